What follows belongs to an exercise in optimizing a design on an open flow for small area, a short achievable clock period and few clock cycles per item; a production flow would make more cautious choices.
At most, simulation tests tie the RTL to the original design; equivalence was not proved.
Runs are listed by start time; runs that overlapped did not see each other's results, and the first one shown may already differ from the original design.
Some runs may be left out. An edit can pass the tests and still lose a function that they never use.
No functional check of the RTL was part of runs 3 to 10, 13 to 16, 20 to 22, 26 and 31.

==> design.v <==
module skid_buffer#(parameter DATA_WIDTH=110,OPT_LOWPOWER=1,OPT_OUTREG=1)(
    input clk,
    input reset,
    input s_axis_valid,
    input [DATA_WIDTH-1:0] s_axis_data,
    output reg s_axis_ready,
    output reg [DATA_WIDTH-1:0] m_axis_data,
    output  reg m_axis_valid,
    input m_axis_ready
);
    reg r_valid;
    reg [DATA_WIDTH-1:0] r_data;
    always@(posedge clk)
        begin
            if(reset)
                begin
                    r_valid<=0;
                end
          else if((((s_axis_valid && s_axis_ready) && (  m_axis_valid && !m_axis_ready))) || ((s_axis_valid && s_axis_ready)  && (!m_axis_ready)))
                begin
                    r_valid<=1;
                end
            else if(m_axis_ready)
                begin
                    r_valid<=0;
                end
        end
  always@(posedge clk)
    begin
      if(OPT_LOWPOWER && reset)
        begin
          r_data<=0;
        end
      else if(OPT_LOWPOWER && ( m_axis_ready))
        begin
          r_data<=0;
        end
      else if((!OPT_LOWPOWER || s_axis_valid ) && (s_axis_ready))
        begin
          r_data<=s_axis_data;
        end
      else if((!OPT_LOWPOWER || !OPT_OUTREG || s_axis_valid) && s_axis_ready)
        begin
          r_data<=s_axis_data;
        end
      else
        begin
        end
    end
  always@(*)
    begin
      s_axis_ready=!r_valid;
    end
  generate if(!OPT_OUTREG)
    begin
      always@(*)
        begin
          m_axis_valid=s_axis_valid || r_valid;
        end
      always@(*)
        begin
          if(r_valid)
            m_axis_data=r_data;
          else if(!OPT_LOWPOWER || s_axis_valid)
            m_axis_data=s_axis_data;
          else
            m_axis_data=0;
        end
    end
    else
      begin
        always@(posedge clk)
          begin
            if(reset)
              begin
                m_axis_valid<=0;
              end
            else if( m_axis_ready)
              begin
                m_axis_valid<=r_valid || s_axis_valid;
              end
            else
              begin
              end
          end
        always@(posedge clk)
          begin
            if(OPT_LOWPOWER && reset)
              m_axis_data<=0;
            else if( m_axis_ready)
              begin
                if(r_valid)
                  m_axis_data<=r_data;
                else if(!OPT_LOWPOWER || s_axis_valid)
                  m_axis_data<=s_axis_data;
                else
                  m_axis_data<=0;
              end
            else
              begin
              end
          end
      end
  endgenerate
endmodule
module pdcch_controller#(
  parameter CONT_OP_CONFIG_BIT_WIDTH=105,
  CONT_IP_CONFIG_BIT_WIDTH=110)(
  input clk,
  input reset,
  input [CONT_IP_CONFIG_BIT_WIDTH-1:0] s_axis_cont_config_data,
  input s_axis_cont_config_valid,
  output reg s_axis_cont_config_ready,
  output reg [CONT_OP_CONFIG_BIT_WIDTH-1:0] m_axis_cont_config_data,
  output reg m_axis_cont_config_valid,
  input m_axis_cont_config_ready
);
  reg [CONT_IP_CONFIG_BIT_WIDTH-1:0] top_configs_1;
  wire [8:0]  Bwpsize            = top_configs_1[109:101];
  wire [11:0] Bwpstart           = top_configs_1[100:89];
  wire [1:0]  coreset_type0      = top_configs_1[88:87];
  wire [6:0]  slotnumber         = top_configs_1[86:80];
  wire [15:0] N_id               = top_configs_1[79:64];
  wire [3:0]  start_symbol       = top_configs_1[63:60];
  wire [12:0] dmrs_offset        = top_configs_1[57:45];
  wire [44:0] freq_bitmap        = top_configs_1[44:0];
  localparam [1:0] IDLE=2'd0, CONT_CONFIG_READ=2'd1, CONT_DATA_CALC=2'd2, CONT_DATA_OUT=2'd3;
  reg [1:0] cont_present_state,cont_next_state;
  reg [63:0] c_init_full;
  reg [15:0] pn_len;
  always@(posedge clk)
    begin
      if(reset)
        begin
          cont_present_state<=IDLE;
        end
      else
        cont_present_state<=cont_next_state;
    end
  always@(*)
    begin
      case(cont_present_state)
        IDLE:begin
          cont_next_state=CONT_CONFIG_READ;
        end
        CONT_CONFIG_READ:begin
          if(s_axis_cont_config_valid && s_axis_cont_config_ready)
            cont_next_state=CONT_DATA_CALC;
          else
            cont_next_state=CONT_CONFIG_READ;
        end
        CONT_DATA_CALC:begin
          cont_next_state=CONT_DATA_OUT;
        end
        CONT_DATA_OUT:begin
          if(m_axis_cont_config_ready)
            cont_next_state=IDLE;
          else
            cont_next_state=CONT_DATA_OUT;
        end
        default:cont_next_state=IDLE;
      endcase
    end
  always@(*)
    begin
      c_init_full=((64'd1<<17)*(((64'd14*slotnumber)+start_symbol+64'd1)*(64'd2*N_id+64'd1))+64'd2*N_id)%(64'd1<<31);
      if(coreset_type0==1)
        pn_len=(Bwpsize*Bwpstart)*6;
      else
        pn_len=Bwpsize*6;
    end
  always@(posedge clk)
    begin
      if(reset)begin
        top_configs_1<=0;
        m_axis_cont_config_data<=0;
      end
      else
        begin
          case(cont_present_state)
            CONT_CONFIG_READ:begin
              if(s_axis_cont_config_valid && s_axis_cont_config_ready)
                top_configs_1<=s_axis_cont_config_data;
            end
            CONT_DATA_CALC:begin
              m_axis_cont_config_data<={c_init_full[30:0],pn_len,dmrs_offset,freq_bitmap};
            end
            default:begin
            end
          endcase
        end
    end
  always@(*)
    begin
      s_axis_cont_config_ready=(cont_present_state==CONT_CONFIG_READ);
      m_axis_cont_config_valid=(cont_present_state==CONT_DATA_OUT);
    end
endmodule
module pdcch_main_module#(
  parameter MAIN_MOD_CONFIG_BIT_WIDTH=105,
  			MAIN_MOD_OP_DATA_WIDTH=8)(
  input clk,
  input reset,
  input [MAIN_MOD_CONFIG_BIT_WIDTH-1:0] s_axis_main_config_data,
  input s_axis_main_config_valid,
  output reg s_axis_main_config_ready,
  output reg [MAIN_MOD_OP_DATA_WIDTH-1:0] m_axis_main_data,
  output reg m_axis_main_valid,
  input m_axis_main_ready
);
  reg [MAIN_MOD_CONFIG_BIT_WIDTH-1:0] cont_configs_2;
  wire [30:0] c_init      = cont_configs_2[104:74];
  wire [15:0] pn_len      = cont_configs_2[73:58];
  wire [12:0] dmrs_offset = cont_configs_2[57:45];
  reg [30:0] x1,x2;
  reg [30:0] lfsr_x1,lfsr_x2;
  reg [15:0] count;
  localparam [2:0] IDLE=3'd0, CONT_CONFIG_READ=3'd1, DATA_CALC=3'd2, LFSR_READ=3'd3, DATA_OUT=3'd4;
  reg [2:0] present_state,next_state;
  wire emit = (count >= {3'b000,dmrs_offset});
  wire step = (present_state==DATA_OUT) && (!emit || m_axis_main_ready);
  always@(posedge clk)
    begin
      if(reset)
        present_state<=IDLE;
      else
        present_state<=next_state;
    end
  always@(*)
    begin
      case(present_state)
        IDLE:next_state=CONT_CONFIG_READ;
        CONT_CONFIG_READ:begin
          if(s_axis_main_config_valid&&s_axis_main_config_ready)
            next_state=DATA_CALC;
          else
            next_state=CONT_CONFIG_READ;
        end
        DATA_CALC:next_state=LFSR_READ;
        LFSR_READ:next_state=DATA_OUT;
        DATA_OUT:begin
          if(step && count==pn_len)
            next_state=IDLE;
          else
            next_state=DATA_OUT;
        end
        default:next_state=IDLE;
      endcase
    end
  always@(posedge clk)
    begin
      if(reset)
        begin
          count<=0;
          cont_configs_2<=0;
          x1<=0;
          x2<=0;
          lfsr_x1<=0;
          lfsr_x2<=0;
        end
      else
        begin
          case(present_state)
            CONT_CONFIG_READ:begin
              if(s_axis_main_config_valid&&s_axis_main_config_ready)
                cont_configs_2<=s_axis_main_config_data;
            end
            DATA_CALC:begin
              x1<=31'h5e485840;
              x2[0] <= ^(c_init & 31'h0099110e);
              x2[1] <= ^(c_init & 31'h0132221c);
              x2[2] <= ^(c_init & 31'h02644438);
              x2[3] <= ^(c_init & 31'h04c88870);
              x2[4] <= ^(c_init & 31'h099110e0);
              x2[5] <= ^(c_init & 31'h132221c0);
              x2[6] <= ^(c_init & 31'h26444380);
              x2[7] <= ^(c_init & 31'h4c888700);
              x2[8] <= ^(c_init & 31'h19110e0f);
              x2[9] <= ^(c_init & 31'h32221c1e);
              x2[10] <= ^(c_init & 31'h6444383c);
              x2[11] <= ^(c_init & 31'h48887077);
              x2[12] <= ^(c_init & 31'h1110e0e1);
              x2[13] <= ^(c_init & 31'h2221c1c2);
              x2[14] <= ^(c_init & 31'h44438384);
              x2[15] <= ^(c_init & 31'h08870707);
              x2[16] <= ^(c_init & 31'h110e0e0e);
              x2[17] <= ^(c_init & 31'h221c1c1c);
              x2[18] <= ^(c_init & 31'h44383838);
              x2[19] <= ^(c_init & 31'h0870707f);
              x2[20] <= ^(c_init & 31'h10e0e0fe);
              x2[21] <= ^(c_init & 31'h21c1c1fc);
              x2[22] <= ^(c_init & 31'h438383f8);
              x2[23] <= ^(c_init & 31'h070707ff);
              x2[24] <= ^(c_init & 31'h0e0e0ffe);
              x2[25] <= ^(c_init & 31'h1c1c1ffc);
              x2[26] <= ^(c_init & 31'h38383ff8);
              x2[27] <= ^(c_init & 31'h70707ff0);
              x2[28] <= ^(c_init & 31'h60e0ffef);
              x2[29] <= ^(c_init & 31'h41c1ffd1);
              x2[30] <= ^(c_init & 31'h0383ffad);
            end
            LFSR_READ:begin
              lfsr_x1<=x1;
              lfsr_x2<=x2;
              count<=0;
            end
            DATA_OUT:begin
              if(step)
                begin
                  lfsr_x1<={lfsr_x1[4]^lfsr_x1[1],lfsr_x1[3]^lfsr_x1[0],lfsr_x1[30:2]};
                  lfsr_x2<={lfsr_x2[4]^lfsr_x2[3]^lfsr_x2[2]^lfsr_x2[1],
                            lfsr_x2[3]^lfsr_x2[2]^lfsr_x2[1]^lfsr_x2[0],lfsr_x2[30:2]};
                  count<=count+1'b1;
                end
            end
            default:begin
            end
          endcase
        end
    end
  always@(*)
    begin
      s_axis_main_config_ready=(present_state==CONT_CONFIG_READ);
      m_axis_main_valid=(present_state==DATA_OUT) && emit;
      m_axis_main_data={6'b000000,lfsr_x1[1]^lfsr_x2[1],lfsr_x1[0]^lfsr_x2[0]};
    end
endmodule
module sync_fifo #(parameter DATA_WIDTH=8,DEPTH=16,PTR_SIZE=$clog2(DEPTH))(
  input aclk,
  input reset,
  input [DATA_WIDTH-1:0] s_axis_data,
  input s_axis_valid,
  output s_axis_ready,
  output [DATA_WIDTH-1:0] m_axis_data,
  output m_axis_valid,
  input m_axis_ready,
  output full,
  output empty
);
  reg [DATA_WIDTH-1:0] fifo[0:DEPTH-1];
  reg [PTR_SIZE:0] wr_ptr,rd_ptr;
  always@(posedge aclk)
    begin
      if(reset)
        wr_ptr<=0;
      else if(s_axis_valid && s_axis_ready)
        begin
          fifo[wr_ptr[PTR_SIZE-1:0]]<=s_axis_data;
          wr_ptr<=wr_ptr+1'b1;
        end
    end
  always@(posedge aclk)
    begin
      if(reset)
        rd_ptr<=0;
      else if(m_axis_valid && m_axis_ready)
        rd_ptr<=rd_ptr+1'b1;
    end
  assign s_axis_ready=!full;
  assign m_axis_data=fifo[rd_ptr[PTR_SIZE-1:0]];
  assign m_axis_valid=!empty;
  assign full=(wr_ptr[PTR_SIZE]!=rd_ptr[PTR_SIZE]) && (wr_ptr[PTR_SIZE-1:0]==rd_ptr[PTR_SIZE-1:0]);
  assign empty=(wr_ptr==rd_ptr);
endmodule
module pdcch_top#(parameter
  TOP_CONFIG_BIT_WIDTH=110,
  CONT_CONFIG_BIT_WIDTH=105,
  OP_DATA_WIDTH=8,
  FIFO_DEPTH=16,
  PTR_SIZE=$clog2(FIFO_DEPTH)
)
  (
    input 								clk,
  	input 								reset,
  	input [TOP_CONFIG_BIT_WIDTH-1:0]  	s_axis_top_config_data,
  	input 								s_axis_top_config_valid,
  	output 								s_axis_top_config_ready,
  	output [OP_DATA_WIDTH-1:0] 	m_axis_top_data,
  	output 						m_axis_top_valid,
  	input 								m_axis_top_ready
);
  wire [TOP_CONFIG_BIT_WIDTH-1:0] 		skid_data;
  wire 									skid_valid;
  wire 									skid_ready;
  skid_buffer#(
    TOP_CONFIG_BIT_WIDTH) 
  s1(
    clk,
    reset,
    s_axis_top_config_valid,
    s_axis_top_config_data,
    s_axis_top_config_ready,
    skid_data,
    skid_valid,
    skid_ready
  );
  wire [CONT_CONFIG_BIT_WIDTH-1:0] 		cont_data;
  wire 									cont_valid;
  wire 									cont_ready;
  pdcch_controller#(
    CONT_CONFIG_BIT_WIDTH,
    TOP_CONFIG_BIT_WIDTH)
  p1(
    clk,
    reset,
    skid_data,
    skid_valid,
    skid_ready,
    cont_data,
    cont_valid,
    cont_ready
  );
  wire [CONT_CONFIG_BIT_WIDTH-1:0] 		skid_2_main_data;
  wire 									skid_2_main_valid;
  wire 									skid_2_main_ready;
  skid_buffer#(
    CONT_CONFIG_BIT_WIDTH)
  s2(
    clk,
    reset,
    cont_valid,
    cont_data,
    cont_ready,
    skid_2_main_data,
    skid_2_main_valid,
    skid_2_main_ready
  );
  wire [OP_DATA_WIDTH-1:0] 				main_2_fifo_data;
  wire 									main_2_fifo_valid;
  wire 									main_2_fifo_ready;
  pdcch_main_module#(
    CONT_CONFIG_BIT_WIDTH,
    OP_DATA_WIDTH)
  m1(
    clk,
    reset,
    skid_2_main_data,
    skid_2_main_valid,
    skid_2_main_ready,
    main_2_fifo_data,
    main_2_fifo_valid,
    main_2_fifo_ready
  );
  wire full,empty;
  sync_fifo#(
    OP_DATA_WIDTH,
    FIFO_DEPTH,
    PTR_SIZE) 
  sf_1(
    clk,
    reset,
    main_2_fifo_data,
    main_2_fifo_valid,
    main_2_fifo_ready,
    m_axis_top_data,
    m_axis_top_valid,
    m_axis_top_ready,
    full,
    empty
  );
endmodule
==> config.mk <==
export PLATFORM = sky130hd
export DESIGN_NAME = pdcch_top
export DESIGN_NICKNAME = pdcch_top
export VERILOG_FILES = /design/flow/design.v
export SDC_FILE = /design/flow/constraint.sdc
export NUM_CORES = 4
export LEC_CHECK = 0
export CAP_MARGIN = 20
export CORE_MARGIN = 2
export CORE_UTILIZATION = 40
export SLEW_MARGIN = 20
==> constraint.sdc <==
create_clock -name core_clock -period 8.5 [get_ports {clk}]
set_input_delay 1.7000 -clock core_clock [delete_from_list [all_inputs] [get_ports {clk}]]
set_output_delay 1.7000 -clock core_clock [all_outputs]
set_load 0.01 [all_outputs]
==> run.sh <==
#!/bin/bash
# synth_recipe.tcl (not shown) runs the flow's synth.tcl, then flattens the netlist and writes it again
# the make line also repeats each setting of config.mk as NAME=value (left out here)
make -C /OpenROAD-flow-scripts/flow DESIGN_CONFIG=/design/flow/config.mk WORK_HOME=/design/flow/orfs CLKGATE_MAP_FILE= SYNTH_SCRIPT=/design/flow/synth_recipe.tcl finish
==> impl_metrics.py, run 1 <==
metrics = {
    "job": {
        "drv_cap": 0,
    },
    "synth": {
        "synth-edff-count": 32,
        "yosys_warnings": 5,
        "synth_top_area_share": 0.362,
        "yosysSeqAreaShare": 0.393,
        "dominantRegCellSynth": "dfxtp_1",
        "synth_commonest_cells": "nand2_1, dfxtp_1, a21oi_1",
        "synthArstFlopShare": 0,
        "netlist-cell-type-count": 61,
        "avgSynthCellArea_um2": 8.43,
        "postSynthCellCount": 3638,
        "netlist_area_mm2": 0.0307,
        "synth_area_leaders": "dfxtp_1, nand2_1, fa_1",
        "yosys.area.top_type": "dfxtp_1",
        "yosys.cell_count.top_type": "nand2_1",
        "synth_seq_cells": 586,
    },
    "routing": {
        "antenna_left": 0,
        "wl_per_cell_um": 14.2,
        "wirelength_um": 65800,
        "drc": 0,
        "vias": 22900,
        "drt_iter0_markers": 1431,
        "first_pass_iters": 5,
        "via_per_inst": 4.94,
    },
    "global_route": {
        "grt_first_pass_wirelength_um": 112000,
        "grt_overflow": 0,
        "globalRouteTotalUtil": 0.169,
        "grt_max_degree": 122,
        "grt_pass1_vias": 22000,
        "antenna_found_initial": 1,
    },
    "clocking": {
        "cts_tree": "yes",
        "postCtsSetupRepairBufs": 0,
        "cts_hold_buf": 0,
        "htree_levels": 2,
        "cts_sinks": 586,
        "clk_latency_ns": 0.63,
        "cts_max_path_buffers": 3,
        "cts_buffers": 61,
        "clk_pin_slew_ns": 0.07,
        "root_buffer": "clkbuf_16",
        "ctsResizeCount": 0,
    },
    "layout": {
        "multi_input_area_mm2": 0.0170,
        "nets": 3903,
        "diodes": 0,
        "synthToLayoutAreaGrowth_pct": 11.7,
        "drive_gt1_frac": 0.0531,
        "ff_latch_area_mm2": 0.0121,
        "num-fill-cells": 7634,
        "final_core_util": 0.451,
    },
    "placement": {
        "place_ws_ns": 0.126,
        "place_hpwl_um": 43900,
        "io_buffers": 70,
        "gp_congestion": 0.859,
    },
    "timing": {
        "slew_viol_final": 0,
        "hold_violations": 0,
        "fin_ws_ns": 0.436,
        "post-route-period-util": 0.949,
        "maxSlewHeadroom": 0.319,
        "worst_pin_slew_ns": 1.02,
        "finClkSkew_ns": 0.0286,
        "period_minus_slack_ns": 8.06,
        "setup_tns_ns": 0,
        "rsz0062_at_grt": "false",
        "whs_ns": 0.434,
        "setup_viol": 0,
        "fmax_mhz": 124,
    },
    "setup_path": {
        "critPathRequiredTime_ns": 8.98,
        "critPathMostFrequentCell": "fa_1",
        "reg2reg_slack_ns": 0.44,
        "path_class": "register to register",
        "critical_path_depth": 30,
        "crit_path_start_kind": "register",
        "critPathArrivalTime_ns": 8.54,
        "cp_max_fo": 4,
        "ff2ff_path_depth": 30,
        "critPathSlowestCell": "fa_1",
        "cp_num_buf_inv": 4,
        "crit_family": "adder cells",
        "critPathCaptureType": "register",
        "cpPeakStageDelay_ns": 0.57,
    },
    "floorplan": {
        "row_count": 101,
        "initial_utilization": 0.404,
        "dieArea_mm2": 0.0789,
        "coreArea_mm2": 0.0759,
        "pin_count": 124,
        "die_w_um": 281,
        "die_h_um": 281,
    },
    "hold_path": {
        "hp-class": "register to register",
        "whs_path_depth": 2,
    },
    "outcome": {
        "status": "no timing/DRC/antenna violations",
    },
}
-- metal layers --
metal,track usage,share of wire
met1,0.241,0.50
met2,0.270,0.45
met5,0,0.00020
met3,0.0213,0.030
met4,0.0394,0.018
-- final timing paths --
path	start	to
worst max-delay path	p1.top_configs_1[81]$_SDFFE_PP0P_	p1.m_axis_cont_config_data[104]$_SDFFE_PP0N_
worst min-delay path	s2.m_axis_data[61]$_SDFFE_PP0P_	m1.cont_configs_2[61]$_SDFFE_PP0P_
worst max register to register	p1.top_configs_1[81]$_SDFFE_PP0P_	p1.m_axis_cont_config_data[104]$_SDFFE_PP0N_
worst min register to register	s2.m_axis_data[61]$_SDFFE_PP0P_	m1.cont_configs_2[61]$_SDFFE_PP0P_
-- layout make-up --
type,count,share of cell area
clock buffer,81,0.0524
clock inverter,32,0.0122
inverter,196,0.0215
multi-input combinational,2596,0.496
sequential,586,0.352
tap,1030,0.0376
timing repair buffer,105,0.0284
-- flip-flops by register name, summed over array words and instances, names as in the netlist, 2 cells and up, named ones only --
signal                      flops
s2.m_axis_data                 58
m1.lfsr_x1                     31
m1.cont_configs_2              58
s1.m_axis_data                 63
p1.top_configs_1               63
sf_1.wr_ptr                     5
m1.present_state                3
s2.r_data                      58
sf_1.rd_ptr                     5
sf_1.fifo                      32
m1.x2                          31
m1.count                       16
p1.cont_present_state           2
s1.r_data                      63
p1.m_axis_cont_config_data     58
m1.lfsr_x2                     31
-- cells in the final DEF (no fill, tap or decap), types with 7 or more instances in the layout --
cell type / synthesis / routed
clkdlybuf4s50_1: 0 / 69
ha_1: 120 / 120
xnor2_1: 194 / 192
clkbuf_8: 0 / 11
nand2b_1: 10 / 10
inv_1: 196 / 195
mux4_2: 10 / 10
o21ai_0: 84 / 84
nand2_1: 891 / 888
nand4_1: 7 / 7
dfxtp_1: 554 / 551
o21a_1: 7 / 7
o31ai_1: 11 / 11
a31oi_1: 59 / 59
or4_1: 12 / 12
nor2_1: 163 / 160
o21bai_1: 8 / 8
nor3_1: 23 / 23
fa_1: 123 / 123
xor2_1: 70 / 68
nand3_1: 39 / 37
nor2b_1: 22 / 20
clkbuf_16: 0 / 65
o211ai_1: 8 / 8
buf_4: 7 / 34
nor4_1: 17 / 16
clkinv_2: 0 / 14
a311oi_1: 66 / 66
a21oi_1: 395 / 394
a211oi_1: 64 / 62
bufinv_16: 0 / 9
edfxtp_1: 32 / 32
a21o_1: 20 / 20
and2_1: 74 / 72
mux2i_1: 33 / 33
-- through the flow --
step / area (um2) / cells
2_1_floorplan: 30700 / 3643
3_3_place_gp: 32000 / 4513
3_5_place_dp: 32000 / 4513
4_1_cts: 34200 / 4626
5_1_grt: 34300 / 4626
6_report: 34300 / 4626
-- cells by family after synthesis --
kind of cell / Yosys count / share of synthesized area
DFF: 586 / 0.393
and+or+nand+nor: 1285 / 0.175
AOI/OAI and AO/OA: 746 / 0.145
muxes: 43 / 0.0181
adders and majority gates: 243 / 0.129
buffers and inverters: 461 / 0.0578
xor gates and xnor gates: 273 / 0.0817
other: 1 / 0.000122
-- tightest hold or removal path, delay by kind of cell (launching register included) --
kind | cells | cell delay (ns)
AO/OA/AOI/OAI | 1 | 0.05
flip-flops | 1 | 0.31
AND/OR/NAND/NOR | 1 | 0.05
Testbench counts, summed over its fixed seeds: cycles 18,818, items 13,663.
Power of run 1 is not shown: the default activity estimate is doubtful for this run.
==> run 2: changes to the inputs <==
==> design.v (replaced) <==
module pdcch_top #(parameter
  TOP_CONFIG_BIT_WIDTH=110,
  CONT_CONFIG_BIT_WIDTH=105,
  OP_DATA_WIDTH=8,
  FIFO_DEPTH=16,
  PTR_SIZE=$clog2(FIFO_DEPTH)
)(
  input                             clk,
  input                             reset,
  input  [TOP_CONFIG_BIT_WIDTH-1:0] s_axis_top_config_data,
  input                             s_axis_top_config_valid,
  output                            s_axis_top_config_ready,
  output [OP_DATA_WIDTH-1:0]        m_axis_top_data,
  output                            m_axis_top_valid,
  input                             m_axis_top_ready
);
  localparam [30:0] X1C = 31'h5e485840;   
  localparam [30:0] R0  = 31'h0099110e;   
  localparam [30:0] R1  = 31'h0132221c;   
  wire [109:0] din  = s_axis_top_config_data;
  wire         vin  = s_axis_top_config_valid;
  wire         mrdy = m_axis_top_ready;
  wire [8:0]  bwpsize  = din[109:101];
  wire [11:0] bwpstart = din[100:89];
  wire        c1       = (din[88:87] == 2'd1);
  wire [6:0]  slot     = din[86:80];
  wire [15:0] nid      = din[79:64];
  wire [3:0]  sym      = din[63:60];
  wire [12:0] doff     = din[57:45];
  wire [11:0] six_b    = {bwpsize, 2'b00} + {1'b0, bwpsize, 1'b0};
  function automatic [30:0] a1_2(input [30:0] s);
    a1_2 = {s[4]^s[1], s[3]^s[0], s[30:2]};
  endfunction
  function automatic [30:0] a2_2(input [30:0] s);
    a2_2 = {s[4]^s[3]^s[2]^s[1], s[3]^s[2]^s[1]^s[0], s[30:2]};
  endfunction
  function automatic [30:0] a1_16(input [30:0] s);
    integer m;
    reg [15:0] e;
    begin
      for (m = 0; m < 16; m = m + 1) e[m] = s[m] ^ s[m+3];
      a1_16 = {e, s[30:16]};
    end
  endfunction
  function automatic [30:0] a2_16(input [30:0] s);
    integer m;
    reg [15:0] e;
    begin
      for (m = 0; m < 16; m = m + 1) e[m] = s[m] ^ s[m+1] ^ s[m+2] ^ s[m+3];
      a2_16 = {e, s[30:16]};
    end
  endfunction
  localparam [2:0] WAIT=3'd0, MUL=3'd1, SKIP=3'd2, ACC=3'd3, EMIT=3'd4;
  reg [2:0]  ph;
  reg [30:0] x1, u;
  reg [13:0] acc;
  reg [12:0] sk;
  reg [16:0] cnt;
  reg [3:0]  j;
  reg [1:0]  pst;
  reg        pcur;
  reg [1:0]  od;
  reg        ov, rdy;
  wire ofree    = !ov || mrdy;
  wire p_ok     = (pst == 2'd3);
  wire last     = (cnt == 17'd0);
  wire emit_now = ((ph == EMIT) || (ph == ACC && !cnt[16])) && ofree;
  wire load     = p_ok && ((ph == WAIT) || (ph == EMIT && emit_now && last));
  wire fast     = |sk[12:3];
  wire skz      = (sk == 13'd0);
  wire [12:0] sk_dec = fast ? sk - 13'd8 : sk - 13'd1;
  wire [16:0] cnt_dec = (ph == SKIP && fast) ? cnt - 17'd8 : cnt - 17'd1;
  wire [1:0] item = {x1[1] ^ (^(u & R1)), x1[0] ^ (^(u & R0))};
  wire [10:0] a_val = {sk[10:4], 4'b0} - {3'b0, sk[10:4], 1'b0} + {7'b0, sk[3:0]} + 11'd1;
  wire [13:0] b_vec = {nid[12:0], 1'b1};    
  wire        bj    = b_vec[j];
  always @(posedge clk) begin
    if (reset) begin
      ph   <= WAIT;
      pst  <= 2'd0;
      pcur <= 1'b0;
      ov   <= 1'b0;
      rdy  <= 1'b0;
    end else begin
      rdy <= 1'b0;
      if (emit_now) begin
        od <= item;
        ov <= 1'b1;
      end else if (mrdy)
        ov <= 1'b0;
      if (!pcur) begin
        if (vin) begin
          sk   <= {2'b00, slot, sym};
          acc  <= 14'd0;
          pst  <= 2'd1;
          pcur <= 1'b1;
        end
      end else if (pst == 2'd1) begin
        sk  <= {2'b00, a_val};
        j   <= 4'd13;
        pst <= 2'd2;
      end else if (pst == 2'd2) begin
        acc <= {acc[12:0], 1'b0} + (bj ? {1'b0, sk} : 14'd0);
        j   <= j - 4'd1;
        if (j == 4'd0) pst <= 2'd3;
      end
      if (load) begin
        u  <= {acc, nid, 1'b0};
        x1 <= c1 ? {X1C[30:12], six_b} : X1C;
        if (c1) begin
          cnt <= 17'd0;
          sk  <= {1'b0, bwpstart};
          ph  <= MUL;
        end else begin
          cnt <= {5'd0, six_b};
          sk  <= doff;
          if (doff == 13'd0) begin
            ph  <= ACC;
            rdy <= 1'b1;
          end else
            ph <= SKIP;
        end
      end else begin
        case (ph)
          MUL: begin
            if (!skz) begin
              cnt[15:0] <= cnt[15:0] + {4'd0, x1[11:0]};
              sk <= sk - 13'd1;
            end else begin
              x1 <= X1C;
              sk <= doff;
              ph <= SKIP;
            end
          end
          SKIP: begin
            if (skz) begin
              ph  <= ACC;
              rdy <= 1'b1;
            end else begin
              if (fast) begin
                x1 <= a1_16(x1);
                u  <= a2_16(u);
              end else begin
                x1 <= a1_2(x1);
                u  <= a2_2(u);
              end
              sk  <= sk_dec;
              cnt <= cnt_dec;
              if (sk_dec == 13'd0) begin
                ph  <= ACC;
                rdy <= 1'b1;
              end
            end
          end
          ACC, EMIT: begin
            if (ph == ACC) begin
              pcur <= 1'b0;
              pst  <= 2'd0;
            end
            if (ph == ACC && cnt[16])
              ph <= WAIT;
            else if (emit_now) begin
              x1  <= a1_2(x1);
              u   <= a2_2(u);
              cnt <= cnt_dec;
              if (last) ph <= WAIT;
              else      ph <= EMIT;
            end else
              ph <= EMIT;
          end
          default: ;
        endcase
      end
    end
  end
  assign s_axis_top_config_ready = rdy;
  assign m_axis_top_valid = ov;
  assign m_axis_top_data  = {6'b000000, od};
endmodule
==> run 2 against run 1 <==
Net effect:
- core utilization up 2.1 points
- clock skew is 0.015 ns lower
- critical path depth decreased by 15
- non-clock buffer count shrank 24
- design area is 66% lower
- worst hold slack gained 0.11 ns
- via count down 62%
- routed wire length fell by 56%
- worst setup slack better by 2.7 ns
- fmax rose by 50%
- synthesized area fell by 67%
- first-iteration DRC count fell by 50%
- critical path type is now primary input to register
==> impl_metrics.py, run 2 <==
metrics = {
    "placement": {
        "io_buffers": 70,
        "gp_congestion": 0.933,
        "place_hpwl_um": 21200,
    },
    "clocking": {
        "cts_buffers": 17,
        "cts_hold_buf": 0,
        "postCtsSetupRepairBufs": 0,
        "root_buffer": "clkbuf_16",
        "cts_tree": "yes",
        "ctsResizeCount": 0,
        "cts_max_path_buffers": 2,
        "cts_sinks": 120,
        "clk_latency_ns": 0.42,
        "clk_pin_slew_ns": 0.07,
        "htree_levels": 4,
    },
    "layout": {
        "layout_common_cells": "nand2_1, edfxtp_1, nor2_1, o21ai_0, xnor2_1",
        "reg_top3": "u: 31 flops, x1: 31 flops, cnt: 17 flops",
        "diodes": 0,
        "synthToLayoutAreaGrowth_pct": 15.6,
        "layout_commonest_cell": "nand2_1",
        "nets": 1356,
        "drive_gt1_frac": 0.0589,
        "num-fill-cells": 2406,
    },
    "timing": {
        "maxSlewHeadroom": 0.258,
        "hold_violations": 0,
        "setup_viol": 0,
        "finClkSkew_ns": 0.0139,
        "post-route-period-util": 0.633,
        "worst_pin_slew_ns": 1.11,
        "slew_viol_final": 0,
        "fmax_mhz": 186,
        "rsz0062_at_grt": "false",
        "setup_tns_ns": 0,
        "period_minus_slack_ns": 5.38,
    },
    "floorplan": {
        "row_count": 57,
        "coreArea_mm2": 0.0245,
        "dieArea_mm2": 0.0263,
        "pin_count": 124,
        "die_h_um": 162,
        "initial_utilization": 0.409,
        "die_w_um": 162,
    },
    "global_route": {
        "antenna_found_initial": 0,
        "grt_overflow": 0,
        "grt_pass1_vias": 8314,
        "globalRouteTotalUtil": 0.220,
        "grt_max_degree": 50,
        "grt_first_pass_wirelength_um": 45500,
    },
    "setup_path": {
        "path_class": "primary input to register",
        "cp_num_buf_inv": 2,
        "cpPeakStageDelay_ns": 0.49,
        "critPathCaptureType": "register",
        "cp_max_fo": 13,
        "crit_family": "compound AO/OA/AOI/OAI gates",
        "critPathRequiredTime_ns": 8.68,
        "path_cells": "clkdlybuf4s50_1 > mux4_2 > a211oi_1 > a21oi_1 > buf_4 > and2_1 > ha_1 > fa_1 > a211oi_1 > nor2_1 > o41ai_1 > o21ai_0 > o41ai_1 > xnor2_1 > and2_1",
        "critPathSlowestCell": "mux4_2",
        "critPathArrivalTime_ns": 5.56,
        "crit_path_start_kind": "primary input",
    },
    "job": {
        "drv_cap": 0,
    },
    "routing": {
        "wirelength_um": 28800,
        "via_per_inst": 5.75,
        "vias": 8689,
        "wl_per_cell_um": 19.0,
        "drt_iter0_markers": 720,
        "first_pass_iters": 5,
        "antenna_left": 0,
        "drc": 0,
    },
    "synth": {
        "dominantRegCellSynth": "edfxtp_1",
        "netlist_area_mm2": 0.0100,
        "yosys_warnings": 1,
        "synthArstFlopShare": 0,
        "postSynthCellCount": 1131,
        "yosys.area.top_type": "edfxtp_1",
        "yosys.cell_count.top_type": "nand2_1",
        "avgSynthCellArea_um2": 8.84,
        "netlist-cell-type-count": 81,
        "synth_seq_cells": 120,
        "synth_commonest_cells": "nand2_1, edfxtp_1, nor2_1",
        "synth_top_area_share": 0.336,
        "synth_area_leaders": "edfxtp_1, ha_1, xnor2_1",
        "synth-edff-count": 112,
        "yosysSeqAreaShare": 0.352,
    },
    "outcome": {
        "status": "no timing/DRC/antenna violations",
    },
    "hold_path": {
        "hp-class": "register to register",
    },
}
[run 2: cell types whose count changed after synthesis, sizes merged, moves of 47 or more]
cell and change:
a21oi -323, a311oi -61, and2 -47, clkbuf -193
dfxtp -546, edfxtp +80, fa -119, ha -57
inv -161, nand2 -766, nor2 -50, xnor2 -119
[run 2: per-layer routing]
layer  routed length [um]  vias to the layer above  part of all wire  track usage
met5                    0                        -                 0            0
met4                  638                        0             0.022       0.0744
met3                 1360                       38             0.047       0.0281
met2                13500                      268              0.47        0.367
met1                13300                     4115              0.46        0.296
li1                     -                     4268                 -            -
[run 2: kinds of logic (layout without fill, tap and decap cells)]
kind of cell,after synthesis,count (layout),synth area share
compound gates,327,327,0.214
xor+xnor,108,108,0.0946
fa+ha+maj,67,67,0.0869
buf+inv,96,148,0.0432
flops,120,120,0.352
mux,8,8,0.0105
other cells,1,6,0.000375
simple gates,404,404,0.198
[run 2: area by class of cell]
cell class	instances	area [um2]	area share
Clock buffer	17	425	0.0368
Clock inverter	15	224	0.0194
Inverter	35	131	0.0114
Multi-Input combinational cell	920	6070	0.525
Sequential cell	120	3520	0.305
Tap cell	324	405	0.0351
Timing Repair Buffer	81	783	0.0678
[run 2: worst paths after layout]
path,from,endpoint,slack (ns),cells past startpoint
worst min-delay path,x1[21]$_SDFFCE_PP0P_,x1[5]$_DFFE_PP_,0.55,2
worst min register to register,x1[21]$_SDFFCE_PP0P_,x1[5]$_DFFE_PP_,0.55,2
worst max register to register,j[0]$_SDFFCE_PP1P_,acc[13]$_SDFFCE_PN0P_,4.14,14
worst max-delay path,s_axis_top_config_data[70],acc[13]$_SDFFCE_PN0P_,3.12,15
[run 2: per-stage QoR]
stage	cells	util	hold WS [ns]	setup slack, ns	area (um2)
CTS	1512	0.473	0.546	3.14	11600
floorplan	1136	-	0.510	3.72	10000
global placement	1480	0.446	0.534	2.73	10900
global route	1512	0.473	0.561	2.85	11600
detailed placement	1480	0.446	0.531	2.71	10900
finish	1512	0.473	0.547	3.12	11600
[run 2: worst min-delay path, delay by kind of cell (launching register included)]
kind / cells / cell delay [ns]
DFF: 1 / 0.35
and+or+nand+nor: 2 / 0.10
Testbench counts for the RTL of run 2, summed over its fixed seeds: cycles 14,881, items 13,663.
Power of run 2 is not shown: the default activity estimate is doubtful for this run.
==> run 3: changes to the inputs <==
--- a/design.v
+++ b/design.v
@@ -27,7 +27,6 @@
   wire [15:0] nid      = din[79:64];
   wire [3:0]  sym      = din[63:60];
   wire [12:0] doff     = din[57:45];
-  wire [11:0] six_b    = {bwpsize, 2'b00} + {1'b0, bwpsize, 1'b0};
   function automatic [30:0] a1_2(input [30:0] s);
     a1_2 = {s[4]^s[1], s[3]^s[0], s[30:2]};
   endfunction
@@ -63,7 +62,10 @@
   reg        ov, rdy;
   wire ofree    = !ov || mrdy;
   wire p_ok     = (pst == 2'd3);
-  wire last     = (cnt == 17'd0);
+  reg  last;                        
+  wire cnt_hi0  = (cnt[16:4] == 13'd0);
+  wire cnt_is1  = cnt_hi0 && (cnt[3:0] == 4'd1);
+  wire cnt_is8  = cnt_hi0 && (cnt[3:0] == 4'd8);
   wire emit_now = ((ph == EMIT) || (ph == ACC && !cnt[16])) && ofree;
   wire load     = p_ok && ((ph == WAIT) || (ph == EMIT && emit_now && last));
   wire fast     = |sk[12:3];
@@ -74,6 +76,8 @@
   wire [10:0] a_val = {sk[10:4], 4'b0} - {3'b0, sk[10:4], 1'b0} + {7'b0, sk[3:0]} + 11'd1;
   wire [13:0] b_vec = {nid[12:0], 1'b1};    
   wire        bj    = b_vec[j];
+  wire [13:0] acc_add = {acc[12:0], 1'b0} + {1'b0, sk};
+  wire [11:0] six_b = {sk[8:0], 2'b00} + {1'b0, sk[8:0], 1'b0};   
   always @(posedge clk) begin
     if (reset) begin
       ph   <= WAIT;
@@ -100,19 +104,24 @@
         j   <= 4'd13;
         pst <= 2'd2;
       end else if (pst == 2'd2) begin
-        acc <= {acc[12:0], 1'b0} + (bj ? {1'b0, sk} : 14'd0);
+        acc <= bj ? acc_add : {acc[12:0], 1'b0};
         j   <= j - 4'd1;
-        if (j == 4'd0) pst <= 2'd3;
+        if (j == 4'd0) begin
+          pst <= 2'd3;
+          sk  <= {4'd0, bwpsize};
+        end
       end
       if (load) begin
         u  <= {acc, nid, 1'b0};
         x1 <= c1 ? {X1C[30:12], six_b} : X1C;
         if (c1) begin
           cnt <= 17'd0;
+          last <= 1'b1;
           sk  <= {1'b0, bwpstart};
           ph  <= MUL;
         end else begin
           cnt <= {5'd0, six_b};
+          last <= (sk[8:0] == 9'd0);
           sk  <= doff;
           if (doff == 13'd0) begin
             ph  <= ACC;
@@ -128,6 +137,7 @@
               sk <= sk - 13'd1;
             end else begin
               x1 <= X1C;
+              last <= (cnt == 17'd0);
               sk <= doff;
               ph <= SKIP;
             end
@@ -146,6 +156,7 @@
               end
               sk  <= sk_dec;
               cnt <= cnt_dec;
+              last <= fast ? cnt_is8 : cnt_is1;
               if (sk_dec == 13'd0) begin
                 ph  <= ACC;
                 rdy <= 1'b1;
@@ -163,6 +174,7 @@
               x1  <= a1_2(x1);
               u   <= a2_2(u);
               cnt <= cnt_dec;
+              last <= cnt_is1;
               if (last) ph <= WAIT;
               else      ph <= EMIT;
             end else
--- a/config.mk
+++ b/config.mk
@@ -5,7 +5,9 @@
 export SDC_FILE = /design/flow/constraint.sdc
 export NUM_CORES = 4
 export LEC_CHECK = 0
+export ABC_CLOCK_PERIOD_IN_PS = 2500
 export CAP_MARGIN = 20
 export CORE_MARGIN = 2
 export CORE_UTILIZATION = 40
+export SETUP_SLACK_MARGIN = 5
 export SLEW_MARGIN = 20
==> run 3 against run 2 <==
Net effect:
- design area grew 4.6%
- count of clock-buffer cells in the layout rose by 3
- worst hold slack better by 0.0068 ns
- still clean on timing, DRC and antenna
- final cell count is 2.7% higher
- die area rose by 1.4%
- synthesized cell count up 1.7%
- global-route usage grew 2.2 points
- flip-flop and latch count grew 1
- sequential share of layout area down 1.1 points
- non-clock buffer count is 18 higher
- routed wire length up 11%
- via count up 4.5%
==> impl_metrics.py, run 3 <==
metrics = {
    "outcome": {
        "status": "no timing/DRC/antenna violations",
    },
    "setup_path": {
        "cp_max_fo": 9,
        "critPathRequiredTime_ns": 8.65,
        "critPathCaptureType": "register",
        "critPathArrivalTime_ns": 3.69,
        "path_class": "primary input to register",
        "crit_path_start_kind": "primary input",
    },
    "clocking": {
        "root_buffer": "clkbuf_16",
        "clk_latency_ns": 0.43,
        "cts_max_path_buffers": 2,
        "cts_sinks": 121,
        "clk_pin_slew_ns": 0.07,
        "cts_tree": "yes",
        "cts_buffers": 17,
        "cts_hold_buf": 0,
        "htree_levels": 4,
    },
    "timing": {
        "finClkSkew_ns": 0.0183,
        "fmax_mhz": 282,
        "worst_pin_slew_ns": 1.05,
        "hold_violations": 0,
        "maxSlewHeadroom": 0.295,
        "slew_viol_final": 0,
        "post-route-period-util": 0.417,
        "setup_tns_ns": 0,
        "period_minus_slack_ns": 3.54,
        "setup_viol": 0,
        "rsz0062_at_grt": "true",
    },
    "routing": {
        "drc": 0,
        "drt_iter0_markers": 911,
        "antenna_left": 0,
        "vias": 9082,
        "via_per_inst": 5.85,
        "wl_per_cell_um": 20.5,
        "wirelength_um": 31900,
        "first_pass_iters": 8,
    },
    "layout": {
        "layout_common_cells": "nand2_1, edfxtp_1, nor2_1, xnor2_1, a21oi_1",
        "reg_top3": "u: 31 flops, x1: 31 flops, cnt: 17 flops",
        "layout_commonest_cell": "nand2_1",
        "diodes": 0,
        "nets": 1401,
        "synthToLayoutAreaGrowth_pct": 19.3,
        "drive_gt1_frac": 0.0883,
        "final_core_util": 0.483,
    },
    "placement": {
        "gp_congestion": 0.978,
        "place_hpwl_um": 22400,
        "io_buffers": 70,
    },
    "synth": {
        "dominantRegCellSynth": "edfxtp_1",
        "synth-edff-count": 113,
        "yosys_warnings": 1,
        "netlist_area_mm2": 0.0101,
        "yosys.cell_count.top_type": "nand2_1",
        "avgSynthCellArea_um2": 8.82,
        "synth_top_area_share": 0.335,
        "yosysSeqAreaShare": 0.350,
        "synth_area_leaders": "edfxtp_1, ha_1, xnor2_1",
        "synthArstFlopShare": 0,
        "synth_commonest_cells": "nand2_1, nor2_1, edfxtp_1",
        "postSynthCellCount": 1150,
        "yosys.area.top_type": "edfxtp_1",
        "synth_seq_cells": 121,
        "netlist-cell-type-count": 76,
    },
    "global_route": {
        "grt_overflow": 0,
        "grt_max_degree": 58,
        "antenna_found_initial": 0,
        "globalRouteTotalUtil": 0.242,
        "grt_pass1_vias": 8663,
        "grt_first_pass_wirelength_um": 49400,
    },
    "floorplan": {
        "dieArea_mm2": 0.0266,
        "row_count": 58,
        "coreArea_mm2": 0.0250,
        "initial_utilization": 0.405,
        "pin_count": 124,
        "die_w_um": 163,
        "die_h_um": 163,
    },
    "hold_path": {
        "hp-class": "register to register",
    },
    "job": {
        "drv_cap": 0,
    },
}
-- run 3: worst max-delay path, stage by stage --
cell and delay [ns]:
clkdlybuf4s50_1 0.46, nand2b_4 0.17, nand2_1 0.12, nand2_2 0.09, and3_4 0.22, buf_12 0.15, nand2_8 0.09, o21ai_4 0.10
a221oi_2 0.39, o21ai_0 0.19
-- run 3: worst paths after layout --
check                        start               to  cells after the start  slack [ns]
hold / removal     ov$_SDFFE_PP0P_  ov$_SDFFE_PP0P_                      2        0.55
setup / recovery  m_axis_top_ready  sk[3]$_DFFE_PN_                     10        4.96
hold reg to reg    ov$_SDFFE_PP0P_  ov$_SDFFE_PP0P_                      2        0.55
setup reg to reg   sk[7]$_DFFE_PN_  sk[3]$_DFFE_PN_                      8        5.09
-- run 3: final cells by class --
type,instances,area (um2)
tap,330,413
clock inverter,12,141
clock buffer,20,457
fill,2407,12900
inverter,47,181
sequential,121,3550
multi-input combinational,924,6330
timing repair buffer,99,1020
-- run 3: through the flow --
stage          std cells  area, um2  worst slack [ns]  hold slack (ns)
2_1_floorplan       1155      10200              5.01            0.527
3_3_place_gp        1501      11100              3.98            0.536
3_5_place_dp        1501      11100              3.93            0.552
4_1_cts             1541      11900              4.91            0.570
5_1_grt             1553      12100              4.92            0.602
6_report            1553      12100              4.96            0.553
-- run 3: per-layer routing --
layer  global-route usage  up-vias  routed length, um
met5                    0        -                  0
met4                0.102        0               1250
met3               0.0396       77               2110
met2                0.371      387              14000
met1                0.337     4293              14600
li1                     -     4325                  -
-- run 3: cell families after synthesis --
group / count (synthesis) / synth area share
adders and majority gates: 77 / 0.0980
AOI/OAI and AO/OA: 325 / 0.206
buffers and inverters: 112 / 0.0455
xor gates and xnor gates: 123 / 0.106
other: 1 / 0.000370
muxes: 24 / 0.0274
DFF: 121 / 0.350
and+or+nand+nor: 367 / 0.166
-- run 3: what timing repair did --
action                                  in CTS  in global routing
pin swaps                                    4                  3
setup buffers                                6                 10
endpoints found under the setup margin     136                 80
gates cloned                                 2                  2
gates resized for setup                     32                 17
Power of run 3 is not shown: the default activity estimate is doubtful for this run.
==> run 4: changes to the inputs <==
--- a/config.mk
+++ b/config.mk
@@ -5,9 +5,7 @@
 export SDC_FILE = /design/flow/constraint.sdc
 export NUM_CORES = 4
 export LEC_CHECK = 0
-export ABC_CLOCK_PERIOD_IN_PS = 2500
 export CAP_MARGIN = 20
 export CORE_MARGIN = 2
 export CORE_UTILIZATION = 40
-export SETUP_SLACK_MARGIN = 5
 export SLEW_MARGIN = 20
==> run 4 against run 3 <==
Net effect:
- synthesized cell count did not move
- flip-flop and latch count did not move
- count of clock-buffer cells in the layout fell by 2
- via count down 3.1%
- worst setup slack got worse by 0.54 ns
- highest routed layer unchanged
- core utilization decreased by 1.6 points
- still clean
- largest cell class unchanged
- routed wire length shrank 5.3%
- clock skew down 0.0038 ns
- critical path type unchanged
==> impl_metrics.py, run 4 <==
metrics = {
    "synth": {
        "synthArstFlopShare": 0,
        "synth_area_leaders": "edfxtp_1, ha_1, xnor2_1",
        "avgSynthCellArea_um2": 8.82,
        "yosys_warnings": 1,
        "netlist-cell-type-count": 76,
        "yosys.area.top_type": "edfxtp_1",
        "synth_commonest_cells": "nand2_1, nor2_1, edfxtp_1",
        "synth_top_area_share": 0.335,
        "yosysSeqAreaShare": 0.350,
        "synth-edff-count": 113,
        "yosys.cell_count.top_type": "nand2_1",
        "dominantRegCellSynth": "edfxtp_1",
        "synth_seq_cells": 121,
        "postSynthCellCount": 1150,
        "netlist_area_mm2": 0.0101,
    },
    "placement": {
        "place_ws_ns": 3.99,
        "io_buffers": 70,
        "gp_congestion": 0.944,
        "place_hpwl_um": 22600,
        "place_inst": 1504,
    },
    "timing": {
        "fin_ws_ns": 4.41,
        "post-route-period-util": 0.481,
        "period_minus_slack_ns": 4.09,
        "setup_viol": 0,
        "finClkSkew_ns": 0.0144,
        "whs_ns": 0.569,
        "worst_pin_slew_ns": 1.10,
        "setup_tns_ns": 0,
        "maxSlewHeadroom": 0.263,
        "rsz0062_at_grt": "false",
        "hold_violations": 0,
        "fmax_mhz": 245,
        "slew_viol_final": 0,
    },
    "setup_path": {
        "r2r_end": "sk[10]$_DFFE_PN_",
        "cp_max_fo": 15,
        "path_class": "primary input to register",
        "reg2reg_slack_ns": 4.61,
        "ff2ff_path_depth": 10,
        "critPathArrivalTime_ns": 4.36,
        "critPathCaptureType": "register",
        "timing.rr.start": "sk[8]$_DFFE_PN_",
        "crit_path_start_kind": "primary input",
        "crit_path_end": "sk[3]$_DFFE_PN_",
        "critPathRequiredTime_ns": 8.78,
        "timing.critical_path.from": "m_axis_top_ready",
    },
    "layout": {
        "layout_common_cells": "nand2_1, edfxtp_1, nor2_1, xnor2_1, a21oi_1",
        "diodes": 0,
        "reg_top3": "u: 31 flops, x1: 31 flops, cnt: 17 flops",
        "num-fill-cells": 2424,
        "multi_input_area_mm2": 0.00616,
        "layout_commonest_cell": "nand2_1",
        "nets": 1384,
        "stdcell_count": 1535,
        "synthToLayoutAreaGrowth_pct": 15.4,
        "ff_latch_area_mm2": 0.00355,
        "drive_gt1_frac": 0.0523,
    },
    "hold_path": {
        "hp-class": "register to register",
        "min-delay-start": "x1[26]$_SDFFCE_PP1P_",
    },
    "routing": {
        "wl_per_cell_um": 19.7,
        "drc": 0,
        "via_per_inst": 5.73,
        "wirelength_um": 30200,
        "antenna_left": 0,
        "vias": 8803,
        "drt_iter0_markers": 843,
        "first_pass_iters": 6,
    },
    "job": {
        "drv_cap": 0,
    },
    "floorplan": {
        "die_h_um": 163,
        "row_count": 58,
        "coreArea_mm2": 0.0250,
        "initial_utilization": 0.405,
        "die_w_um": 163,
        "dieArea_mm2": 0.0266,
        "pin_count": 124,
    },
    "clocking": {
        "cts_sinks": 121,
        "ctsResizeCount": 0,
        "postCtsSetupRepairBufs": 0,
        "htree_levels": 4,
        "clk_latency_ns": 0.43,
        "root_buffer": "clkbuf_16",
        "cts_tree": "yes",
        "cts_max_path_buffers": 2,
        "clk_pin_slew_ns": 0.06,
        "cts_buffers": 17,
        "cts_hold_buf": 0,
    },
    "outcome": {
        "status": "no timing/DRC/antenna violations",
    },
    "global_route": {
        "grt_max_degree": 47,
        "globalRouteTotalUtil": 0.232,
        "grt_overflow": 0,
        "grt_pass1_vias": 8405,
        "antenna_found_initial": 0,
        "grt_first_pass_wirelength_um": 47100,
    },
}
run 4: cell counts after synthesis:
No cell type changed its count.
run 4: cell type report:
| type | count | share of cell area |
|---|---|---|
| clock buffers | 18 | 0.0367 |
| clock inverters | 13 | 0.0144 |
| inverters | 47 | 0.0151 |
| multi-input cells | 922 | 0.526 |
| flip-flops and latches | 121 | 0.304 |
| well taps | 330 | 0.0353 |
| repair buffers | 84 | 0.0689 |
run 4: routing by layer:
| metal | vias to the layer above | wire length [um] | GRT usage |
|---|---|---|---|
| li1 | 4274 | - | - |
| met1 | 4144 | 13800 | 0.321 |
| met2 | 333 | 13400 | 0.356 |
| met3 | 52 | 2080 | 0.0488 |
| met4 | 0 | 857 | 0.0869 |
| met5 | - | 0 | 0 |
run 4: stage by stage:
| step | instance area (um2) | util |
|---|---|---|
| global placement | 11100 | 0.444 |
| finish | 11700 | 0.467 |
| global route | 11700 | 0.467 |
| floorplan | 10200 | - |
| CTS | 11700 | 0.467 |
| detailed placement | 11100 | 0.444 |
run 4: cell families after synthesis:
| group | synth area share |
|---|---|
| XOR/XNOR | 0.106 |
| AO/OA/AOI/OAI | 0.206 |
| buffers and inverters | 0.0455 |
| adder cells (fa/ha/maj) | 0.0980 |
| AND/OR/NAND/NOR | 0.166 |
| flip-flops | 0.350 |
| other | 0.000370 |
| multiplexers | 0.0274 |
run 4: critical path: stages:
cell	delay [ns]
clkdlybuf4s50_1	0.51
nand2b_1	0.17
nand2_1	0.11
nand2_1	0.10
nand3_2	0.35
nor2_1	0.98
a221oi_1	0.29
o21ai_0	0.14
run 4: how the worst min path moves through the flow:
stage | endpoint | slack (ns) | depth (start not counted)
after floorplan | x1[18]$_SDFFCE_PP0P_ | 0.53 | 2
after global placement | x1[18]$_SDFFCE_PP0P_ | 0.54 | 2
after detailed placement | x1[18]$_SDFFCE_PP0P_ | 0.55 | 2
after CTS | x1[24]$_SDFFCE_PP0P_ | 0.56 | 2
after global routing | x1[24]$_SDFFCE_PP0P_ | 0.58 | 2
final | x1[24]$_SDFFCE_PP0P_ | 0.57 | 2
Power of run 4 is not shown: the default activity estimate is doubtful for this run.
==> run 5: changes to the inputs <==
--- a/design.v
+++ b/design.v
@@ -54,75 +54,107 @@
   reg [30:0] x1, u;
   reg [13:0] acc;
   reg [12:0] sk;
+  reg        fast, skz;             
   reg [16:0] cnt;
+  reg        last;                  
   reg [3:0]  j;
   reg [1:0]  pst;
   reg        pcur;
-  reg [1:0]  od;
-  reg        ov, rdy;
-  wire ofree    = !ov || mrdy;
+  reg [1:0]  od, td;                
+  reg        ov, tv;
+  reg        rdy;
   wire p_ok     = (pst == 2'd3);
-  reg  last;                        
+  wire gen      = ((ph == EMIT) || (ph == ACC && !cnt[16])) && !tv;
+  wire load     = p_ok && ((ph == WAIT) || (ph == EMIT && !tv && last));
+  wire [1:0] item = {x1[1] ^ (^(u & R1)), x1[0] ^ (^(u & R0))};
   wire cnt_hi0  = (cnt[16:4] == 13'd0);
   wire cnt_is1  = cnt_hi0 && (cnt[3:0] == 4'd1);
   wire cnt_is8  = cnt_hi0 && (cnt[3:0] == 4'd8);
-  wire emit_now = ((ph == EMIT) || (ph == ACC && !cnt[16])) && ofree;
-  wire load     = p_ok && ((ph == WAIT) || (ph == EMIT && emit_now && last));
-  wire fast     = |sk[12:3];
-  wire skz      = (sk == 13'd0);
+  wire [16:0] cnt_dec = cnt - ((ph == SKIP && fast) ? 17'd8 : 17'd1);
+  wire sk_is1   = (sk == 13'd1);
+  wire sk_is8   = (sk == 13'd8);
   wire [12:0] sk_dec = fast ? sk - 13'd8 : sk - 13'd1;
-  wire [16:0] cnt_dec = (ph == SKIP && fast) ? cnt - 17'd8 : cnt - 17'd1;
-  wire [1:0] item = {x1[1] ^ (^(u & R1)), x1[0] ^ (^(u & R0))};
   wire [10:0] a_val = {sk[10:4], 4'b0} - {3'b0, sk[10:4], 1'b0} + {7'b0, sk[3:0]} + 11'd1;
   wire [13:0] b_vec = {nid[12:0], 1'b1};    
   wire        bj    = b_vec[j];
   wire [13:0] acc_add = {acc[12:0], 1'b0} + {1'b0, sk};
   wire [11:0] six_b = {sk[8:0], 2'b00} + {1'b0, sk[8:0], 1'b0};   
+  reg [12:0] sk_n;
+  reg        sk_w;
+  always @(*) begin
+    sk_w = 1'b0;
+    sk_n = sk;
+    if (!pcur) begin
+      if (vin) begin sk_w = 1'b1; sk_n = {2'b00, slot, sym}; end
+    end else if (pst == 2'd1) begin
+      sk_w = 1'b1; sk_n = {2'b00, a_val};
+    end else if (pst == 2'd2 && j == 4'd0) begin
+      sk_w = 1'b1; sk_n = {4'd0, bwpsize};
+    end
+    if (load) begin
+      sk_w = 1'b1; sk_n = c1 ? {1'b0, bwpstart} : doff;
+    end else if (ph == MUL) begin
+      sk_w = 1'b1; sk_n = skz ? doff : sk - 13'd1;
+    end else if (ph == SKIP && !skz) begin
+      sk_w = 1'b1; sk_n = sk_dec;
+    end
+  end
+  always @(posedge clk) begin
+    if (sk_w) begin
+      sk   <= sk_n;
+      fast <= |sk_n[12:3];
+      skz  <= (sk_n == 13'd0);
+    end
+  end
   always @(posedge clk) begin
     if (reset) begin
       ph   <= WAIT;
       pst  <= 2'd0;
       pcur <= 1'b0;
       ov   <= 1'b0;
+      tv   <= 1'b0;
       rdy  <= 1'b0;
     end else begin
       rdy <= 1'b0;
-      if (emit_now) begin
-        od <= item;
-        ov <= 1'b1;
+      if (tv) begin
+        if (mrdy) begin
+          od <= td;
+          tv <= 1'b0;
+        end
+      end else if (gen) begin
+        if (!ov || mrdy) begin
+          od <= item;
+          ov <= 1'b1;
+        end else begin
+          td <= item;
+          tv <= 1'b1;
+        end
       end else if (mrdy)
         ov <= 1'b0;
       if (!pcur) begin
         if (vin) begin
-          sk   <= {2'b00, slot, sym};
           acc  <= 14'd0;
           pst  <= 2'd1;
           pcur <= 1'b1;
         end
       end else if (pst == 2'd1) begin
-        sk  <= {2'b00, a_val};
         j   <= 4'd13;
         pst <= 2'd2;
       end else if (pst == 2'd2) begin
         acc <= bj ? acc_add : {acc[12:0], 1'b0};
         j   <= j - 4'd1;
-        if (j == 4'd0) begin
-          pst <= 2'd3;
-          sk  <= {4'd0, bwpsize};
-        end
+        if (j == 4'd0) pst <= 2'd3;
       end
       if (load) begin
         u  <= {acc, nid, 1'b0};
         x1 <= c1 ? {X1C[30:12], six_b} : X1C;
         if (c1) begin
-          cnt <= 17'd0;
+          cnt  <= 17'd0;
           last <= 1'b1;
-          sk  <= {1'b0, bwpstart};
-          ph  <= MUL;
+          ph   <= MUL;
         end else begin
-          cnt <= {5'd0, six_b};
+          cnt  <= {5'd0, six_b};
           last <= (sk[8:0] == 9'd0);
-          sk  <= doff;
           if (doff == 13'd0) begin
             ph  <= ACC;
             rdy <= 1'b1;
@@ -132,14 +164,12 @@
       end else begin
         case (ph)
           MUL: begin
-            if (!skz) begin
+            if (!skz)
               cnt[15:0] <= cnt[15:0] + {4'd0, x1[11:0]};
-              sk <= sk - 13'd1;
-            end else begin
-              x1 <= X1C;
+            else begin
+              x1   <= X1C;
               last <= (cnt == 17'd0);
-              sk <= doff;
-              ph <= SKIP;
+              ph   <= SKIP;
             end
           end
           SKIP: begin
@@ -154,10 +184,9 @@
                 x1 <= a1_2(x1);
                 u  <= a2_2(u);
               end
-              sk  <= sk_dec;
-              cnt <= cnt_dec;
+              cnt  <= cnt_dec;
               last <= fast ? cnt_is8 : cnt_is1;
-              if (sk_dec == 13'd0) begin
+              if (fast ? sk_is8 : sk_is1) begin
                 ph  <= ACC;
                 rdy <= 1'b1;
               end
@@ -170,13 +199,12 @@
             end
             if (ph == ACC && cnt[16])
               ph <= WAIT;
-            else if (emit_now) begin
-              x1  <= a1_2(x1);
-              u   <= a2_2(u);
-              cnt <= cnt_dec;
+            else if (gen) begin
+              x1   <= a1_2(x1);
+              u    <= a2_2(u);
+              cnt  <= cnt_dec;
               last <= cnt_is1;
-              if (last) ph <= WAIT;
-              else      ph <= EMIT;
+              ph   <= last ? WAIT : EMIT;
             end else
               ph <= EMIT;
           end
--- a/config.mk
+++ b/config.mk
@@ -5,7 +5,9 @@
 export SDC_FILE = /design/flow/constraint.sdc
 export NUM_CORES = 4
 export LEC_CHECK = 0
+export ABC_CLOCK_PERIOD_IN_PS = 2500
 export CAP_MARGIN = 20
 export CORE_MARGIN = 2
 export CORE_UTILIZATION = 40
+export SETUP_SLACK_MARGIN = 5
 export SLEW_MARGIN = 20
==> run 5 against run 4 <==
Net effect:
- still clean on timing, DRC and antenna
- global-route usage increased by 0.92 points
- synthesized area up 1.5%
- routed wire length up 5.5%
- clock skew down 0.0034 ns
- critical path depth rose by 2
- first-iteration DRC count is 2.0% lower
- worst hold slack got worse by 0.015 ns
- design area up 7.7%
- largest cell class unchanged
- register-to-register slack better by 0.18 ns
- count of clock-buffer cells in the layout down 1
- fmax up 10%
- sequential share of layout area decreased by 1.0 points
==> impl_metrics.py, run 5 <==
metrics = {
    "placement": {
        "io_buffers": 70,
        "gp_congestion": 0.919,
        "place_hpwl_um": 22000,
    },
    "timing": {
        "worst_pin_slew_ns": 0.971,
        "hold_violations": 0,
        "slew_viol_final": 0,
        "setup_viol": 0,
        "setup_tns_ns": 0,
        "period_minus_slack_ns": 3.71,
        "rsz0062_at_grt": "true",
        "fmax_mhz": 269,
        "post-route-period-util": 0.437,
        "maxSlewHeadroom": 0.353,
        "finClkSkew_ns": 0.0110,
    },
    "routing": {
        "via_per_inst": 5.87,
        "drc": 0,
        "first_pass_iters": 9,
        "drt_iter0_markers": 826,
        "wl_per_cell_um": 20.7,
        "wirelength_um": 31800,
        "vias": 9026,
        "antenna_left": 0,
    },
    "floorplan": {
        "die_w_um": 164,
        "coreArea_mm2": 0.0253,
        "row_count": 58,
        "dieArea_mm2": 0.0270,
        "die_h_um": 164,
        "pin_count": 124,
        "initial_utilization": 0.408,
    },
    "synth": {
        "yosys.area.top_type": "edfxtp_1",
        "yosys.cell_count.top_type": "edfxtp_1",
        "yosys_warnings": 1,
        "synth_seq_cells": 126,
        "yosysSeqAreaShare": 0.359,
        "netlist_area_mm2": 0.0103,
        "synth_area_leaders": "edfxtp_1, ha_1, xnor2_1",
        "netlist-cell-type-count": 74,
        "synth_top_area_share": 0.341,
        "synth-edff-count": 117,
        "synth_commonest_cells": "edfxtp_1, nor2_1, nand2_1",
        "postSynthCellCount": 1103,
        "avgSynthCellArea_um2": 9.33,
        "synthArstFlopShare": 0,
        "dominantRegCellSynth": "edfxtp_1",
    },
    "layout": {
        "diodes": 0,
        "drive_gt1_frac": 0.131,
        "layout_common_cells": "edfxtp_1, nor2_1, nand2_1, xnor2_1, ha_1",
        "nets": 1385,
        "synthToLayoutAreaGrowth_pct": 22.5,
        "layout_commonest_cell": "edfxtp_1",
        "reg_top3": "u: 31 flops, x1: 31 flops, cnt: 17 flops",
        "num-fill-cells": 2358,
    },
    "job": {
        "drv_cap": 0,
    },
    "clocking": {
        "htree_levels": 4,
        "cts_buffers": 17,
        "cts_sinks": 126,
        "root_buffer": "clkbuf_16",
        "cts_max_path_buffers": 2,
        "clk_latency_ns": 0.43,
        "cts_tree": "yes",
        "clk_pin_slew_ns": 0.06,
    },
    "setup_path": {
        "critPathCaptureType": "register",
        "crit_path_start_kind": "register",
        "critPathRequiredTime_ns": 8.76,
        "path_class": "register to register",
        "cp_max_fo": 6,
        "critPathArrivalTime_ns": 3.97,
    },
    "hold_path": {
        "hp-class": "register to register",
    },
    "global_route": {
        "grt_pass1_vias": 8676,
        "grt_first_pass_wirelength_um": 49400,
        "globalRouteTotalUtil": 0.241,
        "antenna_found_initial": 0,
        "grt_max_degree": 91,
        "grt_overflow": 0,
    },
    "outcome": {
        "status": "no timing/DRC/antenna violations",
    },
}
run 5: changes by cell type after synthesis, sizes merged, moves of 10 or more:
cell	change
a31oi	-18
a21oi	-20
o21ai	-12
mux2i	+29
nand2	-41
clkbuf	-10
run 5: stage by stage:
stage               instances   util  worst slack [ns]  hold WS [ns]  instance area, um2
floorplan                1108      -              4.55         0.523               10400
global placement         1461  0.448              3.52         0.538               11300
detailed placement       1461  0.448              3.48         0.544               11300
CTS                      1530  0.493              4.80         0.557               12500
global route             1538  0.499              4.70         0.573               12600
finish                   1538  0.499              4.79         0.554               12600
run 5: final timing paths:
kind | slack [ns] | cells past startpoint | start | to
max | 4.79 | 10 | sk[9]$_DFFE_PP_ | skz$_DFFE_PP_
min | 0.55 | 2 | ov$_SDFFE_PP0P_ | ov$_SDFFE_PP0P_
min reg2reg | 0.55 | 2 | ov$_SDFFE_PP0P_ | ov$_SDFFE_PP0P_
max reg2reg | 4.79 | 10 | sk[9]$_DFFE_PP_ | skz$_DFFE_PP_
run 5: layout make-up:
type,instances,area [um2],area share
sequential,126,3700,0.293
tap,330,413,0.0328
clock buffer,17,425,0.0337
timing repair buffer,127,1170,0.0928
clock inverter,15,219,0.0174
multi-input combinational,884,6520,0.517
inverter,39,164,0.0130
run 5: cells by family (layout without fill, tap and decap cells):
family | after synthesis | in the layout | share of synthesized area
simple gates | 341 | 342 | 0.160
other cells | 1 | 6 | 0.000364
mux | 55 | 55 | 0.0574
buf+inv | 100 | 198 | 0.0407
compound gates | 281 | 282 | 0.183
fa+ha+maj | 76 | 76 | 0.0953
flops | 126 | 126 | 0.359
xor+xnor | 123 | 123 | 0.105
run 5: timing repair:
| item | CTS | global route |
|---|---|---|
| cloned | 1 | 1 |
| setup buffers | 36 | 7 |
| resized for setup | 74 | 25 |
| hold buffers | 0 | 0 |
| endpoints found under the setup margin | 56 | 35 |
| pin swaps | 28 | 12 |
run 5: worst max-delay path: stages (launching register included):
cell,delay (ns)
edfxtp_1,0.53
inv_1,0.27
ha_1,0.29
ha_1,0.39
o21ai_0,0.14
a31oi_1,0.22
nand3_2,0.16
a221o_1,0.36
or4_4,0.53
or4_4,0.53
nor4_4,0.14
run 5: metal layers:
| layer | wire length [um] | vias up | GRT usage | part of all wire |
|---|---|---|---|---|
| li1 | - | 4266 | - | - |
| met1 | 14100 | 4304 | 0.324 | 0.44 |
| met2 | 14300 | 379 | 0.380 | 0.45 |
| met3 | 1900 | 77 | 0.0397 | 0.060 |
| met4 | 1490 | 0 | 0.114 | 0.047 |
| met5 | 0 | - | 0 | 0 |
Power of run 5 is not shown: the default activity estimate is doubtful for this run.
==> run 6: changes to the inputs <==
==> flow/run.sh (new file) <==
#!/bin/bash
# Standard layout, with the port buffers made of buf_4 cells instead of the
# default choice (a slow delay buffer).
set -euo pipefail
export BUFFER_PORTS_ARGS="-buffer_cell sky130_fd_sc_hd__buf_4"
bash standard.sh > standard_flow.log 2>&1
==> standard.sh (new file) <==
#!/bin/bash
# synth_recipe.tcl (not shown) runs the flow's synth.tcl, then flattens the netlist and writes it again
# the make line also repeats each setting of config.mk as NAME=value (left out here)
make -C /OpenROAD-flow-scripts/flow DESIGN_CONFIG=/design/flow/config.mk WORK_HOME=/design/flow/orfs CLKGATE_MAP_FILE= SYNTH_SCRIPT=/design/flow/synth_recipe.tcl "${@:-finish}"
removed: run.sh
==> run 6 against run 5 <==
Net effect:
- still clean
- via count shrank 1.3%
- synthesized cell count is the same
- synthesized area unchanged
- routed wire length is 2.0% lower
- sequential share of layout area rose by 0.76 points
- clock skew is 0.0065 ns higher
- register-to-register slack improved by 0.06 ns
- critical path type is now primary input to register
==> impl_metrics.py, run 6 <==
metrics = {
    "global_route": {
        "grt_overflow": 0,
        "antenna_found_initial": 0,
        "grt_pass1_vias": 8445,
        "globalRouteTotalUtil": 0.233,
        "grt_first_pass_wirelength_um": 47700,
        "grt_max_degree": 91,
        "met1_usage": 0.309,
        "grt-busiest-layer": "met2",
        "grtUsageMet2": 0.363,
        "gr-usage-met3": 0.0389,
    },
    "synth": {
        "synth_commonest_cells": "edfxtp_1, nor2_1, nand2_1",
        "synth_area_leaders": "edfxtp_1, ha_1, xnor2_1",
        "postSynthCellCount": 1103,
        "synth_top_area_share": 0.341,
        "netlist-cell-type-count": 74,
        "synth_seq_cells": 126,
        "synthMuxAreaShare": 0.0574,
        "synthSimpleGateAreaFrac": 0.160,
        "dominantRegCellSynth": "edfxtp_1",
        "synth_xor_xnor_area_share": 0.105,
        "avgSynthCellArea_um2": 9.33,
        "yosys.cell_count.top_type": "edfxtp_1",
        "synth_top_family_by_area": "compound AO/OA/AOI/OAI gates",
        "netlist_area_mm2": 0.0103,
        "synthArstFlopShare": 0,
        "synth_compound_area_frac": 0.183,
        "yosysSeqAreaShare": 0.359,
        "synth_fa_ha_area_frac": 0.0953,
        "synth-edff-count": 117,
        "yosys.area.top_type": "edfxtp_1",
        "yosys_warnings": 1,
    },
    "floorplan": {
        "initial_utilization": 0.408,
        "pin_count": 124,
        "die_w_um": 164,
        "row_count": 58,
        "coreArea_mm2": 0.0253,
        "die_h_um": 164,
        "dieArea_mm2": 0.0270,
    },
    "clocking": {
        "cts_buffers": 17,
        "clk_pin_slew_ns": 0.06,
        "cts_tree": "yes",
        "cts_sinks": 126,
        "clk_latency_ns": 0.43,
        "root_buffer": "clkbuf_16",
        "htree_levels": 4,
        "cts_max_path_buffers": 2,
    },
    "timing": {
        "worst_pin_slew_ns": 1.00,
        "rsz0062_at_grt": "true",
        "hold_violations": 0,
        "post-route-period-util": 0.432,
        "maxSlewHeadroom": 0.332,
        "period_minus_slack_ns": 3.68,
        "setup_tns_ns": 0,
        "fmax_mhz": 272,
        "slew_viol_final": 0,
        "whs_ns": 0.554,
        "setup_viol": 0,
        "finClkSkew_ns": 0.0175,
    },
    "placement": {
        "gp_congestion": 0.921,
        "place_inst": 1462,
        "place_hpwl_um": 21700,
        "io_buffers": 70,
        "place_area_mm2": 0.0111,
    },
    "setup_path": {
        "critPathArrivalTime_ns": 3.93,
        "critical_path_depth": 11,
        "cpPeakStageDelay_ns": 0.55,
        "critPathSlowestCell": "or4_1",
        "critPathMostFrequentCell": "buf_4",
        "critPathRequiredTime_ns": 8.76,
        "path_class": "primary input to register",
        "critPathCaptureType": "register",
        "crit_family": "simple AND/OR/NAND/NOR gates",
        "path_cells": "buf_6 > nand2b_4 > buf_4 > buf_4 > nand2_2 > a21oi_2 > a31oi_1 > o211ai_1 > or4_1 > or4_4 > nor4_4",
        "cp_num_buf_inv": 3,
        "ff2ff_path_depth": 12,
        "cp_max_fo": 4,
        "crit_path_start_kind": "primary input",
    },
    "routing": {
        "drc": 0,
        "vias": 8910,
        "first_pass_iters": 7,
        "drt_iter0_markers": 694,
        "wirelength_um": 31200,
        "via_per_inst": 5.79,
        "wl_per_cell_um": 20.3,
        "antenna_left": 0,
    },
    "layout": {
        "num-fill-cells": 2421,
        "final_area_mm2": 0.0123,
        "synthToLayoutAreaGrowth_pct": 19.3,
        "layout_commonest_cell": "buf_4",
        "layout_common_cells": "buf_4, edfxtp_1, nor2_1, nand2_1, xnor2_1",
        "multi_input_area_mm2": 0.00645,
        "ff_latch_area_mm2": 0.00369,
        "nets": 1385,
        "reg_top3": "u: 31 flops, x1: 31 flops, cnt: 17 flops",
        "stdcell_count": 1538,
        "diodes": 0,
        "drive_gt1_frac": 0.180,
    },
    "hold_path": {
        "whs_path_depth": 1,
        "hp-class": "register to register",
    },
    "outcome": {
        "status": "no timing/DRC/antenna violations",
    },
    "job": {
        "drv_cap": 0,
    },
}
## run 6: cell counts after synthesis
Identical to the previous run, type by type.
## run 6: metrics by stage
| stage | worst slack [ns] | utilization |
|---|---|---|
| after CTS | 4.87 | 0.478 |
| after global placement | 4.06 | 0.441 |
| after global routing | 4.75 | 0.486 |
| final | 4.82 | 0.486 |
| after floorplan | 4.55 | - |
| after detailed placement | 4.02 | 0.441 |
## run 6: cells by family after synthesis
| kind of cell | count (synthesis) |
|---|---|
| flops | 126 |
| fa+ha+maj | 76 |
| other cells | 1 |
| xor+xnor | 123 |
| compound gates | 281 |
| simple gates | 341 |
| buf+inv | 100 |
| mux | 55 |
## run 6: area by class of cell
type | count | area share
timing repair buffer | 129 | 0.0811
clock buffer | 18 | 0.0349
multi-input combinational | 882 | 0.525
clock inverter | 14 | 0.0117
tap | 330 | 0.0336
sequential | 126 | 0.301
inverter | 39 | 0.0125
## run 6: worst paths after layout
| kind | start | slack, ns | to |
|---|---|---|---|
| max | s_axis_top_config_data[88] | 4.82 | skz$_DFFE_PP_ |
| min | td[1]$_DFFE_PP_ | 0.55 | od[1]$_DFFE_PP_ |
| max reg2reg | sk[4]$_DFFE_PP_ | 4.85 | skz$_DFFE_PP_ |
| min reg2reg | td[1]$_DFFE_PP_ | 0.55 | od[1]$_DFFE_PP_ |
## run 6: layer usage
metal / up-vias / wire (um)
met5: - / 0
met4: 0 / 1590
met3: 87 / 1950
met2: 387 / 13900
met1: 4175 / 13700
li1: 4261 / -
## run 6: timing repair
action	CTS	global route
gates resized for setup	34	22
hold buffers	0	0
buffers inserted	30	14
pin swaps	17	8
endpoints found under the hold margin	0	0
setup endpoints to repair	4	12
Power of run 6 is not shown: the default activity estimate is doubtful for this run.
==> run 7: changes to the inputs <==
--- a/design.v
+++ b/design.v
@@ -99,11 +99,24 @@
       sk_w = 1'b1; sk_n = sk_dec;
     end
   end
+  reg fast_n, skz_n;
+  always @(*) begin
+    if (load) begin
+      fast_n = |doff[12:3];
+      skz_n  = c1 ? (bwpstart == 12'd0) : (doff == 13'd0);
+    end else if (ph == MUL) begin
+      fast_n = |doff[12:3];
+      skz_n  = skz ? (doff == 13'd0) : sk_is1;
+    end else begin
+      fast_n = fast && (sk[12:3] != 10'd1);
+      skz_n  = fast ? sk_is8 : sk_is1;
+    end
+  end
   always @(posedge clk) begin
     if (sk_w) begin
       sk   <= sk_n;
-      fast <= |sk_n[12:3];
-      skz  <= (sk_n == 13'd0);
+      fast <= fast_n;
+      skz  <= skz_n;
     end
   end
   always @(posedge clk) begin
==> flow/run.sh (replaced) <==
#!/bin/bash
# Standard layout, with the port buffers made of buf_4 cells instead of the
# default choice (a slow delay buffer), and repair_timing aiming at a larger
# setup margin.
set -euo pipefail
export BUFFER_PORTS_ARGS="-buffer_cell sky130_fd_sc_hd__buf_4"
export SETUP_SLACK_MARGIN=6
bash standard.sh > standard_flow.log 2>&1
--- a/config.mk
+++ b/config.mk
@@ -9,5 +9,4 @@
 export CAP_MARGIN = 20
 export CORE_MARGIN = 2
 export CORE_UTILIZATION = 40
-export SETUP_SLACK_MARGIN = 5
 export SLEW_MARGIN = 20
==> run 7 against run 6 <==
Net effect:
- die area shrank 1.3%
- critical path type unchanged
- fmax rose by 28%
- largest cell class unchanged
- still clean
- synthesized area is 1.3% lower
- highest routed layer unchanged
- global-route usage rose by 1.5 points
==> impl_metrics.py, run 7 <==
metrics = {
    "outcome": {
        "status": "no timing/DRC/antenna violations",
    },
    "timing": {
        "post-route-period-util": 0.338,
        "hold_violations": 0,
        "finClkSkew_ns": 0.0120,
        "maxSlewHeadroom": 0.466,
        "setup_tns_ns": 0,
        "slew_viol_final": 0,
        "rsz0062_at_grt": "true",
        "setup_viol": 0,
        "worst_pin_slew_ns": 0.801,
        "fmax_mhz": 348,
        "fin_ws_ns": 5.63,
        "whs_ns": 0.558,
        "period_minus_slack_ns": 2.87,
    },
    "clocking": {
        "root_buffer": "clkbuf_16",
        "cts_max_path_buffers": 2,
        "cts_sinks": 126,
        "cts_hold_buf": 0,
        "clk_latency_ns": 0.43,
        "htree_levels": 4,
        "cts_tree": "yes",
        "cts_buffers": 17,
        "clk_pin_slew_ns": 0.06,
    },
    "setup_path": {
        "path_class": "primary input to register",
        "cp_max_fo": 8,
        "critPathCaptureType": "register",
        "ff2ff_path_depth": 12,
        "crit_path_start_kind": "primary input",
        "critPathArrivalTime_ns": 3.05,
        "critPathRequiredTime_ns": 8.67,
    },
    "synth": {
        "synth_commonest_cells": "edfxtp_1, nor2_1, nand2_1",
        "synthArstFlopShare": 0,
        "netlist_area_mm2": 0.0102,
        "yosys.cell_count.top_type": "edfxtp_1",
        "synth_area_leaders": "edfxtp_1, ha_1, xnor2_1",
        "netlist-cell-type-count": 77,
        "yosys_warnings": 1,
        "dominantRegCellSynth": "edfxtp_1",
        "synthMuxAreaShare": 0.0452,
        "yosys.area.top_type": "edfxtp_1",
        "synth_compound_area_frac": 0.200,
        "synthSimpleGateAreaFrac": 0.159,
        "synth_top_family_by_area": "compound AO/OA/AOI/OAI gates",
        "avgSynthCellArea_um2": 9.23,
        "yosysSeqAreaShare": 0.364,
        "synth_seq_cells": 126,
        "synth_xor_xnor_area_share": 0.0966,
        "synth_top_area_share": 0.346,
        "synth_fa_ha_area_frac": 0.0978,
        "postSynthCellCount": 1100,
        "synth-edff-count": 117,
    },
    "layout": {
        "num-fill-cells": 2220,
        "drive_gt1_frac": 0.281,
        "nets": 1457,
        "layout_common_cells": "buf_4, edfxtp_1, nand2_1, nor2_1, xnor2_1",
        "ff_latch_area_mm2": 0.00371,
        "layout_commonest_cell": "buf_4",
        "synthToLayoutAreaGrowth_pct": 33.8,
        "reg_top3": "u: 31 flops, x1: 31 flops, cnt: 17 flops",
        "multi_input_area_mm2": 0.00696,
        "final_core_util": 0.543,
        "diodes": 0,
    },
    "floorplan": {
        "pin_count": 124,
        "initial_utilization": 0.406,
        "row_count": 58,
        "die_w_um": 163,
        "die_h_um": 163,
        "dieArea_mm2": 0.0267,
        "coreArea_mm2": 0.0250,
    },
    "global_route": {
        "grt_pass1_vias": 9003,
        "grt_max_degree": 58,
        "globalRouteTotalUtil": 0.248,
        "grt_first_pass_wirelength_um": 50300,
        "grt_overflow": 0,
        "antenna_found_initial": 0,
    },
    "routing": {
        "via_per_inst": 5.90,
        "vias": 9493,
        "drc": 0,
        "first_pass_iters": 6,
        "wirelength_um": 34200,
        "antenna_left": 0,
        "wl_per_cell_um": 21.2,
        "drt_iter0_markers": 871,
    },
    "hold_path": {
        "hp-class": "register to register",
        "whs_path_depth": 1,
    },
    "job": {
        "drv_cap": 0,
    },
    "placement": {
        "io_buffers": 70,
        "place_hpwl_um": 21800,
        "place_ws_ns": 4.78,
        "gp_congestion": 0.907,
    },
}
-- run 7: worst max-delay path, stage by stage --
cell and delay (ns):
buf_8 0.07, mux2i_1 0.07, a211oi_2 0.32, a211oi_4 0.07, buf_6 0.15, a21oi_4 0.31, o211ai_1 0.19, mux2i_1 0.15
-- run 7: final cells by class --
| class | count | area share |
|---|---|---|
| flip-flops and latches | 126 | 0.273 |
| repair buffers | 189 | 0.130 |
| inverters | 44 | 0.0133 |
| well taps | 330 | 0.0304 |
| clock inverters | 14 | 0.0104 |
| multi-input cells | 888 | 0.512 |
| clock buffers | 18 | 0.0316 |
-- run 7: final timing paths --
kind	startpoint	to	slack, ns
setup / recovery	s_axis_top_config_data[68]	acc[13]$_SDFFCE_PN0P_	5.63
hold / removal	td[1]$_DFFE_PP_	od[1]$_DFFE_PP_	0.56
setup reg to reg	ph[1]$_SDFFE_PP0P_	cnt[8]$_DFFE_PP_	5.79
hold reg to reg	td[1]$_DFFE_PP_	od[1]$_DFFE_PP_	0.56
-- run 7: through the flow --
stage | cells | cell area [um2]
3_3_place_gp | 1464 | 11200
5_1_grt | 1609 | 13600
4_1_cts | 1576 | 12900
3_5_place_dp | 1465 | 11200
2_1_floorplan | 1105 | 10400
6_report | 1609 | 13600
-- run 7: logic make-up (layout without fill, tap and decap cells) --
logic type / Yosys count / after routing
other cells: 1 / 6
fa+ha+maj: 77 / 77
simple gates: 338 / 340
mux: 43 / 43
flops: 126 / 126
buf+inv: 94 / 265
xor+xnor: 112 / 112
compound gates: 309 / 310
-- run 7: layer usage --
| layer | GRT usage | up-vias | wire, um |
|---|---|---|---|
| li1 | - | 4404 | - |
| met1 | 0.338 | 4570 | 14700 |
| met2 | 0.395 | 445 | 15900 |
| met3 | 0.0437 | 74 | 2540 |
| met4 | 0.0913 | 0 | 1060 |
| met5 | 0 | - | 0 |
-- run 7: repair_timing --
item,in CTS,in global routing
pin swaps,41,54
setup endpoints to repair,162,123
setup buffers,74,33
cloned,5,0
gates resized for setup,114,80
Power of run 7 is not shown: the default activity estimate is doubtful for this run.
==> run 8: changes to the inputs <==
==> flow/run.sh (replaced) <==
#!/bin/bash
# Standard layout, with the port buffers made of buf_4 cells instead of the
# default choice (a slow delay buffer).
set -euo pipefail
export BUFFER_PORTS_ARGS="-buffer_cell sky130_fd_sc_hd__buf_4"
bash standard.sh > standard_flow.log 2>&1
--- a/config.mk
+++ b/config.mk
@@ -9,4 +9,5 @@
 export CAP_MARGIN = 20
 export CORE_MARGIN = 2
 export CORE_UTILIZATION = 40
+export SETUP_SLACK_MARGIN = 5
 export SLEW_MARGIN = 20
==> run 8 against run 7 <==
Net effect:
- still clean
- fmax decreased by 13%
- global-route usage fell by 2.8 points
- sequential share of layout area increased by 4.5 points
- core utilization shrank 7.8 points
- final cell count shrank 6.4%
- die area is the same
- via count decreased by 8.5%
- worst setup slack got worse by 0.44 ns
- highest routed layer unchanged
==> impl_metrics.py, run 8 <==
metrics = {
    "job": {
        "drv_cap": 0,
    },
    "setup_path": {
        "critPathArrivalTime_ns": 3.47,
        "r2r_end": "cnt[8]$_DFFE_PP_",
        "ff2ff_path_depth": 10,
        "path_class": "primary input to register",
        "crit_path_start_kind": "primary input",
        "reg2reg_slack_ns": 5.24,
        "cp_max_fo": 11,
        "timing.rr.start": "ph[1]$_SDFFE_PP0P_",
        "critPathCaptureType": "register",
        "critPathRequiredTime_ns": 8.66,
    },
    "clocking": {
        "root_buffer": "clkbuf_16",
        "cts_buffers": 17,
        "clk_latency_ns": 0.43,
        "cts_sinks": 126,
        "cts_hold_buf": 0,
        "cts_tree": "yes",
        "clk_pin_slew_ns": 0.06,
        "cts_max_path_buffers": 2,
        "htree_levels": 4,
    },
    "synth": {
        "yosys.area.top_type": "edfxtp_1",
        "postSynthCellCount": 1100,
        "synthArstFlopShare": 0,
        "synth-edff-count": 117,
        "netlist_area_mm2": 0.0102,
        "synth_top_area_share": 0.346,
        "synth_area_leaders": "edfxtp_1, ha_1, xnor2_1",
        "yosysSeqAreaShare": 0.364,
        "synth_seq_cells": 126,
        "yosys.cell_count.top_type": "edfxtp_1",
        "netlist-cell-type-count": 77,
        "avgSynthCellArea_um2": 9.23,
        "synth_commonest_cells": "edfxtp_1, nor2_1, nand2_1",
        "dominantRegCellSynth": "edfxtp_1",
        "yosys_warnings": 1,
    },
    "layout": {
        "ff_latch_area_mm2": 0.00370,
        "diodes": 0,
        "num-fill-cells": 2430,
        "multi_input_area_mm2": 0.00614,
        "drive_gt1_frac": 0.126,
        "reg_top3": "u: 31 flops, x1: 31 flops, cnt: 17 flops",
        "nets": 1354,
        "layout_common_cells": "edfxtp_1, nor2_1, nand2_1, o21ai_0, buf_4",
        "layout_commonest_cell": "edfxtp_1",
        "synthToLayoutAreaGrowth_pct": 14.7,
    },
    "timing": {
        "rsz0062_at_grt": "false",
        "fmax_mhz": 302,
        "slew_viol_final": 0,
        "finClkSkew_ns": 0.0129,
        "setup_tns_ns": 0,
        "worst_pin_slew_ns": 1.13,
        "post-route-period-util": 0.390,
        "maxSlewHeadroom": 0.244,
        "setup_viol": 0,
        "period_minus_slack_ns": 3.31,
        "hold_violations": 0,
    },
    "placement": {
        "gp_congestion": 0.955,
        "place_hpwl_um": 21500,
        "io_buffers": 70,
    },
    "global_route": {
        "grt_first_pass_wirelength_um": 45500,
        "grt_overflow": 0,
        "globalRouteTotalUtil": 0.221,
        "grt_pass1_vias": 8291,
        "antenna_found_initial": 0,
        "grt_max_degree": 58,
    },
    "floorplan": {
        "coreArea_mm2": 0.0250,
        "die_w_um": 163,
        "dieArea_mm2": 0.0267,
        "initial_utilization": 0.406,
        "die_h_um": 163,
        "row_count": 58,
        "pin_count": 124,
    },
    "hold_path": {
        "min-delay-start": "td[0]$_DFFE_PP_",
        "worstHoldEndpoint": "od[0]$_DFFE_PP_",
        "hp-class": "register to register",
        "whs_path_depth": 1,
    },
    "routing": {
        "via_per_inst": 5.77,
        "wirelength_um": 29300,
        "antenna_left": 0,
        "first_pass_iters": 8,
        "drt_iter0_markers": 799,
        "drc": 0,
        "wl_per_cell_um": 19.4,
        "vias": 8684,
    },
    "outcome": {
        "status": "no timing/DRC/antenna violations",
    },
}
==> run 8: changes by cell type in the layout (fill, tap and decap cells not counted), sizes merged, moves of 2 or more <==
cell      previous run  this run
clkinvlp             4         2
nor2               107       105
inv                 46        49
buf                188        88
==> run 8: per-layer routing <==
layer	wire (um)	GRT usage
met2	12900	0.340
met3	1690	0.0272
met5	0	0
met1	13900	0.319
met4	838	0.0756
==> run 8: repair_timing <==
item	4_1_cts	5_1_grt
endpoints found under the hold margin	0	0
resized for setup	3	4
gates cloned	0	1
setup endpoints to repair	12	8
setup buffers	0	3
==> run 8: cell type report <==
class,instances,share of cell area
clock inverter,15,0.0128
clock buffer,17,0.0365
inverter,44,0.0145
sequential,126,0.317
timing repair buffer,88,0.0567
tap,330,0.0354
multi-input combinational,886,0.527
==> run 8: worst max-delay path by stage <==
stage,from,to,slack (ns),depth (start not counted)
final,s_axis_top_config_data[88],sk[7]$_DFFE_PP_,5.19,6
after CTS,ph[0]$_SDFFE_PP0P_,cnt[13]$_SDFFCE_PP0P_,5.03,11
after global placement,ph[1]$_SDFFE_PP0P_,cnt[8]$_DFFE_PP_,4.40,10
after detailed placement,ph[1]$_SDFFE_PP0P_,cnt[8]$_DFFE_PP_,4.43,10
after floorplan,reset,last$_DFFE_PP_,4.94,5
after global routing,ph[1]$_SDFFE_PP0P_,cnt[13]$_SDFFCE_PP0P_,5.03,11
==> run 8: metrics by stage <==
step	setup slack [ns]	hold WS (ns)	std cells	instance area, um2	util
after floorplan	4.94	0.510	1105	10200	-
after global placement	4.40	0.532	1470	11000	0.441
after detailed placement	4.43	0.532	1470	11000	0.441
after CTS	5.03	0.554	1502	11600	0.464
after global routing	5.03	0.590	1506	11600	0.465
final	5.19	0.554	1506	11600	0.465
==> run 8: worst max-delay path: stages <==
cell and delay, ns:
buf_4 0.11, nand2b_1 0.33, a22o_1 0.51, a22o_1 0.30
a221oi_1 0.36, o21ai_0 0.16
==> run 8: cells by family after synthesis <==
| logic type | Yosys count | share of synthesized area |
|---|---|---|
| adders and majority gates | 77 | 0.0978 |
| muxes | 43 | 0.0452 |
| buffers and inverters | 94 | 0.0381 |
| xor gates and xnor gates | 112 | 0.0966 |
| DFF | 126 | 0.364 |
| other | 1 | 0.000369 |
| AOI/OAI and AO/OA | 309 | 0.200 |
| and+or+nand+nor | 338 | 0.159 |
Power of run 8 is not shown: the default activity estimate is doubtful for this run.
==> run 9: changes to the inputs <==
==> design.v (replaced) <==
module pdcch_top #(parameter
  TOP_CONFIG_BIT_WIDTH=110,
  CONT_CONFIG_BIT_WIDTH=105,
  OP_DATA_WIDTH=8,
  FIFO_DEPTH=16,
  PTR_SIZE=$clog2(FIFO_DEPTH)
)(
  input                             clk,
  input                             reset,
  input  [TOP_CONFIG_BIT_WIDTH-1:0] s_axis_top_config_data,
  input                             s_axis_top_config_valid,
  output                            s_axis_top_config_ready,
  output [OP_DATA_WIDTH-1:0]        m_axis_top_data,
  output                            m_axis_top_valid,
  input                             m_axis_top_ready
);
  localparam [30:0] X1C = 31'h5e485840;   
  localparam [30:0] R0  = 31'h0099110e;   
  localparam [30:0] R1  = 31'h0132221c;   
  wire [109:0] din  = s_axis_top_config_data;
  wire         vin  = s_axis_top_config_valid;
  wire         mrdy = m_axis_top_ready;
  wire [8:0]  bwpsize  = din[109:101];
  wire [11:0] bwpstart = din[100:89];
  wire        c1       = (din[88:87] == 2'd1);
  wire [6:0]  slot     = din[86:80];
  wire [15:0] nid      = din[79:64];
  wire [3:0]  sym      = din[63:60];
  wire [12:0] doff     = din[57:45];
  function automatic [30:0] a1_2(input [30:0] s);
    a1_2 = {s[4]^s[1], s[3]^s[0], s[30:2]};
  endfunction
  function automatic [30:0] a2_2(input [30:0] s);
    a2_2 = {s[4]^s[3]^s[2]^s[1], s[3]^s[2]^s[1]^s[0], s[30:2]};
  endfunction
  function automatic [30:0] a1_16(input [30:0] s);
    integer m;
    reg [15:0] e;
    begin
      for (m = 0; m < 16; m = m + 1) e[m] = s[m] ^ s[m+3];
      a1_16 = {e, s[30:16]};
    end
  endfunction
  function automatic [30:0] a2_16(input [30:0] s);
    integer m;
    reg [15:0] e;
    begin
      for (m = 0; m < 16; m = m + 1) e[m] = s[m] ^ s[m+1] ^ s[m+2] ^ s[m+3];
      a2_16 = {e, s[30:16]};
    end
  endfunction
  reg        s_wait, s_mul, s_skip, s_acc, s_emit;
  reg [30:0] x1, u;
  reg [13:0] acc;
  reg [12:0] sk;
  reg        fast, skz;             
  reg [16:0] cnt;
  reg        last;                  
  reg [3:0]  j;
  reg        bjr;                   
  reg [1:0]  pst;
  reg        pcur;
  reg [1:0]  od, td;                
  reg        ov, tv;
  wire p_ok   = (pst == 2'd3);
  wire gen    = (s_emit || (s_acc && !cnt[16])) && !tv;
  wire load   = p_ok && (s_wait || (s_emit && !tv && last));
  wire sk_run = s_skip && !skz;
  wire [1:0] item = {x1[1] ^ (^(u & R1)), x1[0] ^ (^(u & R0))};
  wire cnt_hi0  = (cnt[16:4] == 13'd0);
  wire cnt_is1  = cnt_hi0 && (cnt[3:0] == 4'd1);
  wire cnt_is8  = cnt_hi0 && (cnt[3:0] == 4'd8);
  wire [16:0] cnt_op  = s_mul ? {5'd0, x1[11:0]} :
                        (s_skip && fast) ? 17'h1fff8 : 17'h1ffff;
  wire [16:0] cnt_sum = cnt + cnt_op;
  wire sk_is1   = (sk == 13'd1);
  wire sk_is8   = (sk == 13'd8);
  wire [12:0] sk_dec = sk - ((s_skip && fast) ? 13'd8 : 13'd1);
  wire skip_end = fast ? sk_is8 : sk_is1;
  wire [10:0] a_val = {sk[10:4], 4'b0} - {3'b0, sk[10:4], 1'b0} + {7'b0, sk[3:0]} + 11'd1;
  wire [13:0] bsh   = {nid[11:0], 1'b1, 1'b0};    
  wire [13:0] acc_add = {acc[12:0], 1'b0} + {1'b0, sk};
  wire [11:0] six_b = {sk[8:0], 2'b00} + {1'b0, sk[8:0], 1'b0};   
  reg [12:0] sk_n;
  reg        sk_w, fast_n, skz_n;
  always @(*) begin
    sk_w   = 1'b0;
    sk_n   = sk;
    fast_n = fast && (sk[12:3] != 10'd1);
    skz_n  = skip_end;
    if (!pcur) begin
      if (vin) begin sk_w = 1'b1; sk_n = {2'b00, slot, sym}; end
    end else if (pst == 2'd1) begin
      sk_w = 1'b1; sk_n = {2'b00, a_val};
    end else if (pst == 2'd2 && j == 4'd0) begin
      sk_w = 1'b1; sk_n = {4'd0, bwpsize};
    end
    if (load) begin
      sk_w   = 1'b1;
      sk_n   = c1 ? {1'b0, bwpstart} : doff;
      fast_n = |doff[12:3];
      skz_n  = c1 ? (bwpstart == 12'd0) : (doff == 13'd0);
    end else if (s_mul) begin
      sk_w   = 1'b1;
      sk_n   = skz ? doff : sk_dec;
      fast_n = |doff[12:3];
      skz_n  = skz ? (doff == 13'd0) : sk_is1;
    end else if (sk_run) begin
      sk_w   = 1'b1;
      sk_n   = sk_dec;
    end
  end
  always @(posedge clk) begin
    if (sk_w) begin
      sk   <= sk_n;
      fast <= fast_n;
      skz  <= skz_n;
    end
  end
  wire lfsr_en = load || sk_run || gen || (s_mul && skz);
  always @(posedge clk) begin
    if (lfsr_en) begin
      if (load) begin
        u  <= {acc, nid, 1'b0};
        x1 <= c1 ? {X1C[30:12], six_b} : X1C;
      end else if (s_mul) begin
        x1 <= X1C;
      end else if (s_skip && fast) begin
        x1 <= a1_16(x1);
        u  <= a2_16(u);
      end else begin
        x1 <= a1_2(x1);
        u  <= a2_2(u);
      end
    end
  end
  always @(posedge clk) begin
    if (load) begin
      cnt  <= c1 ? 17'd0 : {5'd0, six_b};
      last <= c1 || (sk[8:0] == 9'd0);
    end else if (s_mul) begin
      if (!skz) cnt <= {1'b0, cnt_sum[15:0]};
      else      last <= (cnt == 17'd0);
    end else if (sk_run || gen) begin
      cnt  <= cnt_sum;
      last <= (s_skip && fast) ? cnt_is8 : cnt_is1;
    end
  end
  always @(posedge clk) begin
    if (!pcur) begin
      acc <= 14'd0;
    end else if (pst == 2'd1) begin
      j   <= 4'd13;
      bjr <= nid[12];
    end else if (pst == 2'd2) begin
      acc <= bjr ? acc_add : {acc[12:0], 1'b0};
      j   <= j - 4'd1;
      bjr <= bsh[j];
    end
  end
  always @(posedge clk) begin
    if (reset) begin
      s_wait <= 1'b1;
      s_mul  <= 1'b0;
      s_skip <= 1'b0;
      s_acc  <= 1'b0;
      s_emit <= 1'b0;
      pst    <= 2'd0;
      pcur   <= 1'b0;
      ov     <= 1'b0;
      tv     <= 1'b0;
    end else begin
      if (tv) begin
        if (mrdy) begin
          od <= td;
          tv <= 1'b0;
        end
      end else if (gen) begin
        if (!ov || mrdy) begin
          od <= item;
          ov <= 1'b1;
        end else begin
          td <= item;
          tv <= 1'b1;
        end
      end else if (mrdy)
        ov <= 1'b0;
      if (!pcur) begin
        if (vin) begin
          pst  <= 2'd1;
          pcur <= 1'b1;
        end
      end else if (pst == 2'd1)
        pst <= 2'd2;
      else if (pst == 2'd2 && j == 4'd0)
        pst <= 2'd3;
      if (s_acc) begin
        pcur <= 1'b0;
        pst  <= 2'd0;
      end
      if (load) begin
        s_wait <= 1'b0;
        s_emit <= 1'b0;
        s_mul  <= c1;
        s_acc  <= !c1 && (doff == 13'd0);
        s_skip <= !c1 && (doff != 13'd0);
      end else if (s_mul) begin
        if (skz) begin
          s_mul  <= 1'b0;
          s_skip <= 1'b1;
        end
      end else if (s_skip) begin
        if (skz || skip_end) begin
          s_skip <= 1'b0;
          s_acc  <= 1'b1;
        end
      end else if (s_acc) begin
        s_acc <= 1'b0;
        if (cnt[16] || (gen && last)) s_wait <= 1'b1;
        else                          s_emit <= 1'b1;
      end else if (s_emit) begin
        if (gen && last) begin
          s_emit <= 1'b0;
          s_wait <= 1'b1;
        end
      end
    end
  end
  assign s_axis_top_config_ready = s_acc;
  assign m_axis_top_valid = ov;
  assign m_axis_top_data  = {6'b000000, od};
endmodule
==> run 9 against run 8 <==
Net effect:
- first-iteration DRC count is 21% lower
- die area is 5.0% lower
- synthesized cell count down 3.7%
- still clean on timing, DRC and antenna
- design area shrank 4.6%
- critical path depth shrank 1
- count of clock-buffer cells in the layout grew 8
- via count fell by 7.2%
- critical path type unchanged
- worst setup slack got worse by 0.080 ns
- final cell count shrank 3.9%
- clock skew down 0.0039 ns
- non-clock buffer count up 1
- fmax fell by 2.4%
==> impl_metrics.py, run 9 <==
metrics = {
    "clocking": {
        "cts_max_path_buffers": 2,
        "cts_hold_buf": 0,
        "root_buffer": "clkbuf_16",
        "clk_pin_slew_ns": 0.06,
        "clk_latency_ns": 0.43,
        "cts_tree": "yes",
        "cts_sinks": 128,
        "htree_levels": 4,
        "cts_buffers": 17,
    },
    "floorplan": {
        "dieArea_mm2": 0.0254,
        "die_h_um": 159,
        "pin_count": 124,
        "initial_utilization": 0.409,
        "coreArea_mm2": 0.0235,
        "die_w_um": 159,
        "row_count": 56,
    },
    "global_route": {
        "grt_overflow": 0,
        "grt_max_degree": 61,
        "antenna_found_initial": 0,
        "globalRouteTotalUtil": 0.212,
        "grt_first_pass_wirelength_um": 42600,
        "grt_pass1_vias": 7818,
    },
    "outcome": {
        "status": "no timing/DRC/antenna violations",
    },
    "setup_path": {
        "critPathCaptureType": "register",
        "reg2reg_slack_ns": 5.13,
        "critPathArrivalTime_ns": 3.66,
        "timing.critical_path.from": "s_axis_top_config_data[88]",
        "r2r_end": "cnt[16]$_SDFFCE_PP0P_",
        "timing.rr.start": "fast$_DFFE_PP_",
        "critPathSlowestCell": "nor2_1",
        "critPathRequiredTime_ns": 8.77,
        "path_class": "primary input to register",
        "cp_max_fo": 11,
        "path_cells": "buf_4 > nand2b_1 > nor2_1 > a222oi_1 > o21ai_0",
        "cpPeakStageDelay_ns": 0.95,
        "crit_path_start_kind": "primary input",
        "ff2ff_path_depth": 13,
    },
    "synth": {
        "synth_top_area_share": 0.324,
        "yosysSeqAreaShare": 0.374,
        "synth_area_leaders": "edfxtp_1, ha_1, xnor2_1",
        "yosys_warnings": 1,
        "netlist_area_mm2": 0.00964,
        "yosys.area.top_type": "edfxtp_1",
        "avgSynthCellArea_um2": 9.10,
        "postSynthCellCount": 1059,
        "dominantRegCellSynth": "edfxtp_1",
        "synth_seq_cells": 128,
        "synth-edff-count": 104,
        "synthArstFlopShare": 0,
        "synth_commonest_cells": "nand2_1, edfxtp_1, nor2_1",
        "yosys.cell_count.top_type": "nand2_1",
        "netlist-cell-type-count": 75,
    },
    "layout": {
        "diodes": 0,
        "reg_top3": "u: 31 flops, x1: 31 flops, cnt: 17 flops",
        "nets": 1309,
        "synthToLayoutAreaGrowth_pct": 15.4,
        "final_area_mm2": 0.0111,
        "drive_gt1_frac": 0.130,
        "layout_common_cells": "nand2_1, edfxtp_1, nor2_1, buf_4, xnor2_1",
        "layout_commonest_cell": "nand2_1",
    },
    "placement": {
        "place_hpwl_um": 19500,
        "io_buffers": 70,
        "place_area_mm2": 0.0104,
        "gp_congestion": 0.908,
        "place_ws_ns": 3.95,
    },
    "routing": {
        "drt_iter0_markers": 635,
        "drc": 0,
        "wl_per_cell_um": 18.8,
        "via_per_inst": 5.56,
        "wirelength_um": 27200,
        "first_pass_iters": 7,
        "vias": 8057,
        "antenna_left": 0,
    },
    "timing": {
        "hold_violations": 0,
        "fin_ws_ns": 5.10,
        "worst_pin_slew_ns": 1.18,
        "post-route-period-util": 0.399,
        "setup_viol": 0,
        "rsz0062_at_grt": "false",
        "fmax_mhz": 295,
        "setup_tns_ns": 0,
        "maxSlewHeadroom": 0.214,
        "period_minus_slack_ns": 3.40,
        "slew_viol_final": 0,
        "finClkSkew_ns": 0.00905,
    },
    "hold_path": {
        "whs_path_depth": 2,
        "hp-class": "register to register",
        "worstHoldEndpoint": "acc[13]$_SDFFE_PN0P_",
        "min-delay-start": "acc[13]$_SDFFE_PN0P_",
    },
    "job": {
        "drv_cap": 0,
    },
}
-- run 9: cell count changes after synthesis, sizes merged, moves of 13 or more --
cell | previous run | this run
edfxtp | 117 | 104
mux2i | 38 | 25
dfxtp | 9 | 24
a21oi | 62 | 78
o21ai | 95 | 74
nand2 | 100 | 117
a31oi | 4 | 22
-- run 9: critical path, delay by kind of cell --
family	cells	cell delay (ns)
AOI/OAI and AO/OA	2	0.44
and+or+nand+nor	2	1.41
buffers and inverters	1	0.11
-- run 9: how the worst max path moves through the flow --
stage                       endpoint  slack [ns]  cells past startpoint
2_1_floorplan  cnt[14]$_SDFFCE_PP0P_        5.38                     17
5_1_grt        cnt[16]$_SDFFCE_PP0P_        5.00                     13
4_1_cts        cnt[16]$_SDFFCE_PP0P_        5.02                     13
3_3_place_gp   cnt[16]$_SDFFCE_PP0P_        4.01                     15
6_report             sk[6]$_DFFE_PP_        5.10                      5
3_5_place_dp   cnt[16]$_SDFFCE_PP0P_        3.95                     15
-- run 9: layout make-up --
class	instances	area, um2
well taps	319	399
clock buffers	25	517
fillers	2252	12400
multi-input cells	833	5630
inverters	47	189
flip-flops and latches	128	3610
repair buffers	89	723
clock inverters	7	48.8
-- run 9: metrics by stage --
step           cells  utilization  hold slack [ns]
6_report        1448        0.472            0.488
5_1_grt         1448        0.472            0.521
3_5_place_dp    1406        0.442            0.482
4_1_cts         1439        0.468            0.489
3_3_place_gp    1406        0.442            0.479
2_1_floorplan   1064            -            0.463
-- run 9: routing by layer --
layer	vias up	GRT usage	share of wire
met4	0	0.0694	0.016
met5	-	0	0
li1	3930	-	-
met2	265	0.333	0.46
met1	3831	0.299	0.47
met3	31	0.0339	0.055
-- run 9: cells by family after synthesis --
group / share of synthesized area
and+or+nand+nor: 0.156
adders and majority gates: 0.106
other: 0.000389
xor gates and xnor gates: 0.0963
muxes: 0.0330
AOI/OAI and AO/OA: 0.189
buffers and inverters: 0.0456
DFF: 0.374
-- run 9: timing repair --
item	4_1_cts	5_1_grt
resized for setup	9	3
cloned	1	1
buffers inserted	0	8
pin swaps	0	3
endpoints found under the setup margin	24	6
Power of run 9 is not shown: the default activity estimate is doubtful for this run.
==> run 10: changes to the inputs <==
==> flow/run.sh (replaced) <==
#!/bin/bash
# Standard layout, with the port buffers made of buf_4 cells instead of the
# default choice (a slow delay buffer), and repair_timing aiming at a larger
# setup margin.
set -euo pipefail
export BUFFER_PORTS_ARGS="-buffer_cell sky130_fd_sc_hd__buf_4"
export SETUP_SLACK_MARGIN=5.8
bash standard.sh > standard_flow.log 2>&1
--- a/config.mk
+++ b/config.mk
@@ -9,5 +9,4 @@
 export CAP_MARGIN = 20
 export CORE_MARGIN = 2
 export CORE_UTILIZATION = 40
-export SETUP_SLACK_MARGIN = 5
 export SLEW_MARGIN = 20
==> run 10 against run 9 <==
Net effect:
- flip-flop and latch count stayed put
- clock skew is 0.0015 ns lower
- via count is 4.5% higher
- fmax is 17% higher
- critical endpoint is now cnt[16]$_SDFFCE_PP0P_
==> impl_metrics.py, run 10 <==
metrics = {
    "outcome": {
        "status": "no timing/DRC/antenna violations",
    },
    "timing": {
        "period_minus_slack_ns": 2.90,
        "setup_viol": 0,
        "rsz0062_at_grt": "true",
        "post-route-period-util": 0.341,
        "whs_ns": 0.491,
        "fmax_mhz": 345,
        "hold_violations": 0,
        "finClkSkew_ns": 0.00754,
        "setup_tns_ns": 0,
        "fin_ws_ns": 5.60,
        "slew_viol_final": 0,
        "maxSlewHeadroom": 0.493,
        "worst_pin_slew_ns": 0.758,
    },
    "global_route": {
        "grt_pass1_vias": 8068,
        "grt_overflow": 0,
        "met1_usage": 0.304,
        "grtUsageMet2": 0.360,
        "grt-busiest-layer": "met2",
        "grt_max_degree": 33,
        "globalRouteTotalUtil": 0.220,
        "antenna_found_initial": 0,
        "grt_first_pass_wirelength_um": 44300,
        "gr-usage-met3": 0.0339,
    },
    "synth": {
        "yosys.cell_count.top_type": "nand2_1",
        "synth_commonest_cells": "nand2_1, edfxtp_1, nor2_1",
        "yosysSeqAreaShare": 0.374,
        "synth_top_area_share": 0.324,
        "postSynthCellCount": 1059,
        "yosys.area.top_type": "edfxtp_1",
        "yosys_warnings": 1,
        "netlist-cell-type-count": 75,
        "synth_area_leaders": "edfxtp_1, ha_1, xnor2_1",
        "netlist_area_mm2": 0.00964,
        "synth-edff-count": 104,
        "dominantRegCellSynth": "edfxtp_1",
        "synthArstFlopShare": 0,
        "avgSynthCellArea_um2": 9.10,
        "synth_seq_cells": 128,
    },
    "placement": {
        "place_inst": 1407,
        "io_buffers": 70,
        "place_ws_ns": 4.30,
        "gp_congestion": 0.905,
        "place_hpwl_um": 19400,
    },
    "setup_path": {
        "critPathRequiredTime_ns": 8.64,
        "timing.rr.start": "fast$_DFFE_PP_",
        "r2r_end": "cnt[16]$_SDFFCE_PP0P_",
        "crit_path_end": "cnt[16]$_SDFFCE_PP0P_",
        "critPathCaptureType": "register",
        "cp_max_fo": 3,
        "reg2reg_slack_ns": 5.60,
        "timing.critical_path.from": "fast$_DFFE_PP_",
        "crit_path_start_kind": "register",
        "ff2ff_path_depth": 15,
        "path_class": "register to register",
        "critPathArrivalTime_ns": 3.04,
    },
    "clocking": {
        "htree_levels": 4,
        "cts_hold_buf": 0,
        "cts_max_path_buffers": 2,
        "clk_latency_ns": 0.42,
        "cts_tree": "yes",
        "cts_sinks": 128,
        "root_buffer": "clkbuf_16",
        "clk_pin_slew_ns": 0.06,
        "cts_buffers": 17,
    },
    "layout": {
        "nets": 1352,
        "synthToLayoutAreaGrowth_pct": 24.8,
        "reg_top3": "u: 31 flops, x1: 31 flops, cnt: 17 flops",
        "stdcell_count": 1491,
        "drive_gt1_frac": 0.224,
        "layout_common_cells": "buf_4, nand2_1, edfxtp_1, nor2_1, xnor2_1",
        "num-fill-cells": 2219,
        "diodes": 0,
        "layout_commonest_cell": "buf_4",
    },
    "routing": {
        "drt_iter0_markers": 750,
        "via_per_inst": 5.65,
        "vias": 8421,
        "wl_per_cell_um": 19.1,
        "antenna_left": 0,
        "wirelength_um": 28400,
        "drc": 0,
        "first_pass_iters": 5,
    },
    "floorplan": {
        "row_count": 56,
        "coreArea_mm2": 0.0235,
        "die_w_um": 159,
        "die_h_um": 159,
        "initial_utilization": 0.409,
        "pin_count": 124,
        "dieArea_mm2": 0.0254,
    },
    "hold_path": {
        "min-delay-start": "acc[13]$_SDFFE_PN0P_",
        "hp-class": "register to register",
    },
    "job": {
        "drv_cap": 0,
    },
}
-- run 10: cell types whose count changed in the layout (fill, tap and decap cells not counted), moves of 7 or more --
cell,before,now
inv_1,46,39
ha_1,75,64
a21oi_1,78,65
buf_4,86,118
o21ai_0,66,58
a21oi_2,0,9
ha_4,0,8
-- run 10: worst min path at each step --
| stage | endpoint | slack, ns | depth (start not counted) |
|---|---|---|---|
| floorplan | acc[13]$_SDFFE_PN0P_ | 0.46 | 2 |
| global placement | acc[13]$_SDFFE_PN0P_ | 0.48 | 2 |
| detailed placement | acc[13]$_SDFFE_PN0P_ | 0.48 | 2 |
| CTS | acc[13]$_SDFFE_PN0P_ | 0.50 | 2 |
| global route | acc[13]$_SDFFE_PN0P_ | 0.51 | 2 |
| finish | acc[13]$_SDFFE_PN0P_ | 0.49 | 2 |
-- run 10: routing by layer --
metal  routed length [um]  vias to the layer above
li1                     -                     4027
met3                 1670                       53
met2                13200                      326
met1                12900                     4015
met4                  572                        0
met5                    0                        -
-- run 10: per-stage QoR --
stage | instance area, um2 | utilization
floorplan | 9740 | -
global placement | 10500 | 0.444
detailed placement | 10500 | 0.444
CTS | 11600 | 0.493
global route | 12000 | 0.511
finish | 12000 | 0.511
-- run 10: final cells by class --
class | count | area [um2] | share of cell area
Clock buffer | 18 | 429 | 0.0357
Clock inverter | 14 | 213 | 0.0177
Inverter | 47 | 196 | 0.0163
Sequential cell | 128 | 3610 | 0.300
Timing Repair Buffer | 129 | 1070 | 0.0892
Multi-Input combinational cell | 834 | 6090 | 0.506
Tap cell | 319 | 399 | 0.0332
Timing Repair inverter | 2 | 17.5 | 0.00146
-- run 10: kinds of logic (layout without fill, tap and decap cells) --
kind of cell | count (synthesis) | after routing | share of synthesized area
compound gates | 284 | 285 | 0.189
xor+xnor | 106 | 106 | 0.0963
fa+ha+maj | 79 | 79 | 0.106
buf+inv | 103 | 210 | 0.0456
flops | 128 | 128 | 0.374
mux | 30 | 30 | 0.0330
other cells | 1 | 6 | 0.000389
simple gates | 328 | 328 | 0.156
-- run 10: what timing repair did --
item                                    4_1_cts  5_1_grt
endpoints found under the setup margin       70       43
pin swaps                                    23       39
buffers inserted                             26       21
hold endpoints to repair                      0        0
gates resized for setup                      49       57
gates cloned                                  5        0
-- run 10: worst max-delay path, cell delays in order, from the launching register on --
cell and delay, ns:
edfxtp_1 0.37, and2_4 0.17, buf_12 0.12, inv_16 0.03, nor2_4 0.12, a21oi_2 0.05, ha_2 0.20, inv_2 0.05
fa_2 0.22, nor2b_4 0.05, o31a_1 0.26, o311a_4 0.33, o41ai_4 0.31, o21ai_2 0.14, xnor2_1 0.15, nor2_1 0.05
Power of run 10 is not shown: the default activity estimate is doubtful for this run.
==> run 11: changes to the inputs <==
--- a/design.v
+++ b/design.v
@@ -22,7 +22,6 @@
   wire         mrdy = m_axis_top_ready;
   wire [8:0]  bwpsize  = din[109:101];
   wire [11:0] bwpstart = din[100:89];
-  wire        c1       = (din[88:87] == 2'd1);
   wire [6:0]  slot     = din[86:80];
   wire [15:0] nid      = din[79:64];
   wire [3:0]  sym      = din[63:60];
@@ -51,7 +50,8 @@
   endfunction
   reg        s_wait, s_mul, s_skip, s_acc, s_emit;
   reg [30:0] x1, u;
-  reg [13:0] acc;
+  reg [15:0] acc;
+  reg        c1, dz, df;            
   reg [12:0] sk;
   reg        fast, skz;             
   reg [16:0] cnt;
@@ -70,16 +70,15 @@
   wire cnt_hi0  = (cnt[16:4] == 13'd0);
   wire cnt_is1  = cnt_hi0 && (cnt[3:0] == 4'd1);
   wire cnt_is8  = cnt_hi0 && (cnt[3:0] == 4'd8);
-  wire [16:0] cnt_op  = s_mul ? {5'd0, x1[11:0]} :
-                        (s_skip && fast) ? 17'h1fff8 : 17'h1ffff;
-  wire [16:0] cnt_sum = cnt + cnt_op;
+  wire [16:0] cnt_dec = (s_skip && fast) ? {cnt[16:3] - 14'd1, cnt[2:0]} : cnt - 17'd1;
   wire sk_is1   = (sk == 13'd1);
   wire sk_is8   = (sk == 13'd8);
   wire [12:0] sk_dec = sk - ((s_skip && fast) ? 13'd8 : 13'd1);
   wire skip_end = fast ? sk_is8 : sk_is1;
   wire [10:0] a_val = {sk[10:4], 4'b0} - {3'b0, sk[10:4], 1'b0} + {7'b0, sk[3:0]} + 11'd1;
-  wire [13:0] bsh   = {nid[11:0], 1'b1, 1'b0};    
-  wire [13:0] acc_add = {acc[12:0], 1'b0} + {1'b0, sk};
+  wire [15:0] bsh   = {2'b00, nid[11:0], 1'b1, 1'b0};   
+  wire [15:0] bsh2  = {4'd0, bwpstart[10:0], 1'b0};    
+  wire [15:0] acc_add = {acc[14:0], 1'b0} + {3'b0, sk};
   wire [11:0] six_b = {sk[8:0], 2'b00} + {1'b0, sk[8:0], 1'b0};   
   reg [12:0] sk_n;
   reg        sk_w, fast_n, skz_n;
@@ -92,19 +91,19 @@
       if (vin) begin sk_w = 1'b1; sk_n = {2'b00, slot, sym}; end
     end else if (pst == 2'd1) begin
       sk_w = 1'b1; sk_n = {2'b00, a_val};
-    end else if (pst == 2'd2 && j == 4'd0) begin
+    end else if (pst == 2'd2 && j == 4'd0 && !s_mul) begin
       sk_w = 1'b1; sk_n = {4'd0, bwpsize};
     end
     if (load) begin
       sk_w   = 1'b1;
-      sk_n   = c1 ? {1'b0, bwpstart} : doff;
-      fast_n = |doff[12:3];
-      skz_n  = c1 ? (bwpstart == 12'd0) : (doff == 13'd0);
+      sk_n   = c1 ? {1'b0, six_b} : doff;
+      fast_n = df;
+      skz_n  = dz;
     end else if (s_mul) begin
-      sk_w   = 1'b1;
-      sk_n   = skz ? doff : sk_dec;
-      fast_n = |doff[12:3];
-      skz_n  = skz ? (doff == 13'd0) : sk_is1;
+      sk_w   = (pst == 2'd3);
+      sk_n   = doff;
+      fast_n = df;
+      skz_n  = dz;
     end else if (sk_run) begin
       sk_w   = 1'b1;
       sk_n   = sk_dec;
@@ -117,13 +116,11 @@
       skz  <= skz_n;
     end
   end
-  wire lfsr_en = load || sk_run || gen || (s_mul && skz);
+  wire lfsr_en = load || sk_run || gen;
   always @(posedge clk) begin
     if (lfsr_en) begin
       if (load) begin
-        u  <= {acc, nid, 1'b0};
-        x1 <= c1 ? {X1C[30:12], six_b} : X1C;
-      end else if (s_mul) begin
+        u  <= {acc[13:0], nid, 1'b0};
         x1 <= X1C;
       end else if (s_skip && fast) begin
         x1 <= a1_16(x1);
@@ -136,26 +133,33 @@
   end
   always @(posedge clk) begin
     if (load) begin
-      cnt  <= c1 ? 17'd0 : {5'd0, six_b};
-      last <= c1 || (sk[8:0] == 9'd0);
+      cnt  <= {5'd0, six_b};
+      last <= (sk[8:0] == 9'd0);
     end else if (s_mul) begin
-      if (!skz) cnt <= {1'b0, cnt_sum[15:0]};
-      else      last <= (cnt == 17'd0);
+      cnt  <= {1'b0, acc};
+      last <= (acc == 16'd0);
     end else if (sk_run || gen) begin
-      cnt  <= cnt_sum;
+      cnt  <= cnt_dec;
       last <= (s_skip && fast) ? cnt_is8 : cnt_is1;
     end
   end
   always @(posedge clk) begin
-    if (!pcur) begin
-      acc <= 14'd0;
+    c1 <= (din[88:87] == 2'd1);
+    dz <= (doff == 13'd0);
+    df <= |doff[12:3];
+    if (load) begin
+      acc <= 16'd0;
+      j   <= 4'd11;
+      bjr <= bwpstart[11];
+    end else if (!pcur) begin
+      acc <= 16'd0;
     end else if (pst == 2'd1) begin
       j   <= 4'd13;
       bjr <= nid[12];
     end else if (pst == 2'd2) begin
-      acc <= bjr ? acc_add : {acc[12:0], 1'b0};
+      acc <= bjr ? acc_add : {acc[14:0], 1'b0};
       j   <= j - 4'd1;
-      bjr <= bsh[j];
+      bjr <= s_mul ? bsh2[j] : bsh[j];
     end
   end
   always @(posedge clk) begin
@@ -194,6 +198,8 @@
         pst <= 2'd2;
       else if (pst == 2'd2 && j == 4'd0)
         pst <= 2'd3;
+      if (load && c1)
+        pst <= 2'd2;
       if (s_acc) begin
         pcur <= 1'b0;
         pst  <= 2'd0;
@@ -202,10 +208,10 @@
         s_wait <= 1'b0;
         s_emit <= 1'b0;
         s_mul  <= c1;
-        s_acc  <= !c1 && (doff == 13'd0);
-        s_skip <= !c1 && (doff != 13'd0);
+        s_acc  <= !c1 && dz;
+        s_skip <= !c1 && !dz;
       end else if (s_mul) begin
-        if (skz) begin
+        if (pst == 2'd3) begin
           s_mul  <= 1'b0;
           s_skip <= 1'b1;
         end
--- a/flow/run.sh
+++ b/flow/run.sh
@@ -4,5 +4,5 @@
 # setup margin.
 set -euo pipefail
 export BUFFER_PORTS_ARGS="-buffer_cell sky130_fd_sc_hd__buf_4"
-export SETUP_SLACK_MARGIN=5.8
+export SETUP_SLACK_MARGIN=5.5
 bash standard.sh > standard_flow.log 2>&1
==> run 11 against run 10 <==
Net effect:
- clock skew increased by 0.0066 ns
- still clean
- sequential share of layout area increased by 2.8 points
- worst setup slack got worse by 0.043 ns
- via count decreased by 3.8%
- core utilization decreased by 4.0 points
- register-to-register slack improved by 0.07 ns
- non-clock buffer count decreased by 41
- largest cell class unchanged
- die area decreased by 1.2%
- critical endpoint is now s_axis_top_config_ready
- design area decreased by 8.5%
==> impl_metrics.py, run 11 <==
metrics = {
    "outcome": {
        "status": "no timing/DRC/antenna violations",
    },
    "synth": {
        "synthMuxAreaShare": 0.0328,
        "synth_xor_xnor_area_share": 0.0984,
        "synthArstFlopShare": 0,
        "avgSynthCellArea_um2": 8.82,
        "synth_fa_ha_area_frac": 0.0864,
        "yosys.area.top_type": "edfxtp_1",
        "dominantRegCellSynth": "edfxtp_1",
        "postSynthCellCount": 1080,
        "yosysSeqAreaShare": 0.379,
        "synth-edff-count": 95,
        "yosys.cell_count.top_type": "nand2_1",
        "synth_top_family_by_area": "compound AO/OA/AOI/OAI gates",
        "synth_commonest_cells": "nand2_1, nor2_1, edfxtp_1",
        "netlist-cell-type-count": 67,
        "synth_top_area_share": 0.300,
        "netlist_area_mm2": 0.00952,
        "synth_compound_area_frac": 0.192,
        "synthSimpleGateAreaFrac": 0.167,
        "synth_area_leaders": "edfxtp_1, ha_1, dfxtp_1",
        "yosys_warnings": 1,
        "synth_seq_cells": 133,
    },
    "timing": {
        "worst_pin_slew_ns": 0.899,
        "period_minus_slack_ns": 2.94,
        "rsz0062_at_grt": "false",
        "slew_viol_final": 0,
        "setup_tns_ns": 0,
        "post-route-period-util": 0.346,
        "fin_ws_ns": 5.56,
        "setup_viol": 0,
        "fmax_mhz": 340,
        "finClkSkew_ns": 0.0141,
        "hold_violations": 0,
        "maxSlewHeadroom": 0.399,
    },
    "setup_path": {
        "reg2reg_slack_ns": 5.67,
        "cp_max_fo": 8,
        "crit_path_start_kind": "register",
        "path_cells": "buf_4",
        "crit_family": "flip-flops",
        "critPathCaptureType": "output port",
        "critPathSlowestCell": "dfxtp_1",
        "cp_num_buf_inv": 1,
        "path_class": "register to output port",
        "cpPeakStageDelay_ns": 0.60,
        "critPathRequiredTime_ns": 6.80,
        "critPathArrivalTime_ns": 1.24,
    },
    "routing": {
        "drc": 0,
        "met3WireLength_um": 1140,
        "wl_per_cell_um": 18.1,
        "vias": 8104,
        "wl_met1_um": 12400,
        "first_pass_iters": 5,
        "via_per_inst": 5.54,
        "topRoutingLayerUsed": "met4",
        "drt_iter0_markers": 661,
        "wl_met2_um": 12400,
        "wirelength_um": 26500,
        "antenna_left": 0,
    },
    "clocking": {
        "clk_latency_ns": 0.44,
        "cts_hold_buf": 0,
        "clk_pin_slew_ns": 0.06,
        "cts_max_path_buffers": 2,
        "cts_buffers": 17,
        "cts_tree": "yes",
        "root_buffer": "clkbuf_16",
        "cts_sinks": 133,
        "htree_levels": 4,
    },
    "global_route": {
        "antenna_found_initial": 0,
        "grt_overflow": 0,
        "grt_pass1_vias": 7639,
        "globalRouteTotalUtil": 0.218,
        "grt_first_pass_wirelength_um": 41800,
        "grt_max_degree": 75,
    },
    "layout": {
        "nets": 1308,
        "synthToLayoutAreaGrowth_pct": 15.6,
        "num-fill-cells": 2273,
        "diodes": 0,
        "layout_commonest_cell": "nand2_1",
        "drive_gt1_frac": 0.127,
        "multi_input_area_mm2": 0.00556,
        "final_area_mm2": 0.0110,
        "stdcell_count": 1462,
        "layout_common_cells": "nand2_1, nor2_1, edfxtp_1, buf_4, o21ai_0",
        "reg_top3": "u: 31 flops, x1: 31 flops, cnt: 17 flops",
        "ff_latch_area_mm2": 0.00361,
    },
    "placement": {
        "place_area_mm2": 0.0103,
        "place_inst": 1419,
        "place_ws_ns": 5.23,
        "place_hpwl_um": 19200,
        "gp_congestion": 0.937,
        "io_buffers": 70,
    },
    "job": {
        "drv_cap": 0,
    },
    "floorplan": {
        "initial_utilization": 0.407,
        "die_w_um": 158,
        "pin_count": 124,
        "dieArea_mm2": 0.0251,
        "row_count": 56,
        "die_h_um": 158,
        "coreArea_mm2": 0.0234,
    },
    "hold_path": {
        "hp-class": "register to register",
    },
}
run 11: changes by cell type after synthesis, sizes merged, moves of 7 or more:
cell / change
edfxtp: -9
clkbuf: +16
buf: -10
nor3: +8
dfxtp: +14
nand2b: -10
nand2: +9
o22ai: -11
ha: -14
inv: -8
a211oi: +7
o21ai: +13
run 11: path summary, 6_finish.rpt:
| path | startpoint | endpoint | depth (start not counted) |
|---|---|---|---|
| worst max-delay path | s_acc$_SDFFE_PP0P_ | s_axis_top_config_ready | 1 |
| worst min register to register | acc[14]$_SDFFE_PP0P_ | cnt[14]$_SDFFE_PP0P_ | 2 |
| worst min-delay path | acc[14]$_SDFFE_PP0P_ | cnt[14]$_SDFFE_PP0P_ | 2 |
| worst max register to register | sk[1]$_DFFE_PP_ | sk[9]$_DFFE_PP_ | 12 |
run 11: logic make-up (layout without fill, tap and decap cells):
group,count (synthesis),count (layout)
AOI/OAI and AO/OA,296,296
xor gates and xnor gates,107,107
adders and majority gates,64,64
buffers and inverters,104,162
DFF,133,133
muxes,26,26
other,1,6
and+or+nand+nor,349,349
run 11: repair_timing:
item | in CTS | in global routing
resized for setup | 2 | 10
endpoints found under the setup margin | 3 | 9
gates cloned | 0 | 0
buffers inserted | 2 | 9
run 11: per-layer routing:
| metal | up-vias | track usage |
|---|---|---|
| li1 | 4011 | - |
| met4 | 0 | 0.0644 |
| met1 | 3851 | 0.306 |
| met2 | 207 | 0.349 |
| met3 | 35 | 0.0313 |
| met5 | - | 0 |
run 11: layout make-up:
cell class,instances,share of cell area
Timing Repair Buffer,88,0.0615
Clock inverter,11,0.0136
Multi-Input combinational cell,848,0.505
Clock buffer,21,0.0409
Tap cell,319,0.0362
Inverter,42,0.0143
Sequential cell,133,0.328
run 11: per-stage QoR:
stage / utilization / hold WS, ns
floorplan: - / 0.456
global placement: 0.440 / 0.495
detailed placement: 0.440 / 0.491
CTS: 0.466 / 0.495
global route: 0.470 / 0.513
finish: 0.470 / 0.497
Testbench counts for the RTL of run 11, summed over its fixed seeds: cycles 14,881, items 13,663.
Power of run 11 is not shown: the default activity estimate is doubtful for this run.
==> run 12: changes to the inputs <==
--- a/flow/run.sh
+++ b/flow/run.sh
@@ -4,5 +4,5 @@
 # setup margin.
 set -euo pipefail
 export BUFFER_PORTS_ARGS="-buffer_cell sky130_fd_sc_hd__buf_4"
-export SETUP_SLACK_MARGIN=5.5
+export SETUP_SLACK_MARGIN=5.8
 bash standard.sh > standard_flow.log 2>&1
==> run 12 against run 11 <==
Net effect:
- still clean
- design area up 1.6%
- via count shrank 0.53%
- non-clock buffer count up 6
- worst setup slack better by 0.24 ns
- fmax is 8.8% higher
- synthesized cell count unchanged
- synthesized area unchanged
- global-route usage down 0.71 points
- critical path depth up 11
- worst hold slack worse by 0.0027 ns
- first-iteration DRC count decreased by 13%
- sequential share of layout area is 0.46 points lower
==> impl_metrics.py, run 12 <==
metrics = {
    "outcome": {
        "status": "no timing/DRC/antenna violations",
    },
    "floorplan": {
        "die_w_um": 158,
        "initial_utilization": 0.407,
        "pin_count": 124,
        "row_count": 56,
        "die_h_um": 158,
        "coreArea_mm2": 0.0234,
        "dieArea_mm2": 0.0251,
    },
    "timing": {
        "period_minus_slack_ns": 2.71,
        "slew_viol_final": 0,
        "maxSlewHeadroom": 0.429,
        "fmax_mhz": 370,
        "finClkSkew_ns": 0.0183,
        "rsz0062_at_grt": "true",
        "worst_pin_slew_ns": 0.856,
        "post-route-period-util": 0.318,
        "hold_violations": 0,
        "whs_ns": 0.494,
        "setup_tns_ns": 0,
        "setup_viol": 0,
    },
    "synth": {
        "netlist_area_mm2": 0.00952,
        "synth_commonest_cells": "nand2_1, nor2_1, edfxtp_1",
        "netlist-cell-type-count": 67,
        "dominantRegCellSynth": "edfxtp_1",
        "synthArstFlopShare": 0,
        "avgSynthCellArea_um2": 8.82,
        "synth_seq_cells": 133,
        "yosys.cell_count.top_type": "nand2_1",
        "yosys.area.top_type": "edfxtp_1",
        "synth_area_leaders": "edfxtp_1, ha_1, dfxtp_1",
        "yosys_warnings": 1,
        "synth_top_area_share": 0.300,
        "yosysSeqAreaShare": 0.379,
        "synth-edff-count": 95,
        "postSynthCellCount": 1080,
    },
    "clocking": {
        "root_buffer": "clkbuf_16",
        "htree_levels": 4,
        "cts_sinks": 133,
        "cts_hold_buf": 0,
        "cts_tree": "yes",
        "clk_latency_ns": 0.43,
        "cts_buffers": 17,
        "cts_max_path_buffers": 2,
        "clk_pin_slew_ns": 0.07,
    },
    "placement": {
        "gp_congestion": 0.899,
        "io_buffers": 70,
        "place_hpwl_um": 18800,
    },
    "layout": {
        "reg_top3": "u: 31 flops, x1: 31 flops, cnt: 17 flops",
        "layout_commonest_cell": "nand2_1",
        "layout_common_cells": "nand2_1, nor2_1, edfxtp_1, buf_4, xnor2_1",
        "nets": 1314,
        "synthToLayoutAreaGrowth_pct": 17.4,
        "final_core_util": 0.478,
        "diodes": 0,
        "ff_latch_area_mm2": 0.00362,
        "multi_input_area_mm2": 0.00569,
        "num-fill-cells": 2242,
        "drive_gt1_frac": 0.156,
    },
    "global_route": {
        "grt_overflow": 0,
        "antenna_found_initial": 0,
        "grt_pass1_vias": 7689,
        "grt_max_degree": 76,
        "grt_first_pass_wirelength_um": 40800,
        "globalRouteTotalUtil": 0.211,
    },
    "routing": {
        "antenna_left": 0,
        "vias": 8061,
        "drc": 0,
        "first_pass_iters": 5,
        "wirelength_um": 26000,
        "via_per_inst": 5.49,
        "drt_iter0_markers": 578,
        "wl_per_cell_um": 17.7,
    },
    "setup_path": {
        "cp_max_fo": 3,
        "crit_path_start_kind": "register",
        "critPathArrivalTime_ns": 2.88,
        "critPathCaptureType": "register",
        "critPathRequiredTime_ns": 8.68,
        "ff2ff_path_depth": 12,
        "crit_path_end": "sk[9]$_DFFE_PP_",
        "r2r_end": "sk[9]$_DFFE_PP_",
        "timing.rr.start": "sk[1]$_DFFE_PP_",
        "timing.critical_path.from": "sk[1]$_DFFE_PP_",
        "path_class": "register to register",
        "reg2reg_slack_ns": 5.79,
    },
    "hold_path": {
        "hp-class": "register to register",
    },
    "job": {
        "drv_cap": 0,
    },
}
run 12: cell counts after synthesis:
No cell type changed its count.
run 12: how the worst min path moves through the flow:
stage,startpoint,endpoint,slack [ns],depth (start not counted)
finish,s_acc$_SDFFE_PP0P_,pst[1]$_SDFFE_PP0P_,0.49,1
global route,s_acc$_SDFFE_PP0P_,pst[0]$_SDFFE_PP0P_,0.51,1
CTS,acc[14]$_SDFFE_PP0P_,cnt[14]$_SDFFE_PP0P_,0.50,2
detailed placement,acc[14]$_SDFFE_PP0P_,cnt[14]$_SDFFE_PP0P_,0.49,2
global placement,acc[14]$_SDFFE_PP0P_,cnt[14]$_SDFFE_PP0P_,0.49,2
floorplan,acc[14]$_SDFFE_PP0P_,cnt[14]$_SDFFE_PP0P_,0.46,2
run 12: cells by family (layout without fill, tap and decap cells):
logic type | after synthesis | after routing | synth area share
DFF | 133 | 133 | 0.379
adders and majority gates | 64 | 64 | 0.0864
buffers and inverters | 104 | 168 | 0.0434
and+or+nand+nor | 349 | 349 | 0.167
muxes | 26 | 26 | 0.0328
xor gates and xnor gates | 107 | 107 | 0.0984
other | 1 | 6 | 0.000394
AOI/OAI and AO/OA | 296 | 296 | 0.192
run 12: per-layer routing:
layer	vias up	part of all wire	track usage
met5	-	0	0
met4	0	0.015	0.0553
met3	28	0.043	0.0324
met2	215	0.47	0.345
met1	3814	0.47	0.291
li1	4004	-	-
run 12: metrics by stage:
stage,std cells,instance area [um2],setup slack [ns]
after detailed placement,1420,10300,5.33
after CTS,1463,11000,5.75
after floorplan,1085,9580,5.63
final,1468,11200,5.79
after global routing,1468,11200,5.71
after global placement,1420,10300,5.32
run 12: critical path: stages, from the launching register on:
cell	delay, ns
edfxtp_1	0.41
inv_2	0.10
ha_4	0.20
inv_2	0.06
ha_4	0.13
inv_2	0.04
fa_2	0.38
nand2b_4	0.17
a21o_1	0.17
o31ai_2	0.22
xnor2_1	0.09
a221o_1	0.32
a21o_1	0.17
run 12: layout make-up:
| class | instances | share of cell area |
|---|---|---|
| Clock inverter | 15 | 0.0142 |
| Tap cell | 319 | 0.0357 |
| Multi-Input combinational cell | 848 | 0.509 |
| Sequential cell | 133 | 0.324 |
| Clock buffer | 17 | 0.0380 |
| Inverter | 42 | 0.0141 |
| Timing Repair Buffer | 94 | 0.0658 |
run 12: repair_timing:
action                                  4_1_cts  5_1_grt
endpoints found under the setup margin       74       28
pin swaps                                     2        6
resized for setup                            18       27
buffers inserted                             11        5
Power of run 12 is not shown: the default activity estimate is doubtful for this run.
==> run 13: changes to the inputs <==
--- a/design.v
+++ b/design.v
@@ -73,7 +73,7 @@
   wire [16:0] cnt_dec = (s_skip && fast) ? {cnt[16:3] - 14'd1, cnt[2:0]} : cnt - 17'd1;
   wire sk_is1   = (sk == 13'd1);
   wire sk_is8   = (sk == 13'd8);
-  wire [12:0] sk_dec = sk - ((s_skip && fast) ? 13'd8 : 13'd1);
+  wire [12:0] sk_dec = (s_skip && fast) ? {sk[12:3] - 10'd1, sk[2:0]} : {sk[12:3], sk[2:0] - 3'd1};
   wire skip_end = fast ? sk_is8 : sk_is1;
   wire [10:0] a_val = {sk[10:4], 4'b0} - {3'b0, sk[10:4], 1'b0} + {7'b0, sk[3:0]} + 11'd1;
   wire [15:0] bsh   = {2'b00, nid[11:0], 1'b1, 1'b0};   
==> flow/run.sh (replaced) <==
#!/bin/bash
# Standard layout with two changes: the port buffers are buf_1 (inputs) and
# buf_4 (outputs) instead of the default choice (a slow delay buffer), and
# repair_timing aims at a larger setup margin.
set -euo pipefail
here=$(cd "$(dirname "$0")" && pwd)
export BUFFER_PORTS_ARGS="-inputs -buffer_cell sky130_fd_sc_hd__buf_1"
export PRE_GLOBAL_PLACE_TCL="$here/ports.tcl"
export SETUP_SLACK_MARGIN=5.8
bash standard.sh > standard_flow.log 2>&1
==> flow/ports.tcl (new file) <==
# Output ports get buf_4 buffers (they drive the 10 fF port load); the input
# ports are buffered with buf_1 through BUFFER_PORTS_ARGS.
buffer_ports -outputs -buffer_cell sky130_fd_sc_hd__buf_4
==> run 13 against run 12 <==
Net effect:
- sequential share of layout area up 1.2 points
- core utilization down 1.8 points
- die area down 0.36%
==> impl_metrics.py, run 13 <==
metrics = {
    "routing": {
        "wl_per_cell_um": 17.8,
        "via_per_inst": 5.58,
        "first_pass_iters": 5,
        "drc": 0,
        "antenna_left": 0,
        "wl_met2_um": 11800,
        "met3WireLength_um": 1440,
        "wirelength_um": 25700,
        "wl_met1_um": 12000,
        "vias": 8028,
        "topRoutingLayerUsed": "met4",
        "drt_iter0_markers": 826,
    },
    "global_route": {
        "grt_max_degree": 72,
        "grt_pass1_vias": 7395,
        "antenna_found_initial": 0,
        "grt_first_pass_wirelength_um": 40100,
        "grt_overflow": 0,
        "globalRouteTotalUtil": 0.207,
    },
    "setup_path": {
        "reg2reg_slack_ns": 5.90,
        "crit_path_end": "bjr$_DFFE_PP_",
        "critPathCaptureType": "register",
        "timing.rr.start": "sk[2]$_DFFE_PP_",
        "critPathRequiredTime_ns": 8.64,
        "r2r_end": "sk[9]$_DFFE_PP_",
        "timing.critical_path.from": "s_axis_top_config_data[71]",
        "ff2ff_path_depth": 10,
        "cp_max_fo": 2,
        "critPathArrivalTime_ns": 2.75,
        "crit_path_start_kind": "primary input",
        "path_class": "primary input to register",
    },
    "layout": {
        "drive_gt1_frac": 0.0813,
        "stdcell_count": 1438,
        "layout_common_cells": "nand2_1, edfxtp_1, nor2_1, xnor2_1, buf_1",
        "layout_commonest_cell": "nand2_1",
        "num-fill-cells": 2248,
        "nets": 1281,
        "synthToLayoutAreaGrowth_pct": 13.4,
        "reg_top3": "u: 31 flops, x1: 31 flops, cnt: 17 flops",
        "diodes": 0,
    },
    "synth": {
        "synth_xor_xnor_area_share": 0.0951,
        "synth_compound_area_frac": 0.198,
        "netlist-cell-type-count": 74,
        "synth_top_area_share": 0.301,
        "synth-edff-count": 95,
        "synth_fa_ha_area_frac": 0.0828,
        "synth_top_family_by_area": "compound AO/OA/AOI/OAI gates",
        "yosysSeqAreaShare": 0.381,
        "dominantRegCellSynth": "edfxtp_1",
        "yosys_warnings": 1,
        "synth_area_leaders": "edfxtp_1, dfxtp_1, xnor2_1",
        "yosys.area.top_type": "edfxtp_1",
        "postSynthCellCount": 1052,
        "synth_seq_cells": 133,
        "synth_commonest_cells": "nand2_1, edfxtp_1, nor2_1",
        "yosys.cell_count.top_type": "nand2_1",
        "synthArstFlopShare": 0,
        "netlist_area_mm2": 0.00949,
        "synthMuxAreaShare": 0.0352,
        "synthSimpleGateAreaFrac": 0.159,
        "avgSynthCellArea_um2": 9.02,
    },
    "floorplan": {
        "die_w_um": 158,
        "initial_utilization": 0.405,
        "row_count": 56,
        "dieArea_mm2": 0.0250,
        "coreArea_mm2": 0.0234,
        "die_h_um": 158,
        "pin_count": 124,
    },
    "hold_path": {
        "hp-class": "register to register",
    },
    "clocking": {
        "root_buffer": "clkbuf_16",
        "cts_tree": "yes",
        "clk_latency_ns": 0.42,
        "cts_hold_buf": 0,
        "htree_levels": 4,
        "clk_pin_slew_ns": 0.06,
        "cts_sinks": 133,
        "cts_buffers": 17,
        "cts_max_path_buffers": 2,
    },
    "timing": {
        "finClkSkew_ns": 0.0122,
        "hold_violations": 0,
        "period_minus_slack_ns": 2.60,
        "post-route-period-util": 0.306,
        "fmax_mhz": 384,
        "maxSlewHeadroom": 0.349,
        "slew_viol_final": 0,
        "rsz0062_at_grt": "true",
        "whs_ns": 0.520,
        "setup_viol": 0,
        "setup_tns_ns": 0,
        "worst_pin_slew_ns": 0.975,
    },
    "job": {
        "drv_cap": 0,
    },
    "placement": {
        "place_hpwl_um": 18300,
        "gp_congestion": 0.901,
        "place_inst": 1388,
        "io_buffers": 70,
    },
    "outcome": {
        "status": "no timing/DRC/antenna violations",
    },
}
==> run 13: cell types whose count changed in the layout (fill, tap and decap cells not counted), sizes merged, moves of 4 or more <==
| cell | delta |
|---|---|
| a211oi | +5 |
| a21oi | -11 |
| a31oi | +5 |
| clkbuf | +8 |
| nor2 | -12 |
| nor4 | -4 |
| o2111ai | +4 |
| o211ai | +9 |
| o21a | +5 |
| o21ai | -23 |
==> run 13: critical path, cell delays in order <==
cell and delay (ns):
buf_1 0.10, mux2i_1 0.24, a211oi_2 0.11, a311oi_1 0.26, a311oi_1 0.07, a21oi_1 0.16
o31ai_1 0.11
==> run 13: worst min path at each step <==
| stage | cells past startpoint | slack, ns | from | endpoint |
|---|---|---|---|---|
| 4_1_cts | 2 | 0.52 | df$_DFF_P_ | fast$_DFFE_PP_ |
| 6_report | 2 | 0.52 | acc[15]$_SDFFE_PP0P_ | cnt[15]$_SDFFE_PP0P_ |
| 5_1_grt | 2 | 0.57 | df$_DFF_P_ | fast$_DFFE_PP_ |
| 3_3_place_gp | 2 | 0.50 | acc[15]$_SDFFE_PP0P_ | cnt[15]$_SDFFE_PP0P_ |
| 3_5_place_dp | 2 | 0.51 | df$_DFF_P_ | fast$_DFFE_PP_ |
| 2_1_floorplan | 2 | 0.48 | df$_DFF_P_ | fast$_DFFE_PP_ |
==> run 13: stage by stage <==
step	worst slack (ns)	area, um2	utilization
final	5.90	10800	0.460
after global routing	5.78	10800	0.460
after CTS	5.80	10600	0.453
after detailed placement	5.41	9960	0.425
after global placement	5.43	9960	0.425
after floorplan	5.74	9530	-
==> run 13: cells by family (layout without fill, tap and decap cells) <==
group,count (synthesis),after routing
AOI/OAI and AO/OA,287,287
xor gates and xnor gates,103,103
adders and majority gates,61,61
buffers and inverters,107,169
DFF,133,133
muxes,28,28
other,1,6
and+or+nand+nor,332,332
==> run 13: area by class of cell <==
class / count / area (um2) / area share
Inverter: 45 / 176 / 0.0164
Tap cell: 319 / 399 / 0.0371
Multi-Input combinational cell: 817 / 5510 / 0.512
Timing Repair Buffer: 92 / 479 / 0.0445
Sequential cell: 133 / 3620 / 0.336
Clock buffer: 26 / 551 / 0.0511
Clock inverter: 6 / 35.0 / 0.00325
==> run 13: repair_timing <==
| action | in CTS | in global routing |
|---|---|---|
| endpoints found under the setup margin | 33 | 88 |
| pin swaps | 0 | 5 |
| setup buffers | 3 | 15 |
| gates resized for setup | 10 | 17 |
==> run 13: metal layers <==
metal | up-vias | GRT usage
li1 | 3922 | -
met1 | 3826 | 0.290
met2 | 247 | 0.326
met3 | 33 | 0.0381
met4 | 0 | 0.0618
met5 | - | 0
Power of run 13 is not shown: the default activity estimate is doubtful for this run.
==> run 14: changes to the inputs <==
--- a/design.v
+++ b/design.v
@@ -70,10 +70,13 @@
   wire cnt_hi0  = (cnt[16:4] == 13'd0);
   wire cnt_is1  = cnt_hi0 && (cnt[3:0] == 4'd1);
   wire cnt_is8  = cnt_hi0 && (cnt[3:0] == 4'd8);
-  wire [16:0] cnt_dec = (s_skip && fast) ? {cnt[16:3] - 14'd1, cnt[2:0]} : cnt - 17'd1;
+  wire        dec8    = s_skip && fast;
+  wire [13:0] cnt_hid = cnt[16:3] - 14'd1;
+  wire [16:0] cnt_dec = {(dec8 || cnt[2:0] == 3'd0) ? cnt_hid : cnt[16:3],
+                         dec8 ? cnt[2:0] : cnt[2:0] - 3'd1};
   wire sk_is1   = (sk == 13'd1);
   wire sk_is8   = (sk == 13'd8);
-  wire [12:0] sk_dec = (s_skip && fast) ? {sk[12:3] - 10'd1, sk[2:0]} : {sk[12:3], sk[2:0] - 3'd1};
+  wire [12:0] sk_dec = dec8 ? {sk[12:3] - 10'd1, sk[2:0]} : {sk[12:3], sk[2:0] - 3'd1};
   wire skip_end = fast ? sk_is8 : sk_is1;
   wire [10:0] a_val = {sk[10:4], 4'b0} - {3'b0, sk[10:4], 1'b0} + {7'b0, sk[3:0]} + 11'd1;
   wire [15:0] bsh   = {2'b00, nid[11:0], 1'b1, 1'b0};   
==> run 14 against run 13 <==
Net effect:
- still clean on timing, DRC and antenna
- core utilization down 0.19 points
- first-iteration DRC count shrank 16%
- clock skew rose by 0.0044 ns
- critical path type unchanged
==> impl_metrics.py, run 14 <==
metrics = {
    "outcome": {
        "status": "no timing/DRC/antenna violations",
    },
    "timing": {
        "setup_tns_ns": 0,
        "setup_viol": 0,
        "whs_ns": 0.497,
        "fmax_mhz": 371,
        "finClkSkew_ns": 0.0166,
        "worst_pin_slew_ns": 0.937,
        "hold_violations": 0,
        "slew_viol_final": 0,
        "maxSlewHeadroom": 0.376,
        "period_minus_slack_ns": 2.69,
        "rsz0062_at_grt": "true",
        "post-route-period-util": 0.317,
    },
    "floorplan": {
        "die_w_um": 158,
        "initial_utilization": 0.406,
        "dieArea_mm2": 0.0249,
        "die_h_um": 158,
        "row_count": 56,
        "pin_count": 124,
        "coreArea_mm2": 0.0233,
    },
    "setup_path": {
        "path_class": "primary input to register",
        "path_cells": "buf_6 > mux4_2 > mux2i_2 > nand3_1 > a221oi_2 > nor2_1",
        "cpPeakStageDelay_ns": 0.46,
        "cp_max_fo": 2,
        "critPathArrivalTime_ns": 2.87,
        "critPathCaptureType": "register",
        "critPathSlowestCell": "mux4_2",
        "critPathRequiredTime_ns": 8.68,
        "crit_path_start_kind": "primary input",
    },
    "routing": {
        "antenna_left": 0,
        "drc": 0,
        "first_pass_iters": 5,
        "wirelength_um": 25300,
        "via_per_inst": 5.50,
        "drt_iter0_markers": 693,
        "wl_per_cell_um": 17.5,
        "vias": 7988,
    },
    "global_route": {
        "grt_overflow": 0,
        "grt_max_degree": 77,
        "antenna_found_initial": 0,
        "grt_first_pass_wirelength_um": 40100,
        "grt_pass1_vias": 7325,
        "globalRouteTotalUtil": 0.207,
    },
    "layout": {
        "synthToLayoutAreaGrowth_pct": 12.8,
        "diodes": 0,
        "drive_gt1_frac": 0.0891,
        "layout_commonest_cell": "nand2_1",
        "layout_common_cells": "nand2_1, nor2_1, edfxtp_1, xnor2_1, a21oi_1",
        "num-fill-cells": 2289,
        "stdcell_count": 1452,
        "reg_top3": "u: 31 flops, x1: 31 flops, cnt: 17 flops",
        "final_core_util": 0.458,
        "nets": 1295,
    },
    "clocking": {
        "clk_pin_slew_ns": 0.06,
        "clk_latency_ns": 0.43,
        "cts_tree": "yes",
        "root_buffer": "clkbuf_16",
        "htree_levels": 4,
        "cts_buffers": 17,
        "cts_max_path_buffers": 2,
        "cts_hold_buf": 0,
        "cts_sinks": 133,
    },
    "synth": {
        "avgSynthCellArea_um2": 8.87,
        "yosys.cell_count.top_type": "nand2_1",
        "synth_seq_cells": 133,
        "synth_top_area_share": 0.301,
        "synthArstFlopShare": 0,
        "yosysSeqAreaShare": 0.381,
        "yosys.area.top_type": "edfxtp_1",
        "dominantRegCellSynth": "edfxtp_1",
        "yosys_warnings": 1,
        "netlist-cell-type-count": 77,
        "synth-edff-count": 95,
        "postSynthCellCount": 1068,
        "netlist_area_mm2": 0.00947,
        "synth_area_leaders": "edfxtp_1, dfxtp_1, ha_1",
        "synth_commonest_cells": "nand2_1, edfxtp_1, nor2_1",
    },
    "placement": {
        "place_inst": 1404,
        "gp_congestion": 0.897,
        "io_buffers": 70,
        "place_hpwl_um": 18100,
    },
    "job": {
        "drv_cap": 0,
    },
    "hold_path": {
        "hp-class": "register to register",
    },
}
run 14: cell types whose count changed in the layout (fill, tap and decap cells not counted), sizes merged, moves of 7 or more:
cell,previous run,this run
a21oi,68,83
a21o,13,6
clkbuf,26,17
a211oi,29,17
o21ai,64,78
o211ai,22,15
nand2,128,150
run 14: final timing paths:
kind | cells after the start | from | slack, ns | endpoint
worst min register to register | 2 | dz$_DFF_P_ | 0.50 | s_acc$_SDFFE_PP0P_
worst max-delay path | 6 | s_axis_top_config_data[67] | 5.81 | bjr$_DFFE_PP_
worst min-delay path | 2 | dz$_DFF_P_ | 0.50 | s_acc$_SDFFE_PP0P_
worst max register to register | 7 | pst[1]$_SDFFE_PP0P_ | 5.90 | sk[4]$_DFFE_PP_
run 14: area by class of cell:
| class | instances | area [um2] | area share |
|---|---|---|---|
| clock buffers | 17 | 425 | 0.0398 |
| clock inverters | 15 | 119 | 0.0111 |
| inverters | 42 | 158 | 0.0148 |
| multi-input cells | 836 | 5500 | 0.515 |
| flip-flops and latches | 133 | 3620 | 0.338 |
| well taps | 319 | 399 | 0.0373 |
| repair buffers | 90 | 467 | 0.0437 |
run 14: timing repair:
item                       4_1_cts  5_1_grt
setup buffers                    2       14
pin swaps                        0        5
resized for setup                3       17
setup endpoints to repair       17       26
hold endpoints to repair         0        0
run 14: kinds of logic (layout without fill, tap and decap cells):
logic type      count (synthesis)  count (layout)  synth area share
xor+xnor                      103             103            0.0952
other cells                     1               6          0.000396
fa+ha+maj                      61              61            0.0829
flops                         133             133             0.381
compound gates                282             282             0.185
mux                            25              25            0.0325
buf+inv                       104             164            0.0490
simple gates                  359             359             0.173
run 14: critical path: cells and delay by family:
family	cells	cell delay, ns
muxes	2	0.65
AOI/OAI and AO/OA	1	0.23
and+or+nand+nor	2	0.20
buffers and inverters	1	0.09
run 14: per-layer routing:
| layer | vias to the layer above | GRT usage | part of all wire |
|---|---|---|---|
| met5 | - | 0 | 0 |
| met4 | 0 | 0.0597 | 0.014 |
| met3 | 29 | 0.0276 | 0.051 |
| met2 | 218 | 0.320 | 0.46 |
| met1 | 3796 | 0.300 | 0.48 |
| li1 | 3945 | - | - |
run 14: stage by stage:
step	instance area, um2	setup slack, ns
after global routing	10700	5.71
final	10700	5.81
after floorplan	9530	5.60
after CTS	10500	5.72
after global placement	9950	5.32
after detailed placement	9950	5.32
Power of run 14 is not shown: the default activity estimate is doubtful for this run.
==> run 15: changes to the inputs <==
--- a/config.mk
+++ b/config.mk
@@ -9,4 +9,7 @@
 export CAP_MARGIN = 20
 export CORE_MARGIN = 2
 export CORE_UTILIZATION = 40
+export CTS_BUF_LIST = sky130_fd_sc_hd__clkbuf_8
+export CTS_CLUSTER_DIAMETER = 80
+export CTS_CLUSTER_SIZE = 30
 export SLEW_MARGIN = 20
==> run 15 against run 14 <==
Net effect:
- first-iteration DRC count increased by 5.5%
- critical path type unchanged
- flip-flop and latch count unchanged
- sequential share of layout area grew 0.60 points
- fmax is 0.98% higher
- still clean
- highest routed layer unchanged
==> impl_metrics.py, run 15 <==
metrics = {
    "synth": {
        "synthMuxAreaShare": 0.0325,
        "synth_top_family_by_area": "compound AO/OA/AOI/OAI gates",
        "postSynthCellCount": 1068,
        "yosys.cell_count.top_type": "nand2_1",
        "synth_seq_cells": 133,
        "synth_compound_area_frac": 0.185,
        "synth-edff-count": 95,
        "synthArstFlopShare": 0,
        "netlist-cell-type-count": 77,
        "synth_area_leaders": "edfxtp_1, dfxtp_1, ha_1",
        "synthSimpleGateAreaFrac": 0.173,
        "synth_top_area_share": 0.301,
        "dominantRegCellSynth": "edfxtp_1",
        "netlist_area_mm2": 0.00947,
        "synth_xor_xnor_area_share": 0.0952,
        "avgSynthCellArea_um2": 8.87,
        "yosys.area.top_type": "edfxtp_1",
        "synth_commonest_cells": "nand2_1, edfxtp_1, nor2_1",
        "yosysSeqAreaShare": 0.381,
        "yosys_warnings": 1,
        "synth_fa_ha_area_frac": 0.0829,
    },
    "hold_path": {
        "min-delay-start": "dz$_DFF_P_",
        "hp-class": "register to register",
        "worstHoldEndpoint": "s_acc$_SDFFE_PP0P_",
        "whs_path_depth": 2,
    },
    "clocking": {
        "clk_pin_slew_ns": 0.08,
        "cts_tree": "yes",
        "clk_latency_ns": 0.45,
        "cts_sinks": 133,
        "cts_max_path_buffers": 2,
        "root_buffer": "clkbuf_8",
        "cts_hold_buf": 0,
        "htree_levels": 4,
        "cts_buffers": 17,
    },
    "timing": {
        "period_minus_slack_ns": 2.67,
        "worst_pin_slew_ns": 0.941,
        "fmax_mhz": 375,
        "hold_violations": 0,
        "setup_viol": 0,
        "setup_tns_ns": 0,
        "post-route-period-util": 0.314,
        "finClkSkew_ns": 0.0205,
        "slew_viol_final": 0,
        "rsz0062_at_grt": "true",
        "maxSlewHeadroom": 0.373,
    },
    "job": {
        "drv_cap": 0,
    },
    "placement": {
        "place_area_mm2": 0.00995,
        "place_inst": 1404,
        "io_buffers": 70,
        "place_hpwl_um": 18100,
        "gp_congestion": 0.897,
    },
    "layout": {
        "num-fill-cells": 2306,
        "stdcell_count": 1451,
        "layout_commonest_cell": "nand2_1",
        "reg_top3": "u: 31 flops, x1: 31 flops, cnt: 17 flops",
        "final_core_util": 0.450,
        "layout_common_cells": "nand2_1, nor2_1, edfxtp_1, xnor2_1, a21oi_1",
        "final_area_mm2": 0.0105,
        "nets": 1294,
        "synthToLayoutAreaGrowth_pct": 10.8,
        "drive_gt1_frac": 0.0901,
        "diodes": 0,
    },
    "setup_path": {
        "crit_path_start_kind": "primary input",
        "path_class": "primary input to register",
        "ff2ff_path_depth": 7,
        "critPathCaptureType": "register",
        "critPathArrivalTime_ns": 2.87,
        "r2r_end": "sk[9]$_DFFE_PP_",
        "timing.rr.start": "sk[2]$_DFFE_PP_",
        "critPathSlowestCell": "mux4_2",
        "reg2reg_slack_ns": 5.85,
        "cp_max_fo": 2,
        "critPathRequiredTime_ns": 8.70,
        "path_cells": "buf_6 > mux4_2 > mux2i_2 > nand3_1 > a221oi_2 > nor2_1",
        "cpPeakStageDelay_ns": 0.46,
    },
    "routing": {
        "first_pass_iters": 5,
        "drt_iter0_markers": 731,
        "wl_per_cell_um": 17.5,
        "vias": 7981,
        "via_per_inst": 5.50,
        "antenna_left": 0,
        "wirelength_um": 25300,
        "drc": 0,
    },
    "global_route": {
        "grt_max_degree": 77,
        "globalRouteTotalUtil": 0.206,
        "antenna_found_initial": 0,
        "grt_first_pass_wirelength_um": 40000,
        "grt_overflow": 0,
        "grt_pass1_vias": 7334,
    },
    "floorplan": {
        "dieArea_mm2": 0.0249,
        "initial_utilization": 0.406,
        "pin_count": 124,
        "die_w_um": 158,
        "coreArea_mm2": 0.0233,
        "row_count": 56,
        "die_h_um": 158,
    },
    "outcome": {
        "status": "no timing/DRC/antenna violations",
    },
}
run 15: changes by cell type in the layout (fill, tap and decap cells not counted), sizes merged:
cell,before,now
buf,90,89
run 15: layout make-up:
type                    instances  area [um2]  area share
multi-input cells             836        5520       0.525
inverters                      42         158      0.0150
well taps                     319         399      0.0380
clock buffers                  17         234      0.0223
clock inverters                15         119      0.0113
flip-flops and latches        133        3620       0.344
repair buffers                 89         459      0.0437
run 15: cells by family after synthesis:
family	count (synthesis)
AO/OA/AOI/OAI	282
multiplexers	25
XOR/XNOR	103
buffers and inverters	104
adder cells (fa/ha/maj)	61
flip-flops	133
AND/OR/NAND/NOR	359
other	1
run 15: timing repair:
| action | in CTS | in global routing |
|---|---|---|
| pin swaps | 0 | 6 |
| gates resized for setup | 4 | 18 |
| setup endpoints to repair | 18 | 25 |
| setup buffers | 4 | 11 |
run 15: critical path, delay by kind of cell:
family	cells	cell delay, ns
multiplexers	2	0.65
AO/OA/AOI/OAI	1	0.23
buffers and inverters	1	0.09
AND/OR/NAND/NOR	2	0.20
run 15: worst max path at each step:
| stage | startpoint | endpoint |
|---|---|---|
| floorplan | s_axis_top_config_data[96] | bjr$_DFFE_PP_ |
| global placement | s_axis_top_config_data[67] | bjr$_DFFE_PP_ |
| detailed placement | s_axis_top_config_data[66] | bjr$_DFFE_PP_ |
| CTS | acc[0]$_SDFFE_PP0P_ | acc[15]$_SDFFE_PP0P_ |
| global route | sk[7]$_DFFE_PP_ | acc[12]$_SDFFE_PP0P_ |
| finish | s_axis_top_config_data[67] | bjr$_DFFE_PP_ |
run 15: metal layers:
layer,vias up,GRT usage,wire length (um)
li1,3935,-,-
met5,-,0,0
met2,216,0.320,11600
met1,3806,0.300,12200
met4,0,0.0468,288
met3,24,0.0326,1270
run 15: per-stage QoR:
step / setup WS [ns] / hold slack (ns)
after floorplan: 5.60 / 0.473
after global placement: 5.32 / 0.494
after detailed placement: 5.32 / 0.498
after CTS: 5.81 / 0.509
after global routing: 5.74 / 0.539
final: 5.83 / 0.505
Power of run 15 is not shown: the default activity estimate is doubtful for this run.
==> run 16: changes to the inputs <==
==> config.mk (replaced) <==
export PLATFORM = sky130hd
export DESIGN_NAME = pdcch_top
export DESIGN_NICKNAME = pdcch_top
export VERILOG_FILES = /design/flow/design.v
export SDC_FILE = /design/flow/constraint.sdc
export NUM_CORES = 4
export LEC_CHECK = 0
export ABC_AREA = 1
export ABC_CLOCK_PERIOD_IN_PS = 2500
export CAP_MARGIN = 20
export CORE_MARGIN = 2
export CORE_UTILIZATION = 40
export SLEW_MARGIN = 20
==> run 16 against run 15 <==
Net effect:
- worst hold slack gained 0.013 ns
- core utilization grew 0.20 points
- final cell count grew 21%
- highest routed layer unchanged
==> impl_metrics.py, run 16 <==
metrics = {
    "synth": {
        "dominantRegCellSynth": "edfxtp_1",
        "yosys_warnings": 1,
        "yosys.area.top_type": "edfxtp_1",
        "netlist-cell-type-count": 54,
        "synth-edff-count": 95,
        "synth_seq_cells": 133,
        "synth_area_leaders": "edfxtp_1, nand2_1, dfxtp_1",
        "postSynthCellCount": 1361,
        "synth_top_area_share": 0.283,
        "avgSynthCellArea_um2": 7.41,
        "netlist_area_mm2": 0.0101,
        "synthArstFlopShare": 0,
        "synth_commonest_cells": "nand2_1, inv_1, nor2_1",
        "yosysSeqAreaShare": 0.358,
        "yosys.cell_count.top_type": "nand2_1",
    },
    "clocking": {
        "root_buffer": "clkbuf_16",
        "htree_levels": 4,
        "cts_buffers": 17,
        "cts_tree": "yes",
        "cts_max_path_buffers": 2,
        "clk_latency_ns": 0.43,
        "clk_pin_slew_ns": 0.06,
        "cts_sinks": 133,
    },
    "timing": {
        "period_minus_slack_ns": 2.62,
        "post-route-period-util": 0.308,
        "setup_viol": 0,
        "rsz0062_at_grt": "true",
        "maxSlewHeadroom": 0.435,
        "hold_violations": 0,
        "fmax_mhz": 382,
        "slew_viol_final": 0,
        "worst_pin_slew_ns": 0.847,
        "setup_tns_ns": 0,
        "whs_ns": 0.518,
        "finClkSkew_ns": 0.0107,
    },
    "setup_path": {
        "r2r_end": "sk[6]$_DFFE_PP_",
        "ff2ff_path_depth": 8,
        "crit_path_end": "sk[6]$_DFFE_PP_",
        "critPathRequiredTime_ns": 8.65,
        "reg2reg_slack_ns": 5.88,
        "critPathCaptureType": "register",
        "timing.rr.start": "sk[3]$_DFFE_PP_",
        "timing.critical_path.from": "sk[3]$_DFFE_PP_",
        "path_class": "register to register",
        "cp_max_fo": 9,
        "critPathArrivalTime_ns": 2.77,
        "crit_path_start_kind": "register",
    },
    "routing": {
        "via_per_inst": 5.28,
        "wl_per_cell_um": 16.0,
        "drt_iter0_markers": 756,
        "antenna_left": 0,
        "first_pass_iters": 6,
        "wirelength_um": 28200,
        "vias": 9275,
        "drc": 0,
    },
    "placement": {
        "io_buffers": 70,
        "gp_congestion": 0.858,
        "place_inst": 1714,
        "place_hpwl_um": 20600,
        "place_area_mm2": 0.0105,
    },
    "layout": {
        "synthToLayoutAreaGrowth_pct": 11.9,
        "diodes": 0,
        "layout_common_cells": "nand2_1, inv_1, nor2_1, a21oi_1, edfxtp_1",
        "final_area_mm2": 0.0113,
        "stdcell_count": 1757,
        "nets": 1589,
        "reg_top3": "u: 31 flops, x1: 31 flops, cnt: 17 flops",
        "drive_gt1_frac": 0.0694,
        "num-fill-cells": 2549,
        "layout_commonest_cell": "nand2_1",
    },
    "global_route": {
        "grt_first_pass_wirelength_um": 44300,
        "globalRouteTotalUtil": 0.212,
        "grt_pass1_vias": 8461,
        "grt_overflow": 0,
        "antenna_found_initial": 0,
        "grt_max_degree": 82,
    },
    "floorplan": {
        "die_h_um": 163,
        "coreArea_mm2": 0.0250,
        "pin_count": 124,
        "dieArea_mm2": 0.0265,
        "row_count": 58,
        "initial_utilization": 0.404,
        "die_w_um": 163,
    },
    "outcome": {
        "status": "no timing/DRC/antenna violations",
    },
    "job": {
        "drv_cap": 0,
    },
    "hold_path": {
        "hp-class": "register to register",
    },
}
run 16: changes by cell type after synthesis, sizes merged, moves of 15 or more:
cell    before  now
xnor2       82   35
a21oi       83  110
nand2b      16    0
inv         41  171
nand3       21   89
a211oi      17    2
mux2i       18    0
nand2      150  371
run 16: how the worst min path moves through the flow:
stage | from | end | slack (ns) | depth (start not counted)
after floorplan | cnt[16]$_SDFFE_PN0P_ | cnt[16]$_SDFFE_PN0P_ | 0.47 | 2
after global placement | acc[15]$_SDFFE_PP0P_ | acc[15]$_SDFFE_PP0P_ | 0.50 | 2
after detailed placement | td[1]$_DFFE_PP_ | od[1]$_DFFE_PP_ | 0.50 | 2
after CTS | td[1]$_DFFE_PP_ | od[1]$_DFFE_PP_ | 0.52 | 2
after global routing | acc[6]$_SDFFE_PP0P_ | acc[6]$_SDFFE_PP0P_ | 0.53 | 2
final | td[1]$_DFFE_PP_ | od[1]$_DFFE_PP_ | 0.52 | 2
run 16: cell type report:
type,count,area (um2),area share
clock buffers,24,567,0.0502
clock inverters,8,77.6,0.00688
inverters,173,649,0.0576
multi-input cells,1010,5600,0.496
flip-flops and latches,133,3610,0.320
well taps,330,413,0.0366
repair buffers,79,365,0.0324
run 16: kinds of logic (layout without fill, tap and decap cells):
group | after synthesis | count (layout) | synth area share
AO/OA/AOI/OAI | 263 | 263 | 0.156
XOR/XNOR | 64 | 64 | 0.0571
adder cells (fa/ha/maj) | 61 | 61 | 0.0779
buffers and inverters | 225 | 284 | 0.0935
flip-flops | 133 | 133 | 0.358
other | 1 | 6 | 0.000372
AND/OR/NAND/NOR | 614 | 616 | 0.257
run 16: worst max-delay path, cell delays in order, from the launching register on:
cell and delay, ns:
edfxtp_1 0.59, inv_1 0.18, ha_1 0.41, a21oi_1 0.17
nand2_1 0.13, o21ai_0 0.42, nand3_1 0.14, o21ai_0 0.15
nand3_1 0.14
run 16: timing repair:
action / in CTS / in global routing
setup endpoints to repair: 36 / 27
gates resized for setup: 2 / 9
hold buffers: 0 / 0
pin swaps: 1 / 3
gates cloned: 1 / 1
setup buffers: 1 / 8
endpoints found under the hold margin: 0 / 0
run 16: stage by stage:
stage	utilization	worst slack, ns
2_1_floorplan	-	5.80
3_5_place_dp	0.421	5.38
5_1_grt	0.452	5.71
6_report	0.452	5.88
4_1_cts	0.448	5.82
3_3_place_gp	0.421	5.43
run 16: metal layers:
metal / track usage / part of all wire
met4: 0.0567 / 0.015
met1: 0.302 / 0.47
met5: 0 / 0
met3: 0.0326 / 0.057
met2: 0.335 / 0.46
Power of run 16 is not shown: the default activity estimate is doubtful for this run.
==> run 17: changes to the inputs <==
--- a/design.v
+++ b/design.v
@@ -50,7 +50,7 @@
   endfunction
   reg        s_wait, s_mul, s_skip, s_acc, s_emit;
   reg [30:0] x1, u;
-  reg [15:0] acc;
+  reg [14:0] acc;
   reg        c1, dz, df;            
   reg [12:0] sk;
   reg        fast, skz;             
@@ -79,10 +79,28 @@
   wire [12:0] sk_dec = dec8 ? {sk[12:3] - 10'd1, sk[2:0]} : {sk[12:3], sk[2:0] - 3'd1};
   wire skip_end = fast ? sk_is8 : sk_is1;
   wire [10:0] a_val = {sk[10:4], 4'b0} - {3'b0, sk[10:4], 1'b0} + {7'b0, sk[3:0]} + 11'd1;
-  wire [15:0] bsh   = {2'b00, nid[11:0], 1'b1, 1'b0};   
-  wire [15:0] bsh2  = {4'd0, bwpstart[10:0], 1'b0};    
-  wire [15:0] acc_add = {acc[14:0], 1'b0} + {3'b0, sk};
-  wire [11:0] six_b = {sk[8:0], 2'b00} + {1'b0, sk[8:0], 1'b0};   
+  wire [24:0] bin = {bwpstart, nid[12:0]};
+  reg  [24:0] bsel;
+  reg         bone;
+  integer k;
+  always @(*) begin
+    bsel = 25'd0;
+    bone = 1'b0;
+    if (load)
+      bsel[24] = 1'b1;                        
+    else if (pst == 2'd1)
+      bsel[12] = 1'b1;                        
+    else if (s_mul) begin
+      for (k = 1; k < 13; k = k + 1)
+        if (j == k) bsel[12 + k] = 1'b1;      
+    end else begin
+      for (k = 2; k < 14; k = k + 1)
+        if (j == k) bsel[k - 2] = 1'b1;       
+      if (j == 4'd1) bone = 1'b1;             
+    end
+  end
+  wire [14:0] acc_add = {acc[13:0], 1'b0} + {2'b0, sk};
+  wire [10:0] three_b = {1'b0, sk[8:0], 1'b0} + {2'b0, sk[8:0]};   
   reg [12:0] sk_n;
   reg        sk_w, fast_n, skz_n;
   always @(*) begin
@@ -99,7 +117,7 @@
     end
     if (load) begin
       sk_w   = 1'b1;
-      sk_n   = c1 ? {1'b0, six_b} : doff;
+      sk_n   = c1 ? {2'b0, three_b} : doff;
       fast_n = df;
       skz_n  = dz;
     end else if (s_mul) begin
@@ -136,11 +154,11 @@
   end
   always @(posedge clk) begin
     if (load) begin
-      cnt  <= {5'd0, six_b};
+      cnt  <= {5'd0, three_b, 1'b0};
       last <= (sk[8:0] == 9'd0);
     end else if (s_mul) begin
-      cnt  <= {1'b0, acc};
-      last <= (acc == 16'd0);
+      cnt  <= {1'b0, acc, 1'b0};         
+      last <= (acc == 15'd0);
     end else if (sk_run || gen) begin
       cnt  <= cnt_dec;
       last <= (s_skip && fast) ? cnt_is8 : cnt_is1;
@@ -150,19 +168,17 @@
     c1 <= (din[88:87] == 2'd1);
     dz <= (doff == 13'd0);
     df <= |doff[12:3];
+    bjr <= bone | (|(bin & bsel));
     if (load) begin
-      acc <= 16'd0;
+      acc <= 15'd0;
       j   <= 4'd11;
-      bjr <= bwpstart[11];
     end else if (!pcur) begin
-      acc <= 16'd0;
+      acc <= 15'd0;
     end else if (pst == 2'd1) begin
       j   <= 4'd13;
-      bjr <= nid[12];
     end else if (pst == 2'd2) begin
-      acc <= bjr ? acc_add : {acc[14:0], 1'b0};
+      acc <= bjr ? acc_add : {acc[13:0], 1'b0};
       j   <= j - 4'd1;
-      bjr <= s_mul ? bsh2[j] : bsh[j];
     end
   end
   always @(posedge clk) begin
--- a/flow/run.sh
+++ b/flow/run.sh
@@ -6,5 +6,5 @@
 here=$(cd "$(dirname "$0")" && pwd)
 export BUFFER_PORTS_ARGS="-inputs -buffer_cell sky130_fd_sc_hd__buf_1"
 export PRE_GLOBAL_PLACE_TCL="$here/ports.tcl"
-export SETUP_SLACK_MARGIN=5.8
+export SETUP_SLACK_MARGIN=5.9
 bash standard.sh > standard_flow.log 2>&1
--- a/config.mk
+++ b/config.mk
@@ -5,9 +5,11 @@
 export SDC_FILE = /design/flow/constraint.sdc
 export NUM_CORES = 4
 export LEC_CHECK = 0
-export ABC_AREA = 1
 export ABC_CLOCK_PERIOD_IN_PS = 2500
 export CAP_MARGIN = 20
 export CORE_MARGIN = 2
 export CORE_UTILIZATION = 40
+export CTS_BUF_LIST = sky130_fd_sc_hd__clkbuf_8
+export CTS_CLUSTER_DIAMETER = 80
+export CTS_CLUSTER_SIZE = 30
 export SLEW_MARGIN = 20
==> run 17 against run 16 <==
Net effect:
- still clean on timing, DRC and antenna
- fmax fell by 0.95%
- non-clock buffer count rose by 29
- via count fell by 11%
- synthesized cell count fell by 22%
- core utilization rose by 0.84 points
- critical path type unchanged
- critical endpoint is now cnt[10]$_DFFE_PP_
- highest routed layer unchanged
==> impl_metrics.py, run 17 <==
metrics = {
    "layout": {
        "diodes": 0,
        "layout_common_cells": "nand2_1, nor2_1, edfxtp_1, xnor2_1, a21oi_1",
        "layout_commonest_cell": "nand2_1",
        "drive_gt1_frac": 0.110,
        "nets": 1308,
        "final_area_mm2": 0.0107,
        "reg_top3": "u: 31 flops, x1: 31 flops, cnt: 17 flops",
        "synthToLayoutAreaGrowth_pct": 14.1,
        "num-fill-cells": 2287,
    },
    "floorplan": {
        "pin_count": 124,
        "die_w_um": 157,
        "coreArea_mm2": 0.0233,
        "row_count": 56,
        "initial_utilization": 0.403,
        "die_h_um": 157,
        "dieArea_mm2": 0.0247,
    },
    "synth": {
        "dominantRegCellSynth": "edfxtp_1",
        "avgSynthCellArea_um2": 8.89,
        "netlist_area_mm2": 0.00938,
        "synth_area_leaders": "edfxtp_1, dfxtp_1, ha_1",
        "synth-edff-count": 93,
        "synth_seq_cells": 132,
        "postSynthCellCount": 1055,
        "yosys.cell_count.top_type": "nand2_1",
        "yosys_warnings": 1,
        "synth_top_area_share": 0.298,
        "yosys.area.top_type": "edfxtp_1",
        "synthArstFlopShare": 0,
        "netlist-cell-type-count": 79,
        "synth_commonest_cells": "nand2_1, nor2_1, edfxtp_1",
        "yosysSeqAreaShare": 0.381,
    },
    "global_route": {
        "globalRouteTotalUtil": 0.228,
        "antenna_found_initial": 0,
        "grt_pass1_vias": 7766,
        "grt_first_pass_wirelength_um": 43200,
        "grt_max_degree": 74,
        "grt_overflow": 0,
    },
    "placement": {
        "io_buffers": 70,
        "gp_congestion": 0.915,
        "place_area_mm2": 0.00990,
        "place_hpwl_um": 18800,
    },
    "timing": {
        "setup_tns_ns": 0,
        "worst_pin_slew_ns": 0.831,
        "whs_ns": 0.519,
        "period_minus_slack_ns": 2.64,
        "rsz0062_at_grt": "true",
        "maxSlewHeadroom": 0.446,
        "setup_viol": 0,
        "post-route-period-util": 0.311,
        "slew_viol_final": 0,
        "hold_violations": 0,
        "finClkSkew_ns": 0.00996,
        "fmax_mhz": 379,
    },
    "setup_path": {
        "critPathArrivalTime_ns": 2.86,
        "reg2reg_slack_ns": 5.86,
        "timing.rr.start": "sk[1]$_DFFE_PP_",
        "r2r_end": "cnt[10]$_DFFE_PP_",
        "crit_family": "compound AO/OA/AOI/OAI gates",
        "critPathMostFrequentCell": "o31a_1",
        "cpPeakStageDelay_ns": 0.45,
        "path_class": "register to register",
        "ff2ff_path_depth": 11,
        "critPathCaptureType": "register",
        "critPathSlowestCell": "edfxtp_1",
        "path_cells": "buf_6 > ha_1 > inv_1 > fa_2 > nor2b_2 > o31a_1 > o31a_1 > o22ai_2 > xnor2_2 > buf_4 > o21a_1",
        "crit_path_start_kind": "register",
        "critPathRequiredTime_ns": 8.72,
        "cp_num_buf_inv": 3,
        "cp_max_fo": 4,
    },
    "routing": {
        "wirelength_um": 27600,
        "wl_per_cell_um": 18.9,
        "drt_iter0_markers": 768,
        "via_per_inst": 5.64,
        "antenna_left": 0,
        "first_pass_iters": 5,
        "vias": 8252,
        "drc": 0,
    },
    "clocking": {
        "root_buffer": "clkbuf_8",
        "cts_hold_buf": 0,
        "cts_tree": "yes",
        "cts_sinks": 132,
        "clk_pin_slew_ns": 0.08,
        "cts_buffers": 17,
        "clk_latency_ns": 0.46,
        "htree_levels": 4,
        "cts_max_path_buffers": 2,
    },
    "hold_path": {
        "min-delay-start": "ov$_SDFFE_PP0P_",
        "hp-class": "register to register",
        "worstHoldEndpoint": "ov$_SDFFE_PP0P_",
        "whs_path_depth": 2,
    },
    "job": {
        "drv_cap": 0,
    },
    "outcome": {
        "status": "no timing/DRC/antenna violations",
    },
}
run 17: cell types whose count changed in the layout (fill, tap and decap cells not counted), sizes merged, moves of 29 or more:
cell | previous run | this run
a21oi | 110 | 72
buf | 79 | 108
nand2 | 372 | 134
xnor2 | 35 | 73
nand3 | 89 | 23
inv | 173 | 41
run 17: worst max path at each step:
stage	start	endpoint	depth (start not counted)
5_1_grt	sk[1]$_DFFE_PP_	sk[8]$_DFFE_PP_	10
3_3_place_gp	tv$_SDFF_PP0_	sk[10]$_DFFE_PP_	6
2_1_floorplan	s_axis_top_config_data[84]	sk[8]$_DFFE_PP_	5
4_1_cts	od[0]$_DFFE_PP_	m_axis_top_data[0]	0
6_report	sk[1]$_DFFE_PP_	cnt[10]$_DFFE_PP_	11
3_5_place_dp	tv$_SDFF_PP0_	sk[10]$_DFFE_PP_	6
run 17: kinds of logic after synthesis:
group                      count (synthesis)  synth area share
buffers and inverters                     98            0.0441
and+or+nand+nor                          351             0.171
DFF                                      132             0.381
AOI/OAI and AO/OA                        290             0.202
xor gates and xnor gates                  99            0.0924
other                                      1          0.000400
adders and majority gates                 64            0.0877
muxes                                     20            0.0219
run 17: metrics by stage:
| step | setup slack, ns | cells | utilization |
|---|---|---|---|
| final | 5.86 | 1462 | 0.460 |
| after floorplan | 5.85 | 1060 | - |
| after CTS | 5.88 | 1454 | 0.454 |
| after detailed placement | 5.37 | 1397 | 0.425 |
| after global routing | 5.79 | 1462 | 0.460 |
| after global placement | 5.40 | 1397 | 0.425 |
run 17: tightest hold or removal path: cells and delay by family (launching register included):
family	cells	cell delay, ns
AO/OA/AOI/OAI	2	0.13
flip-flops	1	0.35
run 17: area by class of cell:
type,count,area (um2),area share
Multi-Input combinational cell,832,5630,0.526
Clock buffer,17,234,0.0218
Sequential cell,132,3580,0.334
Clock inverter,15,126,0.0118
Inverter,39,150,0.0140
Tap cell,319,399,0.0373
Timing Repair Buffer,108,592,0.0553
run 17: routing by layer:
metal  up-vias  part of all wire  routed length (um)  global-route usage
met5         -                 0                   0                   0
met3        40             0.072                1980              0.0374
met1      3907              0.46               12700               0.324
met4         0             0.027                 741              0.0788
li1       3982                 -                   -                   -
met2       323              0.44               12200               0.350
run 17: timing repair:
action	4_1_cts	5_1_grt
setup buffers	23	8
setup endpoints to repair	20	24
pin swaps	8	9
resized for setup	25	21
hold endpoints to repair	0	0
gates cloned	2	0
Testbench counts for the RTL of run 17, summed over its fixed seeds: cycles 14,881, items 13,663.
Power of run 17 is not shown: the default activity estimate is doubtful for this run.
==> run 18: changes to the inputs <==
--- a/flow/run.sh
+++ b/flow/run.sh
@@ -6,5 +6,5 @@
 here=$(cd "$(dirname "$0")" && pwd)
 export BUFFER_PORTS_ARGS="-inputs -buffer_cell sky130_fd_sc_hd__buf_1"
 export PRE_GLOBAL_PLACE_TCL="$here/ports.tcl"
-export SETUP_SLACK_MARGIN=5.9
+export SETUP_SLACK_MARGIN=5.8
 bash standard.sh > standard_flow.log 2>&1
==> run 18 against run 17 <==
Net effect:
- final cell count down 0.96%
- design area fell by 2.3%
- die area did not move
- critical path type unchanged
- non-clock buffer count decreased by 14
- count of clock-buffer cells in the layout unchanged
- routed wire length is 1.1% lower
- largest cell class unchanged
==> impl_metrics.py, run 18 <==
metrics = {
    "outcome": {
        "status": "no timing/DRC/antenna violations",
    },
    "clocking": {
        "cts_hold_buf": 0,
        "htree_levels": 4,
        "clk_latency_ns": 0.46,
        "cts_max_path_buffers": 2,
        "clk_pin_slew_ns": 0.08,
        "cts_sinks": 132,
        "root_buffer": "clkbuf_8",
        "cts_tree": "yes",
        "cts_buffers": 17,
    },
    "global_route": {
        "globalRouteTotalUtil": 0.222,
        "grt_overflow": 0,
        "gr-usage-met3": 0.0328,
        "grt-busiest-layer": "met2",
        "antenna_found_initial": 0,
        "grt_max_degree": 74,
        "grtUsageMet2": 0.354,
        "grt_first_pass_wirelength_um": 41900,
        "grt_pass1_vias": 7584,
        "met1_usage": 0.311,
    },
    "synth": {
        "synth-edff-count": 93,
        "dominantRegCellSynth": "edfxtp_1",
        "netlist_area_mm2": 0.00938,
        "synth_seq_cells": 132,
        "yosys_warnings": 1,
        "postSynthCellCount": 1055,
        "synthArstFlopShare": 0,
        "avgSynthCellArea_um2": 8.89,
        "yosys.area.top_type": "edfxtp_1",
        "yosysSeqAreaShare": 0.381,
        "yosys.cell_count.top_type": "nand2_1",
        "synth_area_leaders": "edfxtp_1, dfxtp_1, ha_1",
        "synth_top_area_share": 0.298,
        "netlist-cell-type-count": 79,
        "synth_commonest_cells": "nand2_1, nor2_1, edfxtp_1",
    },
    "timing": {
        "rsz0062_at_grt": "true",
        "hold_violations": 0,
        "slew_viol_final": 0,
        "post-route-period-util": 0.312,
        "setup_tns_ns": 0,
        "finClkSkew_ns": 0.0146,
        "setup_viol": 0,
        "worst_pin_slew_ns": 1.04,
        "whs_ns": 0.517,
        "period_minus_slack_ns": 2.65,
        "fmax_mhz": 377,
        "maxSlewHeadroom": 0.301,
    },
    "setup_path": {
        "ff2ff_path_depth": 12,
        "timing.rr.start": "sk[1]$_DFFE_PP_",
        "crit_family": "adder cells",
        "crit_path_start_kind": "register",
        "critPathSlowestCell": "fa_2",
        "cp_max_fo": 3,
        "cp_num_buf_inv": 3,
        "r2r_end": "sk[7]$_DFFE_PP_",
        "cpPeakStageDelay_ns": 0.41,
        "path_cells": "inv_2 > ha_1 > inv_1 > ha_4 > inv_1 > fa_2 > nor2b_2 > o31a_1 > o21ai_0 > mux2i_1 > o2111ai_1 > nand3_1",
        "critPathRequiredTime_ns": 8.68,
        "reg2reg_slack_ns": 5.85,
        "critPathArrivalTime_ns": 2.84,
        "critPathMostFrequentCell": "inv_1",
        "path_class": "register to register",
        "critPathCaptureType": "register",
    },
    "floorplan": {
        "row_count": 56,
        "pin_count": 124,
        "die_h_um": 157,
        "dieArea_mm2": 0.0247,
        "die_w_um": 157,
        "initial_utilization": 0.403,
        "coreArea_mm2": 0.0233,
    },
    "layout": {
        "num-fill-cells": 2331,
        "drive_gt1_frac": 0.0850,
        "nets": 1294,
        "layout_commonest_cell": "nand2_1",
        "layout_common_cells": "nand2_1, nor2_1, edfxtp_1, xnor2_1, a21oi_1",
        "reg_top3": "u: 31 flops, x1: 31 flops, cnt: 17 flops",
        "synthToLayoutAreaGrowth_pct": 11.5,
        "final_core_util": 0.450,
        "diodes": 0,
    },
    "routing": {
        "antenna_left": 0,
        "vias": 8167,
        "wirelength_um": 27300,
        "drc": 0,
        "drt_iter0_markers": 660,
        "wl_per_cell_um": 18.8,
        "first_pass_iters": 7,
        "via_per_inst": 5.64,
    },
    "hold_path": {
        "whs_path_depth": 2,
        "worstHoldEndpoint": "s_acc$_SDFFE_PP0P_",
        "min-delay-start": "dz$_DFF_P_",
        "hp-class": "register to register",
    },
    "placement": {
        "io_buffers": 70,
        "gp_congestion": 0.899,
        "place_hpwl_um": 18800,
    },
    "job": {
        "drv_cap": 0,
    },
}
## run 18: worst max-delay path by stage
stage               cells after the start                to  slack, ns                  startpoint
floorplan                               5   sk[8]$_DFFE_PP_       5.84  s_axis_top_config_data[84]
global placement                        6  sk[10]$_DFFE_PP_       5.33         pst[0]$_SDFFE_PP0P_
detailed placement                      6  sk[10]$_DFFE_PP_       5.32         pst[0]$_SDFFE_PP0P_
CTS                                     9   sk[8]$_DFFE_PP_       5.83             sk[6]$_DFFE_PP_
global route                           12   sk[7]$_DFFE_PP_       5.72             sk[1]$_DFFE_PP_
finish                                 12   sk[7]$_DFFE_PP_       5.85             sk[1]$_DFFE_PP_
## run 18: worst reg2reg max path: stages, from the launching register on
cell       delay [ns]
edfxtp_1         0.40
inv_2            0.09
ha_1             0.23
inv_1            0.09
ha_4             0.14
inv_1            0.06
fa_2             0.41
nor2b_2          0.16
o31a_1           0.21
o21ai_0          0.12
mux2i_1          0.15
o2111ai_1        0.19
nand3_1          0.13
## run 18: metrics by stage
stage / std cells / setup WS (ns) / instance area, um2
after CTS: 1446 / 5.83 / 10400
after global routing: 1448 / 5.72 / 10500
after detailed placement: 1396 / 5.32 / 9880
final: 1448 / 5.85 / 10500
after floorplan: 1060 / 5.84 / 9420
after global placement: 1396 / 5.33 / 9880
## run 18: final cells by class
cell class              instances  area (um2)  share of cell area
multi-input cells             832        5520               0.527
flip-flops and latches        132        3570               0.342
repair buffers                 94         458              0.0438
well taps                     319         399              0.0382
clock buffers                  17         234              0.0224
inverters                      39         150              0.0144
clock inverters                15         128              0.0122
## run 18: cell families after synthesis
| kind of cell | count (synthesis) | share of synthesized area |
|---|---|---|
| AND/OR/NAND/NOR | 351 | 0.171 |
| AO/OA/AOI/OAI | 290 | 0.202 |
| flip-flops | 132 | 0.381 |
| XOR/XNOR | 99 | 0.0924 |
| buffers and inverters | 98 | 0.0441 |
| adder cells (fa/ha/maj) | 64 | 0.0877 |
| multiplexers | 20 | 0.0219 |
| other | 1 | 0.000400 |
## run 18: metal layers
layer / wire length (um) / part of all wire
met5: 0 / 0
met4: 487 / 0.018
met3: 1480 / 0.054
met2: 12400 / 0.45
met1: 12900 / 0.47
## run 18: what timing repair did
action,in CTS,in global routing
resized for setup,8,16
endpoints found under the hold margin,0,0
buffers inserted,16,2
endpoints found under the setup margin,21,17
gates cloned,2,0
pin swaps,1,2
Power of run 18 is not shown: the default activity estimate is doubtful for this run.
==> run 19: changes to the inputs <==
--- a/config.mk
+++ b/config.mk
@@ -8,7 +8,7 @@
 export ABC_CLOCK_PERIOD_IN_PS = 2500
 export CAP_MARGIN = 20
 export CORE_MARGIN = 2
-export CORE_UTILIZATION = 40
+export CORE_UTILIZATION = 65
 export CTS_BUF_LIST = sky130_fd_sc_hd__clkbuf_8
 export CTS_CLUSTER_DIAMETER = 80
 export CTS_CLUSTER_SIZE = 30
==> run 19 against run 18 <==
Net effect:
- non-clock buffer count shrank 3
- via count grew 2.6%
- still clean on timing, DRC and antenna
- global-route usage grew 12 points
- synthesized area is the same
- first-iteration DRC count grew 66%
- sequential share of layout area grew 0.29 points
- worst hold slack lost 0.015 ns
- synthesized cell count is the same
==> impl_metrics.py, run 19 <==
metrics = {
    "clocking": {
        "cts_sinks": 132,
        "htree_levels": 4,
        "clk_pin_slew_ns": 0.08,
        "root_buffer": "clkbuf_8",
        "cts_tree": "yes",
        "cts_hold_buf": 0,
        "clk_latency_ns": 0.47,
        "cts_buffers": 17,
        "cts_max_path_buffers": 2,
    },
    "setup_path": {
        "cpPeakStageDelay_ns": 0.54,
        "critical_path_depth": 8,
        "path_cells": "buf_4 > ha_1 > a21oi_1 > o2111ai_1 > a31oi_1 > o31ai_1 > mux2i_1 > nor2_1",
        "reg2reg_slack_ns": 5.81,
        "timing.critical_path.from": "sk[2]$_DFFE_PP_",
        "critPathCaptureType": "register",
        "r2r_end": "acc[14]$_SDFFE_PN0P_",
        "timing.rr.start": "sk[2]$_DFFE_PP_",
        "cp_num_buf_inv": 1,
        "critPathSlowestCell": "o31ai_1",
        "crit_path_end": "acc[14]$_SDFFE_PN0P_",
        "crit_family": "compound AO/OA/AOI/OAI gates",
        "path_class": "register to register",
        "crit_path_start_kind": "register",
        "ff2ff_path_depth": 8,
        "critPathRequiredTime_ns": 8.85,
        "cp_max_fo": 4,
        "critPathArrivalTime_ns": 3.05,
    },
    "synth": {
        "synth_area_leaders": "edfxtp_1, dfxtp_1, ha_1",
        "netlist-cell-type-count": 79,
        "avgSynthCellArea_um2": 8.89,
        "synth_seq_cells": 132,
        "synth_commonest_cells": "nand2_1, nor2_1, edfxtp_1",
        "yosys_warnings": 1,
        "postSynthCellCount": 1055,
        "synthArstFlopShare": 0,
        "yosysSeqAreaShare": 0.381,
        "yosys.area.top_type": "edfxtp_1",
        "netlist_area_mm2": 0.00938,
        "dominantRegCellSynth": "edfxtp_1",
        "yosys.cell_count.top_type": "nand2_1",
        "synth-edff-count": 93,
        "synth_top_area_share": 0.298,
    },
    "timing": {
        "fmax_mhz": 371,
        "setup_tns_ns": 0,
        "period_minus_slack_ns": 2.69,
        "slew_viol_final": 0,
        "setup_viol": 0,
        "post-route-period-util": 0.317,
        "rsz0062_at_grt": "true",
        "finClkSkew_ns": 0.0127,
        "hold_violations": 0,
        "maxSlewHeadroom": 0.457,
        "worst_pin_slew_ns": 0.815,
    },
    "routing": {
        "drc": 0,
        "drt_iter0_markers": 1096,
        "first_pass_iters": 5,
        "antenna_left": 0,
        "wirelength_um": 26200,
        "vias": 8380,
        "wl_per_cell_um": 20.1,
        "via_per_inst": 6.42,
    },
    "floorplan": {
        "die_w_um": 124,
        "die_h_um": 124,
        "row_count": 43,
        "dieArea_mm2": 0.0154,
        "initial_utilization": 0.671,
        "pin_count": 124,
        "coreArea_mm2": 0.0140,
    },
    "layout": {
        "layout_commonest_cell": "nand2_1",
        "synthToLayoutAreaGrowth_pct": 10.5,
        "final_core_util": 0.741,
        "reg_top3": "u: 31 flops, x1: 31 flops, cnt: 17 flops",
        "layout_common_cells": "nand2_1, nor2_1, edfxtp_1, xnor2_1, a21oi_1",
        "nets": 1291,
        "diodes": 0,
        "drive_gt1_frac": 0.0915,
    },
    "placement": {
        "gp_congestion": 0.956,
        "place_hpwl_um": 18000,
        "io_buffers": 70,
    },
    "global_route": {
        "grt_pass1_vias": 7550,
        "grt_first_pass_wirelength_um": 40000,
        "globalRouteTotalUtil": 0.345,
        "antenna_found_initial": 0,
        "grt_overflow": 0,
        "grt_max_degree": 74,
    },
    "hold_path": {
        "hp-class": "register to register",
    },
    "job": {
        "drv_cap": 0,
    },
    "outcome": {
        "status": "no timing/DRC/antenna violations",
    },
}
run 19: cell count changes in the layout (fill, tap and decap cells not counted), sizes merged:
cell	previous run	this run
clkinv	9	3
bufinv	2	3
inv	42	40
buf	94	91
clkbuf	17	23
clkinvlp	1	2
run 19: through the flow:
step	setup WS (ns)	instance area [um2]	hold WS [ns]	cells
global placement	5.47	9690	0.484	1255
finish	5.81	10400	0.503	1306
CTS	5.78	10300	0.500	1300
global route	5.69	10400	0.519	1306
floorplan	5.84	9420	0.469	1060
detailed placement	5.46	9690	0.497	1255
run 19: worst reg2reg max path: cells and delay by family, from the launching register on:
family                     cells  cell delay [ns]
AOI/OAI and AO/OA              4             1.20
muxes                          1             0.30
and+or+nand+nor                1             0.06
buffers and inverters          1             0.22
DFF                            1             0.52
adders and majority gates      1             0.26
run 19: timing repair:
| item | CTS | global route |
|---|---|---|
| gates cloned | 2 | 0 |
| pin swaps | 2 | 6 |
| buffers inserted | 11 | 6 |
| hold endpoints to repair | 0 | 0 |
| setup endpoints to repair | 6 | 83 |
| resized for setup | 8 | 17 |
run 19: logic make-up (layout without fill, tap and decap cells):
logic type / Yosys count / after routing / share of synthesized area
AND/OR/NAND/NOR: 351 / 351 / 0.171
AO/OA/AOI/OAI: 290 / 292 / 0.202
flip-flops: 132 / 132 / 0.381
XOR/XNOR: 99 / 99 / 0.0924
buffers and inverters: 98 / 162 / 0.0441
adder cells (fa/ha/maj): 64 / 64 / 0.0877
multiplexers: 20 / 20 / 0.0219
other: 1 / 6 / 0.000400
run 19: layout make-up:
type	instances	area, um2
clock buffer	23	317
clock inverter	9	139
fill	1096	3620
inverter	39	150
multi-input combinational	832	5530
sequential	132	3570
tap	180	225
timing repair buffer	91	435
run 19: per-layer routing:
layer	track usage	part of all wire
met5	0	0
met4	0.125	0.026
met3	0.0623	0.080
met2	0.528	0.45
met1	0.490	0.44
run 19: how the worst min path moves through the flow:
stage | start | to | slack (ns) | cells after the start
after CTS | dz$_DFF_P_ | s_acc$_SDFFE_PP0P_ | 0.50 | 2
final | dz$_DFF_P_ | s_acc$_SDFFE_PP0P_ | 0.50 | 2
after global routing | dz$_DFF_P_ | s_acc$_SDFFE_PP0P_ | 0.52 | 2
after detailed placement | dz$_DFF_P_ | s_acc$_SDFFE_PP0P_ | 0.50 | 2
after global placement | dz$_DFF_P_ | s_acc$_SDFFE_PP0P_ | 0.48 | 2
after floorplan | dz$_DFF_P_ | s_acc$_SDFFE_PP0P_ | 0.47 | 2
Power of run 19 is not shown: the default activity estimate is doubtful for this run.
==> run 20: changes to the inputs <==
--- a/design.v
+++ b/design.v
@@ -26,6 +26,9 @@
   wire [15:0] nid      = din[79:64];
   wire [3:0]  sym      = din[63:60];
   wire [12:0] doff     = din[57:45];
+  wire        c1       = (din[88:87] == 2'd1);
+  wire        dz       = (doff == 13'd0);
+  wire        df       = |doff[12:3];
   function automatic [30:0] a1_2(input [30:0] s);
     a1_2 = {s[4]^s[1], s[3]^s[0], s[30:2]};
   endfunction
@@ -51,7 +54,6 @@
   reg        s_wait, s_mul, s_skip, s_acc, s_emit;
   reg [30:0] x1, u;
   reg [14:0] acc;
-  reg        c1, dz, df;            
   reg [12:0] sk;
   reg        fast, skz;             
   reg [16:0] cnt;
@@ -60,11 +62,12 @@
   reg        bjr;                   
   reg [1:0]  pst;
   reg        pcur;
-  reg [1:0]  od, td;                
-  reg        ov, tv;
+  reg [1:0]  od;                    
+  reg        ov;
   wire p_ok   = (pst == 2'd3);
-  wire gen    = (s_emit || (s_acc && !cnt[16])) && !tv;
-  wire load   = p_ok && (s_wait || (s_emit && !tv && last));
+  wire ofree  = !ov || mrdy;
+  wire gen    = (s_emit || (s_acc && !cnt[16])) && ofree;
+  wire load   = p_ok && (s_wait || (s_emit && ofree && last));
   wire sk_run = s_skip && !skz;
   wire [1:0] item = {x1[1] ^ (^(u & R1)), x1[0] ^ (^(u & R0))};
   wire cnt_hi0  = (cnt[16:4] == 13'd0);
@@ -165,9 +168,6 @@
     end
   end
   always @(posedge clk) begin
-    c1 <= (din[88:87] == 2'd1);
-    dz <= (doff == 13'd0);
-    df <= |doff[12:3];
     bjr <= bone | (|(bin & bsel));
     if (load) begin
       acc <= 15'd0;
@@ -191,21 +191,10 @@
       pst    <= 2'd0;
       pcur   <= 1'b0;
       ov     <= 1'b0;
-      tv     <= 1'b0;
     end else begin
-      if (tv) begin
-        if (mrdy) begin
-          od <= td;
-          tv <= 1'b0;
-        end
-      end else if (gen) begin
-        if (!ov || mrdy) begin
-          od <= item;
-          ov <= 1'b1;
-        end else begin
-          td <= item;
-          tv <= 1'b1;
-        end
+      if (gen) begin
+        od <= item;
+        ov <= 1'b1;
       end else if (mrdy)
         ov <= 1'b0;
       if (!pcur) begin
--- a/flow/run.sh
+++ b/flow/run.sh
@@ -6,5 +6,5 @@
 here=$(cd "$(dirname "$0")" && pwd)
 export BUFFER_PORTS_ARGS="-inputs -buffer_cell sky130_fd_sc_hd__buf_1"
 export PRE_GLOBAL_PLACE_TCL="$here/ports.tcl"
-export SETUP_SLACK_MARGIN=5.8
+export SETUP_SLACK_MARGIN=5.9
 bash standard.sh > standard_flow.log 2>&1
--- a/config.mk
+++ b/config.mk
@@ -8,7 +8,7 @@
 export ABC_CLOCK_PERIOD_IN_PS = 2500
 export CAP_MARGIN = 20
 export CORE_MARGIN = 2
-export CORE_UTILIZATION = 65
+export CORE_UTILIZATION = 40
 export CTS_BUF_LIST = sky130_fd_sc_hd__clkbuf_8
 export CTS_CLUSTER_DIAMETER = 80
 export CTS_CLUSTER_SIZE = 30
==> run 20 against run 19 <==
Net effect:
- synthesized cell count fell by 4.0%
- final cell count rose by 10%
- non-clock buffer count grew 60
- global-route usage fell by 13 points
- design area grew 11%
- worst setup slack got worse by 0.14 ns
- first-iteration DRC count down 48%
- flip-flop and latch count shrank 6
- clock skew up 0.0036 ns
- count of clock-buffer cells in the layout down 6
- critical path depth increased by 1
- largest cell class unchanged
==> impl_metrics.py, run 20 <==
metrics = {
    "routing": {
        "via_per_inst": 5.68,
        "wl_per_cell_um": 19.4,
        "antenna_left": 0,
        "drc": 0,
        "wirelength_um": 28000,
        "first_pass_iters": 7,
        "drt_iter0_markers": 573,
        "vias": 8174,
    },
    "synth": {
        "synth_fa_ha_area_frac": 0.0902,
        "synth_xor_xnor_area_share": 0.101,
        "netlist_area_mm2": 0.00912,
        "synth_top_area_share": 0.300,
        "synth_commonest_cells": "nand2_1, nor2_1, edfxtp_1",
        "dominantRegCellSynth": "edfxtp_1",
        "postSynthCellCount": 1013,
        "yosys.area.top_type": "edfxtp_1",
        "synthSimpleGateAreaFrac": 0.169,
        "synth_area_leaders": "edfxtp_1, ha_1, xnor2_1",
        "synth_top_family_by_area": "compound AO/OA/AOI/OAI gates",
        "synthMuxAreaShare": 0.0255,
        "synth_seq_cells": 126,
        "yosysSeqAreaShare": 0.376,
        "synth-edff-count": 91,
        "netlist-cell-type-count": 77,
        "yosys_warnings": 1,
        "yosys.cell_count.top_type": "nand2_1",
        "synth_compound_area_frac": 0.193,
        "avgSynthCellArea_um2": 9.01,
        "synthArstFlopShare": 0,
    },
    "clocking": {
        "clk_latency_ns": 0.46,
        "cts_tree": "yes",
        "root_buffer": "clkbuf_8",
        "htree_levels": 4,
        "cts_sinks": 126,
        "cts_hold_buf": 0,
        "cts_max_path_buffers": 2,
        "clk_pin_slew_ns": 0.09,
        "cts_buffers": 17,
    },
    "floorplan": {
        "die_w_um": 155,
        "die_h_um": 155,
        "initial_utilization": 0.405,
        "row_count": 55,
        "dieArea_mm2": 0.0240,
        "pin_count": 124,
        "coreArea_mm2": 0.0225,
    },
    "global_route": {
        "globalRouteTotalUtil": 0.215,
        "antenna_found_initial": 0,
        "grt_pass1_vias": 7531,
        "grt_overflow": 0,
        "grt_max_degree": 70,
        "grt_first_pass_wirelength_um": 40400,
    },
    "hold_path": {
        "hp-class": "register to register",
        "whs_path_depth": 1,
        "min-delay-start": "s_acc$_SDFFE_PP0P_",
        "worstHoldEndpoint": "pst[0]$_SDFFE_PP0P_",
    },
    "layout": {
        "layout_commonest_cell": "nand2_1",
        "synthToLayoutAreaGrowth_pct": 26.3,
        "num-fill-cells": 2071,
        "layout_common_cells": "nand2_1, nor2_1, edfxtp_1, xnor2_1",
        "diodes": 0,
        "ff_latch_area_mm2": 0.00344,
        "reg_top3": "u: 31 flops, x1: 31 flops, cnt: 17 flops",
        "drive_gt1_frac": 0.211,
        "nets": 1319,
        "multi_input_area_mm2": 0.00606,
    },
    "timing": {
        "slew_viol_final": 0,
        "setup_tns_ns": 0,
        "fmax_mhz": 353,
        "post-route-period-util": 0.334,
        "setup_viol": 0,
        "maxSlewHeadroom": 0.358,
        "finClkSkew_ns": 0.0163,
        "worst_pin_slew_ns": 0.962,
        "hold_violations": 0,
        "period_minus_slack_ns": 2.84,
        "rsz0062_at_grt": "true",
    },
    "placement": {
        "io_buffers": 70,
        "place_hpwl_um": 17200,
        "gp_congestion": 0.864,
    },
    "setup_path": {
        "timing.rr.start": "sk[0]$_DFFE_PP_",
        "cp_max_fo": 6,
        "critPathArrivalTime_ns": 3.03,
        "crit_path_start_kind": "primary input",
        "reg2reg_slack_ns": 5.79,
        "critPathRequiredTime_ns": 8.70,
        "path_class": "primary input to register",
        "critPathCaptureType": "register",
        "r2r_end": "sk[7]$_DFFE_PP_",
        "ff2ff_path_depth": 10,
    },
    "outcome": {
        "status": "no timing/DRC/antenna violations",
    },
    "job": {
        "drv_cap": 0,
    },
}
-- run 20: cell types whose count changed in the layout (fill, tap and decap cells not counted), moves of 9 or more --
cell / delta
buf_12: +9
o21ai_1: +13
nand3_1: -11
buf_6: +22
a211oi_2: +11
xnor2_1: +12
buf_4: +26
nand2_8: +11
o21ai_0: -25
nand2_1: -12
-- run 20: layout make-up --
| class | instances | area share |
|---|---|---|
| Clock buffer | 17 | 0.0203 |
| Multi-Input combinational cell | 810 | 0.525 |
| Clock inverter | 15 | 0.0118 |
| Timing Repair Buffer | 151 | 0.101 |
| Inverter | 35 | 0.0117 |
| Tap cell | 285 | 0.0309 |
| Sequential cell | 126 | 0.298 |
-- run 20: per-stage QoR --
| step | worst slack (ns) | cells | hold slack [ns] | utilization | cell area, um2 |
|---|---|---|---|---|---|
| 2_1_floorplan | 5.48 | 1018 | 0.473 | - | 9490 |
| 3_3_place_gp | 4.47 | 1316 | 0.510 | 0.432 | 9730 |
| 3_5_place_dp | 4.45 | 1316 | 0.513 | 0.432 | 9730 |
| 4_1_cts | 5.66 | 1394 | 0.533 | 0.476 | 10700 |
| 5_1_grt | 5.61 | 1439 | 0.550 | 0.512 | 11500 |
| 6_report | 5.66 | 1439 | 0.540 | 0.512 | 11500 |
-- run 20: how the worst max path moves through the flow --
stage | slack (ns) | startpoint | end | cells past startpoint
3_3_place_gp | 4.47 | m_axis_top_ready | sk[10]$_DFFE_PP_ | 8
2_1_floorplan | 5.48 | m_axis_top_ready | sk[8]$_DFFE_PP_ | 8
4_1_cts | 5.66 | sk[5]$_DFFE_PP_ | sk[10]$_DFFE_PP_ | 10
5_1_grt | 5.61 | sk[5]$_DFFE_PP_ | sk[10]$_DFFE_PP_ | 10
3_5_place_dp | 4.45 | m_axis_top_ready | sk[10]$_DFFE_PP_ | 8
6_report | 5.66 | m_axis_top_ready | sk[7]$_DFFE_PP_ | 9
-- run 20: critical path, cell delays in order --
cell and delay [ns]:
buf_1 0.06, nand2b_4 0.12, a31o_4 0.19, buf_12 0.12, nand2_8 0.08, nor2_8 0.16, nor2_4 0.09, a222oi_1 0.36
o31ai_1 0.13
-- run 20: routing by layer --
metal,vias to the layer above,track usage,share of wire
met5,-,0,0
met4,0,0.0710,0.026
met3,43,0.0440,0.068
met2,311,0.354,0.48
met1,3891,0.283,0.43
li1,3929,-,-
-- run 20: logic make-up after synthesis --
group | count (synthesis)
xor gates and xnor gates | 105
and+or+nand+nor | 336
DFF | 126
adders and majority gates | 64
muxes | 23
AOI/OAI and AO/OA | 264
buffers and inverters | 94
other | 1
-- run 20: repair_timing --
item,4_1_cts,5_1_grt
cloned,8,8
pin swaps,20,42
setup endpoints to repair,212,164
resized for setup,45,91
setup buffers,38,37
Power of run 20 is not shown: the default activity estimate is doubtful for this run.
==> run 21: changes to the inputs <==
--- a/flow/run.sh
+++ b/flow/run.sh
@@ -6,5 +6,5 @@
 here=$(cd "$(dirname "$0")" && pwd)
 export BUFFER_PORTS_ARGS="-inputs -buffer_cell sky130_fd_sc_hd__buf_1"
 export PRE_GLOBAL_PLACE_TCL="$here/ports.tcl"
-export SETUP_SLACK_MARGIN=5.9
+export SETUP_SLACK_MARGIN=5.8
 bash standard.sh > standard_flow.log 2>&1
==> run 21 against run 20 <==
Net effect:
- still clean
- flip-flop and latch count is the same
- clock skew fell by 0.0022 ns
- via count decreased by 5.9%
- critical path depth up 1
- synthesized cell count is the same
- core utilization is 4.2 points lower
- final cell count down 3.6%
- routed wire length fell by 12%
- synthesized area unchanged
- global-route usage down 1.2 points
- die area did not move
- worst hold slack got worse by 0.016 ns
==> impl_metrics.py, run 21 <==
metrics = {
    "hold_path": {
        "hp-class": "register to register",
        "whs_path_depth": 2,
    },
    "floorplan": {
        "row_count": 55,
        "initial_utilization": 0.405,
        "die_w_um": 155,
        "die_h_um": 155,
        "coreArea_mm2": 0.0225,
        "pin_count": 124,
        "dieArea_mm2": 0.0240,
    },
    "synth": {
        "postSynthCellCount": 1013,
        "synthArstFlopShare": 0,
        "yosys_warnings": 1,
        "dominantRegCellSynth": "edfxtp_1",
        "yosys.area.top_type": "edfxtp_1",
        "yosysSeqAreaShare": 0.376,
        "synth_commonest_cells": "nand2_1, nor2_1, edfxtp_1",
        "synth_area_leaders": "edfxtp_1, ha_1, xnor2_1",
        "synth_seq_cells": 126,
        "avgSynthCellArea_um2": 9.01,
        "synth_top_area_share": 0.300,
        "yosys.cell_count.top_type": "nand2_1",
        "synth-edff-count": 91,
        "netlist-cell-type-count": 77,
        "netlist_area_mm2": 0.00912,
    },
    "global_route": {
        "globalRouteTotalUtil": 0.203,
        "antenna_found_initial": 0,
        "grt_first_pass_wirelength_um": 38600,
        "grt_overflow": 0,
        "grt_max_degree": 70,
        "grt_pass1_vias": 7291,
    },
    "timing": {
        "rsz0062_at_grt": "true",
        "post-route-period-util": 0.332,
        "worst_pin_slew_ns": 1.01,
        "setup_viol": 0,
        "hold_violations": 0,
        "period_minus_slack_ns": 2.82,
        "fmax_mhz": 355,
        "setup_tns_ns": 0,
        "slew_viol_final": 0,
        "maxSlewHeadroom": 0.327,
        "finClkSkew_ns": 0.0141,
    },
    "layout": {
        "drive_gt1_frac": 0.141,
        "diodes": 0,
        "layout_common_cells": "nand2_1, nor2_1, edfxtp_1, xnor2_1, a21oi_1",
        "layout_commonest_cell": "nand2_1",
        "reg_top3": "u: 31 flops, x1: 31 flops, cnt: 17 flops",
        "synthToLayoutAreaGrowth_pct": 16.1,
        "nets": 1267,
    },
    "setup_path": {
        "critPathRequiredTime_ns": 8.71,
        "critPathCaptureType": "register",
        "crit_path_start_kind": "primary input",
        "path_class": "primary input to register",
        "ff2ff_path_depth": 12,
        "cp_max_fo": 7,
        "critPathArrivalTime_ns": 3.03,
    },
    "outcome": {
        "status": "no timing/DRC/antenna violations",
    },
    "clocking": {
        "clk_latency_ns": 0.47,
        "clk_pin_slew_ns": 0.09,
        "root_buffer": "clkbuf_8",
        "cts_tree": "yes",
        "cts_max_path_buffers": 2,
        "htree_levels": 4,
        "cts_sinks": 126,
        "cts_buffers": 17,
    },
    "placement": {
        "place_hpwl_um": 16600,
        "gp_congestion": 0.885,
        "io_buffers": 70,
    },
    "routing": {
        "wirelength_um": 24500,
        "first_pass_iters": 5,
        "drt_iter0_markers": 416,
        "drc": 0,
        "vias": 7690,
        "antenna_left": 0,
        "via_per_inst": 5.54,
        "wl_per_cell_um": 17.7,
    },
    "job": {
        "drv_cap": 0,
    },
}
run 21: cell type report:
| cell class | count | area, um2 |
|---|---|---|
| Multi-Input combinational cell | 802 | 5700 |
| Fill cell | 2137 | 11900 |
| Tap cell | 285 | 357 |
| Sequential cell | 126 | 3430 |
| Clock inverter | 15 | 115 |
| Timing Repair Buffer | 107 | 618 |
| Clock buffer | 17 | 234 |
| Inverter | 35 | 131 |
run 21: worst paths after layout:
kind | start | endpoint | slack (ns)
worst max-delay path | m_axis_top_ready | sk[9]$_DFFE_PP_ | 5.68
worst min-delay path | acc[14]$_SDFFE_PN0P_ | acc[14]$_SDFFE_PN0P_ | 0.52
worst max register to register | sk[1]$_DFFE_PP_ | acc[11]$_SDFFE_PN0P_ | 5.75
worst min register to register | acc[14]$_SDFFE_PN0P_ | acc[14]$_SDFFE_PN0P_ | 0.52
run 21: stage by stage:
step	area, um2	utilization	worst slack (ns)	instances	hold WS, ns
2_1_floorplan	9480	-	5.48	1018	0.470
3_3_place_gp	9720	0.432	4.48	1315	0.511
3_5_place_dp	9720	0.432	4.47	1315	0.511
4_1_cts	10500	0.465	5.69	1378	0.531
5_1_grt	10600	0.471	5.64	1387	0.548
6_report	10600	0.471	5.68	1387	0.524
run 21: what timing repair did:
action | CTS | global route
gates resized for setup | 25 | 15
setup buffers | 28 | 8
setup endpoints to repair | 206 | 100
hold buffers | 0 | 0
gates cloned | 3 | 1
pin swaps | 16 | 14
hold endpoints to repair | 0 | 0
run 21: per-layer routing:
| metal | track usage | wire, um |
|---|---|---|
| met1 | 0.276 | 11400 |
| met2 | 0.334 | 11800 |
| met3 | 0.0323 | 1020 |
| met4 | 0.0582 | 287 |
| met5 | 0 | 0 |
run 21: cells by family after synthesis:
family                     count (synthesis)  share of synthesized area
xor gates and xnor gates                 105                      0.101
DFF                                      126                      0.376
adders and majority gates                 64                     0.0902
other                                      1                   0.000411
muxes                                     23                     0.0255
and+or+nand+nor                          336                      0.169
AOI/OAI and AO/OA                        264                      0.193
buffers and inverters                     94                     0.0446
run 21: critical path, cell delays in order:
cell and delay (ns):
buf_1 0.07, nand2b_4 0.13, a31o_4 0.21, a21oi_4 0.08, buf_12 0.17, buf_6 0.13
nand2_8 0.07, nor2_1 0.08, a221oi_2 0.25, o211ai_1 0.13
Power of run 21 is not shown: the default activity estimate is doubtful for this run.
==> run 22: changes to the inputs <==
--- a/design.v
+++ b/design.v
@@ -26,9 +26,6 @@
   wire [15:0] nid      = din[79:64];
   wire [3:0]  sym      = din[63:60];
   wire [12:0] doff     = din[57:45];
-  wire        c1       = (din[88:87] == 2'd1);
-  wire        dz       = (doff == 13'd0);
-  wire        df       = |doff[12:3];
   function automatic [30:0] a1_2(input [30:0] s);
     a1_2 = {s[4]^s[1], s[3]^s[0], s[30:2]};
   endfunction
@@ -54,6 +51,7 @@
   reg        s_wait, s_mul, s_skip, s_acc, s_emit;
   reg [30:0] x1, u;
   reg [14:0] acc;
+  reg        c1, dz, df;            
   reg [12:0] sk;
   reg        fast, skz;             
   reg [16:0] cnt;
@@ -168,6 +166,9 @@
     end
   end
   always @(posedge clk) begin
+    c1 <= (din[88:87] == 2'd1);
+    dz <= (doff == 13'd0);
+    df <= |doff[12:3];
     bjr <= bone | (|(bin & bsel));
     if (load) begin
       acc <= 15'd0;
==> run 22 against run 21 <==
Net effect:
- sequential share of layout area down 2.5 points
- die area increased by 1.1%
- register-to-register slack hardly changed
- synthesized area is 1.1% higher
- via count grew 13%
- still clean on timing, DRC and antenna
- final cell count increased by 4.2%
- highest routed layer unchanged
- largest cell class unchanged
- critical path type unchanged
- fmax decreased by 2.3%
- critical endpoint unchanged
- critical path depth down 3
- global-route usage grew 3.1 points
- flip-flop and latch count increased by 3
- synthesized cell count is 1.3% higher
==> impl_metrics.py, run 22 <==
metrics = {
    "synth": {
        "yosys_warnings": 1,
        "synth-edff-count": 91,
        "postSynthCellCount": 1026,
        "netlist-cell-type-count": 79,
        "synth_seq_cells": 129,
        "yosys.area.top_type": "edfxtp_1",
        "dominantRegCellSynth": "edfxtp_1",
        "yosysSeqAreaShare": 0.379,
        "synthArstFlopShare": 0,
        "netlist_area_mm2": 0.00922,
        "synth_commonest_cells": "nand2_1, edfxtp_1, nor2_1",
        "synth_top_area_share": 0.296,
        "yosys.cell_count.top_type": "nand2_1",
        "avgSynthCellArea_um2": 8.99,
        "synth_area_leaders": "edfxtp_1, ha_1, dfxtp_1",
    },
    "layout": {
        "diodes": 0,
        "nets": 1325,
        "layout_commonest_cell": "nand2_1",
        "drive_gt1_frac": 0.178,
        "reg_top3": "u: 31 flops, x1: 31 flops, cnt: 17 flops",
        "synthToLayoutAreaGrowth_pct": 26.7,
        "layout_common_cells": "nand2_1, edfxtp_1, xnor2_1, nor2_1, buf_1",
    },
    "outcome": {
        "status": "no timing/DRC/antenna violations",
    },
    "floorplan": {
        "die_w_um": 156,
        "initial_utilization": 0.407,
        "row_count": 55,
        "die_h_um": 156,
        "dieArea_mm2": 0.0243,
        "coreArea_mm2": 0.0226,
        "pin_count": 124,
    },
    "setup_path": {
        "cp_max_fo": 5,
        "critPathSlowestCell": "nand3b_1",
        "critPathArrivalTime_ns": 3.10,
        "timing.rr.start": "sk[1]$_DFFE_PP_",
        "crit_path_start_kind": "primary input",
        "cp_num_buf_inv": 1,
        "critPathCaptureType": "register",
        "timing.critical_path.from": "m_axis_top_ready",
        "path_class": "primary input to register",
        "cpPeakStageDelay_ns": 0.36,
        "path_cells": "buf_1 > nand2b_4 > a31oi_4 > nand3b_1 > mux2i_1 > a221o_1 > a211o_1",
        "crit_family": "compound AO/OA/AOI/OAI gates",
        "critPathRequiredTime_ns": 8.71,
    },
    "clocking": {
        "htree_levels": 4,
        "clk_pin_slew_ns": 0.09,
        "cts_sinks": 129,
        "root_buffer": "clkbuf_8",
        "cts_max_path_buffers": 2,
        "cts_hold_buf": 0,
        "cts_tree": "yes",
        "clk_latency_ns": 0.46,
        "cts_buffers": 17,
    },
    "placement": {
        "io_buffers": 70,
        "gp_congestion": 0.865,
        "place_hpwl_um": 18600,
    },
    "routing": {
        "wirelength_um": 30700,
        "via_per_inst": 5.99,
        "antenna_left": 0,
        "first_pass_iters": 5,
        "drc": 0,
        "wl_per_cell_um": 21.2,
        "drt_iter0_markers": 933,
        "vias": 8652,
    },
    "job": {
        "drv_cap": 0,
    },
    "timing": {
        "rsz0062_at_grt": "true",
        "worst_pin_slew_ns": 1.12,
        "post-route-period-util": 0.340,
        "fmax_mhz": 346,
        "slew_viol_final": 0,
        "period_minus_slack_ns": 2.89,
        "setup_viol": 0,
        "setup_tns_ns": 0,
        "maxSlewHeadroom": 0.255,
        "hold_violations": 0,
        "finClkSkew_ns": 0.0174,
    },
    "global_route": {
        "globalRouteTotalUtil": 0.234,
        "grt_overflow": 0,
        "grt_max_degree": 68,
        "grt_first_pass_wirelength_um": 43800,
        "grt_pass1_vias": 7862,
        "antenna_found_initial": 0,
    },
    "hold_path": {
        "min-delay-start": "dz$_DFF_P_",
        "hp-class": "register to register",
    },
}
[run 22: changes by cell type after synthesis, sizes merged, moves of 6 or more]
cell / change
mux2i: -7
clkbuf: +12
nor2: -19
a21oi: -13
o21ai: +7
buf: -13
o21bai: +6
nand3: +14
[run 22: logic make-up after synthesis]
family          Yosys count  share of synthesized area
other cells               1                   0.000407
fa+ha+maj                64                     0.0893
buf+inv                  95                     0.0434
simple gates            341                      0.172
compound gates          281                      0.203
xor+xnor                 97                     0.0921
mux                      18                     0.0213
flops                   129                      0.379
[run 22: final timing paths]
kind / cells after the start / slack, ns / to
max: 7 / 5.61 / sk[9]$_DFFE_PP_
min: 2 / 0.52 / s_acc$_SDFFE_PP0P_
max reg2reg: 12 / 5.74 / sk[9]$_DFFE_PP_
min reg2reg: 2 / 0.52 / s_acc$_SDFFE_PP0P_
[run 22: area by class of cell]
class | count | area (um2)
tap | 285 | 357
timing repair buffer | 147 | 1340
clock buffer | 17 | 234
multi-input combinational | 815 | 5980
fill | 2027 | 11000
clock inverter | 15 | 135
inverter | 37 | 141
sequential | 129 | 3490
[run 22: worst reg2reg max path, cell delays in order, from the launching register on]
cell	delay, ns
edfxtp_1	0.41
inv_2	0.12
ha_1	0.23
inv_1	0.06
ha_2	0.19
inv_1	0.07
fa_1	0.46
nor2b_1	0.16
o31a_1	0.18
or2_1	0.12
a31oi_1	0.09
xnor2_1	0.15
a211o_1	0.30
[run 22: routing by layer]
| layer | vias to the layer above | GRT usage | share of wire |
|---|---|---|---|
| met5 | - | 0 | 0 |
| met4 | 0 | 0.0974 | 0.027 |
| met3 | 49 | 0.0422 | 0.085 |
| met2 | 436 | 0.381 | 0.47 |
| met1 | 4150 | 0.307 | 0.42 |
| li1 | 4017 | - | - |
[run 22: stage by stage]
| stage | cells | worst slack, ns | instance area (um2) | util | hold WS, ns |
|---|---|---|---|---|---|
| 5_1_grt | 1445 | 5.55 | 11700 | 0.516 | 0.538 |
| 2_1_floorplan | 1031 | 5.38 | 9520 | - | 0.474 |
| 3_3_place_gp | 1332 | 4.43 | 9840 | 0.435 | 0.510 |
| 6_report | 1445 | 5.61 | 11700 | 0.516 | 0.523 |
| 4_1_cts | 1401 | 5.65 | 10800 | 0.477 | 0.513 |
| 3_5_place_dp | 1332 | 4.42 | 9840 | 0.435 | 0.506 |
[run 22: repair_timing]
action	in CTS	in global routing
setup endpoints to repair	185	121
cloned	6	18
pin swaps	11	31
gates resized for setup	35	72
setup buffers	31	26
Power of run 22 is not shown: the default activity estimate is doubtful for this run.
==> run 23: changes to the inputs <==
--- a/design.v
+++ b/design.v
@@ -60,12 +60,11 @@
   reg        bjr;                   
   reg [1:0]  pst;
   reg        pcur;
-  reg [1:0]  od;                    
-  reg        ov;
+  reg [1:0]  od, td;                
+  reg        ov, tv;
   wire p_ok   = (pst == 2'd3);
-  wire ofree  = !ov || mrdy;
-  wire gen    = (s_emit || (s_acc && !cnt[16])) && ofree;
-  wire load   = p_ok && (s_wait || (s_emit && ofree && last));
+  wire gen    = (s_emit || (s_acc && !cnt[16])) && !tv;
+  wire load   = p_ok && (s_wait || (s_emit && !tv && last));
   wire sk_run = s_skip && !skz;
   wire [1:0] item = {x1[1] ^ (^(u & R1)), x1[0] ^ (^(u & R0))};
   wire cnt_hi0  = (cnt[16:4] == 13'd0);
@@ -192,10 +191,21 @@
       pst    <= 2'd0;
       pcur   <= 1'b0;
       ov     <= 1'b0;
+      tv     <= 1'b0;
     end else begin
-      if (gen) begin
-        od <= item;
-        ov <= 1'b1;
+      if (tv) begin
+        if (mrdy) begin
+          od <= td;
+          tv <= 1'b0;
+        end
+      end else if (gen) begin
+        if (!ov || mrdy) begin
+          od <= item;
+          ov <= 1'b1;
+        end else begin
+          td <= item;
+          tv <= 1'b1;
+        end
       end else if (mrdy)
         ov <= 1'b0;
       if (!pcur) begin
--- a/flow/run.sh
+++ b/flow/run.sh
@@ -6,5 +6,5 @@
 here=$(cd "$(dirname "$0")" && pwd)
 export BUFFER_PORTS_ARGS="-inputs -buffer_cell sky130_fd_sc_hd__buf_1"
 export PRE_GLOBAL_PLACE_TCL="$here/ports.tcl"
-export SETUP_SLACK_MARGIN=5.8
+export SETUP_SLACK_MARGIN=5.7
 bash standard.sh > standard_flow.log 2>&1
==> run 23 against run 22 <==
Net effect:
- still clean
- first-iteration DRC count fell by 28%
- non-clock buffer count shrank 54
- synthesized cell count rose by 2.8%
- fmax up 4.8%
- register-to-register slack about the same
- clock skew decreased by 0.0012 ns
- global-route usage is 0.82 points lower
- count of clock-buffer cells in the layout unchanged
- final cell count rose by 0.14%
- critical path type is now register to register
- largest cell class unchanged
==> impl_metrics.py, run 23 <==
metrics = {
    "clocking": {
        "cts_sinks": 132,
        "cts_buffers": 17,
        "root_buffer": "clkbuf_8",
        "cts_tree": "yes",
        "htree_levels": 4,
        "clk_latency_ns": 0.46,
        "cts_max_path_buffers": 2,
        "cts_hold_buf": 0,
        "clk_pin_slew_ns": 0.09,
    },
    "routing": {
        "drc": 0,
        "drt_iter0_markers": 672,
        "antenna_left": 0,
        "first_pass_iters": 8,
        "wirelength_um": 27500,
        "via_per_inst": 5.62,
        "vias": 8138,
        "wl_per_cell_um": 19.0,
    },
    "placement": {
        "gp_congestion": 0.921,
        "io_buffers": 70,
        "place_hpwl_um": 18900,
    },
    "timing": {
        "setup_viol": 0,
        "worst_pin_slew_ns": 0.883,
        "post-route-period-util": 0.324,
        "fmax_mhz": 363,
        "rsz0062_at_grt": "true",
        "hold_violations": 0,
        "setup_tns_ns": 0,
        "period_minus_slack_ns": 2.75,
        "maxSlewHeadroom": 0.407,
        "finClkSkew_ns": 0.0162,
        "slew_viol_final": 0,
    },
    "synth": {
        "synth_area_leaders": "edfxtp_1, dfxtp_1, ha_1",
        "synth_seq_cells": 132,
        "synth-edff-count": 93,
        "avgSynthCellArea_um2": 8.89,
        "synth_commonest_cells": "nand2_1, nor2_1, edfxtp_1",
        "synthArstFlopShare": 0,
        "postSynthCellCount": 1055,
        "yosys.area.top_type": "edfxtp_1",
        "netlist_area_mm2": 0.00938,
        "synth_top_area_share": 0.298,
        "yosys.cell_count.top_type": "nand2_1",
        "netlist-cell-type-count": 79,
        "yosysSeqAreaShare": 0.381,
        "dominantRegCellSynth": "edfxtp_1",
        "yosys_warnings": 1,
    },
    "floorplan": {
        "row_count": 56,
        "die_w_um": 157,
        "coreArea_mm2": 0.0233,
        "initial_utilization": 0.403,
        "dieArea_mm2": 0.0247,
        "pin_count": 124,
        "die_h_um": 157,
    },
    "setup_path": {
        "crit_path_start_kind": "register",
        "critPathSlowestCell": "dfxtp_1",
        "cp_num_buf_inv": 1,
        "path_cells": "inv_1 > a22oi_1 > nor2_1 > a31o_2 > a222oi_1 > o21ai_0",
        "path_class": "register to register",
        "critPathRequiredTime_ns": 8.70,
        "cp_max_fo": 15,
        "crit_family": "compound AO/OA/AOI/OAI gates",
        "critPathCaptureType": "register",
        "cpPeakStageDelay_ns": 0.80,
        "critPathArrivalTime_ns": 2.95,
    },
    "layout": {
        "diodes": 0,
        "layout_common_cells": "nand2_1, nor2_1, edfxtp_1, xnor2_1, a21oi_1",
        "synthToLayoutAreaGrowth_pct": 12.1,
        "reg_top3": "u: 31 flops, x1: 31 flops, cnt: 17 flops",
        "layout_commonest_cell": "nand2_1",
        "nets": 1293,
        "drive_gt1_frac": 0.0851,
    },
    "hold_path": {
        "hp-class": "register to register",
    },
    "global_route": {
        "grt_first_pass_wirelength_um": 42800,
        "grt_max_degree": 74,
        "grt_overflow": 0,
        "globalRouteTotalUtil": 0.226,
        "antenna_found_initial": 0,
        "grt_pass1_vias": 7584,
    },
    "outcome": {
        "status": "no timing/DRC/antenna violations",
    },
    "job": {
        "drv_cap": 0,
    },
}
[run 23: worst paths after layout]
path                             end  cells after the start  slack [ns]             from
hold reg to reg   s_acc$_SDFFE_PP0P_                      2        0.52       dz$_DFF_P_
setup / recovery     sk[8]$_DFFE_PP_                      6        5.75  pcur$_SDFF_PP0_
setup reg to reg     sk[8]$_DFFE_PP_                      6        5.75  pcur$_SDFF_PP0_
hold / removal    s_acc$_SDFFE_PP0P_                      2        0.52       dz$_DFF_P_
[run 23: cells by family (layout without fill, tap and decap cells)]
group / Yosys count / count (layout) / synth area share
and+or+nand+nor: 351 / 351 / 0.171
xor gates and xnor gates: 99 / 99 / 0.0924
DFF: 132 / 132 / 0.381
AOI/OAI and AO/OA: 290 / 292 / 0.202
muxes: 20 / 20 / 0.0219
buffers and inverters: 98 / 164 / 0.0441
adders and majority gates: 64 / 64 / 0.0877
other: 1 / 6 / 0.000400
[run 23: cell type report]
class                           count  area, um2
Fill cell                        2299      12700
Multi-Input combinational cell    832       5500
Sequential cell                   132       3570
Timing Repair Buffer               93        463
Tap cell                          319        399
Clock buffer                       17        234
Clock inverter                     15        203
Inverter                           39        146
[run 23: what timing repair did]
| item | CTS | global route |
|---|---|---|
| buffers inserted | 8 | 10 |
| endpoints found under the hold margin | 0 | 0 |
| gates cloned | 2 | 0 |
| endpoints found under the setup margin | 17 | 65 |
| gates resized for setup | 5 | 11 |
| pin swaps | 0 | 2 |
[run 23: per-stage QoR]
stage                     hold WS [ns]  cells  setup slack [ns]  cell area [um2]   util
after detailed placement         0.505   1395              5.15             9870  0.424
final                            0.519   1447              5.75            10500  0.452
after global routing             0.564   1447              5.61            10500  0.452
after global placement           0.501   1395              5.16             9870  0.424
after floorplan                  0.469   1060              5.71             9410      -
after CTS                        0.528   1437              5.71            10400  0.447
[run 23: metal layers]
metal  GRT usage  share of wire
met1       0.323           0.47
met2       0.357           0.45
met3      0.0352          0.060
met5           0              0
met4      0.0589          0.014
[run 23: worst reg2reg max path, stage by stage (launching register included)]
cell	delay [ns]
dfxtp_1	0.80
inv_1	0.57
a22oi_1	0.38
nor2_1	0.07
a31o_2	0.22
a222oi_1	0.29
o21ai_0	0.17
Testbench counts for the RTL of run 23, summed over its fixed seeds: cycles 14,881, items 13,663.
Power of run 23 is not shown: the default activity estimate is doubtful for this run.
==> run 24: changes to the inputs <==
--- a/flow/run.sh
+++ b/flow/run.sh
@@ -6,5 +6,5 @@
 here=$(cd "$(dirname "$0")" && pwd)
 export BUFFER_PORTS_ARGS="-inputs -buffer_cell sky130_fd_sc_hd__buf_1"
 export PRE_GLOBAL_PLACE_TCL="$here/ports.tcl"
-export SETUP_SLACK_MARGIN=5.7
+export SETUP_SLACK_MARGIN=5.8
 bash standard.sh > standard_flow.log 2>&1
--- a/config.mk
+++ b/config.mk
@@ -5,7 +5,7 @@
 export SDC_FILE = /design/flow/constraint.sdc
 export NUM_CORES = 4
 export LEC_CHECK = 0
-export ABC_CLOCK_PERIOD_IN_PS = 2500
+export ABC_CLOCK_PERIOD_IN_PS = 2000
 export CAP_MARGIN = 20
 export CORE_MARGIN = 2
 export CORE_UTILIZATION = 40
==> run 24 against run 23 <==
Net effect:
- die area stayed put
- worst hold slack lost 0.0010 ns
- via count up 0.36%
- global-route usage is 0.43 points lower
- register-to-register slack improved by 0.10 ns
- highest routed layer unchanged
- final cell count is essentially flat
==> impl_metrics.py, run 24 <==
metrics = {
    "floorplan": {
        "dieArea_mm2": 0.0247,
        "row_count": 56,
        "coreArea_mm2": 0.0233,
        "die_h_um": 157,
        "initial_utilization": 0.403,
        "pin_count": 124,
        "die_w_um": 157,
    },
    "hold_path": {
        "whs_path_depth": 2,
        "worstHoldEndpoint": "s_acc$_SDFFE_PP0P_",
        "min-delay-start": "dz$_DFF_P_",
        "hp-class": "register to register",
    },
    "timing": {
        "fmax_mhz": 377,
        "finClkSkew_ns": 0.0146,
        "setup_viol": 0,
        "maxSlewHeadroom": 0.301,
        "slew_viol_final": 0,
        "period_minus_slack_ns": 2.65,
        "hold_violations": 0,
        "post-route-period-util": 0.312,
        "worst_pin_slew_ns": 1.04,
        "rsz0062_at_grt": "true",
        "setup_tns_ns": 0,
    },
    "routing": {
        "via_per_inst": 5.64,
        "wirelength_um": 27300,
        "drc": 0,
        "first_pass_iters": 7,
        "wl_per_cell_um": 18.8,
        "antenna_left": 0,
        "drt_iter0_markers": 660,
        "vias": 8167,
    },
    "clocking": {
        "cts_max_path_buffers": 2,
        "cts_buffers": 17,
        "cts_tree": "yes",
        "clk_latency_ns": 0.46,
        "cts_sinks": 132,
        "root_buffer": "clkbuf_8",
        "htree_levels": 4,
        "clk_pin_slew_ns": 0.08,
    },
    "outcome": {
        "status": "no timing/DRC/antenna violations",
    },
    "setup_path": {
        "critPathRequiredTime_ns": 8.68,
        "path_class": "register to register",
        "critPathArrivalTime_ns": 2.84,
        "timing.rr.start": "sk[1]$_DFFE_PP_",
        "ff2ff_path_depth": 12,
        "crit_path_start_kind": "register",
        "cp_max_fo": 3,
        "reg2reg_slack_ns": 5.85,
        "critPathCaptureType": "register",
        "r2r_end": "sk[7]$_DFFE_PP_",
    },
    "synth": {
        "postSynthCellCount": 1055,
        "synth_area_leaders": "edfxtp_1, dfxtp_1, ha_1",
        "netlist_area_mm2": 0.00938,
        "synth_seq_cells": 132,
        "synth_commonest_cells": "nand2_1, nor2_1, edfxtp_1",
        "dominantRegCellSynth": "edfxtp_1",
        "yosys_warnings": 1,
        "synth-edff-count": 93,
        "yosys.cell_count.top_type": "nand2_1",
        "synth_top_area_share": 0.298,
        "avgSynthCellArea_um2": 8.89,
        "yosysSeqAreaShare": 0.381,
        "synthArstFlopShare": 0,
        "netlist-cell-type-count": 79,
        "yosys.area.top_type": "edfxtp_1",
    },
    "layout": {
        "drive_gt1_frac": 0.0850,
        "layout_common_cells": "nand2_1, nor2_1, edfxtp_1, xnor2_1, a21oi_1",
        "ff_latch_area_mm2": 0.00357,
        "multi_input_area_mm2": 0.00552,
        "num-fill-cells": 2331,
        "diodes": 0,
        "final_area_mm2": 0.0105,
        "final_core_util": 0.450,
        "reg_top3": "u: 31 flops, x1: 31 flops, cnt: 17 flops",
        "nets": 1294,
        "layout_commonest_cell": "nand2_1",
        "synthToLayoutAreaGrowth_pct": 11.5,
    },
    "global_route": {
        "grt_overflow": 0,
        "grt_max_degree": 74,
        "antenna_found_initial": 0,
        "grtUsageMet2": 0.354,
        "gr-usage-met3": 0.0328,
        "globalRouteTotalUtil": 0.222,
        "grt-busiest-layer": "met2",
        "met1_usage": 0.311,
        "grt_first_pass_wirelength_um": 41900,
        "grt_pass1_vias": 7584,
    },
    "job": {
        "drv_cap": 0,
    },
    "placement": {
        "place_hpwl_um": 18800,
        "place_area_mm2": 0.00988,
        "io_buffers": 70,
        "gp_congestion": 0.899,
    },
}
==> run 24: cells by family after synthesis <==
| group | synth area share |
|---|---|
| compound gates | 0.202 |
| xor+xnor | 0.0924 |
| fa+ha+maj | 0.0877 |
| buf+inv | 0.0441 |
| flops | 0.381 |
| mux | 0.0219 |
| other cells | 0.000400 |
| simple gates | 0.171 |
==> run 24: metal layers <==
layer | vias to the layer above | wire length [um]
li1 | 3961 | -
met1 | 3903 | 12900
met2 | 275 | 12400
met3 | 28 | 1480
met4 | 0 | 487
met5 | - | 0
==> run 24: through the flow <==
step | std cells | hold slack, ns | setup WS [ns]
2_1_floorplan | 1060 | 0.469 | 5.84
3_3_place_gp | 1396 | 0.501 | 5.33
3_5_place_dp | 1396 | 0.509 | 5.32
4_1_cts | 1446 | 0.519 | 5.83
5_1_grt | 1448 | 0.558 | 5.72
6_report | 1448 | 0.517 | 5.85
==> run 24: area by class of cell <==
type                    instances  share of cell area
clock inverters                15              0.0122
well taps                     319              0.0382
flip-flops and latches        132               0.342
multi-input cells             832               0.527
clock buffers                  17              0.0224
inverters                      39              0.0144
repair buffers                 94              0.0438
==> run 24: worst max-delay path by stage <==
stage	end	slack, ns	start	depth (start not counted)
final	sk[7]$_DFFE_PP_	5.85	sk[1]$_DFFE_PP_	12
after global routing	sk[7]$_DFFE_PP_	5.72	sk[1]$_DFFE_PP_	12
after detailed placement	sk[10]$_DFFE_PP_	5.32	pst[0]$_SDFFE_PP0P_	6
after CTS	sk[8]$_DFFE_PP_	5.83	sk[6]$_DFFE_PP_	9
after global placement	sk[10]$_DFFE_PP_	5.33	pst[0]$_SDFFE_PP0P_	6
after floorplan	sk[8]$_DFFE_PP_	5.84	s_axis_top_config_data[84]	5
==> run 24: what timing repair did <==
action                                  4_1_cts  5_1_grt
hold buffers                                  0        0
hold endpoints to repair                      0        0
pin swaps                                     1        2
cloned                                        2        0
resized for setup                             8       16
endpoints found under the setup margin       21       17
buffers inserted                             16        2
==> run 24: critical path, cell delays in order, from the launching register on <==
cell and delay (ns):
edfxtp_1 0.40, inv_2 0.09, ha_1 0.23, inv_1 0.09
ha_4 0.14, inv_1 0.06, fa_2 0.41, nor2b_2 0.16
o31a_1 0.20, o21ai_0 0.12, mux2i_1 0.15, o2111ai_1 0.19
nand3_1 0.13
Power of run 24 is not shown: the default activity estimate is doubtful for this run.
==> run 25: changes to the inputs <==
--- a/design.v
+++ b/design.v
@@ -109,7 +109,7 @@
     fast_n = fast && (sk[12:3] != 10'd1);
     skz_n  = skip_end;
     if (!pcur) begin
-      if (vin) begin sk_w = 1'b1; sk_n = {2'b00, slot, sym}; end
+      sk_w = 1'b1; sk_n = {2'b00, slot, sym};
     end else if (pst == 2'd1) begin
       sk_w = 1'b1; sk_n = {2'b00, a_val};
     end else if (pst == 2'd2 && j == 4'd0 && !s_mul) begin
--- a/config.mk
+++ b/config.mk
@@ -5,7 +5,7 @@
 export SDC_FILE = /design/flow/constraint.sdc
 export NUM_CORES = 4
 export LEC_CHECK = 0
-export ABC_CLOCK_PERIOD_IN_PS = 2000
+export ABC_CLOCK_PERIOD_IN_PS = 2500
 export CAP_MARGIN = 20
 export CORE_MARGIN = 2
 export CORE_UTILIZATION = 40
==> run 25 against run 24 <==
Net effect:
- final cell count fell by 2.7%
- die area fell by 1.4%
- worst setup slack improved by 0.059 ns
- design area fell by 0.61%
- synthesized cell count fell by 1.1%
- register-to-register slack improved by 0.07 ns
- critical endpoint is now s_axis_top_config_ready
==> impl_metrics.py, run 25 <==
metrics = {
    "outcome": {
        "status": "no timing/DRC/antenna violations",
    },
    "routing": {
        "antenna_left": 0,
        "via_per_inst": 5.66,
        "drc": 0,
        "wirelength_um": 26000,
        "vias": 7980,
        "wl_per_cell_um": 18.5,
        "drt_iter0_markers": 708,
        "first_pass_iters": 6,
    },
    "layout": {
        "drive_gt1_frac": 0.0881,
        "diodes": 0,
        "nets": 1289,
        "synthToLayoutAreaGrowth_pct": 12.4,
        "layout_common_cells": "nand2_1, edfxtp_1, nor2_1, xnor2_1, a21oi_1",
        "reg_top3": "u: 31 flops, x1: 31 flops, cnt: 17 flops",
        "layout_commonest_cell": "nand2_1",
    },
    "floorplan": {
        "die_h_um": 156,
        "initial_utilization": 0.408,
        "row_count": 55,
        "die_w_um": 156,
        "coreArea_mm2": 0.0226,
        "dieArea_mm2": 0.0244,
        "pin_count": 124,
    },
    "timing": {
        "fmax_mhz": 385,
        "slew_viol_final": 0,
        "worst_pin_slew_ns": 0.947,
        "finClkSkew_ns": 0.0149,
        "setup_tns_ns": 0,
        "hold_violations": 0,
        "rsz0062_at_grt": "false",
        "setup_viol": 0,
        "post-route-period-util": 0.305,
        "maxSlewHeadroom": 0.368,
        "period_minus_slack_ns": 2.60,
    },
    "synth": {
        "yosys_warnings": 1,
        "synth_seq_cells": 132,
        "synth-edff-count": 93,
        "dominantRegCellSynth": "edfxtp_1",
        "netlist-cell-type-count": 69,
        "synth_commonest_cells": "nand2_1, edfxtp_1, nor2_1",
        "yosys.cell_count.top_type": "nand2_1",
        "synthArstFlopShare": 0,
        "synth_top_area_share": 0.302,
        "postSynthCellCount": 1043,
        "netlist_area_mm2": 0.00925,
        "yosys.area.top_type": "edfxtp_1",
        "synth_area_leaders": "edfxtp_1, dfxtp_1, xnor2_1",
        "avgSynthCellArea_um2": 8.87,
        "yosysSeqAreaShare": 0.386,
    },
    "hold_path": {
        "hp-class": "register to register",
    },
    "job": {
        "drv_cap": 0,
    },
    "placement": {
        "place_hpwl_um": 18400,
        "gp_congestion": 0.896,
        "io_buffers": 70,
    },
    "clocking": {
        "cts_sinks": 132,
        "clk_pin_slew_ns": 0.07,
        "cts_buffers": 17,
        "cts_tree": "yes",
        "htree_levels": 4,
        "root_buffer": "clkbuf_8",
        "cts_max_path_buffers": 2,
        "cts_hold_buf": 0,
        "clk_latency_ns": 0.46,
    },
    "setup_path": {
        "critPathArrivalTime_ns": 0.90,
        "cp_max_fo": 9,
        "crit_path_start_kind": "register",
        "critPathCaptureType": "output port",
        "critPathRequiredTime_ns": 6.80,
        "path_class": "register to output port",
    },
    "global_route": {
        "grt_pass1_vias": 7476,
        "globalRouteTotalUtil": 0.215,
        "grt_first_pass_wirelength_um": 40700,
        "grt_max_degree": 78,
        "grt_overflow": 0,
        "antenna_found_initial": 0,
    },
}
## run 25: cell families (layout without fill, tap and decap cells)
group / count (synthesis) / after routing / share of synthesized area
other cells: 1 / 6 / 0.000406
buf+inv: 97 / 173 / 0.0436
fa+ha+maj: 64 / 64 / 0.0890
mux: 17 / 17 / 0.0187
xor+xnor: 107 / 107 / 0.101
simple gates: 339 / 339 / 0.165
compound gates: 286 / 286 / 0.195
flops: 132 / 132 / 0.386
## run 25: final timing paths
kind	depth (start not counted)	start	endpoint	slack [ns]
max	0	s_acc$_SDFFE_PP0P_	s_axis_top_config_ready	5.90
min reg2reg	2	dz$_DFF_P_	s_acc$_SDFFE_PP0P_	0.50
min	2	dz$_DFF_P_	s_acc$_SDFFE_PP0P_	0.50
max reg2reg	13	sk[1]$_DFFE_PP_	sk[5]$_DFFE_PP_	5.92
## run 25: layout make-up
type / instances / area, um2
flip-flops and latches: 132 / 3580
clock buffers: 18 / 248
fillers: 2202 / 12200
multi-input cells: 819 / 5410
well taps: 285 / 357
inverters: 41 / 154
clock inverters: 14 / 98.8
repair buffers: 100 / 551
## run 25: repair_timing
action	in CTS	in global routing
pin swaps	0	8
setup endpoints to repair	33	61
gates resized for setup	16	22
buffers inserted	7	18
## run 25: per-layer routing
layer / global-route usage / up-vias / share of wire
met5: 0 / - / 0
met4: 0.0747 / 0 / 0.023
met2: 0.337 / 253 / 0.46
met1: 0.306 / 3817 / 0.46
li1: - / 3873 / -
met3: 0.0289 / 37 / 0.051
## run 25: stage by stage
stage / setup slack, ns / area [um2] / std cells / hold WS, ns / utilization
finish: 5.90 / 10400 / 1409 / 0.500 / 0.459
global placement: 4.61 / 9710 / 1352 / 0.478 / 0.429
global route: 5.76 / 10400 / 1409 / 0.514 / 0.459
detailed placement: 4.55 / 9710 / 1352 / 0.483 / 0.429
CTS: 5.81 / 10200 / 1391 / 0.493 / 0.450
floorplan: 5.81 / 9280 / 1048 / 0.441 / -
## run 25: tightest hold or removal path, cell delays in order, from the launching register on
cell and delay [ns]:
dfxtp_1 0.33, nand3b_1 0.08, a21oi_1 0.06
Testbench counts for the RTL of run 25, summed over its fixed seeds: cycles 14,881, items 13,663.
Power of run 25 is not shown: the default activity estimate is doubtful for this run.
==> run 26: changes to the inputs <==
--- a/design.v
+++ b/design.v
@@ -58,11 +58,12 @@
   reg        last;                  
   reg [3:0]  j;
   reg        bjr;                   
-  reg [1:0]  pst;
+  reg        p_a, p_h, p_d;         
+  reg        jz;                    
   reg        pcur;
   reg [1:0]  od, td;                
   reg        ov, tv;
-  wire p_ok   = (pst == 2'd3);
+  wire p_ok   = p_d;
   wire gen    = (s_emit || (s_acc && !cnt[16])) && !tv;
   wire load   = p_ok && (s_wait || (s_emit && !tv && last));
   wire sk_run = s_skip && !skz;
@@ -88,7 +89,7 @@
     bone = 1'b0;
     if (load)
       bsel[24] = 1'b1;                        
-    else if (pst == 2'd1)
+    else if (p_a)
       bsel[12] = 1'b1;                        
     else if (s_mul) begin
       for (k = 1; k < 13; k = k + 1)
@@ -110,9 +111,9 @@
     skz_n  = skip_end;
     if (!pcur) begin
       sk_w = 1'b1; sk_n = {2'b00, slot, sym};
-    end else if (pst == 2'd1) begin
+    end else if (p_a) begin
       sk_w = 1'b1; sk_n = {2'b00, a_val};
-    end else if (pst == 2'd2 && j == 4'd0 && !s_mul) begin
+    end else if (p_h && jz && !s_mul) begin
       sk_w = 1'b1; sk_n = {4'd0, bwpsize};
     end
     if (load) begin
@@ -121,7 +122,7 @@
       fast_n = df;
       skz_n  = dz;
     end else if (s_mul) begin
-      sk_w   = (pst == 2'd3);
+      sk_w   = p_d;
       sk_n   = doff;
       fast_n = df;
       skz_n  = dz;
@@ -172,13 +173,16 @@
     if (load) begin
       acc <= 15'd0;
       j   <= 4'd11;
+      jz  <= 1'b0;
     end else if (!pcur) begin
       acc <= 15'd0;
-    end else if (pst == 2'd1) begin
+    end else if (p_a) begin
       j   <= 4'd13;
-    end else if (pst == 2'd2) begin
+      jz  <= 1'b0;
+    end else if (p_h) begin
       acc <= bjr ? acc_add : {acc[13:0], 1'b0};
       j   <= j - 4'd1;
+      jz  <= (j == 4'd1);
     end
   end
   always @(posedge clk) begin
@@ -188,7 +192,9 @@
       s_skip <= 1'b0;
       s_acc  <= 1'b0;
       s_emit <= 1'b0;
-      pst    <= 2'd0;
+      p_a    <= 1'b0;
+      p_h    <= 1'b0;
+      p_d    <= 1'b0;
       pcur   <= 1'b0;
       ov     <= 1'b0;
       tv     <= 1'b0;
@@ -210,18 +216,25 @@
         ov <= 1'b0;
       if (!pcur) begin
         if (vin) begin
-          pst  <= 2'd1;
+          p_a  <= 1'b1;
           pcur <= 1'b1;
         end
-      end else if (pst == 2'd1)
-        pst <= 2'd2;
-      else if (pst == 2'd2 && j == 4'd0)
-        pst <= 2'd3;
-      if (load && c1)
-        pst <= 2'd2;
+      end else if (p_a) begin
+        p_a <= 1'b0;
+        p_h <= 1'b1;
+      end else if (p_h && jz) begin
+        p_h <= 1'b0;
+        p_d <= 1'b1;
+      end
+      if (load && c1) begin
+        p_d <= 1'b0;
+        p_h <= 1'b1;
+      end
       if (s_acc) begin
         pcur <= 1'b0;
-        pst  <= 2'd0;
+        p_a  <= 1'b0;
+        p_h  <= 1'b0;
+        p_d  <= 1'b0;
       end
       if (load) begin
         s_wait <= 1'b0;
@@ -230,7 +243,7 @@
         s_acc  <= !c1 && dz;
         s_skip <= !c1 && !dz;
       end else if (s_mul) begin
-        if (pst == 2'd3) begin
+        if (p_d) begin
           s_mul  <= 1'b0;
           s_skip <= 1'b1;
         end
==> run 26 against run 25 <==
Net effect:
- still clean
- synthesized area grew 1.7%
- routed wire length grew 3.5%
- critical path depth grew 11
- final cell count grew 3.7%
- worst setup slack lost 0.075 ns
- sequential share of layout area shrank 0.26 points
- via count grew 4.5%
- critical path type is now register to register
- critical endpoint is now sk[9]$_DFFE_PP_
==> impl_metrics.py, run 26 <==
metrics = {
    "outcome": {
        "status": "no timing/DRC/antenna violations",
    },
    "global_route": {
        "grt_pass1_vias": 7503,
        "grt_overflow": 0,
        "grt_max_degree": 81,
        "antenna_found_initial": 0,
        "grt_first_pass_wirelength_um": 41900,
        "globalRouteTotalUtil": 0.218,
    },
    "routing": {
        "drt_iter0_markers": 798,
        "vias": 8338,
        "topRoutingLayerUsed": "met4",
        "wl_met2_um": 11800,
        "drc": 0,
        "wirelength_um": 27000,
        "antenna_left": 0,
        "via_per_inst": 5.71,
        "met3WireLength_um": 1580,
        "wl_met1_um": 12800,
        "wl_per_cell_um": 18.4,
        "first_pass_iters": 5,
    },
    "synth": {
        "yosys_warnings": 1,
        "synth_top_family_by_area": "compound AO/OA/AOI/OAI gates",
        "synthMuxAreaShare": 0.0122,
        "postSynthCellCount": 1066,
        "netlist-cell-type-count": 77,
        "synthSimpleGateAreaFrac": 0.178,
        "yosysSeqAreaShare": 0.384,
        "avgSynthCellArea_um2": 8.82,
        "yosys.cell_count.top_type": "nand2_1",
        "synth_compound_area_frac": 0.212,
        "synth_top_area_share": 0.297,
        "dominantRegCellSynth": "edfxtp_1",
        "synth_xor_xnor_area_share": 0.0866,
        "netlist_area_mm2": 0.00940,
        "yosys.area.top_type": "edfxtp_1",
        "synth_seq_cells": 134,
        "synthArstFlopShare": 0,
        "synth-edff-count": 93,
        "synth_fa_ha_area_frac": 0.0822,
        "synth_area_leaders": "edfxtp_1, dfxtp_1, ha_1",
        "synth_commonest_cells": "nand2_1, nor2_1, edfxtp_1",
    },
    "timing": {
        "finClkSkew_ns": 0.0162,
        "rsz0062_at_grt": "true",
        "setup_viol": 0,
        "setup_tns_ns": 0,
        "fmax_mhz": 374,
        "slew_viol_final": 0,
        "worst_pin_slew_ns": 0.915,
        "period_minus_slack_ns": 2.67,
        "hold_violations": 0,
        "maxSlewHeadroom": 0.389,
        "post-route-period-util": 0.314,
    },
    "layout": {
        "layout_common_cells": "nand2_1, nor2_1, edfxtp_1, o21ai_0, xnor2_1",
        "reg_top3": "u: 31 flops, x1: 31 flops, cnt: 17 flops",
        "nets": 1304,
        "drive_gt1_frac": 0.0989,
        "layout_commonest_cell": "nand2_1",
        "synthToLayoutAreaGrowth_pct": 12.7,
        "diodes": 0,
    },
    "floorplan": {
        "row_count": 56,
        "coreArea_mm2": 0.0233,
        "pin_count": 124,
        "dieArea_mm2": 0.0247,
        "die_w_um": 157,
        "die_h_um": 157,
        "initial_utilization": 0.404,
    },
    "setup_path": {
        "critPathArrivalTime_ns": 2.92,
        "cp_max_fo": 3,
        "path_class": "register to register",
        "critPathRequiredTime_ns": 8.75,
        "crit_path_start_kind": "register",
        "reg2reg_slack_ns": 5.83,
        "critPathCaptureType": "register",
    },
    "hold_path": {
        "hp-class": "register to register",
    },
    "clocking": {
        "root_buffer": "clkbuf_8",
        "cts_tree": "yes",
        "clk_latency_ns": 0.45,
        "cts_sinks": 134,
        "htree_levels": 4,
        "clk_pin_slew_ns": 0.08,
        "cts_max_path_buffers": 2,
        "cts_buffers": 17,
    },
    "placement": {
        "gp_congestion": 0.921,
        "place_hpwl_um": 19000,
        "io_buffers": 70,
    },
    "job": {
        "drv_cap": 0,
    },
}
[run 26: kinds of logic after synthesis]
kind of cell             count (synthesis)
multiplexers                            11
flip-flops                             134
XOR/XNOR                                93
buffers and inverters                   96
other                                    1
AND/OR/NAND/NOR                        368
adder cells (fa/ha/maj)                 60
AO/OA/AOI/OAI                          303
[run 26: per-layer routing]
metal	vias to the layer above	track usage
li1	4026	-
met1	3946	0.314
met2	324	0.330
met3	42	0.0303
met4	0	0.0848
met5	-	0
[run 26: path summary, 6_finish.rpt]
kind	startpoint	cells past startpoint	endpoint
worst max-delay path	sk[4]$_DFFE_PP_	11	sk[9]$_DFFE_PP_
worst min-delay path	jz$_SDFFE_PP0P_	2	jz$_SDFFE_PP0P_
worst max register to register	sk[4]$_DFFE_PP_	11	sk[9]$_DFFE_PP_
worst min register to register	jz$_SDFFE_PP0P_	2	jz$_SDFFE_PP0P_
[run 26: metrics by stage]
step,hold WS [ns],util,cells,setup WS (ns),cell area (um2)
floorplan,0.472,-,1071,5.58,9430
global route,0.599,0.455,1461,5.70,10600
detailed placement,0.536,0.425,1406,5.37,9880
finish,0.560,0.455,1461,5.83,10600
global placement,0.538,0.425,1406,5.39,9880
CTS,0.562,0.446,1453,5.78,10400
[run 26: layout make-up]
type | count | area (um2)
Fill cell | 2310 | 12700
Multi-Input combinational cell | 841 | 5590
Sequential cell | 134 | 3620
Timing Repair Buffer | 99 | 503
Tap cell | 319 | 399
Clock buffer | 17 | 234
Inverter | 37 | 141
Clock inverter | 14 | 113
[run 26: worst max-delay path: stages (launching register included)]
cell and delay [ns]:
edfxtp_1 0.47, ha_4 0.30, inv_2 0.03, ha_4 0.16, inv_2 0.06, fa_2 0.20, nor2b_2 0.05, o31a_1 0.31
o21a_1 0.21, o41ai_2 0.26, xnor2_1 0.12, o311ai_1 0.27
[run 26: timing repair]
action                                  CTS  global route
pin swaps                                 3             7
resized for setup                        12            28
setup buffers                            16             8
endpoints found under the setup margin   20            41
hold buffers                              0             0
endpoints found under the hold margin     0             0
Power of run 26 is not shown: the default activity estimate is doubtful for this run.
==> run 27: changes to the inputs <==
==> design.v: back to that of run 25 <==
--- a/flow/run.sh
+++ b/flow/run.sh
@@ -6,5 +6,5 @@
 here=$(cd "$(dirname "$0")" && pwd)
 export BUFFER_PORTS_ARGS="-inputs -buffer_cell sky130_fd_sc_hd__buf_1"
 export PRE_GLOBAL_PLACE_TCL="$here/ports.tcl"
-export SETUP_SLACK_MARGIN=5.8
+export SETUP_SLACK_MARGIN=5.9
 bash standard.sh > standard_flow.log 2>&1
==> run 27 against run 26 <==
Net effect:
- highest routed layer unchanged
- via count fell by 4.9%
- routed wire length decreased by 2.4%
- register-to-register slack better by 0.12 ns
- count of clock-buffer cells in the layout did not move
- still clean
- worst setup slack improved by 0.078 ns
- critical endpoint is now m_axis_top_data[0]
- flip-flop and latch count decreased by 2
- clock skew shrank 0.0050 ns
- first-iteration DRC count shrank 5.9%
- global-route usage decreased by 0.53 points
- synthesized area down 1.7%
==> impl_metrics.py, run 27 <==
metrics = {
    "timing": {
        "worst_pin_slew_ns": 0.967,
        "hold_violations": 0,
        "post-route-period-util": 0.305,
        "rsz0062_at_grt": "true",
        "finClkSkew_ns": 0.0112,
        "setup_tns_ns": 0,
        "slew_viol_final": 0,
        "setup_viol": 0,
        "maxSlewHeadroom": 0.355,
        "period_minus_slack_ns": 2.59,
        "fmax_mhz": 386,
    },
    "clocking": {
        "cts_buffers": 17,
        "clk_latency_ns": 0.46,
        "cts_tree": "yes",
        "root_buffer": "clkbuf_8",
        "clk_pin_slew_ns": 0.08,
        "htree_levels": 4,
        "cts_sinks": 132,
        "cts_max_path_buffers": 2,
    },
    "layout": {
        "ff_latch_area_mm2": 0.00358,
        "diodes": 0,
        "layout_commonest_cell": "nand2_1",
        "reg_top3": "u: 31 flops, x1: 31 flops, cnt: 17 flops",
        "nets": 1290,
        "num-fill-cells": 2166,
        "layout_common_cells": "nand2_1, edfxtp_1, nor2_1, xnor2_1, a21oi_1",
        "multi_input_area_mm2": 0.00546,
        "drive_gt1_frac": 0.100,
        "synthToLayoutAreaGrowth_pct": 14.5,
    },
    "global_route": {
        "globalRouteTotalUtil": 0.213,
        "antenna_found_initial": 2,
        "grt_overflow": 0,
        "grt_pass1_vias": 7454,
        "grt_first_pass_wirelength_um": 40400,
        "grt_max_degree": 78,
    },
    "synth": {
        "dominantRegCellSynth": "edfxtp_1",
        "yosys_warnings": 1,
        "yosys.cell_count.top_type": "nand2_1",
        "synthMuxAreaShare": 0.0187,
        "postSynthCellCount": 1043,
        "netlist-cell-type-count": 69,
        "synth_compound_area_frac": 0.195,
        "yosysSeqAreaShare": 0.386,
        "synth_commonest_cells": "nand2_1, edfxtp_1, nor2_1",
        "synth_seq_cells": 132,
        "synth_fa_ha_area_frac": 0.0890,
        "synth_area_leaders": "edfxtp_1, dfxtp_1, xnor2_1",
        "synth_top_family_by_area": "compound AO/OA/AOI/OAI gates",
        "avgSynthCellArea_um2": 8.87,
        "synthSimpleGateAreaFrac": 0.165,
        "synth_top_area_share": 0.302,
        "synth_xor_xnor_area_share": 0.101,
        "netlist_area_mm2": 0.00925,
        "synthArstFlopShare": 0,
        "synth-edff-count": 93,
        "yosys.area.top_type": "edfxtp_1",
    },
    "setup_path": {
        "critPathRequiredTime_ns": 6.80,
        "cp_max_fo": 1,
        "critPathArrivalTime_ns": 0.89,
        "crit_path_start_kind": "register",
        "path_class": "register to output port",
        "critPathCaptureType": "output port",
    },
    "floorplan": {
        "die_h_um": 156,
        "coreArea_mm2": 0.0226,
        "pin_count": 124,
        "initial_utilization": 0.408,
        "die_w_um": 156,
        "row_count": 55,
        "dieArea_mm2": 0.0244,
    },
    "placement": {
        "gp_congestion": 0.886,
        "io_buffers": 70,
        "place_hpwl_um": 18100,
    },
    "routing": {
        "antenna_left": 0,
        "drc": 0,
        "via_per_inst": 5.62,
        "vias": 7931,
        "first_pass_iters": 6,
        "wirelength_um": 26300,
        "drt_iter0_markers": 751,
        "wl_per_cell_um": 18.6,
    },
    "outcome": {
        "status": "no timing/DRC/antenna violations",
    },
    "job": {
        "drv_cap": 0,
    },
    "hold_path": {
        "hp-class": "register to register",
    },
}
## run 27: worst reg2reg max path: stages, from the launching register on
cell and delay, ns:
edfxtp_1 0.38, buf_4 0.15, ha_1 0.21, inv_1 0.07, fa_1 0.40, nor2b_1 0.13, o21a_1 0.13, o21ai_1 0.13
a2111oi_2 0.41, o21ai_1 0.14, xor2_1 0.20, a21oi_1 0.14
## run 27: what timing repair did
| item | 4_1_cts | 5_1_grt |
|---|---|---|
| cloned | 0 | 1 |
| setup endpoints to repair | 38 | 89 |
| endpoints found under the hold margin | 0 | 0 |
| pin swaps | 8 | 12 |
| hold buffers | 0 | 0 |
| buffers inserted | 15 | 11 |
| resized for setup | 24 | 24 |
## run 27: final cells by class
type	count	area share
flip-flops and latches	132	0.338
inverters	41	0.0149
well taps	285	0.0337
multi-input cells	819	0.516
repair buffers	101	0.0547
clock inverters	15	0.0202
clock buffers	17	0.0221
## run 27: path summary, 6_finish.rpt
| check | start | end | slack (ns) | cells after the start |
|---|---|---|---|---|
| setup / recovery | od[0]$_DFFE_PP_ | m_axis_top_data[0] | 5.91 | 0 |
| hold / removal | cnt[12]$_SDFFE_PP0P_ | cnt[12]$_SDFFE_PP0P_ | 0.49 | 2 |
| setup reg to reg | sk[1]$_DFFE_PP_ | acc[13]$_SDFFE_PN0P_ | 5.95 | 11 |
| hold reg to reg | cnt[12]$_SDFFE_PP0P_ | cnt[12]$_SDFFE_PP0P_ | 0.49 | 2 |
## run 27: kinds of logic after synthesis
| logic type | count (synthesis) |
|---|---|
| AND/OR/NAND/NOR | 339 |
| AO/OA/AOI/OAI | 286 |
| flip-flops | 132 |
| XOR/XNOR | 107 |
| buffers and inverters | 97 |
| adder cells (fa/ha/maj) | 64 |
| multiplexers | 17 |
| other | 1 |
## run 27: routing by layer
metal,track usage,routed length (um)
met5,0,0
met4,0.0690,549
met3,0.0303,1390
met2,0.335,12100
met1,0.301,12300
## run 27: metrics by stage
stage	util	hold slack (ns)	area (um2)	setup slack, ns	instances
floorplan	-	0.441	9280	5.81	1048
global placement	0.429	0.477	9710	4.59	1351
detailed placement	0.429	0.481	9710	4.53	1351
CTS	0.458	0.490	10400	5.88	1398
global route	0.467	0.519	10600	5.78	1410
finish	0.467	0.487	10600	5.91	1410
Testbench counts for the RTL of run 27, summed over its fixed seeds: cycles 14,881, items 13,663.
Power of run 27 is not shown: the default activity estimate is doubtful for this run.
==> run 28: changes to the inputs <==
--- a/flow/run.sh
+++ b/flow/run.sh
@@ -6,5 +6,5 @@
 here=$(cd "$(dirname "$0")" && pwd)
 export BUFFER_PORTS_ARGS="-inputs -buffer_cell sky130_fd_sc_hd__buf_1"
 export PRE_GLOBAL_PLACE_TCL="$here/ports.tcl"
-export SETUP_SLACK_MARGIN=5.9
+export SETUP_SLACK_MARGIN=5.85
 bash standard.sh > standard_flow.log 2>&1
==> run 28 against run 27 <==
Net effect:
- non-clock buffer count fell by 7
- worst setup slack got worse by 0.025 ns
- core utilization shrank 0.36 points
==> impl_metrics.py, run 28 <==
metrics = {
    "hold_path": {
        "hp-class": "register to register",
    },
    "timing": {
        "period_minus_slack_ns": 2.62,
        "worst_pin_slew_ns": 0.958,
        "setup_viol": 0,
        "finClkSkew_ns": 0.0135,
        "rsz0062_at_grt": "true",
        "hold_violations": 0,
        "post-route-period-util": 0.308,
        "fmax_mhz": 382,
        "slew_viol_final": 0,
        "maxSlewHeadroom": 0.360,
        "setup_tns_ns": 0,
        "fin_ws_ns": 5.88,
    },
    "global_route": {
        "antenna_found_initial": 0,
        "grt_pass1_vias": 7222,
        "grt_overflow": 0,
        "grt_max_degree": 78,
        "globalRouteTotalUtil": 0.213,
        "grt_first_pass_wirelength_um": 40400,
    },
    "setup_path": {
        "ff2ff_path_depth": 9,
        "cp_num_buf_inv": 0,
        "path_cells": "ha_1 > ha_1 > a211o_1 > nor2_1 > o21ai_0 > o211a_1 > a31o_2 > xor2_1 > o211ai_1",
        "r2r_end": "sk[10]$_DFFE_PP_",
        "critical_path_depth": 9,
        "critPathCaptureType": "register",
        "critPathMostFrequentCell": "ha_1",
        "critPathSlowestCell": "edfxtp_1",
        "critPathRequiredTime_ns": 8.71,
        "timing.rr.start": "sk[7]$_DFFE_PP_",
        "path_class": "register to register",
        "crit_path_start_kind": "register",
        "crit_path_end": "sk[10]$_DFFE_PP_",
        "timing.critical_path.from": "sk[7]$_DFFE_PP_",
        "crit_family": "compound AO/OA/AOI/OAI gates",
        "cp_max_fo": 7,
        "cpPeakStageDelay_ns": 0.54,
        "reg2reg_slack_ns": 5.88,
        "critPathArrivalTime_ns": 2.82,
    },
    "clocking": {
        "cts_tree": "yes",
        "clk_latency_ns": 0.46,
        "cts_buffers": 17,
        "root_buffer": "clkbuf_8",
        "clk_pin_slew_ns": 0.08,
        "cts_hold_buf": 0,
        "cts_sinks": 132,
        "cts_max_path_buffers": 2,
        "htree_levels": 4,
    },
    "job": {
        "drv_cap": 0,
    },
    "synth": {
        "netlist-cell-type-count": 69,
        "synth_xor_xnor_area_share": 0.101,
        "synth-edff-count": 93,
        "synth_compound_area_frac": 0.195,
        "synth_top_family_by_area": "compound AO/OA/AOI/OAI gates",
        "synth_area_leaders": "edfxtp_1, dfxtp_1, xnor2_1",
        "synthMuxAreaShare": 0.0187,
        "synth_fa_ha_area_frac": 0.0890,
        "yosys.cell_count.top_type": "nand2_1",
        "postSynthCellCount": 1043,
        "synth_top_area_share": 0.302,
        "synthSimpleGateAreaFrac": 0.165,
        "dominantRegCellSynth": "edfxtp_1",
        "synth_seq_cells": 132,
        "synthArstFlopShare": 0,
        "synth_commonest_cells": "nand2_1, edfxtp_1, nor2_1",
        "netlist_area_mm2": 0.00925,
        "yosysSeqAreaShare": 0.386,
        "yosys.area.top_type": "edfxtp_1",
        "yosys_warnings": 1,
        "avgSynthCellArea_um2": 8.87,
    },
    "floorplan": {
        "initial_utilization": 0.408,
        "die_w_um": 156,
        "die_h_um": 156,
        "dieArea_mm2": 0.0244,
        "row_count": 55,
        "pin_count": 124,
        "coreArea_mm2": 0.0226,
    },
    "layout": {
        "diodes": 0,
        "layout_commonest_cell": "nand2_1",
        "layout_common_cells": "nand2_1, edfxtp_1, nor2_1, xnor2_1, a21oi_1",
        "drive_gt1_frac": 0.0930,
        "num-fill-cells": 2182,
        "synthToLayoutAreaGrowth_pct": 13.6,
        "reg_top3": "u: 31 flops, x1: 31 flops, cnt: 17 flops",
        "nets": 1283,
    },
    "routing": {
        "met3WireLength_um": 1430,
        "wl_met1_um": 12100,
        "first_pass_iters": 5,
        "antenna_left": 0,
        "topRoutingLayerUsed": "met4",
        "wirelength_um": 25900,
        "via_per_inst": 5.68,
        "wl_per_cell_um": 18.4,
        "drc": 0,
        "wl_met2_um": 11900,
        "drt_iter0_markers": 710,
        "vias": 7976,
    },
    "placement": {
        "io_buffers": 70,
        "place_hpwl_um": 18300,
        "place_ws_ns": 5.15,
        "gp_congestion": 0.886,
    },
    "outcome": {
        "status": "no timing/DRC/antenna violations",
    },
}
==> run 28: cell counts after synthesis <==
No cell type changed its count.
==> run 28: worst min-delay path by stage <==
stage	start	endpoint	slack (ns)	depth (start not counted)
after floorplan	acc[14]$_SDFFE_PN0P_	cnt[15]$_SDFFE_PP0P_	0.44	2
after global placement	cnt[12]$_SDFFE_PP0P_	cnt[12]$_SDFFE_PP0P_	0.48	2
after detailed placement	cnt[12]$_SDFFE_PP0P_	cnt[12]$_SDFFE_PP0P_	0.48	2
after CTS	cnt[12]$_SDFFE_PP0P_	cnt[12]$_SDFFE_PP0P_	0.49	2
after global routing	cnt[12]$_SDFFE_PP0P_	cnt[12]$_SDFFE_PP0P_	0.52	2
final	cnt[12]$_SDFFE_PP0P_	cnt[12]$_SDFFE_PP0P_	0.50	2
==> run 28: tightest hold or removal path: stages, from the launching register on <==
cell     delay, ns
dfxtp_1       0.31
o31ai_1       0.06
a31oi_1       0.08
==> run 28: logic make-up (layout without fill, tap and decap cells) <==
kind of cell	Yosys count	after routing
AND/OR/NAND/NOR	339	339
AO/OA/AOI/OAI	286	286
flip-flops	132	132
XOR/XNOR	107	107
buffers and inverters	97	167
adder cells (fa/ha/maj)	64	64
multiplexers	17	17
other	1	6
==> run 28: layer usage <==
metal  global-route usage  up-vias
met2                0.330      253
met3               0.0378       22
met1                0.302     3823
li1                     -     3878
met4               0.0673        0
met5                    0        -
==> run 28: what timing repair did <==
action / CTS / global route
endpoints found under the hold margin: 0 / 0
setup endpoints to repair: 31 / 86
pin swaps: 3 / 15
resized for setup: 18 / 31
buffers inserted: 13 / 7
==> run 28: per-stage QoR <==
stage / std cells / hold WS [ns] / area (um2) / utilization
after detailed placement: 1351 / 0.480 / 9700 / 0.429
after floorplan: 1048 / 0.441 / 9280 / -
after CTS: 1396 / 0.494 / 10300 / 0.456
after global routing: 1403 / 0.520 / 10500 / 0.464
after global placement: 1351 / 0.478 / 9700 / 0.429
final: 1403 / 0.495 / 10500 / 0.464
==> run 28: final cells by class <==
type,count,area (um2),share of cell area
Multi-Input combinational cell,819,5460,0.520
Sequential cell,132,3580,0.341
Timing Repair Buffer,94,520,0.0496
Tap cell,285,357,0.0340
Clock buffer,17,234,0.0223
Clock inverter,15,189,0.0180
Inverter,41,163,0.0155
Power of run 28 is not shown: the default activity estimate is doubtful for this run.
==> run 29: changes to the inputs <==
--- a/flow/run.sh
+++ b/flow/run.sh
@@ -6,5 +6,5 @@
 here=$(cd "$(dirname "$0")" && pwd)
 export BUFFER_PORTS_ARGS="-inputs -buffer_cell sky130_fd_sc_hd__buf_1"
 export PRE_GLOBAL_PLACE_TCL="$here/ports.tcl"
-export SETUP_SLACK_MARGIN=5.85
+export SETUP_SLACK_MARGIN=5.8
 bash standard.sh > standard_flow.log 2>&1
--- a/config.mk
+++ b/config.mk
@@ -10,6 +10,5 @@
 export CORE_MARGIN = 2
 export CORE_UTILIZATION = 40
 export CTS_BUF_LIST = sky130_fd_sc_hd__clkbuf_8
-export CTS_CLUSTER_DIAMETER = 80
-export CTS_CLUSTER_SIZE = 30
+export PLACE_DENSITY = 0.5
 export SLEW_MARGIN = 20
==> run 29 against run 28 <==
Net effect:
- routed wire length grew 4.2%
- design area fell by 0.89%
- first-iteration DRC count shrank 4.2%
- sequential share of layout area increased by 0.31 points
- worst hold slack worse by 0.0016 ns
- final cell count grew 0.21%
- synthesized area stayed put
- flip-flop and latch count unchanged
- largest cell class unchanged
==> impl_metrics.py, run 29 <==
metrics = {
    "outcome": {
        "status": "no timing/DRC/antenna violations",
    },
    "floorplan": {
        "row_count": 55,
        "die_h_um": 156,
        "pin_count": 124,
        "initial_utilization": 0.408,
        "die_w_um": 156,
        "coreArea_mm2": 0.0226,
        "dieArea_mm2": 0.0244,
    },
    "synth": {
        "yosys.cell_count.top_type": "nand2_1",
        "yosys_warnings": 1,
        "synthArstFlopShare": 0,
        "yosysSeqAreaShare": 0.386,
        "synth_top_area_share": 0.302,
        "postSynthCellCount": 1043,
        "netlist_area_mm2": 0.00925,
        "synth_commonest_cells": "nand2_1, edfxtp_1, nor2_1",
        "synth-edff-count": 93,
        "netlist-cell-type-count": 69,
        "synth_seq_cells": 132,
        "avgSynthCellArea_um2": 8.87,
        "dominantRegCellSynth": "edfxtp_1",
        "yosys.area.top_type": "edfxtp_1",
        "synth_area_leaders": "edfxtp_1, dfxtp_1, xnor2_1",
    },
    "layout": {
        "reg_top3": "u: 31 flops, x1: 31 flops, cnt: 17 flops",
        "layout_commonest_cell": "nand2_1",
        "diodes": 0,
        "nets": 1286,
        "drive_gt1_frac": 0.0856,
        "synthToLayoutAreaGrowth_pct": 12.5,
        "layout_common_cells": "nand2_1, edfxtp_1, nor2_1, xnor2_1, a21oi_1",
    },
    "setup_path": {
        "ff2ff_path_depth": 9,
        "reg2reg_slack_ns": 5.88,
        "crit_path_start_kind": "register",
        "path_class": "register to register",
        "critPathCaptureType": "register",
        "cp_max_fo": 4,
        "critPathArrivalTime_ns": 2.83,
        "r2r_end": "sk[5]$_DFFE_PP_",
        "critPathRequiredTime_ns": 8.71,
        "timing.rr.start": "sk[2]$_DFFE_PP_",
    },
    "routing": {
        "wirelength_um": 26900,
        "wl_per_cell_um": 19.2,
        "drt_iter0_markers": 680,
        "antenna_left": 0,
        "first_pass_iters": 5,
        "via_per_inst": 5.58,
        "vias": 7848,
        "drc": 0,
    },
    "timing": {
        "setup_viol": 0,
        "fmax_mhz": 382,
        "post-route-period-util": 0.308,
        "maxSlewHeadroom": 0.353,
        "finClkSkew_ns": 0.0151,
        "worst_pin_slew_ns": 0.969,
        "rsz0062_at_grt": "true",
        "slew_viol_final": 0,
        "hold_violations": 0,
        "period_minus_slack_ns": 2.62,
        "setup_tns_ns": 0,
    },
    "hold_path": {
        "hp-class": "register to register",
        "whs_path_depth": 2,
        "worstHoldEndpoint": "cnt[12]$_SDFFE_PP0P_",
        "min-delay-start": "cnt[12]$_SDFFE_PP0P_",
    },
    "clocking": {
        "clk_pin_slew_ns": 0.09,
        "root_buffer": "clkbuf_8",
        "clk_latency_ns": 0.46,
        "cts_buffers": 17,
        "cts_hold_buf": 0,
        "cts_max_path_buffers": 2,
        "htree_levels": 4,
        "cts_sinks": 132,
        "cts_tree": "yes",
    },
    "global_route": {
        "grt_first_pass_wirelength_um": 42000,
        "antenna_found_initial": 0,
        "globalRouteTotalUtil": 0.224,
        "grt_overflow": 0,
        "grt_max_degree": 78,
        "grt_pass1_vias": 7505,
    },
    "placement": {
        "io_buffers": 70,
        "gp_congestion": 0.893,
        "place_hpwl_um": 19200,
    },
    "job": {
        "drv_cap": 0,
    },
}
run 29: cell families (layout without fill, tap and decap cells):
family / after synthesis / after routing / share of synthesized area
buf+inv: 97 / 170 / 0.0436
xor+xnor: 107 / 107 / 0.101
simple gates: 339 / 339 / 0.165
compound gates: 286 / 286 / 0.195
flops: 132 / 132 / 0.386
mux: 17 / 17 / 0.0187
other cells: 1 / 6 / 0.000406
fa+ha+maj: 64 / 64 / 0.0890
run 29: worst max path at each step:
stage	from	to	cells past startpoint
after floorplan	s_axis_top_config_data[72]	bjr$_DFF_P_	6
after global placement	pst[1]$_SDFFE_PP0P_	sk[11]$_DFFE_PP_	7
after detailed placement	pst[1]$_SDFFE_PP0P_	sk[12]$_DFFE_PP_	7
after CTS	sk[1]$_DFFE_PP_	sk[5]$_DFFE_PP_	13
after global routing	sk[1]$_DFFE_PP_	sk[5]$_DFFE_PP_	13
final	sk[2]$_DFFE_PP_	sk[5]$_DFFE_PP_	9
run 29: timing repair:
item | 4_1_cts | 5_1_grt
gates resized for setup | 17 | 16
endpoints found under the setup margin | 30 | 85
pin swaps | 1 | 8
buffers inserted | 9 | 13
run 29: per-stage QoR:
step / hold WS (ns) / std cells / util / cell area [um2] / setup slack (ns)
final: 0.493 / 1406 / 0.460 / 10400 / 5.88
after global routing: 0.524 / 1406 / 0.460 / 10400 / 5.74
after CTS: 0.497 / 1393 / 0.452 / 10200 / 5.81
after detailed placement: 0.487 / 1352 / 0.429 / 9710 / 5.10
after global placement: 0.479 / 1352 / 0.429 / 9710 / 5.11
after floorplan: 0.441 / 1048 / - / 9280 / 5.81
run 29: per-layer routing:
metal  GRT usage  wire (um)  part of all wire  vias up
met5           0          0                 0        -
met4      0.0559        369             0.014        0
met3      0.0314       1190             0.044       32
met2       0.346      11900              0.44      203
met1       0.331      13400              0.50     3721
li1            -          -                 -     3892
run 29: worst max-delay path, cell delays in order (launching register included):
cell and delay (ns):
edfxtp_1 0.46, buf_4 0.17, inv_1 0.14, ha_1 0.29, nor2b_1 0.15, o21ai_1 0.21, nand2_1 0.11, xnor2_1 0.40
o22ai_1 0.16, a221o_1 0.28
run 29: layout make-up:
class / instances / area (um2)
well taps: 285 / 357
fillers: 2292 / 12200
inverters: 41 / 158
multi-input cells: 819 / 5390
clock buffers: 17 / 234
flip-flops and latches: 132 / 3580
clock inverters: 15 / 156
repair buffers: 97 / 537
Power of run 29 is not shown: the default activity estimate is doubtful for this run.
==> run 30: changes to the inputs <==
--- a/config.mk
+++ b/config.mk
@@ -10,5 +10,5 @@
 export CORE_MARGIN = 2
 export CORE_UTILIZATION = 40
 export CTS_BUF_LIST = sky130_fd_sc_hd__clkbuf_8
-export PLACE_DENSITY = 0.5
+export PLACE_DENSITY = 0.7
 export SLEW_MARGIN = 20
==> run 30 against run 29 <==
Net effect:
- worst setup slack got worse by 0.021 ns
- flip-flop and latch count stayed put
- synthesized area unchanged
- sequential share of layout area decreased by 0.25 points
- design area grew 0.71%
- critical path type unchanged
- critical endpoint is now cnt[9]$_DFFE_PP_
==> impl_metrics.py, run 30 <==
metrics = {
    "clocking": {
        "clk_pin_slew_ns": 0.08,
        "clk_latency_ns": 0.47,
        "cts_hold_buf": 0,
        "htree_levels": 4,
        "cts_buffers": 17,
        "cts_tree": "yes",
        "root_buffer": "clkbuf_8",
        "cts_sinks": 132,
        "cts_max_path_buffers": 2,
    },
    "global_route": {
        "antenna_found_initial": 0,
        "grt_pass1_vias": 7459,
        "grt_first_pass_wirelength_um": 39500,
        "grt_max_degree": 77,
        "grt_overflow": 0,
        "globalRouteTotalUtil": 0.204,
    },
    "synth": {
        "avgSynthCellArea_um2": 8.87,
        "synth_commonest_cells": "nand2_1, edfxtp_1, nor2_1",
        "yosys.cell_count.top_type": "nand2_1",
        "synth_seq_cells": 132,
        "netlist-cell-type-count": 69,
        "synth-edff-count": 93,
        "yosys.area.top_type": "edfxtp_1",
        "postSynthCellCount": 1043,
        "synth_area_leaders": "edfxtp_1, dfxtp_1, xnor2_1",
        "yosys_warnings": 1,
        "netlist_area_mm2": 0.00925,
        "synthArstFlopShare": 0,
        "synth_top_area_share": 0.302,
        "yosysSeqAreaShare": 0.386,
        "dominantRegCellSynth": "edfxtp_1",
    },
    "setup_path": {
        "path_class": "register to register",
        "critPathCaptureType": "register",
        "critPathArrivalTime_ns": 2.84,
        "cp_max_fo": 6,
        "crit_path_start_kind": "register",
        "reg2reg_slack_ns": 5.86,
        "critPathRequiredTime_ns": 8.70,
    },
    "layout": {
        "diodes": 0,
        "num-fill-cells": 2138,
        "synthToLayoutAreaGrowth_pct": 13.3,
        "reg_top3": "u: 31 flops, x1: 31 flops, cnt: 17 flops",
        "layout_common_cells": "nand2_1, edfxtp_1, nor2_1, xnor2_1, a21oi_1",
        "layout_commonest_cell": "nand2_1",
        "drive_gt1_frac": 0.0899,
        "nets": 1289,
    },
    "timing": {
        "period_minus_slack_ns": 2.64,
        "setup_tns_ns": 0,
        "fmax_mhz": 379,
        "rsz0062_at_grt": "false",
        "maxSlewHeadroom": 0.387,
        "worst_pin_slew_ns": 0.918,
        "setup_viol": 0,
        "hold_violations": 0,
        "post-route-period-util": 0.310,
        "finClkSkew_ns": 0.0174,
        "slew_viol_final": 0,
    },
    "routing": {
        "first_pass_iters": 7,
        "via_per_inst": 5.73,
        "antenna_left": 0,
        "drt_iter0_markers": 762,
        "topRoutingLayerUsed": "met4",
        "met3WireLength_um": 1820,
        "drc": 0,
        "wl_met1_um": 11400,
        "vias": 8069,
        "wl_per_cell_um": 17.8,
        "wl_met2_um": 11600,
        "wirelength_um": 25100,
    },
    "placement": {
        "gp_congestion": 0.914,
        "place_hpwl_um": 17500,
        "io_buffers": 70,
    },
    "hold_path": {
        "hp-class": "register to register",
    },
    "outcome": {
        "status": "no timing/DRC/antenna violations",
    },
    "floorplan": {
        "initial_utilization": 0.408,
        "pin_count": 124,
        "dieArea_mm2": 0.0244,
        "row_count": 55,
        "die_w_um": 156,
        "die_h_um": 156,
        "coreArea_mm2": 0.0226,
    },
    "job": {
        "drv_cap": 0,
    },
}
run 30: cell counts after synthesis:
Identical to the previous run, type by type.
run 30: final timing paths:
path | start | end | cells after the start
hold reg to reg | cnt[12]$_SDFFE_PP0P_ | cnt[12]$_SDFFE_PP0P_ | 2
hold / removal | cnt[12]$_SDFFE_PP0P_ | cnt[12]$_SDFFE_PP0P_ | 2
setup reg to reg | sk[2]$_DFFE_PP_ | cnt[9]$_DFFE_PP_ | 9
setup / recovery | sk[2]$_DFFE_PP_ | cnt[9]$_DFFE_PP_ | 9
run 30: final cells by class:
| type | count | area [um2] | area share |
|---|---|---|---|
| multi-input cells | 819 | 5420 | 0.517 |
| flip-flops and latches | 132 | 3580 | 0.341 |
| repair buffers | 100 | 559 | 0.0534 |
| well taps | 285 | 357 | 0.0340 |
| clock buffers | 17 | 234 | 0.0223 |
| clock inverters | 15 | 183 | 0.0174 |
| inverters | 41 | 158 | 0.0150 |
run 30: logic make-up (layout without fill, tap and decap cells):
family / count (synthesis) / after routing / synth area share
AO/OA/AOI/OAI: 286 / 286 / 0.195
XOR/XNOR: 107 / 107 / 0.101
adder cells (fa/ha/maj): 64 / 64 / 0.0890
buffers and inverters: 97 / 173 / 0.0436
flip-flops: 132 / 132 / 0.386
multiplexers: 17 / 17 / 0.0187
other: 1 / 6 / 0.000406
AND/OR/NAND/NOR: 339 / 339 / 0.165
run 30: repair_timing:
item | 4_1_cts | 5_1_grt
gates cloned | 0 | 1
setup endpoints to repair | 28 | 81
buffers inserted | 7 | 20
pin swaps | 1 | 9
resized for setup | 13 | 23
run 30: routing by layer:
metal,global-route usage,vias to the layer above
met3,0.0381,26
met4,0.0472,0
li1,-,3894
met1,0.289,3833
met2,0.323,316
met5,0,-
run 30: worst max-delay path, cell delays in order (launching register included):
cell	delay, ns
edfxtp_1	0.52
buf_4	0.19
ha_1	0.26
a21o_1	0.18
a21o_1	0.22
a21o_1	0.21
nand2_1	0.07
a21oi_1	0.10
xnor2_1	0.47
a21oi_1	0.15
run 30: through the flow:
stage	instance area (um2)	util	worst slack, ns	hold WS (ns)	cells
floorplan	9280	-	5.81	0.441	1048
global placement	9690	0.428	5.22	0.475	1349
detailed placement	9690	0.428	5.18	0.489	1349
CTS	10200	0.451	5.81	0.500	1388
global route	10500	0.463	5.76	0.544	1409
finish	10500	0.463	5.86	0.501	1409
Power of run 30 is not shown: the default activity estimate is doubtful for this run.
==> run 31: changes to the inputs <==
--- a/design.v
+++ b/design.v
@@ -78,7 +78,7 @@
   wire sk_is8   = (sk == 13'd8);
   wire [12:0] sk_dec = dec8 ? {sk[12:3] - 10'd1, sk[2:0]} : {sk[12:3], sk[2:0] - 3'd1};
   wire skip_end = fast ? sk_is8 : sk_is1;
-  wire [10:0] a_val = {sk[10:4], 4'b0} - {3'b0, sk[10:4], 1'b0} + {7'b0, sk[3:0]} + 11'd1;
+  wire [10:0] a_val = {acc[10:4], 4'b0} - {3'b0, acc[10:4], 1'b0} + {7'b0, acc[3:0]} + 11'd1;
   wire [24:0] bin = {bwpstart, nid[12:0]};
   reg  [24:0] bsel;
   reg         bone;
@@ -109,7 +109,6 @@
     fast_n = fast && (sk[12:3] != 10'd1);
     skz_n  = skip_end;
     if (!pcur) begin
-      sk_w = 1'b1; sk_n = {2'b00, slot, sym};
     end else if (pst == 2'd1) begin
       sk_w = 1'b1; sk_n = {2'b00, a_val};
     end else if (pst == 2'd2 && j == 4'd0 && !s_mul) begin
@@ -173,8 +172,9 @@
       acc <= 15'd0;
       j   <= 4'd11;
     end else if (!pcur) begin
+      acc <= {4'd0, slot, sym};          
+    end else if (pst == 2'd1) begin
       acc <= 15'd0;
-    end else if (pst == 2'd1) begin
       j   <= 4'd13;
     end else if (pst == 2'd2) begin
       acc <= bjr ? acc_add : {acc[13:0], 1'b0};
--- a/config.mk
+++ b/config.mk
@@ -10,5 +10,6 @@
 export CORE_MARGIN = 2
 export CORE_UTILIZATION = 40
 export CTS_BUF_LIST = sky130_fd_sc_hd__clkbuf_8
-export PLACE_DENSITY = 0.7
+export CTS_CLUSTER_DIAMETER = 80
+export CTS_CLUSTER_SIZE = 30
 export SLEW_MARGIN = 20
==> run 31 against run 30 <==
Net effect:
- worst setup slack better by 0.010 ns
- count of clock-buffer cells in the layout unchanged
- non-clock buffer count down 10
- first-iteration DRC count down 8.4%
- fmax up 0.39%
- die area up 1.7%
- critical path type unchanged
==> impl_metrics.py, run 31 <==
metrics = {
    "clocking": {
        "htree_levels": 4,
        "cts_sinks": 132,
        "clk_latency_ns": 0.48,
        "clk_pin_slew_ns": 0.09,
        "cts_tree": "yes",
        "cts_hold_buf": 0,
        "cts_buffers": 17,
        "root_buffer": "clkbuf_8",
        "cts_max_path_buffers": 2,
    },
    "setup_path": {
        "critPathArrivalTime_ns": 2.84,
        "path_cells": "inv_6 > ha_4 > inv_2 > ha_4 > inv_2 > fa_2 > nor2b_4 > o31a_1 > or4_4 > a31oi_4 > xnor2_2 > o211ai_2",
        "crit_path_start_kind": "register",
        "cpPeakStageDelay_ns": 0.43,
        "ff2ff_path_depth": 12,
        "timing.rr.start": "acc[1]$_SDFFE_PP0P_",
        "reg2reg_slack_ns": 5.87,
        "critPathSlowestCell": "or4_4",
        "r2r_end": "sk[9]$_DFFE_PP_",
        "cp_num_buf_inv": 3,
        "crit_family": "adder cells",
        "critPathRequiredTime_ns": 8.71,
        "path_class": "register to register",
        "critPathCaptureType": "register",
        "cp_max_fo": 2,
    },
    "layout": {
        "ff_latch_area_mm2": 0.00360,
        "num-fill-cells": 2318,
        "multi_input_area_mm2": 0.00554,
        "drive_gt1_frac": 0.0924,
        "diodes": 0,
        "synthToLayoutAreaGrowth_pct": 11.8,
        "nets": 1290,
        "layout_commonest_cell": "nand2_1",
        "reg_top3": "u: 31 flops, x1: 31 flops, cnt: 17 flops",
        "layout_common_cells": "nand2_1, edfxtp_1, nor2_1, xnor2_1, a21oi_1",
    },
    "hold_path": {
        "min-delay-start": "df$_DFF_P_",
        "whs_path_depth": 2,
        "hp-class": "register to register",
        "worstHoldEndpoint": "fast$_DFFE_PP_",
    },
    "floorplan": {
        "coreArea_mm2": 0.0233,
        "die_w_um": 157,
        "die_h_um": 157,
        "pin_count": 124,
        "initial_utilization": 0.405,
        "row_count": 56,
        "dieArea_mm2": 0.0248,
    },
    "timing": {
        "hold_violations": 0,
        "fmax_mhz": 381,
        "maxSlewHeadroom": 0.357,
        "rsz0062_at_grt": "false",
        "worst_pin_slew_ns": 0.964,
        "whs_ns": 0.502,
        "finClkSkew_ns": 0.0149,
        "slew_viol_final": 0,
        "post-route-period-util": 0.309,
        "setup_viol": 0,
        "setup_tns_ns": 0,
        "period_minus_slack_ns": 2.63,
        "fin_ws_ns": 5.87,
    },
    "routing": {
        "drc": 0,
        "wirelength_um": 26300,
        "first_pass_iters": 7,
        "wl_per_cell_um": 18.2,
        "antenna_left": 0,
        "vias": 8022,
        "via_per_inst": 5.55,
        "drt_iter0_markers": 698,
    },
    "synth": {
        "dominantRegCellSynth": "edfxtp_1",
        "postSynthCellCount": 1062,
        "netlist-cell-type-count": 76,
        "avgSynthCellArea_um2": 8.86,
        "synth_top_area_share": 0.297,
        "synth_seq_cells": 132,
        "synthArstFlopShare": 0,
        "yosys.cell_count.top_type": "nand2_1",
        "yosys_warnings": 1,
        "synth_commonest_cells": "nand2_1, edfxtp_1, nor2_1",
        "yosys.area.top_type": "edfxtp_1",
        "netlist_area_mm2": 0.00941,
        "synth_area_leaders": "edfxtp_1, dfxtp_1, ha_1",
        "yosysSeqAreaShare": 0.380,
        "synth-edff-count": 93,
    },
    "global_route": {
        "globalRouteTotalUtil": 0.219,
        "antenna_found_initial": 0,
        "grt_pass1_vias": 7589,
        "grt_first_pass_wirelength_um": 42000,
        "grt_overflow": 0,
        "grt_max_degree": 89,
    },
    "job": {
        "drv_cap": 0,
    },
    "placement": {
        "gp_congestion": 0.874,
        "place_ws_ns": 5.19,
        "place_hpwl_um": 18200,
        "io_buffers": 70,
    },
    "outcome": {
        "status": "no timing/DRC/antenna violations",
    },
}
-- run 31: stage by stage --
| step | cell area [um2] | std cells | utilization |
|---|---|---|---|
| 3_5_place_dp | 9870 | 1397 | 0.424 |
| 3_3_place_gp | 9870 | 1397 | 0.424 |
| 2_1_floorplan | 9430 | 1067 | - |
| 6_report | 10500 | 1445 | 0.452 |
| 4_1_cts | 10400 | 1437 | 0.448 |
| 5_1_grt | 10500 | 1445 | 0.452 |
-- run 31: worst reg2reg max path, delay by kind of cell, from the launching register on --
| kind | cells | cell delay, ns |
|---|---|---|
| compound gates | 3 | 0.58 |
| xor+xnor | 1 | 0.16 |
| fa+ha+maj | 3 | 0.64 |
| buf+inv | 3 | 0.13 |
| flops | 1 | 0.38 |
| simple gates | 2 | 0.48 |
-- run 31: routing by layer --
metal / track usage / routed length (um)
met1: 0.317 / 12300
met2: 0.336 / 11800
met3: 0.0369 / 1660
met4: 0.0606 / 456
met5: 0 / 0
-- run 31: final cells by class --
type,count,share of cell area
multi-input combinational,831,0.527
clock buffer,17,0.0222
sequential,132,0.342
tap,319,0.0379
clock inverter,15,0.0150
inverter,41,0.0151
timing repair buffer,90,0.0410
-- run 31: timing repair --
| action | CTS | global route |
|---|---|---|
| gates cloned | 0 | 0 |
| setup endpoints to repair | 25 | 75 |
| setup buffers | 8 | 8 |
| resized for setup | 30 | 9 |
| pin swaps | 7 | 7 |
-- run 31: how the worst max path moves through the flow --
stage	depth (start not counted)	start	end	slack, ns
after global routing	8	sk[1]$_DFFE_PP_	sk[7]$_DFFE_PP_	5.80
after CTS	12	acc[1]$_SDFFE_PP0P_	sk[9]$_DFFE_PP_	5.78
after floorplan	6	s_axis_top_config_data[72]	bjr$_DFF_P_	5.83
after detailed placement	6	pst[1]$_SDFFE_PP0P_	sk[7]$_DFFE_PP_	5.19
after global placement	6	pst[0]$_SDFFE_PP0P_	sk[10]$_DFFE_PP_	5.28
final	12	acc[1]$_SDFFE_PP0P_	sk[9]$_DFFE_PP_	5.87
-- run 31: kinds of logic (layout without fill, tap and decap cells) --
logic type,after synthesis,after routing,share of synthesized area
simple gates,346,346,0.165
compound gates,293,293,0.205
flops,132,132,0.380
xor+xnor,105,105,0.0977
buf+inv,104,163,0.0459
fa+ha+maj,63,63,0.0862
mux,18,18,0.0197
other cells,1,6,0.000399
Power of run 31 is not shown: the default activity estimate is doubtful for this run.
==> run 32: changes to the inputs <==
--- a/design.v
+++ b/design.v
@@ -78,7 +78,7 @@
   wire sk_is8   = (sk == 13'd8);
   wire [12:0] sk_dec = dec8 ? {sk[12:3] - 10'd1, sk[2:0]} : {sk[12:3], sk[2:0] - 3'd1};
   wire skip_end = fast ? sk_is8 : sk_is1;
-  wire [10:0] a_val = {acc[10:4], 4'b0} - {3'b0, acc[10:4], 1'b0} + {7'b0, acc[3:0]} + 11'd1;
+  wire [10:0] a_val = {sk[10:4], 4'b0} - {3'b0, sk[10:4], 1'b0} + {7'b0, sk[3:0]} + 11'd1;
   wire [24:0] bin = {bwpstart, nid[12:0]};
   reg  [24:0] bsel;
   reg         bone;
@@ -109,6 +109,7 @@
     fast_n = fast && (sk[12:3] != 10'd1);
     skz_n  = skip_end;
     if (!pcur) begin
+      sk_w = 1'b1; sk_n = {2'b00, slot, sym};
     end else if (pst == 2'd1) begin
       sk_w = 1'b1; sk_n = {2'b00, a_val};
     end else if (pst == 2'd2 && j == 4'd0 && !s_mul) begin
@@ -172,9 +173,8 @@
       acc <= 15'd0;
       j   <= 4'd11;
     end else if (!pcur) begin
-      acc <= {4'd0, slot, sym};          
+      acc <= 15'd0;
     end else if (pst == 2'd1) begin
-      acc <= 15'd0;
       j   <= 4'd13;
     end else if (pst == 2'd2) begin
       acc <= bjr ? acc_add : {acc[13:0], 1'b0};
--- a/config.mk
+++ b/config.mk
@@ -9,7 +9,5 @@
 export CAP_MARGIN = 20
 export CORE_MARGIN = 2
 export CORE_UTILIZATION = 40
-export CTS_BUF_LIST = sky130_fd_sc_hd__clkbuf_8
-export CTS_CLUSTER_DIAMETER = 80
-export CTS_CLUSTER_SIZE = 30
+export CTS_BUF_LIST = sky130_fd_sc_hd__clkbuf_4 sky130_fd_sc_hd__clkbuf_8
 export SLEW_MARGIN = 20
==> run 32 against run 31 <==
Net effect:
- via count is 0.62% lower
- register-to-register slack hardly changed
- non-clock buffer count is 10 higher
- synthesized area is 1.7% lower
- still clean on timing, DRC and antenna
- final cell count is 2.5% lower
- highest routed layer unchanged
- critical path depth is 3 lower
==> impl_metrics.py, run 32 <==
metrics = {
    "placement": {
        "io_buffers": 70,
        "gp_congestion": 0.896,
        "place_hpwl_um": 18400,
        "place_ws_ns": 4.55,
    },
    "synth": {
        "yosys.area.top_type": "edfxtp_1",
        "synthArstFlopShare": 0,
        "avgSynthCellArea_um2": 8.87,
        "netlist-cell-type-count": 69,
        "yosysSeqAreaShare": 0.386,
        "synth_area_leaders": "edfxtp_1, dfxtp_1, xnor2_1",
        "synth_top_area_share": 0.302,
        "dominantRegCellSynth": "edfxtp_1",
        "yosys_warnings": 1,
        "synth_commonest_cells": "nand2_1, edfxtp_1, nor2_1",
        "postSynthCellCount": 1043,
        "synth_seq_cells": 132,
        "yosys.cell_count.top_type": "nand2_1",
        "netlist_area_mm2": 0.00925,
        "synth-edff-count": 93,
    },
    "routing": {
        "vias": 7972,
        "topRoutingLayerUsed": "met4",
        "wl_per_cell_um": 18.5,
        "met3WireLength_um": 1230,
        "first_pass_iters": 5,
        "drc": 0,
        "wirelength_um": 26100,
        "wl_met1_um": 12200,
        "drt_iter0_markers": 692,
        "antenna_left": 0,
        "via_per_inst": 5.66,
        "wl_met2_um": 12100,
    },
    "timing": {
        "worst_pin_slew_ns": 0.947,
        "finClkSkew_ns": 0.0157,
        "period_minus_slack_ns": 2.62,
        "fin_ws_ns": 5.88,
        "maxSlewHeadroom": 0.368,
        "setup_viol": 0,
        "hold_violations": 0,
        "slew_viol_final": 0,
        "post-route-period-util": 0.308,
        "fmax_mhz": 382,
        "setup_tns_ns": 0,
        "rsz0062_at_grt": "false",
    },
    "floorplan": {
        "dieArea_mm2": 0.0244,
        "row_count": 55,
        "die_h_um": 156,
        "coreArea_mm2": 0.0226,
        "die_w_um": 156,
        "initial_utilization": 0.408,
        "pin_count": 124,
    },
    "clocking": {
        "root_buffer": "clkbuf_8",
        "htree_levels": 4,
        "clk_pin_slew_ns": 0.08,
        "cts_tree": "yes",
        "cts_max_path_buffers": 2,
        "clk_latency_ns": 0.46,
        "cts_buffers": 17,
        "cts_sinks": 132,
    },
    "outcome": {
        "status": "no timing/DRC/antenna violations",
    },
    "setup_path": {
        "timing.rr.start": "sk[2]$_DFFE_PP_",
        "timing.critical_path.from": "sk[2]$_DFFE_PP_",
        "critPathCaptureType": "register",
        "cp_max_fo": 4,
        "crit_path_start_kind": "register",
        "critPathArrivalTime_ns": 2.84,
        "reg2reg_slack_ns": 5.88,
        "path_class": "register to register",
        "r2r_end": "sk[5]$_DFFE_PP_",
        "critPathRequiredTime_ns": 8.72,
        "crit_path_end": "sk[5]$_DFFE_PP_",
        "ff2ff_path_depth": 9,
    },
    "global_route": {
        "grt_max_degree": 78,
        "antenna_found_initial": 0,
        "grt_overflow": 0,
        "grt_first_pass_wirelength_um": 40800,
        "globalRouteTotalUtil": 0.215,
        "grt_pass1_vias": 7480,
    },
    "layout": {
        "reg_top3": "u: 31 flops, x1: 31 flops, cnt: 17 flops",
        "drive_gt1_frac": 0.0916,
        "synthToLayoutAreaGrowth_pct": 12.6,
        "layout_common_cells": "nand2_1, edfxtp_1, nor2_1, xnor2_1, a21oi_1",
        "nets": 1289,
        "final_core_util": 0.460,
        "layout_commonest_cell": "nand2_1",
        "diodes": 0,
    },
    "job": {
        "drv_cap": 0,
    },
    "hold_path": {
        "hp-class": "register to register",
    },
}
==> run 32: cell count changes after synthesis, moves of 5 or more <==
cell      before  now
a211oi_1      19   25
a21oi_1       67   84
buf_1          7   12
buf_2         10    4
clkbuf_1      37   32
nand2_1      152  147
nand3_1       20   15
o211ai_1      29   15
o21ai_1        2    7
o311ai_0       5    0
==> run 32: kinds of logic (layout without fill, tap and decap cells) <==
logic type / count (synthesis) / in the layout / synth area share
and+or+nand+nor: 339 / 339 / 0.165
AOI/OAI and AO/OA: 286 / 286 / 0.195
DFF: 132 / 132 / 0.386
xor gates and xnor gates: 107 / 107 / 0.101
buffers and inverters: 97 / 173 / 0.0436
adders and majority gates: 64 / 64 / 0.0890
muxes: 17 / 17 / 0.0187
other: 1 / 6 / 0.000406
==> run 32: area by class of cell <==
cell class	instances	area (um2)
fillers	2202	12200
repair buffers	100	551
flip-flops and latches	132	3580
clock buffers	22	278
clock inverters	10	83.8
inverters	41	154
multi-input cells	819	5410
well taps	285	357
==> run 32: timing repair <==
item | 4_1_cts | 5_1_grt
setup buffers | 7 | 18
pin swaps | 0 | 8
endpoints found under the setup margin | 33 | 61
hold buffers | 0 | 0
resized for setup | 16 | 22
==> run 32: worst max-delay path: stages, from the launching register on <==
cell and delay (ns):
edfxtp_1 0.45, buf_4 0.17, inv_1 0.13, ha_1 0.30, nor2b_1 0.15, o21ai_1 0.22, nand2_1 0.11, xnor2_1 0.42
o22ai_1 0.17, a221o_1 0.27
==> run 32: per-stage QoR <==
| stage | area (um2) | std cells | hold WS [ns] |
|---|---|---|---|
| after global routing | 10400 | 1409 | 0.514 |
| after floorplan | 9280 | 1048 | 0.441 |
| after CTS | 10200 | 1391 | 0.493 |
| after global placement | 9710 | 1352 | 0.478 |
| final | 10400 | 1409 | 0.500 |
| after detailed placement | 9710 | 1352 | 0.483 |
==> run 32: worst min path at each step <==
| stage | start | end | slack, ns | depth (start not counted) |
|---|---|---|---|---|
| after floorplan | acc[14]$_SDFFE_PN0P_ | cnt[15]$_SDFFE_PP0P_ | 0.44 | 2 |
| after global placement | cnt[12]$_SDFFE_PP0P_ | cnt[12]$_SDFFE_PP0P_ | 0.48 | 2 |
| after detailed placement | cnt[12]$_SDFFE_PP0P_ | cnt[12]$_SDFFE_PP0P_ | 0.48 | 2 |
| after CTS | cnt[12]$_SDFFE_PP0P_ | cnt[12]$_SDFFE_PP0P_ | 0.49 | 2 |
| after global routing | dz$_DFF_P_ | s_acc$_SDFFE_PP0P_ | 0.51 | 2 |
| final | dz$_DFF_P_ | s_acc$_SDFFE_PP0P_ | 0.50 | 2 |
==> run 32: per-layer routing <==
layer  up-vias  global-route usage
met3        38              0.0289
met4         0              0.0747
met5         -                   0
met1      3834               0.306
met2       220               0.337
li1       3880                   -
Testbench counts for the RTL of run 32, summed over its fixed seeds: cycles 14,881, items 13,663.
Power of run 32 is not shown: the default activity estimate is doubtful for this run.

separate check: timing with driven ports:
In the flow no input, the clock included, has a driving cell. The finished layouts below were timed again as built, in two steps. Step 1, drivers: a clkbuf_16 drives clk and a buf_2 each remaining input, both assumed. Step 2 moves the port delays by t, midway between the first and last clock arrival at a register: inputs arrive t later, outputs are due t later. That takes back most of the time a late clock gives input paths. Slacks: ideal ports / drivers / drivers and shift; pairs: ideal ports / drivers.
run	shift t [ns]	slack for setup (ns)	worst setup path at the end	worst register clock-pin slew, ns
run 1	0.673	0.436 / 0.436 / 0.436	register to register	0.07 / 0.07
run 2	0.460	3.121 / 3.147 / 2.687	input to register	0.07 / 0.07
run 3	0.472	4.958 / 4.982 / 4.510	input to register	0.07 / 0.07
run 4	0.474	4.414 / 4.441 / 3.967	input to register	0.06 / 0.06
run 5	0.473	4.787 / 4.787 / 4.330	input to register	0.06 / 0.06
run 6	0.471	4.825 / 4.840 / 4.369	input to register	0.06 / 0.06
run 7	0.473	5.626 / 5.619 / 5.146	input to register	0.07 / 0.07
run 8	0.473	5.185 / 5.209 / 4.737	input to register	0.07 / 0.07
run 9	0.472	5.105 / 5.127 / 4.660	input to register	0.06 / 0.06
run 10	0.463	5.598 / 5.598 / 5.315	input to register	0.06 / 0.06
run 11	0.475	5.555 / 5.510 / 5.228	input to register	0.07 / 0.07
run 12	0.472	5.794 / 5.794 / 5.360	input to register	0.07 / 0.07
run 13	0.469	5.896 / 5.892 / 5.451	input to register	0.06 / 0.06
run 14	0.470	5.808 / 5.820 / 5.350	input to register	0.07 / 0.07
run 15	0.484	5.834 / 5.839 / 5.355	input to register	0.09 / 0.09
run 16	0.471	5.884 / 5.872 / 5.456	input to register	0.07 / 0.07
run 17	0.494	5.859 / 5.859 / 5.524	input to register	0.08 / 0.08
run 18	0.491	5.846 / 5.834 / 5.389	input to register	0.08 / 0.08
run 19	0.512	5.805 / 5.805 / 5.406	input to register	0.08 / 0.08
run 20	0.493	5.664 / 5.685 / 5.192	input to register	0.09 / 0.09
run 21	0.499	5.679 / 5.696 / 5.197	input to register	0.09 / 0.09
run 22	0.491	5.612 / 5.631 / 5.140	input to register	0.10 / 0.10
run 23	0.497	5.746 / 5.746 / 5.327	input to register	0.09 / 0.09
run 24	0.491	5.846 / 5.834 / 5.389	input to register	0.08 / 0.08
run 25	0.491	5.904 / 5.862 / 5.473	input to register	0.08 / 0.08
run 26	0.491	5.829 / 5.829 / 5.405	input to register	0.09 / 0.09
run 27	0.494	5.906 / 5.863 / 5.507	input to register	0.08 / 0.08
run 28	0.498	5.882 / 5.855 / 5.517	input to register	0.08 / 0.08
run 29	0.492	5.883 / 5.848 / 5.516	input to register	0.09 / 0.09
run 30	0.499	5.862 / 5.843 / 5.528	input to register	0.09 / 0.09
run 31	0.514	5.873 / 5.843 / 5.460	input to register	0.10 / 0.10
run 32	0.497	5.881 / 5.856 / 5.477	input to register	0.08 / 0.08
After both steps every run listed still meets setup and hold. The setup slack of run 21, which loses most, moves by +0.017 ns with the drivers and by -0.482 ns with both steps.
